What follows belongs to an exercise in optimizing a design on an open flow for small area and a short achievable clock period; a production flow would make more cautious choices. At most, simulation tests tie the RTL to the original design; equivalence was not proved. Runs are listed by start time; runs that overlapped did not see each other's results, and the first one shown may already differ from the original design. Some runs may be left out. An edit can pass the tests and still lose a function that they never use. The RTL of runs 1 to 4, 7 and 11 to 20 was laid out without a check of its function. Power and IR drop assume default switching activity.

[config.mk]
export PLATFORM = sky130hd
export DESIGN_NAME = alu_stage
export DESIGN_NICKNAME = alu_stage
export VERILOG_FILES = /design/flow/design.v
export SDC_FILE = /design/flow/constraint.sdc
export NUM_CORES = 4
export LEC_CHECK = 0
export CAP_MARGIN = 20
export CORE_MARGIN = 2
export CORE_UTILIZATION = 40
export SLEW_MARGIN = 20
[constraint.sdc]
create_clock -name core_clock -period 15.0 [get_ports {clk}]
set_input_delay 3.0000 -clock core_clock [delete_from_list [all_inputs] [get_ports {clk}]]
set_output_delay 3.0000 -clock core_clock [all_outputs]
set_load 0.01 [all_outputs]
[design.v]
module Adder32Bit(a, b, s);
	input [31:0] a, b;
	output [31:0] s;
	wire [32:0] c;
	assign c[0] = 1'b0;
	genvar i;
	generate
		for(i=0; i<32; i=i+1) begin : fa_chain
			fullAdder fa(c[i], a[i], b[i], c[i+1], s[i]);
		end
	endgenerate
endmodule
module fullAdder(cin, x, y, cout, s);
	input cin, x, y;
	output cout, s;
	assign cout = (x&y) | (x&cin) | (y&cin);
	assign s = x^y^cin;
endmodule
module SignExtender(sign, _sign);
	input [9:0] sign;
	output [31:0] _sign;
	assign _sign[9:0] = sign[9:0]; 
	genvar i;
	for(i=10; i<32; i=i+1)
		assign _sign[i] = sign[9];
endmodule
module ALU(readData1, readData2, sign_extended, aluSrc, aluControl, zero, result);
	input [31:0] readData1, readData2, sign_extended;
	input aluSrc;
	input [2:0] aluControl;
	output zero;
	output [31:0] result;
	reg [31:0] res;
	reg [31:0] temp1, temp2;
	wire [31:0] sum;
	assign result = (aluControl == 3'b000 || aluControl == 3'b001) ? sum : res;
	assign zero = (result == 32'b0);
	always@(*)begin
		temp1 = 32'b0;
		temp2 = 32'b0;
		res = 32'b0;
		case(aluControl)
		3'b000:begin	 
			temp1 = readData1;
			temp2 = aluSrc? sign_extended : readData2;
		end
		3'b001:begin	 
			temp1 = readData1;
			temp2 = aluSrc? -sign_extended : -readData2;
		end
		3'b010:begin	 
			res = -readData1;
		end
		3'b011:begin
			res = readData1*readData2;	 
		end
		3'b100:begin
			res = readData1&readData2;
		end
		3'b101:begin
			res = readData1|readData2;
		end
		3'b110:begin
			res = readData1^readData2;
		end
		3'b111:begin
			res = ~readData1;
		end
		endcase
	end
	Adder32Bit adder(temp1, temp2, sum);
endmodule
module alu_stage(clk, a, b, imm, alu_src, alu_ctl, result, zero);
	input clk;
	input [31:0] a, b;
	input [9:0] imm;
	input alu_src;
	input [2:0] alu_ctl;
	output reg [31:0] result;
	output reg zero;
	reg [31:0] a_q, b_q;
	reg [9:0] imm_q;
	reg src_q;
	reg [2:0] ctl_q;
	wire [31:0] imm_ext;
	wire [31:0] alu_result;
	wire alu_zero;
	always@(posedge clk) begin
		a_q <= a;
		b_q <= b;
		imm_q <= imm;
		src_q <= alu_src;
		ctl_q <= alu_ctl;
		result <= alu_result;
		zero <= alu_zero;
	end
	SignExtender se(imm_q, imm_ext);
	ALU alu(a_q, b_q, imm_ext, src_q, ctl_q, alu_zero, alu_result);
endmodule
[run.sh]
#!/bin/bash
# synth_recipe.tcl (not shown) runs the flow's synth.tcl, then flattens the netlist and writes it again
# the make line also repeats each setting of config.mk as NAME=value (left out here)
make -C /OpenROAD-flow-scripts/flow DESIGN_CONFIG=/design/flow/config.mk WORK_HOME=/design/flow/orfs CLKGATE_MAP_FILE= SYNTH_SCRIPT=/design/flow/synth_recipe.tcl finish
==> results of run 1 <==
-- stage by stage --
stage	instances	worst slack, ns
after global routing	3675	0.0282
after detailed placement	3659	-0.173
after global placement	3659	-0.0559
final	3675	0.407
after CTS	3675	0.0350
after floorplan	2857	0.0445
-- how the worst max path moves through the flow --
stage,to,cells past startpoint,startpoint
final,zero,43,imm_q[0]
after global routing,zero,43,imm_q[0]
after CTS,zero,43,b_q[0]
after detailed placement,zero,43,b_q[0]
after global placement,zero,43,imm_q[0]
after floorplan,zero,45,b_q[0]
-- registers in the layout (all words and copies together) (netlist names) --
| name | cells |
|---|---|
| a_q | 32 |
| b_q | 32 |
| ctl_q | 3 |
| imm_q | 10 |
| result | 32 |
| src_q | 1 |
| zero | 1 |
-- cell type report --
cell class,instances,area (um^2)
Sequential cell,111,2230
Inverter,614,2310
Multi-Input combinational cell,1978,18700
Clock inverter,7,101
Fill cell,5873,32600
Tap cell,773,967
Timing Repair Buffer,183,1650
Clock buffer,9,225
-- per-layer routing --
layer  track usage (%)  routed length, um  vias up
met3              6.62               9150      248
met1              42.2              37900    10342
li1                  -                  -     8803
met4              16.1               5260        4
met5                 0                 35        -
met2              48.0              40700     1129
-- kinds of logic after synthesis --
logic type,Yosys count,synth area share [%]
buffers and inverters,768,12.3
DFF,111,9.36
muxes,39,2.19
and+or+nand+nor,863,15.3
AOI/OAI and AO/OA,318,8.83
xor gates and xnor gates,122,4.56
adders and majority gates,636,47.4
-- worst register-to-register path: cells and delay by family, from the launching register on --
family | cells | cell delay, ns
flip-flops | 1 | 0.34
buffers and inverters | 2 | 0.10
AND/OR/NAND/NOR | 5 | 1.23
XOR/XNOR | 1 | 0.17
multiplexers | 1 | 0.50
adder cells (fa/ha/maj) | 31 | 11.63
AO/OA/AOI/OAI | 3 | 0.54
-- cells in the final DEF, fill, tap and decap left out, types with 14 or more instances in the layout --
| cell type | n |
|---|---|
| sky130_fd_sc_hd__xor2_1 | 22 |
| sky130_fd_sc_hd__o22ai_1 | 14 |
| sky130_fd_sc_hd__clkdlybuf4s50_1 | 111 |
| sky130_fd_sc_hd__nand3_1 | 24 |
| sky130_fd_sc_hd__a21oi_1 | 82 |
| sky130_fd_sc_hd__xnor2_1 | 99 |
| sky130_fd_sc_hd__nor2_1 | 255 |
| sky130_fd_sc_hd__mux2i_1 | 26 |
| sky130_fd_sc_hd__or3_1 | 14 |
| sky130_fd_sc_hd__nand2_1 | 466 |
| sky130_fd_sc_hd__o21ai_0 | 76 |
| sky130_fd_sc_hd__fa_2 | 28 |
| sky130_fd_sc_hd__inv_1 | 596 |
| sky130_fd_sc_hd__fa_1 | 410 |
| sky130_fd_sc_hd__clkinv_1 | 14 |
| sky130_fd_sc_hd__nor3_1 | 26 |
| sky130_fd_sc_hd__dfxtp_1 | 106 |
| sky130_fd_sc_hd__buf_4 | 72 |
| sky130_fd_sc_hd__ha_1 | 198 |
-- timing repair --
action	CTS	global route
resized for setup	4	2
hold buffers	0	0
pin swaps	3	11
endpoints found under the hold margin	0	0
endpoints found under the setup margin	1	1
==> out/metrics.sh, run 1 <==
GRT_START_MAX_NET_PINS=73
SYNTH.DISTINCT_CELLS=81
INITIAL_CORE_UTIL_PCT=40.4
DRT.ANTENNA.VIOLATING_NETS=0
MIN-DELAY-START='a_q[1]'
YOSYS.AREA.TOP_TYPE='sky130_fd_sc_hd__fa_1'
CTS_BUFFERS=9
SETUP-TNS-FINAL_NS=0
SYNTH-EDFF-COUNT=0
AVGSYNTHCELLAREA_UM2=8.31
POST_SYNTH_MOST_FREQUENT_CELLS='596 x sky130_fd_sc_hd__inv_1, 468 x sky130_fd_sc_hd__nand2_1, 438 x sky130_fd_sc_hd__fa_1'
N_ANTENNA_CELL=0
DETAIL_ROUTE.WIRELENGTH_MM=93.1
WORST-PATH-BUF-INV=2
POST_SYNTH_INSTANCE_AREA_UM2=23700
CAP_VIOLATIONS=0
DIE-WIDTH_UM=248
CTS.ROOT.BUFFER_CELL='sky130_fd_sc_hd__clkbuf_16'
FINAL_NETS=3612
VIA_COUNT_OF_THE_FIRST_GLOBAL_ROUTING_PASS=21751
DRC=0
POST_CTS.REPAIR.SETUP_BUFFERS=0
RUN_STATUS='timing/DRC/antenna clean'
WHS_ENDPOINT='result[1]'
MAX_SLEW.WORST_PIN.SLEW_NS=1.20
CRITPATHARRIVALTIME_NS=14.94
SETUP_VIOLATIONS=0
STD_CELL_ROWS=89
CP-END-KIND='flip-flop'
R2R_START='imm_q[0]'
ROUTED-VIA-COUNT=20526
DP.FINAL_HPWL_MM=71.7
POST_SYNTH_INST_COUNT=2857
FINALCRITICALPERIOD_NS=14.59
GRT_SETUP_UNREPAIRED='no'
FINAL_HOLD_SLACK_NS=0.743
WORST_SKEW_PAIR.LATE_LATENCY_NS=0.43
CRITICAL_PATH.MAX_FANOUT=3
CLOCK-SKEW-FINAL_NS=0.0326
CORE-AREA_UM2=58800
FINAL_MIN_PERIOD_OVER_CLOCK_PERIOD_PCT=97.3
CTSLONGESTPATHBUFFERS=2
DRIVE_ABOVE_1_SHARE_PCT=5.75
SYNTH.AREA.TOP_CELLS='sky130_fd_sc_hd__fa_1 37%, sky130_fd_sc_hd__ha_1 10%, sky130_fd_sc_hd__inv_1 9.4%, sky130_fd_sc_hd__dfxtp_1 9.4%, sky130_fd_sc_hd__nand2_1 7.4%'
GRT_UTIL_ALL_LAYERS_PCT=31.4
CTS_NUM_SINKS=111
TIMING.CRITICAL_PATH.MAX_DELAY_FAMILY='adder cells'
FINAL_CELL_AREA_UM2=26200
POST-SYNTH-TOP-AREA-FRACTION_PCT=37.0
FINALWEIGHTEDCONGESTION=1.03
R2R-END='zero'
PATH_COMMON_CELL='sky130_fd_sc_hd__fa_2'
MAX_FREQ_MHz=68.5
YOSYSMOSTFREQUENTCELL='sky130_fd_sc_hd__inv_1'
MAX_SLEW_MARGIN_PCT=19.8
SYNTH_FP_NETS=3572
SETUP.REG_TO_REG.WORST_SLACK_NS=0.41
SYNTH.YOSYS.WARNINGS=2
GLOBALROUTE.TOTALOVERFLOW=0
CP_MAX_STAGE_DELAY_NS=0.50
FLOORPLAN.DIE.HEIGHT_UM=248
ASYNCSETRESETFLOPFRACSYNTH_PCT=0
PIN_COUNT=112
REQ_TIME_CRIT_PATH_NS=15.34
FINAL-MAX-SLEW-VIOLATION-COUNT=0
CRIT_PATH_START_KIND='flip-flop'
DETAILED_PLACE.AREA_UM2=25800
LAYOUT.CORE_UTILIZATION_PCT=44.5
CTS_MAX_LEVEL=3
MIN_PATH_CELLS=3
PORT_BUFFERS=111
FP.DIEAREA_UM2=61300
CTS.REPORTEDPATHS.CLKPINSLEW_NS=0.10
ROUTE.DETAILED.WL_PER_INST_UM=25.3
YOSYS_REGISTER_BITS=111
CTS_TREE='built'
SYNTH-SEQ-AREA-SHARE_PCT=9.36
GRT_FIRST_PASS_WIRELENGTH_MM=139
GRT_ANTENNA_BEFORE_REPAIR=4
DETAIL_ROUTE.ITER0.VIOLATIONS=2059
WORST-R2R-CELL-COUNT=43
SYNTHFLOPTYPE='sky130_fd_sc_hd__dfxtp_1'
VIAS_PER_CELL=5.59
WORST_HOLD_PATH_TYPE='reg2reg'
TIMING.SETUP.CRITICAL_PATH_CLASS='reg2reg'
AREA.GROWTH.SYNTH_TO_FINAL_PCT=10.3
SLOWEST_STAGE='sky130_fd_sc_hd__mux4_2'
DRT-PASS1-ITER-COUNT=6
NUMBER_OF_HOLD_SLACK_VIOLATIONS_IN_THE_FINAL_TIMING_REPORT=0
Power of run 1 is not shown: default switching activity piles up to over one toggle a cycle in this logic, so the estimate is an artifact.
==> run 2: changes to the inputs <==
==> design.v (replaced) <==
module Adder32Bit(a, b, s);
	input [31:0] a, b;
	output [31:0] s;
	assign s = a + b;
endmodule
module SignExtender(sign, _sign);
	input [9:0] sign;
	output [31:0] _sign;
	assign _sign[9:0] = sign[9:0]; 
	genvar i;
	for(i=10; i<32; i=i+1)
		assign _sign[i] = sign[9];
endmodule
module ALUEncode(readData1, readData2, sign_extended, aluSrc, aluControl, one, two, inv, k0, cr);
	input [31:0] readData1, readData2, sign_extended;
	input aluSrc;
	input [2:0] aluControl;
	output [15:0] one, two, inv;
	output k0;
	output [31:0] cr;
	wire [31:0] a = readData1;
	wire [31:0] b = readData2;
	wire [31:0] op2 = aluSrc ? sign_extended : readData2;
	wire is_add = aluControl == 3'b000;
	wire is_sub = aluControl == 3'b001;
	wire is_neg = aluControl == 3'b010;
	wire is_mul = aluControl == 3'b011;
	wire is_and = aluControl == 3'b100;
	wire is_or  = aluControl == 3'b101;
	wire is_xor = aluControl == 3'b110;
	wire is_not = aluControl == 3'b111;
	assign cr = ({32{is_add}} & op2) | ({32{is_sub}} & ~op2) |
		({32{is_and}} & (a & b)) | ({32{is_or}} & (a | b)) | ({32{is_xor}} & (a ^ b));
	wire [32:0] bx = {b, 1'b0};
	assign k0 = is_mul ? bx[2] : (is_neg | is_sub);
	genvar i;
	generate
		for (i = 0; i < 16; i = i + 1) begin : enc
			wire b0 = bx[2*i], b1 = bx[2*i+1], b2 = bx[2*i+2];
			if (i == 0) begin : d0
				assign one[i] = is_mul ? (b1 ^ b0) : (is_add | is_sub | is_neg | is_not);
				assign two[i] = is_mul & ((b2 & ~b1 & ~b0) | (~b2 & b1 & b0));
				assign inv[i] = is_mul ? b2 : (is_neg | is_not);
			end else begin : dn
				assign one[i] = is_mul & (b1 ^ b0);
				assign two[i] = is_mul & ((b2 & ~b1 & ~b0) | (~b2 & b1 & b0));
				assign inv[i] = is_mul & b2;
			end
		end
	endgenerate
endmodule
module ALU(a, one, two, inv, k0, cr, result);
	input [31:0] a;
	input [15:0] one, two, inv;
	input k0;
	input [31:0] cr;
	output [31:0] result;
	wire [31:0] pp0 = ((({32{one[0]}} & a[31:0]) | ({32{two[0]}} & {a[30:0], 1'b0})) ^ {32{inv[0]}});
	wire [29:0] pp1 = ((({30{one[1]}} & a[29:0]) | ({30{two[1]}} & {a[28:0], 1'b0})) ^ {30{inv[1]}});
	wire [27:0] pp2 = ((({28{one[2]}} & a[27:0]) | ({28{two[2]}} & {a[26:0], 1'b0})) ^ {28{inv[2]}});
	wire [25:0] pp3 = ((({26{one[3]}} & a[25:0]) | ({26{two[3]}} & {a[24:0], 1'b0})) ^ {26{inv[3]}});
	wire [23:0] pp4 = ((({24{one[4]}} & a[23:0]) | ({24{two[4]}} & {a[22:0], 1'b0})) ^ {24{inv[4]}});
	wire [21:0] pp5 = ((({22{one[5]}} & a[21:0]) | ({22{two[5]}} & {a[20:0], 1'b0})) ^ {22{inv[5]}});
	wire [19:0] pp6 = ((({20{one[6]}} & a[19:0]) | ({20{two[6]}} & {a[18:0], 1'b0})) ^ {20{inv[6]}});
	wire [17:0] pp7 = ((({18{one[7]}} & a[17:0]) | ({18{two[7]}} & {a[16:0], 1'b0})) ^ {18{inv[7]}});
	wire [15:0] pp8 = ((({16{one[8]}} & a[15:0]) | ({16{two[8]}} & {a[14:0], 1'b0})) ^ {16{inv[8]}});
	wire [13:0] pp9 = ((({14{one[9]}} & a[13:0]) | ({14{two[9]}} & {a[12:0], 1'b0})) ^ {14{inv[9]}});
	wire [11:0] pp10 = ((({12{one[10]}} & a[11:0]) | ({12{two[10]}} & {a[10:0], 1'b0})) ^ {12{inv[10]}});
	wire [9:0] pp11 = ((({10{one[11]}} & a[9:0]) | ({10{two[11]}} & {a[8:0], 1'b0})) ^ {10{inv[11]}});
	wire [7:0] pp12 = ((({8{one[12]}} & a[7:0]) | ({8{two[12]}} & {a[6:0], 1'b0})) ^ {8{inv[12]}});
	wire [5:0] pp13 = ((({6{one[13]}} & a[5:0]) | ({6{two[13]}} & {a[4:0], 1'b0})) ^ {6{inv[13]}});
	wire [3:0] pp14 = ((({4{one[14]}} & a[3:0]) | ({4{two[14]}} & {a[2:0], 1'b0})) ^ {4{inv[14]}});
	wire [1:0] pp15 = ((({2{one[15]}} & a[1:0]) | ({2{two[15]}} & {a[0:0], 1'b0})) ^ {2{inv[15]}});
	wire s0, t0, s1, t1, s2, t2, s3, t3, s4, t4, s5, t5, s6, t6, s7, t7;
	wire s8, t8, s9, t9, s10, t10, s11, t11, s12, t12, s13, t13, s14, t14, s15, t15;
	wire s16, t16, s17, t17, s18, t18, s19, t19, s20, t20, s21, t21, s22, t22, s23, t23;
	wire s24, t24, s25, s26, s27, s28, s29, s30, t30, s31, t31, s32, t32, s33, t33, s34;
	wire t34, s35, t35, s36, t36, s37, t37, s38, t38, s39, t39, s40, t40, s41, t41, s42;
	wire t42, s43, t43, s44, t44, s45, t45, s46, t46, s47, t47, s48, t48, s49, t49, s50;
	wire t50, s51, t51, s52, t52, s53, t53, s54, t54, s55, t55, s56, t56, s57, t57, s58;
	wire t58, s59, t59, s60, t60, s61, t61, s62, t62, s63, t63, s64, t64, s65, t65, s66;
	wire t66, s67, t67, s68, t68, s69, t69, s70, t70, s71, t71, s72, t72, s73, t73, s74;
	wire t74, s75, t75, s76, t76, s77, t77, s78, t78, s79, t79, s80, t80, s81, t81, s82;
	wire t82, s83, t83, s84, t84, s85, t85, s86, s87, s88, s89, s90, t90, s91, t91, s92;
	wire t92, s93, t93, s94, t94, s95, t95, s96, t96, s97, t97, s98, t98, s99, t99, s100;
	wire t100, s101, t101, s102, t102, s103, t103, s104, t104, s105, t105, s106, t106, s107, t107, s108;
	wire t108, s109, t109, s110, t110, s111, t111, s112, t112, s113, t113, s114, t114, s115, t115, s116;
	wire t116, s117, t117, s118, t118, s119, t119, s120, t120, s121, t121, s122, t122, s123, t123, s124;
	wire t124, s125, t125, s126, t126, s127, t127, s128, t128, s129, t129, s130, t130, s131, t131, s132;
	wire t132, s133, t133, s134, t134, s135, t135, s136, t136, s137, t137, s138, t138, s139, t139, s140;
	wire t140, s141, t141, s142, t142, s143, t143, s144, t144, s145, t145, s146, t146, s147, t147, s148;
	wire t148, s149, t149, s150, t150, s151, t151, s152, t152, s153, s154, s155, s156, t156, s157, t157;
	wire s158, t158, s159, t159, s160, t160, s161, t161, s162, t162, s163, t163, s164, t164, s165, t165;
	wire s166, t166, s167, t167, s168, t168, s169, t169, s170, t170, s171, t171, s172, t172, s173, t173;
	wire s174, t174, s175, t175, s176, t176, s177, t177, s178, t178, s179, t179, s180, t180, s181, t181;
	wire s182, t182, s183, t183, s184, t184, s185, t185, s186, t186, s187, t187, s188, t188, s189, t189;
	wire s190, t190, s191, t191, s192, t192, s193, t193, s194, t194, s195, t195, s196, t196, s197, t197;
	wire s198, t198, s199, t199, s200, t200, s201, t201, s202, t202, s203, t203, s204, t204, s205, t205;
	wire s206, t206, s207, t207, s208, s209, s210, t210, s211, t211, s212, t212, s213, t213, s214, t214;
	wire s215, t215, s216, t216, s217, t217, s218, t218, s219, t219, s220, t220, s221, t221, s222, t222;
	wire s223, t223, s224, t224, s225, t225, s226, t226, s227, t227, s228, t228, s229, t229, s230, t230;
	wire s231, t231, s232, t232, s233, t233, s234, t234, s235, t235, s236, t236, s237, t237, s238, t238;
	wire s239, s240, t240, s241, t241, s242, t242, s243, t243, s244, t244, s245, t245, s246, t246, s247;
	wire t247, s248, t248, s249, t249, s250, t250, s251, t251, s252, t252, s253, t253, s254, t254, s255;
	wire t255, s256, t256, s257, t257, s258, t258, s259, t259, s260, t260, s261, t261, s262, t262, s263;
	wire t263, s264, t264, s265, t265, s266, t266, s267, t267, s268, t268, s269, t269, s270, t270, s271;
	assign s0 = inv[11] ^ cr[22];
	assign t0 = inv[11] & cr[22];
	assign s1 = cr[23] ^ pp0[23];
	assign t1 = cr[23] & pp0[23];
	assign s2 = inv[12] ^ cr[24] ^ pp0[24];
	assign t2 = (inv[12] & cr[24]) | (inv[12] & pp0[24]) | (cr[24] & pp0[24]);
	assign s3 = pp1[22] ^ pp2[20];
	assign t3 = pp1[22] & pp2[20];
	assign s4 = cr[25] ^ pp0[25] ^ pp1[23];
	assign t4 = (cr[25] & pp0[25]) | (cr[25] & pp1[23]) | (pp0[25] & pp1[23]);
	assign s5 = pp2[21] ^ pp3[19];
	assign t5 = pp2[21] & pp3[19];
	assign s6 = inv[13] ^ cr[26] ^ pp0[26];
	assign t6 = (inv[13] & cr[26]) | (inv[13] & pp0[26]) | (cr[26] & pp0[26]);
	assign s7 = pp1[24] ^ pp2[22] ^ pp3[20];
	assign t7 = (pp1[24] & pp2[22]) | (pp1[24] & pp3[20]) | (pp2[22] & pp3[20]);
	assign s8 = pp4[18] ^ pp5[16];
	assign t8 = pp4[18] & pp5[16];
	assign s9 = cr[27] ^ pp0[27] ^ pp1[25];
	assign t9 = (cr[27] & pp0[27]) | (cr[27] & pp1[25]) | (pp0[27] & pp1[25]);
	assign s10 = pp2[23] ^ pp3[21] ^ pp4[19];
	assign t10 = (pp2[23] & pp3[21]) | (pp2[23] & pp4[19]) | (pp3[21] & pp4[19]);
	assign s11 = pp5[17] ^ pp6[15];
	assign t11 = pp5[17] & pp6[15];
	assign s12 = inv[14] ^ cr[28] ^ pp0[28];
	assign t12 = (inv[14] & cr[28]) | (inv[14] & pp0[28]) | (cr[28] & pp0[28]);
	assign s13 = pp1[26] ^ pp2[24] ^ pp3[22];
	assign t13 = (pp1[26] & pp2[24]) | (pp1[26] & pp3[22]) | (pp2[24] & pp3[22]);
	assign s14 = pp4[20] ^ pp5[18] ^ pp6[16];
	assign t14 = (pp4[20] & pp5[18]) | (pp4[20] & pp6[16]) | (pp5[18] & pp6[16]);
	assign s15 = pp7[14] ^ pp8[12];
	assign t15 = pp7[14] & pp8[12];
	assign s16 = cr[29] ^ pp0[29] ^ pp1[27];
	assign t16 = (cr[29] & pp0[29]) | (cr[29] & pp1[27]) | (pp0[29] & pp1[27]);
	assign s17 = pp2[25] ^ pp3[23] ^ pp4[21];
	assign t17 = (pp2[25] & pp3[23]) | (pp2[25] & pp4[21]) | (pp3[23] & pp4[21]);
	assign s18 = pp5[19] ^ pp6[17] ^ pp7[15];
	assign t18 = (pp5[19] & pp6[17]) | (pp5[19] & pp7[15]) | (pp6[17] & pp7[15]);
	assign s19 = pp8[13] ^ pp9[11];
	assign t19 = pp8[13] & pp9[11];
	assign s20 = inv[15] ^ cr[30] ^ pp0[30];
	assign t20 = (inv[15] & cr[30]) | (inv[15] & pp0[30]) | (cr[30] & pp0[30]);
	assign s21 = pp1[28] ^ pp2[26] ^ pp3[24];
	assign t21 = (pp1[28] & pp2[26]) | (pp1[28] & pp3[24]) | (pp2[26] & pp3[24]);
	assign s22 = pp4[22] ^ pp5[20] ^ pp6[18];
	assign t22 = (pp4[22] & pp5[20]) | (pp4[22] & pp6[18]) | (pp5[20] & pp6[18]);
	assign s23 = pp7[16] ^ pp8[14] ^ pp9[12];
	assign t23 = (pp7[16] & pp8[14]) | (pp7[16] & pp9[12]) | (pp8[14] & pp9[12]);
	assign s24 = pp10[10] ^ pp11[8];
	assign t24 = pp10[10] & pp11[8];
	assign s25 = cr[31] ^ pp0[31] ^ pp1[29];
	assign s26 = pp2[27] ^ pp3[25] ^ pp4[23];
	assign s27 = pp5[21] ^ pp6[19] ^ pp7[17];
	assign s28 = pp8[15] ^ pp9[13] ^ pp10[11];
	assign s29 = pp11[9] ^ pp12[7];
	assign s30 = inv[7] ^ cr[14];
	assign t30 = inv[7] & cr[14];
	assign s31 = cr[15] ^ pp0[15];
	assign t31 = cr[15] & pp0[15];
	assign s32 = inv[8] ^ cr[16] ^ pp0[16];
	assign t32 = (inv[8] & cr[16]) | (inv[8] & pp0[16]) | (cr[16] & pp0[16]);
	assign s33 = pp1[14] ^ pp2[12];
	assign t33 = pp1[14] & pp2[12];
	assign s34 = cr[17] ^ pp0[17] ^ pp1[15];
	assign t34 = (cr[17] & pp0[17]) | (cr[17] & pp1[15]) | (pp0[17] & pp1[15]);
	assign s35 = pp2[13] ^ pp3[11];
	assign t35 = pp2[13] & pp3[11];
	assign s36 = inv[9] ^ cr[18] ^ pp0[18];
	assign t36 = (inv[9] & cr[18]) | (inv[9] & pp0[18]) | (cr[18] & pp0[18]);
	assign s37 = pp1[16] ^ pp2[14] ^ pp3[12];
	assign t37 = (pp1[16] & pp2[14]) | (pp1[16] & pp3[12]) | (pp2[14] & pp3[12]);
	assign s38 = pp4[10] ^ pp5[8];
	assign t38 = pp4[10] & pp5[8];
	assign s39 = cr[19] ^ pp0[19] ^ pp1[17];
	assign t39 = (cr[19] & pp0[19]) | (cr[19] & pp1[17]) | (pp0[19] & pp1[17]);
	assign s40 = pp2[15] ^ pp3[13] ^ pp4[11];
	assign t40 = (pp2[15] & pp3[13]) | (pp2[15] & pp4[11]) | (pp3[13] & pp4[11]);
	assign s41 = pp5[9] ^ pp6[7];
	assign t41 = pp5[9] & pp6[7];
	assign s42 = inv[10] ^ cr[20] ^ pp0[20];
	assign t42 = (inv[10] & cr[20]) | (inv[10] & pp0[20]) | (cr[20] & pp0[20]);
	assign s43 = pp1[18] ^ pp2[16] ^ pp3[14];
	assign t43 = (pp1[18] & pp2[16]) | (pp1[18] & pp3[14]) | (pp2[16] & pp3[14]);
	assign s44 = pp4[12] ^ pp5[10] ^ pp6[8];
	assign t44 = (pp4[12] & pp5[10]) | (pp4[12] & pp6[8]) | (pp5[10] & pp6[8]);
	assign s45 = pp7[6] ^ pp8[4];
	assign t45 = pp7[6] & pp8[4];
	assign s46 = cr[21] ^ pp0[21] ^ pp1[19];
	assign t46 = (cr[21] & pp0[21]) | (cr[21] & pp1[19]) | (pp0[21] & pp1[19]);
	assign s47 = pp2[17] ^ pp3[15] ^ pp4[13];
	assign t47 = (pp2[17] & pp3[15]) | (pp2[17] & pp4[13]) | (pp3[15] & pp4[13]);
	assign s48 = pp5[11] ^ pp6[9] ^ pp7[7];
	assign t48 = (pp5[11] & pp6[9]) | (pp5[11] & pp7[7]) | (pp6[9] & pp7[7]);
	assign s49 = pp8[5] ^ pp9[3];
	assign t49 = pp8[5] & pp9[3];
	assign s50 = s0 ^ pp0[22] ^ pp1[20];
	assign t50 = (s0 & pp0[22]) | (s0 & pp1[20]) | (pp0[22] & pp1[20]);
	assign s51 = pp2[18] ^ pp3[16] ^ pp4[14];
	assign t51 = (pp2[18] & pp3[16]) | (pp2[18] & pp4[14]) | (pp3[16] & pp4[14]);
	assign s52 = pp5[12] ^ pp6[10] ^ pp7[8];
	assign t52 = (pp5[12] & pp6[10]) | (pp5[12] & pp7[8]) | (pp6[10] & pp7[8]);
	assign s53 = pp8[6] ^ pp9[4] ^ pp10[2];
	assign t53 = (pp8[6] & pp9[4]) | (pp8[6] & pp10[2]) | (pp9[4] & pp10[2]);
	assign s54 = t0 ^ pp1[21] ^ pp2[19];
	assign t54 = (t0 & pp1[21]) | (t0 & pp2[19]) | (pp1[21] & pp2[19]);
	assign s55 = pp3[17] ^ pp4[15] ^ pp5[13];
	assign t55 = (pp3[17] & pp4[15]) | (pp3[17] & pp5[13]) | (pp4[15] & pp5[13]);
	assign s56 = pp6[11] ^ pp7[9] ^ pp8[7];
	assign t56 = (pp6[11] & pp7[9]) | (pp6[11] & pp8[7]) | (pp7[9] & pp8[7]);
	assign s57 = pp9[5] ^ pp10[3] ^ pp11[1];
	assign t57 = (pp9[5] & pp10[3]) | (pp9[5] & pp11[1]) | (pp10[3] & pp11[1]);
	assign s58 = pp3[18] ^ pp4[16] ^ pp5[14];
	assign t58 = (pp3[18] & pp4[16]) | (pp3[18] & pp5[14]) | (pp4[16] & pp5[14]);
	assign s59 = pp6[12] ^ pp7[10] ^ pp8[8];
	assign t59 = (pp6[12] & pp7[10]) | (pp6[12] & pp8[8]) | (pp7[10] & pp8[8]);
	assign s60 = pp9[6] ^ pp10[4] ^ pp11[2];
	assign t60 = (pp9[6] & pp10[4]) | (pp9[6] & pp11[2]) | (pp10[4] & pp11[2]);
	assign s61 = pp12[0] ^ t1 ^ s2;
	assign t61 = (pp12[0] & t1) | (pp12[0] & s2) | (t1 & s2);
	assign s62 = pp4[17] ^ pp5[15] ^ pp6[13];
	assign t62 = (pp4[17] & pp5[15]) | (pp4[17] & pp6[13]) | (pp5[15] & pp6[13]);
	assign s63 = pp7[11] ^ pp8[9] ^ pp9[7];
	assign t63 = (pp7[11] & pp8[9]) | (pp7[11] & pp9[7]) | (pp8[9] & pp9[7]);
	assign s64 = pp10[5] ^ pp11[3] ^ pp12[1];
	assign t64 = (pp10[5] & pp11[3]) | (pp10[5] & pp12[1]) | (pp11[3] & pp12[1]);
	assign s65 = t2 ^ t3 ^ s4;
	assign t65 = (t2 & t3) | (t2 & s4) | (t3 & s4);
	assign s66 = pp6[14] ^ pp7[12] ^ pp8[10];
	assign t66 = (pp6[14] & pp7[12]) | (pp6[14] & pp8[10]) | (pp7[12] & pp8[10]);
	assign s67 = pp9[8] ^ pp10[6] ^ pp11[4];
	assign t67 = (pp9[8] & pp10[6]) | (pp9[8] & pp11[4]) | (pp10[6] & pp11[4]);
	assign s68 = pp12[2] ^ pp13[0] ^ t4;
	assign t68 = (pp12[2] & pp13[0]) | (pp12[2] & t4) | (pp13[0] & t4);
	assign s69 = t5 ^ s6 ^ s7;
	assign t69 = (t5 & s6) | (t5 & s7) | (s6 & s7);
	assign s70 = pp7[13] ^ pp8[11] ^ pp9[9];
	assign t70 = (pp7[13] & pp8[11]) | (pp7[13] & pp9[9]) | (pp8[11] & pp9[9]);
	assign s71 = pp10[7] ^ pp11[5] ^ pp12[3];
	assign t71 = (pp10[7] & pp11[5]) | (pp10[7] & pp12[3]) | (pp11[5] & pp12[3]);
	assign s72 = pp13[1] ^ t6 ^ t7;
	assign t72 = (pp13[1] & t6) | (pp13[1] & t7) | (t6 & t7);
	assign s73 = t8 ^ s9 ^ s10;
	assign t73 = (t8 & s9) | (t8 & s10) | (s9 & s10);
	assign s74 = pp9[10] ^ pp10[8] ^ pp11[6];
	assign t74 = (pp9[10] & pp10[8]) | (pp9[10] & pp11[6]) | (pp10[8] & pp11[6]);
	assign s75 = pp12[4] ^ pp13[2] ^ pp14[0];
	assign t75 = (pp12[4] & pp13[2]) | (pp12[4] & pp14[0]) | (pp13[2] & pp14[0]);
	assign s76 = t9 ^ t10 ^ t11;
	assign t76 = (t9 & t10) | (t9 & t11) | (t10 & t11);
	assign s77 = s12 ^ s13 ^ s14;
	assign t77 = (s12 & s13) | (s12 & s14) | (s13 & s14);
	assign s78 = pp10[9] ^ pp11[7] ^ pp12[5];
	assign t78 = (pp10[9] & pp11[7]) | (pp10[9] & pp12[5]) | (pp11[7] & pp12[5]);
	assign s79 = pp13[3] ^ pp14[1] ^ t12;
	assign t79 = (pp13[3] & pp14[1]) | (pp13[3] & t12) | (pp14[1] & t12);
	assign s80 = t13 ^ t14 ^ t15;
	assign t80 = (t13 & t14) | (t13 & t15) | (t14 & t15);
	assign s81 = s16 ^ s17 ^ s18;
	assign t81 = (s16 & s17) | (s16 & s18) | (s17 & s18);
	assign s82 = pp12[6] ^ pp13[4] ^ pp14[2];
	assign t82 = (pp12[6] & pp13[4]) | (pp12[6] & pp14[2]) | (pp13[4] & pp14[2]);
	assign s83 = pp15[0] ^ t16 ^ t17;
	assign t83 = (pp15[0] & t16) | (pp15[0] & t17) | (t16 & t17);
	assign s84 = t18 ^ t19 ^ s20;
	assign t84 = (t18 & t19) | (t18 & s20) | (t19 & s20);
	assign s85 = s21 ^ s22 ^ s23;
	assign t85 = (s21 & s22) | (s21 & s23) | (s22 & s23);
	assign s86 = pp13[5] ^ pp14[3] ^ pp15[1];
	assign s87 = t20 ^ t21 ^ t22;
	assign s88 = t23 ^ t24 ^ s25;
	assign s89 = s26 ^ s27 ^ s28;
	assign s90 = inv[4] ^ cr[8];
	assign t90 = inv[4] & cr[8];
	assign s91 = cr[9] ^ pp0[9];
	assign t91 = cr[9] & pp0[9];
	assign s92 = inv[5] ^ cr[10] ^ pp0[10];
	assign t92 = (inv[5] & cr[10]) | (inv[5] & pp0[10]) | (cr[10] & pp0[10]);
	assign s93 = pp1[8] ^ pp2[6];
	assign t93 = pp1[8] & pp2[6];
	assign s94 = cr[11] ^ pp0[11] ^ pp1[9];
	assign t94 = (cr[11] & pp0[11]) | (cr[11] & pp1[9]) | (pp0[11] & pp1[9]);
	assign s95 = pp2[7] ^ pp3[5];
	assign t95 = pp2[7] & pp3[5];
	assign s96 = inv[6] ^ cr[12] ^ pp0[12];
	assign t96 = (inv[6] & cr[12]) | (inv[6] & pp0[12]) | (cr[12] & pp0[12]);
	assign s97 = pp1[10] ^ pp2[8] ^ pp3[6];
	assign t97 = (pp1[10] & pp2[8]) | (pp1[10] & pp3[6]) | (pp2[8] & pp3[6]);
	assign s98 = pp4[4] ^ pp5[2];
	assign t98 = pp4[4] & pp5[2];
	assign s99 = cr[13] ^ pp0[13] ^ pp1[11];
	assign t99 = (cr[13] & pp0[13]) | (cr[13] & pp1[11]) | (pp0[13] & pp1[11]);
	assign s100 = pp2[9] ^ pp3[7] ^ pp4[5];
	assign t100 = (pp2[9] & pp3[7]) | (pp2[9] & pp4[5]) | (pp3[7] & pp4[5]);
	assign s101 = pp5[3] ^ pp6[1];
	assign t101 = pp5[3] & pp6[1];
	assign s102 = s30 ^ pp0[14] ^ pp1[12];
	assign t102 = (s30 & pp0[14]) | (s30 & pp1[12]) | (pp0[14] & pp1[12]);
	assign s103 = pp2[10] ^ pp3[8] ^ pp4[6];
	assign t103 = (pp2[10] & pp3[8]) | (pp2[10] & pp4[6]) | (pp3[8] & pp4[6]);
	assign s104 = pp5[4] ^ pp6[2] ^ pp7[0];
	assign t104 = (pp5[4] & pp6[2]) | (pp5[4] & pp7[0]) | (pp6[2] & pp7[0]);
	assign s105 = t30 ^ pp1[13] ^ pp2[11];
	assign t105 = (t30 & pp1[13]) | (t30 & pp2[11]) | (pp1[13] & pp2[11]);
	assign s106 = pp3[9] ^ pp4[7] ^ pp5[5];
	assign t106 = (pp3[9] & pp4[7]) | (pp3[9] & pp5[5]) | (pp4[7] & pp5[5]);
	assign s107 = pp6[3] ^ pp7[1] ^ s31;
	assign t107 = (pp6[3] & pp7[1]) | (pp6[3] & s31) | (pp7[1] & s31);
	assign s108 = pp3[10] ^ pp4[8] ^ pp5[6];
	assign t108 = (pp3[10] & pp4[8]) | (pp3[10] & pp5[6]) | (pp4[8] & pp5[6]);
	assign s109 = pp6[4] ^ pp7[2] ^ pp8[0];
	assign t109 = (pp6[4] & pp7[2]) | (pp6[4] & pp8[0]) | (pp7[2] & pp8[0]);
	assign s110 = t31 ^ s32 ^ s33;
	assign t110 = (t31 & s32) | (t31 & s33) | (s32 & s33);
	assign s111 = pp4[9] ^ pp5[7] ^ pp6[5];
	assign t111 = (pp4[9] & pp5[7]) | (pp4[9] & pp6[5]) | (pp5[7] & pp6[5]);
	assign s112 = pp7[3] ^ pp8[1] ^ t32;
	assign t112 = (pp7[3] & pp8[1]) | (pp7[3] & t32) | (pp8[1] & t32);
	assign s113 = t33 ^ s34 ^ s35;
	assign t113 = (t33 & s34) | (t33 & s35) | (s34 & s35);
	assign s114 = pp6[6] ^ pp7[4] ^ pp8[2];
	assign t114 = (pp6[6] & pp7[4]) | (pp6[6] & pp8[2]) | (pp7[4] & pp8[2]);
	assign s115 = pp9[0] ^ t34 ^ t35;
	assign t115 = (pp9[0] & t34) | (pp9[0] & t35) | (t34 & t35);
	assign s116 = s36 ^ s37 ^ s38;
	assign t116 = (s36 & s37) | (s36 & s38) | (s37 & s38);
	assign s117 = pp7[5] ^ pp8[3] ^ pp9[1];
	assign t117 = (pp7[5] & pp8[3]) | (pp7[5] & pp9[1]) | (pp8[3] & pp9[1]);
	assign s118 = t36 ^ t37 ^ t38;
	assign t118 = (t36 & t37) | (t36 & t38) | (t37 & t38);
	assign s119 = s39 ^ s40 ^ s41;
	assign t119 = (s39 & s40) | (s39 & s41) | (s40 & s41);
	assign s120 = pp9[2] ^ pp10[0] ^ t39;
	assign t120 = (pp9[2] & pp10[0]) | (pp9[2] & t39) | (pp10[0] & t39);
	assign s121 = t40 ^ t41 ^ s42;
	assign t121 = (t40 & t41) | (t40 & s42) | (t41 & s42);
	assign s122 = s43 ^ s44 ^ s45;
	assign t122 = (s43 & s44) | (s43 & s45) | (s44 & s45);
	assign s123 = pp10[1] ^ t42 ^ t43;
	assign t123 = (pp10[1] & t42) | (pp10[1] & t43) | (t42 & t43);
	assign s124 = t44 ^ t45 ^ s46;
	assign t124 = (t44 & t45) | (t44 & s46) | (t45 & s46);
	assign s125 = s47 ^ s48 ^ s49;
	assign t125 = (s47 & s48) | (s47 & s49) | (s48 & s49);
	assign s126 = pp11[0] ^ t46 ^ t47;
	assign t126 = (pp11[0] & t46) | (pp11[0] & t47) | (t46 & t47);
	assign s127 = t48 ^ t49 ^ s50;
	assign t127 = (t48 & t49) | (t48 & s50) | (t49 & s50);
	assign s128 = s51 ^ s52 ^ s53;
	assign t128 = (s51 & s52) | (s51 & s53) | (s52 & s53);
	assign s129 = t50 ^ t51 ^ t52;
	assign t129 = (t50 & t51) | (t50 & t52) | (t51 & t52);
	assign s130 = t53 ^ s54 ^ s55;
	assign t130 = (t53 & s54) | (t53 & s55) | (s54 & s55);
	assign s131 = s56 ^ s57 ^ s1;
	assign t131 = (s56 & s57) | (s56 & s1) | (s57 & s1);
	assign s132 = t54 ^ t55 ^ t56;
	assign t132 = (t54 & t55) | (t54 & t56) | (t55 & t56);
	assign s133 = t57 ^ s58 ^ s59;
	assign t133 = (t57 & s58) | (t57 & s59) | (s58 & s59);
	assign s134 = s60 ^ s3 ^ s61;
	assign t134 = (s60 & s3) | (s60 & s61) | (s3 & s61);
	assign s135 = t58 ^ t59 ^ t60;
	assign t135 = (t58 & t59) | (t58 & t60) | (t59 & t60);
	assign s136 = s62 ^ s63 ^ s64;
	assign t136 = (s62 & s63) | (s62 & s64) | (s63 & s64);
	assign s137 = s5 ^ t61 ^ s65;
	assign t137 = (s5 & t61) | (s5 & s65) | (t61 & s65);
	assign s138 = t62 ^ t63 ^ t64;
	assign t138 = (t62 & t63) | (t62 & t64) | (t63 & t64);
	assign s139 = s66 ^ s67 ^ s8;
	assign t139 = (s66 & s67) | (s66 & s8) | (s67 & s8);
	assign s140 = s68 ^ t65 ^ s69;
	assign t140 = (s68 & t65) | (s68 & s69) | (t65 & s69);
	assign s141 = t66 ^ t67 ^ s70;
	assign t141 = (t66 & t67) | (t66 & s70) | (t67 & s70);
	assign s142 = s71 ^ s11 ^ t68;
	assign t142 = (s71 & s11) | (s71 & t68) | (s11 & t68);
	assign s143 = s72 ^ t69 ^ s73;
	assign t143 = (s72 & t69) | (s72 & s73) | (t69 & s73);
	assign s144 = t70 ^ t71 ^ s74;
	assign t144 = (t70 & t71) | (t70 & s74) | (t71 & s74);
	assign s145 = s75 ^ s15 ^ t72;
	assign t145 = (s75 & s15) | (s75 & t72) | (s15 & t72);
	assign s146 = s76 ^ t73 ^ s77;
	assign t146 = (s76 & t73) | (s76 & s77) | (t73 & s77);
	assign s147 = t74 ^ t75 ^ s78;
	assign t147 = (t74 & t75) | (t74 & s78) | (t75 & s78);
	assign s148 = s19 ^ t76 ^ s79;
	assign t148 = (s19 & t76) | (s19 & s79) | (t76 & s79);
	assign s149 = s80 ^ t77 ^ s81;
	assign t149 = (s80 & t77) | (s80 & s81) | (t77 & s81);
	assign s150 = t78 ^ s82 ^ s24;
	assign t150 = (t78 & s82) | (t78 & s24) | (s82 & s24);
	assign s151 = t79 ^ t80 ^ s83;
	assign t151 = (t79 & t80) | (t79 & s83) | (t80 & s83);
	assign s152 = t81 ^ s84 ^ s85;
	assign t152 = (t81 & s84) | (t81 & s85) | (s84 & s85);
	assign s153 = t82 ^ s86 ^ s29;
	assign s154 = t83 ^ s87 ^ t84;
	assign s155 = t85 ^ s88 ^ s89;
	assign s156 = inv[2] ^ cr[4];
	assign t156 = inv[2] & cr[4];
	assign s157 = cr[5] ^ pp0[5];
	assign t157 = cr[5] & pp0[5];
	assign s158 = inv[3] ^ cr[6] ^ pp0[6];
	assign t158 = (inv[3] & cr[6]) | (inv[3] & pp0[6]) | (cr[6] & pp0[6]);
	assign s159 = pp1[4] ^ pp2[2];
	assign t159 = pp1[4] & pp2[2];
	assign s160 = cr[7] ^ pp0[7] ^ pp1[5];
	assign t160 = (cr[7] & pp0[7]) | (cr[7] & pp1[5]) | (pp0[7] & pp1[5]);
	assign s161 = pp2[3] ^ pp3[1];
	assign t161 = pp2[3] & pp3[1];
	assign s162 = s90 ^ pp0[8] ^ pp1[6];
	assign t162 = (s90 & pp0[8]) | (s90 & pp1[6]) | (pp0[8] & pp1[6]);
	assign s163 = pp2[4] ^ pp3[2] ^ pp4[0];
	assign t163 = (pp2[4] & pp3[2]) | (pp2[4] & pp4[0]) | (pp3[2] & pp4[0]);
	assign s164 = t90 ^ pp1[7] ^ pp2[5];
	assign t164 = (t90 & pp1[7]) | (t90 & pp2[5]) | (pp1[7] & pp2[5]);
	assign s165 = pp3[3] ^ pp4[1] ^ s91;
	assign t165 = (pp3[3] & pp4[1]) | (pp3[3] & s91) | (pp4[1] & s91);
	assign s166 = pp3[4] ^ pp4[2] ^ pp5[0];
	assign t166 = (pp3[4] & pp4[2]) | (pp3[4] & pp5[0]) | (pp4[2] & pp5[0]);
	assign s167 = t91 ^ s92 ^ s93;
	assign t167 = (t91 & s92) | (t91 & s93) | (s92 & s93);
	assign s168 = pp4[3] ^ pp5[1] ^ t92;
	assign t168 = (pp4[3] & pp5[1]) | (pp4[3] & t92) | (pp5[1] & t92);
	assign s169 = t93 ^ s94 ^ s95;
	assign t169 = (t93 & s94) | (t93 & s95) | (s94 & s95);
	assign s170 = pp6[0] ^ t94 ^ t95;
	assign t170 = (pp6[0] & t94) | (pp6[0] & t95) | (t94 & t95);
	assign s171 = s96 ^ s97 ^ s98;
	assign t171 = (s96 & s97) | (s96 & s98) | (s97 & s98);
	assign s172 = t96 ^ t97 ^ t98;
	assign t172 = (t96 & t97) | (t96 & t98) | (t97 & t98);
	assign s173 = s99 ^ s100 ^ s101;
	assign t173 = (s99 & s100) | (s99 & s101) | (s100 & s101);
	assign s174 = t99 ^ t100 ^ t101;
	assign t174 = (t99 & t100) | (t99 & t101) | (t100 & t101);
	assign s175 = s102 ^ s103 ^ s104;
	assign t175 = (s102 & s103) | (s102 & s104) | (s103 & s104);
	assign s176 = t102 ^ t103 ^ t104;
	assign t176 = (t102 & t103) | (t102 & t104) | (t103 & t104);
	assign s177 = s105 ^ s106 ^ s107;
	assign t177 = (s105 & s106) | (s105 & s107) | (s106 & s107);
	assign s178 = t105 ^ t106 ^ s108;
	assign t178 = (t105 & t106) | (t105 & s108) | (t106 & s108);
	assign s179 = s109 ^ t107 ^ s110;
	assign t179 = (s109 & t107) | (s109 & s110) | (t107 & s110);
	assign s180 = t108 ^ t109 ^ s111;
	assign t180 = (t108 & t109) | (t108 & s111) | (t109 & s111);
	assign s181 = s112 ^ t110 ^ s113;
	assign t181 = (s112 & t110) | (s112 & s113) | (t110 & s113);
	assign s182 = t111 ^ s114 ^ t112;
	assign t182 = (t111 & s114) | (t111 & t112) | (s114 & t112);
	assign s183 = s115 ^ t113 ^ s116;
	assign t183 = (s115 & t113) | (s115 & s116) | (t113 & s116);
	assign s184 = t114 ^ s117 ^ t115;
	assign t184 = (t114 & s117) | (t114 & t115) | (s117 & t115);
	assign s185 = s118 ^ t116 ^ s119;
	assign t185 = (s118 & t116) | (s118 & s119) | (t116 & s119);
	assign s186 = t117 ^ t118 ^ s120;
	assign t186 = (t117 & t118) | (t117 & s120) | (t118 & s120);
	assign s187 = t119 ^ s121 ^ s122;
	assign t187 = (t119 & s121) | (t119 & s122) | (s121 & s122);
	assign s188 = t120 ^ s123 ^ t121;
	assign t188 = (t120 & s123) | (t120 & t121) | (s123 & t121);
	assign s189 = t122 ^ s124 ^ s125;
	assign t189 = (t122 & s124) | (t122 & s125) | (s124 & s125);
	assign s190 = t123 ^ s126 ^ t124;
	assign t190 = (t123 & s126) | (t123 & t124) | (s126 & t124);
	assign s191 = t125 ^ s127 ^ s128;
	assign t191 = (t125 & s127) | (t125 & s128) | (s127 & s128);
	assign s192 = t126 ^ s129 ^ t127;
	assign t192 = (t126 & s129) | (t126 & t127) | (s129 & t127);
	assign s193 = t128 ^ s130 ^ s131;
	assign t193 = (t128 & s130) | (t128 & s131) | (s130 & s131);
	assign s194 = t129 ^ s132 ^ t130;
	assign t194 = (t129 & s132) | (t129 & t130) | (s132 & t130);
	assign s195 = t131 ^ s133 ^ s134;
	assign t195 = (t131 & s133) | (t131 & s134) | (s133 & s134);
	assign s196 = t132 ^ s135 ^ t133;
	assign t196 = (t132 & s135) | (t132 & t133) | (s135 & t133);
	assign s197 = s136 ^ t134 ^ s137;
	assign t197 = (s136 & t134) | (s136 & s137) | (t134 & s137);
	assign s198 = t135 ^ s138 ^ t136;
	assign t198 = (t135 & s138) | (t135 & t136) | (s138 & t136);
	assign s199 = s139 ^ t137 ^ s140;
	assign t199 = (s139 & t137) | (s139 & s140) | (t137 & s140);
	assign s200 = t138 ^ t139 ^ s141;
	assign t200 = (t138 & t139) | (t138 & s141) | (t139 & s141);
	assign s201 = s142 ^ t140 ^ s143;
	assign t201 = (s142 & t140) | (s142 & s143) | (t140 & s143);
	assign s202 = t141 ^ s144 ^ t142;
	assign t202 = (t141 & s144) | (t141 & t142) | (s144 & t142);
	assign s203 = s145 ^ t143 ^ s146;
	assign t203 = (s145 & t143) | (s145 & s146) | (t143 & s146);
	assign s204 = t144 ^ s147 ^ t145;
	assign t204 = (t144 & s147) | (t144 & t145) | (s147 & t145);
	assign s205 = t146 ^ s148 ^ s149;
	assign t205 = (t146 & s148) | (t146 & s149) | (s148 & s149);
	assign s206 = t147 ^ s150 ^ t148;
	assign t206 = (t147 & s150) | (t147 & t148) | (s150 & t148);
	assign s207 = t149 ^ s151 ^ s152;
	assign t207 = (t149 & s151) | (t149 & s152) | (s151 & s152);
	assign s208 = t150 ^ s153 ^ t151;
	assign s209 = t152 ^ s154 ^ s155;
	assign s210 = inv[1] ^ cr[2];
	assign t210 = inv[1] & cr[2];
	assign s211 = cr[3] ^ pp0[3];
	assign t211 = cr[3] & pp0[3];
	assign s212 = s156 ^ pp0[4] ^ pp1[2];
	assign t212 = (s156 & pp0[4]) | (s156 & pp1[2]) | (pp0[4] & pp1[2]);
	assign s213 = t156 ^ pp1[3] ^ pp2[1];
	assign t213 = (t156 & pp1[3]) | (t156 & pp2[1]) | (pp1[3] & pp2[1]);
	assign s214 = pp3[0] ^ t157 ^ s158;
	assign t214 = (pp3[0] & t157) | (pp3[0] & s158) | (t157 & s158);
	assign s215 = t158 ^ t159 ^ s160;
	assign t215 = (t158 & t159) | (t158 & s160) | (t159 & s160);
	assign s216 = t160 ^ t161 ^ s162;
	assign t216 = (t160 & t161) | (t160 & s162) | (t161 & s162);
	assign s217 = t162 ^ t163 ^ s164;
	assign t217 = (t162 & t163) | (t162 & s164) | (t163 & s164);
	assign s218 = t164 ^ s166 ^ t165;
	assign t218 = (t164 & s166) | (t164 & t165) | (s166 & t165);
	assign s219 = t166 ^ s168 ^ t167;
	assign t219 = (t166 & s168) | (t166 & t167) | (s168 & t167);
	assign s220 = t168 ^ s170 ^ t169;
	assign t220 = (t168 & s170) | (t168 & t169) | (s170 & t169);
	assign s221 = t170 ^ s172 ^ t171;
	assign t221 = (t170 & s172) | (t170 & t171) | (s172 & t171);
	assign s222 = t172 ^ s174 ^ t173;
	assign t222 = (t172 & s174) | (t172 & t173) | (s174 & t173);
	assign s223 = t174 ^ s176 ^ t175;
	assign t223 = (t174 & s176) | (t174 & t175) | (s176 & t175);
	assign s224 = t176 ^ s178 ^ t177;
	assign t224 = (t176 & s178) | (t176 & t177) | (s178 & t177);
	assign s225 = t178 ^ s180 ^ t179;
	assign t225 = (t178 & s180) | (t178 & t179) | (s180 & t179);
	assign s226 = t180 ^ s182 ^ t181;
	assign t226 = (t180 & s182) | (t180 & t181) | (s182 & t181);
	assign s227 = t182 ^ s184 ^ t183;
	assign t227 = (t182 & s184) | (t182 & t183) | (s184 & t183);
	assign s228 = t184 ^ t185 ^ s186;
	assign t228 = (t184 & t185) | (t184 & s186) | (t185 & s186);
	assign s229 = t186 ^ t187 ^ s188;
	assign t229 = (t186 & t187) | (t186 & s188) | (t187 & s188);
	assign s230 = t188 ^ t189 ^ s190;
	assign t230 = (t188 & t189) | (t188 & s190) | (t189 & s190);
	assign s231 = t190 ^ t191 ^ s192;
	assign t231 = (t190 & t191) | (t190 & s192) | (t191 & s192);
	assign s232 = t192 ^ t193 ^ s194;
	assign t232 = (t192 & t193) | (t192 & s194) | (t193 & s194);
	assign s233 = t194 ^ s196 ^ t195;
	assign t233 = (t194 & s196) | (t194 & t195) | (s196 & t195);
	assign s234 = t196 ^ s198 ^ t197;
	assign t234 = (t196 & s198) | (t196 & t197) | (s198 & t197);
	assign s235 = t198 ^ s200 ^ t199;
	assign t235 = (t198 & s200) | (t198 & t199) | (s200 & t199);
	assign s236 = t200 ^ s202 ^ t201;
	assign t236 = (t200 & s202) | (t200 & t201) | (s202 & t201);
	assign s237 = t202 ^ s204 ^ t203;
	assign t237 = (t202 & s204) | (t202 & t203) | (s204 & t203);
	assign s238 = t204 ^ s206 ^ t205;
	assign t238 = (t204 & s206) | (t204 & t205) | (s206 & t205);
	assign s239 = t206 ^ s208 ^ t207;
	assign s240 = k0 ^ cr[0];
	assign t240 = k0 & cr[0];
	assign s241 = cr[1] ^ pp0[1];
	assign t241 = cr[1] & pp0[1];
	assign s242 = s210 ^ pp0[2] ^ pp1[0];
	assign t242 = (s210 & pp0[2]) | (s210 & pp1[0]) | (pp0[2] & pp1[0]);
	assign s243 = t210 ^ pp1[1] ^ s211;
	assign t243 = (t210 & pp1[1]) | (t210 & s211) | (pp1[1] & s211);
	assign s244 = pp2[0] ^ t211 ^ s212;
	assign t244 = (pp2[0] & t211) | (pp2[0] & s212) | (t211 & s212);
	assign s245 = t212 ^ s213 ^ s157;
	assign t245 = (t212 & s213) | (t212 & s157) | (s213 & s157);
	assign s246 = t213 ^ s159 ^ s214;
	assign t246 = (t213 & s159) | (t213 & s214) | (s159 & s214);
	assign s247 = s161 ^ t214 ^ s215;
	assign t247 = (s161 & t214) | (s161 & s215) | (t214 & s215);
	assign s248 = s163 ^ t215 ^ s216;
	assign t248 = (s163 & t215) | (s163 & s216) | (t215 & s216);
	assign s249 = t216 ^ s217 ^ s165;
	assign t249 = (t216 & s217) | (t216 & s165) | (s217 & s165);
	assign s250 = t217 ^ s167 ^ s218;
	assign t250 = (t217 & s167) | (t217 & s218) | (s167 & s218);
	assign s251 = s169 ^ t218 ^ s219;
	assign t251 = (s169 & t218) | (s169 & s219) | (t218 & s219);
	assign s252 = s171 ^ t219 ^ s220;
	assign t252 = (s171 & t219) | (s171 & s220) | (t219 & s220);
	assign s253 = s173 ^ t220 ^ s221;
	assign t253 = (s173 & t220) | (s173 & s221) | (t220 & s221);
	assign s254 = s175 ^ t221 ^ s222;
	assign t254 = (s175 & t221) | (s175 & s222) | (t221 & s222);
	assign s255 = t222 ^ s223 ^ s177;
	assign t255 = (t222 & s223) | (t222 & s177) | (s223 & s177);
	assign s256 = t223 ^ s179 ^ s224;
	assign t256 = (t223 & s179) | (t223 & s224) | (s179 & s224);
	assign s257 = s181 ^ t224 ^ s225;
	assign t257 = (s181 & t224) | (s181 & s225) | (t224 & s225);
	assign s258 = s183 ^ t225 ^ s226;
	assign t258 = (s183 & t225) | (s183 & s226) | (t225 & s226);
	assign s259 = s185 ^ t226 ^ s227;
	assign t259 = (s185 & t226) | (s185 & s227) | (t226 & s227);
	assign s260 = s187 ^ t227 ^ s228;
	assign t260 = (s187 & t227) | (s187 & s228) | (t227 & s228);
	assign s261 = s189 ^ t228 ^ s229;
	assign t261 = (s189 & t228) | (s189 & s229) | (t228 & s229);
	assign s262 = s191 ^ t229 ^ s230;
	assign t262 = (s191 & t229) | (s191 & s230) | (t229 & s230);
	assign s263 = s193 ^ t230 ^ s231;
	assign t263 = (s193 & t230) | (s193 & s231) | (t230 & s231);
	assign s264 = t231 ^ s232 ^ s195;
	assign t264 = (t231 & s232) | (t231 & s195) | (s232 & s195);
	assign s265 = t232 ^ s197 ^ s233;
	assign t265 = (t232 & s197) | (t232 & s233) | (s197 & s233);
	assign s266 = s199 ^ t233 ^ s234;
	assign t266 = (s199 & t233) | (s199 & s234) | (t233 & s234);
	assign s267 = s201 ^ t234 ^ s235;
	assign t267 = (s201 & t234) | (s201 & s235) | (t234 & s235);
	assign s268 = s203 ^ t235 ^ s236;
	assign t268 = (s203 & t235) | (s203 & s236) | (t235 & s236);
	assign s269 = s205 ^ t236 ^ s237;
	assign t269 = (s205 & t236) | (s205 & s237) | (t236 & s237);
	assign s270 = s207 ^ t237 ^ s238;
	assign t270 = (s207 & t237) | (s207 & s238) | (t237 & s238);
	assign s271 = s209 ^ t238 ^ s239;
	wire [31:0] x = {t270, t269, t268, t267, t266, t265, t264, t263, t262, t261, t260, t259, t258, t257, t256, t255, t254, t253, t252, t251, t250, t249, t248, t247, t246, t245, t244, t243, t242, t241, t240, s240};
	wire [31:0] y = {s271, s270, s269, s268, s267, s266, s265, s264, s263, s262, s261, s260, s259, s258, s257, s256, s255, s254, s253, s252, s251, s250, s249, s248, s247, s246, s245, s244, s243, s242, s241, pp0[0]};
	Adder32Bit cpa(x, y, result);
endmodule
module alu_stage(clk, a, b, imm, alu_src, alu_ctl, result, zero);
	input clk;
	input [31:0] a, b;
	input [9:0] imm;
	input alu_src;
	input [2:0] alu_ctl;
	output reg [31:0] result;
	output zero;
	wire [31:0] imm_ext;
	wire [15:0] one, two, inv;
	wire k0;
	wire [31:0] cr;
	wire [31:0] alu_result;
	reg [31:0] a_q, cr_q;
	reg [15:0] one_q, two_q, inv_q;
	reg k0_q;
	SignExtender se(imm, imm_ext);
	ALUEncode enc(a, b, imm_ext, alu_src, alu_ctl, one, two, inv, k0, cr);
	always@(posedge clk) begin
		a_q <= a;
		cr_q <= cr;
		one_q <= one;
		two_q <= two;
		inv_q <= inv;
		k0_q <= k0;
		result <= alu_result;
	end
	assign zero = (result == 32'b0);
	ALU alu(a_q, one_q, two_q, inv_q, k0_q, cr_q, alu_result);
endmodule
--- a/config.mk
+++ b/config.mk
@@ -6,4 +6,5 @@
 export NUM_CORES = 4
 export LEC_CHECK = 0
+export ABC_AREA = 1
 export CAP_MARGIN = 20
 export CORE_MARGIN = 2
==> run 2 against run 1 <==
Against the previous run:
- cell area down 20%
- critical path type unchanged
- highest routed layer unchanged
- first-iteration DRC count fell by 25%
- synthesized cell count fell by 20%
- final cell count fell by 20%
- register-to-register slack better by 8.3 ns
==> out/metrics.sh, run 2 <==
POST_SYNTH_MUX_AREA_SHARE_PCT=0  # -2.2 points
TOP_REGS='a_q x32, cr_q x32, result x32'
CTS.REPORTEDPATHS.CLKPINSLEW_NS=0.07  # -0.03 ns
POWER.SEQUENTIAL.FRACTION_PCT=15.7
AVGSYNTHCELLAREA_UM2=8.17  # -1.6%
FINAL_NETS=2753  # -24%
CTSLONGESTPATHBUFFERS=2  # unchanged
CTS_BUFFERS=17  # +8
CTS.REPAIR.RESIZED=0  # -4
CAP_VIOLATIONS=0  # unchanged
GRT_START_MAX_NET_PINS=37  # -49%
CP-END-KIND='flip-flop'
POWER.INTERNAL_W=0.00165
POST_SYNTH_MOST_FREQUENT_CELLS='426 x sky130_fd_sc_hd__inv_1, 282 x sky130_fd_sc_hd__xor2_1, 276 x sky130_fd_sc_hd__nand2_1'
CLOCK-SKEW-FINAL_NS=0.0171  # -0.0154 ns
ASYNCSETRESETFLOPFRACSYNTH_PCT=0  # unchanged
YOSYS.AREA.TOP_TYPE='sky130_fd_sc_hd__fa_1'
SYNTHFLOPTYPE='sky130_fd_sc_hd__dfxtp_1'
CRIT_PATH_START_KIND='flip-flop'
POWER.COMBINATIONAL.FRACTION_PCT=71.1
VDD.IR_DROP.WORST_mV=0.138
VIAS_PER_CELL=5.56  # -0.37%
FIN_TOTAL_PWR_W=0.00334
PORT_BUFFERS=111  # unchanged
SYNTH_TOP_FAMILY_BY_AREA='adder cells'
DETAILED_PLACE.AREA_UM2=20200  # -22%
GRT_SETUP_UNREPAIRED='no'
GRT_USE_MET2_PCT=40.5  # -7.5 points
DETAIL_ROUTE.WIRELENGTH_MM=63.1  # -32%
GLOBALROUTE.TOTALOVERFLOW=0  # unchanged
DRT.ANTENNA.VIOLATING_NETS=0  # unchanged
SETUP_VIOLATIONS=0  # unchanged
CORE-AREA_UM2=46400  # -21%
NUMBER_OF_HOLD_SLACK_VIOLATIONS_IN_THE_FINAL_TIMING_REPORT=0  # unchanged
FINAL_HOLD_SLACK_NS=0.615  # -0.128 ns
POST-SYNTH-TOP-AREA-FRACTION_PCT=24.2  # -13 points
GRT_UTIL_ALL_LAYERS_PCT=26.3  # -5.2 points
POST_SYNTH_INSTANCE_AREA_UM2=18700  # -21%
FINAL_MIN_PERIOD_OVER_CLOCK_PERIOD_PCT=41.9  # -55 points
POWER_SWITCHING_SHARE_PCT=50.5
SYNTH-SEQ-AREA-SHARE_PCT=15.5  # +6.2 points
REQ_TIME_CRIT_PATH_NS=15.38  # +0.04 ns
FINALWEIGHTEDCONGESTION=0.931  # -9.2%
POWER.NET_SWITCHING_W=0.00168
SYNTH_SIMPLE_GATE_AREA_SHARE_PCT=10.1  # -5.2 points
YOSYS.AREA_SHARE.XOR_XNOR_PCT=13.9  # +9.3 points
WORST_HOLD_PATH_TYPE='reg2reg'
TIMING.SETUP.CRITICAL_PATH_CLASS='reg2reg'
CTSHOLDBUFFERS=0  # unchanged
SYNTH-EDFF-COUNT=0  # unchanged
GRT_BUSIEST_LAYER='met2'
GR-USAGE-MET1_PCT=35.1  # -7.1 points
DRT-PASS1-ITER-COUNT=6  # unchanged
MAX_FREQ_MHz=159  # +130%
CTS.ROOT.BUFFER_CELL='sky130_fd_sc_hd__clkbuf_16'
ROUTE.DETAILED.WL_PER_INST_UM=21.4  # -15%
DETAIL_ROUTE.ITER0.VIOLATIONS=1541  # -25%
POWER.DENSITY_CELL_AREA_nW_PER_UM2=160
POWER.SHARE.CLOCK_PCT=13.2
GRT_ANTENNA_BEFORE_REPAIR=0  # -4
DP.FINAL_HPWL_MM=48.2  # -33%
SYNTH.YOSYS.WARNINGS=1  # -1
WORST_SKEW_PAIR.LATE_LATENCY_NS=0.46  # +0.03 ns
VIA_COUNT_OF_THE_FIRST_GLOBAL_ROUTING_PASS=16353  # -25%
YOSYS.AREA_SHARE.ADDER_PCT=32.6  # -15 points
PIN_COUNT=112  # unchanged
CRIT_CHAIN='inv_1 > xor2_1 > fa_1 > fa_1 > fa_1 > inv_1 > fa_1 > inv_1 > fa_1 > fa_1 > inv_1 > ha_1 > inv_1 > nor3_1 > nand2_1 > inv_1 > nand3_1 > o211ai_1 > xor2_1'
YOSYSMOSTFREQUENTCELL='sky130_fd_sc_hd__inv_1'
INITIAL_CORE_UTIL_PCT=40.4  # about the same
AREA.GROWTH.SYNTH_TO_FINAL_PCT=11.2
CTS_TREE='built'
FP.DIEAREA_UM2=48500  # -21%
TIMING.CRITICAL_PATH.MAX_DELAY_FAMILY='adder cells'
DRC=0  # unchanged
FINALCRITICALPERIOD_NS=6.29  # -8.30 ns
YOSYS_REGISTER_BITS=145  # +31%
SLOWEST_STAGE='sky130_fd_sc_hd__dfxtp_1'
CRITPATHARRIVALTIME_NS=6.67  # -8.27 ns
SYNTH_FP_NETS=2721  # -24%
GRT_FIRST_PASS_WIRELENGTH_MM=95.8  # -31%
CRITICAL_PATH.MAX_FANOUT=17  # +14
STD_CELL_ROWS=79  # -11%
SYNTH.DISTINCT_CELLS=46  # -43%
CTS_MAX_LEVEL=4  # +1
RUN_STATUS='timing/DRC/antenna clean'
MAX_SLEW.WORST_PIN.SLEW_NS=1.07  # -0.131 ns
CTS_NUM_SINKS=145  # +31%
ROUTED-VIA-COUNT=16376  # -20%
COMPLEX_GATE_FRACTION_OF_THE_SYNTHESIZED_AREA_PCT=15.8  # +7.0 points
MAX_SLEW_MARGIN_PCT=28.7  # +8.9 points
WORST-PATH-BUF-INV=6  # +4
DIE-WIDTH_UM=220  # -11%
SYNTH.AREA.TOP_CELLS='sky130_fd_sc_hd__fa_1 24%, sky130_fd_sc_hd__dfxtp_1 16%, sky130_fd_sc_hd__xor2_1 13%, sky130_fd_sc_hd__inv_1 8.5%, sky130_fd_sc_hd__ha_1 8.4%'
LAYOUT_COMMON_CELLS='426 x sky130_fd_sc_hd__inv_1, 282 x sky130_fd_sc_hd__xor2_1, 276 x sky130_fd_sc_hd__nand2_1, 244 x sky130_fd_sc_hd__o22ai_1, 226 x sky130_fd_sc_hd__fa_1'
POST_CTS.REPAIR.SETUP_BUFFERS=0  # unchanged
GRT_USE_MET3_PCT=5.46  # -1.2 points
FINAL_CELL_AREA_UM2=20800  # -20%
POST_SYNTH_INST_COUNT=2290  # -20%
DRIVE_ABOVE_1_SHARE_PCT=3.98  # -1.8 points
SETUP-TNS-FINAL_NS=0  # unchanged
FINAL-MAX-SLEW-VIOLATION-COUNT=0  # unchanged
FLOORPLAN.DIE.HEIGHT_UM=220  # -11%
CP_MAX_STAGE_DELAY_NS=0.94  # +0.44 ns
LAYOUT.CELLS.MOST_COMMON='sky130_fd_sc_hd__inv_1'
P_LEAK_nW=9.94
-- run 2: cell count changes after synthesis, moves of 170 or more --
cell                      before  now
sky130_fd_sc_hd__fa_1        438  226
sky130_fd_sc_hd__inv_1       596  426
sky130_fd_sc_hd__nand2_1     468  276
sky130_fd_sc_hd__nor2_1      255   66
sky130_fd_sc_hd__o22ai_1      14  244
sky130_fd_sc_hd__xor2_1       22  282
-- run 2: cell families (layout without fill, tap and decap cells) --
family,count (synthesis),in the layout
compound gates,468,468
simple gates,453,453
buf+inv,575,620
fa+ha+maj,352,352
flops,145,145
other cells,0,1
xor+xnor,297,297
-- run 2: cell type report --
| cell class | count | area [um^2] |
|---|---|---|
| Fill cell | 4527 | 25600 |
| Multi-Input combinational cell | 1570 | 13600 |
| Sequential cell | 145 | 2900 |
| Inverter | 458 | 1730 |
| Timing Repair Buffer | 130 | 1250 |
| Tap cell | 607 | 759 |
| Clock buffer | 18 | 439 |
| Clock inverter | 14 | 165 |
| Antenna cell | 1 | 2.50 |
-- run 2: worst reg2reg max path, stage by stage (launching register included) --
cell,delay (ns)
sky130_fd_sc_hd__dfxtp_1,0.94
sky130_fd_sc_hd__inv_1,0.62
sky130_fd_sc_hd__xor2_1,0.33
sky130_fd_sc_hd__fa_1,0.60
sky130_fd_sc_hd__fa_1,0.44
sky130_fd_sc_hd__fa_1,0.50
sky130_fd_sc_hd__inv_1,0.05
sky130_fd_sc_hd__fa_1,0.35
sky130_fd_sc_hd__inv_1,0.08
sky130_fd_sc_hd__fa_1,0.43
sky130_fd_sc_hd__fa_1,0.57
sky130_fd_sc_hd__inv_1,0.06
sky130_fd_sc_hd__ha_1,0.36
sky130_fd_sc_hd__inv_1,0.08
sky130_fd_sc_hd__nor3_1,0.24
sky130_fd_sc_hd__nand2_1,0.08
sky130_fd_sc_hd__inv_1,0.07
sky130_fd_sc_hd__nand3_1,0.06
sky130_fd_sc_hd__o211ai_1,0.21
sky130_fd_sc_hd__xor2_1,0.15
-- run 2: power by group through the flow --
stage / Sequential (W) / Clock [W] / Combinational (W)
3_3_place_gp: 0.000532 / 0 / 0.00232
5_1_grt: 0.000530 / 0.000463 / 0.00265
4_1_cts: 0.000524 / 0.000447 / 0.00236
6_report: 0.000523 / 0.000442 / 0.00237
3_5_place_dp: 0.000532 / 0 / 0.00235
2_1_floorplan: 0.000538 / 0 / 0.00164
-- run 2: worst paths after layout --
kind | startpoint | endpoint | slack (ns) | cells after the start
setup / recovery | inv_q[4] | result[30] | 8.71 | 19
setup reg to reg | inv_q[4] | result[30] | 8.71 | 19
hold / removal | k0_q | result[0] | 0.62 | 2
hold reg to reg | k0_q | result[0] | 0.62 | 2
-- run 2: per-layer routing --
metal  up-vias  wire length (um)
met5         -                56
met4         2              3100
met3       166              5850
met2       913             27600
met1      7836             26500
li1       7459                 -
-- run 2: stage by stage --
stage / util (%) / std cells / setup slack (ns)
floorplan: - / 2290 / 9.88
global placement: 43.6 / 2910 / 8.83
detailed placement: 43.6 / 2910 / 8.82
CTS: 44.9 / 2942 / 8.80
global route: 44.9 / 2942 / 8.36
finish: 44.9 / 2943 / 8.71
==> run 3: changes to the inputs <==
--- a/config.mk
+++ b/config.mk
@@ -10,3 +10,3 @@
 export CORE_MARGIN = 2
 export CORE_UTILIZATION = 40
-export SLEW_MARGIN = 20
+export SLEW_MARGIN = 85
==> run 3 against run 2 <==
Against the previous run:
- power grew 12%
- sequential power grew 4.2%
- critical endpoint is now zero
- critical path depth shrank 8
- sequential share of layout area shrank 2.5 points
- die area is the same
- flip-flop and latch count is the same
- critical path type is now reg2out
- register-to-register slack gained 0.33 ns
- routed wire length grew 10%
- synthesized cell count is the same
- largest power group unchanged
- via count grew 6.6%
==> out/metrics.sh, run 3 <==
RUN_STATUS='timing/DRC/antenna clean'
GRT_UTIL_ALL_LAYERS_PCT=27.9  # +1.6 points
SYNTH-EDFF-COUNT=0  # unchanged
VIA_COUNT_OF_THE_FIRST_GLOBAL_ROUTING_PASS=17789  # +8.8%
FINALCRITICALPERIOD_NS=6.60  # +0.311 ns
PIN_COUNT=112  # unchanged
POWER.DENSITY_CELL_AREA_nW_PER_UM2=143  # -11%
MAX_FREQ_MHz=151  # -4.7%
DPL_WORST_SLACK_NS=8.81  # -0.00542 ns
GRT_FIRST_PASS_WIRELENGTH_MM=102  # +6.8%
INITIAL_CORE_UTIL_PCT=40.4  # unchanged
POST_SYNTH_INST_COUNT=2290  # unchanged
POST_SYNTH_MOST_FREQUENT_CELLS='426 x sky130_fd_sc_hd__inv_1, 282 x sky130_fd_sc_hd__xor2_1, 276 x sky130_fd_sc_hd__nand2_1'
FINAL_HOLD_SLACK_NS=0.626  # +0.0108 ns
SETUP_VIOLATIONS=0  # unchanged
FP.DIEAREA_UM2=48500  # unchanged
YOSYSMOSTFREQUENTCELL='sky130_fd_sc_hd__inv_1'
CTS_MAX_LEVEL=4  # unchanged
SYNTH.AREA.TOP_CELLS='sky130_fd_sc_hd__fa_1 24%, sky130_fd_sc_hd__dfxtp_1 16%, sky130_fd_sc_hd__xor2_1 13%, sky130_fd_sc_hd__inv_1 8.5%, sky130_fd_sc_hd__ha_1 8.4%'
POST-SYNTH-TOP-AREA-FRACTION_PCT=24.2  # unchanged
FINAL-MAX-SLEW-VIOLATION-COUNT=0  # unchanged
GRT_START_MAX_NET_PINS=31  # -16%
VIAS_PER_CELL=5.74  # +3.1%
FILLCELLCOUNT=3750  # -17%
SYNTH.YOSYS.WARNINGS=1  # unchanged
CTS_BUFFERS=17  # unchanged
CLOCK-SKEW-FINAL_NS=0.0104  # -0.00666 ns
PORT_BUFFERS=111  # unchanged
NUMBER_OF_HOLD_SLACK_VIOLATIONS_IN_THE_FINAL_TIMING_REPORT=0  # unchanged
MAX_SLEW_MARGIN_PCT=82.7  # +54 points
SYNTHFLOPTYPE='sky130_fd_sc_hd__dfxtp_1'
POWER_SWITCHING_SHARE_PCT=50.7  # +0.17 points
DETAIL_ROUTE.ITER0.VIOLATIONS=1753  # +14%
CAP_VIOLATIONS=0  # unchanged
POST_SYNTH_INSTANCE_AREA_UM2=18700  # unchanged
CTSLONGESTPATHBUFFERS=2  # unchanged
DRIVE_ABOVE_1_SHARE_PCT=29.1  # +25 points
ROUTE.DETAILED.WL_PER_INST_UM=22.8  # +6.4%
DRT.ANTENNA.VIOLATING_NETS=0  # unchanged
POST_CTS.REPAIR.SETUP_BUFFERS=0  # unchanged
DRT-PASS1-ITER-COUNT=7  # +1
CRITPATHARRIVALTIME_NS=3.60  # -3.07 ns
MIN_SETUP_SLACK_POST_ROUTE_NS=8.40  # -0.311 ns
TOP_REGS='a_q x32, cr_q x32, result x32'
DETAIL_ROUTE.WIRELENGTH_MM=69.4  # +10%
AREA.GROWTH.SYNTH_TO_FINAL_PCT=39.4
WORST_HOLD_PATH_TYPE='reg2reg'
LAYOUT_COMMON_CELLS='387 x sky130_fd_sc_hd__inv_1, 270 x sky130_fd_sc_hd__nand2_1, 226 x sky130_fd_sc_hd__fa_1, 158 x sky130_fd_sc_hd__xor2_1, 120 x sky130_fd_sc_hd__xor2_2'
CRITICAL_PATH.MAX_FANOUT=2  # -15
AVGSYNTHCELLAREA_UM2=8.17  # unchanged
CTS_TREE='built'
POWER.NET_SWITCHING_W=0.00189  # +12%
POWER.COMBINATIONAL.FRACTION_PCT=74.3  # +3.2 points
GRT_BUSIEST_LAYER='met2'
CTSHOLDBUFFERS=0  # unchanged
CTS_NUM_SINKS=145  # unchanged
DRC=0  # unchanged
POWER.SEQUENTIAL.FRACTION_PCT=14.6  # -1.1 points
CORE-AREA_UM2=46400  # unchanged
VDD.IR_DROP.WORST_mV=0.173  # +26%
CRIT_PATH_START_KIND='flip-flop'
YOSYS_REGISTER_BITS=145  # unchanged
FINAL_NETS=2854  # +3.7%
FINALWEIGHTEDCONGESTION=0.931  # unchanged
POWER.SHARE.CLOCK_PCT=11.1  # -2.1 points
LAYOUT.CELLS.MOST_COMMON='sky130_fd_sc_hd__inv_1'
GRT_ANTENNA_BEFORE_REPAIR=0  # unchanged
N_ANTENNA_CELL=0  # -1
GRT_USE_MET2_PCT=43.6  # +3.1 points
STD_CELL_ROWS=79  # unchanged
GLOBALROUTE.TOTALOVERFLOW=0  # unchanged
CTS.REPAIR.RESIZED=0  # unchanged
DETAILED_PLACE.AREA_UM2=24300  # +20%
POWER.INTERNAL_W=0.00184  # +11%
MAX_SLEW.WORST_PIN.SLEW_NS=0.259  # -0.809 ns
SYNTH-SEQ-AREA-SHARE_PCT=15.5  # unchanged
GR-USAGE-MET1_PCT=35.8  # +0.71 points
DP.FINAL_HPWL_MM=54.0  # +12%
P_LEAK_nW=11.3  # +14%
CTS.ROOT.BUFFER_CELL='sky130_fd_sc_hd__clkbuf_16'
CP-END-KIND='output pin'
ROUTED-VIA-COUNT=17458  # +6.6%
REQ_TIME_CRIT_PATH_NS=12.00  # -3.38 ns
YOSYS.AREA.TOP_TYPE='sky130_fd_sc_hd__fa_1'
SETUP-TNS-FINAL_NS=0  # unchanged
FLOORPLAN.DIE.HEIGHT_UM=220  # unchanged
SYNTH.DISTINCT_CELLS=46  # unchanged
DIE-WIDTH_UM=220  # unchanged
GRT_SETUP_UNREPAIRED='no'
TIMING.SETUP.CRITICAL_PATH_CLASS='reg2out'
GRT_USE_MET3_PCT=6.31  # +0.85 points
SYNTH_FP_NETS=2721  # unchanged
CTS.REPORTEDPATHS.CLKPINSLEW_NS=0.06  # about the same
ASYNCSETRESETFLOPFRACSYNTH_PCT=0  # unchanged
FINAL_CELL_AREA_UM2=26100  # +25%
WORST_SKEW_PAIR.LATE_LATENCY_NS=0.44  # -0.02 ns
FINAL_MIN_PERIOD_OVER_CLOCK_PERIOD_PCT=44.0  # +2.1 points
## run 3: cell counts after synthesis
Identical to the previous run, type by type.
## run 3: per-layer routing
layer	vias up	share of wire, %	wire [um]
met4	0	6.7	4630
met3	281	8.9	6210
met5	-	0	0
li1	7599	-	-
met2	989	45	31500
met1	8589	39	27100
## run 3: area by class of cell
cell class | instances | area (um^2) | share of cell area [%]
clock inverters | 13 | 128 | 0.489
multi-input cells | 1570 | 17000 | 65.1
well taps | 607 | 759 | 2.91
repair buffers | 231 | 2710 | 10.4
inverters | 458 | 2090 | 8.01
flip-flops and latches | 145 | 2980 | 11.4
clock buffers | 19 | 443 | 1.70
## run 3: kinds of logic (layout without fill, tap and decap cells)
family	Yosys count	count (layout)	share of synthesized area [%]
AOI/OAI and AO/OA	468	468	15.8
xor gates and xnor gates	297	297	13.9
adders and majority gates	352	352	32.6
buffers and inverters	575	721	12.1
DFF	145	145	15.5
and+or+nand+nor	453	453	10.1
## run 3: through the flow
step	utilization, %	power (W)	std cells
2_1_floorplan	-	0.00218	2290
3_3_place_gp	43.6	0.00285	2910
3_5_place_dp	52.3	0.00318	3004
4_1_cts	53.5	0.00361	3036
5_1_grt	56.3	0.00404	3043
6_report	56.3	0.00372	3043
## run 3: power by group through the flow
stage | Clock [W] | Sequential [W] | Combinational (W)
6_report | 0.000414 | 0.000545 | 0.00276
2_1_floorplan | 0 | 0.000538 | 0.00164
3_3_place_gp | 0 | 0.000532 | 0.00232
3_5_place_dp | 0 | 0.000543 | 0.00264
4_1_cts | 0.000423 | 0.000534 | 0.00265
5_1_grt | 0.000438 | 0.000552 | 0.00305
## run 3: worst paths after layout
path / end / depth (start not counted) / startpoint / slack [ns]
worst min-delay path: result[0] / 2 / cr_q[0] / 0.63
worst min register to register: result[0] / 2 / cr_q[0] / 0.63
worst max-delay path: zero / 11 / result[1] / 8.40
worst max register to register: result[29] / 22 / two_q[2] / 9.04
## run 3: worst max-delay path, stage by stage (launching register included)
cell	delay (ns)
sky130_fd_sc_hd__dfxtp_1	0.34
sky130_fd_sc_hd__nor4_4	0.26
sky130_fd_sc_hd__clkdlybuf4s50_1	0.50
sky130_fd_sc_hd__clkdlybuf4s50_1	0.47
sky130_fd_sc_hd__clkdlybuf4s50_1	0.48
sky130_fd_sc_hd__buf_1	0.09
sky130_fd_sc_hd__buf_1	0.08
sky130_fd_sc_hd__buf_1	0.09
sky130_fd_sc_hd__buf_1	0.11
sky130_fd_sc_hd__nand4_1	0.10
sky130_fd_sc_hd__nor2_1	0.10
sky130_fd_sc_hd__clkdlybuf4s50_1	0.54
==> run 4: changes to the inputs <==
--- a/config.mk
+++ b/config.mk
@@ -10,3 +10,3 @@
 export CORE_MARGIN = 2
 export CORE_UTILIZATION = 40
-export SLEW_MARGIN = 85
+export SLEW_MARGIN = 70
==> run 4 against run 3 <==
Against the previous run:
- sequential power shrank 3%
- fmax grew 16%
- count of clock-buffer cells in the layout shrank 2
- worst setup slack gained 0.89 ns
- sequential share of layout area grew 2.5 points
- die area is the same
- cell area shrank 20%
- critical path depth grew 9
- final cell count shrank 3.3%
- utilization shrank 11 points
- global-route usage shrank 1.5 points
- largest cell class unchanged
- largest power group unchanged
==> out/metrics.sh, run 4 <==
SETUP_VIOLATIONS=0  # unchanged
WHS_ENDPOINT='result[0]'
FINAL_MIN_PERIOD_OVER_CLOCK_PERIOD_PCT=38.1  # -5.9 points
PATH_COMMON_CELL='sky130_fd_sc_hd__fa_1'
CRITPATHARRIVALTIME_NS=6.10  # +2.50 ns
PORT_BUFFERS=111  # unchanged
POST_SYNTH_INSTANCE_AREA_UM2=18700  # unchanged
SYNTH.DISTINCT_CELLS=46  # unchanged
YOSYSMOSTFREQUENTCELL='sky130_fd_sc_hd__inv_1'
CRIT_CHAIN='buf_6 > clkinv_2 > xor2_1 > fa_1 > fa_1 > fa_1 > inv_1 > fa_1 > inv_1 > fa_1 > fa_1 > inv_1 > ha_1 > inv_1 > nor3_1 > nand2_1 > inv_1 > nand3_1 > o211ai_1 > xor2_1'
R2R_START='inv_q[0]'
LAYOUT.CELLS.MOST_COMMON='sky130_fd_sc_hd__inv_1'
SYNTH_FP_NETS=2721  # unchanged
WORST_SKEW_PAIR.LATE_LATENCY_NS=0.46  # +0.02 ns
CTS.REPORTEDPATHS.CLKPINSLEW_NS=0.07  # about the same
N_ANTENNA_CELL=0  # unchanged
MAX_SLEW.WORST_PIN.SLEW_NS=0.441  # +0.182 ns
CTSHOLDBUFFERS=0  # unchanged
FLOORPLAN.DIE.HEIGHT_UM=220  # unchanged
SYNTH-SEQ-AREA-SHARE_PCT=15.5  # unchanged
CP_MAX_STAGE_DELAY_NS=0.55  # about the same
POST_CTS.REPAIR.SETUP_BUFFERS=0  # unchanged
P_LEAK_nW=9.95  # -12%
LAYOUT_COMMON_CELLS='399 x sky130_fd_sc_hd__inv_1, 282 x sky130_fd_sc_hd__xor2_1, 276 x sky130_fd_sc_hd__nand2_1, 244 x sky130_fd_sc_hd__o22ai_1, 226 x sky130_fd_sc_hd__fa_1'
NUMBER_OF_HOLD_SLACK_VIOLATIONS_IN_THE_FINAL_TIMING_REPORT=0  # unchanged
VIA_COUNT_OF_THE_FIRST_GLOBAL_ROUTING_PASS=16393  # -7.8%
FINAL_CELL_AREA_UM2=20900  # -20%
MAX_FREQ_MHz=175  # +16%
DRIVE_ABOVE_1_SHARE_PCT=5.82  # -23 points
FP.DIEAREA_UM2=48500  # unchanged
LAYOUT.CORE_UTILIZATION_PCT=45.1  # -11 points
ROUTE.DETAILED.WL_PER_INST_UM=21.5  # -6.0%
CTS_MAX_LEVEL=4  # unchanged
TIMING.CRITICAL_PATH.MAX_DELAY_FAMILY='adder cells'
DETAIL_ROUTE.ITER0.VIOLATIONS=1586  # -9.5%
SYNTHFLOPTYPE='sky130_fd_sc_hd__dfxtp_1'
INSTANCES_NO_FILL=2943  # -3.3%
SETUP.REG_TO_REG.WORST_SLACK_NS=9.28  # +0.24 ns
DIE-WIDTH_UM=220  # unchanged
ROUTED-VIA-COUNT=16572  # -5.1%
TOP_SIGNAL_LAYER_USED='met4'
PIN_COUNT=112  # unchanged
SETUP-TNS-FINAL_NS=0  # unchanged
FINAL-MAX-SLEW-VIOLATION-COUNT=0  # unchanged
STD_CELL_ROWS=79  # unchanged
CTS.ROOT.BUFFER_CELL='sky130_fd_sc_hd__clkbuf_16'
RUN_STATUS='timing/DRC/antenna clean'
SYNTH.YOSYS.WARNINGS=1  # unchanged
DRT-PASS1-ITER-COUNT=6  # -1
YOSYS_REGISTER_BITS=145  # unchanged
SYNTH.AREA.TOP_CELLS='sky130_fd_sc_hd__fa_1 24%, sky130_fd_sc_hd__dfxtp_1 16%, sky130_fd_sc_hd__xor2_1 13%, sky130_fd_sc_hd__inv_1 8.5%, sky130_fd_sc_hd__ha_1 8.4%'
ASYNCSETRESETFLOPFRACSYNTH_PCT=0  # unchanged
POST_SYNTH_INST_COUNT=2290  # unchanged
VIAS_PER_CELL=5.63  # -1.8%
DP_CELLS=2911  # -3.1%
CRITICAL_PATH.MAX_FANOUT=22  # +20
VDD.IR_DROP.WORST_mV=0.157  # -9.4%
WORST-PATH-BUF-INV=7  # -1
DRC=0  # unchanged
CAP_VIOLATIONS=0  # unchanged
DETAILED_PLACE.AREA_UM2=20300  # -16%
CTSLONGESTPATHBUFFERS=2  # unchanged
CTS.REPAIR.RESIZED=0  # unchanged
GRT_START_MAX_NET_PINS=37  # +19%
TOP_REGS='a_q x32, cr_q x32, result x32'
GRT_ANTENNA_BEFORE_REPAIR=0  # unchanged
WORST-R2R-CELL-COUNT=20  # -9.1%
SLOWEST_STAGE='sky130_fd_sc_hd__fa_1'
AVGSYNTHCELLAREA_UM2=8.17  # unchanged
CLOCK-SKEW-FINAL_NS=0.0119  # +0.00148 ns
CTS_NUM_SINKS=145  # unchanged
CTS_BUFFERS=17  # unchanged
POWER.DENSITY_CELL_AREA_nW_PER_UM2=159  # +11%
YOSYS.AREA.TOP_TYPE='sky130_fd_sc_hd__fa_1'
SYNTH-EDFF-COUNT=0  # unchanged
REQ_TIME_CRIT_PATH_NS=15.39  # +3.39 ns
INITIAL_CORE_UTIL_PCT=40.4  # unchanged
TIMING.SETUP.CRITICAL_PATH_CLASS='reg2reg'
DRT.ANTENNA.VIOLATING_NETS=0  # unchanged
MET2WIRELENGTH_MM=27.7  # -12%
FINALCRITICALPERIOD_NS=5.72  # -0.886 ns
GRT_SETUP_UNREPAIRED='no'
DR_WL_MET3_MM=5.87  # -5.6%
ROUTED_METAL_1_WIRE_LENGTH_MM=26.7  # -1.7%
MIN_PATH_CELLS=2  # unchanged
MIN-DELAY-START='k0_q'
CRIT_PATH_START_KIND='flip-flop'
DP.FINAL_HPWL_MM=48.3  # -11%
FINAL_NETS=2754  # -3.5%
GRT_FIRST_PASS_WIRELENGTH_MM=96.3  # -5.9%
GLOBALROUTE.TOTALOVERFLOW=0  # unchanged
FINALWEIGHTEDCONGESTION=0.931  # unchanged
GRT_UTIL_ALL_LAYERS_PCT=26.4  # -1.5 points
WORST_HOLD_PATH_TYPE='reg2reg'
POST-SYNTH-TOP-AREA-FRACTION_PCT=24.2  # unchanged
CTS_TREE='built'
CORE-AREA_UM2=46400  # unchanged
MAX_SLEW_MARGIN_PCT=70.6  # -12 points
AREA.GROWTH.SYNTH_TO_FINAL_PCT=11.7
R2R-END='result[30]'
CP-END-KIND='flip-flop'
POST_SYNTH_MOST_FREQUENT_CELLS='426 x sky130_fd_sc_hd__inv_1, 282 x sky130_fd_sc_hd__xor2_1, 276 x sky130_fd_sc_hd__nand2_1'
DETAIL_ROUTE.WIRELENGTH_MM=63.1  # -9.1%
[run 4: cell counts after synthesis]
No cell type changed its count.
[run 4: cell type report]
cell class                 count  area [um^2]
clock inverter                15          165
inverter                     458         1790
sequential                   145         2920
timing repair buffer         131         1270
multi-input combinational   1570        13600
fill                        4556        25500
tap                          607          759
clock buffer                  17          425
[run 4: routing by layer]
| metal | track usage (%) | up-vias |
|---|---|---|
| li1 | - | 7474 |
| met1 | 35.4 | 7954 |
| met2 | 40.9 | 968 |
| met3 | 5.42 | 176 |
| met4 | 12.0 | 0 |
| met5 | 0 | - |
[run 4: how the worst max path moves through the flow]
stage | slack, ns | to | depth (start not counted) | startpoint
global route | 8.95 | result[30] | 20 | inv_q[0]
finish | 9.28 | result[30] | 20 | inv_q[0]
floorplan | 9.88 | result[26] | 21 | one_q[0]
CTS | 9.37 | result[30] | 20 | inv_q[0]
detailed placement | 9.39 | result[30] | 20 | inv_q[0]
global placement | 8.83 | result[30] | 19 | inv_q[4]
[run 4: worst reg2reg max path, stage by stage (launching register included)]
cell                       delay, ns
sky130_fd_sc_hd__dfxtp_1        0.33
sky130_fd_sc_hd__buf_6          0.31
sky130_fd_sc_hd__clkinv_2       0.42
sky130_fd_sc_hd__xor2_1         0.31
sky130_fd_sc_hd__fa_1           0.53
sky130_fd_sc_hd__fa_1           0.51
sky130_fd_sc_hd__fa_1           0.49
sky130_fd_sc_hd__inv_1          0.05
sky130_fd_sc_hd__fa_1           0.36
sky130_fd_sc_hd__inv_1          0.08
sky130_fd_sc_hd__fa_1           0.42
sky130_fd_sc_hd__fa_1           0.55
sky130_fd_sc_hd__inv_1          0.07
sky130_fd_sc_hd__ha_1           0.36
sky130_fd_sc_hd__inv_1          0.07
sky130_fd_sc_hd__nor3_1         0.23
sky130_fd_sc_hd__nand2_1        0.07
sky130_fd_sc_hd__inv_1          0.07
sky130_fd_sc_hd__nand3_1        0.06
sky130_fd_sc_hd__o211ai_1       0.21
sky130_fd_sc_hd__xor2_1         0.15
[run 4: logic make-up (layout without fill, tap and decap cells)]
kind of cell / Yosys count / after routing / synth area share (%)
compound gates: 468 / 468 / 15.8
xor+xnor: 297 / 297 / 13.9
fa+ha+maj: 352 / 352 / 32.6
buf+inv: 575 / 621 / 12.1
flops: 145 / 145 / 15.5
simple gates: 453 / 453 / 10.1
[run 4: metrics by stage]
stage / power (W) / setup slack (ns) / hold WS, ns
2_1_floorplan: 0.00218 / 9.88 / 0.530
3_3_place_gp: 0.00285 / 8.83 / 0.609
3_5_place_dp: 0.00288 / 9.39 / 0.605
4_1_cts: 0.00332 / 9.37 / 0.626
5_1_grt: 0.00364 / 8.95 / 0.667
6_report: 0.00332 / 9.28 / 0.629
[run 4: where the power goes]
| part | switching (W) | internal (W) | total, W |
|---|---|---|---|
| Combinational | 0.00145 | 0.000920 | 0.00237 |
| Sequential | 0.0000472 | 0.000480 | 0.000527 |
| Clock | 0.000194 | 0.000236 | 0.000430 |
| Total | 0.00169 | 0.00164 | 0.00332 |
==> run 5: changes to the inputs <==
==> design.v (replaced) <==
module Adder32Bit(a, b, s);
	input [31:0] a, b;
	output [31:0] s;
	assign s = a + b;
endmodule
module SignExtender(sign, _sign);
	input [9:0] sign;
	output [31:0] _sign;
	assign _sign[9:0] = sign[9:0]; 
	genvar i;
	for(i=10; i<32; i=i+1)
		assign _sign[i] = sign[9];
endmodule
module fullAdder(cin, x, y, cout, s);
	input cin, x, y;
	output cout, s;
	assign cout = (x&y) | (x&cin) | (y&cin);
	assign s = x^y^cin;
endmodule
module halfAdder(x, y, cout, s);
	input x, y;
	output cout, s;
	assign cout = x & y;
	assign s = x ^ y;
endmodule
module alu_stage(clk, a, b, imm, alu_src, alu_ctl, result, zero);
	input clk;
	input [31:0] a, b;
	input [9:0] imm;
	input alu_src;
	input [2:0] alu_ctl;
	output [31:0] result;
	output zero;
	wire [31:0] se = {{22{imm[9]}}, imm};
	wire is_add = alu_ctl == 3'b000;
	wire is_sub = alu_ctl == 3'b001;
	wire is_neg = alu_ctl == 3'b010;
	wire is_mul = alu_ctl == 3'b011;
	wire is_and = alu_ctl == 3'b100;
	wire is_or  = alu_ctl == 3'b101;
	wire is_xor = alu_ctl == 3'b110;
	wire is_not = alu_ctl == 3'b111;
	wire [31:0] u = (alu_src & (is_add | is_sub)) ? se : b;
	wire p1 = is_add | is_or, q1 = is_and, r1 = is_xor;
	wire p0 = is_sub, q0 = is_or | is_xor;
	wire [31:0] cr = (u & ({32{p1}} | ({32{q1}} & a) | ({32{r1}} & ~a))) |
		(~u & ({32{p0}} | ({32{q0}} & a)));
	wire [15:0] one, two, inv;
	wire [32:0] bx = {b, 1'b0};
	wire k0 = is_mul ? bx[2] : (is_neg | is_sub);
	genvar i;
	generate
		for (i = 0; i < 16; i = i + 1) begin : enc
			wire b0 = bx[2*i], b1 = bx[2*i+1], b2 = bx[2*i+2];
			if (i == 0) begin : d0
				assign one[i] = is_mul ? (b1 ^ b0) : (is_add | is_sub | is_neg | is_not);
				assign two[i] = is_mul & ((b2 & ~b1 & ~b0) | (~b2 & b1 & b0));
				assign inv[i] = is_mul ? b2 : (is_neg | is_not);
			end else begin : dn
				assign one[i] = is_mul & (b1 ^ b0);
				assign two[i] = is_mul & ((b2 & ~b1 & ~b0) | (~b2 & b1 & b0));
				assign inv[i] = is_mul & b2;
			end
		end
	endgenerate
	reg [31:0] a_q, cr_q;
	reg [15:0] one_q, two_q, inv_q;
	reg k0_q;
	always@(posedge clk) begin
		a_q <= a;
		cr_q <= cr;
		one_q <= one;
		two_q <= two;
		inv_q <= inv;
		k0_q <= k0;
	end
	wire [31:0] pp0 = ((({32{one_q[0]}} & a_q[31:0]) | ({32{two_q[0]}} & {a_q[30:0], 1'b0})) ^ {32{inv_q[0]}});
	wire [29:0] pp1 = ((({30{one_q[1]}} & a_q[29:0]) | ({30{two_q[1]}} & {a_q[28:0], 1'b0})) ^ {30{inv_q[1]}});
	wire [27:0] pp2 = ((({28{one_q[2]}} & a_q[27:0]) | ({28{two_q[2]}} & {a_q[26:0], 1'b0})) ^ {28{inv_q[2]}});
	wire [25:0] pp3 = ((({26{one_q[3]}} & a_q[25:0]) | ({26{two_q[3]}} & {a_q[24:0], 1'b0})) ^ {26{inv_q[3]}});
	wire [23:0] pp4 = ((({24{one_q[4]}} & a_q[23:0]) | ({24{two_q[4]}} & {a_q[22:0], 1'b0})) ^ {24{inv_q[4]}});
	wire [21:0] pp5 = ((({22{one_q[5]}} & a_q[21:0]) | ({22{two_q[5]}} & {a_q[20:0], 1'b0})) ^ {22{inv_q[5]}});
	wire [19:0] pp6 = ((({20{one_q[6]}} & a_q[19:0]) | ({20{two_q[6]}} & {a_q[18:0], 1'b0})) ^ {20{inv_q[6]}});
	wire [17:0] pp7 = ((({18{one_q[7]}} & a_q[17:0]) | ({18{two_q[7]}} & {a_q[16:0], 1'b0})) ^ {18{inv_q[7]}});
	wire [15:0] pp8 = ((({16{one_q[8]}} & a_q[15:0]) | ({16{two_q[8]}} & {a_q[14:0], 1'b0})) ^ {16{inv_q[8]}});
	wire [13:0] pp9 = ((({14{one_q[9]}} & a_q[13:0]) | ({14{two_q[9]}} & {a_q[12:0], 1'b0})) ^ {14{inv_q[9]}});
	wire [11:0] pp10 = ((({12{one_q[10]}} & a_q[11:0]) | ({12{two_q[10]}} & {a_q[10:0], 1'b0})) ^ {12{inv_q[10]}});
	wire [9:0] pp11 = ((({10{one_q[11]}} & a_q[9:0]) | ({10{two_q[11]}} & {a_q[8:0], 1'b0})) ^ {10{inv_q[11]}});
	wire [7:0] pp12 = ((({8{one_q[12]}} & a_q[7:0]) | ({8{two_q[12]}} & {a_q[6:0], 1'b0})) ^ {8{inv_q[12]}});
	wire [5:0] pp13 = ((({6{one_q[13]}} & a_q[5:0]) | ({6{two_q[13]}} & {a_q[4:0], 1'b0})) ^ {6{inv_q[13]}});
	wire [3:0] pp14 = ((({4{one_q[14]}} & a_q[3:0]) | ({4{two_q[14]}} & {a_q[2:0], 1'b0})) ^ {4{inv_q[14]}});
	wire [1:0] pp15 = ((({2{one_q[15]}} & a_q[1:0]) | ({2{two_q[15]}} & {a_q[0:0], 1'b0})) ^ {2{inv_q[15]}});
	wire s0, t0, s1, t1, s2, t2, s3, t3, s4, t4, s5, t5, s6, t6, s7, t7;
	wire s8, t8, s9, t9, s10, t10, s11, t11, s12, t12, s13, t13, s14, t14, s15, t15;
	wire s16, t16, s17, t17, s18, t18, s19, t19, s20, t20, s21, t21, s22, t22, s23, t23;
	wire s24, t24, s25, s26, s27, s28, s29, s30, t30, s31, t31, s32, t32, s33, t33, s34;
	wire t34, s35, t35, s36, t36, s37, t37, s38, t38, s39, t39, s40, t40, s41, t41, s42;
	wire t42, s43, t43, s44, t44, s45, t45, s46, t46, s47, t47, s48, t48, s49, t49, s50;
	wire t50, s51, t51, s52, t52, s53, t53, s54, t54, s55, t55, s56, t56, s57, t57, s58;
	wire t58, s59, t59, s60, t60, s61, t61, s62, t62, s63, t63, s64, t64, s65, t65, s66;
	wire t66, s67, t67, s68, t68, s69, t69, s70, t70, s71, t71, s72, t72, s73, t73, s74;
	wire t74, s75, t75, s76, t76, s77, t77, s78, t78, s79, t79, s80, t80, s81, t81, s82;
	wire t82, s83, t83, s84, t84, s85, t85, s86, s87, s88, s89, s90, t90, s91, t91, s92;
	wire t92, s93, t93, s94, t94, s95, t95, s96, t96, s97, t97, s98, t98, s99, t99, s100;
	wire t100, s101, t101, s102, t102, s103, t103, s104, t104, s105, t105, s106, t106, s107, t107, s108;
	wire t108, s109, t109, s110, t110, s111, t111, s112, t112, s113, t113, s114, t114, s115, t115, s116;
	wire t116, s117, t117, s118, t118, s119, t119, s120, t120, s121, t121, s122, t122, s123, t123, s124;
	wire t124, s125, t125, s126, t126, s127, t127, s128, t128, s129, t129, s130, t130, s131, t131, s132;
	wire t132, s133, t133, s134, t134, s135, t135, s136, t136, s137, t137, s138, t138, s139, t139, s140;
	wire t140, s141, t141, s142, t142, s143, t143, s144, t144, s145, t145, s146, t146, s147, t147, s148;
	wire t148, s149, t149, s150, t150, s151, t151, s152, t152, s153, s154, s155, s156, t156, s157, t157;
	wire s158, t158, s159, t159, s160, t160, s161, t161, s162, t162, s163, t163, s164, t164, s165, t165;
	wire s166, t166, s167, t167, s168, t168, s169, t169, s170, t170, s171, t171, s172, t172, s173, t173;
	wire s174, t174, s175, t175, s176, t176, s177, t177, s178, t178, s179, t179, s180, t180, s181, t181;
	wire s182, t182, s183, t183, s184, t184, s185, t185, s186, t186, s187, t187, s188, t188, s189, t189;
	wire s190, t190, s191, t191, s192, t192, s193, t193, s194, t194, s195, t195, s196, t196, s197, t197;
	wire s198, t198, s199, t199, s200, t200, s201, t201, s202, t202, s203, t203, s204, t204, s205, t205;
	wire s206, t206, s207, t207, s208, s209, s210, t210, s211, t211, s212, t212, s213, t213, s214, t214;
	wire s215, t215, s216, t216, s217, t217, s218, t218, s219, t219, s220, t220, s221, t221, s222, t222;
	wire s223, t223, s224, t224, s225, t225, s226, t226, s227, t227, s228, t228, s229, t229, s230, t230;
	wire s231, t231, s232, t232, s233, t233, s234, t234, s235, t235, s236, t236, s237, t237, s238, t238;
	wire s239, s240, t240, s241, t241, s242, t242, s243, t243, s244, t244, s245, t245, s246, t246, s247;
	wire t247, s248, t248, s249, t249, s250, t250, s251, t251, s252, t252, s253, t253, s254, t254, s255;
	wire t255, s256, t256, s257, t257, s258, t258, s259, t259, s260, t260, s261, t261, s262, t262, s263;
	wire t263, s264, t264, s265, t265, s266, t266, s267, t267, s268, t268, s269, t269, s270, t270, s271;
	halfAdder ha0(inv_q[11], cr_q[22], t0, s0);
	halfAdder ha1(cr_q[23], pp0[23], t1, s1);
	fullAdder fa2(pp0[24], inv_q[12], cr_q[24], t2, s2);
	halfAdder ha3(pp1[22], pp2[20], t3, s3);
	fullAdder fa4(pp1[23], cr_q[25], pp0[25], t4, s4);
	halfAdder ha5(pp2[21], pp3[19], t5, s5);
	fullAdder fa6(pp0[26], inv_q[13], cr_q[26], t6, s6);
	fullAdder fa7(pp3[20], pp1[24], pp2[22], t7, s7);
	halfAdder ha8(pp4[18], pp5[16], t8, s8);
	fullAdder fa9(pp1[25], cr_q[27], pp0[27], t9, s9);
	fullAdder fa10(pp4[19], pp2[23], pp3[21], t10, s10);
	halfAdder ha11(pp5[17], pp6[15], t11, s11);
	fullAdder fa12(pp0[28], inv_q[14], cr_q[28], t12, s12);
	fullAdder fa13(pp3[22], pp1[26], pp2[24], t13, s13);
	fullAdder fa14(pp6[16], pp4[20], pp5[18], t14, s14);
	halfAdder ha15(pp7[14], pp8[12], t15, s15);
	fullAdder fa16(pp1[27], cr_q[29], pp0[29], t16, s16);
	fullAdder fa17(pp4[21], pp2[25], pp3[23], t17, s17);
	fullAdder fa18(pp7[15], pp5[19], pp6[17], t18, s18);
	halfAdder ha19(pp8[13], pp9[11], t19, s19);
	fullAdder fa20(pp0[30], inv_q[15], cr_q[30], t20, s20);
	fullAdder fa21(pp3[24], pp1[28], pp2[26], t21, s21);
	fullAdder fa22(pp6[18], pp4[22], pp5[20], t22, s22);
	fullAdder fa23(pp9[12], pp7[16], pp8[14], t23, s23);
	halfAdder ha24(pp10[10], pp11[8], t24, s24);
	assign s25 = cr_q[31] ^ pp0[31] ^ pp1[29];
	assign s26 = pp2[27] ^ pp3[25] ^ pp4[23];
	assign s27 = pp5[21] ^ pp6[19] ^ pp7[17];
	assign s28 = pp8[15] ^ pp9[13] ^ pp10[11];
	assign s29 = pp11[9] ^ pp12[7];
	halfAdder ha30(inv_q[7], cr_q[14], t30, s30);
	halfAdder ha31(cr_q[15], pp0[15], t31, s31);
	fullAdder fa32(pp0[16], inv_q[8], cr_q[16], t32, s32);
	halfAdder ha33(pp1[14], pp2[12], t33, s33);
	fullAdder fa34(pp1[15], cr_q[17], pp0[17], t34, s34);
	halfAdder ha35(pp2[13], pp3[11], t35, s35);
	fullAdder fa36(pp0[18], inv_q[9], cr_q[18], t36, s36);
	fullAdder fa37(pp3[12], pp1[16], pp2[14], t37, s37);
	halfAdder ha38(pp4[10], pp5[8], t38, s38);
	fullAdder fa39(pp1[17], cr_q[19], pp0[19], t39, s39);
	fullAdder fa40(pp4[11], pp2[15], pp3[13], t40, s40);
	halfAdder ha41(pp5[9], pp6[7], t41, s41);
	fullAdder fa42(pp0[20], inv_q[10], cr_q[20], t42, s42);
	fullAdder fa43(pp3[14], pp1[18], pp2[16], t43, s43);
	fullAdder fa44(pp6[8], pp4[12], pp5[10], t44, s44);
	halfAdder ha45(pp7[6], pp8[4], t45, s45);
	fullAdder fa46(pp1[19], cr_q[21], pp0[21], t46, s46);
	fullAdder fa47(pp4[13], pp2[17], pp3[15], t47, s47);
	fullAdder fa48(pp7[7], pp5[11], pp6[9], t48, s48);
	halfAdder ha49(pp8[5], pp9[3], t49, s49);
	fullAdder fa50(pp1[20], s0, pp0[22], t50, s50);
	fullAdder fa51(pp4[14], pp2[18], pp3[16], t51, s51);
	fullAdder fa52(pp7[8], pp5[12], pp6[10], t52, s52);
	fullAdder fa53(pp10[2], pp8[6], pp9[4], t53, s53);
	fullAdder fa54(pp2[19], t0, pp1[21], t54, s54);
	fullAdder fa55(pp5[13], pp3[17], pp4[15], t55, s55);
	fullAdder fa56(pp8[7], pp6[11], pp7[9], t56, s56);
	fullAdder fa57(pp11[1], pp9[5], pp10[3], t57, s57);
	fullAdder fa58(pp5[14], pp3[18], pp4[16], t58, s58);
	fullAdder fa59(pp8[8], pp6[12], pp7[10], t59, s59);
	fullAdder fa60(pp11[2], pp9[6], pp10[4], t60, s60);
	fullAdder fa61(s2, pp12[0], t1, t61, s61);
	fullAdder fa62(pp6[13], pp4[17], pp5[15], t62, s62);
	fullAdder fa63(pp9[7], pp7[11], pp8[9], t63, s63);
	fullAdder fa64(pp12[1], pp10[5], pp11[3], t64, s64);
	fullAdder fa65(s4, t2, t3, t65, s65);
	fullAdder fa66(pp8[10], pp6[14], pp7[12], t66, s66);
	fullAdder fa67(pp11[4], pp9[8], pp10[6], t67, s67);
	fullAdder fa68(t4, pp12[2], pp13[0], t68, s68);
	fullAdder fa69(s7, t5, s6, t69, s69);
	fullAdder fa70(pp9[9], pp7[13], pp8[11], t70, s70);
	fullAdder fa71(pp12[3], pp10[7], pp11[5], t71, s71);
	fullAdder fa72(t7, pp13[1], t6, t72, s72);
	fullAdder fa73(s10, t8, s9, t73, s73);
	fullAdder fa74(pp11[6], pp9[10], pp10[8], t74, s74);
	fullAdder fa75(pp14[0], pp12[4], pp13[2], t75, s75);
	fullAdder fa76(t11, t9, t10, t76, s76);
	fullAdder fa77(s14, s12, s13, t77, s77);
	fullAdder fa78(pp12[5], pp10[9], pp11[7], t78, s78);
	fullAdder fa79(t12, pp13[3], pp14[1], t79, s79);
	fullAdder fa80(t15, t13, t14, t80, s80);
	fullAdder fa81(s18, s16, s17, t81, s81);
	fullAdder fa82(pp14[2], pp12[6], pp13[4], t82, s82);
	fullAdder fa83(t17, pp15[0], t16, t83, s83);
	fullAdder fa84(s20, t18, t19, t84, s84);
	fullAdder fa85(s23, s21, s22, t85, s85);
	assign s86 = pp13[5] ^ pp14[3] ^ pp15[1];
	assign s87 = t20 ^ t21 ^ t22;
	assign s88 = t23 ^ t24 ^ s25;
	assign s89 = s26 ^ s27 ^ s28;
	halfAdder ha90(inv_q[4], cr_q[8], t90, s90);
	halfAdder ha91(cr_q[9], pp0[9], t91, s91);
	fullAdder fa92(pp0[10], inv_q[5], cr_q[10], t92, s92);
	halfAdder ha93(pp1[8], pp2[6], t93, s93);
	fullAdder fa94(pp1[9], cr_q[11], pp0[11], t94, s94);
	halfAdder ha95(pp2[7], pp3[5], t95, s95);
	fullAdder fa96(pp0[12], inv_q[6], cr_q[12], t96, s96);
	fullAdder fa97(pp3[6], pp1[10], pp2[8], t97, s97);
	halfAdder ha98(pp4[4], pp5[2], t98, s98);
	fullAdder fa99(pp1[11], cr_q[13], pp0[13], t99, s99);
	fullAdder fa100(pp4[5], pp2[9], pp3[7], t100, s100);
	halfAdder ha101(pp5[3], pp6[1], t101, s101);
	fullAdder fa102(pp1[12], s30, pp0[14], t102, s102);
	fullAdder fa103(pp4[6], pp2[10], pp3[8], t103, s103);
	fullAdder fa104(pp7[0], pp5[4], pp6[2], t104, s104);
	fullAdder fa105(pp2[11], t30, pp1[13], t105, s105);
	fullAdder fa106(pp5[5], pp3[9], pp4[7], t106, s106);
	fullAdder fa107(s31, pp6[3], pp7[1], t107, s107);
	fullAdder fa108(pp5[6], pp3[10], pp4[8], t108, s108);
	fullAdder fa109(pp8[0], pp6[4], pp7[2], t109, s109);
	fullAdder fa110(s33, t31, s32, t110, s110);
	fullAdder fa111(pp6[5], pp4[9], pp5[7], t111, s111);
	fullAdder fa112(t32, pp7[3], pp8[1], t112, s112);
	fullAdder fa113(s35, t33, s34, t113, s113);
	fullAdder fa114(pp8[2], pp6[6], pp7[4], t114, s114);
	fullAdder fa115(t35, pp9[0], t34, t115, s115);
	fullAdder fa116(s38, s36, s37, t116, s116);
	fullAdder fa117(pp9[1], pp7[5], pp8[3], t117, s117);
	fullAdder fa118(t38, t36, t37, t118, s118);
	fullAdder fa119(s41, s39, s40, t119, s119);
	fullAdder fa120(t39, pp9[2], pp10[0], t120, s120);
	fullAdder fa121(s42, t40, t41, t121, s121);
	fullAdder fa122(s45, s43, s44, t122, s122);
	fullAdder fa123(t43, pp10[1], t42, t123, s123);
	fullAdder fa124(s46, t44, t45, t124, s124);
	fullAdder fa125(s49, s47, s48, t125, s125);
	fullAdder fa126(t47, pp11[0], t46, t126, s126);
	fullAdder fa127(s50, t48, t49, t127, s127);
	fullAdder fa128(s53, s51, s52, t128, s128);
	fullAdder fa129(t52, t50, t51, t129, s129);
	fullAdder fa130(s55, t53, s54, t130, s130);
	fullAdder fa131(s1, s56, s57, t131, s131);
	fullAdder fa132(t56, t54, t55, t132, s132);
	fullAdder fa133(s59, t57, s58, t133, s133);
	fullAdder fa134(s61, s60, s3, t134, s134);
	fullAdder fa135(t60, t58, t59, t135, s135);
	fullAdder fa136(s64, s62, s63, t136, s136);
	fullAdder fa137(s65, s5, t61, t137, s137);
	fullAdder fa138(t64, t62, t63, t138, s138);
	fullAdder fa139(s8, s66, s67, t139, s139);
	fullAdder fa140(s69, s68, t65, t140, s140);
	fullAdder fa141(s70, t66, t67, t141, s141);
	fullAdder fa142(t68, s71, s11, t142, s142);
	fullAdder fa143(s73, s72, t69, t143, s143);
	fullAdder fa144(s74, t70, t71, t144, s144);
	fullAdder fa145(t72, s75, s15, t145, s145);
	fullAdder fa146(s77, s76, t73, t146, s146);
	fullAdder fa147(s78, t74, t75, t147, s147);
	fullAdder fa148(s79, s19, t76, t148, s148);
	fullAdder fa149(s81, s80, t77, t149, s149);
	fullAdder fa150(s24, t78, s82, t150, s150);
	fullAdder fa151(s83, t79, t80, t151, s151);
	fullAdder fa152(s85, t81, s84, t152, s152);
	assign s153 = t82 ^ s86 ^ s29;
	assign s154 = t83 ^ s87 ^ t84;
	assign s155 = t85 ^ s88 ^ s89;
	halfAdder ha156(inv_q[2], cr_q[4], t156, s156);
	halfAdder ha157(cr_q[5], pp0[5], t157, s157);
	fullAdder fa158(pp0[6], inv_q[3], cr_q[6], t158, s158);
	halfAdder ha159(pp1[4], pp2[2], t159, s159);
	fullAdder fa160(pp1[5], cr_q[7], pp0[7], t160, s160);
	halfAdder ha161(pp2[3], pp3[1], t161, s161);
	fullAdder fa162(pp1[6], s90, pp0[8], t162, s162);
	fullAdder fa163(pp4[0], pp2[4], pp3[2], t163, s163);
	fullAdder fa164(pp2[5], t90, pp1[7], t164, s164);
	fullAdder fa165(s91, pp3[3], pp4[1], t165, s165);
	fullAdder fa166(pp5[0], pp3[4], pp4[2], t166, s166);
	fullAdder fa167(s93, t91, s92, t167, s167);
	fullAdder fa168(t92, pp4[3], pp5[1], t168, s168);
	fullAdder fa169(s95, t93, s94, t169, s169);
	fullAdder fa170(t95, pp6[0], t94, t170, s170);
	fullAdder fa171(s98, s96, s97, t171, s171);
	fullAdder fa172(t98, t96, t97, t172, s172);
	fullAdder fa173(s101, s99, s100, t173, s173);
	fullAdder fa174(t101, t99, t100, t174, s174);
	fullAdder fa175(s104, s102, s103, t175, s175);
	fullAdder fa176(t104, t102, t103, t176, s176);
	fullAdder fa177(s107, s105, s106, t177, s177);
	fullAdder fa178(s108, t105, t106, t178, s178);
	fullAdder fa179(s110, s109, t107, t179, s179);
	fullAdder fa180(s111, t108, t109, t180, s180);
	fullAdder fa181(s113, s112, t110, t181, s181);
	fullAdder fa182(t112, t111, s114, t182, s182);
	fullAdder fa183(s116, s115, t113, t183, s183);
	fullAdder fa184(t115, t114, s117, t184, s184);
	fullAdder fa185(s119, s118, t116, t185, s185);
	fullAdder fa186(s120, t117, t118, t186, s186);
	fullAdder fa187(s122, t119, s121, t187, s187);
	fullAdder fa188(t121, t120, s123, t188, s188);
	fullAdder fa189(s125, t122, s124, t189, s189);
	fullAdder fa190(t124, t123, s126, t190, s190);
	fullAdder fa191(s128, t125, s127, t191, s191);
	fullAdder fa192(t127, t126, s129, t192, s192);
	fullAdder fa193(s131, t128, s130, t193, s193);
	fullAdder fa194(t130, t129, s132, t194, s194);
	fullAdder fa195(s134, t131, s133, t195, s195);
	fullAdder fa196(t133, t132, s135, t196, s196);
	fullAdder fa197(s137, s136, t134, t197, s197);
	fullAdder fa198(t136, t135, s138, t198, s198);
	fullAdder fa199(s140, s139, t137, t199, s199);
	fullAdder fa200(s141, t138, t139, t200, s200);
	fullAdder fa201(s143, s142, t140, t201, s201);
	fullAdder fa202(t142, t141, s144, t202, s202);
	fullAdder fa203(s146, s145, t143, t203, s203);
	fullAdder fa204(t145, t144, s147, t204, s204);
	fullAdder fa205(s149, t146, s148, t205, s205);
	fullAdder fa206(t148, t147, s150, t206, s206);
	fullAdder fa207(s152, t149, s151, t207, s207);
	assign s208 = t150 ^ s153 ^ t151;
	assign s209 = t152 ^ s154 ^ s155;
	halfAdder ha210(inv_q[1], cr_q[2], t210, s210);
	halfAdder ha211(cr_q[3], pp0[3], t211, s211);
	fullAdder fa212(pp1[2], s156, pp0[4], t212, s212);
	fullAdder fa213(pp2[1], t156, pp1[3], t213, s213);
	fullAdder fa214(s158, pp3[0], t157, t214, s214);
	fullAdder fa215(s160, t158, t159, t215, s215);
	fullAdder fa216(s162, t160, t161, t216, s216);
	fullAdder fa217(s164, t162, t163, t217, s217);
	fullAdder fa218(t165, t164, s166, t218, s218);
	fullAdder fa219(t167, t166, s168, t219, s219);
	fullAdder fa220(t169, t168, s170, t220, s220);
	fullAdder fa221(t171, t170, s172, t221, s221);
	fullAdder fa222(t173, t172, s174, t222, s222);
	fullAdder fa223(t175, t174, s176, t223, s223);
	fullAdder fa224(t177, t176, s178, t224, s224);
	fullAdder fa225(t179, t178, s180, t225, s225);
	fullAdder fa226(t181, t180, s182, t226, s226);
	fullAdder fa227(t183, t182, s184, t227, s227);
	fullAdder fa228(s186, t184, t185, t228, s228);
	fullAdder fa229(s188, t186, t187, t229, s229);
	fullAdder fa230(s190, t188, t189, t230, s230);
	fullAdder fa231(s192, t190, t191, t231, s231);
	fullAdder fa232(s194, t192, t193, t232, s232);
	fullAdder fa233(t195, t194, s196, t233, s233);
	fullAdder fa234(t197, t196, s198, t234, s234);
	fullAdder fa235(t199, t198, s200, t235, s235);
	fullAdder fa236(t201, t200, s202, t236, s236);
	fullAdder fa237(t203, t202, s204, t237, s237);
	fullAdder fa238(t205, t204, s206, t238, s238);
	assign s239 = t206 ^ s208 ^ t207;
	halfAdder ha240(k0_q, cr_q[0], t240, s240);
	halfAdder ha241(cr_q[1], pp0[1], t241, s241);
	fullAdder fa242(pp1[0], s210, pp0[2], t242, s242);
	fullAdder fa243(s211, t210, pp1[1], t243, s243);
	fullAdder fa244(s212, pp2[0], t211, t244, s244);
	fullAdder fa245(s157, t212, s213, t245, s245);
	fullAdder fa246(s214, t213, s159, t246, s246);
	fullAdder fa247(s215, s161, t214, t247, s247);
	fullAdder fa248(s216, s163, t215, t248, s248);
	fullAdder fa249(s165, t216, s217, t249, s249);
	fullAdder fa250(s218, t217, s167, t250, s250);
	fullAdder fa251(s219, s169, t218, t251, s251);
	fullAdder fa252(s220, s171, t219, t252, s252);
	fullAdder fa253(s221, s173, t220, t253, s253);
	fullAdder fa254(s222, s175, t221, t254, s254);
	fullAdder fa255(s177, t222, s223, t255, s255);
	fullAdder fa256(s224, t223, s179, t256, s256);
	fullAdder fa257(s225, s181, t224, t257, s257);
	fullAdder fa258(s226, s183, t225, t258, s258);
	fullAdder fa259(s227, s185, t226, t259, s259);
	fullAdder fa260(s228, s187, t227, t260, s260);
	fullAdder fa261(s229, s189, t228, t261, s261);
	fullAdder fa262(s230, s191, t229, t262, s262);
	fullAdder fa263(s231, s193, t230, t263, s263);
	fullAdder fa264(s195, t231, s232, t264, s264);
	fullAdder fa265(s233, t232, s197, t265, s265);
	fullAdder fa266(s234, s199, t233, t266, s266);
	fullAdder fa267(s235, s201, t234, t267, s267);
	fullAdder fa268(s236, s203, t235, t268, s268);
	fullAdder fa269(s237, s205, t236, t269, s269);
	fullAdder fa270(s238, s207, t237, t270, s270);
	assign s271 = s209 ^ t238 ^ s239;
	wire [31:0] x = {t270, t269, t268, t267, t266, t265, t264, t263, t262, t261, t260, t259, t258, t257, t256, t255, t254, t253, t252, t251, t250, t249, t248, t247, t246, t245, t244, t243, t242, t241, t240, s240};
	wire [31:0] y = {s271, s270, s269, s268, s267, s266, s265, s264, s263, s262, s261, s260, s259, s258, s257, s256, s255, s254, s253, s252, s251, s250, s249, s248, s247, s246, s245, s244, s243, s242, s241, pp0[0]};
	wire [20:0] lo = x[19:0] + y[19:0];
	reg [19:0] lo_q;
	reg c_q;
	reg [11:0] xh_q, yh_q;
	always@(posedge clk) begin
		lo_q <= lo[19:0];
		c_q <= lo[20];
		xh_q <= x[31:20];
		yh_q <= y[31:20];
	end
	wire [12:0] hs = {xh_q, 1'b1} + {yh_q, c_q};
	wire [11:0] hi = hs[12:1];
	assign result = {hi, lo_q};
	wire [11:0] hx = xh_q ^ yh_q;
	wire [11:0] hc = {xh_q[10:0] | yh_q[10:0], c_q};
	assign zero = (lo_q == 20'b0) & (hx == hc);
endmodule
--- a/config.mk
+++ b/config.mk
@@ -10,3 +10,5 @@
 export CORE_MARGIN = 2
 export CORE_UTILIZATION = 40
-export SLEW_MARGIN = 70
+export SLEW_MARGIN = 20
+export SYNTH_HIERARCHICAL = 1
+export SYNTH_MINIMUM_KEEP_SIZE = 0
==> run 5 against run 4 <==
Against the previous run:
- non-clock buffer count rose by 10
- largest cell class unchanged
- register-to-register slack improved by 0.39 ns
- routed wire length fell by 10%
- critical endpoint is now cr_q[23]
- power fell by 18%
- final cell count fell by 13%
==> out/metrics.sh, run 5 <==
RUN_STATUS='timing/DRC/antenna clean'
FINALCRITICALPERIOD_NS=5.86  # +0.144 ns
WORST_SKEW_PAIR.LATE_LATENCY_NS=0.47  # about the same
CRIT_PATH_START_KIND='input pin'
VDD.IR_DROP.WORST_mV=0.0974  # -38%
CTS.REPORTEDPATHS.CLKPINSLEW_NS=0.07  # about the same
DRC=0  # unchanged
CAP_VIOLATIONS=0  # unchanged
POWER.DENSITY_CELL_AREA_nW_PER_UM2=143  # -10%
DRT-PASS1-ITER-COUNT=6  # unchanged
CTS_NUM_SINKS=158  # +9.0%
DETAIL_ROUTE.WIRELENGTH_MM=56.7  # -10%
GRT_START_MAX_NET_PINS=35  # -5.4%
DRT.ANTENNA.VIOLATING_NETS=0  # unchanged
YOSYSMOSTFREQUENTCELL='sky130_fd_sc_hd__nand2_1'
VIA_COUNT_OF_THE_FIRST_GLOBAL_ROUTING_PASS=14769  # -9.9%
MAX_SLEW.WORST_PIN.SLEW_NS=1.04  # +0.600 ns
MIN-DELAY-START='k0_q'
SYNTH-SEQ-AREA-SHARE_PCT=18.5  # +2.9 points
R2R-END='c_q'
POST_SYNTH_MOST_FREQUENT_CELLS='285 x sky130_fd_sc_hd__nand2_1, 279 x sky130_fd_sc_hd__xor2_1, 241 x sky130_fd_sc_hd__o22ai_1'
TIMING.SETUP.CRITICAL_PATH_CLASS='in2reg'
R2R_START='one_q[0]'
SYNTH.DISTINCT_CELLS=43  # -6.5%
FP.DIEAREA_UM2=44500  # -8.3%
CTS.REPAIR.RESIZED=0  # unchanged
GRT_UTIL_ALL_LAYERS_PCT=26.1  # -0.33 points
P_LEAK_nW=9.65  # -3.1%
REQ_TIME_CRIT_PATH_NS=15.34  # -0.05 ns
CTSHOLDBUFFERS=0  # unchanged
N_ANTENNA_CELL=0  # unchanged
GLOBALROUTE.TOTALOVERFLOW=0  # unchanged
POST_CTS.REPAIR.SETUP_BUFFERS=0  # unchanged
CRITPATHARRIVALTIME_NS=6.20  # +0.10 ns
LAYOUT.CELLS.MOST_COMMON='sky130_fd_sc_hd__nand2_1'
FINALWEIGHTEDCONGESTION=0.932  # about the same
SETUP.REG_TO_REG.WORST_SLACK_NS=9.67  # +0.39 ns
SETUP-TNS-FINAL_NS=0  # unchanged
POST-SYNTH-TOP-AREA-FRACTION_PCT=26.5  # +2.3 points
SYNTH.AREA.TOP_CELLS='sky130_fd_sc_hd__fa_1 27%, sky130_fd_sc_hd__dfxtp_1 18%, sky130_fd_sc_hd__xor2_1 14%, sky130_fd_sc_hd__o22ai_1 8.8%, sky130_fd_sc_hd__nand2_1 6.2%'
ROUTED-VIA-COUNT=14769  # -11%
CRITICAL_PATH.MAX_FANOUT=34  # +55%
ROUTE.DETAILED.WL_PER_INST_UM=22.1  # +2.8%
DRIVE_ABOVE_1_SHARE_PCT=4.19  # -1.6 points
WORST_HOLD_PATH_TYPE='reg2reg'
DP.FINAL_HPWL_MM=42.1  # -13%
CTS_TREE='built'
POST_SYNTH_INST_COUNT=1987  # -13%
GRT_ANTENNA_BEFORE_REPAIR=2  # +2
CP-END-KIND='flip-flop'
FINAL_MIN_PERIOD_OVER_CLOCK_PERIOD_PCT=39.1  # +0.96 points
YOSYS.AREA.TOP_TYPE='sky130_fd_sc_hd__fa_1'
AVGSYNTHCELLAREA_UM2=8.62  # +5.5%
CTS_BUFFERS=17  # unchanged
SYNTH_FP_NETS=2366  # -13%
FIN_TOTAL_PWR_W=0.00274  # -18%
CLOCK-SKEW-FINAL_NS=0.0228  # +0.0109 ns
SYNTHFLOPTYPE='sky130_fd_sc_hd__dfxtp_1'
SETUP_VIOLATIONS=0  # unchanged
DP_CELLS=2537  # -13%
YOSYS_REGISTER_BITS=158  # +9.0%
STD_CELL_ROWS=75  # -5.1%
PORT_BUFFERS=111  # unchanged
CTSLONGESTPATHBUFFERS=2  # unchanged
FINAL-MAX-SLEW-VIOLATION-COUNT=0  # unchanged
MAX_FREQ_MHz=171  # -2.5%
CTS.ROOT.BUFFER_CELL='sky130_fd_sc_hd__clkbuf_16'
CTS_MAX_LEVEL=4  # unchanged
FINAL_NETS=2396  # -13%
INITIAL_CORE_UTIL_PCT=40.7  # +0.31 points
WHS_ENDPOINT='lo_q[0]'
LAYOUT_COMMON_CELLS='285 x sky130_fd_sc_hd__nand2_1, 279 x sky130_fd_sc_hd__xor2_1, 241 x sky130_fd_sc_hd__o22ai_1, 227 x sky130_fd_sc_hd__fa_1, 156 x sky130_fd_sc_hd__dfxtp_1'
AREA.GROWTH.SYNTH_TO_FINAL_PCT=11.9
TOP_REGS='a_q x32, cr_q x32, lo_q x20'
SYNTH-EDFF-COUNT=0  # unchanged
GRT_SETUP_UNREPAIRED='no'
MAX_SLEW_MARGIN_PCT=30.5  # -40 points
POST_SYNTH_INSTANCE_AREA_UM2=17100  # -8.4%
WORST-R2R-CELL-COUNT=16  # -20%
ASYNCSETRESETFLOPFRACSYNTH_PCT=0  # unchanged
PIN_COUNT=112  # unchanged
GRT_FIRST_PASS_WIRELENGTH_MM=88.0  # -8.6%
DETAIL_ROUTE.ITER0.VIOLATIONS=1587  # +0.063%
SYNTH.YOSYS.WARNINGS=7  # +6
VIAS_PER_CELL=5.75  # +2.1%
NUMBER_OF_HOLD_SLACK_VIOLATIONS_IN_THE_FINAL_TIMING_REPORT=0  # unchanged
MIN_PATH_CELLS=2  # unchanged
INSTANCES_NO_FILL=2569  # -13%
FLOORPLAN.DIE.HEIGHT_UM=211  # -4.2%
CORE-AREA_UM2=42100  # -9.1%
DIE-WIDTH_UM=211  # -4.2%
[run 5: through the flow]
stage          util, %  hold slack, ns  setup slack [ns]  instance area (um^2)
4_1_cts           45.5           0.635              9.23                 19200
5_1_grt           45.5           0.652              8.77                 19200
3_3_place_gp      44.1           0.615              8.87                 18600
3_5_place_dp      44.1           0.608              8.74                 18600
2_1_floorplan        -           0.543             10.32                 17100
6_report          45.5           0.645              9.14                 19200
[run 5: cells by family (layout without fill, tap and decap cells)]
kind of cell,after synthesis,count (layout),synth area share (%)
AOI/OAI and AO/OA,503,503,17.2
and+or+nand+nor,425,425,10.1
buffers and inverters,302,345,7.09
adders and majority gates,300,300,31.9
xor gates and xnor gates,297,297,15.2
DFF,158,158,18.5
muxes,2,2,0.117
[run 5: per-layer routing]
| metal | global-route usage, % | part of all wire, % | wire, um |
|---|---|---|---|
| met5 | 0 | 0.021 | 12 |
| met1 | 36.7 | 44 | 25100 |
| met4 | 11.4 | 4.1 | 2340 |
| met2 | 39.5 | 43 | 24600 |
| met3 | 4.37 | 8.2 | 4640 |
[run 5: final cells by class]
cell class	instances	area, um^2
fillers	4074	23000
multi-input cells	1527	12800
flip-flops and latches	158	3170
repair buffers	141	1340
well taps	539	674
inverters	172	646
clock buffers	17	425
clock inverters	15	170
[run 5: Yosys stat by module (local to each module, per instance)]
module,cell area (um^2),flip-flops and latches,cells inside,times used
halfAdder,12.5,0,1,31
alu_stage,12200,158,1731,1
fullAdder,20.0,0,1,225
[run 5: worst max-delay path: stages]
cell	delay, ns
sky130_fd_sc_hd__clkdlybuf4s50_1	0.56
sky130_fd_sc_hd__inv_2	0.17
sky130_fd_sc_hd__nand3_1	0.64
sky130_fd_sc_hd__inv_1	0.84
sky130_fd_sc_hd__nand2_2	0.56
sky130_fd_sc_hd__o21ai_0	0.29
sky130_fd_sc_hd__o21ai_1	0.12
[run 5: worst max-delay path by stage]
stage / from / end / slack [ns] / cells after the start
4_1_cts: alu_ctl[2] / cr_q[13] / 9.23 / 7
2_1_floorplan: xh_q[2] / result[29] / 10.32 / 10
6_report: alu_ctl[2] / cr_q[23] / 9.14 / 7
3_3_place_gp: alu_ctl[2] / cr_q[11] / 8.87 / 7
3_5_place_dp: alu_ctl[2] / cr_q[11] / 8.74 / 7
5_1_grt: alu_ctl[2] / cr_q[17] / 8.77 / 8
[run 5: report_power, final]
part | leakage, nW | internal [W] | switching, W | total, W
Combinational | 8.04 | 0.000748 | 0.000964 | 0.00171
Sequential | 1.32 | 0.000520 | 0.0000563 | 0.000576
Clock | 0.293 | 0.000224 | 0.000224 | 0.000449
Total | 9.65 | 0.00149 | 0.00124 | 0.00274
==> run 6: changes to the inputs <==
--- a/config.mk
+++ b/config.mk
@@ -10,5 +10,5 @@
 export CORE_MARGIN = 2
 export CORE_UTILIZATION = 40
-export SLEW_MARGIN = 20
+export SLEW_MARGIN = 70
 export SYNTH_HIERARCHICAL = 1
 export SYNTH_MINIMUM_KEEP_SIZE = 0
==> run 6 against run 5 <==
Against the previous run:
- cell area grew 1.0%
- combinational power is essentially flat
- flip-flop and latch count is the same
- non-clock buffer count grew 2
- still clean
- critical endpoint is now result[28]
- utilization grew 0.47 points
- hold slack lost 0.0041 ns
- routed wire length grew 0.31%
- worst setup slack gained 0.097 ns
- clock skew shrank 0.0098 ns
- global-route usage is essentially flat
- fmax grew 1.7%
==> out/metrics.sh, run 6 <==
CTS_TREE='built'
DIE-WIDTH_UM=211  # unchanged
DP.FINAL_HPWL_MM=42.2  # +0.24%
GRT_FIRST_PASS_WIRELENGTH_MM=87.8  # -0.24%
TIMING.CRITICAL_PATH.MAX_DELAY_FAMILY='compound AO/OA/AOI/OAI gates'
SYNTH-SEQ-AREA-SHARE_PCT=18.5  # unchanged
PORT_BUFFERS=111  # unchanged
LAYOUT_COMMON_CELLS='285 x sky130_fd_sc_hd__nand2_1, 278 x sky130_fd_sc_hd__xor2_1, 241 x sky130_fd_sc_hd__o22ai_1, 227 x sky130_fd_sc_hd__fa_1, 153 x sky130_fd_sc_hd__dfxtp_1'
INITIAL_CORE_UTIL_PCT=40.7  # unchanged
ASYNCSETRESETFLOPFRACSYNTH_PCT=0  # unchanged
CORE-AREA_UM2=42100  # unchanged
POWER.COMBINATIONAL.FRACTION_PCT=62.0  # -0.6 points
POST_SYNTH_INSTANCE_AREA_UM2=17100  # unchanged
CTSLONGESTPATHBUFFERS=2  # unchanged
SYNTH_FP_NETS=2366  # unchanged
FINAL_CELL_AREA_UM2=19400  # +1.0%
CRIT_CHAIN='inv_1 > ha_1 > inv_1 > o21bai_1 > a21oi_1 > o21ai_0 > xor2_1 > clkdlybuf4s50_1'
DETAILED_PLACE.AREA_UM2=18700  # +0.56%
SLOWEST_STAGE='sky130_fd_sc_hd__clkdlybuf4s50_1'
POST-SYNTH-TOP-AREA-FRACTION_PCT=26.5  # unchanged
SETUP.REG_TO_REG.WORST_SLACK_NS=9.85  # +0.18 ns
FINALCRITICALPERIOD_NS=5.76  # -0.0970 ns
GRT_BUSIEST_LAYER='met2'
POWER.NET_SWITCHING_W=0.00124  # -0.34%
NUMBER_OF_HOLD_SLACK_VIOLATIONS_IN_THE_FINAL_TIMING_REPORT=0  # unchanged
WORST_SKEW_PAIR.LATE_LATENCY_NS=0.46  # about the same
REQ_TIME_CRIT_PATH_NS=12.00  # -3.34 ns
FINAL_MIN_PERIOD_OVER_CLOCK_PERIOD_PCT=38.4  # -0.65 points
POWER.SEQUENTIAL.FRACTION_PCT=20.8  # -0.2 points
DRT-PASS1-ITER-COUNT=8  # +2
WORST-PATH-BUF-INV=3  # unchanged
CTS.REPAIR.RESIZED=0  # unchanged
SYNTH-EDFF-COUNT=0  # unchanged
DETAIL_ROUTE.WIRELENGTH_MM=56.8  # +0.31%
GRT_USE_MET3_PCT=4.46  # +0.089 points
CTS.ROOT.BUFFER_CELL='sky130_fd_sc_hd__clkbuf_16'
SYNTH.YOSYS.WARNINGS=7  # unchanged
FLOORPLAN.DIE.HEIGHT_UM=211  # unchanged
CLOCK-SKEW-FINAL_NS=0.0130  # -0.00983 ns
AREA.GROWTH.SYNTH_TO_FINAL_PCT=13.1
CRIT_PATH_START_KIND='flip-flop'
SETUP_VIOLATIONS=0  # unchanged
PIN_COUNT=112  # unchanged
DRT.ANTENNA.VIOLATING_NETS=0  # unchanged
MAX_FREQ_MHz=174  # +1.7%
LAYOUT.CELLS.MOST_COMMON='sky130_fd_sc_hd__nand2_1'
FINAL_HOLD_SLACK_NS=0.641  # -0.00414 ns
POWER.DENSITY_CELL_AREA_nW_PER_UM2=144  # +0.61%
SYNTHFLOPTYPE='sky130_fd_sc_hd__dfxtp_1'
GRT_SETUP_UNREPAIRED='no'
VDD.IR_DROP.WORST_mV=0.0891  # -8.5%
P_LEAK_nW=9.71  # +0.68%
YOSYS.AREA.TOP_TYPE='sky130_fd_sc_hd__fa_1'
CTSHOLDBUFFERS=0  # unchanged
FP.DIEAREA_UM2=44500  # unchanged
N_ANTENNA_CELL=0  # unchanged
CRITPATHARRIVALTIME_NS=2.76  # -3.44 ns
GRT_UTIL_ALL_LAYERS_PCT=26.0  # about the same
DRC=0  # unchanged
GLOBALROUTE.TOTALOVERFLOW=0  # unchanged
FILLCELLCOUNT=4005  # -1.7%
CTS_NUM_SINKS=158  # unchanged
POST_SYNTH_INST_COUNT=1987  # unchanged
SYNTH.AREA.TOP_CELLS='sky130_fd_sc_hd__fa_1 27%, sky130_fd_sc_hd__dfxtp_1 18%, sky130_fd_sc_hd__xor2_1 14%, sky130_fd_sc_hd__o22ai_1 8.8%, sky130_fd_sc_hd__nand2_1 6.2%'
RUN_STATUS='timing/DRC/antenna clean'
GRT_USE_MET2_PCT=39.2  # -0.30 points
TOP_REGS='a_q x32, cr_q x32, lo_q x20'
GRT_START_MAX_NET_PINS=35  # unchanged
VIAS_PER_CELL=5.82  # +1.2%
STD_CELL_ROWS=75  # unchanged
VIA_COUNT_OF_THE_FIRST_GLOBAL_ROUTING_PASS=14924  # +1.0%
CP-END-KIND='output pin'
POST_SYNTH_MOST_FREQUENT_CELLS='285 x sky130_fd_sc_hd__nand2_1, 279 x sky130_fd_sc_hd__xor2_1, 241 x sky130_fd_sc_hd__o22ai_1'
TIMING.SETUP.CRITICAL_PATH_CLASS='reg2out'
ROUTED-VIA-COUNT=14958  # +1.3%
CTS.REPORTEDPATHS.CLKPINSLEW_NS=0.07  # about the same
MAX_SLEW.WORST_PIN.SLEW_NS=0.452  # -0.589 ns
CTS_MAX_LEVEL=4  # unchanged
SYNTH.DISTINCT_CELLS=43  # unchanged
CP_MAX_STAGE_DELAY_NS=0.55  # -0.29 ns
FINAL_NETS=2398  # +0.083%
GR-USAGE-MET1_PCT=36.8  # +0.12 points
POWER_SWITCHING_SHARE_PCT=44.6  # -0.89 points
CAP_VIOLATIONS=0  # unchanged
DRIVE_ABOVE_1_SHARE_PCT=5.91  # +1.7 points
YOSYSMOSTFREQUENTCELL='sky130_fd_sc_hd__nand2_1'
YOSYS_REGISTER_BITS=158  # unchanged
MAX_SLEW_MARGIN_PCT=69.9  # +39 points
FINALWEIGHTEDCONGESTION=0.932  # unchanged
PATH_COMMON_CELL='sky130_fd_sc_hd__inv_1'
CTS_BUFFERS=17  # unchanged
POWER.SHARE.CLOCK_PCT=17.2  # +0.8 points
FINAL-MAX-SLEW-VIOLATION-COUNT=0  # unchanged
GRT_ANTENNA_BEFORE_REPAIR=1  # -1
DETAIL_ROUTE.ITER0.VIOLATIONS=1509  # -4.9%
CRITICAL_PATH.MAX_FANOUT=4  # -88%
SETUP-TNS-FINAL_NS=0  # unchanged
ROUTE.DETAILED.WL_PER_INST_UM=22.1  # +0.23%
AVGSYNTHCELLAREA_UM2=8.62  # unchanged
WORST_HOLD_PATH_TYPE='reg2reg'
POWER.INTERNAL_W=0.00154  # +3.3%
POST_CTS.REPAIR.SETUP_BUFFERS=0  # unchanged
==> run 6: cell counts after synthesis <==
Identical to the previous run, type by type.
==> run 6: path summary, 6_finish.rpt <==
path,endpoint,cells after the start,startpoint
max reg2reg,c_q,16,one_q[0]
max,result[28],8,xh_q[1]
min,lo_q[0],2,k0_q
min reg2reg,lo_q[0],2,k0_q
==> run 6: through the flow <==
| stage | std cells | power (W) | setup WS (ns) | util [%] |
|---|---|---|---|---|
| 2_1_floorplan | 1987 | 0.00169 | 10.32 | - |
| 3_3_place_gp | 2537 | 0.00228 | 8.87 | 44.1 |
| 3_5_place_dp | 2537 | 0.00231 | 9.72 | 44.4 |
| 4_1_cts | 2569 | 0.00279 | 9.21 | 45.8 |
| 5_1_grt | 2571 | 0.00300 | 9.03 | 46.0 |
| 6_report | 2571 | 0.00278 | 9.24 | 46.0 |
==> run 6: cell families (layout without fill, tap and decap cells) <==
group / Yosys count / count (layout) / share of synthesized area, %
adder cells (fa/ha/maj): 300 / 300 / 31.9
AND/OR/NAND/NOR: 425 / 425 / 10.1
multiplexers: 2 / 2 / 0.117
XOR/XNOR: 297 / 297 / 15.2
AO/OA/AOI/OAI: 503 / 503 / 17.2
flip-flops: 158 / 158 / 18.5
buffers and inverters: 302 / 347 / 7.09
==> run 6: power by group through the flow <==
stage	clock network (W)	logic [W]	registers (W)
3_5_place_dp	0	0.00172	0.000590
4_1_cts	0.000484	0.00173	0.000580
2_1_floorplan	0	0.00111	0.000576
6_report	0.000478	0.00172	0.000579
3_3_place_gp	0	0.00169	0.000586
5_1_grt	0.000499	0.00191	0.000589
==> run 6: routing by layer <==
layer	vias up	share of wire (%)	wire length, um
met5	-	0	0
met4	0	4.1	2310
met3	122	9.5	5410
met2	878	43	24700
met1	7233	43	24500
li1	6725	-	-
==> run 6: Yosys stat by module, one instance, submodules excluded <==
module	cell area, um^2	flip-flops and latches	cells
alu_stage	12200	158	1731
fullAdder	20.0	0	1
halfAdder	12.5	0	1
==> run 6: cell type report <==
cell class	instances	area, um^2	share of cell area, %
flip-flops and latches	158	3170	16.4
clock buffers	18	429	2.21
inverters	172	681	3.51
clock inverters	14	200	1.03
multi-input cells	1527	12800	66.1
well taps	539	674	3.48
repair buffers	143	1410	7.28
==> run 6: worst reg2reg max path, cell delays in order (launching register included) <==
cell	delay, ns
sky130_fd_sc_hd__dfxtp_1	0.44
sky130_fd_sc_hd__inv_2	0.18
sky130_fd_sc_hd__buf_4	0.24
sky130_fd_sc_hd__o22ai_1	0.21
sky130_fd_sc_hd__xor2_1	0.24
sky130_fd_sc_hd__fa_1	0.48
sky130_fd_sc_hd__fa_1	0.53
sky130_fd_sc_hd__fa_1	0.45
sky130_fd_sc_hd__fa_1	0.56
sky130_fd_sc_hd__fa_1	0.43
sky130_fd_sc_hd__ha_1	0.37
sky130_fd_sc_hd__nand2_1	0.09
sky130_fd_sc_hd__nor4_1	0.34
sky130_fd_sc_hd__nand4_1	0.14
sky130_fd_sc_hd__nand3_1	0.14
sky130_fd_sc_hd__a21oi_1	0.09
sky130_fd_sc_hd__o21bai_1	0.13
==> run 7: changes to the inputs <==
--- a/design.v
+++ b/design.v
@@ -398,19 +398,19 @@
 	wire [31:0] x = {t270, t269, t268, t267, t266, t265, t264, t263, t262, t261, t260, t259, t258, t257, t256, t255, t254, t253, t252, t251, t250, t249, t248, t247, t246, t245, t244, t243, t242, t241, t240, s240};
 	wire [31:0] y = {s271, s270, s269, s268, s267, s266, s265, s264, s263, s262, s261, s260, s259, s258, s257, s256, s255, s254, s253, s252, s251, s250, s249, s248, s247, s246, s245, s244, s243, s242, s241, pp0[0]};
-	wire [20:0] lo = x[19:0] + y[19:0];
-	reg [19:0] lo_q;
+	wire [24:0] lo = x[23:0] + y[23:0];
+	reg [23:0] lo_q;
 	reg c_q;
-	reg [11:0] xh_q, yh_q;
+	reg [7:0] xh_q, yh_q;
 	always@(posedge clk) begin
-		lo_q <= lo[19:0];
-		c_q <= lo[20];
-		xh_q <= x[31:20];
-		yh_q <= y[31:20];
+		lo_q <= lo[23:0];
+		c_q <= lo[24];
+		xh_q <= x[31:24];
+		yh_q <= y[31:24];
 	end
-	wire [12:0] hs = {xh_q, 1'b1} + {yh_q, c_q};
-	wire [11:0] hi = hs[12:1];
+	wire [8:0] hs = {xh_q, 1'b1} + {yh_q, c_q};
+	wire [7:0] hi = hs[8:1];
 	assign result = {hi, lo_q};
-	wire [11:0] hx = xh_q ^ yh_q;
-	wire [11:0] hc = {xh_q[10:0] | yh_q[10:0], c_q};
-	assign zero = (lo_q == 20'b0) & (hx == hc);
+	wire [7:0] hx = xh_q ^ yh_q;
+	wire [7:0] hc = {xh_q[6:0] | yh_q[6:0], c_q};
+	assign zero = (lo_q == 24'b0) & (hx == hc);
 endmodule
==> run 7 against run 6 <==
Against the previous run:
- clock skew increased by 0.0056 ns
- sequential power shrank 2%
- register-to-register slack got worse by 0.08 ns
- flip-flop and latch count down 4
- clock power shrank 6.5%
- cell area decreased by 1.8%
- critical endpoint is now result[31]
- highest routed layer unchanged
==> out/metrics.sh, run 7 <==
RUN_STATUS='timing/DRC/antenna clean'
VIA_COUNT_OF_THE_FIRST_GLOBAL_ROUTING_PASS=14519  # -2.7%
WORST_HOLD_PATH_TYPE='reg2reg'
CRITICAL_PATH.MAX_FANOUT=2  # -2
MAX_SLEW_MARGIN_PCT=69.7  # -0.19 points
SYNTHFLOPTYPE='sky130_fd_sc_hd__dfxtp_1'
FINAL-MAX-SLEW-VIOLATION-COUNT=0  # unchanged
CP-END-KIND='output pin'
GRT_SETUP_UNREPAIRED='no'
TOP_REGS='a_q x32, cr_q x32, lo_q x24'
CTS_TREE='built'
FINAL_MIN_PERIOD_OVER_CLOCK_PERIOD_PCT=38.2  # -0.22 points
DIE-WIDTH_UM=210  # -0.59%
FINAL_CELL_AREA_UM2=19000  # -1.8%
POST_SYNTH_MUX_AREA_SHARE_PCT=0.237  # +0.12 points
R2R-END='lo_q[21]'
N_ANTENNA_CELL=0  # unchanged
AVGSYNTHCELLAREA_UM2=8.75  # +1.5%
DRT-PASS1-ITER-COUNT=6  # -2
FINALWEIGHTEDCONGESTION=0.878  # -5.8%
ROUTED-VIA-COUNT=14521  # -2.9%
SYNTH_FP_NETS=2310  # -2.4%
SYNTH.DISTINCT_CELLS=43  # unchanged
POST-SYNTH-TOP-AREA-FRACTION_PCT=26.8  # +0.32 points
CTSHOLDBUFFERS=0  # unchanged
SETUP_VIOLATIONS=0  # unchanged
CTS_BUFFERS=17  # unchanged
FINALCRITICALPERIOD_NS=5.73  # -0.0337 ns
CTS_NUM_SINKS=154  # -2.5%
WORST_SKEW_PAIR.LATE_LATENCY_NS=0.45  # about the same
SYNTH.YOSYS.WARNINGS=7  # unchanged
POST_CTS.REPAIR.SETUP_BUFFERS=0  # unchanged
CAP_VIOLATIONS=0  # unchanged
POWER.SHARE.CLOCK_PCT=15.9  # -1.3 points
GLOBALROUTE.TOTALOVERFLOW=0  # unchanged
WORST_SETUP_PATH_STARTPOINT='c_q'
SYNTH-EDFF-COUNT=0  # unchanged
WORST-R2R-CELL-COUNT=16  # unchanged
VDD.IR_DROP.WORST_mV=0.0854  # -4.2%
INITIAL_CORE_UTIL_PCT=40.4  # -0.22 points
STD_CELL_ROWS=75  # unchanged
INSTANCES_NO_FILL=2522  # -1.9%
GRT_UTIL_ALL_LAYERS_PCT=25.8  # -0.27 points
FINAL_NETS=2345  # -2.2%
NUMBER_OF_HOLD_SLACK_VIOLATIONS_IN_THE_FINAL_TIMING_REPORT=0  # unchanged
YOSYS.AREA_SHARE.ADDER_PCT=31.9  # +0.090 points
CTS.REPAIR.RESIZED=0  # unchanged
YOSYS_REGISTER_BITS=154  # -2.5%
TIMING.SETUP.CRITICAL_PATH_CLASS='reg2out'
GRT_ANTENNA_BEFORE_REPAIR=1  # unchanged
MAX_FREQ_MHz=175  # +0.59%
MAX_SLEW.WORST_PIN.SLEW_NS=0.454  # +0.00226 ns
POWER.INTERNAL_W=0.00151  # -1.8%
COMPLEX_GATE_FRACTION_OF_THE_SYNTHESIZED_AREA_PCT=16.7  # -0.49 points
YOSYSMOSTFREQUENTCELL='sky130_fd_sc_hd__xor2_1'
FILLCELLCOUNT=4049  # +1.1%
FP.DIEAREA_UM2=44000  # -1.2%
PIN_COUNT=112  # unchanged
VIAS_PER_CELL=5.76  # -1.0%
CTS.ROOT.BUFFER_CELL='sky130_fd_sc_hd__clkbuf_16'
CLOCK-SKEW-FINAL_NS=0.0186  # +0.00556 ns
LAYOUT.CELLS.MOST_COMMON='sky130_fd_sc_hd__xor2_1'
SETUP-TNS-FINAL_NS=0  # unchanged
REQ_TIME_CRIT_PATH_NS=12.00  # about the same
ASYNCSETRESETFLOPFRACSYNTH_PCT=0  # unchanged
DRIVE_ABOVE_1_SHARE_PCT=6.81  # +0.90 points
PORT_BUFFERS=111  # unchanged
SYNTH_TOP_FAMILY_BY_AREA='adder cells'
SYNTH.AREA.TOP_CELLS='sky130_fd_sc_hd__fa_1 27%, sky130_fd_sc_hd__dfxtp_1 18%, sky130_fd_sc_hd__xor2_1 14%, sky130_fd_sc_hd__o22ai_1 8.9%, sky130_fd_sc_hd__nand2_1 5.7%'
POWER.COMBINATIONAL.FRACTION_PCT=63.8  # +1.8 points
YOSYS.AREA_SHARE.XOR_XNOR_PCT=15.5  # +0.34 points
SYNTH_SIMPLE_GATE_AREA_SHARE_PCT=10.3  # +0.25 points
POWER.SEQUENTIAL.FRACTION_PCT=20.3  # -0.5 points
POWER.DENSITY_CELL_AREA_nW_PER_UM2=147  # +2.5%
CRITPATHARRIVALTIME_NS=2.73  # -0.03 ns
DETAIL_ROUTE.ITER0.VIOLATIONS=1375  # -8.9%
AREA.GROWTH.SYNTH_TO_FINAL_PCT=12.4
DRT.ANTENNA.VIOLATING_NETS=0  # unchanged
DETAILED_PLACE.AREA_UM2=18500  # -1.3%
R2R_START='one_q[0]'
ROUTE.DETAILED.WL_PER_INST_UM=22.2  # +0.26%
CORE-AREA_UM2=41900  # -0.67%
CTSLONGESTPATHBUFFERS=2  # unchanged
LAYOUT_COMMON_CELLS='276 x sky130_fd_sc_hd__xor2_1, 255 x sky130_fd_sc_hd__nand2_1, 242 x sky130_fd_sc_hd__o22ai_1, 227 x sky130_fd_sc_hd__fa_1, 152 x sky130_fd_sc_hd__dfxtp_1'
GRT_START_MAX_NET_PINS=35  # unchanged
DP.FINAL_HPWL_MM=41.8  # -0.91%
POWER_SWITCHING_SHARE_PCT=45.9  # +1.3 points
CTS.REPORTEDPATHS.CLKPINSLEW_NS=0.07  # about the same
POWER.NET_SWITCHING_W=0.00129  # +3.7%
CTS_MAX_LEVEL=4  # unchanged
POST_SYNTH_MOST_FREQUENT_CELLS='277 x sky130_fd_sc_hd__xor2_1, 255 x sky130_fd_sc_hd__nand2_1, 242 x sky130_fd_sc_hd__o22ai_1'
POST_SYNTH_INSTANCE_AREA_UM2=16900  # -1.2%
DETAIL_ROUTE.WIRELENGTH_MM=55.9  # -1.7%
SETUP.REG_TO_REG.WORST_SLACK_NS=9.77  # -0.08 ns
YOSYS.AREA.TOP_TYPE='sky130_fd_sc_hd__fa_1'
DP_CELLS=2490  # -1.9%
POST_SYNTH_INST_COUNT=1935  # -2.6%
SYNTH-SEQ-AREA-SHARE_PCT=18.2  # -0.25 points
CRIT_END='result[31]'
GRT_FIRST_PASS_WIRELENGTH_MM=86.5  # -1.5%
P_LEAK_nW=9.49  # -2.3%
CRIT_PATH_START_KIND='flip-flop'
FLOORPLAN.DIE.HEIGHT_UM=210  # -0.59%
DRC=0  # unchanged
==> run 7: changes by cell type after synthesis, sizes merged, moves of 4 or more <==
| cell | previous run | this run |
|---|---|---|
| xnor2 | 18 | 23 |
| inv | 160 | 145 |
| nor2 | 71 | 89 |
| nand2 | 287 | 264 |
| buf | 63 | 71 |
| a31oi | 21 | 14 |
| nor4 | 9 | 5 |
| a21oi | 126 | 119 |
| dfxtp | 158 | 154 |
| ha | 73 | 69 |
| clkbuf | 67 | 57 |
==> run 7: logic make-up after synthesis <==
logic type | Yosys count
adder cells (fa/ha/maj) | 296
AO/OA/AOI/OAI | 483
buffers and inverters | 282
multiplexers | 4
flip-flops | 154
XOR/XNOR | 300
AND/OR/NAND/NOR | 416
==> run 7: power groups by stage <==
stage	sequential (W)	clock, W	combinational, W
after floorplan	0.000566	0	0.00119
after global placement	0.000574	0	0.00176
after detailed placement	0.000579	0	0.00180
after CTS	0.000569	0.000453	0.00181
after global routing	0.000576	0.000467	0.00201
final	0.000567	0.000447	0.00179
==> run 7: per-stage QoR <==
| step | worst slack [ns] | total power (W) | hold WS [ns] | util [%] |
|---|---|---|---|---|
| 6_report | 9.27 | 0.00280 | 0.810 | 45.5 |
| 3_5_place_dp | 9.65 | 0.00238 | 0.758 | 44.1 |
| 2_1_floorplan | 10.30 | 0.00176 | 0.543 | - |
| 4_1_cts | 9.16 | 0.00283 | 0.781 | 45.5 |
| 5_1_grt | 8.92 | 0.00306 | 0.808 | 45.5 |
| 3_3_place_gp | 9.41 | 0.00233 | 0.749 | 43.8 |
==> run 7: worst min-delay path by stage <==
stage / start / end / cells past startpoint
2_1_floorplan: k0_q / lo_q[0] / 2
3_3_place_gp: k0_q / lo_q[0] / 2
3_5_place_dp: k0_q / lo_q[0] / 2
4_1_cts: k0_q / lo_q[0] / 2
5_1_grt: k0_q / lo_q[0] / 2
6_report: k0_q / lo_q[0] / 2
==> run 7: final cells by class <==
class	instances	area (um^2)	share of cell area (%)
clock buffer	19	443	2.33
multi-input combinational	1499	12700	66.8
sequential	154	3090	16.2
clock inverter	13	131	0.690
inverter	154	608	3.20
tap	539	674	3.54
timing repair buffer	144	1390	7.28
==> run 7: layer usage <==
| layer | vias up | routed length [um] | global-route usage [%] |
|---|---|---|---|
| li1 | 6556 | - | - |
| met1 | 6991 | 23800 | 35.6 |
| met2 | 835 | 24500 | 39.7 |
| met3 | 139 | 4980 | 4.25 |
| met4 | 0 | 2690 | 11.7 |
| met5 | - | 0 | 0 |
==> run 7: worst max-delay path: stages (launching register included) <==
cell and delay, ns:
sky130_fd_sc_hd__dfxtp_1 0.33, sky130_fd_sc_hd__fa_1 0.47, sky130_fd_sc_hd__nand3_1 0.11, sky130_fd_sc_hd__nand3_1 0.11, sky130_fd_sc_hd__nand2_1 0.08, sky130_fd_sc_hd__nand2_1 0.05, sky130_fd_sc_hd__nand2_1 0.07, sky130_fd_sc_hd__a21boi_0 0.11
sky130_fd_sc_hd__nor2_1 0.10, sky130_fd_sc_hd__nor2_1 0.04, sky130_fd_sc_hd__nor2_1 0.10, sky130_fd_sc_hd__xor2_1 0.16, sky130_fd_sc_hd__clkdlybuf4s50_1 0.55
==> run 7: modules after synthesis, one instance, submodules excluded <==
| module | cells inside | area [um^2] |
|---|---|---|
| alu_stage | 1679 | 12000 |
| fullAdder | 1 | 20.0 |
| halfAdder | 1 | 12.5 |
==> run 8: changes to the inputs <==
--- a/design.v
+++ b/design.v
@@ -398,19 +398,19 @@
 	wire [31:0] x = {t270, t269, t268, t267, t266, t265, t264, t263, t262, t261, t260, t259, t258, t257, t256, t255, t254, t253, t252, t251, t250, t249, t248, t247, t246, t245, t244, t243, t242, t241, t240, s240};
 	wire [31:0] y = {s271, s270, s269, s268, s267, s266, s265, s264, s263, s262, s261, s260, s259, s258, s257, s256, s255, s254, s253, s252, s251, s250, s249, s248, s247, s246, s245, s244, s243, s242, s241, pp0[0]};
-	wire [24:0] lo = x[23:0] + y[23:0];
-	reg [23:0] lo_q;
+	wire [20:0] lo = x[19:0] + y[19:0];
+	reg [19:0] lo_q;
 	reg c_q;
-	reg [7:0] xh_q, yh_q;
+	reg [11:0] xh_q, yh_q;
 	always@(posedge clk) begin
-		lo_q <= lo[23:0];
-		c_q <= lo[24];
-		xh_q <= x[31:24];
-		yh_q <= y[31:24];
+		lo_q <= lo[19:0];
+		c_q <= lo[20];
+		xh_q <= x[31:20];
+		yh_q <= y[31:20];
 	end
-	wire [8:0] hs = {xh_q, 1'b1} + {yh_q, c_q};
-	wire [7:0] hi = hs[8:1];
+	wire [12:0] hs = {xh_q, 1'b1} + {yh_q, c_q};
+	wire [11:0] hi = hs[12:1];
 	assign result = {hi, lo_q};
-	wire [7:0] hx = xh_q ^ yh_q;
-	wire [7:0] hc = {xh_q[6:0] | yh_q[6:0], c_q};
-	assign zero = (lo_q == 24'b0) & (hx == hc);
+	wire [11:0] hx = xh_q ^ yh_q;
+	wire [11:0] hc = {xh_q[10:0] | yh_q[10:0], c_q};
+	assign zero = (lo_q == 20'b0) & (hx == hc);
 endmodule
==> flow/run.sh (new file) <==
#!/bin/bash
# The standard layout with faster port buffers and early gate sizing by load.
set -euo pipefail
bash standard.sh BUFFER_PORTS_ARGS="-buffer_cell sky130_fd_sc_hd__buf_4" EARLY_SIZING_CAP_RATIO=4 finish > standard.log 2>&1
==> standard.sh (new file) <==
#!/bin/bash
# synth_recipe.tcl (not shown) runs the flow's synth.tcl, then flattens the netlist and writes it again
# the make line also repeats each setting of config.mk as NAME=value (left out here)
make -C /OpenROAD-flow-scripts/flow DESIGN_CONFIG=/design/flow/config.mk WORK_HOME=/design/flow/orfs CLKGATE_MAP_FILE= SYNTH_SCRIPT=/design/flow/synth_recipe.tcl "${@:-finish}"
removed: run.sh
==> run 8 against run 7 <==
Against the previous run:
- power shrank 2.8%
- utilization shrank 0.21 points
- routed wire length grew 2.8%
- die area grew 1.2%
- sequential share of layout area grew 0.40 points
- largest cell class unchanged
- global-route usage grew 0.54 points
- flip-flop and latch count grew 4
- register-to-register slack gained 0.13 ns
- critical endpoint is now result[28]
- clock skew is essentially flat
- first-iteration DRC count grew 19%
- area after synthesis grew 1.2%
- final cell count grew 1.9%
==> out/metrics.sh, run 8 <==
ASYNCSETRESETFLOPFRACSYNTH_PCT=0  # unchanged
CTS_MAX_LEVEL=4  # unchanged
YOSYS_REGISTER_BITS=158  # +2.6%
AREA_OF_THE_MULTI_INPUT_GATES_UM2=12800  # +0.98%
LAYOUT.CORE_UTILIZATION_PCT=45.3  # -0.21 points
FP.DIEAREA_UM2=44500  # +1.2%
SYNTH-SEQ-AREA-SHARE_PCT=18.5  # +0.25 points
MAX_SLEW_MARGIN_PCT=69.5  # -0.20 points
R2R-END='c_q'
SYNTHFLOPTYPE='sky130_fd_sc_hd__dfxtp_1'
CTS_BUFFERS=17  # unchanged
VIA_COUNT_OF_THE_FIRST_GLOBAL_ROUTING_PASS=14947  # +2.9%
GRT_FIRST_PASS_WIRELENGTH_MM=88.3  # +2.1%
INITIAL_CORE_UTIL_PCT=40.7  # +0.22 points
POST-SYNTH-TOP-AREA-FRACTION_PCT=26.5  # -0.32 points
FINAL-MAX-SLEW-VIOLATION-COUNT=0  # unchanged
WORST-R2R-CELL-COUNT=16  # unchanged
CTS.REPAIR.RESIZED=0  # unchanged
FINAL_HOLD_SLACK_NS=0.624  # -0.186 ns
DP.FINAL_HPWL_MM=42.3  # +1.1%
FLOORPLAN.DIE.HEIGHT_UM=211  # +0.59%
RUN_STATUS='timing/DRC/antenna clean'
POST_SYNTH_MOST_FREQUENT_CELLS='285 x sky130_fd_sc_hd__nand2_1, 279 x sky130_fd_sc_hd__xor2_1, 241 x sky130_fd_sc_hd__o22ai_1'
FINALWEIGHTEDCONGESTION=0.923  # +5.1%
CP-END-KIND='output pin'
GRT_UTIL_ALL_LAYERS_PCT=26.3  # +0.54 points
MIN-DELAY-START='k0_q'
DIE-WIDTH_UM=211  # +0.59%
LAYOUT_COMMON_CELLS='285 x sky130_fd_sc_hd__nand2_1, 278 x sky130_fd_sc_hd__xor2_1, 241 x sky130_fd_sc_hd__o22ai_1, 227 x sky130_fd_sc_hd__fa_1, 154 x sky130_fd_sc_hd__dfxtp_1'
FILLCELLCOUNT=4074  # +0.62%
SETUP.REG_TO_REG.WORST_SLACK_NS=9.90  # +0.13 ns
CTS.REPORTEDPATHS.CLKPINSLEW_NS=0.08  # about the same
REGAREA_UM2=3170  # +2.7%
GRT_ANTENNA_BEFORE_REPAIR=0  # -1
POST_SYNTH_INSTANCE_AREA_UM2=17100  # +1.2%
YOSYSMOSTFREQUENTCELL='sky130_fd_sc_hd__nand2_1'
POST_CTS.REPAIR.SETUP_BUFFERS=0  # unchanged
FINAL_CELL_AREA_UM2=19100  # +0.21%
DRT.ANTENNA.VIOLATING_NETS=0  # unchanged
FINAL_MIN_PERIOD_OVER_CLOCK_PERIOD_PCT=35.5  # -2.7 points
DETAIL_ROUTE.WIRELENGTH_MM=57.5  # +2.8%
SYNTH.YOSYS.WARNINGS=7  # unchanged
DRT-PASS1-ITER-COUNT=6  # unchanged
SYNTH.DISTINCT_CELLS=43  # unchanged
GRT_START_MAX_NET_PINS=35  # unchanged
LAYOUT.CELLS.MOST_COMMON='sky130_fd_sc_hd__nand2_1'
WORST_SKEW_PAIR.LATE_LATENCY_NS=0.46  # about the same
SETUP-TNS-FINAL_NS=0  # unchanged
CRIT_PATH_START_KIND='flip-flop'
CAP_VIOLATIONS=0  # unchanged
VIAS_PER_CELL=5.82  # +1.0%
POST_SYNTH_INST_COUNT=1987  # +2.7%
AREA.GROWTH.SYNTH_TO_FINAL_PCT=11.3
CRITPATHARRIVALTIME_NS=2.33  # -0.40 ns
CTS.ROOT.BUFFER_CELL='sky130_fd_sc_hd__clkbuf_16'
REQ_TIME_CRIT_PATH_NS=12.00  # about the same
CTSLONGESTPATHBUFFERS=2  # unchanged
SYNTH-EDFF-COUNT=0  # unchanged
MAX_FREQ_MHz=188  # +7.5%
DRIVE_ABOVE_1_SHARE_PCT=11.4  # +4.6 points
DETAILED_PLACE.AREA_UM2=18500  # about the same
INSTANCES_NO_FILL=2570  # +1.9%
PORT_BUFFERS=111  # unchanged
ROUTE.DETAILED.WL_PER_INST_UM=22.4  # +0.88%
MAX_SLEW.WORST_PIN.SLEW_NS=0.458  # +0.00360 ns
TOP_REGS='a_q x32, cr_q x32, lo_q x20'
P_LEAK_nW=9.77  # +2.9%
GLOBALROUTE.TOTALOVERFLOW=0  # unchanged
FINALCRITICALPERIOD_NS=5.33  # -0.398 ns
PIN_COUNT=112  # unchanged
ROUTED-VIA-COUNT=14945  # +2.9%
DP_CELLS=2537  # +1.9%
AVGSYNTHCELLAREA_UM2=8.62  # -1.4%
NUMBER_OF_HOLD_SLACK_VIOLATIONS_IN_THE_FINAL_TIMING_REPORT=0  # unchanged
YOSYS.AREA.TOP_TYPE='sky130_fd_sc_hd__fa_1'
SYNTH.AREA.TOP_CELLS='sky130_fd_sc_hd__fa_1 27%, sky130_fd_sc_hd__dfxtp_1 18%, sky130_fd_sc_hd__xor2_1 14%, sky130_fd_sc_hd__o22ai_1 8.8%, sky130_fd_sc_hd__nand2_1 6.2%'
MIN_PATH_CELLS=2  # unchanged
DETAIL_ROUTE.ITER0.VIOLATIONS=1638  # +19%
GRT_SETUP_UNREPAIRED='no'
SYNTH_FP_NETS=2366  # +2.4%
CRITICAL_PATH.MAX_FANOUT=4  # +2
FINAL_NETS=2396  # +2.2%
DRC=0  # unchanged
POWER.DENSITY_CELL_AREA_nW_PER_UM2=143  # -3.0%
STD_CELL_ROWS=75  # unchanged
SETUP_VIOLATIONS=0  # unchanged
CORE-AREA_UM2=42100  # +0.67%
CTS_NUM_SINKS=158  # +2.6%
CTS_TREE='built'
WORST_HOLD_PATH_TYPE='reg2reg'
WHS_ENDPOINT='lo_q[0]'
VDD.IR_DROP.WORST_mV=0.0865  # +1.3%
R2R_START='one_q[0]'
CLOCK-SKEW-FINAL_NS=0.0181  # -0.000462 ns
TIMING.SETUP.CRITICAL_PATH_CLASS='reg2out'
CTSHOLDBUFFERS=0  # unchanged
run 8: how the worst max path moves through the flow:
stage / slack, ns / end / from / cells past startpoint
global route: 9.47 / result[28] / xh_q[1] / 8
detailed placement: 9.84 / lo_q[19] / one_q[0] / 15
CTS: 9.64 / result[28] / xh_q[1] / 8
floorplan: 10.32 / result[29] / xh_q[2] / 10
global placement: 9.33 / cr_q[13] / alu_ctl[2] / 7
finish: 9.67 / result[28] / xh_q[1] / 8
run 8: power breakdown:
part | switching (W) | internal (W) | total (W)
sequential | 0.0000641 | 0.000520 | 0.000584
combinational | 0.000970 | 0.000710 | 0.00168
clock | 0.000221 | 0.000238 | 0.000459
total | 0.00126 | 0.00147 | 0.00272
run 8: worst max-delay path, cell delays in order (launching register included):
cell,delay [ns]
sky130_fd_sc_hd__dfxtp_1,0.35
sky130_fd_sc_hd__inv_1,0.05
sky130_fd_sc_hd__ha_1,0.34
sky130_fd_sc_hd__inv_1,0.09
sky130_fd_sc_hd__o21bai_1,0.36
sky130_fd_sc_hd__a21oi_1,0.17
sky130_fd_sc_hd__o21ai_0,0.23
sky130_fd_sc_hd__xor2_1,0.17
sky130_fd_sc_hd__buf_4,0.14
run 8: through the flow:
step	total power, W	worst slack, ns
2_1_floorplan	0.00169	10.32
3_3_place_gp	0.00223	9.33
3_5_place_dp	0.00227	9.84
4_1_cts	0.00273	9.64
5_1_grt	0.00296	9.47
6_report	0.00272	9.67
run 8: cells by family (layout without fill, tap and decap cells):
logic type	Yosys count	in the layout	synth area share (%)
AOI/OAI and AO/OA	503	503	17.2
and+or+nand+nor	425	425	10.1
buffers and inverters	302	345	7.09
adders and majority gates	300	300	31.9
xor gates and xnor gates	297	297	15.2
DFF	158	158	18.5
muxes	2	2	0.117
other	0	1	0
run 8: layout make-up:
class / count / area share [%]
multi-input cells: 1527 / 67.3
clock buffers: 17 / 2.23
repair buffers: 141 / 5.83
clock inverters: 15 / 0.899
diodes: 1 / 0.0131
inverters: 172 / 3.61
flip-flops and latches: 158 / 16.6
well taps: 539 / 3.54
run 8: per-layer routing:
metal  vias to the layer above  share of wire (%)  GRT usage (%)  routed length, um
met5                         -                  0              0                  0
met4                         0                4.3           11.3               2470
met3                       138                 11           5.95               6050
met2                       901                 43           39.5              24400
met1                      7183                 43           36.5              24500
li1                       6723                  -              -                  -
run 8: modules after synthesis, one instance, submodules excluded:
module,area (um^2),copies in the design,cells
fullAdder,20.0,225,1
halfAdder,12.5,31,1
alu_stage,12200,1,1731
==> run 9: changes to the inputs <==
==> flow/run.sh (replaced) <==
#!/bin/bash
# The standard layout with faster port buffers and gain-based buffering of
# high-fanout nets before the placement repair.
set -euo pipefail
bash standard.sh BUFFER_PORTS_ARGS="-buffer_cell sky130_fd_sc_hd__buf_4" PRE_RESIZE_TCL="$PWD/flow/pre_resize.tcl" finish > standard.log 2>&1
==> flow/pre_resize.tcl (new file) <==
# Gain-based buffering of high-fanout nets.
repair_design -buffer_gain 4.0 -verbose
==> run 9 against run 8 <==
Against the previous run:
- still clean on timing, DRC and antenna
- sequential power fell by 1%
- final cell count rose by 3.3%
- hold slack improved by 0.014 ns
- critical path depth rose by 2
- routed wire length rose by 5.3%
- register-to-register slack got worse by 0.07 ns
- via count rose by 3.6%
- clock skew rose by 0.0044 ns
- combinational power barely moved
- area after synthesis did not move
- fmax fell by 1.7%
- critical path type unchanged
- largest power group unchanged
- highest routed layer unchanged
==> out/metrics.sh, run 9 <==
CTS.REPAIR.RESIZED=0  # unchanged
DETAIL_ROUTE.ITER0.VIOLATIONS=1743  # +6.4%
MAX_SLEW.WORST_PIN.SLEW_NS=0.418  # -0.0395 ns
SETUP-TNS-FINAL_NS=0  # unchanged
POST_SYNTH_INSTANCE_AREA_UM2=17100  # unchanged
YOSYS.AREA.TOP_TYPE='sky130_fd_sc_hd__fa_1'
VIAS_PER_CELL=5.83  # +0.33%
STD_CELL_ROWS=75  # unchanged
WORST-R2R-CELL-COUNT=17  # +1
FINALWEIGHTEDCONGESTION=0.923  # unchanged
GRT_FIRST_PASS_WIRELENGTH_MM=92.2  # +4.5%
DRC=0  # unchanged
CAP_VIOLATIONS=0  # unchanged
DP.FINAL_HPWL_MM=45.2  # +6.7%
SYNTH.YOSYS.WARNINGS=7  # unchanged
GRT_UTIL_ALL_LAYERS_PCT=27.6  # +1.2 points
CLOCK-SKEW-FINAL_NS=0.0226  # +0.00445 ns
CTS_NUM_SINKS=158  # unchanged
ROUTE.DETAILED.WL_PER_INST_UM=22.8  # +1.9%
RUN_STATUS='timing/DRC/antenna clean'
POST_SYNTH_MOST_FREQUENT_CELLS='285 x sky130_fd_sc_hd__nand2_1, 279 x sky130_fd_sc_hd__xor2_1, 241 x sky130_fd_sc_hd__o22ai_1'
LAYOUT.CELLS.MOST_COMMON='sky130_fd_sc_hd__nand2_1'
GRT_ANTENNA_BEFORE_REPAIR=0  # unchanged
R2R-END='lo_q[19]'
LAYOUT.CORE_UTILIZATION_PCT=48.0  # +2.7 points
SYNTH.AREA.TOP_CELLS='sky130_fd_sc_hd__fa_1 27%, sky130_fd_sc_hd__dfxtp_1 18%, sky130_fd_sc_hd__xor2_1 14%, sky130_fd_sc_hd__o22ai_1 8.8%, sky130_fd_sc_hd__nand2_1 6.2%'
TOP_REGS='a_q x32, cr_q x32, lo_q x20'
NUMBER_OF_HOLD_SLACK_VIOLATIONS_IN_THE_FINAL_TIMING_REPORT=0  # unchanged
WORST_SKEW_PAIR.LATE_LATENCY_NS=0.47  # about the same
MAX_FREQ_MHz=184  # -1.7%
SETUP_VIOLATIONS=0  # unchanged
INITIAL_CORE_UTIL_PCT=40.7  # unchanged
POST_CTS.REPAIR.SETUP_BUFFERS=0  # unchanged
GRT_START_MAX_NET_PINS=35  # unchanged
AREA.GROWTH.SYNTH_TO_FINAL_PCT=18.0
FINAL_MIN_PERIOD_OVER_CLOCK_PERIOD_PCT=36.2  # +0.62 points
GLOBALROUTE.TOTALOVERFLOW=0  # unchanged
DRT-PASS1-ITER-COUNT=6  # unchanged
DETAIL_ROUTE.WIRELENGTH_MM=60.5  # +5.3%
FLOORPLAN.DIE.HEIGHT_UM=211  # unchanged
FINALCRITICALPERIOD_NS=5.42  # +0.0926 ns
CRITPATHARRIVALTIME_NS=2.42  # +0.09 ns
FINAL-MAX-SLEW-VIOLATION-COUNT=0  # unchanged
CTS.ROOT.BUFFER_CELL='sky130_fd_sc_hd__clkbuf_16'
PORT_BUFFERS=111  # unchanged
SLOWEST_STAGE='sky130_fd_sc_hd__ha_1'
SYNTH.DISTINCT_CELLS=43  # unchanged
CTS.REPORTEDPATHS.CLKPINSLEW_NS=0.08  # about the same
CORE-AREA_UM2=42100  # unchanged
POST_SYNTH_INST_COUNT=1987  # unchanged
YOSYS_REGISTER_BITS=158  # unchanged
CP-END-KIND='output pin'
FP.DIEAREA_UM2=44500  # unchanged
MIN_SETUP_SLACK_POST_ROUTE_NS=9.58  # -0.0926 ns
POWER.DENSITY_CELL_AREA_nW_PER_UM2=136  # -5.0%
ASYNCSETRESETFLOPFRACSYNTH_PCT=0  # unchanged
VIA_COUNT_OF_THE_FIRST_GLOBAL_ROUTING_PASS=15482  # +3.6%
TIMING.SETUP.CRITICAL_PATH_CLASS='reg2out'
CRIT_CHAIN='inv_1 > ha_1 > nand2_1 > nand2_1 > a31oi_1 > inv_1 > a21o_1 > a31oi_1 > xor2_1 > buf_4'
P_LEAK_nW=10.4  # +6.2%
CTSLONGESTPATHBUFFERS=2  # unchanged
DPL_WORST_SLACK_NS=9.82  # -0.0237 ns
N_ANTENNA_CELL=0  # -1
WHS_ENDPOINT='lo_q[0]'
LAYOUT_COMMON_CELLS='281 x sky130_fd_sc_hd__nand2_1, 277 x sky130_fd_sc_hd__xor2_1, 241 x sky130_fd_sc_hd__o22ai_1, 227 x sky130_fd_sc_hd__fa_1, 184 x sky130_fd_sc_hd__buf_4'
SYNTH-SEQ-AREA-SHARE_PCT=18.5  # unchanged
FINAL_NETS=2482  # +3.6%
CRIT_PATH_START_KIND='flip-flop'
YOSYSMOSTFREQUENTCELL='sky130_fd_sc_hd__nand2_1'
MIN_PATH_CELLS=2  # unchanged
CP_MAX_STAGE_DELAY_NS=0.38  # +0.02 ns
GRT_SETUP_UNREPAIRED='no'
ROUTED-VIA-COUNT=15490  # +3.6%
POST-SYNTH-TOP-AREA-FRACTION_PCT=26.5  # unchanged
SYNTH-EDFF-COUNT=0  # unchanged
WORST-PATH-BUF-INV=3  # unchanged
DRIVE_ABOVE_1_SHARE_PCT=14.9  # +3.5 points
WORST_HOLD_PATH_TYPE='reg2reg'
DIE-WIDTH_UM=211  # unchanged
DRT.ANTENNA.VIOLATING_NETS=0  # unchanged
CTS_BUFFERS=17  # unchanged
CTS_MAX_LEVEL=4  # unchanged
R2R_START='one_q[0]'
CTSHOLDBUFFERS=0  # unchanged
SYNTH_FP_NETS=2366  # unchanged
MIN-DELAY-START='k0_q'
CTS_TREE='built'
CRITICAL_PATH.MAX_FANOUT=7  # +3
TIMING.CRITICAL_PATH.MAX_DELAY_FAMILY='compound AO/OA/AOI/OAI gates'
VDD.IR_DROP.WORST_mV=0.0928  # +7.4%
MAX_SLEW_MARGIN_PCT=72.1  # +2.6 points
SYNTHFLOPTYPE='sky130_fd_sc_hd__dfxtp_1'
PIN_COUNT=112  # unchanged
SETUP.REG_TO_REG.WORST_SLACK_NS=9.83  # -0.07 ns
REQ_TIME_CRIT_PATH_NS=12.00  # about the same
AVGSYNTHCELLAREA_UM2=8.62  # unchanged
[run 9: worst max path at each step]
stage                     startpoint          to  slack [ns]  depth (start not counted)
after floorplan              xh_q[2]  result[29]       10.32                         10
after global placement    alu_ctl[2]    cr_q[13]        9.33                          7
after detailed placement    one_q[0]    lo_q[19]        9.82                         17
after CTS                    xh_q[2]  result[29]        9.53                         10
after global routing         xh_q[2]  result[29]        9.39                         10
final                        xh_q[2]  result[29]        9.58                         10
[run 9: where the power goes]
group          switching (W)  internal [W]
clock network       0.000228      0.000224
logic               0.000982      0.000732
registers          0.0000583      0.000520
[run 9: final cells by class]
type,instances,area [um^2]
inverters,172,816
multi-input cells,1527,12800
fillers,3975,21900
well taps,539,674
flip-flops and latches,158,3160
repair buffers,227,2210
clock buffers,17,425
clock inverters,15,169
[run 9: through the flow]
stage	total power (W)	std cells	instance area, um^2	hold slack (ns)
final	0.00274	2655	20200	0.638
after global routing	0.00298	2655	20200	0.651
after CTS	0.00276	2655	20200	0.639
after detailed placement	0.00230	2623	19600	0.614
after global placement	0.00223	2534	18300	0.606
after floorplan	0.00169	1987	17100	0.543
[run 9: per-module statistics from Yosys (local to each module, per instance)]
module | times used | cell area (um^2)
alu_stage | 1 | 12200
fullAdder | 225 | 20.0
halfAdder | 31 | 12.5
[run 9: layer usage]
metal  vias to the layer above  share of wire (%)  track usage, %
met4                         0                4.6            12.8
li1                       6900                  -               -
met2                       971                 43            41.1
met3                       154                 11            6.85
met1                      7465                 42            37.6
met5                         -                  0               0
[run 9: worst register-to-register path, cell delays in order, from the launching register on]
cell	delay (ns)
sky130_fd_sc_hd__dfxtp_1	0.34
sky130_fd_sc_hd__buf_4	0.15
sky130_fd_sc_hd__inv_1	0.05
sky130_fd_sc_hd__buf_4	0.14
sky130_fd_sc_hd__buf_12	0.17
sky130_fd_sc_hd__o22ai_1	0.23
sky130_fd_sc_hd__xor2_1	0.22
sky130_fd_sc_hd__fa_1	0.48
sky130_fd_sc_hd__fa_1	0.54
sky130_fd_sc_hd__fa_1	0.44
sky130_fd_sc_hd__fa_1	0.56
sky130_fd_sc_hd__fa_1	0.43
sky130_fd_sc_hd__ha_1	0.37
sky130_fd_sc_hd__nand2_1	0.13
sky130_fd_sc_hd__nor4_1	0.43
sky130_fd_sc_hd__nand4_1	0.15
sky130_fd_sc_hd__nand3_1	0.15
sky130_fd_sc_hd__xor2_1	0.14
[run 9: cell families after synthesis]
logic type	after synthesis	share of synthesized area, %
AOI/OAI and AO/OA	503	17.2
and+or+nand+nor	425	10.1
buffers and inverters	302	7.09
adders and majority gates	300	31.9
xor gates and xnor gates	297	15.2
DFF	158	18.5
muxes	2	0.117
==> run 10: changes to the inputs <==
==> flow/run.sh (replaced) <==
#!/bin/bash
# The standard layout, with faster port buffers than the default choice.
set -euo pipefail
bash standard.sh BUFFER_PORTS_ARGS="-buffer_cell sky130_fd_sc_hd__buf_4" finish > standard.log 2>&1
removed: flow/pre_resize.tcl
==> run 10 against run 9 <==
Against the previous run:
- critical endpoint is now result[28]
- highest routed layer unchanged
- largest cell class unchanged
- combinational power about the same
- clock power up 2%
- final cell count down 3.2%
==> out/metrics.sh, run 10 <==
WHS_ENDPOINT='lo_q[0]'
ROUTE.DETAILED.WL_PER_INST_UM=22.4  # -1.9%
CTS_MAX_LEVEL=4  # unchanged
DETAIL_ROUTE.ITER0.VIOLATIONS=1638  # -6.0%
R2R_START='one_q[0]'
SETUP-TNS-FINAL_NS=0  # unchanged
SYNTH.YOSYS.WARNINGS=7  # unchanged
ASYNCSETRESETFLOPFRACSYNTH_PCT=0  # unchanged
FINAL_MIN_PERIOD_OVER_CLOCK_PERIOD_PCT=35.5  # -0.62 points
YOSYSMOSTFREQUENTCELL='sky130_fd_sc_hd__nand2_1'
SYNTH.AREA.TOP_CELLS='sky130_fd_sc_hd__fa_1 27%, sky130_fd_sc_hd__dfxtp_1 18%, sky130_fd_sc_hd__xor2_1 14%, sky130_fd_sc_hd__o22ai_1 8.8%, sky130_fd_sc_hd__nand2_1 6.2%'
CTS.REPORTEDPATHS.CLKPINSLEW_NS=0.08  # about the same
FINAL_CELL_AREA_UM2=19100  # -5.7%
GRT_FIRST_PASS_WIRELENGTH_MM=88.3  # -4.3%
DRIVE_ABOVE_1_SHARE_PCT=11.4  # -3.5 points
SYNTH_FP_NETS=2366  # unchanged
CTS.ROOT.BUFFER_CELL='sky130_fd_sc_hd__clkbuf_16'
DETAILED_PLACE.AREA_UM2=18500  # -5.9%
TOP_SIGNAL_LAYER_USED='met4'
MAX_SLEW_MARGIN_PCT=69.5  # -2.6 points
INITIAL_CORE_UTIL_PCT=40.7  # unchanged
DIE-WIDTH_UM=211  # unchanged
MAX_SLEW.WORST_PIN.SLEW_NS=0.458  # +0.0395 ns
POST_CTS.REPAIR.SETUP_BUFFERS=0  # unchanged
POWER.DENSITY_CELL_AREA_nW_PER_UM2=143  # +5.2%
FINALWEIGHTEDCONGESTION=0.923  # unchanged
POST-SYNTH-TOP-AREA-FRACTION_PCT=26.5  # unchanged
TOP_REGS='a_q x32, cr_q x32, lo_q x20'
CTS_TREE='built'
SETUP.REG_TO_REG.WORST_SLACK_NS=9.90  # +0.07 ns
DRT.ANTENNA.VIOLATING_NETS=0  # unchanged
SYNTH.DISTINCT_CELLS=43  # unchanged
POST_SYNTH_INST_COUNT=1987  # unchanged
SYNTH-SEQ-AREA-SHARE_PCT=18.5  # unchanged
CTS_NUM_SINKS=158  # unchanged
FILLCELLCOUNT=4074  # +2.5%
ROUTED_METAL_1_WIRE_LENGTH_MM=24.5  # -2.8%
MET2WIRELENGTH_MM=24.4  # -5.9%
MIN_PATH_CELLS=2  # unchanged
DRT-PASS1-ITER-COUNT=6  # unchanged
PIN_COUNT=112  # unchanged
CTS.REPAIR.RESIZED=0  # unchanged
YOSYS.AREA.TOP_TYPE='sky130_fd_sc_hd__fa_1'
STD_CELL_ROWS=75  # unchanged
FINAL_NETS=2396  # -3.5%
VIAS_PER_CELL=5.82  # -0.33%
SETUP_VIOLATIONS=0  # unchanged
POST_SYNTH_MOST_FREQUENT_CELLS='285 x sky130_fd_sc_hd__nand2_1, 279 x sky130_fd_sc_hd__xor2_1, 241 x sky130_fd_sc_hd__o22ai_1'
CTSHOLDBUFFERS=0  # unchanged
FP.DIEAREA_UM2=44500  # unchanged
DETAIL_ROUTE.WIRELENGTH_MM=57.5  # -5.0%
AREA.GROWTH.SYNTH_TO_FINAL_PCT=11.3
R2R-END='c_q'
LAYOUT.CELLS.MOST_COMMON='sky130_fd_sc_hd__nand2_1'
AVGSYNTHCELLAREA_UM2=8.62  # unchanged
POST_SYNTH_INSTANCE_AREA_UM2=17100  # unchanged
REQ_TIME_CRIT_PATH_NS=12.00  # about the same
CRITPATHARRIVALTIME_NS=2.33  # -0.09 ns
CTSLONGESTPATHBUFFERS=2  # unchanged
DR_WL_MET3_MM=6.05  # -7.7%
GRT_UTIL_ALL_LAYERS_PCT=26.3  # -1.2 points
P_LEAK_nW=9.77  # -5.8%
TIMING.SETUP.CRITICAL_PATH_CLASS='reg2out'
MAX_FREQ_MHz=188  # +1.7%
VDD.IR_DROP.WORST_mV=0.0865  # -6.9%
CTS_BUFFERS=17  # unchanged
SYNTH-EDFF-COUNT=0  # unchanged
WORST-R2R-CELL-COUNT=16  # -1
MIN-DELAY-START='k0_q'
CORE-AREA_UM2=42100  # unchanged
WORST_HOLD_PATH_TYPE='reg2reg'
CAP_VIOLATIONS=0  # unchanged
VIA_COUNT_OF_THE_FIRST_GLOBAL_ROUTING_PASS=14947  # -3.5%
DRC=0  # unchanged
YOSYS_REGISTER_BITS=158  # unchanged
LAYOUT_COMMON_CELLS='285 x sky130_fd_sc_hd__nand2_1, 278 x sky130_fd_sc_hd__xor2_1, 241 x sky130_fd_sc_hd__o22ai_1, 227 x sky130_fd_sc_hd__fa_1, 154 x sky130_fd_sc_hd__dfxtp_1'
ROUTED-VIA-COUNT=14945  # -3.5%
WORST_SKEW_PAIR.LATE_LATENCY_NS=0.46  # about the same
GRT_START_MAX_NET_PINS=35  # unchanged
SYNTHFLOPTYPE='sky130_fd_sc_hd__dfxtp_1'
GRT_ANTENNA_BEFORE_REPAIR=0  # unchanged
CRITICAL_PATH.MAX_FANOUT=4  # -3
CRIT_PATH_START_KIND='flip-flop'
FINALCRITICALPERIOD_NS=5.33  # -0.0926 ns
RUN_STATUS='timing/DRC/antenna clean'
GRT_SETUP_UNREPAIRED='no'
DP.FINAL_HPWL_MM=42.3  # -6.3%
NUMBER_OF_HOLD_SLACK_VIOLATIONS_IN_THE_FINAL_TIMING_REPORT=0  # unchanged
GLOBALROUTE.TOTALOVERFLOW=0  # unchanged
CLOCK-SKEW-FINAL_NS=0.0181  # -0.00445 ns
FLOORPLAN.DIE.HEIGHT_UM=211  # unchanged
FINAL-MAX-SLEW-VIOLATION-COUNT=0  # unchanged
PORT_BUFFERS=111  # unchanged
CP-END-KIND='output pin'
==> run 10: cell count changes in the layout (fill, tap and decap cells not counted), sizes merged <==
cell      before  now
buf          227  140
clkbuf        17   18
inv          169  167
bufinv         0    1
diode          0    1
clkinvlp       2    5
clkinv        16   14
==> run 10: how the worst max path moves through the flow <==
stage	startpoint	endpoint	slack, ns
after global placement	alu_ctl[2]	cr_q[13]	9.33
after detailed placement	one_q[0]	lo_q[19]	9.84
after floorplan	xh_q[2]	result[29]	10.32
after CTS	xh_q[1]	result[28]	9.64
final	xh_q[1]	result[28]	9.67
after global routing	xh_q[1]	result[28]	9.47
==> run 10: where the power goes <==
part / switching [W] / internal, W
clock network: 0.000221 / 0.000238
registers: 0.0000641 / 0.000520
logic: 0.000970 / 0.000710
total: 0.00126 / 0.00147
==> run 10: cell families after synthesis <==
kind of cell | count (synthesis) | synth area share, %
AOI/OAI and AO/OA | 503 | 17.2
xor gates and xnor gates | 297 | 15.2
adders and majority gates | 300 | 31.9
buffers and inverters | 302 | 7.09
DFF | 158 | 18.5
muxes | 2 | 0.117
and+or+nand+nor | 425 | 10.1
==> run 10: through the flow <==
stage / utilization [%] / total power, W / instances / worst slack [ns] / hold slack (ns)
detailed placement: 43.8 / 0.00227 / 2537 / 9.84 / 0.601
finish: 45.3 / 0.00272 / 2570 / 9.67 / 0.624
floorplan: - / 0.00169 / 1987 / 10.32 / 0.543
global placement: 43.4 / 0.00223 / 2534 / 9.33 / 0.606
global route: 45.3 / 0.00296 / 2569 / 9.47 / 0.636
CTS: 45.2 / 0.00273 / 2569 / 9.64 / 0.621
==> run 10: cell type report <==
type                    count  area [um^2]  area share [%]
repair buffers            141         1110            5.83
multi-input cells        1527        12800            67.3
well taps                 539          674            3.54
inverters                 172          688            3.61
diodes                      1         2.50          0.0131
clock buffers              17          425            2.23
flip-flops and latches    158         3170            16.6
clock inverters            15          171           0.899
==> run 10: per-module statistics from Yosys (local to each module, per instance) <==
module,cells,cell area (um^2),copies in the design,flip-flops and latches
alu_stage,1731,12200,1,158
fullAdder,1,20.0,225,0
halfAdder,1,12.5,31,0
==> run 10: layer usage <==
layer	GRT usage [%]	vias up
li1	-	6723
met1	36.5	7183
met2	39.5	901
met3	5.95	138
met4	11.3	0
met5	0	-
==> run 10: critical path, cell delays in order (launching register included) <==
cell and delay, ns:
sky130_fd_sc_hd__dfxtp_1 0.35, sky130_fd_sc_hd__inv_1 0.05, sky130_fd_sc_hd__ha_1 0.34, sky130_fd_sc_hd__inv_1 0.09
sky130_fd_sc_hd__o21bai_1 0.36, sky130_fd_sc_hd__a21oi_1 0.17, sky130_fd_sc_hd__o21ai_0 0.23, sky130_fd_sc_hd__xor2_1 0.17
sky130_fd_sc_hd__buf_4 0.14
==> run 11: changes to the inputs <==
--- a/design.v
+++ b/design.v
@@ -24,4 +24,14 @@
 	assign s = x ^ y;
 endmodule
+module boothSel(onen, twon, inv, an1, an0, pp);
+	input onen, twon, inv, an1, an0;
+	output pp;
+	assign pp = ~((onen | an1) & (twon | an0)) ^ inv;
+endmodule
+module boothSel0(onen, inv, an1, pp);
+	input onen, inv, an1;
+	output pp;
+	assign pp = ~(onen | an1) ^ inv;
+endmodule
 module alu_stage(clk, a, b, imm, alu_src, alu_ctl, result, zero);
 	input clk;
@@ -64,31 +74,303 @@
 		end
 	endgenerate
-	reg [31:0] a_q, cr_q;
-	reg [15:0] one_q, two_q, inv_q;
+	reg [31:0] an_q, cr_q;
+	reg [15:0] onen_q, twon_q, inv_q;
 	reg k0_q;
 	always@(posedge clk) begin
-		a_q <= a;
+		an_q <= ~a;
 		cr_q <= cr;
-		one_q <= one;
-		two_q <= two;
+		onen_q <= ~one;
+		twon_q <= ~two;
 		inv_q <= inv;
 		k0_q <= k0;
 	end
-	wire [31:0] pp0 = ((({32{one_q[0]}} & a_q[31:0]) | ({32{two_q[0]}} & {a_q[30:0], 1'b0})) ^ {32{inv_q[0]}});
-	wire [29:0] pp1 = ((({30{one_q[1]}} & a_q[29:0]) | ({30{two_q[1]}} & {a_q[28:0], 1'b0})) ^ {30{inv_q[1]}});
-	wire [27:0] pp2 = ((({28{one_q[2]}} & a_q[27:0]) | ({28{two_q[2]}} & {a_q[26:0], 1'b0})) ^ {28{inv_q[2]}});
-	wire [25:0] pp3 = ((({26{one_q[3]}} & a_q[25:0]) | ({26{two_q[3]}} & {a_q[24:0], 1'b0})) ^ {26{inv_q[3]}});
-	wire [23:0] pp4 = ((({24{one_q[4]}} & a_q[23:0]) | ({24{two_q[4]}} & {a_q[22:0], 1'b0})) ^ {24{inv_q[4]}});
-	wire [21:0] pp5 = ((({22{one_q[5]}} & a_q[21:0]) | ({22{two_q[5]}} & {a_q[20:0], 1'b0})) ^ {22{inv_q[5]}});
-	wire [19:0] pp6 = ((({20{one_q[6]}} & a_q[19:0]) | ({20{two_q[6]}} & {a_q[18:0], 1'b0})) ^ {20{inv_q[6]}});
-	wire [17:0] pp7 = ((({18{one_q[7]}} & a_q[17:0]) | ({18{two_q[7]}} & {a_q[16:0], 1'b0})) ^ {18{inv_q[7]}});
-	wire [15:0] pp8 = ((({16{one_q[8]}} & a_q[15:0]) | ({16{two_q[8]}} & {a_q[14:0], 1'b0})) ^ {16{inv_q[8]}});
-	wire [13:0] pp9 = ((({14{one_q[9]}} & a_q[13:0]) | ({14{two_q[9]}} & {a_q[12:0], 1'b0})) ^ {14{inv_q[9]}});
-	wire [11:0] pp10 = ((({12{one_q[10]}} & a_q[11:0]) | ({12{two_q[10]}} & {a_q[10:0], 1'b0})) ^ {12{inv_q[10]}});
-	wire [9:0] pp11 = ((({10{one_q[11]}} & a_q[9:0]) | ({10{two_q[11]}} & {a_q[8:0], 1'b0})) ^ {10{inv_q[11]}});
-	wire [7:0] pp12 = ((({8{one_q[12]}} & a_q[7:0]) | ({8{two_q[12]}} & {a_q[6:0], 1'b0})) ^ {8{inv_q[12]}});
-	wire [5:0] pp13 = ((({6{one_q[13]}} & a_q[5:0]) | ({6{two_q[13]}} & {a_q[4:0], 1'b0})) ^ {6{inv_q[13]}});
-	wire [3:0] pp14 = ((({4{one_q[14]}} & a_q[3:0]) | ({4{two_q[14]}} & {a_q[2:0], 1'b0})) ^ {4{inv_q[14]}});
-	wire [1:0] pp15 = ((({2{one_q[15]}} & a_q[1:0]) | ({2{two_q[15]}} & {a_q[0:0], 1'b0})) ^ {2{inv_q[15]}});
+	wire [31:0] pp0;
+	boothSel0 bs0_0(onen_q[0], inv_q[0], an_q[0], pp0[0]);
+	boothSel bs0_1(onen_q[0], twon_q[0], inv_q[0], an_q[1], an_q[0], pp0[1]);
+	boothSel bs0_2(onen_q[0], twon_q[0], inv_q[0], an_q[2], an_q[1], pp0[2]);
+	boothSel bs0_3(onen_q[0], twon_q[0], inv_q[0], an_q[3], an_q[2], pp0[3]);
+	boothSel bs0_4(onen_q[0], twon_q[0], inv_q[0], an_q[4], an_q[3], pp0[4]);
+	boothSel bs0_5(onen_q[0], twon_q[0], inv_q[0], an_q[5], an_q[4], pp0[5]);
+	boothSel bs0_6(onen_q[0], twon_q[0], inv_q[0], an_q[6], an_q[5], pp0[6]);
+	boothSel bs0_7(onen_q[0], twon_q[0], inv_q[0], an_q[7], an_q[6], pp0[7]);
+	boothSel bs0_8(onen_q[0], twon_q[0], inv_q[0], an_q[8], an_q[7], pp0[8]);
+	boothSel bs0_9(onen_q[0], twon_q[0], inv_q[0], an_q[9], an_q[8], pp0[9]);
+	boothSel bs0_10(onen_q[0], twon_q[0], inv_q[0], an_q[10], an_q[9], pp0[10]);
+	boothSel bs0_11(onen_q[0], twon_q[0], inv_q[0], an_q[11], an_q[10], pp0[11]);
+	boothSel bs0_12(onen_q[0], twon_q[0], inv_q[0], an_q[12], an_q[11], pp0[12]);
+	boothSel bs0_13(onen_q[0], twon_q[0], inv_q[0], an_q[13], an_q[12], pp0[13]);
+	boothSel bs0_14(onen_q[0], twon_q[0], inv_q[0], an_q[14], an_q[13], pp0[14]);
+	boothSel bs0_15(onen_q[0], twon_q[0], inv_q[0], an_q[15], an_q[14], pp0[15]);
+	boothSel bs0_16(onen_q[0], twon_q[0], inv_q[0], an_q[16], an_q[15], pp0[16]);
+	boothSel bs0_17(onen_q[0], twon_q[0], inv_q[0], an_q[17], an_q[16], pp0[17]);
+	boothSel bs0_18(onen_q[0], twon_q[0], inv_q[0], an_q[18], an_q[17], pp0[18]);
+	boothSel bs0_19(onen_q[0], twon_q[0], inv_q[0], an_q[19], an_q[18], pp0[19]);
+	boothSel bs0_20(onen_q[0], twon_q[0], inv_q[0], an_q[20], an_q[19], pp0[20]);
+	boothSel bs0_21(onen_q[0], twon_q[0], inv_q[0], an_q[21], an_q[20], pp0[21]);
+	boothSel bs0_22(onen_q[0], twon_q[0], inv_q[0], an_q[22], an_q[21], pp0[22]);
+	boothSel bs0_23(onen_q[0], twon_q[0], inv_q[0], an_q[23], an_q[22], pp0[23]);
+	boothSel bs0_24(onen_q[0], twon_q[0], inv_q[0], an_q[24], an_q[23], pp0[24]);
+	boothSel bs0_25(onen_q[0], twon_q[0], inv_q[0], an_q[25], an_q[24], pp0[25]);
+	boothSel bs0_26(onen_q[0], twon_q[0], inv_q[0], an_q[26], an_q[25], pp0[26]);
+	boothSel bs0_27(onen_q[0], twon_q[0], inv_q[0], an_q[27], an_q[26], pp0[27]);
+	boothSel bs0_28(onen_q[0], twon_q[0], inv_q[0], an_q[28], an_q[27], pp0[28]);
+	boothSel bs0_29(onen_q[0], twon_q[0], inv_q[0], an_q[29], an_q[28], pp0[29]);
+	boothSel bs0_30(onen_q[0], twon_q[0], inv_q[0], an_q[30], an_q[29], pp0[30]);
+	boothSel bs0_31(onen_q[0], twon_q[0], inv_q[0], an_q[31], an_q[30], pp0[31]);
+	wire [29:0] pp1;
+	boothSel0 bs1_0(onen_q[1], inv_q[1], an_q[0], pp1[0]);
+	boothSel bs1_1(onen_q[1], twon_q[1], inv_q[1], an_q[1], an_q[0], pp1[1]);
+	boothSel bs1_2(onen_q[1], twon_q[1], inv_q[1], an_q[2], an_q[1], pp1[2]);
+	boothSel bs1_3(onen_q[1], twon_q[1], inv_q[1], an_q[3], an_q[2], pp1[3]);
+	boothSel bs1_4(onen_q[1], twon_q[1], inv_q[1], an_q[4], an_q[3], pp1[4]);
+	boothSel bs1_5(onen_q[1], twon_q[1], inv_q[1], an_q[5], an_q[4], pp1[5]);
+	boothSel bs1_6(onen_q[1], twon_q[1], inv_q[1], an_q[6], an_q[5], pp1[6]);
+	boothSel bs1_7(onen_q[1], twon_q[1], inv_q[1], an_q[7], an_q[6], pp1[7]);
+	boothSel bs1_8(onen_q[1], twon_q[1], inv_q[1], an_q[8], an_q[7], pp1[8]);
+	boothSel bs1_9(onen_q[1], twon_q[1], inv_q[1], an_q[9], an_q[8], pp1[9]);
+	boothSel bs1_10(onen_q[1], twon_q[1], inv_q[1], an_q[10], an_q[9], pp1[10]);
+	boothSel bs1_11(onen_q[1], twon_q[1], inv_q[1], an_q[11], an_q[10], pp1[11]);
+	boothSel bs1_12(onen_q[1], twon_q[1], inv_q[1], an_q[12], an_q[11], pp1[12]);
+	boothSel bs1_13(onen_q[1], twon_q[1], inv_q[1], an_q[13], an_q[12], pp1[13]);
+	boothSel bs1_14(onen_q[1], twon_q[1], inv_q[1], an_q[14], an_q[13], pp1[14]);
+	boothSel bs1_15(onen_q[1], twon_q[1], inv_q[1], an_q[15], an_q[14], pp1[15]);
+	boothSel bs1_16(onen_q[1], twon_q[1], inv_q[1], an_q[16], an_q[15], pp1[16]);
+	boothSel bs1_17(onen_q[1], twon_q[1], inv_q[1], an_q[17], an_q[16], pp1[17]);
+	boothSel bs1_18(onen_q[1], twon_q[1], inv_q[1], an_q[18], an_q[17], pp1[18]);
+	boothSel bs1_19(onen_q[1], twon_q[1], inv_q[1], an_q[19], an_q[18], pp1[19]);
+	boothSel bs1_20(onen_q[1], twon_q[1], inv_q[1], an_q[20], an_q[19], pp1[20]);
+	boothSel bs1_21(onen_q[1], twon_q[1], inv_q[1], an_q[21], an_q[20], pp1[21]);
+	boothSel bs1_22(onen_q[1], twon_q[1], inv_q[1], an_q[22], an_q[21], pp1[22]);
+	boothSel bs1_23(onen_q[1], twon_q[1], inv_q[1], an_q[23], an_q[22], pp1[23]);
+	boothSel bs1_24(onen_q[1], twon_q[1], inv_q[1], an_q[24], an_q[23], pp1[24]);
+	boothSel bs1_25(onen_q[1], twon_q[1], inv_q[1], an_q[25], an_q[24], pp1[25]);
+	boothSel bs1_26(onen_q[1], twon_q[1], inv_q[1], an_q[26], an_q[25], pp1[26]);
+	boothSel bs1_27(onen_q[1], twon_q[1], inv_q[1], an_q[27], an_q[26], pp1[27]);
+	boothSel bs1_28(onen_q[1], twon_q[1], inv_q[1], an_q[28], an_q[27], pp1[28]);
+	boothSel bs1_29(onen_q[1], twon_q[1], inv_q[1], an_q[29], an_q[28], pp1[29]);
+	wire [27:0] pp2;
+	boothSel0 bs2_0(onen_q[2], inv_q[2], an_q[0], pp2[0]);
+	boothSel bs2_1(onen_q[2], twon_q[2], inv_q[2], an_q[1], an_q[0], pp2[1]);
+	boothSel bs2_2(onen_q[2], twon_q[2], inv_q[2], an_q[2], an_q[1], pp2[2]);
+	boothSel bs2_3(onen_q[2], twon_q[2], inv_q[2], an_q[3], an_q[2], pp2[3]);
+	boothSel bs2_4(onen_q[2], twon_q[2], inv_q[2], an_q[4], an_q[3], pp2[4]);
+	boothSel bs2_5(onen_q[2], twon_q[2], inv_q[2], an_q[5], an_q[4], pp2[5]);
+	boothSel bs2_6(onen_q[2], twon_q[2], inv_q[2], an_q[6], an_q[5], pp2[6]);
+	boothSel bs2_7(onen_q[2], twon_q[2], inv_q[2], an_q[7], an_q[6], pp2[7]);
+	boothSel bs2_8(onen_q[2], twon_q[2], inv_q[2], an_q[8], an_q[7], pp2[8]);
+	boothSel bs2_9(onen_q[2], twon_q[2], inv_q[2], an_q[9], an_q[8], pp2[9]);
+	boothSel bs2_10(onen_q[2], twon_q[2], inv_q[2], an_q[10], an_q[9], pp2[10]);
+	boothSel bs2_11(onen_q[2], twon_q[2], inv_q[2], an_q[11], an_q[10], pp2[11]);
+	boothSel bs2_12(onen_q[2], twon_q[2], inv_q[2], an_q[12], an_q[11], pp2[12]);
+	boothSel bs2_13(onen_q[2], twon_q[2], inv_q[2], an_q[13], an_q[12], pp2[13]);
+	boothSel bs2_14(onen_q[2], twon_q[2], inv_q[2], an_q[14], an_q[13], pp2[14]);
+	boothSel bs2_15(onen_q[2], twon_q[2], inv_q[2], an_q[15], an_q[14], pp2[15]);
+	boothSel bs2_16(onen_q[2], twon_q[2], inv_q[2], an_q[16], an_q[15], pp2[16]);
+	boothSel bs2_17(onen_q[2], twon_q[2], inv_q[2], an_q[17], an_q[16], pp2[17]);
+	boothSel bs2_18(onen_q[2], twon_q[2], inv_q[2], an_q[18], an_q[17], pp2[18]);
+	boothSel bs2_19(onen_q[2], twon_q[2], inv_q[2], an_q[19], an_q[18], pp2[19]);
+	boothSel bs2_20(onen_q[2], twon_q[2], inv_q[2], an_q[20], an_q[19], pp2[20]);
+	boothSel bs2_21(onen_q[2], twon_q[2], inv_q[2], an_q[21], an_q[20], pp2[21]);
+	boothSel bs2_22(onen_q[2], twon_q[2], inv_q[2], an_q[22], an_q[21], pp2[22]);
+	boothSel bs2_23(onen_q[2], twon_q[2], inv_q[2], an_q[23], an_q[22], pp2[23]);
+	boothSel bs2_24(onen_q[2], twon_q[2], inv_q[2], an_q[24], an_q[23], pp2[24]);
+	boothSel bs2_25(onen_q[2], twon_q[2], inv_q[2], an_q[25], an_q[24], pp2[25]);
+	boothSel bs2_26(onen_q[2], twon_q[2], inv_q[2], an_q[26], an_q[25], pp2[26]);
+	boothSel bs2_27(onen_q[2], twon_q[2], inv_q[2], an_q[27], an_q[26], pp2[27]);
+	wire [25:0] pp3;
+	boothSel0 bs3_0(onen_q[3], inv_q[3], an_q[0], pp3[0]);
+	boothSel bs3_1(onen_q[3], twon_q[3], inv_q[3], an_q[1], an_q[0], pp3[1]);
+	boothSel bs3_2(onen_q[3], twon_q[3], inv_q[3], an_q[2], an_q[1], pp3[2]);
+	boothSel bs3_3(onen_q[3], twon_q[3], inv_q[3], an_q[3], an_q[2], pp3[3]);
+	boothSel bs3_4(onen_q[3], twon_q[3], inv_q[3], an_q[4], an_q[3], pp3[4]);
+	boothSel bs3_5(onen_q[3], twon_q[3], inv_q[3], an_q[5], an_q[4], pp3[5]);
+	boothSel bs3_6(onen_q[3], twon_q[3], inv_q[3], an_q[6], an_q[5], pp3[6]);
+	boothSel bs3_7(onen_q[3], twon_q[3], inv_q[3], an_q[7], an_q[6], pp3[7]);
+	boothSel bs3_8(onen_q[3], twon_q[3], inv_q[3], an_q[8], an_q[7], pp3[8]);
+	boothSel bs3_9(onen_q[3], twon_q[3], inv_q[3], an_q[9], an_q[8], pp3[9]);
+	boothSel bs3_10(onen_q[3], twon_q[3], inv_q[3], an_q[10], an_q[9], pp3[10]);
+	boothSel bs3_11(onen_q[3], twon_q[3], inv_q[3], an_q[11], an_q[10], pp3[11]);
+	boothSel bs3_12(onen_q[3], twon_q[3], inv_q[3], an_q[12], an_q[11], pp3[12]);
+	boothSel bs3_13(onen_q[3], twon_q[3], inv_q[3], an_q[13], an_q[12], pp3[13]);
+	boothSel bs3_14(onen_q[3], twon_q[3], inv_q[3], an_q[14], an_q[13], pp3[14]);
+	boothSel bs3_15(onen_q[3], twon_q[3], inv_q[3], an_q[15], an_q[14], pp3[15]);
+	boothSel bs3_16(onen_q[3], twon_q[3], inv_q[3], an_q[16], an_q[15], pp3[16]);
+	boothSel bs3_17(onen_q[3], twon_q[3], inv_q[3], an_q[17], an_q[16], pp3[17]);
+	boothSel bs3_18(onen_q[3], twon_q[3], inv_q[3], an_q[18], an_q[17], pp3[18]);
+	boothSel bs3_19(onen_q[3], twon_q[3], inv_q[3], an_q[19], an_q[18], pp3[19]);
+	boothSel bs3_20(onen_q[3], twon_q[3], inv_q[3], an_q[20], an_q[19], pp3[20]);
+	boothSel bs3_21(onen_q[3], twon_q[3], inv_q[3], an_q[21], an_q[20], pp3[21]);
+	boothSel bs3_22(onen_q[3], twon_q[3], inv_q[3], an_q[22], an_q[21], pp3[22]);
+	boothSel bs3_23(onen_q[3], twon_q[3], inv_q[3], an_q[23], an_q[22], pp3[23]);
+	boothSel bs3_24(onen_q[3], twon_q[3], inv_q[3], an_q[24], an_q[23], pp3[24]);
+	boothSel bs3_25(onen_q[3], twon_q[3], inv_q[3], an_q[25], an_q[24], pp3[25]);
+	wire [23:0] pp4;
+	boothSel0 bs4_0(onen_q[4], inv_q[4], an_q[0], pp4[0]);
+	boothSel bs4_1(onen_q[4], twon_q[4], inv_q[4], an_q[1], an_q[0], pp4[1]);
+	boothSel bs4_2(onen_q[4], twon_q[4], inv_q[4], an_q[2], an_q[1], pp4[2]);
+	boothSel bs4_3(onen_q[4], twon_q[4], inv_q[4], an_q[3], an_q[2], pp4[3]);
+	boothSel bs4_4(onen_q[4], twon_q[4], inv_q[4], an_q[4], an_q[3], pp4[4]);
+	boothSel bs4_5(onen_q[4], twon_q[4], inv_q[4], an_q[5], an_q[4], pp4[5]);
+	boothSel bs4_6(onen_q[4], twon_q[4], inv_q[4], an_q[6], an_q[5], pp4[6]);
+	boothSel bs4_7(onen_q[4], twon_q[4], inv_q[4], an_q[7], an_q[6], pp4[7]);
+	boothSel bs4_8(onen_q[4], twon_q[4], inv_q[4], an_q[8], an_q[7], pp4[8]);
+	boothSel bs4_9(onen_q[4], twon_q[4], inv_q[4], an_q[9], an_q[8], pp4[9]);
+	boothSel bs4_10(onen_q[4], twon_q[4], inv_q[4], an_q[10], an_q[9], pp4[10]);
+	boothSel bs4_11(onen_q[4], twon_q[4], inv_q[4], an_q[11], an_q[10], pp4[11]);
+	boothSel bs4_12(onen_q[4], twon_q[4], inv_q[4], an_q[12], an_q[11], pp4[12]);
+	boothSel bs4_13(onen_q[4], twon_q[4], inv_q[4], an_q[13], an_q[12], pp4[13]);
+	boothSel bs4_14(onen_q[4], twon_q[4], inv_q[4], an_q[14], an_q[13], pp4[14]);
+	boothSel bs4_15(onen_q[4], twon_q[4], inv_q[4], an_q[15], an_q[14], pp4[15]);
+	boothSel bs4_16(onen_q[4], twon_q[4], inv_q[4], an_q[16], an_q[15], pp4[16]);
+	boothSel bs4_17(onen_q[4], twon_q[4], inv_q[4], an_q[17], an_q[16], pp4[17]);
+	boothSel bs4_18(onen_q[4], twon_q[4], inv_q[4], an_q[18], an_q[17], pp4[18]);
+	boothSel bs4_19(onen_q[4], twon_q[4], inv_q[4], an_q[19], an_q[18], pp4[19]);
+	boothSel bs4_20(onen_q[4], twon_q[4], inv_q[4], an_q[20], an_q[19], pp4[20]);
+	boothSel bs4_21(onen_q[4], twon_q[4], inv_q[4], an_q[21], an_q[20], pp4[21]);
+	boothSel bs4_22(onen_q[4], twon_q[4], inv_q[4], an_q[22], an_q[21], pp4[22]);
+	boothSel bs4_23(onen_q[4], twon_q[4], inv_q[4], an_q[23], an_q[22], pp4[23]);
+	wire [21:0] pp5;
+	boothSel0 bs5_0(onen_q[5], inv_q[5], an_q[0], pp5[0]);
+	boothSel bs5_1(onen_q[5], twon_q[5], inv_q[5], an_q[1], an_q[0], pp5[1]);
+	boothSel bs5_2(onen_q[5], twon_q[5], inv_q[5], an_q[2], an_q[1], pp5[2]);
+	boothSel bs5_3(onen_q[5], twon_q[5], inv_q[5], an_q[3], an_q[2], pp5[3]);
+	boothSel bs5_4(onen_q[5], twon_q[5], inv_q[5], an_q[4], an_q[3], pp5[4]);
+	boothSel bs5_5(onen_q[5], twon_q[5], inv_q[5], an_q[5], an_q[4], pp5[5]);
+	boothSel bs5_6(onen_q[5], twon_q[5], inv_q[5], an_q[6], an_q[5], pp5[6]);
+	boothSel bs5_7(onen_q[5], twon_q[5], inv_q[5], an_q[7], an_q[6], pp5[7]);
+	boothSel bs5_8(onen_q[5], twon_q[5], inv_q[5], an_q[8], an_q[7], pp5[8]);
+	boothSel bs5_9(onen_q[5], twon_q[5], inv_q[5], an_q[9], an_q[8], pp5[9]);
+	boothSel bs5_10(onen_q[5], twon_q[5], inv_q[5], an_q[10], an_q[9], pp5[10]);
+	boothSel bs5_11(onen_q[5], twon_q[5], inv_q[5], an_q[11], an_q[10], pp5[11]);
+	boothSel bs5_12(onen_q[5], twon_q[5], inv_q[5], an_q[12], an_q[11], pp5[12]);
+	boothSel bs5_13(onen_q[5], twon_q[5], inv_q[5], an_q[13], an_q[12], pp5[13]);
+	boothSel bs5_14(onen_q[5], twon_q[5], inv_q[5], an_q[14], an_q[13], pp5[14]);
+	boothSel bs5_15(onen_q[5], twon_q[5], inv_q[5], an_q[15], an_q[14], pp5[15]);
+	boothSel bs5_16(onen_q[5], twon_q[5], inv_q[5], an_q[16], an_q[15], pp5[16]);
+	boothSel bs5_17(onen_q[5], twon_q[5], inv_q[5], an_q[17], an_q[16], pp5[17]);
+	boothSel bs5_18(onen_q[5], twon_q[5], inv_q[5], an_q[18], an_q[17], pp5[18]);
+	boothSel bs5_19(onen_q[5], twon_q[5], inv_q[5], an_q[19], an_q[18], pp5[19]);
+	boothSel bs5_20(onen_q[5], twon_q[5], inv_q[5], an_q[20], an_q[19], pp5[20]);
+	boothSel bs5_21(onen_q[5], twon_q[5], inv_q[5], an_q[21], an_q[20], pp5[21]);
+	wire [19:0] pp6;
+	boothSel0 bs6_0(onen_q[6], inv_q[6], an_q[0], pp6[0]);
+	boothSel bs6_1(onen_q[6], twon_q[6], inv_q[6], an_q[1], an_q[0], pp6[1]);
+	boothSel bs6_2(onen_q[6], twon_q[6], inv_q[6], an_q[2], an_q[1], pp6[2]);
+	boothSel bs6_3(onen_q[6], twon_q[6], inv_q[6], an_q[3], an_q[2], pp6[3]);
+	boothSel bs6_4(onen_q[6], twon_q[6], inv_q[6], an_q[4], an_q[3], pp6[4]);
+	boothSel bs6_5(onen_q[6], twon_q[6], inv_q[6], an_q[5], an_q[4], pp6[5]);
+	boothSel bs6_6(onen_q[6], twon_q[6], inv_q[6], an_q[6], an_q[5], pp6[6]);
+	boothSel bs6_7(onen_q[6], twon_q[6], inv_q[6], an_q[7], an_q[6], pp6[7]);
+	boothSel bs6_8(onen_q[6], twon_q[6], inv_q[6], an_q[8], an_q[7], pp6[8]);
+	boothSel bs6_9(onen_q[6], twon_q[6], inv_q[6], an_q[9], an_q[8], pp6[9]);
+	boothSel bs6_10(onen_q[6], twon_q[6], inv_q[6], an_q[10], an_q[9], pp6[10]);
+	boothSel bs6_11(onen_q[6], twon_q[6], inv_q[6], an_q[11], an_q[10], pp6[11]);
+	boothSel bs6_12(onen_q[6], twon_q[6], inv_q[6], an_q[12], an_q[11], pp6[12]);
+	boothSel bs6_13(onen_q[6], twon_q[6], inv_q[6], an_q[13], an_q[12], pp6[13]);
+	boothSel bs6_14(onen_q[6], twon_q[6], inv_q[6], an_q[14], an_q[13], pp6[14]);
+	boothSel bs6_15(onen_q[6], twon_q[6], inv_q[6], an_q[15], an_q[14], pp6[15]);
+	boothSel bs6_16(onen_q[6], twon_q[6], inv_q[6], an_q[16], an_q[15], pp6[16]);
+	boothSel bs6_17(onen_q[6], twon_q[6], inv_q[6], an_q[17], an_q[16], pp6[17]);
+	boothSel bs6_18(onen_q[6], twon_q[6], inv_q[6], an_q[18], an_q[17], pp6[18]);
+	boothSel bs6_19(onen_q[6], twon_q[6], inv_q[6], an_q[19], an_q[18], pp6[19]);
+	wire [17:0] pp7;
+	boothSel0 bs7_0(onen_q[7], inv_q[7], an_q[0], pp7[0]);
+	boothSel bs7_1(onen_q[7], twon_q[7], inv_q[7], an_q[1], an_q[0], pp7[1]);
+	boothSel bs7_2(onen_q[7], twon_q[7], inv_q[7], an_q[2], an_q[1], pp7[2]);
+	boothSel bs7_3(onen_q[7], twon_q[7], inv_q[7], an_q[3], an_q[2], pp7[3]);
+	boothSel bs7_4(onen_q[7], twon_q[7], inv_q[7], an_q[4], an_q[3], pp7[4]);
+	boothSel bs7_5(onen_q[7], twon_q[7], inv_q[7], an_q[5], an_q[4], pp7[5]);
+	boothSel bs7_6(onen_q[7], twon_q[7], inv_q[7], an_q[6], an_q[5], pp7[6]);
+	boothSel bs7_7(onen_q[7], twon_q[7], inv_q[7], an_q[7], an_q[6], pp7[7]);
+	boothSel bs7_8(onen_q[7], twon_q[7], inv_q[7], an_q[8], an_q[7], pp7[8]);
+	boothSel bs7_9(onen_q[7], twon_q[7], inv_q[7], an_q[9], an_q[8], pp7[9]);
+	boothSel bs7_10(onen_q[7], twon_q[7], inv_q[7], an_q[10], an_q[9], pp7[10]);
+	boothSel bs7_11(onen_q[7], twon_q[7], inv_q[7], an_q[11], an_q[10], pp7[11]);
+	boothSel bs7_12(onen_q[7], twon_q[7], inv_q[7], an_q[12], an_q[11], pp7[12]);
+	boothSel bs7_13(onen_q[7], twon_q[7], inv_q[7], an_q[13], an_q[12], pp7[13]);
+	boothSel bs7_14(onen_q[7], twon_q[7], inv_q[7], an_q[14], an_q[13], pp7[14]);
+	boothSel bs7_15(onen_q[7], twon_q[7], inv_q[7], an_q[15], an_q[14], pp7[15]);
+	boothSel bs7_16(onen_q[7], twon_q[7], inv_q[7], an_q[16], an_q[15], pp7[16]);
+	boothSel bs7_17(onen_q[7], twon_q[7], inv_q[7], an_q[17], an_q[16], pp7[17]);
+	wire [15:0] pp8;
+	boothSel0 bs8_0(onen_q[8], inv_q[8], an_q[0], pp8[0]);
+	boothSel bs8_1(onen_q[8], twon_q[8], inv_q[8], an_q[1], an_q[0], pp8[1]);
+	boothSel bs8_2(onen_q[8], twon_q[8], inv_q[8], an_q[2], an_q[1], pp8[2]);
+	boothSel bs8_3(onen_q[8], twon_q[8], inv_q[8], an_q[3], an_q[2], pp8[3]);
+	boothSel bs8_4(onen_q[8], twon_q[8], inv_q[8], an_q[4], an_q[3], pp8[4]);
+	boothSel bs8_5(onen_q[8], twon_q[8], inv_q[8], an_q[5], an_q[4], pp8[5]);
+	boothSel bs8_6(onen_q[8], twon_q[8], inv_q[8], an_q[6], an_q[5], pp8[6]);
+	boothSel bs8_7(onen_q[8], twon_q[8], inv_q[8], an_q[7], an_q[6], pp8[7]);
+	boothSel bs8_8(onen_q[8], twon_q[8], inv_q[8], an_q[8], an_q[7], pp8[8]);
+	boothSel bs8_9(onen_q[8], twon_q[8], inv_q[8], an_q[9], an_q[8], pp8[9]);
+	boothSel bs8_10(onen_q[8], twon_q[8], inv_q[8], an_q[10], an_q[9], pp8[10]);
+	boothSel bs8_11(onen_q[8], twon_q[8], inv_q[8], an_q[11], an_q[10], pp8[11]);
+	boothSel bs8_12(onen_q[8], twon_q[8], inv_q[8], an_q[12], an_q[11], pp8[12]);
+	boothSel bs8_13(onen_q[8], twon_q[8], inv_q[8], an_q[13], an_q[12], pp8[13]);
+	boothSel bs8_14(onen_q[8], twon_q[8], inv_q[8], an_q[14], an_q[13], pp8[14]);
+	boothSel bs8_15(onen_q[8], twon_q[8], inv_q[8], an_q[15], an_q[14], pp8[15]);
+	wire [13:0] pp9;
+	boothSel0 bs9_0(onen_q[9], inv_q[9], an_q[0], pp9[0]);
+	boothSel bs9_1(onen_q[9], twon_q[9], inv_q[9], an_q[1], an_q[0], pp9[1]);
+	boothSel bs9_2(onen_q[9], twon_q[9], inv_q[9], an_q[2], an_q[1], pp9[2]);
+	boothSel bs9_3(onen_q[9], twon_q[9], inv_q[9], an_q[3], an_q[2], pp9[3]);
+	boothSel bs9_4(onen_q[9], twon_q[9], inv_q[9], an_q[4], an_q[3], pp9[4]);
+	boothSel bs9_5(onen_q[9], twon_q[9], inv_q[9], an_q[5], an_q[4], pp9[5]);
+	boothSel bs9_6(onen_q[9], twon_q[9], inv_q[9], an_q[6], an_q[5], pp9[6]);
+	boothSel bs9_7(onen_q[9], twon_q[9], inv_q[9], an_q[7], an_q[6], pp9[7]);
+	boothSel bs9_8(onen_q[9], twon_q[9], inv_q[9], an_q[8], an_q[7], pp9[8]);
+	boothSel bs9_9(onen_q[9], twon_q[9], inv_q[9], an_q[9], an_q[8], pp9[9]);
+	boothSel bs9_10(onen_q[9], twon_q[9], inv_q[9], an_q[10], an_q[9], pp9[10]);
+	boothSel bs9_11(onen_q[9], twon_q[9], inv_q[9], an_q[11], an_q[10], pp9[11]);
+	boothSel bs9_12(onen_q[9], twon_q[9], inv_q[9], an_q[12], an_q[11], pp9[12]);
+	boothSel bs9_13(onen_q[9], twon_q[9], inv_q[9], an_q[13], an_q[12], pp9[13]);
+	wire [11:0] pp10;
+	boothSel0 bs10_0(onen_q[10], inv_q[10], an_q[0], pp10[0]);
+	boothSel bs10_1(onen_q[10], twon_q[10], inv_q[10], an_q[1], an_q[0], pp10[1]);
+	boothSel bs10_2(onen_q[10], twon_q[10], inv_q[10], an_q[2], an_q[1], pp10[2]);
+	boothSel bs10_3(onen_q[10], twon_q[10], inv_q[10], an_q[3], an_q[2], pp10[3]);
+	boothSel bs10_4(onen_q[10], twon_q[10], inv_q[10], an_q[4], an_q[3], pp10[4]);
+	boothSel bs10_5(onen_q[10], twon_q[10], inv_q[10], an_q[5], an_q[4], pp10[5]);
+	boothSel bs10_6(onen_q[10], twon_q[10], inv_q[10], an_q[6], an_q[5], pp10[6]);
+	boothSel bs10_7(onen_q[10], twon_q[10], inv_q[10], an_q[7], an_q[6], pp10[7]);
+	boothSel bs10_8(onen_q[10], twon_q[10], inv_q[10], an_q[8], an_q[7], pp10[8]);
+	boothSel bs10_9(onen_q[10], twon_q[10], inv_q[10], an_q[9], an_q[8], pp10[9]);
+	boothSel bs10_10(onen_q[10], twon_q[10], inv_q[10], an_q[10], an_q[9], pp10[10]);
+	boothSel bs10_11(onen_q[10], twon_q[10], inv_q[10], an_q[11], an_q[10], pp10[11]);
+	wire [9:0] pp11;
+	boothSel0 bs11_0(onen_q[11], inv_q[11], an_q[0], pp11[0]);
+	boothSel bs11_1(onen_q[11], twon_q[11], inv_q[11], an_q[1], an_q[0], pp11[1]);
+	boothSel bs11_2(onen_q[11], twon_q[11], inv_q[11], an_q[2], an_q[1], pp11[2]);
+	boothSel bs11_3(onen_q[11], twon_q[11], inv_q[11], an_q[3], an_q[2], pp11[3]);
+	boothSel bs11_4(onen_q[11], twon_q[11], inv_q[11], an_q[4], an_q[3], pp11[4]);
+	boothSel bs11_5(onen_q[11], twon_q[11], inv_q[11], an_q[5], an_q[4], pp11[5]);
+	boothSel bs11_6(onen_q[11], twon_q[11], inv_q[11], an_q[6], an_q[5], pp11[6]);
+	boothSel bs11_7(onen_q[11], twon_q[11], inv_q[11], an_q[7], an_q[6], pp11[7]);
+	boothSel bs11_8(onen_q[11], twon_q[11], inv_q[11], an_q[8], an_q[7], pp11[8]);
+	boothSel bs11_9(onen_q[11], twon_q[11], inv_q[11], an_q[9], an_q[8], pp11[9]);
+	wire [7:0] pp12;
+	boothSel0 bs12_0(onen_q[12], inv_q[12], an_q[0], pp12[0]);
+	boothSel bs12_1(onen_q[12], twon_q[12], inv_q[12], an_q[1], an_q[0], pp12[1]);
+	boothSel bs12_2(onen_q[12], twon_q[12], inv_q[12], an_q[2], an_q[1], pp12[2]);
+	boothSel bs12_3(onen_q[12], twon_q[12], inv_q[12], an_q[3], an_q[2], pp12[3]);
+	boothSel bs12_4(onen_q[12], twon_q[12], inv_q[12], an_q[4], an_q[3], pp12[4]);
+	boothSel bs12_5(onen_q[12], twon_q[12], inv_q[12], an_q[5], an_q[4], pp12[5]);
+	boothSel bs12_6(onen_q[12], twon_q[12], inv_q[12], an_q[6], an_q[5], pp12[6]);
+	boothSel bs12_7(onen_q[12], twon_q[12], inv_q[12], an_q[7], an_q[6], pp12[7]);
+	wire [5:0] pp13;
+	boothSel0 bs13_0(onen_q[13], inv_q[13], an_q[0], pp13[0]);
+	boothSel bs13_1(onen_q[13], twon_q[13], inv_q[13], an_q[1], an_q[0], pp13[1]);
+	boothSel bs13_2(onen_q[13], twon_q[13], inv_q[13], an_q[2], an_q[1], pp13[2]);
+	boothSel bs13_3(onen_q[13], twon_q[13], inv_q[13], an_q[3], an_q[2], pp13[3]);
+	boothSel bs13_4(onen_q[13], twon_q[13], inv_q[13], an_q[4], an_q[3], pp13[4]);
+	boothSel bs13_5(onen_q[13], twon_q[13], inv_q[13], an_q[5], an_q[4], pp13[5]);
+	wire [3:0] pp14;
+	boothSel0 bs14_0(onen_q[14], inv_q[14], an_q[0], pp14[0]);
+	boothSel bs14_1(onen_q[14], twon_q[14], inv_q[14], an_q[1], an_q[0], pp14[1]);
+	boothSel bs14_2(onen_q[14], twon_q[14], inv_q[14], an_q[2], an_q[1], pp14[2]);
+	boothSel bs14_3(onen_q[14], twon_q[14], inv_q[14], an_q[3], an_q[2], pp14[3]);
+	wire [1:0] pp15;
+	boothSel0 bs15_0(onen_q[15], inv_q[15], an_q[0], pp15[0]);
+	boothSel bs15_1(onen_q[15], twon_q[15], inv_q[15], an_q[1], an_q[0], pp15[1]);
 	wire s0, t0, s1, t1, s2, t2, s3, t3, s4, t4, s5, t5, s6, t6, s7, t7;
 	wire s8, t8, s9, t9, s10, t10, s11, t11, s12, t12, s13, t13, s14, t14, s15, t15;
==> flow/run.sh (replaced) <==
#!/bin/bash
# Layout flow: the standard flow (standard.sh), except that
#  - the arithmetic primitive modules (full/half adders, Booth selectors) are
#    synthesized as the library cells given in flow/cells.v (the rest of the
#    design goes through the standard synthesis unchanged), each module kept
#    whole until the final flatten;
#  - ports are buffered with buf_4 cells.
set -euo pipefail
python3 flow/map.py design.v flow/cells.v design_mapped.v > map.log 2>&1
bash standard.sh VERILOG_FILES="$PWD/design_mapped.v" \
  BUFFER_PORTS_ARGS="-buffer_cell sky130_fd_sc_hd__buf_4" finish > standard.log 2>&1
==> flow/cells.v (new file) <==
// Cell-level bodies for the design's arithmetic primitive modules. map.py puts
// these in place of the RTL bodies of the modules of the same names.
module fullAdder(cin, x, y, cout, s);
	input cin, x, y;
	output cout, s;
	sky130_fd_sc_hd__fa_1 c(.A(x), .B(y), .CIN(cin), .COUT(cout), .SUM(s));
endmodule
module halfAdder(x, y, cout, s);
	input x, y;
	output cout, s;
	sky130_fd_sc_hd__ha_1 c(.A(x), .B(y), .COUT(cout), .SUM(s));
endmodule
module boothSel(onen, twon, inv, an1, an0, pp);
	input onen, twon, inv, an1, an0;
	output pp;
	wire n;
	sky130_fd_sc_hd__o22ai_1 c0(.A1(onen), .A2(an1), .B1(twon), .B2(an0), .Y(n));
	sky130_fd_sc_hd__xor2_1 c1(.A(n), .B(inv), .X(pp));
endmodule
module boothSel0(onen, inv, an1, pp);
	input onen, inv, an1;
	output pp;
	wire n;
	sky130_fd_sc_hd__nor2_1 c0(.A(onen), .B(an1), .Y(n));
	sky130_fd_sc_hd__xor2_1 c1(.A(n), .B(inv), .X(pp));
endmodule
==> flow/map.py (new file) <==
#!/usr/bin/env python3
"""map.py DESIGN CELLS OUT: copy DESIGN to OUT with the body of every module
that CELLS also defines replaced by CELLS's cell-level body."""
import re, sys
design, cells, out = sys.argv[1:4]
mod = re.compile(r'^\s*module\s+(\w+).*?^\s*endmodule\b', re.S | re.M)
repl = {m.group(1): m.group(0) for m in mod.finditer(open(cells).read())}
done = set()
def sub(m):
    name = m.group(1)
    if name in repl:
        done.add(name)
        return repl[name]
    return m.group(0)
text = mod.sub(sub, open(design).read())
missing = set(repl) - done
if missing:
    sys.exit(f"map.py: modules not found in {design}: {sorted(missing)}")
open(out, 'w').write(text)
==> run 11 against run 10 <==
Against the previous run:
- flip-flop and latch count unchanged
- die area fell by 2.8%
- fmax down 0.89%
- critical path depth increased by 1
- area after synthesis decreased by 2.9%
- via count shrank 2.3%
- combinational power grew 5%
- first-iteration DRC count shrank 14%
- clock skew shrank 0.00052 ns
- non-clock buffer count rose by 12
- power grew 3.0%
- register-to-register slack improved by 0.37 ns
- critical path type unchanged
- critical endpoint is now zero
==> out/metrics.sh, run 11 <==
RUN_STATUS='timing/DRC/antenna clean'
GRT_ANTENNA_BEFORE_REPAIR=0  # unchanged
REQ_TIME_CRIT_PATH_NS=12.00  # about the same
TOP_REGS='an_q x32, cr_q x32, lo_q x20'
WORST_HOLD_PATH_TYPE='reg2reg'
WORST_SKEW_PAIR.LATE_LATENCY_NS=0.46  # about the same
INITIAL_CORE_UTIL_PCT=40.7  # about the same
FP.DIEAREA_UM2=43300  # -2.8%
GRT_FIRST_PASS_WIRELENGTH_MM=86.0  # -2.5%
MAX_SLEW.WORST_PIN.SLEW_NS=0.447  # -0.0112 ns
REGAREA_UM2=3240  # +2.3%
CTS.REPAIR.RESIZED=0  # unchanged
FINAL-MAX-SLEW-VIOLATION-COUNT=0  # unchanged
DRC=0  # unchanged
CP-END-KIND='output pin'
FINAL_NETS=2342  # -2.3%
YOSYSMOSTFREQUENTCELL='sky130_fd_sc_hd__xor2_1'
VIA_COUNT_OF_THE_FIRST_GLOBAL_ROUTING_PASS=14684  # -1.8%
N_ANTENNA_CELL=0  # -1
GLOBALROUTE.TOTALOVERFLOW=0  # unchanged
POST_SYNTH_INST_COUNT=1821  # -8.4%
SETUP_VIOLATIONS=0  # unchanged
CAP_VIOLATIONS=0  # unchanged
SYNTH.YOSYS.WARNINGS=7  # unchanged
YOSYS.AREA.TOP_TYPE='sky130_fd_sc_hd__fa_1'
CTS.REPORTEDPATHS.CLKPINSLEW_NS=0.07  # about the same
SYNTH.DISTINCT_CELLS=42  # -2.3%
CTSHOLDBUFFERS=0  # unchanged
SYNTH_FP_NETS=2200  # -7.0%
POST-SYNTH-TOP-AREA-FRACTION_PCT=27.3  # +0.78 points
ROUTE.DETAILED.WL_PER_INST_UM=22.3  # -0.33%
CTS_MAX_LEVEL=4  # unchanged
ASYNCSETRESETFLOPFRACSYNTH_PCT=0  # unchanged
YOSYS_REGISTER_BITS=158  # unchanged
POWER.DENSITY_CELL_AREA_nW_PER_UM2=147  # +3.1%
VIAS_PER_CELL=5.82  # +0.12%
CORE-AREA_UM2=40900  # -2.9%
CLOCK-SKEW-FINAL_NS=0.0176  # -0.000517 ns
DETAIL_ROUTE.ITER0.VIOLATIONS=1407  # -14%
DETAIL_ROUTE.WIRELENGTH_MM=55.9  # -2.8%
GRT_SETUP_UNREPAIRED='no'
AREA.GROWTH.SYNTH_TO_FINAL_PCT=14.5
ROUTED-VIA-COUNT=14596  # -2.3%
SETUP-TNS-FINAL_NS=0  # unchanged
FLOORPLAN.DIE.HEIGHT_UM=208  # -1.4%
LAYOUT.CORE_UTILIZATION_PCT=46.6  # +1.3 points
CTSLONGESTPATHBUFFERS=2  # unchanged
VDD.IR_DROP.WORST_mV=0.0743  # -14%
PORT_BUFFERS=111  # unchanged
SYNTH-SEQ-AREA-SHARE_PCT=19.0  # +0.54 points
AVGSYNTHCELLAREA_UM2=9.14  # +6.0%
CTS_NUM_SINKS=158  # unchanged
POST_CTS.REPAIR.SETUP_BUFFERS=0  # unchanged
DRT.ANTENNA.VIOLATING_NETS=0  # unchanged
FILLCELLCOUNT=3917  # -3.9%
LAYOUT_COMMON_CELLS='299 x sky130_fd_sc_hd__xor2_1, 258 x sky130_fd_sc_hd__o22ai_1, 227 x sky130_fd_sc_hd__fa_1, 211 x sky130_fd_sc_hd__nand2_1'
GRT_UTIL_ALL_LAYERS_PCT=25.8  # -0.56 points
FINALWEIGHTEDCONGESTION=0.899  # -2.5%
NUMBER_OF_HOLD_SLACK_VIOLATIONS_IN_THE_FINAL_TIMING_REPORT=0  # unchanged
GRT_START_MAX_NET_PINS=38  # +8.6%
MAX_FREQ_MHz=186  # -0.89%
LAYOUT.CELLS.MOST_COMMON='sky130_fd_sc_hd__xor2_1'
FINAL_MIN_PERIOD_OVER_CLOCK_PERIOD_PCT=35.9  # +0.32 points
CRITPATHARRIVALTIME_NS=2.38  # +0.05 ns
SYNTH.AREA.TOP_CELLS='sky130_fd_sc_hd__fa_1 27%, sky130_fd_sc_hd__dfxtp_1 19%, sky130_fd_sc_hd__xor2_1 16%, sky130_fd_sc_hd__o22ai_1 9.7%, sky130_fd_sc_hd__ha_1 5.5%'
SYNTH-EDFF-COUNT=0  # unchanged
CTS_BUFFERS=17  # unchanged
P_LEAK_nW=9.99  # +2.2%
AREA_OF_THE_MULTI_INPUT_GATES_UM2=12800  # -0.60%
CRIT_PATH_START_KIND='flip-flop'
DRT-PASS1-ITER-COUNT=7  # +1
CRITICAL_PATH.MAX_FANOUT=3  # -1
SYNTHFLOPTYPE='sky130_fd_sc_hd__dfxtp_1'
CTS_TREE='built'
TIMING.SETUP.CRITICAL_PATH_CLASS='reg2out'
DP.FINAL_HPWL_MM=39.6  # -6.3%
POST_SYNTH_MOST_FREQUENT_CELLS='299 x sky130_fd_sc_hd__xor2_1, 258 x sky130_fd_sc_hd__o22ai_1, 227 x sky130_fd_sc_hd__fa_1'
MAX_SLEW_MARGIN_PCT=70.2  # +0.75 points
CTS.ROOT.BUFFER_CELL='sky130_fd_sc_hd__clkbuf_16'
PIN_COUNT=112  # unchanged
STD_CELL_ROWS=74  # -1.3%
FINALCRITICALPERIOD_NS=5.38  # +0.0480 ns
FIN_TOTAL_PWR_W=0.00280  # +3.0%
POST_SYNTH_INSTANCE_AREA_UM2=16600  # -2.9%
DIE-WIDTH_UM=208  # -1.4%
DRIVE_ABOVE_1_SHARE_PCT=12.0  # +0.57 points
run 11: cell count changes after synthesis, sizes merged, moves of 15 or more:
cell,previous run,this run
a31oi,21,36
nand3,41,70
nor2,71,89
o22ai,241,258
xor2,279,299
clkbuf,67,7
o21ai,93,141
inv,160,141
a21oi,126,30
buf,63,23
nand2,287,214
run 11: worst max-delay path, stage by stage, from the launching register on:
cell and delay [ns]:
sky130_fd_sc_hd__dfxtp_1 0.31, sky130_fd_sc_hd__inv_1 0.08, sky130_fd_sc_hd__fa_1 0.54, sky130_fd_sc_hd__inv_1 0.05, sky130_fd_sc_hd__a211oi_1 0.29, sky130_fd_sc_hd__nand2_1 0.08, sky130_fd_sc_hd__nor2_1 0.17, sky130_fd_sc_hd__nand2_1 0.07
sky130_fd_sc_hd__nor3_1 0.17, sky130_fd_sc_hd__buf_4 0.16
run 11: per-stage QoR:
step / instance area, um^2 / hold WS (ns) / worst slack [ns] / std cells
final: 19100 / 0.875 / 9.62 / 2507
after global routing: 19100 / 0.861 / 9.43 / 2507
after CTS: 19000 / 0.833 / 9.59 / 2507
after detailed placement: 18500 / 0.801 / 10.08 / 2476
after global placement: 18200 / 0.814 / 10.02 / 2466
after floorplan: 16600 / 0.530 / 10.30 / 1821
run 11: area by class of cell:
type | instances | area share (%)
flip-flops and latches | 158 | 17.0
clock inverters | 10 | 0.545
well taps | 532 | 3.49
clock buffers | 21 | 2.48
multi-input cells | 1491 | 66.9
inverters | 142 | 2.89
repair buffers | 153 | 6.66
run 11: final timing paths:
path	startpoint	end	slack [ns]	cells past startpoint
setup / recovery	c_q	zero	9.62	9
hold / removal	cr_q[0]	lo_q[0]	0.88	2
setup reg to reg	twon_q[0]	lo_q[18]	10.27	14
hold reg to reg	cr_q[0]	lo_q[0]	0.88	2
run 11: report_power, final:
| part | internal [W] | total (W) | switching, W |
|---|---|---|---|
| logic | 0.000754 | 0.00177 | 0.00101 |
| clock network | 0.000245 | 0.000440 | 0.000195 |
| registers | 0.000522 | 0.000596 | 0.0000741 |
| total | 0.00152 | 0.00280 | 0.00128 |
run 11: logic make-up after synthesis:
family | Yosys count | share of synthesized area, %
xor gates and xnor gates | 317 | 16.7
DFF | 158 | 19.0
buffers and inverters | 172 | 4.58
AOI/OAI and AO/OA | 475 | 16.7
adders and majority gates | 300 | 32.8
and+or+nand+nor | 399 | 10.3
run 11: routing by layer:
| layer | global-route usage (%) | wire length [um] | vias up | part of all wire [%] |
|---|---|---|---|---|
| li1 | - | - | 6594 | - |
| met1 | 36.5 | 25100 | 7176 | 45 |
| met2 | 39.4 | 24500 | 726 | 44 |
| met3 | 5.30 | 4850 | 100 | 8.7 |
| met4 | 8.24 | 1440 | 0 | 2.6 |
| met5 | 0 | 0 | - | 0 |
run 11: per-module statistics from Yosys (local to each module, per instance):
module / cell area (um^2) / flip-flops and latches
alu_stage: 7710 / 158
fullAdder: 20.0 / 0
boothSel: 15.0 / 0
boothSel0: 12.5 / 0
halfAdder: 12.5 / 0
==> run 12: changes to the inputs <==
--- a/flow/run.sh
+++ b/flow/run.sh
@@ -5,7 +5,9 @@
 #    design goes through the standard synthesis unchanged), each module kept
 #    whole until the final flatten;
-#  - ports are buffered with buf_4 cells.
+#  - ports are buffered with buf_4 cells;
+#  - flip-flops driving many pins are upsized before the placement repair.
 set -euo pipefail
 python3 flow/map.py design.v flow/cells.v design_mapped.v > map.log 2>&1
 bash standard.sh VERILOG_FILES="$PWD/design_mapped.v" \
-  BUFFER_PORTS_ARGS="-buffer_cell sky130_fd_sc_hd__buf_4" finish > standard.log 2>&1
+  BUFFER_PORTS_ARGS="-buffer_cell sky130_fd_sc_hd__buf_4" \
+  PRE_RESIZE_TCL="$PWD/flow/pre_resize.tcl" finish > standard.log 2>&1
==> flow/pre_resize.tcl (new file) <==
# Before the placement repair: flip-flops whose output drives many pins get
# the library's strongest version of their own cell type.
set n 0
foreach inst [get_cells *] {
  set ref [get_property $inst ref_name]
  if {$ref ne "sky130_fd_sc_hd__dfxtp_1"} { continue }
  set q [get_pins -of_objects $inst -filter "direction == output"]
  set net [get_nets -of_objects $q]
  set fo [llength [get_pins -of_objects $net -filter "direction == input"]]
  if {$fo >= 8} {
    replace_cell $inst sky130_fd_sc_hd__dfxtp_4
    incr n
  }
}
puts "pre_resize: $n flip-flops upsized"
==> run 12 against run 11 <==
Against the previous run:
- still clean on timing, DRC and antenna
- clock power down 6.1%
- fmax up 1.7%
- first-iteration DRC count up 15%
- combinational power about the same
- cell area up 0.15%
- register-to-register slack better by 0.11 ns
- worst setup slack better by 0.088 ns
- flip-flop and latch count unchanged
- critical endpoint unchanged
- highest routed layer unchanged
==> out/metrics.sh, run 12 <==
FINALWEIGHTEDCONGESTION=0.899  # unchanged
SYNTHFLOPTYPE='sky130_fd_sc_hd__dfxtp_1'
POST_SYNTH_INSTANCE_AREA_UM2=16600  # unchanged
SYNTH-SEQ-AREA-SHARE_PCT=19.0  # unchanged
CRITPATHARRIVALTIME_NS=2.29  # -0.09 ns
CORE-AREA_UM2=40900  # unchanged
PIN_COUNT=112  # unchanged
VDD.IR_DROP.WORST_mV=0.0910  # +22%
FINAL-MAX-SLEW-VIOLATION-COUNT=0  # unchanged
YOSYS.AREA.TOP_TYPE='sky130_fd_sc_hd__fa_1'
SYNTH_FP_NETS=2200  # unchanged
CTS_TREE='built'
DRIVE_ABOVE_1_SHARE_PCT=12.3  # +0.30 points
POST-SYNTH-TOP-AREA-FRACTION_PCT=27.3  # unchanged
GRT_FIRST_PASS_WIRELENGTH_MM=86.4  # +0.49%
FLOORPLAN.DIE.HEIGHT_UM=208  # unchanged
CTS_BUFFERS=17  # unchanged
GRT_ANTENNA_BEFORE_REPAIR=0  # unchanged
YOSYSMOSTFREQUENTCELL='sky130_fd_sc_hd__xor2_1'
FINAL_MIN_PERIOD_OVER_CLOCK_PERIOD_PCT=35.3  # -0.59 points
SLOWEST_STAGE='sky130_fd_sc_hd__fa_1'
LAYOUT.CELLS.MOST_COMMON='sky130_fd_sc_hd__xor2_1'
VIA_COUNT_OF_THE_FIRST_GLOBAL_ROUTING_PASS=14688  # +0.027%
CP-END-KIND='output pin'
GRT_UTIL_ALL_LAYERS_PCT=25.7  # about the same
DP.FINAL_HPWL_MM=39.7  # +0.16%
DETAIL_ROUTE.ITER0.VIOLATIONS=1624  # +15%
DETAIL_ROUTE.WIRELENGTH_MM=55.6  # -0.39%
NUMBER_OF_HOLD_SLACK_VIOLATIONS_IN_THE_FINAL_TIMING_REPORT=0  # unchanged
POST_CTS.REPAIR.SETUP_BUFFERS=0  # unchanged
DRT.ANTENNA.VIOLATING_NETS=0  # unchanged
SETUP_VIOLATIONS=0  # unchanged
DIE-WIDTH_UM=208  # unchanged
FINALCRITICALPERIOD_NS=5.29  # -0.0885 ns
SYNTH.AREA.TOP_CELLS='sky130_fd_sc_hd__fa_1 27%, sky130_fd_sc_hd__dfxtp_1 19%, sky130_fd_sc_hd__xor2_1 16%, sky130_fd_sc_hd__o22ai_1 9.7%, sky130_fd_sc_hd__ha_1 5.5%'
CAP_VIOLATIONS=0  # unchanged
REQ_TIME_CRIT_PATH_NS=12.00  # about the same
PORT_BUFFERS=111  # unchanged
TIMING.CRITICAL_PATH.MAX_DELAY_FAMILY='adder cells'
GRT_SETUP_UNREPAIRED='no'
TOP_REGS='an_q x32, cr_q x32, lo_q x20'
FP.DIEAREA_UM2=43300  # unchanged
DRC=0  # unchanged
DRT-PASS1-ITER-COUNT=5  # -2
MAX_FREQ_MHz=189  # +1.7%
P_LEAK_nW=9.99  # about the same
CTSLONGESTPATHBUFFERS=2  # unchanged
CRIT_CHAIN='inv_1 > fa_1 > inv_1 > a211oi_1 > nand2_1 > nor2_1 > nand2_1 > nor3_1 > buf_4'
RUN_STATUS='timing/DRC/antenna clean'
AVGSYNTHCELLAREA_UM2=9.14  # unchanged
GLOBALROUTE.TOTALOVERFLOW=0  # unchanged
CTS_MAX_LEVEL=4  # unchanged
DPL_WORST_SLACK_NS=10.11  # +0.0302 ns
CTS.REPORTEDPATHS.CLKPINSLEW_NS=0.06  # about the same
FINAL_HOLD_SLACK_NS=0.829  # -0.0468 ns
POST_SYNTH_INST_COUNT=1821  # unchanged
TIMING.SETUP.CRITICAL_PATH_CLASS='reg2out'
CTS_NUM_SINKS=158  # unchanged
WORST_SKEW_PAIR.LATE_LATENCY_NS=0.45  # about the same
POST_SYNTH_MOST_FREQUENT_CELLS='299 x sky130_fd_sc_hd__xor2_1, 258 x sky130_fd_sc_hd__o22ai_1, 227 x sky130_fd_sc_hd__fa_1'
CTS.REPAIR.RESIZED=0  # unchanged
CTSHOLDBUFFERS=0  # unchanged
FILLCELLCOUNT=3941  # +0.61%
CTS.ROOT.BUFFER_CELL='sky130_fd_sc_hd__clkbuf_16'
YOSYS_REGISTER_BITS=158  # unchanged
VIAS_PER_CELL=5.80  # -0.34%
ROUTED-VIA-COUNT=14552  # -0.30%
ASYNCSETRESETFLOPFRACSYNTH_PCT=0  # unchanged
SYNTH-EDFF-COUNT=0  # unchanged
FIN_TOTAL_PWR_W=0.00276  # -1.5%
SYNTH.YOSYS.WARNINGS=7  # unchanged
GRT_START_MAX_NET_PINS=38  # unchanged
MAX_SLEW_MARGIN_PCT=70.5  # +0.28 points
AREA.GROWTH.SYNTH_TO_FINAL_PCT=14.7
WORST-PATH-BUF-INV=3  # unchanged
CRITICAL_PATH.MAX_FANOUT=3  # unchanged
STD_CELL_ROWS=74  # unchanged
N_ANTENNA_CELL=0  # unchanged
POWER.DENSITY_CELL_AREA_nW_PER_UM2=145  # -1.7%
SYNTH.DISTINCT_CELLS=42  # unchanged
ROUTE.DETAILED.WL_PER_INST_UM=22.2  # -0.43%
LAYOUT_COMMON_CELLS='299 x sky130_fd_sc_hd__xor2_1, 258 x sky130_fd_sc_hd__o22ai_1, 227 x sky130_fd_sc_hd__fa_1, 211 x sky130_fd_sc_hd__nand2_1'
FINAL_NETS=2342  # unchanged
SETUP-TNS-FINAL_NS=0  # unchanged
MAX_SLEW.WORST_PIN.SLEW_NS=0.442  # -0.00427 ns
CLOCK-SKEW-FINAL_NS=0.0161  # -0.00151 ns
CRIT_PATH_START_KIND='flip-flop'
MIN_SETUP_SLACK_POST_ROUTE_NS=9.71  # +0.0885 ns
INITIAL_CORE_UTIL_PCT=40.7  # unchanged
CP_MAX_STAGE_DELAY_NS=0.54  # about the same
WORST_HOLD_PATH_TYPE='reg2reg'
==> run 12: cell counts after synthesis <==
Identical to the previous run, type by type.
==> run 12: through the flow <==
stage | utilization, % | cells | instance area (um^2)
3_3_place_gp | 44.4 | 2466 | 18200
4_1_cts | 46.6 | 2508 | 19100
2_1_floorplan | - | 1821 | 16600
3_5_place_dp | 45.3 | 2476 | 18500
6_report | 46.6 | 2508 | 19100
5_1_grt | 46.6 | 2508 | 19100
==> run 12: path summary, 6_finish.rpt <==
kind	start	to	slack, ns	cells past startpoint
setup reg to reg	twon_q[0]	lo_q[19]	10.38	14
hold / removal	cr_q[0]	lo_q[0]	0.83	2
setup / recovery	c_q	zero	9.71	9
hold reg to reg	cr_q[0]	lo_q[0]	0.83	2
==> run 12: layer usage <==
| metal | track usage (%) | up-vias | part of all wire [%] |
|---|---|---|---|
| li1 | - | 6590 | - |
| met3 | 4.71 | 90 | 9.2 |
| met5 | 0 | - | 0 |
| met1 | 36.8 | 7092 | 44 |
| met4 | 7.65 | 0 | 2.4 |
| met2 | 39.6 | 780 | 44 |
==> run 12: logic make-up (layout without fill, tap and decap cells) <==
group / Yosys count / count (layout) / synth area share [%]
buf+inv: 172 / 327 / 4.58
simple gates: 399 / 399 / 10.3
compound gates: 475 / 475 / 16.7
fa+ha+maj: 300 / 300 / 32.8
flops: 158 / 158 / 19.0
xor+xnor: 317 / 317 / 16.7
==> run 12: worst min-delay path, cell delays in order, from the launching register on <==
cell	delay, ns
sky130_fd_sc_hd__dfxtp_1	0.32
sky130_fd_sc_hd__ha_1	0.26
sky130_fd_sc_hd__ha_1	0.20
==> run 12: power breakdown <==
part / internal, W / total [W] / leakage (nW) / switching [W]
Combinational: 0.000751 / 0.00176 / 8.38 / 0.00100
Sequential: 0.000520 / 0.000594 / 1.33 / 0.0000743
Clock: 0.000227 / 0.000413 / 0.278 / 0.000186
Total: 0.00150 / 0.00276 / 9.99 / 0.00126
==> run 12: cell type report <==
cell class	count	area [um^2]	share of cell area [%]
repair buffers	153	1270	6.65
clock inverters	10	76.3	0.400
flip-flops and latches	158	3300	17.3
inverters	142	551	2.88
well taps	532	666	3.49
multi-input cells	1491	12800	66.8
clock buffers	22	474	2.48
==> run 12: modules after synthesis (local to each module, per instance) <==
module     flops+latches  times used  area (um^2)  cells
boothSel               0         256         15.0      2
halfAdder              0          31         12.5      1
alu_stage            158           1         7710   1021
fullAdder              0         225         20.0      1
boothSel0              0          16         12.5      2
==> run 13: changes to the inputs <==
--- a/design.v
+++ b/design.v
@@ -680,19 +680,19 @@
 	wire [31:0] x = {t270, t269, t268, t267, t266, t265, t264, t263, t262, t261, t260, t259, t258, t257, t256, t255, t254, t253, t252, t251, t250, t249, t248, t247, t246, t245, t244, t243, t242, t241, t240, s240};
 	wire [31:0] y = {s271, s270, s269, s268, s267, s266, s265, s264, s263, s262, s261, s260, s259, s258, s257, s256, s255, s254, s253, s252, s251, s250, s249, s248, s247, s246, s245, s244, s243, s242, s241, pp0[0]};
-	wire [20:0] lo = x[19:0] + y[19:0];
-	reg [19:0] lo_q;
+	wire [24:0] lo = x[23:0] + y[23:0];
+	reg [23:0] lo_q;
 	reg c_q;
-	reg [11:0] xh_q, yh_q;
+	reg [7:0] xh_q, yh_q;
 	always@(posedge clk) begin
-		lo_q <= lo[19:0];
-		c_q <= lo[20];
-		xh_q <= x[31:20];
-		yh_q <= y[31:20];
+		lo_q <= lo[23:0];
+		c_q <= lo[24];
+		xh_q <= x[31:24];
+		yh_q <= y[31:24];
 	end
-	wire [12:0] hs = {xh_q, 1'b1} + {yh_q, c_q};
-	wire [11:0] hi = hs[12:1];
+	wire [8:0] hs = {xh_q, 1'b1} + {yh_q, c_q};
+	wire [7:0] hi = hs[8:1];
 	assign result = {hi, lo_q};
-	wire [11:0] hx = xh_q ^ yh_q;
-	wire [11:0] hc = {xh_q[10:0] | yh_q[10:0], c_q};
-	assign zero = (lo_q == 20'b0) & (hx == hc);
+	wire [7:0] hx = xh_q ^ yh_q;
+	wire [7:0] hc = {xh_q[6:0] | yh_q[6:0], c_q};
+	assign zero = (lo_q == 24'b0) & (hx == hc);
 endmodule
==> run 13 against run 12 <==
Against the previous run:
- still clean on timing, DRC and antenna
- routed wire length up 5.1%
- combinational power is 11% higher
- clock skew is 0.00083 ns higher
- sequential power fell by 3%
- hold slack gained 0.0056 ns
- critical path type unchanged
- critical endpoint is now result[28]
- largest power group unchanged
==> out/metrics.sh, run 13 <==
FINALCRITICALPERIOD_NS=5.10  # -0.188 ns
CTSLONGESTPATHBUFFERS=2  # unchanged
CORE-AREA_UM2=40900  # unchanged
DPL_WORST_SLACK_NS=10.21  # +0.0997 ns
VIAS_PER_CELL=5.88  # +1.3%
VIA_COUNT_OF_THE_FIRST_GLOBAL_ROUTING_PASS=15181  # +3.4%
DIE-WIDTH_UM=208  # -0.17%
CTS.REPORTEDPATHS.CLKPINSLEW_NS=0.08  # +0.02 ns
ROUTED-VIA-COUNT=14839  # +2.0%
SLOWEST_STAGE='sky130_fd_sc_hd__ha_1'
YOSYS_REGISTER_BITS=154  # -2.5%
AREA_OF_THE_MULTI_INPUT_GATES_UM2=12800  # +0.37%
GLOBALROUTE.TOTALOVERFLOW=0  # unchanged
CLOCK-SKEW-FINAL_NS=0.0169  # +0.000831 ns
CTS.ROOT.BUFFER_CELL='sky130_fd_sc_hd__clkbuf_16'
GRT_START_MAX_NET_PINS=38  # unchanged
YOSYS.AREA.TOP_TYPE='sky130_fd_sc_hd__fa_1'
YOSYS.AREA_SHARE.XOR_XNOR_PCT=16.6  # -0.048 points
INITIAL_CORE_UTIL_PCT=40.5  # -0.14 points
FP.DIEAREA_UM2=43100  # -0.34%
SYNTHFLOPTYPE='sky130_fd_sc_hd__dfxtp_1'
CRIT_CHAIN='inv_1 > ha_1 > a21oi_1 > o21ai_0 > a41oi_1 > xor2_1 > buf_4'
DRIVE_ABOVE_1_SHARE_PCT=12.2  # -0.049 points
DRC=0  # unchanged
FILLCELLCOUNT=3952  # +0.28%
GRT_UTIL_ALL_LAYERS_PCT=27.4  # +1.6 points
GRT_FIRST_PASS_WIRELENGTH_MM=90.9  # +5.2%
RUN_STATUS='timing/DRC/antenna clean'
CRITICAL_PATH.MAX_FANOUT=6  # +3
AVGSYNTHCELLAREA_UM2=9.06  # -0.84%
CAP_VIOLATIONS=0  # unchanged
DRT-PASS1-ITER-COUNT=5  # unchanged
MET2WIRELENGTH_MM=26.2  # +6.9%
SYNTH_TOP_FAMILY_BY_AREA='adder cells'
POST_SYNTH_INST_COUNT=1830  # +0.49%
POST_SYNTH_INSTANCE_AREA_UM2=16600  # -0.35%
LAYOUT.CELLS.MOST_COMMON='sky130_fd_sc_hd__xor2_1'
CTSHOLDBUFFERS=0  # unchanged
R2R_START='onen_q[0]'
PATH_DEPTH=7  # -2
SETUP-TNS-FINAL_NS=0  # unchanged
POST-SYNTH-TOP-AREA-FRACTION_PCT=27.4  # +0.095 points
SYNTH.YOSYS.WARNINGS=7  # unchanged
FLOORPLAN.DIE.HEIGHT_UM=208  # -0.17%
SYNTH.AREA.TOP_CELLS='sky130_fd_sc_hd__fa_1 27%, sky130_fd_sc_hd__dfxtp_1 19%, sky130_fd_sc_hd__xor2_1 16%, sky130_fd_sc_hd__o22ai_1 9.7%, sky130_fd_sc_hd__ha_1 5.2%'
CP-END-KIND='output pin'
SETUP.REG_TO_REG.WORST_SLACK_NS=10.15  # -0.23 ns
WORST_SETUP_PATH_STARTPOINT='xh_q[3]'
YOSYSMOSTFREQUENTCELL='sky130_fd_sc_hd__xor2_1'
FINAL_CELL_AREA_UM2=19100  # about the same
CRIT_END='result[28]'
SYNTH-EDFF-COUNT=0  # unchanged
FINALWEIGHTEDCONGESTION=0.995  # +11%
CTS.REPAIR.RESIZED=0  # unchanged
TIMING.SETUP.CRITICAL_PATH_CLASS='reg2out'
INSTANCES_NO_FILL=2524  # +0.64%
MAX_FREQ_MHz=196  # +3.7%
POST_CTS.REPAIR.SETUP_BUFFERS=0  # unchanged
MAX_SLEW.WORST_PIN.SLEW_NS=0.461  # +0.0182 ns
R2R-END='lo_q[21]'
LAYOUT_COMMON_CELLS='301 x sky130_fd_sc_hd__xor2_1, 257 x sky130_fd_sc_hd__o22ai_1, 227 x sky130_fd_sc_hd__fa_1, 224 x sky130_fd_sc_hd__nand2_1, 147 x sky130_fd_sc_hd__buf_4'
TIMING.CRITICAL_PATH.MAX_DELAY_FAMILY='compound AO/OA/AOI/OAI gates'
CRIT_PATH_START_KIND='flip-flop'
STD_CELL_ROWS=74  # unchanged
NUMBER_OF_HOLD_SLACK_VIOLATIONS_IN_THE_FINAL_TIMING_REPORT=0  # unchanged
FINAL_MIN_PERIOD_OVER_CLOCK_PERIOD_PCT=34.0  # -1.3 points
SYNTH.DISTINCT_CELLS=47  # +12%
PORT_BUFFERS=111  # unchanged
AREA.GROWTH.SYNTH_TO_FINAL_PCT=15.0
CTS_TREE='built'
DETAIL_ROUTE.ITER0.VIOLATIONS=1244  # -23%
DR_WL_MET3_MM=5.15  # +1.0%
MIN_SETUP_SLACK_POST_ROUTE_NS=9.90  # +0.188 ns
LAYOUT.CORE_UTILIZATION_PCT=46.6  # about the same
GRT_ANTENNA_BEFORE_REPAIR=0  # unchanged
CTS_MAX_LEVEL=4  # unchanged
CTS_NUM_SINKS=154  # -2.5%
WORST_SKEW_PAIR.LATE_LATENCY_NS=0.46  # about the same
ASYNCSETRESETFLOPFRACSYNTH_PCT=0  # unchanged
GRT_SETUP_UNREPAIRED='no'
POWER.DENSITY_CELL_AREA_nW_PER_UM2=156  # +8.0%
CRITPATHARRIVALTIME_NS=2.10  # -0.19 ns
ROUTE.DETAILED.WL_PER_INST_UM=23.2  # +4.4%
TOP_REGS='an_q x32, cr_q x32, lo_q x24'
TOP_SIGNAL_LAYER_USED='met4'
SYNTH-SEQ-AREA-SHARE_PCT=18.6  # -0.42 points
P_LEAK_nW=9.99  # about the same
SYNTH_FP_NETS=2205  # +0.23%
DP_CELLS=2492  # +0.65%
CP_MAX_STAGE_DELAY_NS=0.38  # -0.16 ns
SYNTH_SIMPLE_GATE_AREA_SHARE_PCT=10.8  # +0.48 points
REGAREA_UM2=3180  # -3.6%
DETAILED_PLACE.AREA_UM2=18500  # -0.27%
FINAL_NETS=2354  # +0.51%
YOSYS.AREA_SHARE.ADDER_PCT=32.6  # -0.19 points
N_ANTENNA_CELL=0  # unchanged
ROUTED_METAL_1_WIRE_LENGTH_MM=24.7  # +0.17%
WORST_HOLD_PATH_TYPE='reg2reg'
CTS_BUFFERS=17  # unchanged
REQ_TIME_CRIT_PATH_NS=12.00  # about the same
WORST-PATH-BUF-INV=2  # -1
DETAIL_ROUTE.WIRELENGTH_MM=58.5  # +5.1%
PIN_COUNT=112  # unchanged
DRT.ANTENNA.VIOLATING_NETS=0  # unchanged
WORST-R2R-CELL-COUNT=14  # unchanged
SETUP_VIOLATIONS=0  # unchanged
DP.FINAL_HPWL_MM=42.0  # +5.9%
POST_SYNTH_MOST_FREQUENT_CELLS='301 x sky130_fd_sc_hd__xor2_1, 257 x sky130_fd_sc_hd__o22ai_1, 227 x sky130_fd_sc_hd__fa_1'
VDD.IR_DROP.WORST_mV=0.0842  # -7.5%
POST_SYNTH_MUX_AREA_SHARE_PCT=0  # unchanged
COMPLEX_GATE_FRACTION_OF_THE_SYNTHESIZED_AREA_PCT=17.1  # +0.43 points
MAX_SLEW_MARGIN_PCT=69.3  # -1.2 points
FINAL-MAX-SLEW-VIOLATION-COUNT=0  # unchanged
==> run 13: stage by stage <==
| step | hold WS (ns) | power [W] |
|---|---|---|
| finish | 0.834 | 0.00298 |
| global placement | 0.823 | 0.00252 |
| global route | 0.847 | 0.00326 |
| detailed placement | 0.820 | 0.00255 |
| floorplan | 0.530 | 0.00190 |
| CTS | 0.833 | 0.00300 |
==> run 13: worst reg2reg max path, delay by kind of cell, from the launching register on <==
| kind | cells | cell delay, ns |
|---|---|---|
| fa+ha+maj | 6 | 2.75 |
| simple gates | 4 | 0.67 |
| flops | 1 | 0.44 |
| compound gates | 2 | 0.36 |
| buf+inv | 1 | 0.29 |
| xor+xnor | 1 | 0.23 |
==> run 13: cell families (layout without fill, tap and decap cells) <==
| logic type | count (synthesis) | after routing |
|---|---|---|
| adders and majority gates | 296 | 296 |
| and+or+nand+nor | 421 | 421 |
| AOI/OAI and AO/OA | 480 | 480 |
| buffers and inverters | 164 | 326 |
| DFF | 154 | 154 |
| xor gates and xnor gates | 315 | 315 |
==> run 13: routing by layer <==
metal	global-route usage, %	up-vias
li1	-	6640
met1	37.4	7166
met2	42.7	870
met3	5.14	163
met4	11.3	0
met5	0	-
==> run 13: modules after synthesis (local to each module, per instance) <==
module     cells  copies in the design  cell area (um^2)
halfAdder      1                    31              12.5
alu_stage   1030                     1              7650
boothSel0      2                    16              12.5
fullAdder      1                   225              20.0
boothSel       2                   256              15.0
==> run 13: final cells by class <==
class	count	area share, %
Sequential cell	154	16.7
Inverter	133	2.71
Multi-Input combinational cell	1512	67.1
Clock inverter	12	0.689
Tap cell	532	3.49
Clock buffer	20	2.34
Timing Repair Buffer	161	6.98
==> run 13: report_power, final <==
| group | internal [W] | switching, W | total [W] |
|---|---|---|---|
| Clock | 0.000238 | 0.000208 | 0.000446 |
| Combinational | 0.000804 | 0.00115 | 0.00196 |
| Sequential | 0.000509 | 0.0000692 | 0.000578 |
==> run 13: how the worst min path moves through the flow <==
stage | slack, ns | cells after the start | end | startpoint
finish | 0.83 | 2 | lo_q[1] | cr_q[1]
global route | 0.85 | 2 | lo_q[0] | cr_q[0]
CTS | 0.83 | 2 | lo_q[1] | cr_q[1]
detailed placement | 0.82 | 2 | lo_q[1] | cr_q[1]
global placement | 0.82 | 2 | lo_q[1] | cr_q[1]
floorplan | 0.53 | 2 | lo_q[0] | cr_q[0]
==> run 14: changes to the inputs <==
--- a/design.v
+++ b/design.v
@@ -680,19 +680,19 @@
 	wire [31:0] x = {t270, t269, t268, t267, t266, t265, t264, t263, t262, t261, t260, t259, t258, t257, t256, t255, t254, t253, t252, t251, t250, t249, t248, t247, t246, t245, t244, t243, t242, t241, t240, s240};
 	wire [31:0] y = {s271, s270, s269, s268, s267, s266, s265, s264, s263, s262, s261, s260, s259, s258, s257, s256, s255, s254, s253, s252, s251, s250, s249, s248, s247, s246, s245, s244, s243, s242, s241, pp0[0]};
-	wire [24:0] lo = x[23:0] + y[23:0];
-	reg [23:0] lo_q;
+	wire [26:0] lo = x[25:0] + y[25:0];
+	reg [25:0] lo_q;
 	reg c_q;
-	reg [7:0] xh_q, yh_q;
+	reg [5:0] xh_q, yh_q;
 	always@(posedge clk) begin
-		lo_q <= lo[23:0];
-		c_q <= lo[24];
-		xh_q <= x[31:24];
-		yh_q <= y[31:24];
+		lo_q <= lo[25:0];
+		c_q <= lo[26];
+		xh_q <= x[31:26];
+		yh_q <= y[31:26];
 	end
-	wire [8:0] hs = {xh_q, 1'b1} + {yh_q, c_q};
-	wire [7:0] hi = hs[8:1];
+	wire [6:0] hs = {xh_q, 1'b1} + {yh_q, c_q};
+	wire [5:0] hi = hs[6:1];
 	assign result = {hi, lo_q};
-	wire [7:0] hx = xh_q ^ yh_q;
-	wire [7:0] hc = {xh_q[6:0] | yh_q[6:0], c_q};
-	assign zero = (lo_q == 24'b0) & (hx == hc);
+	wire [5:0] hx = xh_q ^ yh_q;
+	wire [5:0] hc = {xh_q[4:0] | yh_q[4:0], c_q};
+	assign zero = (lo_q == 26'b0) & (hx == hc);
 endmodule
==> run 14 against run 13 <==
Against the previous run:
- global-route usage fell by 0.21 points
- non-clock buffer count fell by 4
- critical endpoint is now result[31]
- area after synthesis decreased by 0.38%
- combinational power grew 7%
- fmax is 3.9% lower
- utilization grew 0.090 points
- largest power group unchanged
- routed wire length shrank 1.1%
- highest routed layer unchanged
- first-iteration DRC count is 18% higher
- clock power is 4.9% lower
- count of clock-buffer cells in the layout is 2 higher
- via count increased by 0.75%
- worst setup slack worse by 0.21 ns
==> out/metrics.sh, run 14 <==
FP.DIEAREA_UM2=43000  # -0.38%
DRC=0  # unchanged
CTS_MAX_LEVEL=4  # unchanged
FINAL_NETS=2381  # +1.1%
TOP_REGS='an_q x32, cr_q x32, lo_q x26'
CRITICAL_PATH.MAX_FANOUT=2  # -4
FIN_TOTAL_PWR_W=0.00309  # +3.8%
POWER.SHARE.CLOCK_PCT=13.7  # -1.3 points
POST_SYNTH_INST_COUNT=1860  # +1.6%
N_ANTENNA_CELL=0  # unchanged
CRIT_CHAIN='inv_1 > fa_1 > o21ai_0 > a21oi_1 > nor2_1 > nor2_1 > xor2_1 > buf_4'
CTS.REPAIR.RESIZED=0  # unchanged
SETUP-TNS-FINAL_NS=0  # unchanged
ROUTED_METAL_1_WIRE_LENGTH_MM=24.2  # -2.0%
POST_SYNTH_INSTANCE_AREA_UM2=16500  # -0.38%
GLOBALROUTE.TOTALOVERFLOW=0  # unchanged
CTS.ROOT.BUFFER_CELL='sky130_fd_sc_hd__clkbuf_16'
POWER.NET_SWITCHING_W=0.00152  # +6.2%
SYNTH-EDFF-COUNT=0  # unchanged
FINAL-MAX-SLEW-VIOLATION-COUNT=0  # unchanged
STD_CELL_ROWS=74  # unchanged
POWER.INTERNAL_W=0.00157  # +1.5%
ASYNCSETRESETFLOPFRACSYNTH_PCT=0  # unchanged
VIAS_PER_CELL=5.86  # -0.36%
MAX_SLEW_MARGIN_PCT=68.1  # -1.2 points
POWER.COMBINATIONAL.FRACTION_PCT=67.9  # +2.3 points
FILLCELLCOUNT=3906  # -1.2%
NUMBER_OF_HOLD_SLACK_VIOLATIONS_IN_THE_FINAL_TIMING_REPORT=0  # unchanged
ROUTED-VIA-COUNT=14950  # +0.75%
LAYOUT.CORE_UTILIZATION_PCT=46.7  # +0.090 points
CTSLONGESTPATHBUFFERS=2  # unchanged
CTS_TREE='built'
CLOCK-SKEW-FINAL_NS=0.0173  # +0.000387 ns
SYNTH_FP_NETS=2233  # +1.3%
YOSYSMOSTFREQUENTCELL='sky130_fd_sc_hd__xor2_1'
CTSHOLDBUFFERS=0  # unchanged
CRIT_PATH_START_KIND='flip-flop'
SYNTH.DISTINCT_CELLS=40  # -15%
DRIVE_ABOVE_1_SHARE_PCT=11.8  # -0.47 points
SYNTH-SEQ-AREA-SHARE_PCT=18.4  # -0.17 points
MET2WIRELENGTH_MM=26.0  # -0.82%
POST_CTS.REPAIR.SETUP_BUFFERS=0  # unchanged
DRT-PASS1-ITER-COUNT=5  # unchanged
FINAL_MIN_PERIOD_OVER_CLOCK_PERIOD_PCT=35.4  # +1.4 points
DRT.ANTENNA.VIOLATING_NETS=0  # unchanged
GRT_SETUP_UNREPAIRED='no'
SYNTHFLOPTYPE='sky130_fd_sc_hd__dfxtp_1'
DETAIL_ROUTE.ITER0.VIOLATIONS=1471  # +18%
DETAIL_ROUTE.WIRELENGTH_MM=57.8  # -1.1%
AVGSYNTHCELLAREA_UM2=8.88  # -2.0%
POWER.SEQUENTIAL.FRACTION_PCT=18.4  # -1.0 points
GRT_FIRST_PASS_WIRELENGTH_MM=90.5  # -0.49%
SETUP_VIOLATIONS=0  # unchanged
CP_MAX_STAGE_DELAY_NS=0.48  # +0.10 ns
CRITPATHARRIVALTIME_NS=2.31  # +0.21 ns
POWER.DENSITY_CELL_AREA_nW_PER_UM2=162  # +3.8%
CTS_NUM_SINKS=152  # -1.3%
ROUTE.DETAILED.WL_PER_INST_UM=22.7  # -2.2%
CP-END-KIND='output pin'
PATH_COMMON_CELL='sky130_fd_sc_hd__nor2_1'
PIN_COUNT=112  # unchanged
DIE-WIDTH_UM=207  # -0.19%
CAP_VIOLATIONS=0  # unchanged
VIA_COUNT_OF_THE_FIRST_GLOBAL_ROUTING_PASS=15540  # +2.4%
FINALWEIGHTEDCONGESTION=0.874  # -12%
SYNTH.YOSYS.WARNINGS=7  # unchanged
PORT_BUFFERS=111  # unchanged
RUN_STATUS='timing/DRC/antenna clean'
WORST_HOLD_PATH_TYPE='reg2reg'
GRT_UTIL_ALL_LAYERS_PCT=27.2  # -0.21 points
CTS.REPORTEDPATHS.CLKPINSLEW_NS=0.07  # about the same
SYNTH.AREA.TOP_CELLS='sky130_fd_sc_hd__fa_1 28%, sky130_fd_sc_hd__dfxtp_1 18%, sky130_fd_sc_hd__xor2_1 16%, sky130_fd_sc_hd__o22ai_1 9.7%, sky130_fd_sc_hd__nand2_1 5.7%'
GRT_START_MAX_NET_PINS=38  # unchanged
YOSYS_REGISTER_BITS=152  # -1.3%
P_LEAK_nW=9.96  # -0.30%
REQ_TIME_CRIT_PATH_NS=12.00  # about the same
DR_WL_MET3_MM=5.65  # +9.8%
TIMING.SETUP.CRITICAL_PATH_CLASS='reg2out'
FINALCRITICALPERIOD_NS=5.31  # +0.207 ns
LAYOUT_COMMON_CELLS='297 x sky130_fd_sc_hd__xor2_1, 256 x sky130_fd_sc_hd__o22ai_1, 249 x sky130_fd_sc_hd__nand2_1, 227 x sky130_fd_sc_hd__fa_1, 140 x sky130_fd_sc_hd__buf_4'
WORST_SKEW_PAIR.LATE_LATENCY_NS=0.47  # about the same
TOP_SIGNAL_LAYER_USED='met4'
FLOORPLAN.DIE.HEIGHT_UM=207  # -0.19%
DP.FINAL_HPWL_MM=41.1  # -2.2%
CORE-AREA_UM2=40800  # -0.23%
LAYOUT.CELLS.MOST_COMMON='sky130_fd_sc_hd__xor2_1'
SLOWEST_STAGE='sky130_fd_sc_hd__fa_1'
YOSYS.AREA.TOP_TYPE='sky130_fd_sc_hd__fa_1'
INITIAL_CORE_UTIL_PCT=40.5  # -0.064 points
POST-SYNTH-TOP-AREA-FRACTION_PCT=27.5  # +0.11 points
VDD.IR_DROP.WORST_mV=0.0853  # +1.3%
CTS_BUFFERS=17  # unchanged
MAX_SLEW.WORST_PIN.SLEW_NS=0.478  # +0.0173 ns
GRT_ANTENNA_BEFORE_REPAIR=0  # unchanged
AREA.GROWTH.SYNTH_TO_FINAL_PCT=15.4
POST_SYNTH_MOST_FREQUENT_CELLS='297 x sky130_fd_sc_hd__xor2_1, 256 x sky130_fd_sc_hd__o22ai_1, 250 x sky130_fd_sc_hd__nand2_1'
POWER_SWITCHING_SHARE_PCT=49.1  # +1.1 points
MAX_FREQ_MHz=188  # -3.9%
run 14: cell families after synthesis:
logic type | count (synthesis) | share of synthesized area [%]
buffers and inverters | 163 | 3.93
AOI/OAI and AO/OA | 480 | 16.9
adders and majority gates | 294 | 32.6
DFF | 152 | 18.4
and+or+nand+nor | 460 | 11.7
xor gates and xnor gates | 311 | 16.5
run 14: worst paths after layout:
| path | start | end | slack [ns] | depth (start not counted) |
|---|---|---|---|---|
| setup / recovery | c_q | result[31] | 9.69 | 8 |
| hold / removal | cr_q[0] | lo_q[0] | 0.79 | 2 |
| setup reg to reg | twon_q[0] | c_q | 9.99 | 14 |
| hold reg to reg | cr_q[0] | lo_q[0] | 0.79 | 2 |
run 14: power by group through the flow:
stage                     logic (W)  registers [W]  clock network [W]
after floorplan             0.00141       0.000591                  0
after global placement      0.00208       0.000579                  0
after detailed placement    0.00211       0.000578                  0
after CTS                   0.00212       0.000569           0.000429
after global routing        0.00238       0.000576           0.000448
final                       0.00210       0.000569           0.000424
run 14: stage by stage:
step,area (um^2),instances,worst slack [ns],hold WS [ns]
after global placement,18200,2515,9.78,0.772
after CTS,19000,2552,9.66,0.774
after global routing,19100,2552,9.55,0.828
after floorplan,16500,1860,10.09,0.530
final,19100,2552,9.69,0.794
after detailed placement,18500,2521,9.89,0.763
run 14: cell type report:
class                      count  area [um^2]  area share (%)
timing repair buffer         157         1310            6.86
clock buffer                  22          485            2.55
clock inverter                 9         67.6           0.354
inverter                     135          518            2.72
sequential                   152         3150            16.5
tap                          532          666            3.49
multi-input combinational   1545        12900            67.5
run 14: Yosys stat by module (local to each module, per instance):
module,copies in the design,cell area [um^2]
alu_stage,1,7590
boothSel,256,15.0
boothSel0,16,12.5
fullAdder,225,20.0
halfAdder,31,12.5
run 14: per-layer routing:
layer  global-route usage (%)  vias to the layer above
li1                         -                     6723
met1                     35.9                     7270
met2                     42.5                      809
met3                     7.13                      148
met4                     10.6                        0
met5                        0                        -
run 14: worst max-delay path, delay by kind of cell (launching register included):
kind	cells	cell delay, ns
flops	1	0.34
buf+inv	2	0.22
simple gates	2	0.18
xor+xnor	1	0.14
compound gates	2	0.50
fa+ha+maj	1	0.48
==> run 15: changes to the inputs <==
--- a/design.v
+++ b/design.v
@@ -376,34 +376,35 @@
 	wire s8, t8, s9, t9, s10, t10, s11, t11, s12, t12, s13, t13, s14, t14, s15, t15;
 	wire s16, t16, s17, t17, s18, t18, s19, t19, s20, t20, s21, t21, s22, t22, s23, t23;
-	wire s24, t24, s25, s26, s27, s28, s29, s30, t30, s31, t31, s32, t32, s33, t33, s34;
-	wire t34, s35, t35, s36, t36, s37, t37, s38, t38, s39, t39, s40, t40, s41, t41, s42;
-	wire t42, s43, t43, s44, t44, s45, t45, s46, t46, s47, t47, s48, t48, s49, t49, s50;
-	wire t50, s51, t51, s52, t52, s53, t53, s54, t54, s55, t55, s56, t56, s57, t57, s58;
-	wire t58, s59, t59, s60, t60, s61, t61, s62, t62, s63, t63, s64, t64, s65, t65, s66;
-	wire t66, s67, t67, s68, t68, s69, t69, s70, t70, s71, t71, s72, t72, s73, t73, s74;
-	wire t74, s75, t75, s76, t76, s77, t77, s78, t78, s79, t79, s80, t80, s81, t81, s82;
-	wire t82, s83, t83, s84, t84, s85, t85, s86, s87, s88, s89, s90, t90, s91, t91, s92;
-	wire t92, s93, t93, s94, t94, s95, t95, s96, t96, s97, t97, s98, t98, s99, t99, s100;
-	wire t100, s101, t101, s102, t102, s103, t103, s104, t104, s105, t105, s106, t106, s107, t107, s108;
-	wire t108, s109, t109, s110, t110, s111, t111, s112, t112, s113, t113, s114, t114, s115, t115, s116;
-	wire t116, s117, t117, s118, t118, s119, t119, s120, t120, s121, t121, s122, t122, s123, t123, s124;
-	wire t124, s125, t125, s126, t126, s127, t127, s128, t128, s129, t129, s130, t130, s131, t131, s132;
-	wire t132, s133, t133, s134, t134, s135, t135, s136, t136, s137, t137, s138, t138, s139, t139, s140;
-	wire t140, s141, t141, s142, t142, s143, t143, s144, t144, s145, t145, s146, t146, s147, t147, s148;
-	wire t148, s149, t149, s150, t150, s151, t151, s152, t152, s153, s154, s155, s156, t156, s157, t157;
-	wire s158, t158, s159, t159, s160, t160, s161, t161, s162, t162, s163, t163, s164, t164, s165, t165;
-	wire s166, t166, s167, t167, s168, t168, s169, t169, s170, t170, s171, t171, s172, t172, s173, t173;
-	wire s174, t174, s175, t175, s176, t176, s177, t177, s178, t178, s179, t179, s180, t180, s181, t181;
-	wire s182, t182, s183, t183, s184, t184, s185, t185, s186, t186, s187, t187, s188, t188, s189, t189;
-	wire s190, t190, s191, t191, s192, t192, s193, t193, s194, t194, s195, t195, s196, t196, s197, t197;
-	wire s198, t198, s199, t199, s200, t200, s201, t201, s202, t202, s203, t203, s204, t204, s205, t205;
-	wire s206, t206, s207, t207, s208, s209, s210, t210, s211, t211, s212, t212, s213, t213, s214, t214;
-	wire s215, t215, s216, t216, s217, t217, s218, t218, s219, t219, s220, t220, s221, t221, s222, t222;
-	wire s223, t223, s224, t224, s225, t225, s226, t226, s227, t227, s228, t228, s229, t229, s230, t230;
-	wire s231, t231, s232, t232, s233, t233, s234, t234, s235, t235, s236, t236, s237, t237, s238, t238;
-	wire s239, s240, t240, s241, t241, s242, t242, s243, t243, s244, t244, s245, t245, s246, t246, s247;
-	wire t247, s248, t248, s249, t249, s250, t250, s251, t251, s252, t252, s253, t253, s254, t254, s255;
-	wire t255, s256, t256, s257, t257, s258, t258, s259, t259, s260, t260, s261, t261, s262, t262, s263;
-	wire t263, s264, t264, s265, t265, s266, t266, s267, t267, s268, t268, s269, t269, s270, t270, s271;
+	wire s24, t24, s25, nc25, s26, nc26, s27, nc27, s28, nc28, s29, nc29, s30, t30, s31, t31;
+	wire s32, t32, s33, t33, s34, t34, s35, t35, s36, t36, s37, t37, s38, t38, s39, t39;
+	wire s40, t40, s41, t41, s42, t42, s43, t43, s44, t44, s45, t45, s46, t46, s47, t47;
+	wire s48, t48, s49, t49, s50, t50, s51, t51, s52, t52, s53, t53, s54, t54, s55, t55;
+	wire s56, t56, s57, t57, s58, t58, s59, t59, s60, t60, s61, t61, s62, t62, s63, t63;
+	wire s64, t64, s65, t65, s66, t66, s67, t67, s68, t68, s69, t69, s70, t70, s71, t71;
+	wire s72, t72, s73, t73, s74, t74, s75, t75, s76, t76, s77, t77, s78, t78, s79, t79;
+	wire s80, t80, s81, t81, s82, t82, s83, t83, s84, t84, s85, t85, s86, nc86, s87, nc87;
+	wire s88, nc88, s89, nc89, s90, t90, s91, t91, s92, t92, s93, t93, s94, t94, s95, t95;
+	wire s96, t96, s97, t97, s98, t98, s99, t99, s100, t100, s101, t101, s102, t102, s103, t103;
+	wire s104, t104, s105, t105, s106, t106, s107, t107, s108, t108, s109, t109, s110, t110, s111, t111;
+	wire s112, t112, s113, t113, s114, t114, s115, t115, s116, t116, s117, t117, s118, t118, s119, t119;
+	wire s120, t120, s121, t121, s122, t122, s123, t123, s124, t124, s125, t125, s126, t126, s127, t127;
+	wire s128, t128, s129, t129, s130, t130, s131, t131, s132, t132, s133, t133, s134, t134, s135, t135;
+	wire s136, t136, s137, t137, s138, t138, s139, t139, s140, t140, s141, t141, s142, t142, s143, t143;
+	wire s144, t144, s145, t145, s146, t146, s147, t147, s148, t148, s149, t149, s150, t150, s151, t151;
+	wire s152, t152, s153, nc153, s154, nc154, s155, nc155, s156, t156, s157, t157, s158, t158, s159, t159;
+	wire s160, t160, s161, t161, s162, t162, s163, t163, s164, t164, s165, t165, s166, t166, s167, t167;
+	wire s168, t168, s169, t169, s170, t170, s171, t171, s172, t172, s173, t173, s174, t174, s175, t175;
+	wire s176, t176, s177, t177, s178, t178, s179, t179, s180, t180, s181, t181, s182, t182, s183, t183;
+	wire s184, t184, s185, t185, s186, t186, s187, t187, s188, t188, s189, t189, s190, t190, s191, t191;
+	wire s192, t192, s193, t193, s194, t194, s195, t195, s196, t196, s197, t197, s198, t198, s199, t199;
+	wire s200, t200, s201, t201, s202, t202, s203, t203, s204, t204, s205, t205, s206, t206, s207, t207;
+	wire s208, nc208, s209, nc209, s210, t210, s211, t211, s212, t212, s213, t213, s214, t214, s215, t215;
+	wire s216, t216, s217, t217, s218, t218, s219, t219, s220, t220, s221, t221, s222, t222, s223, t223;
+	wire s224, t224, s225, t225, s226, t226, s227, t227, s228, t228, s229, t229, s230, t230, s231, t231;
+	wire s232, t232, s233, t233, s234, t234, s235, t235, s236, t236, s237, t237, s238, t238, s239, nc239;
+	wire s240, t240, s241, t241, s242, t242, s243, t243, s244, t244, s245, t245, s246, t246, s247, t247;
+	wire s248, t248, s249, t249, s250, t250, s251, t251, s252, t252, s253, t253, s254, t254, s255, t255;
+	wire s256, t256, s257, t257, s258, t258, s259, t259, s260, t260, s261, t261, s262, t262, s263, t263;
+	wire s264, t264, s265, t265, s266, t266, s267, t267, s268, t268, s269, t269, s270, t270, s271, nc271;
 	halfAdder ha0(inv_q[11], cr_q[22], t0, s0);
 	halfAdder ha1(cr_q[23], pp0[23], t1, s1);
@@ -431,9 +432,9 @@
 	fullAdder fa23(pp9[12], pp7[16], pp8[14], t23, s23);
 	halfAdder ha24(pp10[10], pp11[8], t24, s24);
-	assign s25 = cr_q[31] ^ pp0[31] ^ pp1[29];
-	assign s26 = pp2[27] ^ pp3[25] ^ pp4[23];
-	assign s27 = pp5[21] ^ pp6[19] ^ pp7[17];
-	assign s28 = pp8[15] ^ pp9[13] ^ pp10[11];
-	assign s29 = pp11[9] ^ pp12[7];
+	fullAdder fa25(pp1[29], cr_q[31], pp0[31], nc25, s25);
+	fullAdder fa26(pp4[23], pp2[27], pp3[25], nc26, s26);
+	fullAdder fa27(pp7[17], pp5[21], pp6[19], nc27, s27);
+	fullAdder fa28(pp10[11], pp8[15], pp9[13], nc28, s28);
+	halfAdder ha29(pp11[9], pp12[7], nc29, s29);
 	halfAdder ha30(inv_q[7], cr_q[14], t30, s30);
 	halfAdder ha31(cr_q[15], pp0[15], t31, s31);
@@ -492,8 +493,8 @@
 	fullAdder fa84(s20, t18, t19, t84, s84);
 	fullAdder fa85(s23, s21, s22, t85, s85);
-	assign s86 = pp13[5] ^ pp14[3] ^ pp15[1];
-	assign s87 = t20 ^ t21 ^ t22;
-	assign s88 = t23 ^ t24 ^ s25;
-	assign s89 = s26 ^ s27 ^ s28;
+	fullAdder fa86(pp15[1], pp13[5], pp14[3], nc86, s86);
+	fullAdder fa87(t22, t20, t21, nc87, s87);
+	fullAdder fa88(s25, t23, t24, nc88, s88);
+	fullAdder fa89(s28, s26, s27, nc89, s89);
 	halfAdder ha90(inv_q[4], cr_q[8], t90, s90);
 	halfAdder ha91(cr_q[9], pp0[9], t91, s91);
@@ -559,7 +560,7 @@
 	fullAdder fa151(s83, t79, t80, t151, s151);
 	fullAdder fa152(s85, t81, s84, t152, s152);
-	assign s153 = t82 ^ s86 ^ s29;
-	assign s154 = t83 ^ s87 ^ t84;
-	assign s155 = t85 ^ s88 ^ s89;
+	fullAdder fa153(s29, t82, s86, nc153, s153);
+	fullAdder fa154(t84, t83, s87, nc154, s154);
+	fullAdder fa155(s89, t85, s88, nc155, s155);
 	halfAdder ha156(inv_q[2], cr_q[4], t156, s156);
 	halfAdder ha157(cr_q[5], pp0[5], t157, s157);
@@ -614,6 +615,6 @@
 	fullAdder fa206(t148, t147, s150, t206, s206);
 	fullAdder fa207(s152, t149, s151, t207, s207);
-	assign s208 = t150 ^ s153 ^ t151;
-	assign s209 = t152 ^ s154 ^ s155;
+	fullAdder fa208(t151, t150, s153, nc208, s208);
+	fullAdder fa209(s155, t152, s154, nc209, s209);
 	halfAdder ha210(inv_q[1], cr_q[2], t210, s210);
 	halfAdder ha211(cr_q[3], pp0[3], t211, s211);
@@ -645,5 +646,5 @@
 	fullAdder fa237(t203, t202, s204, t237, s237);
 	fullAdder fa238(t205, t204, s206, t238, s238);
-	assign s239 = t206 ^ s208 ^ t207;
+	fullAdder fa239(t207, t206, s208, nc239, s239);
 	halfAdder ha240(k0_q, cr_q[0], t240, s240);
 	halfAdder ha241(cr_q[1], pp0[1], t241, s241);
@@ -677,22 +678,42 @@
 	fullAdder fa269(s237, s205, t236, t269, s269);
 	fullAdder fa270(s238, s207, t237, t270, s270);
-	assign s271 = s209 ^ t238 ^ s239;
+	fullAdder fa271(s239, s209, t238, nc271, s271);
 	wire [31:0] x = {t270, t269, t268, t267, t266, t265, t264, t263, t262, t261, t260, t259, t258, t257, t256, t255, t254, t253, t252, t251, t250, t249, t248, t247, t246, t245, t244, t243, t242, t241, t240, s240};
 	wire [31:0] y = {s271, s270, s269, s268, s267, s266, s265, s264, s263, s262, s261, s260, s259, s258, s257, s256, s255, s254, s253, s252, s251, s250, s249, s248, s247, s246, s245, s244, s243, s242, s241, pp0[0]};
-	wire [26:0] lo = x[25:0] + y[25:0];
-	reg [25:0] lo_q;
+	wire [24:0] lo = x[23:0] + y[23:0];
+	wire [7:0] hp, hg;
+	halfAdder hpg0(x[24], y[24], hg[0], hp[0]);
+	halfAdder hpg1(x[25], y[25], hg[1], hp[1]);
+	halfAdder hpg2(x[26], y[26], hg[2], hp[2]);
+	halfAdder hpg3(x[27], y[27], hg[3], hp[3]);
+	halfAdder hpg4(x[28], y[28], hg[4], hp[4]);
+	halfAdder hpg5(x[29], y[29], hg[5], hp[5]);
+	halfAdder hpg6(x[30], y[30], hg[6], hp[6]);
+	halfAdder hpg7(x[31], y[31], hg[7], hp[7]);
+	reg [23:0] lo_q;
 	reg c_q;
-	reg [5:0] xh_q, yh_q;
+	reg [7:0] p_q;
+	reg [6:0] g_q;
 	always@(posedge clk) begin
-		lo_q <= lo[25:0];
-		c_q <= lo[26];
-		xh_q <= x[31:26];
-		yh_q <= y[31:26];
+		lo_q <= lo[23:0];
+		c_q <= lo[24];
+		p_q <= hp;
+		g_q <= hg[6:0];
 	end
-	wire [6:0] hs = {xh_q, 1'b1} + {yh_q, c_q};
-	wire [5:0] hi = hs[6:1];
-	assign result = {hi, lo_q};
-	wire [5:0] hx = xh_q ^ yh_q;
-	wire [5:0] hc = {xh_q[4:0] | yh_q[4:0], c_q};
-	assign zero = (lo_q == 26'b0) & (hx == hc);
+	wire hg0_0 = g_q[0] | (p_q[0] & c_q);
+	wire hg1_1 = g_q[1] | (p_q[1] & hg0_0);
+	wire hg1_3 = g_q[3] | (p_q[3] & g_q[2]);
+	wire hp1_3 = p_q[3] & p_q[2];
+	wire hg1_5 = g_q[5] | (p_q[5] & g_q[4]);
+	wire hp1_5 = p_q[5] & p_q[4];
+	wire hg2_2 = g_q[2] | (p_q[2] & hg1_1);
+	wire hg2_3 = hg1_3 | (hp1_3 & hg1_1);
+	wire hg2_6 = g_q[6] | (p_q[6] & hg1_5);
+	wire hp2_6 = p_q[6] & hp1_5;
+	wire hg3_4 = g_q[4] | (p_q[4] & hg2_3);
+	wire hg3_5 = hg1_5 | (hp1_5 & hg2_3);
+	wire hg3_6 = hg2_6 | (hp2_6 & hg2_3);
+	wire [7:0] hcy = {hg3_6, hg3_5, hg3_4, hg2_3, hg2_2, hg1_1, hg0_0, c_q};
+	assign result = {p_q ^ hcy, lo_q};
+	assign zero = (lo_q == 24'b0) & (p_q == {g_q | p_q[6:0], c_q});
 endmodule
==> run 15 against run 14 <==
Against the previous run:
- still clean
- die area down 0.80%
- final cell count decreased by 1.1%
- clock power is 6.8% higher
- synthesized cell count is 1.6% lower
- sequential share of layout area increased by 0.23 points
- first-iteration DRC count grew 7.3%
- flip-flop and latch count up 1
- worst setup slack lost 0.16 ns
==> out/metrics.sh, run 15 <==
POWER.DENSITY_CELL_AREA_nW_PER_UM2=156  # -3.5%
WORST_SKEW_PAIR.LATE_LATENCY_NS=0.46  # about the same
DIE-WIDTH_UM=206  # -0.40%
DRIVE_ABOVE_1_SHARE_PCT=11.6  # -0.14 points
WORST_HOLD_PATH_TYPE='reg2reg'
CRIT_PATH_START_KIND='flip-flop'
PORT_BUFFERS=111  # unchanged
SYNTH.AREA.TOP_CELLS='sky130_fd_sc_hd__fa_1 29%, sky130_fd_sc_hd__dfxtp_1 19%, sky130_fd_sc_hd__xor2_1 15%, sky130_fd_sc_hd__o22ai_1 9.8%, sky130_fd_sc_hd__nand2_1 6.0%'
CTS.ROOT.BUFFER_CELL='sky130_fd_sc_hd__clkbuf_16'
FINAL_CELL_AREA_UM2=18900  # -1.0%
GRT_START_MAX_NET_PINS=38  # unchanged
MIN_PATH_CELLS=2  # unchanged
SYNTH.YOSYS.WARNINGS=7  # unchanged
SYNTH.DISTINCT_CELLS=30  # -25%
GLOBALROUTE.TOTALOVERFLOW=0  # unchanged
AREA_OF_THE_MULTI_INPUT_GATES_UM2=12700  # -1.6%
VIAS_PER_CELL=5.70  # -2.7%
POST_SYNTH_MOST_FREQUENT_CELLS='287 x sky130_fd_sc_hd__xor2_1, 261 x sky130_fd_sc_hd__nand2_1, 256 x sky130_fd_sc_hd__o22ai_1'
RUN_STATUS='timing/DRC/antenna clean'
POWER.SEQUENTIAL.FRACTION_PCT=19.4  # +1.0 points
FIN_TOTAL_PWR_W=0.00295  # -4.5%
FP.DIEAREA_UM2=42600  # -0.80%
POWER.INTERNAL_W=0.00154  # -2.4%
YOSYS.AREA.TOP_TYPE='sky130_fd_sc_hd__fa_1'
FINALWEIGHTEDCONGESTION=0.894  # +2.2%
FINALCRITICALPERIOD_NS=5.47  # +0.159 ns
SETUP-TNS-FINAL_NS=0  # unchanged
N_ANTENNA_CELL=0  # unchanged
MIN-DELAY-START='k0_q'
CTS_MAX_LEVEL=4  # unchanged
POST_SYNTH_INST_COUNT=1831  # -1.6%
FINAL_NETS=2367  # -0.59%
INSTANCES_NO_FILL=2524  # -1.1%
ROUTED-VIA-COUNT=14393  # -3.7%
CORE-AREA_UM2=40600  # -0.45%
YOSYS_REGISTER_BITS=153  # +0.66%
POWER_SWITCHING_SHARE_PCT=48.0  # -1.1 points
WHS_ENDPOINT='lo_q[0]'
SYNTHFLOPTYPE='sky130_fd_sc_hd__dfxtp_1'
GRT_ANTENNA_BEFORE_REPAIR=0  # unchanged
FLOORPLAN.DIE.HEIGHT_UM=206  # -0.40%
CRITPATHARRIVALTIME_NS=2.47  # +0.16 ns
POWER.COMBINATIONAL.FRACTION_PCT=65.3  # -2.6 points
POST_CTS.REPAIR.SETUP_BUFFERS=0  # unchanged
DETAIL_ROUTE.WIRELENGTH_MM=53.7  # -7.2%
YOSYSMOSTFREQUENTCELL='sky130_fd_sc_hd__xor2_1'
AVGSYNTHCELLAREA_UM2=8.95  # +0.75%
CTS_BUFFERS=17  # unchanged
VIA_COUNT_OF_THE_FIRST_GLOBAL_ROUTING_PASS=14573  # -6.2%
CTS.REPORTEDPATHS.CLKPINSLEW_NS=0.07  # about the same
SETUP_VIOLATIONS=0  # unchanged
R2R-END='lo_q[20]'
GRT_UTIL_ALL_LAYERS_PCT=25.8  # -1.3 points
R2R_START='onen_q[1]'
WORST-R2R-CELL-COUNT=16  # +2
POWER.NET_SWITCHING_W=0.00142  # -6.7%
CLOCK-SKEW-FINAL_NS=0.0152  # -0.00207 ns
P_LEAK_nW=10.1  # +1.7%
DETAILED_PLACE.AREA_UM2=18200  # -1.3%
SETUP.REG_TO_REG.WORST_SLACK_NS=10.22  # +0.23 ns
TIMING.SETUP.CRITICAL_PATH_CLASS='reg2out'
POWER.SHARE.CLOCK_PCT=15.3  # +1.6 points
REGAREA_UM2=3160  # +0.36%
POST-SYNTH-TOP-AREA-FRACTION_PCT=29.4  # +1.9 points
DRC=0  # unchanged
TOP_REGS='an_q x32, cr_q x32, lo_q x24'
NUMBER_OF_HOLD_SLACK_VIOLATIONS_IN_THE_FINAL_TIMING_REPORT=0  # unchanged
DP.FINAL_HPWL_MM=37.9  # -7.9%
ASYNCSETRESETFLOPFRACSYNTH_PCT=0  # unchanged
DETAIL_ROUTE.ITER0.VIOLATIONS=1578  # +7.3%
GRT_FIRST_PASS_WIRELENGTH_MM=83.7  # -7.5%
SYNTH-SEQ-AREA-SHARE_PCT=18.7  # +0.27 points
CTS.REPAIR.RESIZED=0  # unchanged
GRT_SETUP_UNREPAIRED='no'
VDD.IR_DROP.WORST_mV=0.0835  # -2.0%
SYNTH-EDFF-COUNT=0  # unchanged
CTS_TREE='built'
CRITICAL_PATH.MAX_FANOUT=3  # +1
CTS_NUM_SINKS=153  # +0.66%
LAYOUT.CELLS.MOST_COMMON='sky130_fd_sc_hd__xor2_1'
SYNTH_FP_NETS=2219  # -0.63%
DRT-PASS1-ITER-COUNT=5  # unchanged
MAX_SLEW.WORST_PIN.SLEW_NS=0.462  # -0.0163 ns
CTSHOLDBUFFERS=0  # unchanged
CAP_VIOLATIONS=0  # unchanged
LAYOUT_COMMON_CELLS='287 x sky130_fd_sc_hd__xor2_1, 260 x sky130_fd_sc_hd__nand2_1, 256 x sky130_fd_sc_hd__o22ai_1, 241 x sky130_fd_sc_hd__fa_1, 147 x sky130_fd_sc_hd__inv_1'
AREA.GROWTH.SYNTH_TO_FINAL_PCT=15.1
PIN_COUNT=112  # unchanged
REQ_TIME_CRIT_PATH_NS=12.00  # about the same
ROUTE.DETAILED.WL_PER_INST_UM=21.3  # -6.1%
MAX_FREQ_MHz=183  # -2.9%
INITIAL_CORE_UTIL_PCT=40.3  # -0.15 points
FINAL_MIN_PERIOD_OVER_CLOCK_PERIOD_PCT=36.5  # +1.1 points
CP-END-KIND='output pin'
LAYOUT.CORE_UTILIZATION_PCT=46.4  # -0.26 points
POST_SYNTH_INSTANCE_AREA_UM2=16400  # -0.82%
DRT.ANTENNA.VIOLATING_NETS=0  # unchanged
DP_CELLS=2491  # -1.2%
FILLCELLCOUNT=3876  # -0.77%
FINAL-MAX-SLEW-VIOLATION-COUNT=0  # unchanged
STD_CELL_ROWS=74  # unchanged
MAX_SLEW_MARGIN_PCT=69.2  # +1.1 points
CTSLONGESTPATHBUFFERS=2  # unchanged
==> run 15: worst max-delay path: stages, from the launching register on <==
cell                      delay [ns]
sky130_fd_sc_hd__dfxtp_1        0.32
sky130_fd_sc_hd__ha_1           0.17
sky130_fd_sc_hd__or2_2          0.27
sky130_fd_sc_hd__ha_1           0.18
sky130_fd_sc_hd__or2_2          0.31
sky130_fd_sc_hd__nand3_1        0.07
sky130_fd_sc_hd__nand2_1        0.09
sky130_fd_sc_hd__ha_1           0.19
sky130_fd_sc_hd__nor2_1         0.12
sky130_fd_sc_hd__xor2_1         0.15
sky130_fd_sc_hd__buf_4          0.14
==> run 15: Yosys stat by module (local to each module, per instance) <==
module     times used  cells  cell area, um^2  flops+latches
boothSel0          16      2             12.5              0
boothSel          256      2             15.0              0
halfAdder          40      1             12.5              0
alu_stage           1   1007             7040            153
fullAdder         240      1             20.0              0
==> run 15: power by group through the flow <==
stage               clock, W  combinational [W]  sequential [W]
finish              0.000453            0.00193        0.000573
global route        0.000476            0.00223        0.000583
CTS                 0.000459            0.00195        0.000574
detailed placement         0            0.00193        0.000583
global placement           0            0.00192        0.000584
floorplan                  0            0.00131        0.000595
==> run 15: worst max path at each step <==
stage	start	endpoint	slack, ns	depth (start not counted)
after floorplan	p_q[0]	result[29]	10.15	9
after global placement	p_q[0]	result[29]	9.98	10
after detailed placement	p_q[0]	result[29]	10.01	10
after CTS	p_q[0]	result[29]	9.50	10
after global routing	p_q[0]	result[29]	9.36	10
final	p_q[0]	result[29]	9.53	10
==> run 15: logic make-up (layout without fill, tap and decap cells) <==
family | count (synthesis) | after routing | synth area share (%)
compound gates | 436 | 436 | 15.3
xor+xnor | 288 | 288 | 15.4
fa+ha+maj | 309 | 309 | 34.6
buf+inv | 175 | 336 | 4.22
flops | 153 | 153 | 18.7
simple gates | 470 | 470 | 11.7
==> run 15: metal layers <==
metal	vias up	GRT usage [%]	share of wire (%)
met5	-	0	0
met4	0	9.06	3.2
met3	131	5.41	9.0
met2	780	40.4	45
met1	6971	35.4	43
li1	6511	-	-
==> run 15: per-stage QoR <==
stage | worst slack (ns) | hold WS [ns]
2_1_floorplan | 10.15 | 0.530
3_3_place_gp | 9.98 | 0.732
3_5_place_dp | 10.01 | 0.716
4_1_cts | 9.50 | 0.733
5_1_grt | 9.36 | 0.759
6_report | 9.53 | 0.754
==> run 15: final cells by class <==
class,count,area share [%]
sequential,153,16.8
clock buffer,20,2.48
multi-input combinational,1503,67.1
tap,532,3.53
clock inverter,12,0.663
inverter,151,3.04
timing repair buffer,153,6.40
==> run 16: changes to the inputs <==
--- a/design.v
+++ b/design.v
@@ -681,23 +681,25 @@
 	wire [31:0] x = {t270, t269, t268, t267, t266, t265, t264, t263, t262, t261, t260, t259, t258, t257, t256, t255, t254, t253, t252, t251, t250, t249, t248, t247, t246, t245, t244, t243, t242, t241, t240, s240};
 	wire [31:0] y = {s271, s270, s269, s268, s267, s266, s265, s264, s263, s262, s261, s260, s259, s258, s257, s256, s255, s254, s253, s252, s251, s250, s249, s248, s247, s246, s245, s244, s243, s242, s241, pp0[0]};
-	wire [24:0] lo = x[23:0] + y[23:0];
-	wire [7:0] hp, hg;
-	halfAdder hpg0(x[24], y[24], hg[0], hp[0]);
-	halfAdder hpg1(x[25], y[25], hg[1], hp[1]);
-	halfAdder hpg2(x[26], y[26], hg[2], hp[2]);
-	halfAdder hpg3(x[27], y[27], hg[3], hp[3]);
-	halfAdder hpg4(x[28], y[28], hg[4], hp[4]);
-	halfAdder hpg5(x[29], y[29], hg[5], hp[5]);
-	halfAdder hpg6(x[30], y[30], hg[6], hp[6]);
-	halfAdder hpg7(x[31], y[31], hg[7], hp[7]);
-	reg [23:0] lo_q;
+	wire [22:0] lo = x[21:0] + y[21:0];
+	wire [9:0] hp, hg;
+	halfAdder hpg0(x[22], y[22], hg[0], hp[0]);
+	halfAdder hpg1(x[23], y[23], hg[1], hp[1]);
+	halfAdder hpg2(x[24], y[24], hg[2], hp[2]);
+	halfAdder hpg3(x[25], y[25], hg[3], hp[3]);
+	halfAdder hpg4(x[26], y[26], hg[4], hp[4]);
+	halfAdder hpg5(x[27], y[27], hg[5], hp[5]);
+	halfAdder hpg6(x[28], y[28], hg[6], hp[6]);
+	halfAdder hpg7(x[29], y[29], hg[7], hp[7]);
+	halfAdder hpg8(x[30], y[30], hg[8], hp[8]);
+	halfAdder hpg9(x[31], y[31], hg[9], hp[9]);
+	reg [21:0] lo_q;
 	reg c_q;
-	reg [7:0] p_q;
-	reg [6:0] g_q;
+	reg [9:0] p_q;
+	reg [8:0] g_q;
 	always@(posedge clk) begin
-		lo_q <= lo[23:0];
-		c_q <= lo[24];
+		lo_q <= lo[21:0];
+		c_q <= lo[22];
 		p_q <= hp;
-		g_q <= hg[6:0];
+		g_q <= hg[8:0];
 	end
 	wire hg0_0 = g_q[0] | (p_q[0] & c_q);
@@ -707,13 +709,19 @@
 	wire hg1_5 = g_q[5] | (p_q[5] & g_q[4]);
 	wire hp1_5 = p_q[5] & p_q[4];
+	wire hg1_7 = g_q[7] | (p_q[7] & g_q[6]);
+	wire hp1_7 = p_q[7] & p_q[6];
 	wire hg2_2 = g_q[2] | (p_q[2] & hg1_1);
 	wire hg2_3 = hg1_3 | (hp1_3 & hg1_1);
 	wire hg2_6 = g_q[6] | (p_q[6] & hg1_5);
 	wire hp2_6 = p_q[6] & hp1_5;
+	wire hg2_7 = hg1_7 | (hp1_7 & hg1_5);
+	wire hp2_7 = hp1_7 & hp1_5;
 	wire hg3_4 = g_q[4] | (p_q[4] & hg2_3);
 	wire hg3_5 = hg1_5 | (hp1_5 & hg2_3);
 	wire hg3_6 = hg2_6 | (hp2_6 & hg2_3);
-	wire [7:0] hcy = {hg3_6, hg3_5, hg3_4, hg2_3, hg2_2, hg1_1, hg0_0, c_q};
+	wire hg3_7 = hg2_7 | (hp2_7 & hg2_3);
+	wire hg4_8 = g_q[8] | (p_q[8] & hg3_7);
+	wire [9:0] hcy = {hg4_8, hg3_7, hg3_6, hg3_5, hg3_4, hg2_3, hg2_2, hg1_1, hg0_0, c_q};
 	assign result = {p_q ^ hcy, lo_q};
-	assign zero = (lo_q == 24'b0) & (p_q == {g_q | p_q[6:0], c_q});
+	assign zero = (lo_q == 22'b0) & (p_q == {g_q | p_q[8:0], c_q});
 endmodule
==> run 16 against run 15 <==
Against the previous run:
- still clean
- utilization up 0.54 points
- worst setup slack got worse by 0.30 ns
- critical path depth up 3
- non-clock buffer count shrank 1
- sequential share of layout area up 0.54 points
- count of clock-buffer cells in the layout fell by 3
- critical endpoint is now result[31]
==> out/metrics.sh, run 16 <==
RUN_STATUS='timing/DRC/antenna clean'
INSTANCES_NO_FILL=2461  # -2.5%
FINAL_NETS=2312  # -2.3%
POST-SYNTH-TOP-AREA-FRACTION_PCT=29.7  # +0.23 points
GLOBALROUTE.TOTALOVERFLOW=0  # unchanged
FP.DIEAREA_UM2=42300  # -0.77%
FINALCRITICALPERIOD_NS=5.76  # +0.295 ns
POWER.INTERNAL_W=0.00150  # -2.0%
DP.FINAL_HPWL_MM=38.5  # +1.6%
DETAIL_ROUTE.WIRELENGTH_MM=52.2  # -2.9%
GRT_FIRST_PASS_WIRELENGTH_MM=80.8  # -3.5%
MAX_SLEW_MARGIN_PCT=70.3  # +1.1 points
POWER.NET_SWITCHING_W=0.00132  # -6.9%
MAX_SLEW.WORST_PIN.SLEW_NS=0.445  # -0.0164 ns
POWER.COMBINATIONAL.FRACTION_PCT=63.7  # -1.6 points
STD_CELL_ROWS=73  # -1.4%
SYNTH_FP_NETS=2165  # -2.4%
YOSYS_REGISTER_BITS=155  # +1.3%
CTS.REPAIR.RESIZED=0  # unchanged
DIE-WIDTH_UM=206  # -0.39%
CTS_TREE='built'
YOSYS.AREA.TOP_TYPE='sky130_fd_sc_hd__fa_1'
DP_CELLS=2428  # -2.5%
PATH_COMMON_CELL='sky130_fd_sc_hd__ha_1'
CTS.ROOT.BUFFER_CELL='sky130_fd_sc_hd__clkbuf_16'
CORE-AREA_UM2=39900  # -1.8%
POWER.SEQUENTIAL.FRACTION_PCT=20.6  # +1.2 points
SYNTH-SEQ-AREA-SHARE_PCT=19.1  # +0.39 points
VIAS_PER_CELL=5.68  # -0.35%
GRT_UTIL_ALL_LAYERS_PCT=25.3  # -0.56 points
DRT.ANTENNA.VIOLATING_NETS=0  # unchanged
CLOCK-SKEW-FINAL_NS=0.0123  # -0.00290 ns
MAX_FREQ_MHz=174  # -5.1%
PIN_COUNT=112  # unchanged
SETUP-TNS-FINAL_NS=0  # unchanged
WORST_SKEW_PAIR.LATE_LATENCY_NS=0.45  # about the same
DETAILED_PLACE.AREA_UM2=18100  # -0.66%
CTS.REPORTEDPATHS.CLKPINSLEW_NS=0.07  # about the same
GRT_START_MAX_NET_PINS=38  # unchanged
VDD.IR_DROP.WORST_mV=0.0810  # -3.1%
GRT_ANTENNA_BEFORE_REPAIR=0  # unchanged
CP_MAX_STAGE_DELAY_NS=0.32  # about the same
GRT_SETUP_UNREPAIRED='no'
ROUTE.DETAILED.WL_PER_INST_UM=21.2  # -0.38%
POST_CTS.REPAIR.SETUP_BUFFERS=0  # unchanged
POWER_SWITCHING_SHARE_PCT=46.7  # -1.3 points
P_LEAK_nW=10.0  # -1.3%
FINAL-MAX-SLEW-VIOLATION-COUNT=0  # unchanged
POST_SYNTH_MOST_FREQUENT_CELLS='289 x sky130_fd_sc_hd__xor2_1, 256 x sky130_fd_sc_hd__o22ai_1, 241 x sky130_fd_sc_hd__fa_1'
FINALWEIGHTEDCONGESTION=0.867  # -3.0%
POST_SYNTH_INST_COUNT=1776  # -3.0%
POST_SYNTH_INSTANCE_AREA_UM2=16300  # -0.79%
CRIT_CHAIN='ha_1 > or2_2 > ha_1 > or2_2 > nand3_1 > nand2_1 > nand3_1 > nand2_1 > a21o_1 > ha_1 > nor2_1 > xnor2_1 > buf_4'
POWER.DENSITY_CELL_AREA_nW_PER_UM2=151  # -3.7%
SYNTH.DISTINCT_CELLS=30  # unchanged
PATH_DEPTH=13  # +3
WORST-PATH-BUF-INV=1  # unchanged
WORST_HOLD_PATH_TYPE='reg2reg'
CAP_VIOLATIONS=0  # unchanged
CTS_BUFFERS=17  # unchanged
CTS_MAX_LEVEL=4  # unchanged
VIA_COUNT_OF_THE_FIRST_GLOBAL_ROUTING_PASS=13943  # -4.3%
ASYNCSETRESETFLOPFRACSYNTH_PCT=0  # unchanged
FLOORPLAN.DIE.HEIGHT_UM=206  # -0.39%
DRC=0  # unchanged
CRITICAL_PATH.MAX_FANOUT=3  # unchanged
POWER.SHARE.CLOCK_PCT=15.7  # +0.4 points
N_ANTENNA_CELL=0  # unchanged
TIMING.CRITICAL_PATH.MAX_DELAY_FAMILY='simple AND/OR/NAND/NOR gates'
DRT-PASS1-ITER-COUNT=6  # +1
MIN_SETUP_SLACK_POST_ROUTE_NS=9.24  # -0.295 ns
CRITPATHARRIVALTIME_NS=2.76  # +0.29 ns
CTSHOLDBUFFERS=0  # unchanged
SLOWEST_STAGE='sky130_fd_sc_hd__dfxtp_1'
TOP_REGS='an_q x32, cr_q x32, lo_q x22'
DETAIL_ROUTE.ITER0.VIOLATIONS=1436  # -9.0%
CRIT_PATH_START_KIND='flip-flop'
DPL_WORST_SLACK_NS=9.70  # -0.310 ns
YOSYSMOSTFREQUENTCELL='sky130_fd_sc_hd__xor2_1'
SYNTHFLOPTYPE='sky130_fd_sc_hd__dfxtp_1'
WORST-R2R-CELL-COUNT=15  # -1
TIMING.SETUP.CRITICAL_PATH_CLASS='reg2out'
FINAL_MIN_PERIOD_OVER_CLOCK_PERIOD_PCT=38.4  # +2.0 points
SYNTH.YOSYS.WARNINGS=7  # unchanged
NUMBER_OF_HOLD_SLACK_VIOLATIONS_IN_THE_FINAL_TIMING_REPORT=0  # unchanged
CP-END-KIND='output pin'
LAYOUT_COMMON_CELLS='289 x sky130_fd_sc_hd__xor2_1, 256 x sky130_fd_sc_hd__o22ai_1, 241 x sky130_fd_sc_hd__fa_1, 220 x sky130_fd_sc_hd__nand2_1, 142 x sky130_fd_sc_hd__buf_4'
INITIAL_CORE_UTIL_PCT=40.7  # +0.42 points
AREA.GROWTH.SYNTH_TO_FINAL_PCT=15.3
LAYOUT.CELLS.MOST_COMMON='sky130_fd_sc_hd__xor2_1'
CTSLONGESTPATHBUFFERS=2  # unchanged
AVGSYNTHCELLAREA_UM2=9.16  # +2.3%
MIN_PATH_CELLS=2  # unchanged
REQ_TIME_CRIT_PATH_NS=12.00  # about the same
DRIVE_ABOVE_1_SHARE_PCT=12.5  # +0.85 points
ROUTED-VIA-COUNT=13985  # -2.8%
FINAL_CELL_AREA_UM2=18700  # -0.65%
SYNTH.AREA.TOP_CELLS='sky130_fd_sc_hd__fa_1 30%, sky130_fd_sc_hd__dfxtp_1 19%, sky130_fd_sc_hd__xor2_1 16%, sky130_fd_sc_hd__o22ai_1 9.8%, sky130_fd_sc_hd__ha_1 5.3%'
PORT_BUFFERS=111  # unchanged
CTS_NUM_SINKS=155  # +1.3%
SETUP_VIOLATIONS=0  # unchanged
SYNTH-EDFF-COUNT=0  # unchanged
-- run 16: Yosys stat by module, one instance, submodules excluded --
module     cells inside  copies in the design  area, um^2
halfAdder             1                    42        12.5
boothSel              2                   256        15.0
boothSel0             2                    16        12.5
fullAdder             1                   240        20.0
alu_stage           950                     1        6890
-- run 16: worst min-delay path: stages, from the launching register on --
cell and delay, ns:
sky130_fd_sc_hd__dfxtp_1 0.31, sky130_fd_sc_hd__ha_1 0.13, sky130_fd_sc_hd__ha_1 0.11
-- run 16: power by group through the flow --
stage	Clock, W	Sequential, W	Combinational, W
after global routing	0.000464	0.000590	0.00204
final	0.000443	0.000581	0.00180
after floorplan	0	0.000603	0.00120
after global placement	0	0.000591	0.00178
after CTS	0.000449	0.000581	0.00181
after detailed placement	0	0.000590	0.00180
-- run 16: path summary, 6_finish.rpt --
kind,slack [ns],startpoint,end
max,9.24,p_q[0],result[31]
min,0.58,cr_q[0],lo_q[0]
max reg2reg,10.25,twon_q[0],lo_q[20]
min reg2reg,0.58,cr_q[0],lo_q[0]
-- run 16: cell families after synthesis --
kind of cell	share of synthesized area [%]
AOI/OAI and AO/OA	15.5
adders and majority gates	35.0
xor gates and xnor gates	16.0
DFF	19.1
buffers and inverters	3.78
and+or+nand+nor	10.6
-- run 16: area by class of cell --
| type | count | area (um^2) |
|---|---|---|
| multi-input cells | 1465 | 12600 |
| inverters | 132 | 503 |
| flip-flops and latches | 155 | 3240 |
| clock inverters | 15 | 163 |
| well taps | 525 | 657 |
| repair buffers | 152 | 1190 |
| clock buffers | 17 | 425 |
| fillers | 3778 | 21200 |
-- run 16: routing by layer --
| layer | vias up | wire length (um) | track usage [%] |
|---|---|---|---|
| met4 | 0 | 1750 | 10.4 |
| met5 | - | 0 | 0 |
| met3 | 114 | 4540 | 3.82 |
| li1 | 6363 | - | - |
| met1 | 6773 | 22800 | 35.7 |
| met2 | 735 | 23000 | 38.7 |
-- run 16: through the flow --
stage,hold slack [ns],utilization (%),power [W]
floorplan,0.530,-,0.00180
global placement,0.564,44.9,0.00238
detailed placement,0.563,45.4,0.00239
CTS,0.585,46.9,0.00284
global route,0.616,47.0,0.00310
finish,0.577,47.0,0.00282
==> run 17: changes to the inputs <==
--- a/design.v
+++ b/design.v
@@ -34,4 +34,24 @@
 	assign pp = ~(onen | an1) ^ inv;
 endmodule
+module gpCell(gh, ph, gl, g);
+	input gh, ph, gl;
+	output g;
+	assign g = gh | (ph & gl);
+endmodule
+module andCell(x, y, z);
+	input x, y;
+	output z;
+	assign z = x & y;
+endmodule
+module xorCell(x, y, z);
+	input x, y;
+	output z;
+	assign z = x ^ y;
+endmodule
+module xnorCell(x, y, z);
+	input x, y;
+	output z;
+	assign z = ~(x ^ y);
+endmodule
 module alu_stage(clk, a, b, imm, alu_src, alu_ctl, result, zero);
 	input clk;
@@ -681,47 +701,70 @@
 	wire [31:0] x = {t270, t269, t268, t267, t266, t265, t264, t263, t262, t261, t260, t259, t258, t257, t256, t255, t254, t253, t252, t251, t250, t249, t248, t247, t246, t245, t244, t243, t242, t241, t240, s240};
 	wire [31:0] y = {s271, s270, s269, s268, s267, s266, s265, s264, s263, s262, s261, s260, s259, s258, s257, s256, s255, s254, s253, s252, s251, s250, s249, s248, s247, s246, s245, s244, s243, s242, s241, pp0[0]};
-	wire [22:0] lo = x[21:0] + y[21:0];
-	wire [9:0] hp, hg;
-	halfAdder hpg0(x[22], y[22], hg[0], hp[0]);
-	halfAdder hpg1(x[23], y[23], hg[1], hp[1]);
-	halfAdder hpg2(x[24], y[24], hg[2], hp[2]);
-	halfAdder hpg3(x[25], y[25], hg[3], hp[3]);
-	halfAdder hpg4(x[26], y[26], hg[4], hp[4]);
-	halfAdder hpg5(x[27], y[27], hg[5], hp[5]);
-	halfAdder hpg6(x[28], y[28], hg[6], hp[6]);
-	halfAdder hpg7(x[29], y[29], hg[7], hp[7]);
-	halfAdder hpg8(x[30], y[30], hg[8], hp[8]);
-	halfAdder hpg9(x[31], y[31], hg[9], hp[9]);
-	reg [21:0] lo_q;
+	wire [24:0] lo = x[23:0] + y[23:0];
+	wire [7:0] hp, hg;
+	halfAdder hpg0(x[24], y[24], hg[0], hp[0]);
+	halfAdder hpg1(x[25], y[25], hg[1], hp[1]);
+	halfAdder hpg2(x[26], y[26], hg[2], hp[2]);
+	halfAdder hpg3(x[27], y[27], hg[3], hp[3]);
+	halfAdder hpg4(x[28], y[28], hg[4], hp[4]);
+	halfAdder hpg5(x[29], y[29], hg[5], hp[5]);
+	halfAdder hpg6(x[30], y[30], hg[6], hp[6]);
+	halfAdder hpg7(x[31], y[31], hg[7], hp[7]);
+	reg [23:0] lo_q;
 	reg c_q;
-	reg [9:0] p_q;
-	reg [8:0] g_q;
+	reg [7:0] p_q;
+	reg [6:0] g_q;
 	always@(posedge clk) begin
-		lo_q <= lo[21:0];
-		c_q <= lo[22];
+		lo_q <= lo[23:0];
+		c_q <= lo[24];
 		p_q <= hp;
-		g_q <= hg[8:0];
+		g_q <= hg[6:0];
 	end
-	wire hg0_0 = g_q[0] | (p_q[0] & c_q);
-	wire hg1_1 = g_q[1] | (p_q[1] & hg0_0);
-	wire hg1_3 = g_q[3] | (p_q[3] & g_q[2]);
-	wire hp1_3 = p_q[3] & p_q[2];
-	wire hg1_5 = g_q[5] | (p_q[5] & g_q[4]);
-	wire hp1_5 = p_q[5] & p_q[4];
-	wire hg1_7 = g_q[7] | (p_q[7] & g_q[6]);
-	wire hp1_7 = p_q[7] & p_q[6];
-	wire hg2_2 = g_q[2] | (p_q[2] & hg1_1);
-	wire hg2_3 = hg1_3 | (hp1_3 & hg1_1);
-	wire hg2_6 = g_q[6] | (p_q[6] & hg1_5);
-	wire hp2_6 = p_q[6] & hp1_5;
-	wire hg2_7 = hg1_7 | (hp1_7 & hg1_5);
-	wire hp2_7 = hp1_7 & hp1_5;
-	wire hg3_4 = g_q[4] | (p_q[4] & hg2_3);
-	wire hg3_5 = hg1_5 | (hp1_5 & hg2_3);
-	wire hg3_6 = hg2_6 | (hp2_6 & hg2_3);
-	wire hg3_7 = hg2_7 | (hp2_7 & hg2_3);
-	wire hg4_8 = g_q[8] | (p_q[8] & hg3_7);
-	wire [9:0] hcy = {hg4_8, hg3_7, hg3_6, hg3_5, hg3_4, hg2_3, hg2_2, hg1_1, hg0_0, c_q};
-	assign result = {p_q ^ hcy, lo_q};
-	assign zero = (lo_q == 22'b0) & (p_q == {g_q | p_q[8:0], c_q});
+	wire hg0_0;
+	gpCell gp0_0(g_q[0], p_q[0], c_q, hg0_0);
+	wire hg1_1;
+	gpCell gp1_1(g_q[1], p_q[1], hg0_0, hg1_1);
+	wire hg1_3;
+	gpCell gp1_3(g_q[3], p_q[3], g_q[2], hg1_3);
+	wire hp1_3;
+	andCell pa1_3(p_q[3], p_q[2], hp1_3);
+	wire hg1_5;
+	gpCell gp1_5(g_q[5], p_q[5], g_q[4], hg1_5);
+	wire hp1_5;
+	andCell pa1_5(p_q[5], p_q[4], hp1_5);
+	wire hg2_2;
+	gpCell gp2_2(g_q[2], p_q[2], hg1_1, hg2_2);
+	wire hg2_3;
+	gpCell gp2_3(hg1_3, hp1_3, hg1_1, hg2_3);
+	wire hg2_6;
+	gpCell gp2_6(g_q[6], p_q[6], hg1_5, hg2_6);
+	wire hp2_6;
+	andCell pa2_6(p_q[6], hp1_5, hp2_6);
+	wire hg3_4;
+	gpCell gp3_4(g_q[4], p_q[4], hg2_3, hg3_4);
+	wire hg3_5;
+	gpCell gp3_5(hg1_5, hp1_5, hg2_3, hg3_5);
+	wire hg3_6;
+	gpCell gp3_6(hg2_6, hp2_6, hg2_3, hg3_6);
+	wire [7:0] hcy = {hg3_6, hg3_5, hg3_4, hg2_3, hg2_2, hg1_1, hg0_0, c_q};
+	wire [7:0] hi, heq;
+	wire [7:0] he = {g_q | p_q[6:0], c_q};
+	xorCell hs0(p_q[0], hcy[0], hi[0]);
+	xorCell hs1(p_q[1], hcy[1], hi[1]);
+	xorCell hs2(p_q[2], hcy[2], hi[2]);
+	xorCell hs3(p_q[3], hcy[3], hi[3]);
+	xorCell hs4(p_q[4], hcy[4], hi[4]);
+	xorCell hs5(p_q[5], hcy[5], hi[5]);
+	xorCell hs6(p_q[6], hcy[6], hi[6]);
+	xorCell hs7(p_q[7], hcy[7], hi[7]);
+	xnorCell hz0(p_q[0], he[0], heq[0]);
+	xnorCell hz1(p_q[1], he[1], heq[1]);
+	xnorCell hz2(p_q[2], he[2], heq[2]);
+	xnorCell hz3(p_q[3], he[3], heq[3]);
+	xnorCell hz4(p_q[4], he[4], heq[4]);
+	xnorCell hz5(p_q[5], he[5], heq[5]);
+	xnorCell hz6(p_q[6], he[6], heq[6]);
+	xnorCell hz7(p_q[7], he[7], heq[7]);
+	assign result = {hi, lo_q};
+	assign zero = (lo_q == 24'b0) & (&heq);
 endmodule
--- a/flow/cells.v
+++ b/flow/cells.v
@@ -25,2 +25,22 @@
 	sky130_fd_sc_hd__xor2_1 c1(.A(n), .B(inv), .X(pp));
 endmodule
+module gpCell(gh, ph, gl, g);
+	input gh, ph, gl;
+	output g;
+	sky130_fd_sc_hd__a21o_1 c(.A1(ph), .A2(gl), .B1(gh), .X(g));
+endmodule
+module andCell(x, y, z);
+	input x, y;
+	output z;
+	sky130_fd_sc_hd__and2_1 c(.A(x), .B(y), .X(z));
+endmodule
+module xorCell(x, y, z);
+	input x, y;
+	output z;
+	sky130_fd_sc_hd__xor2_1 c(.A(x), .B(y), .X(z));
+endmodule
+module xnorCell(x, y, z);
+	input x, y;
+	output z;
+	sky130_fd_sc_hd__xnor2_1 c(.A(x), .B(y), .Y(z));
+endmodule
==> run 17 against run 16 <==
Against the previous run:
- sequential power is 1% lower
- via count is 2.0% higher
- combinational power is 9% higher
- still clean on timing, DRC and antenna
- first-iteration DRC count is 7.7% lower
==> out/metrics.sh, run 17 <==
RUN_STATUS='timing/DRC/antenna clean'
FP.DIEAREA_UM2=42600  # +0.74%
DP_CELLS=2477  # +2.0%
DETAILED_PLACE.AREA_UM2=18300  # +0.79%
WORST_HOLD_PATH_TYPE='reg2reg'
YOSYSMOSTFREQUENTCELL='sky130_fd_sc_hd__xor2_1'
DRT-PASS1-ITER-COUNT=5  # -1
GRT_UTIL_ALL_LAYERS_PCT=26.6  # +1.4 points
CAP_VIOLATIONS=0  # unchanged
P_LEAK_nW=10.2  # +1.7%
CRIT_PATH_START_KIND='flip-flop'
CRITPATHARRIVALTIME_NS=2.09  # -0.67 ns
DRC=0  # unchanged
SYNTHFLOPTYPE='sky130_fd_sc_hd__dfxtp_1'
TOP_REGS='an_q x32, cr_q x32, lo_q x24'
POWER_SWITCHING_SHARE_PCT=48.0  # +1.3 points
SYNTH-EDFF-COUNT=0  # unchanged
ROUTE.DETAILED.WL_PER_INST_UM=21.9  # +3.2%
POST_SYNTH_INSTANCE_AREA_UM2=16400  # +0.75%
DP.FINAL_HPWL_MM=38.9  # +1.1%
TIMING.SETUP.CRITICAL_PATH_CLASS='reg2out'
STD_CELL_ROWS=74  # +1.4%
SYNTH_FP_NETS=2195  # +1.4%
POST_SYNTH_MOST_FREQUENT_CELLS='291 x sky130_fd_sc_hd__xor2_1, 256 x sky130_fd_sc_hd__o22ai_1, 246 x sky130_fd_sc_hd__nand2_1'
SYNTH.DISTINCT_CELLS=29  # -3.3%
SYNTH.AREA.TOP_CELLS='sky130_fd_sc_hd__fa_1 29%, sky130_fd_sc_hd__dfxtp_1 19%, sky130_fd_sc_hd__xor2_1 16%, sky130_fd_sc_hd__o22ai_1 9.8%, sky130_fd_sc_hd__nand2_1 5.6%'
FINAL_MIN_PERIOD_OVER_CLOCK_PERIOD_PCT=33.9  # -4.5 points
DETAIL_ROUTE.WIRELENGTH_MM=54.9  # +5.3%
FINALWEIGHTEDCONGESTION=0.909  # +4.8%
CTSHOLDBUFFERS=0  # unchanged
CORE-AREA_UM2=40600  # +1.8%
LAYOUT.CELLS.MOST_COMMON='sky130_fd_sc_hd__xor2_1'
CP-END-KIND='output pin'
ASYNCSETRESETFLOPFRACSYNTH_PCT=0  # unchanged
SYNTH.YOSYS.WARNINGS=7  # unchanged
GLOBALROUTE.TOTALOVERFLOW=0  # unchanged
POWER.SEQUENTIAL.FRACTION_PCT=19.1  # -1.5 points
FIN_TOTAL_PWR_W=0.00301  # +6.5%
GRT_FIRST_PASS_WIRELENGTH_MM=85.2  # +5.5%
MAX_SLEW_MARGIN_PCT=69.5  # -0.81 points
DIE-WIDTH_UM=206  # +0.37%
SETUP_VIOLATIONS=0  # unchanged
POWER.INTERNAL_W=0.00156  # +4.0%
CTS.REPAIR.RESIZED=0  # unchanged
MIN-DELAY-START='k0_q'
R2R-END='lo_q[18]'
CTS.REPORTEDPATHS.CLKPINSLEW_NS=0.07  # about the same
SYNTH-SEQ-AREA-SHARE_PCT=18.7  # -0.39 points
POWER.DENSITY_CELL_AREA_nW_PER_UM2=159  # +5.6%
REQ_TIME_CRIT_PATH_NS=12.00  # about the same
CTS_TREE='built'
YOSYS.AREA.TOP_TYPE='sky130_fd_sc_hd__fa_1'
POWER.NET_SWITCHING_W=0.00144  # +9.4%
N_ANTENNA_CELL=0  # unchanged
LAYOUT_COMMON_CELLS='291 x sky130_fd_sc_hd__xor2_1, 256 x sky130_fd_sc_hd__o22ai_1, 245 x sky130_fd_sc_hd__nand2_1, 241 x sky130_fd_sc_hd__fa_1, 150 x sky130_fd_sc_hd__buf_4'
DRIVE_ABOVE_1_SHARE_PCT=12.1  # -0.37 points
FINALCRITICALPERIOD_NS=5.09  # -0.676 ns
CTS.ROOT.BUFFER_CELL='sky130_fd_sc_hd__clkbuf_16'
CLOCK-SKEW-FINAL_NS=0.0156  # +0.00325 ns
PIN_COUNT=112  # unchanged
INSTANCES_NO_FILL=2510  # +2.0%
CRITICAL_PATH.MAX_FANOUT=5  # +2
VIA_COUNT_OF_THE_FIRST_GLOBAL_ROUTING_PASS=14787  # +6.1%
MIN_PATH_CELLS=2  # unchanged
FINAL-MAX-SLEW-VIOLATION-COUNT=0  # unchanged
WHS_ENDPOINT='lo_q[0]'
R2R_START='onen_q[0]'
SETUP-TNS-FINAL_NS=0  # unchanged
YOSYS_REGISTER_BITS=153  # -1.3%
POST-SYNTH-TOP-AREA-FRACTION_PCT=29.5  # -0.22 points
SETUP.REG_TO_REG.WORST_SLACK_NS=10.23  # -0.02 ns
AVGSYNTHCELLAREA_UM2=9.05  # -1.2%
NUMBER_OF_HOLD_SLACK_VIOLATIONS_IN_THE_FINAL_TIMING_REPORT=0  # unchanged
POST_CTS.REPAIR.SETUP_BUFFERS=0  # unchanged
FINAL_NETS=2349  # +1.6%
POST_SYNTH_INST_COUNT=1811  # +2.0%
WORST_SKEW_PAIR.LATE_LATENCY_NS=0.46  # about the same
INITIAL_CORE_UTIL_PCT=40.3  # -0.43 points
POWER.SHARE.CLOCK_PCT=15.5  # -0.2 points
CTS_BUFFERS=17  # unchanged
VIAS_PER_CELL=5.68  # about the same
GRT_START_MAX_NET_PINS=38  # unchanged
WORST-R2R-CELL-COUNT=16  # +1
POWER.COMBINATIONAL.FRACTION_PCT=65.4  # +1.7 points
CTSLONGESTPATHBUFFERS=2  # unchanged
FINAL_CELL_AREA_UM2=18900  # +0.91%
VDD.IR_DROP.WORST_mV=0.0953  # +18%
PORT_BUFFERS=111  # unchanged
FLOORPLAN.DIE.HEIGHT_UM=206  # +0.37%
CTS_NUM_SINKS=153  # -1.3%
DRT.ANTENNA.VIOLATING_NETS=0  # unchanged
CTS_MAX_LEVEL=4  # unchanged
GRT_ANTENNA_BEFORE_REPAIR=0  # unchanged
DETAIL_ROUTE.ITER0.VIOLATIONS=1325  # -7.7%
ROUTED-VIA-COUNT=14258  # +2.0%
GRT_SETUP_UNREPAIRED='no'
MAX_SLEW.WORST_PIN.SLEW_NS=0.457  # +0.0121 ns
AREA.GROWTH.SYNTH_TO_FINAL_PCT=15.5
MAX_FREQ_MHz=197  # +13%
[run 17: critical path: stages (launching register included)]
cell	delay, ns
sky130_fd_sc_hd__dfxtp_1	0.36
sky130_fd_sc_hd__or2_2	0.32
sky130_fd_sc_hd__xnor2_1	0.14
sky130_fd_sc_hd__nand4_1	0.16
sky130_fd_sc_hd__nor2_2	0.28
sky130_fd_sc_hd__nand3_1	0.12
sky130_fd_sc_hd__nor2_1	0.12
sky130_fd_sc_hd__buf_4	0.13
[run 17: layout make-up]
| class | instances | area [um^2] |
|---|---|---|
| Timing Repair Buffer | 159 | 1250 |
| Tap cell | 532 | 666 |
| Sequential cell | 153 | 3150 |
| Clock buffer | 19 | 453 |
| Inverter | 146 | 556 |
| Multi-Input combinational cell | 1488 | 12700 |
| Fill cell | 3971 | 21700 |
| Clock inverter | 13 | 159 |
[run 17: kinds of logic after synthesis]
group,after synthesis,share of synthesized area (%)
DFF,153,18.7
adders and majority gates,305,34.3
and+or+nand+nor,445,11.3
buffers and inverters,170,4.11
AOI/OAI and AO/OA,439,15.6
xor gates and xnor gates,299,16.0
[run 17: power by group through the flow]
stage          clock network (W)  logic, W  registers, W
5_1_grt                 0.000487   0.00224      0.000585
4_1_cts                 0.000474   0.00199      0.000575
3_5_place_dp                   0   0.00198      0.000584
6_report                0.000465   0.00197      0.000575
3_3_place_gp                   0   0.00196      0.000581
2_1_floorplan                  0   0.00132      0.000597
[run 17: layer usage]
layer | vias up | share of wire [%] | track usage (%)
met2 | 724 | 45 | 41.9
met4 | 0 | 3.5 | 10.4
li1 | 6474 | - | -
met5 | - | 0 | 0
met3 | 143 | 9.0 | 6.35
met1 | 6917 | 43 | 35.4
[run 17: metrics by stage]
stage                     hold slack [ns]  setup slack, ns  utilization, %
after floorplan                     0.530            10.21               -
after global placement              0.661            10.02            44.6
after detailed placement            0.665            10.24            44.9
after CTS                           0.683             9.76            46.4
after global routing                0.696             9.69            46.5
final                               0.669             9.91            46.5
[run 17: worst max-delay path by stage]
stage	start	to	slack [ns]	depth (start not counted)
2_1_floorplan	inv_q[0]	lo_q[22]	10.21	14
4_1_cts	p_q[6]	zero	9.76	7
6_report	p_q[5]	zero	9.91	7
5_1_grt	p_q[6]	zero	9.69	7
3_3_place_gp	onen_q[1]	c_q	10.02	15
3_5_place_dp	twon_q[0]	lo_q[18]	10.24	16
[run 17: modules after synthesis (local to each module, per instance), a selection]
module	flops+latches	times used
xnorCell	0	8
halfAdder	0	40
boothSel0	0	16
boothSel	0	256
fullAdder	0	240
alu_stage	153	1
andCell	0	3
gpCell	0	10
==> run 18: changes to the inputs <==
--- a/design.v
+++ b/design.v
@@ -701,23 +701,25 @@
 	wire [31:0] x = {t270, t269, t268, t267, t266, t265, t264, t263, t262, t261, t260, t259, t258, t257, t256, t255, t254, t253, t252, t251, t250, t249, t248, t247, t246, t245, t244, t243, t242, t241, t240, s240};
 	wire [31:0] y = {s271, s270, s269, s268, s267, s266, s265, s264, s263, s262, s261, s260, s259, s258, s257, s256, s255, s254, s253, s252, s251, s250, s249, s248, s247, s246, s245, s244, s243, s242, s241, pp0[0]};
-	wire [24:0] lo = x[23:0] + y[23:0];
-	wire [7:0] hp, hg;
-	halfAdder hpg0(x[24], y[24], hg[0], hp[0]);
-	halfAdder hpg1(x[25], y[25], hg[1], hp[1]);
-	halfAdder hpg2(x[26], y[26], hg[2], hp[2]);
-	halfAdder hpg3(x[27], y[27], hg[3], hp[3]);
-	halfAdder hpg4(x[28], y[28], hg[4], hp[4]);
-	halfAdder hpg5(x[29], y[29], hg[5], hp[5]);
-	halfAdder hpg6(x[30], y[30], hg[6], hp[6]);
-	halfAdder hpg7(x[31], y[31], hg[7], hp[7]);
-	reg [23:0] lo_q;
+	wire [22:0] lo = x[21:0] + y[21:0];
+	wire [9:0] hp, hg;
+	halfAdder hpg0(x[22], y[22], hg[0], hp[0]);
+	halfAdder hpg1(x[23], y[23], hg[1], hp[1]);
+	halfAdder hpg2(x[24], y[24], hg[2], hp[2]);
+	halfAdder hpg3(x[25], y[25], hg[3], hp[3]);
+	halfAdder hpg4(x[26], y[26], hg[4], hp[4]);
+	halfAdder hpg5(x[27], y[27], hg[5], hp[5]);
+	halfAdder hpg6(x[28], y[28], hg[6], hp[6]);
+	halfAdder hpg7(x[29], y[29], hg[7], hp[7]);
+	halfAdder hpg8(x[30], y[30], hg[8], hp[8]);
+	halfAdder hpg9(x[31], y[31], hg[9], hp[9]);
+	reg [21:0] lo_q;
 	reg c_q;
-	reg [7:0] p_q;
-	reg [6:0] g_q;
+	reg [9:0] p_q;
+	reg [8:0] g_q;
 	always@(posedge clk) begin
-		lo_q <= lo[23:0];
-		c_q <= lo[24];
+		lo_q <= lo[21:0];
+		c_q <= lo[22];
 		p_q <= hp;
-		g_q <= hg[6:0];
+		g_q <= hg[8:0];
 	end
 	wire hg0_0;
@@ -733,4 +735,8 @@
 	wire hp1_5;
 	andCell pa1_5(p_q[5], p_q[4], hp1_5);
+	wire hg1_7;
+	gpCell gp1_7(g_q[7], p_q[7], g_q[6], hg1_7);
+	wire hp1_7;
+	andCell pa1_7(p_q[7], p_q[6], hp1_7);
 	wire hg2_2;
 	gpCell gp2_2(g_q[2], p_q[2], hg1_1, hg2_2);
@@ -741,4 +747,8 @@
 	wire hp2_6;
 	andCell pa2_6(p_q[6], hp1_5, hp2_6);
+	wire hg2_7;
+	gpCell gp2_7(hg1_7, hp1_7, hg1_5, hg2_7);
+	wire hp2_7;
+	andCell pa2_7(hp1_7, hp1_5, hp2_7);
 	wire hg3_4;
 	gpCell gp3_4(g_q[4], p_q[4], hg2_3, hg3_4);
@@ -747,7 +757,11 @@
 	wire hg3_6;
 	gpCell gp3_6(hg2_6, hp2_6, hg2_3, hg3_6);
-	wire [7:0] hcy = {hg3_6, hg3_5, hg3_4, hg2_3, hg2_2, hg1_1, hg0_0, c_q};
-	wire [7:0] hi, heq;
-	wire [7:0] he = {g_q | p_q[6:0], c_q};
+	wire hg3_7;
+	gpCell gp3_7(hg2_7, hp2_7, hg2_3, hg3_7);
+	wire hg4_8;
+	gpCell gp4_8(g_q[8], p_q[8], hg3_7, hg4_8);
+	wire [9:0] hcy = {hg4_8, hg3_7, hg3_6, hg3_5, hg3_4, hg2_3, hg2_2, hg1_1, hg0_0, c_q};
+	wire [9:0] hi, heq;
+	wire [9:0] he = {g_q | p_q[8:0], c_q};
 	xorCell hs0(p_q[0], hcy[0], hi[0]);
 	xorCell hs1(p_q[1], hcy[1], hi[1]);
@@ -758,4 +772,6 @@
 	xorCell hs6(p_q[6], hcy[6], hi[6]);
 	xorCell hs7(p_q[7], hcy[7], hi[7]);
+	xorCell hs8(p_q[8], hcy[8], hi[8]);
+	xorCell hs9(p_q[9], hcy[9], hi[9]);
 	xnorCell hz0(p_q[0], he[0], heq[0]);
 	xnorCell hz1(p_q[1], he[1], heq[1]);
@@ -766,5 +782,7 @@
 	xnorCell hz6(p_q[6], he[6], heq[6]);
 	xnorCell hz7(p_q[7], he[7], heq[7]);
+	xnorCell hz8(p_q[8], he[8], heq[8]);
+	xnorCell hz9(p_q[9], he[9], heq[9]);
 	assign result = {hi, lo_q};
-	assign zero = (lo_q == 24'b0) & (&heq);
+	assign zero = (lo_q == 22'b0) & (&heq);
 endmodule
==> run 18 against run 17 <==
Against the previous run:
- largest cell class unchanged
- combinational power shrank about 10%
- register-to-register slack lost 0.03 ns
- sequential power grew 2%
- critical path depth is the same
- fmax shrank 2.6%
==> out/metrics.sh, run 18 <==
RUN_STATUS='timing/DRC/antenna clean'
FINAL-MAX-SLEW-VIOLATION-COUNT=0  # unchanged
PIN_COUNT=112  # unchanged
ROUTE.DETAILED.WL_PER_INST_UM=21.9  # about the same
SLOWEST_STAGE='sky130_fd_sc_hd__dfxtp_1'
N_ANTENNA_CELL=0  # unchanged
CORE-AREA_UM2=40000  # -1.6%
DETAIL_ROUTE.ITER0.VIOLATIONS=1354  # +2.2%
SETUP-TNS-FINAL_NS=0  # unchanged
LAYOUT_COMMON_CELLS='291 x sky130_fd_sc_hd__xor2_1, 256 x sky130_fd_sc_hd__o22ai_1, 241 x sky130_fd_sc_hd__fa_1, 216 x sky130_fd_sc_hd__nand2_1, 136 x sky130_fd_sc_hd__buf_4'
DRC=0  # unchanged
YOSYS.AREA.TOP_TYPE='sky130_fd_sc_hd__fa_1'
POST-SYNTH-TOP-AREA-FRACTION_PCT=29.6  # +0.14 points
STD_CELL_ROWS=73  # -1.4%
POST_CTS.REPAIR.SETUP_BUFFERS=0  # unchanged
CRITPATHARRIVALTIME_NS=2.22  # +0.13 ns
DIE-WIDTH_UM=206  # -0.23%
SYNTH-SEQ-AREA-SHARE_PCT=19.0  # +0.33 points
PATH_COMMON_CELL='sky130_fd_sc_hd__a21o_1'
TOP_REGS='an_q x32, cr_q x32, lo_q x22'
P_LEAK_nW=10.0  # -1.3%
CTSHOLDBUFFERS=0  # unchanged
CRIT_CHAIN='a21o_1 > a21o_1 > a21o_1 > a21o_1 > a21o_1 > xor2_1 > buf_4'
GRT_FIRST_PASS_WIRELENGTH_MM=82.6  # -3.1%
CTS_MAX_LEVEL=4  # unchanged
DETAIL_ROUTE.WIRELENGTH_MM=53.6  # -2.3%
AREA.GROWTH.SYNTH_TO_FINAL_PCT=15.1
POWER.SEQUENTIAL.FRACTION_PCT=21.0  # +1.9 points
VDD.IR_DROP.WORST_mV=0.0829  # -13%
POWER_SWITCHING_SHARE_PCT=46.2  # -1.8 points
GLOBALROUTE.TOTALOVERFLOW=0  # unchanged
WORST-PATH-BUF-INV=1  # unchanged
CAP_VIOLATIONS=0  # unchanged
LAYOUT.CORE_UTILIZATION_PCT=46.9  # +0.37 points
CTS.REPAIR.RESIZED=0  # unchanged
CTSLONGESTPATHBUFFERS=2  # unchanged
FINAL_NETS=2297  # -2.2%
POWER.SHARE.CLOCK_PCT=15.9  # +0.4 points
GRT_START_MAX_NET_PINS=38  # unchanged
PORT_BUFFERS=111  # unchanged
DRT-PASS1-ITER-COUNT=6  # +1
DP.FINAL_HPWL_MM=38.5  # -1.1%
VIA_COUNT_OF_THE_FIRST_GLOBAL_ROUTING_PASS=14238  # -3.7%
CP-END-KIND='output pin'
YOSYSMOSTFREQUENTCELL='sky130_fd_sc_hd__xor2_1'
POWER.DENSITY_CELL_AREA_nW_PER_UM2=149  # -6.0%
CLOCK-SKEW-FINAL_NS=0.0173  # +0.00171 ns
POST_SYNTH_MOST_FREQUENT_CELLS='291 x sky130_fd_sc_hd__xor2_1, 256 x sky130_fd_sc_hd__o22ai_1, 241 x sky130_fd_sc_hd__fa_1'
DPL_WORST_SLACK_NS=10.18  # -0.0590 ns
FINALCRITICALPERIOD_NS=5.22  # +0.137 ns
POWER.NET_SWITCHING_W=0.00129  # -10%
TIMING.SETUP.CRITICAL_PATH_CLASS='reg2out'
CTS_TREE='built'
YOSYS_REGISTER_BITS=155  # +1.3%
ASYNCSETRESETFLOPFRACSYNTH_PCT=0  # unchanged
CTS_NUM_SINKS=155  # +1.3%
LAYOUT.CELLS.MOST_COMMON='sky130_fd_sc_hd__xor2_1'
CTS_BUFFERS=17  # unchanged
GRT_UTIL_ALL_LAYERS_PCT=25.7  # -0.94 points
MIN_SETUP_SLACK_POST_ROUTE_NS=9.78  # -0.137 ns
VIAS_PER_CELL=5.71  # +0.55%
SYNTH-EDFF-COUNT=0  # unchanged
FINAL_MIN_PERIOD_OVER_CLOCK_PERIOD_PCT=34.8  # +0.91 points
SYNTH.YOSYS.WARNINGS=7  # unchanged
MAX_SLEW.WORST_PIN.SLEW_NS=0.457  # -0.000386 ns
NUMBER_OF_HOLD_SLACK_VIOLATIONS_IN_THE_FINAL_TIMING_REPORT=0  # unchanged
REQ_TIME_CRIT_PATH_NS=12.00  # about the same
DRT.ANTENNA.VIOLATING_NETS=0  # unchanged
FIN_TOTAL_PWR_W=0.00280  # -6.7%
AVGSYNTHCELLAREA_UM2=9.21  # +1.8%
ROUTED-VIA-COUNT=14000  # -1.8%
POST_SYNTH_INSTANCE_AREA_UM2=16300  # -0.47%
MAX_SLEW_MARGIN_PCT=69.5  # about the same
GRT_ANTENNA_BEFORE_REPAIR=0  # unchanged
SETUP_VIOLATIONS=0  # unchanged
CTS.REPORTEDPATHS.CLKPINSLEW_NS=0.08  # about the same
MAX_FREQ_MHz=191  # -2.6%
CTS.ROOT.BUFFER_CELL='sky130_fd_sc_hd__clkbuf_16'
SYNTH.DISTINCT_CELLS=31  # +6.9%
SYNTH.AREA.TOP_CELLS='sky130_fd_sc_hd__fa_1 30%, sky130_fd_sc_hd__dfxtp_1 19%, sky130_fd_sc_hd__xor2_1 16%, sky130_fd_sc_hd__o22ai_1 9.8%, sky130_fd_sc_hd__nand2_1 5.0%'
POWER.COMBINATIONAL.FRACTION_PCT=63.1  # -2.3 points
SYNTH_FP_NETS=2155  # -1.8%
GRT_SETUP_UNREPAIRED='no'
WORST_HOLD_PATH_TYPE='reg2reg'
FLOORPLAN.DIE.HEIGHT_UM=206  # -0.23%
WORST_SKEW_PAIR.LATE_LATENCY_NS=0.44  # -0.02 ns
POST_SYNTH_INST_COUNT=1771  # -2.2%
DRIVE_ABOVE_1_SHARE_PCT=12.4  # +0.22 points
SYNTHFLOPTYPE='sky130_fd_sc_hd__dfxtp_1'
FINALWEIGHTEDCONGESTION=0.881  # -3.0%
CRITICAL_PATH.MAX_FANOUT=5  # unchanged
POWER.INTERNAL_W=0.00151  # -3.5%
CRIT_PATH_START_KIND='flip-flop'
TIMING.CRITICAL_PATH.MAX_DELAY_FAMILY='compound AO/OA/AOI/OAI gates'
FP.DIEAREA_UM2=42400  # -0.46%
INITIAL_CORE_UTIL_PCT=40.8  # +0.45 points
FILLCELLCOUNT=3873  # -2.5%
CP_MAX_STAGE_DELAY_NS=0.37  # about the same
[run 18: cell count changes in the layout (fill, tap and decap cells not counted), moves of 8 or more]
| cell | previous run | this run |
|---|---|---|
| sky130_fd_sc_hd__dfxtp_1 | 129 | 118 |
| sky130_fd_sc_hd__buf_4 | 150 | 136 |
| sky130_fd_sc_hd__nand2_1 | 245 | 216 |
| sky130_fd_sc_hd__dfxtp_4 | 22 | 34 |
| sky130_fd_sc_hd__nor2_1 | 102 | 94 |
| sky130_fd_sc_hd__inv_1 | 142 | 126 |
[run 18: per-module statistics from Yosys, one instance, submodules excluded, excerpt]
module     cells  flip-flops and latches  cell area [um^2]
boothSel0      2                       0              12.5
andCell        1                       0              6.26
xnorCell       1                       0              8.76
alu_stage    906                     155              6620
fullAdder      1                       0              20.0
boothSel       2                       0              15.0
[run 18: cells by family (layout without fill, tap and decap cells)]
family	after synthesis	count (layout)	synth area share, %
buffers and inverters	154	309	3.72
AND/OR/NAND/NOR	407	407	10.5
AO/OA/AOI/OAI	447	447	16.0
flip-flops	155	155	19.0
XOR/XNOR	303	303	16.3
adder cells (fa/ha/maj)	305	305	34.5
[run 18: final timing paths]
check,startpoint,end,slack (ns),depth (start not counted)
worst max-delay path,c_q,result[31],9.78,7
worst min-delay path,cr_q[0],lo_q[0],0.62,2
worst max register to register,onen_q[1],lo_q[20],10.20,15
worst min register to register,cr_q[0],lo_q[0],0.62,2
[run 18: cell type report]
class                      count  area [um^2]  area share (%)
sequential                   155         3230            17.2
tap                          525          657            3.50
clock buffer                  20          447            2.38
clock inverter                12          138           0.733
multi-input combinational   1462        12600            67.2
timing repair buffer         147         1180            6.27
inverter                     130          493            2.63
[run 18: per-stage QoR]
stage	instances	cell area, um^2	hold slack [ns]
floorplan	1771	16300	0.530
global placement	2417	17900	0.608
detailed placement	2419	18200	0.601
CTS	2451	18800	0.626
global route	2451	18800	0.660
finish	2451	18800	0.618
[run 18: tightest hold or removal path, cell delays in order, from the launching register on]
cell	delay, ns
sky130_fd_sc_hd__dfxtp_1	0.32
sky130_fd_sc_hd__ha_1	0.15
sky130_fd_sc_hd__ha_1	0.12
[run 18: power by group through the flow]
| stage | clock network, W | logic [W] | registers (W) |
|---|---|---|---|
| 2_1_floorplan | 0 | 0.00121 | 0.000605 |
| 3_3_place_gp | 0 | 0.00177 | 0.000599 |
| 3_5_place_dp | 0 | 0.00178 | 0.000599 |
| 4_1_cts | 0.000453 | 0.00179 | 0.000589 |
| 5_1_grt | 0.000471 | 0.00203 | 0.000598 |
| 6_report | 0.000446 | 0.00177 | 0.000588 |
[run 18: routing by layer]
layer | vias to the layer above | share of wire, % | global-route usage (%) | wire, um
li1 | 6350 | - | - | -
met1 | 6775 | 43 | 35.8 | 23200
met2 | 770 | 45 | 40.8 | 24400
met3 | 105 | 8.4 | 4.15 | 4520
met4 | 0 | 2.9 | 8.42 | 1580
met5 | - | 0 | 0 | 0
==> run 19: changes to the inputs <==
--- a/design.v
+++ b/design.v
@@ -701,67 +701,109 @@
 	wire [31:0] x = {t270, t269, t268, t267, t266, t265, t264, t263, t262, t261, t260, t259, t258, t257, t256, t255, t254, t253, t252, t251, t250, t249, t248, t247, t246, t245, t244, t243, t242, t241, t240, s240};
 	wire [31:0] y = {s271, s270, s269, s268, s267, s266, s265, s264, s263, s262, s261, s260, s259, s258, s257, s256, s255, s254, s253, s252, s251, s250, s249, s248, s247, s246, s245, s244, s243, s242, s241, pp0[0]};
-	wire [22:0] lo = x[21:0] + y[21:0];
-	wire [9:0] hp, hg;
-	halfAdder hpg0(x[22], y[22], hg[0], hp[0]);
-	halfAdder hpg1(x[23], y[23], hg[1], hp[1]);
-	halfAdder hpg2(x[24], y[24], hg[2], hp[2]);
-	halfAdder hpg3(x[25], y[25], hg[3], hp[3]);
-	halfAdder hpg4(x[26], y[26], hg[4], hp[4]);
-	halfAdder hpg5(x[27], y[27], hg[5], hp[5]);
-	halfAdder hpg6(x[28], y[28], hg[6], hp[6]);
-	halfAdder hpg7(x[29], y[29], hg[7], hp[7]);
-	halfAdder hpg8(x[30], y[30], hg[8], hp[8]);
-	halfAdder hpg9(x[31], y[31], hg[9], hp[9]);
-	reg [21:0] lo_q;
+	wire [20:0] lo = x[19:0] + y[19:0];
+	wire [11:0] hp, hg;
+	halfAdder hpg0(x[20], y[20], hg[0], hp[0]);
+	halfAdder hpg1(x[21], y[21], hg[1], hp[1]);
+	halfAdder hpg2(x[22], y[22], hg[2], hp[2]);
+	halfAdder hpg3(x[23], y[23], hg[3], hp[3]);
+	halfAdder hpg4(x[24], y[24], hg[4], hp[4]);
+	halfAdder hpg5(x[25], y[25], hg[5], hp[5]);
+	halfAdder hpg6(x[26], y[26], hg[6], hp[6]);
+	halfAdder hpg7(x[27], y[27], hg[7], hp[7]);
+	halfAdder hpg8(x[28], y[28], hg[8], hp[8]);
+	halfAdder hpg9(x[29], y[29], hg[9], hp[9]);
+	halfAdder hpg10(x[30], y[30], hg[10], hp[10]);
+	halfAdder hpg11(x[31], y[31], hg[11], hp[11]);
+	wire bg1_1, bp1_1;
+	gpCell bgc1_1(hg[1], hp[1], hg[0], bg1_1);
+	andCell bpc1_1(hp[1], hp[0], bp1_1);
+	wire bg1_3, bp1_3;
+	gpCell bgc1_3(hg[3], hp[3], hg[2], bg1_3);
+	andCell bpc1_3(hp[3], hp[2], bp1_3);
+	wire bg1_5, bp1_5;
+	gpCell bgc1_5(hg[5], hp[5], hg[4], bg1_5);
+	andCell bpc1_5(hp[5], hp[4], bp1_5);
+	wire bg1_7, bp1_7;
+	gpCell bgc1_7(hg[7], hp[7], hg[6], bg1_7);
+	andCell bpc1_7(hp[7], hp[6], bp1_7);
+	wire bg1_9, bp1_9;
+	gpCell bgc1_9(hg[9], hp[9], hg[8], bg1_9);
+	andCell bpc1_9(hp[9], hp[8], bp1_9);
+	wire bg2_2, bp2_2;
+	gpCell bgc2_2(hg[2], hp[2], bg1_1, bg2_2);
+	andCell bpc2_2(hp[2], bp1_1, bp2_2);
+	wire bg2_3, bp2_3;
+	gpCell bgc2_3(bg1_3, bp1_3, bg1_1, bg2_3);
+	andCell bpc2_3(bp1_3, bp1_1, bp2_3);
+	wire bg2_6, bp2_6;
+	gpCell bgc2_6(hg[6], hp[6], bg1_5, bg2_6);
+	andCell bpc2_6(hp[6], bp1_5, bp2_6);
+	wire bg2_7, bp2_7;
+	gpCell bgc2_7(bg1_7, bp1_7, bg1_5, bg2_7);
+	andCell bpc2_7(bp1_7, bp1_5, bp2_7);
+	wire bg2_10, bp2_10;
+	gpCell bgc2_10(hg[10], hp[10], bg1_9, bg2_10);
+	andCell bpc2_10(hp[10], bp1_9, bp2_10);
+	wire bg3_4, bp3_4;
+	gpCell bgc3_4(hg[4], hp[4], bg2_3, bg3_4);
+	andCell bpc3_4(hp[4], bp2_3, bp3_4);
+	wire bg3_5, bp3_5;
+	gpCell bgc3_5(bg1_5, bp1_5, bg2_3, bg3_5);
+	andCell bpc3_5(bp1_5, bp2_3, bp3_5);
+	wire bg3_6, bp3_6;
+	gpCell bgc3_6(bg2_6, bp2_6, bg2_3, bg3_6);
+	andCell bpc3_6(bp2_6, bp2_3, bp3_6);
+	wire bg3_7, bp3_7;
+	gpCell bgc3_7(bg2_7, bp2_7, bg2_3, bg3_7);
+	andCell bpc3_7(bp2_7, bp2_3, bp3_7);
+	wire bg4_8, bp4_8;
+	gpCell bgc4_8(hg[8], hp[8], bg3_7, bg4_8);
+	andCell bpc4_8(hp[8], bp3_7, bp4_8);
+	wire bg4_9, bp4_9;
+	gpCell bgc4_9(bg1_9, bp1_9, bg3_7, bg4_9);
+	andCell bpc4_9(bp1_9, bp3_7, bp4_9);
+	wire bg4_10, bp4_10;
+	gpCell bgc4_10(bg2_10, bp2_10, bg3_7, bg4_10);
+	andCell bpc4_10(bp2_10, bp3_7, bp4_10);
+	wire [10:0] bg = {bg4_10, bg4_9, bg4_8, bg3_7, bg3_6, bg3_5, bg3_4, bg2_3, bg2_2, bg1_1, hg[0]};
+	wire [10:0] bp = {bp4_10, bp4_9, bp4_8, bp3_7, bp3_6, bp3_5, bp3_4, bp2_3, bp2_2, bp1_1, hp[0]};
+	wire [11:1] heq;
+	xnorCell hz1(hp[1], hg[0] | hp[0], heq[1]);
+	xnorCell hz2(hp[2], hg[1] | hp[1], heq[2]);
+	xnorCell hz3(hp[3], hg[2] | hp[2], heq[3]);
+	xnorCell hz4(hp[4], hg[3] | hp[3], heq[4]);
+	xnorCell hz5(hp[5], hg[4] | hp[4], heq[5]);
+	xnorCell hz6(hp[6], hg[5] | hp[5], heq[6]);
+	xnorCell hz7(hp[7], hg[6] | hp[6], heq[7]);
+	xnorCell hz8(hp[8], hg[7] | hp[7], heq[8]);
+	xnorCell hz9(hp[9], hg[8] | hp[8], heq[9]);
+	xnorCell hz10(hp[10], hg[9] | hp[9], heq[10]);
+	xnorCell hz11(hp[11], hg[10] | hp[10], heq[11]);
+	reg [19:0] lo_q;
 	reg c_q;
-	reg [9:0] p_q;
-	reg [8:0] g_q;
+	reg [11:0] p_q;
+	reg [10:0] bg_q, bp_q;
+	reg zh_q;
 	always@(posedge clk) begin
-		lo_q <= lo[21:0];
-		c_q <= lo[22];
+		lo_q <= lo[19:0];
+		c_q <= lo[20];
 		p_q <= hp;
-		g_q <= hg[8:0];
+		bg_q <= bg;
+		bp_q <= bp;
+		zh_q <= &heq;
 	end
-	wire hg0_0;
-	gpCell gp0_0(g_q[0], p_q[0], c_q, hg0_0);
-	wire hg1_1;
-	gpCell gp1_1(g_q[1], p_q[1], hg0_0, hg1_1);
-	wire hg1_3;
-	gpCell gp1_3(g_q[3], p_q[3], g_q[2], hg1_3);
-	wire hp1_3;
-	andCell pa1_3(p_q[3], p_q[2], hp1_3);
-	wire hg1_5;
-	gpCell gp1_5(g_q[5], p_q[5], g_q[4], hg1_5);
-	wire hp1_5;
-	andCell pa1_5(p_q[5], p_q[4], hp1_5);
-	wire hg1_7;
-	gpCell gp1_7(g_q[7], p_q[7], g_q[6], hg1_7);
-	wire hp1_7;
-	andCell pa1_7(p_q[7], p_q[6], hp1_7);
-	wire hg2_2;
-	gpCell gp2_2(g_q[2], p_q[2], hg1_1, hg2_2);
-	wire hg2_3;
-	gpCell gp2_3(hg1_3, hp1_3, hg1_1, hg2_3);
-	wire hg2_6;
-	gpCell gp2_6(g_q[6], p_q[6], hg1_5, hg2_6);
-	wire hp2_6;
-	andCell pa2_6(p_q[6], hp1_5, hp2_6);
-	wire hg2_7;
-	gpCell gp2_7(hg1_7, hp1_7, hg1_5, hg2_7);
-	wire hp2_7;
-	andCell pa2_7(hp1_7, hp1_5, hp2_7);
-	wire hg3_4;
-	gpCell gp3_4(g_q[4], p_q[4], hg2_3, hg3_4);
-	wire hg3_5;
-	gpCell gp3_5(hg1_5, hp1_5, hg2_3, hg3_5);
-	wire hg3_6;
-	gpCell gp3_6(hg2_6, hp2_6, hg2_3, hg3_6);
-	wire hg3_7;
-	gpCell gp3_7(hg2_7, hp2_7, hg2_3, hg3_7);
-	wire hg4_8;
-	gpCell gp4_8(g_q[8], p_q[8], hg3_7, hg4_8);
-	wire [9:0] hcy = {hg4_8, hg3_7, hg3_6, hg3_5, hg3_4, hg2_3, hg2_2, hg1_1, hg0_0, c_q};
-	wire [9:0] hi, heq;
-	wire [9:0] he = {g_q | p_q[8:0], c_q};
+	wire [11:0] hcy, hi;
+	assign hcy[0] = c_q;
+	gpCell hc1(bg_q[0], bp_q[0], c_q, hcy[1]);
+	gpCell hc2(bg_q[1], bp_q[1], c_q, hcy[2]);
+	gpCell hc3(bg_q[2], bp_q[2], c_q, hcy[3]);
+	gpCell hc4(bg_q[3], bp_q[3], c_q, hcy[4]);
+	gpCell hc5(bg_q[4], bp_q[4], c_q, hcy[5]);
+	gpCell hc6(bg_q[5], bp_q[5], c_q, hcy[6]);
+	gpCell hc7(bg_q[6], bp_q[6], c_q, hcy[7]);
+	gpCell hc8(bg_q[7], bp_q[7], c_q, hcy[8]);
+	gpCell hc9(bg_q[8], bp_q[8], c_q, hcy[9]);
+	gpCell hc10(bg_q[9], bp_q[9], c_q, hcy[10]);
+	gpCell hc11(bg_q[10], bp_q[10], c_q, hcy[11]);
 	xorCell hs0(p_q[0], hcy[0], hi[0]);
 	xorCell hs1(p_q[1], hcy[1], hi[1]);
@@ -774,15 +816,9 @@
 	xorCell hs8(p_q[8], hcy[8], hi[8]);
 	xorCell hs9(p_q[9], hcy[9], hi[9]);
-	xnorCell hz0(p_q[0], he[0], heq[0]);
-	xnorCell hz1(p_q[1], he[1], heq[1]);
-	xnorCell hz2(p_q[2], he[2], heq[2]);
-	xnorCell hz3(p_q[3], he[3], heq[3]);
-	xnorCell hz4(p_q[4], he[4], heq[4]);
-	xnorCell hz5(p_q[5], he[5], heq[5]);
-	xnorCell hz6(p_q[6], he[6], heq[6]);
-	xnorCell hz7(p_q[7], he[7], heq[7]);
-	xnorCell hz8(p_q[8], he[8], heq[8]);
-	xnorCell hz9(p_q[9], he[9], heq[9]);
+	xorCell hs10(p_q[10], hcy[10], hi[10]);
+	xorCell hs11(p_q[11], hcy[11], hi[11]);
+	wire heq0;
+	xnorCell hz0(p_q[0], c_q, heq0);
 	assign result = {hi, lo_q};
-	assign zero = (lo_q == 22'b0) & (&heq);
+	assign zero = (lo_q == 20'b0) & zh_q & heq0;
 endmodule
==> run 19 against run 18 <==
Against the previous run:
- via count rose by 0.15%
- non-clock buffer count rose by 7
- synthesized cell count fell by 1.4%
- critical path depth rose by 7
- count of clock-buffer cells in the layout fell by 3
- power rose by 26%
- utilization fell by 0.18 points
- combinational power rose by 37%
==> out/metrics.sh, run 19 <==
RUN_STATUS='timing/DRC/antenna clean'
CRIT_CHAIN='buf_4 > o22ai_1 > xor2_1 > fa_1 > fa_1 > fa_1 > fa_1 > fa_1 > fa_1 > ha_1 > or2_2 > xnor2_1 > nand4_1 > nor3_1'
CORE-AREA_UM2=40800  # +2.1%
SYNTH.YOSYS.WARNINGS=7  # unchanged
DETAIL_ROUTE.ITER0.VIOLATIONS=1144  # -16%
GRT_USE_MET2_PCT=38.6  # -2.2 points
CTS_NUM_SINKS=168  # +8.4%
WORST-PATH-BUF-INV=1  # unchanged
WORST-R2R-CELL-COUNT=14  # -1
GRT_BUSIEST_LAYER='met2'
CLOCK-SKEW-FINAL_NS=0.0141  # -0.00315 ns
CTSHOLDBUFFERS=0  # unchanged
TIMING.SETUP.CRITICAL_PATH_CLASS='reg2reg'
DPL_WORST_SLACK_NS=9.81  # -0.372 ns
PIN_COUNT=112  # unchanged
SETUP.REG_TO_REG.WORST_SLACK_NS=9.72  # -0.48 ns
SYNTH-SEQ-AREA-SHARE_PCT=20.4  # +1.3 points
DRT.ANTENNA.VIOLATING_NETS=0  # unchanged
CTS.ROOT.BUFFER_CELL='sky130_fd_sc_hd__clkbuf_16'
CTS_MAX_LEVEL=4  # unchanged
YOSYSMOSTFREQUENTCELL='sky130_fd_sc_hd__xor2_1'
WORST_HOLD_PATH_TYPE='reg2reg'
SYNTH-EDFF-COUNT=0  # unchanged
YOSYS.AREA.TOP_TYPE='sky130_fd_sc_hd__fa_1'
SYNTH.DISTINCT_CELLS=32  # +3.2%
CAP_VIOLATIONS=0  # unchanged
REGAREA_UM2=3500  # +8.1%
AVGSYNTHCELLAREA_UM2=9.46  # +2.7%
WORST_SETUP_PATH_STARTPOINT='onen_q[1]'
FP.DIEAREA_UM2=42900  # +1.3%
N_ANTENNA_CELL=0  # unchanged
FINAL_MIN_PERIOD_OVER_CLOCK_PERIOD_PCT=35.2  # +0.34 points
DP.FINAL_HPWL_MM=38.4  # about the same
REQ_TIME_CRIT_PATH_NS=15.39  # +3.39 ns
GRT_UTIL_ALL_LAYERS_PCT=25.1  # -0.56 points
SLOWEST_STAGE='sky130_fd_sc_hd__fa_1'
POST_CTS.REPAIR.SETUP_BUFFERS=0  # unchanged
STD_CELL_ROWS=74  # +1.4%
YOSYS_REGISTER_BITS=168  # +8.4%
ROUTED-VIA-COUNT=14021  # +0.15%
CRITPATHARRIVALTIME_NS=5.67  # +3.45 ns
VDD.IR_DROP.WORST_mV=0.243  # +190%
DETAIL_ROUTE.WIRELENGTH_MM=53.7  # +0.10%
POST_SYNTH_MOST_FREQUENT_CELLS='292 x sky130_fd_sc_hd__xor2_1, 256 x sky130_fd_sc_hd__o22ai_1, 241 x sky130_fd_sc_hd__fa_1'
PORT_BUFFERS=111  # unchanged
TOP_REGS='an_q x32, cr_q x32, lo_q x20'
CTSLONGESTPATHBUFFERS=2  # unchanged
ASYNCSETRESETFLOPFRACSYNTH_PCT=0  # unchanged
INITIAL_CORE_UTIL_PCT=40.4  # -0.32 points
POST-SYNTH-TOP-AREA-FRACTION_PCT=29.2  # -0.37 points
FINALWEIGHTEDCONGESTION=0.916  # +3.9%
SYNTH_FP_NETS=2130  # -1.2%
LAYOUT.CORE_UTILIZATION_PCT=46.7  # -0.18 points
MIN_SETUP_SLACK_POST_ROUTE_NS=9.72  # -0.0516 ns
R2R_START='onen_q[1]'
GRT_START_MAX_NET_PINS=38  # unchanged
GLOBALROUTE.TOTALOVERFLOW=0  # unchanged
CTS_TREE='built'
CTS_BUFFERS=17  # unchanged
TIMING.CRITICAL_PATH.MAX_DELAY_FAMILY='adder cells'
MIN-DELAY-START='cr_q[0]'
FINALCRITICALPERIOD_NS=5.28  # +0.0516 ns
FINAL-MAX-SLEW-VIOLATION-COUNT=0  # unchanged
CTS.REPORTEDPATHS.CLKPINSLEW_NS=0.07  # about the same
DRIVE_ABOVE_1_SHARE_PCT=12.9  # +0.59 points
FINAL_NETS=2279  # -0.78%
GR-USAGE-MET1_PCT=34.8  # -1.0 points
AREA_OF_THE_MULTI_INPUT_GATES_UM2=12700  # +0.58%
MAX_SLEW.WORST_PIN.SLEW_NS=0.476  # +0.0195 ns
CP_MAX_STAGE_DELAY_NS=0.64  # +0.27 ns
SETUP_VIOLATIONS=0  # unchanged
POWER.DENSITY_CELL_AREA_nW_PER_UM2=185  # +23%
AREA.GROWTH.SYNTH_TO_FINAL_PCT=15.5
R2R-END='zh_q'
SETUP-TNS-FINAL_NS=0  # unchanged
ROUTE.DETAILED.WL_PER_INST_UM=22.0  # +0.55%
MIN_PATH_CELLS=2  # unchanged
SYNTHFLOPTYPE='sky130_fd_sc_hd__dfxtp_1'
PATH_COMMON_CELL='sky130_fd_sc_hd__fa_1'
NUMBER_OF_HOLD_SLACK_VIOLATIONS_IN_THE_FINAL_TIMING_REPORT=0  # unchanged
DRT-PASS1-ITER-COUNT=6  # unchanged
WHS_ENDPOINT='lo_q[0]'
MAX_SLEW_MARGIN_PCT=68.2  # -1.3 points
WORST_SKEW_PAIR.LATE_LATENCY_NS=0.48  # +0.04 ns
GRT_FIRST_PASS_WIRELENGTH_MM=83.2  # +0.75%
GRT_USE_MET3_PCT=5.81  # +1.7 points
LAYOUT.CELLS.MOST_COMMON='sky130_fd_sc_hd__xor2_1'
CTS.REPAIR.RESIZED=0  # unchanged
SYNTH.AREA.TOP_CELLS='sky130_fd_sc_hd__fa_1 29%, sky130_fd_sc_hd__dfxtp_1 20%, sky130_fd_sc_hd__xor2_1 15%, sky130_fd_sc_hd__o22ai_1 9.7%, sky130_fd_sc_hd__ha_1 4.8%'
FINAL_HOLD_SLACK_NS=0.585  # -0.0331 ns
DRC=0  # unchanged
GRT_SETUP_UNREPAIRED='no'
MAX_FREQ_MHz=190  # -0.98%
FLOORPLAN.DIE.HEIGHT_UM=207  # +0.62%
VIA_COUNT_OF_THE_FIRST_GLOBAL_ROUTING_PASS=14107  # -0.92%
POST_SYNTH_INSTANCE_AREA_UM2=16500  # +1.3%
POST_SYNTH_INST_COUNT=1746  # -1.4%
FILLCELLCOUNT=3877  # +0.10%
CRITICAL_PATH.MAX_FANOUT=30  # +25
LAYOUT_COMMON_CELLS='292 x sky130_fd_sc_hd__xor2_1, 256 x sky130_fd_sc_hd__o22ai_1, 241 x sky130_fd_sc_hd__fa_1, 179 x sky130_fd_sc_hd__nand2_1, 140 x sky130_fd_sc_hd__buf_4'
CP-END-KIND='flip-flop'
CRIT_PATH_START_KIND='flip-flop'
GRT_ANTENNA_BEFORE_REPAIR=0  # unchanged
P_LEAK_nW=10.1  # +0.80%
DIE-WIDTH_UM=207  # +0.62%
VIAS_PER_CELL=5.75  # +0.60%
## run 19: cell count changes in the layout (fill, tap and decap cells not counted), moves of 4 or more
cell,previous run,this run
sky130_fd_sc_hd__and2_1,8,19
sky130_fd_sc_hd__nand2_1,216,179
sky130_fd_sc_hd__inv_1,126,94
sky130_fd_sc_hd__a21o_1,14,28
sky130_fd_sc_hd__inv_6,3,7
sky130_fd_sc_hd__buf_4,136,140
sky130_fd_sc_hd__dfxtp_1,118,131
## run 19: how the worst max path moves through the flow
stage | to | cells after the start
2_1_floorplan | zh_q | 12
3_3_place_gp | zh_q | 13
3_5_place_dp | zh_q | 14
4_1_cts | zh_q | 14
5_1_grt | zh_q | 14
6_report | zh_q | 14
## run 19: per-module statistics from Yosys (local to each module, per instance)
module     copies in the design  cells inside  flops+latches
alu_stage                     1           849            168
fullAdder                   240             1              0
boothSel                    256             2              0
boothSel0                    16             2              0
halfAdder                    44             1              0
xnorCell                     12             1              0
xorCell                      12             1              0
gpCell                       28             1              0
andCell                      17             1              0
## run 19: tightest hold or removal path, stage by stage (launching register included)
cell and delay [ns]:
sky130_fd_sc_hd__dfxtp_1 0.32, sky130_fd_sc_hd__ha_1 0.12, sky130_fd_sc_hd__ha_1 0.11
## run 19: cell families (layout without fill, tap and decap cells)
kind of cell,Yosys count,in the layout,synth area share (%)
compound gates,466,466,16.6
simple gates,380,380,9.90
fa+ha+maj,305,305,34.1
xor+xnor,305,305,16.2
flops,168,168,20.4
buf+inv,122,284,2.93
## run 19: area by class of cell
type	count	area share, %
Clock buffer	17	2.23
Inverter	98	1.97
Sequential cell	168	18.3
Clock inverter	15	0.990
Multi-Input combinational cell	1456	66.5
Tap cell	532	3.49
Timing Repair Buffer	154	6.47
## run 19: stage by stage
step / power, W / std cells / cell area (um^2)
2_1_floorplan: 0.00242 / 1746 / 16500
3_3_place_gp: 0.00304 / 2402 / 18200
5_1_grt: 0.00388 / 2440 / 19100
3_5_place_dp: 0.00306 / 2407 / 18400
6_report: 0.00352 / 2440 / 19100
4_1_cts: 0.00355 / 2439 / 19000
## run 19: per-layer routing
metal / share of wire, % / vias to the layer above
met1: 44 / 6868
met5: 0 / -
met4: 2.9 / 0
li1: - / 6329
met3: 8.8 / 106
met2: 45 / 718
## run 19: report_power, final
group	leakage (nW)	total [W]	internal [W]	switching (W)
sequential	1.41	0.000625	0.000561	0.0000644
clock	0.291	0.000480	0.000266	0.000215
combinational	8.42	0.00242	0.00111	0.00130
total	10.1	0.00352	0.00194	0.00158
==> run 20: changes to the inputs <==
--- a/design.v
+++ b/design.v
@@ -701,18 +701,14 @@
 	wire [31:0] x = {t270, t269, t268, t267, t266, t265, t264, t263, t262, t261, t260, t259, t258, t257, t256, t255, t254, t253, t252, t251, t250, t249, t248, t247, t246, t245, t244, t243, t242, t241, t240, s240};
 	wire [31:0] y = {s271, s270, s269, s268, s267, s266, s265, s264, s263, s262, s261, s260, s259, s258, s257, s256, s255, s254, s253, s252, s251, s250, s249, s248, s247, s246, s245, s244, s243, s242, s241, pp0[0]};
-	wire [20:0] lo = x[19:0] + y[19:0];
-	wire [11:0] hp, hg;
-	halfAdder hpg0(x[20], y[20], hg[0], hp[0]);
-	halfAdder hpg1(x[21], y[21], hg[1], hp[1]);
-	halfAdder hpg2(x[22], y[22], hg[2], hp[2]);
-	halfAdder hpg3(x[23], y[23], hg[3], hp[3]);
-	halfAdder hpg4(x[24], y[24], hg[4], hp[4]);
-	halfAdder hpg5(x[25], y[25], hg[5], hp[5]);
-	halfAdder hpg6(x[26], y[26], hg[6], hp[6]);
-	halfAdder hpg7(x[27], y[27], hg[7], hp[7]);
-	halfAdder hpg8(x[28], y[28], hg[8], hp[8]);
-	halfAdder hpg9(x[29], y[29], hg[9], hp[9]);
-	halfAdder hpg10(x[30], y[30], hg[10], hp[10]);
-	halfAdder hpg11(x[31], y[31], hg[11], hp[11]);
+	wire [24:0] lo = x[23:0] + y[23:0];
+	wire [7:0] hp, hg;
+	halfAdder hpg0(x[24], y[24], hg[0], hp[0]);
+	halfAdder hpg1(x[25], y[25], hg[1], hp[1]);
+	halfAdder hpg2(x[26], y[26], hg[2], hp[2]);
+	halfAdder hpg3(x[27], y[27], hg[3], hp[3]);
+	halfAdder hpg4(x[28], y[28], hg[4], hp[4]);
+	halfAdder hpg5(x[29], y[29], hg[5], hp[5]);
+	halfAdder hpg6(x[30], y[30], hg[6], hp[6]);
+	halfAdder hpg7(x[31], y[31], hg[7], hp[7]);
 	wire bg1_1, bp1_1;
 	gpCell bgc1_1(hg[1], hp[1], hg[0], bg1_1);
@@ -724,10 +720,4 @@
 	gpCell bgc1_5(hg[5], hp[5], hg[4], bg1_5);
 	andCell bpc1_5(hp[5], hp[4], bp1_5);
-	wire bg1_7, bp1_7;
-	gpCell bgc1_7(hg[7], hp[7], hg[6], bg1_7);
-	andCell bpc1_7(hp[7], hp[6], bp1_7);
-	wire bg1_9, bp1_9;
-	gpCell bgc1_9(hg[9], hp[9], hg[8], bg1_9);
-	andCell bpc1_9(hp[9], hp[8], bp1_9);
 	wire bg2_2, bp2_2;
 	gpCell bgc2_2(hg[2], hp[2], bg1_1, bg2_2);
@@ -739,10 +729,4 @@
 	gpCell bgc2_6(hg[6], hp[6], bg1_5, bg2_6);
 	andCell bpc2_6(hp[6], bp1_5, bp2_6);
-	wire bg2_7, bp2_7;
-	gpCell bgc2_7(bg1_7, bp1_7, bg1_5, bg2_7);
-	andCell bpc2_7(bp1_7, bp1_5, bp2_7);
-	wire bg2_10, bp2_10;
-	gpCell bgc2_10(hg[10], hp[10], bg1_9, bg2_10);
-	andCell bpc2_10(hp[10], bp1_9, bp2_10);
 	wire bg3_4, bp3_4;
 	gpCell bgc3_4(hg[4], hp[4], bg2_3, bg3_4);
@@ -754,19 +738,7 @@
 	gpCell bgc3_6(bg2_6, bp2_6, bg2_3, bg3_6);
 	andCell bpc3_6(bp2_6, bp2_3, bp3_6);
-	wire bg3_7, bp3_7;
-	gpCell bgc3_7(bg2_7, bp2_7, bg2_3, bg3_7);
-	andCell bpc3_7(bp2_7, bp2_3, bp3_7);
-	wire bg4_8, bp4_8;
-	gpCell bgc4_8(hg[8], hp[8], bg3_7, bg4_8);
-	andCell bpc4_8(hp[8], bp3_7, bp4_8);
-	wire bg4_9, bp4_9;
-	gpCell bgc4_9(bg1_9, bp1_9, bg3_7, bg4_9);
-	andCell bpc4_9(bp1_9, bp3_7, bp4_9);
-	wire bg4_10, bp4_10;
-	gpCell bgc4_10(bg2_10, bp2_10, bg3_7, bg4_10);
-	andCell bpc4_10(bp2_10, bp3_7, bp4_10);
-	wire [10:0] bg = {bg4_10, bg4_9, bg4_8, bg3_7, bg3_6, bg3_5, bg3_4, bg2_3, bg2_2, bg1_1, hg[0]};
-	wire [10:0] bp = {bp4_10, bp4_9, bp4_8, bp3_7, bp3_6, bp3_5, bp3_4, bp2_3, bp2_2, bp1_1, hp[0]};
-	wire [11:1] heq;
+	wire [6:0] bg = {bg3_6, bg3_5, bg3_4, bg2_3, bg2_2, bg1_1, hg[0]};
+	wire [6:0] bp = {bp3_6, bp3_5, bp3_4, bp2_3, bp2_2, bp1_1, hp[0]};
+	wire [7:1] heq;
 	xnorCell hz1(hp[1], hg[0] | hp[0], heq[1]);
 	xnorCell hz2(hp[2], hg[1] | hp[1], heq[2]);
@@ -776,16 +748,12 @@
 	xnorCell hz6(hp[6], hg[5] | hp[5], heq[6]);
 	xnorCell hz7(hp[7], hg[6] | hp[6], heq[7]);
-	xnorCell hz8(hp[8], hg[7] | hp[7], heq[8]);
-	xnorCell hz9(hp[9], hg[8] | hp[8], heq[9]);
-	xnorCell hz10(hp[10], hg[9] | hp[9], heq[10]);
-	xnorCell hz11(hp[11], hg[10] | hp[10], heq[11]);
-	reg [19:0] lo_q;
+	reg [23:0] lo_q;
 	reg c_q;
-	reg [11:0] p_q;
-	reg [10:0] bg_q, bp_q;
+	reg [7:0] p_q;
+	reg [6:0] bg_q, bp_q;
 	reg zh_q;
 	always@(posedge clk) begin
-		lo_q <= lo[19:0];
-		c_q <= lo[20];
+		lo_q <= lo[23:0];
+		c_q <= lo[24];
 		p_q <= hp;
 		bg_q <= bg;
@@ -793,5 +761,5 @@
 		zh_q <= &heq;
 	end
-	wire [11:0] hcy, hi;
+	wire [7:0] hcy, hi;
 	assign hcy[0] = c_q;
 	gpCell hc1(bg_q[0], bp_q[0], c_q, hcy[1]);
@@ -802,8 +770,4 @@
 	gpCell hc6(bg_q[5], bp_q[5], c_q, hcy[6]);
 	gpCell hc7(bg_q[6], bp_q[6], c_q, hcy[7]);
-	gpCell hc8(bg_q[7], bp_q[7], c_q, hcy[8]);
-	gpCell hc9(bg_q[8], bp_q[8], c_q, hcy[9]);
-	gpCell hc10(bg_q[9], bp_q[9], c_q, hcy[10]);
-	gpCell hc11(bg_q[10], bp_q[10], c_q, hcy[11]);
 	xorCell hs0(p_q[0], hcy[0], hi[0]);
 	xorCell hs1(p_q[1], hcy[1], hi[1]);
@@ -814,11 +778,7 @@
 	xorCell hs6(p_q[6], hcy[6], hi[6]);
 	xorCell hs7(p_q[7], hcy[7], hi[7]);
-	xorCell hs8(p_q[8], hcy[8], hi[8]);
-	xorCell hs9(p_q[9], hcy[9], hi[9]);
-	xorCell hs10(p_q[10], hcy[10], hi[10]);
-	xorCell hs11(p_q[11], hcy[11], hi[11]);
 	wire heq0;
 	xnorCell hz0(p_q[0], c_q, heq0);
 	assign result = {hi, lo_q};
-	assign zero = (lo_q == 20'b0) & zh_q & heq0;
+	assign zero = (lo_q == 24'b0) & zh_q & heq0;
 endmodule
==> run 20 against run 19 <==
Against the previous run:
- clock skew is 0.0043 ns higher
- routed wire length rose by 4.4%
- combinational power grew 3%
- final cell count is 3.5% higher
- power is 0.72% higher
- count of clock-buffer cells in the layout rose by 5
- synthesized cell count is 4.9% higher
- fmax grew 1.6%
- critical path depth stayed put
- critical endpoint unchanged
- largest power group unchanged
- highest routed layer unchanged
==> out/metrics.sh, run 20 <==
CTSLONGESTPATHBUFFERS=2  # unchanged
POST_SYNTH_MUX_AREA_SHARE_PCT=0  # unchanged
POST-SYNTH-TOP-AREA-FRACTION_PCT=29.0  # -0.17 points
ROUTE.DETAILED.WL_PER_INST_UM=22.2  # +0.80%
POST_SYNTH_INST_COUNT=1832  # +4.9%
CTS.REPAIR.RESIZED=0  # unchanged
WORST_HOLD_PATH_TYPE='reg2reg'
POWER.SHARE.CLOCK_PCT=12.7  # -0.9 points
AVGSYNTHCELLAREA_UM2=9.07  # -4.1%
ASYNCSETRESETFLOPFRACSYNTH_PCT=0  # unchanged
N_ANTENNA_CELL=0  # unchanged
STD_CELL_ROWS=74  # unchanged
TIMING.SETUP.CRITICAL_PATH_CLASS='reg2reg'
SETUP-TNS-FINAL_NS=0  # unchanged
DRT-PASS1-ITER-COUNT=6  # unchanged
CRITICAL_PATH.MAX_FANOUT=25  # -17%
CTS.ROOT.BUFFER_CELL='sky130_fd_sc_hd__clkbuf_16'
NUMBER_OF_HOLD_SLACK_VIOLATIONS_IN_THE_FINAL_TIMING_REPORT=0  # unchanged
DETAIL_ROUTE.WIRELENGTH_MM=56.0  # +4.4%
FINALCRITICALPERIOD_NS=5.19  # -0.0853 ns
DIE-WIDTH_UM=208  # +0.28%
P_LEAK_nW=10.3  # +1.8%
YOSYSMOSTFREQUENTCELL='sky130_fd_sc_hd__xor2_1'
FINAL-MAX-SLEW-VIOLATION-COUNT=0  # unchanged
CP-END-KIND='flip-flop'
SYNTH_TOP_FAMILY_BY_AREA='adder cells'
POWER.COMBINATIONAL.FRACTION_PCT=70.4  # +1.8 points
VIA_COUNT_OF_THE_FIRST_GLOBAL_ROUTING_PASS=14999  # +6.3%
SYNTH_SIMPLE_GATE_AREA_SHARE_PCT=11.4  # +1.5 points
CTSHOLDBUFFERS=0  # unchanged
CAP_VIOLATIONS=0  # unchanged
FINALWEIGHTEDCONGESTION=0.906  # -1.1%
FP.DIEAREA_UM2=43200  # +0.57%
GRT_FIRST_PASS_WIRELENGTH_MM=87.4  # +5.0%
MIN_SETUP_SLACK_POST_ROUTE_NS=9.81  # +0.0853 ns
CTS_TREE='built'
REQ_TIME_CRIT_PATH_NS=15.41  # +0.02 ns
LAYOUT_COMMON_CELLS='291 x sky130_fd_sc_hd__xor2_1, 256 x sky130_fd_sc_hd__o22ai_1, 246 x sky130_fd_sc_hd__nand2_1, 241 x sky130_fd_sc_hd__fa_1'
POWER.INTERNAL_W=0.00185  # -4.4%
POST_CTS.REPAIR.SETUP_BUFFERS=0  # unchanged
CRIT_PATH_START_KIND='flip-flop'
CTS_MAX_LEVEL=4  # unchanged
POWER.DENSITY_CELL_AREA_nW_PER_UM2=185  # +0.37%
SYNTHFLOPTYPE='sky130_fd_sc_hd__dfxtp_1'
GRT_UTIL_ALL_LAYERS_PCT=26.2  # +1.0 points
SYNTH_FP_NETS=2216  # +4.0%
INITIAL_CORE_UTIL_PCT=40.6  # +0.14 points
LAYOUT.CELLS.MOST_COMMON='sky130_fd_sc_hd__xor2_1'
SETUP.REG_TO_REG.WORST_SLACK_NS=9.81  # +0.09 ns
COMPLEX_GATE_FRACTION_OF_THE_SYNTHESIZED_AREA_PCT=15.6  # -0.94 points
GRT_ANTENNA_BEFORE_REPAIR=0  # unchanged
DPL_WORST_SLACK_NS=9.89  # +0.0817 ns
ROUTED-VIA-COUNT=14372  # +2.5%
DRIVE_ABOVE_1_SHARE_PCT=11.9  # -1.0 points
POWER.NET_SWITCHING_W=0.00169  # +7.0%
SYNTH-EDFF-COUNT=0  # unchanged
PORT_BUFFERS=111  # unchanged
FLOORPLAN.DIE.HEIGHT_UM=208  # +0.28%
CTS_NUM_SINKS=160  # -4.8%
SYNTH-SEQ-AREA-SHARE_PCT=19.3  # -1.1 points
POST_SYNTH_MOST_FREQUENT_CELLS='291 x sky130_fd_sc_hd__xor2_1, 256 x sky130_fd_sc_hd__o22ai_1, 247 x sky130_fd_sc_hd__nand2_1'
YOSYS_REGISTER_BITS=160  # -4.8%
RUN_STATUS='timing/DRC/antenna clean'
GLOBALROUTE.TOTALOVERFLOW=0  # unchanged
SYNTH.YOSYS.WARNINGS=7  # unchanged
SYNTH.DISTINCT_CELLS=29  # -9.4%
SETUP_VIOLATIONS=0  # unchanged
POWER_SWITCHING_SHARE_PCT=47.7  # +2.8 points
POST_SYNTH_INSTANCE_AREA_UM2=16600  # +0.58%
DP.FINAL_HPWL_MM=40.4  # +5.1%
CTS_BUFFERS=17  # unchanged
GRT_SETUP_UNREPAIRED='no'
WORST_SKEW_PAIR.LATE_LATENCY_NS=0.48  # about the same
YOSYS.AREA_SHARE.ADDER_PCT=33.9  # -0.20 points
MAX_SLEW_MARGIN_PCT=69.3  # +1.0 points
PIN_COUNT=112  # unchanged
TOP_REGS='an_q x32, cr_q x32, lo_q x24'
SYNTH.AREA.TOP_CELLS='sky130_fd_sc_hd__fa_1 29%, sky130_fd_sc_hd__dfxtp_1 19%, sky130_fd_sc_hd__xor2_1 15%, sky130_fd_sc_hd__o22ai_1 9.6%, sky130_fd_sc_hd__nand2_1 5.6%'
FINAL_MIN_PERIOD_OVER_CLOCK_PERIOD_PCT=34.6  # -0.57 points
GRT_START_MAX_NET_PINS=38  # unchanged
MAX_SLEW.WORST_PIN.SLEW_NS=0.461  # -0.0156 ns
AREA.GROWTH.SYNTH_TO_FINAL_PCT=15.3
CRITPATHARRIVALTIME_NS=5.60  # -0.07 ns
CORE-AREA_UM2=40900  # +0.23%
VIAS_PER_CELL=5.69  # -0.99%
YOSYS.AREA.TOP_TYPE='sky130_fd_sc_hd__fa_1'
YOSYS.AREA_SHARE.XOR_XNOR_PCT=15.8  # -0.41 points
DETAIL_ROUTE.ITER0.VIOLATIONS=1211  # +5.9%
MAX_FREQ_MHz=193  # +1.6%
POWER.SEQUENTIAL.FRACTION_PCT=16.9  # -0.9 points
DRT.ANTENNA.VIOLATING_NETS=0  # unchanged
CTS.REPORTEDPATHS.CLKPINSLEW_NS=0.07  # about the same
VDD.IR_DROP.WORST_mV=0.230  # -5.7%
DRC=0  # unchanged
FINAL_NETS=2366  # +3.8%
CLOCK-SKEW-FINAL_NS=0.0184  # +0.00426 ns
-- run 20: cell types whose count changed after synthesis, sizes merged, moves of 4 or more --
cell	change
a21o	-12
and2	-8
dfxtp	-8
inv	+48
nand2	+68
nand3	+5
nor2	+8
nor4	+4
o21ai	-4
or2	-4
xnor2	-5
-- run 20: layout make-up --
| class | instances | area, um^2 |
|---|---|---|
| Timing Repair Buffer | 155 | 1270 |
| Fill cell | 3966 | 21800 |
| Multi-Input combinational cell | 1502 | 12800 |
| Tap cell | 532 | 666 |
| Inverter | 146 | 556 |
| Clock buffer | 22 | 484 |
| Sequential cell | 160 | 3320 |
| Clock inverter | 9 | 93.8 |
-- run 20: cells by family after synthesis --
kind of cell | after synthesis
AND/OR/NAND/NOR | 453
AO/OA/AOI/OAI | 445
buffers and inverters | 170
flip-flops | 160
adder cells (fa/ha/maj) | 305
XOR/XNOR | 299
-- run 20: power groups by stage --
stage	logic (W)	clock network (W)	registers (W)
5_1_grt	0.00284	0.000475	0.000608
3_3_place_gp	0.00247	0	0.000612
2_1_floorplan	0.00178	0	0.000623
6_report	0.00250	0.000451	0.000600
3_5_place_dp	0.00250	0	0.000610
4_1_cts	0.00252	0.000456	0.000600
-- run 20: modules after synthesis (local to each module, per instance) --
| module | cells inside | cell area [um^2] | flops+latches |
|---|---|---|---|
| xnorCell | 1 | 8.76 | 0 |
| boothSel0 | 2 | 12.5 | 0 |
| xorCell | 1 | 8.76 | 0 |
| halfAdder | 1 | 12.5 | 0 |
| fullAdder | 1 | 20.0 | 0 |
| alu_stage | 967 | 6940 | 160 |
| gpCell | 1 | 7.51 | 0 |
| boothSel | 2 | 15.0 | 0 |
| andCell | 1 | 6.26 | 0 |
-- run 20: worst paths after layout --
| kind | from | to | cells past startpoint |
|---|---|---|---|
| min | k0_q | lo_q[0] | 2 |
| min reg2reg | k0_q | lo_q[0] | 2 |
| max | onen_q[1] | zh_q | 14 |
| max reg2reg | onen_q[1] | zh_q | 14 |
-- run 20: through the flow --
step	total power [W]	instance area, um^2	cells	util [%]	hold slack [ns]
5_1_grt	0.00392	19100	2526	46.8	0.758
3_3_place_gp	0.00308	18300	2490	44.7	0.686
3_5_place_dp	0.00311	18500	2494	45.3	0.703
4_1_cts	0.00357	19100	2525	46.7	0.724
6_report	0.00355	19100	2526	46.8	0.735
2_1_floorplan	0.00240	16600	1832	-	0.530
-- run 20: worst max-delay path, stage by stage, from the launching register on --
cell and delay (ns):
sky130_fd_sc_hd__dfxtp_1 0.43, sky130_fd_sc_hd__buf_4 0.38, sky130_fd_sc_hd__o22ai_1 0.20, sky130_fd_sc_hd__xor2_1 0.22, sky130_fd_sc_hd__fa_1 0.46, sky130_fd_sc_hd__fa_1 0.52, sky130_fd_sc_hd__fa_1 0.45, sky130_fd_sc_hd__fa_1 0.43
sky130_fd_sc_hd__fa_1 0.53, sky130_fd_sc_hd__fa_1 0.42, sky130_fd_sc_hd__ha_1 0.36, sky130_fd_sc_hd__or2_2 0.33, sky130_fd_sc_hd__xnor2_1 0.13, sky130_fd_sc_hd__nand4_1 0.14, sky130_fd_sc_hd__nor2_1 0.12
-- run 20: per-layer routing --
metal	GRT usage (%)	wire length (um)
met5	0	0
met4	10.2	2060
met3	5.75	5200
met2	40.2	24900
met1	35.9	23900
==> run 21: changes to the inputs <==
--- a/design.v
+++ b/design.v
@@ -54,4 +54,9 @@
 	assign z = ~(x ^ y);
 endmodule
+module norCell(x, y, z);
+	input x, y;
+	output z;
+	assign z = ~(x | y);
+endmodule
 module alu_stage(clk, a, b, imm, alu_src, alu_ctl, result, zero);
 	input clk;
@@ -711,45 +716,23 @@
 	halfAdder hpg6(x[30], y[30], hg[6], hp[6]);
 	halfAdder hpg7(x[31], y[31], hg[7], hp[7]);
-	wire bg1_1, bp1_1;
-	gpCell bgc1_1(hg[1], hp[1], hg[0], bg1_1);
-	andCell bpc1_1(hp[1], hp[0], bp1_1);
-	wire bg1_3, bp1_3;
-	gpCell bgc1_3(hg[3], hp[3], hg[2], bg1_3);
-	andCell bpc1_3(hp[3], hp[2], bp1_3);
-	wire bg1_5, bp1_5;
-	gpCell bgc1_5(hg[5], hp[5], hg[4], bg1_5);
-	andCell bpc1_5(hp[5], hp[4], bp1_5);
-	wire bg2_2, bp2_2;
-	gpCell bgc2_2(hg[2], hp[2], bg1_1, bg2_2);
-	andCell bpc2_2(hp[2], bp1_1, bp2_2);
-	wire bg2_3, bp2_3;
-	gpCell bgc2_3(bg1_3, bp1_3, bg1_1, bg2_3);
-	andCell bpc2_3(bp1_3, bp1_1, bp2_3);
-	wire bg2_6, bp2_6;
-	gpCell bgc2_6(hg[6], hp[6], bg1_5, bg2_6);
-	andCell bpc2_6(hp[6], bp1_5, bp2_6);
-	wire bg3_4, bp3_4;
-	gpCell bgc3_4(hg[4], hp[4], bg2_3, bg3_4);
-	andCell bpc3_4(hp[4], bp2_3, bp3_4);
-	wire bg3_5, bp3_5;
-	gpCell bgc3_5(bg1_5, bp1_5, bg2_3, bg3_5);
-	andCell bpc3_5(bp1_5, bp2_3, bp3_5);
-	wire bg3_6, bp3_6;
-	gpCell bgc3_6(bg2_6, bp2_6, bg2_3, bg3_6);
-	andCell bpc3_6(bp2_6, bp2_3, bp3_6);
-	wire [6:0] bg = {bg3_6, bg3_5, bg3_4, bg2_3, bg2_2, bg1_1, hg[0]};
-	wire [6:0] bp = {bp3_6, bp3_5, bp3_4, bp2_3, bp2_2, bp1_1, hp[0]};
-	wire [7:1] heq;
-	xnorCell hz1(hp[1], hg[0] | hp[0], heq[1]);
-	xnorCell hz2(hp[2], hg[1] | hp[1], heq[2]);
-	xnorCell hz3(hp[3], hg[2] | hp[2], heq[3]);
-	xnorCell hz4(hp[4], hg[3] | hp[3], heq[4]);
-	xnorCell hz5(hp[5], hg[4] | hp[4], heq[5]);
-	xnorCell hz6(hp[6], hg[5] | hp[5], heq[6]);
-	xnorCell hz7(hp[7], hg[6] | hp[6], heq[7]);
+	wire [7:1] heq, hn;
+	norCell hn1(x[24], y[24], hn[1]);
+	xorCell hz1(hp[1], hn[1], heq[1]);
+	norCell hn2(x[25], y[25], hn[2]);
+	xorCell hz2(hp[2], hn[2], heq[2]);
+	norCell hn3(x[26], y[26], hn[3]);
+	xorCell hz3(hp[3], hn[3], heq[3]);
+	norCell hn4(x[27], y[27], hn[4]);
+	xorCell hz4(hp[4], hn[4], heq[4]);
+	norCell hn5(x[28], y[28], hn[5]);
+	xorCell hz5(hp[5], hn[5], heq[5]);
+	norCell hn6(x[29], y[29], hn[6]);
+	xorCell hz6(hp[6], hn[6], heq[6]);
+	norCell hn7(x[30], y[30], hn[7]);
+	xorCell hz7(hp[7], hn[7], heq[7]);
 	reg [23:0] lo_q;
 	reg c_q;
 	reg [7:0] p_q;
-	reg [6:0] bg_q, bp_q;
+	reg [6:0] g_q;
 	reg zh_q;
 	always@(posedge clk) begin
@@ -757,17 +740,35 @@
 		c_q <= lo[24];
 		p_q <= hp;
-		bg_q <= bg;
-		bp_q <= bp;
+		g_q <= hg[6:0];
 		zh_q <= &heq;
 	end
-	wire [7:0] hcy, hi;
-	assign hcy[0] = c_q;
-	gpCell hc1(bg_q[0], bp_q[0], c_q, hcy[1]);
-	gpCell hc2(bg_q[1], bp_q[1], c_q, hcy[2]);
-	gpCell hc3(bg_q[2], bp_q[2], c_q, hcy[3]);
-	gpCell hc4(bg_q[3], bp_q[3], c_q, hcy[4]);
-	gpCell hc5(bg_q[4], bp_q[4], c_q, hcy[5]);
-	gpCell hc6(bg_q[5], bp_q[5], c_q, hcy[6]);
-	gpCell hc7(bg_q[6], bp_q[6], c_q, hcy[7]);
+	wire hg0_0;
+	gpCell gp0_0(g_q[0], p_q[0], c_q, hg0_0);
+	wire hg1_1;
+	gpCell gp1_1(g_q[1], p_q[1], hg0_0, hg1_1);
+	wire hg1_3;
+	gpCell gp1_3(g_q[3], p_q[3], g_q[2], hg1_3);
+	wire hp1_3;
+	andCell pa1_3(p_q[3], p_q[2], hp1_3);
+	wire hg1_5;
+	gpCell gp1_5(g_q[5], p_q[5], g_q[4], hg1_5);
+	wire hp1_5;
+	andCell pa1_5(p_q[5], p_q[4], hp1_5);
+	wire hg2_2;
+	gpCell gp2_2(g_q[2], p_q[2], hg1_1, hg2_2);
+	wire hg2_3;
+	gpCell gp2_3(hg1_3, hp1_3, hg1_1, hg2_3);
+	wire hg2_6;
+	gpCell gp2_6(g_q[6], p_q[6], hg1_5, hg2_6);
+	wire hp2_6;
+	andCell pa2_6(p_q[6], hp1_5, hp2_6);
+	wire hg3_4;
+	gpCell gp3_4(g_q[4], p_q[4], hg2_3, hg3_4);
+	wire hg3_5;
+	gpCell gp3_5(hg1_5, hp1_5, hg2_3, hg3_5);
+	wire hg3_6;
+	gpCell gp3_6(hg2_6, hp2_6, hg2_3, hg3_6);
+	wire [7:0] hcy = {hg3_6, hg3_5, hg3_4, hg2_3, hg2_2, hg1_1, hg0_0, c_q};
+	wire [7:0] hi;
 	xorCell hs0(p_q[0], hcy[0], hi[0]);
 	xorCell hs1(p_q[1], hcy[1], hi[1]);
--- a/flow/cells.v
+++ b/flow/cells.v
@@ -45,2 +45,7 @@
 	sky130_fd_sc_hd__xnor2_1 c(.A(x), .B(y), .Y(z));
 endmodule
+module norCell(x, y, z);
+	input x, y;
+	output z;
+	sky130_fd_sc_hd__nor2_1 c(.A(x), .B(y), .Y(z));
+endmodule
==> run 21 against run 20 <==
Against the previous run:
- critical endpoint is now result[31]
- flip-flop and latch count shrank 6
- fmax grew 4.4%
- global-route usage up 0.22 points
- highest routed layer unchanged
- sequential power fell by 4.7%
- critical path type is now reg2out
- clock skew decreased by 0.0052 ns
- worst setup slack better by 0.22 ns
- first-iteration DRC count increased by 11%
- area after synthesis shrank 1.2%
- largest cell class unchanged
- final cell count down 0.55%
- hold slack lost 0.027 ns
- non-clock buffer count down 2
- register-to-register slack better by 0.37 ns
==> out/metrics.sh, run 21 <==
CTS_TREE='built'
GRT_SETUP_UNREPAIRED='no'
TOP_REGS='an_q x32, cr_q x32, lo_q x24'
CTS_NUM_SINKS=154  # -3.8%
POST_SYNTH_INST_COUNT=1819  # -0.71%
DETAIL_ROUTE.WIRELENGTH_MM=54.8  # -2.1%
WORST_HOLD_PATH_TYPE='reg2reg'
INSTANCES_NO_FILL=2512  # -0.55%
R2R_START='twon_q[0]'
SETUP.REG_TO_REG.WORST_SLACK_NS=10.18  # +0.37 ns
CP-END-KIND='output pin'
GRT_FIRST_PASS_WIRELENGTH_MM=85.0  # -2.7%
REQ_TIME_CRIT_PATH_NS=12.00  # -3.41 ns
SYNTH-SEQ-AREA-SHARE_PCT=18.8  # -0.49 points
MAX_SLEW.WORST_PIN.SLEW_NS=0.457  # -0.00402 ns
AREA.GROWTH.SYNTH_TO_FINAL_PCT=15.3  # about the same
MIN_PATH_CELLS=2  # unchanged
CRITPATHARRIVALTIME_NS=1.97  # -3.63 ns
CP_MAX_STAGE_DELAY_NS=0.36  # -0.17 ns
VIA_COUNT_OF_THE_FIRST_GLOBAL_ROUTING_PASS=14569  # -2.9%
DP.FINAL_HPWL_MM=39.5  # -2.3%
CTSHOLDBUFFERS=0  # unchanged
FP.DIEAREA_UM2=42700  # -1.2%
FINAL_CELL_AREA_UM2=18900  # -1.2%
VDD.IR_DROP.WORST_mV=0.127  # -45%
ROUTE.DETAILED.WL_PER_INST_UM=21.8  # -1.6%
TIMING.SETUP.CRITICAL_PATH_CLASS='reg2out'
CTS.REPORTEDPATHS.CLKPINSLEW_NS=0.08  # about the same
CTS_BUFFERS=17  # unchanged
FINAL_MIN_PERIOD_OVER_CLOCK_PERIOD_PCT=33.2  # -1.4 points
WHS_ENDPOINT='lo_q[0]'
MAX_FREQ_MHz=201  # +4.4%
P_LEAK_nW=10.2  # -0.87%
YOSYS_REGISTER_BITS=154  # -3.8%
DETAIL_ROUTE.ITER0.VIOLATIONS=1344  # +11%
ASYNCSETRESETFLOPFRACSYNTH_PCT=0  # unchanged
INITIAL_CORE_UTIL_PCT=40.4  # -0.22 points
CRITICAL_PATH.MAX_FANOUT=4  # -84%
LAYOUT.CELLS.MOST_COMMON='sky130_fd_sc_hd__xor2_1'
CTS.REPAIR.RESIZED=0  # unchanged
PIN_COUNT=112  # unchanged
RUN_STATUS='timing/DRC/antenna clean'
DP_CELLS=2480  # -0.56%
CRIT_PATH_START_KIND='flip-flop'
DETAILED_PLACE.AREA_UM2=18300  # -1.2%
FINAL_NETS=2351  # -0.63%
MAX_SLEW_MARGIN_PCT=69.5  # +0.27 points
YOSYSMOSTFREQUENTCELL='sky130_fd_sc_hd__xor2_1'
CRIT_CHAIN='a21o_1 > a21o_1 > a21o_1 > a21o_1 > xor2_1 > buf_4'
YOSYS.AREA.TOP_TYPE='sky130_fd_sc_hd__fa_1'
DRIVE_ABOVE_1_SHARE_PCT=11.7  # -0.27 points
NUMBER_OF_HOLD_SLACK_VIOLATIONS_IN_THE_FINAL_TIMING_REPORT=0  # unchanged
POWER.DENSITY_CELL_AREA_nW_PER_UM2=169  # -9.0%
FINALCRITICALPERIOD_NS=4.97  # -0.217 ns
DRT.ANTENNA.VIOLATING_NETS=0  # unchanged
CTS.ROOT.BUFFER_CELL='sky130_fd_sc_hd__clkbuf_16'
STD_CELL_ROWS=74  # unchanged
ROUTED-VIA-COUNT=14311  # -0.42%
POST_SYNTH_MOST_FREQUENT_CELLS='298 x sky130_fd_sc_hd__xor2_1, 256 x sky130_fd_sc_hd__o22ai_1, 255 x sky130_fd_sc_hd__nand2_1'
GRT_ANTENNA_BEFORE_REPAIR=0  # unchanged
SYNTH.AREA.TOP_CELLS='sky130_fd_sc_hd__fa_1 29%, sky130_fd_sc_hd__dfxtp_1 19%, sky130_fd_sc_hd__xor2_1 16%, sky130_fd_sc_hd__o22ai_1 9.8%, sky130_fd_sc_hd__nand2_1 5.8%'
FLOORPLAN.DIE.HEIGHT_UM=207  # -0.60%
CTSLONGESTPATHBUFFERS=2  # unchanged
MIN-DELAY-START='cr_q[0]'
CTS_MAX_LEVEL=4  # unchanged
LAYOUT_COMMON_CELLS='298 x sky130_fd_sc_hd__xor2_1, 256 x sky130_fd_sc_hd__o22ai_1, 254 x sky130_fd_sc_hd__nand2_1, 241 x sky130_fd_sc_hd__fa_1, 144 x sky130_fd_sc_hd__inv_1'
DIE-WIDTH_UM=207  # -0.60%
SYNTH_FP_NETS=2203  # -0.59%
FINALWEIGHTEDCONGESTION=0.924  # +2.0%
GRT_UTIL_ALL_LAYERS_PCT=26.4  # +0.22 points
GRT_START_MAX_NET_PINS=38  # unchanged
SYNTHFLOPTYPE='sky130_fd_sc_hd__dfxtp_1'
SLOWEST_STAGE='sky130_fd_sc_hd__dfxtp_1'
CAP_VIOLATIONS=0  # unchanged
SETUP_VIOLATIONS=0  # unchanged
AVGSYNTHCELLAREA_UM2=9.02  # -0.52%
WORST_SKEW_PAIR.LATE_LATENCY_NS=0.47  # about the same
CORE-AREA_UM2=40600  # -0.68%
R2R-END='zh_q'
POST_CTS.REPAIR.SETUP_BUFFERS=0  # unchanged
DRT-PASS1-ITER-COUNT=5  # -1
POST-SYNTH-TOP-AREA-FRACTION_PCT=29.4  # +0.36 points
VIAS_PER_CELL=5.70  # +0.13%
N_ANTENNA_CELL=0  # unchanged
SYNTH.DISTINCT_CELLS=30  # +3.4%
GLOBALROUTE.TOTALOVERFLOW=0  # unchanged
SETUP-TNS-FINAL_NS=0  # unchanged
CLOCK-SKEW-FINAL_NS=0.0132  # -0.00521 ns
POST_SYNTH_INSTANCE_AREA_UM2=16400  # -1.2%
DRC=0  # unchanged
PORT_BUFFERS=111  # unchanged
SYNTH-EDFF-COUNT=0  # unchanged
PATH_COMMON_CELL='sky130_fd_sc_hd__a21o_1'
FINAL-MAX-SLEW-VIOLATION-COUNT=0  # unchanged
SYNTH.YOSYS.WARNINGS=7  # unchanged
WORST-R2R-CELL-COUNT=13  # -1
-- run 21: cell count changes after synthesis, sizes merged, moves of 2 or more --
cell   before  now
inv       146  148
dfxtp     160  154
nand2     248  256
or2        11    4
nor2      105  110
and2       11    4
xnor2       8    1
a21o       16   10
xor2      291  298
-- run 21: power breakdown --
part | leakage [nW] | switching [W] | internal (W)
Sequential | 1.29 | 0.0000660 | 0.000506
Clock | 0.301 | 0.000204 | 0.000252
Combinational | 8.61 | 0.00127 | 0.000889
Total | 10.2 | 0.00154 | 0.00165
-- run 21: per-module statistics from Yosys, one instance, submodules excluded, excerpt --
module	times used	cell area (um^2)
alu_stage	1	6800
gpCell	10	7.51
boothSel0	16	12.5
xorCell	15	8.76
boothSel	256	15.0
xnorCell	1	8.76
fullAdder	240	20.0
norCell	7	3.75
halfAdder	40	12.5
-- run 21: routing by layer --
metal	share of wire [%]	routed length, um	global-route usage (%)	vias to the layer above
met2	46	25200	42.4	756
met5	0	0	0	-
met4	2.9	1620	8.98	0
li1	-	-	-	6480
met3	8.7	4790	5.27	109
met1	42	23300	35.5	6966
-- run 21: worst max-delay path by stage --
| stage | startpoint | cells after the start | to |
|---|---|---|---|
| global placement | inv_q[1] | 11 | zh_q |
| floorplan | inv_q[0] | 11 | zh_q |
| detailed placement | twon_q[0] | 13 | zh_q |
| finish | c_q | 6 | result[31] |
| CTS | c_q | 6 | result[31] |
| global route | c_q | 6 | result[29] |
-- run 21: layout make-up --
class,instances,area [um^2]
clock inverter,12,124
tap,532,666
sequential,154,3200
inverter,148,563
fill,3890,21700
multi-input combinational,1493,12700
timing repair buffer,153,1230
clock buffer,20,478
-- run 21: worst max-delay path, delay by kind of cell (launching register included) --
family          cells  cell delay, ns
xor+xnor            1            0.14
compound gates      4            0.87
buf+inv             1            0.14
flops               1            0.36
-- run 21: cells by family after synthesis --
group | after synthesis | share of synthesized area, %
AO/OA/AOI/OAI | 438 | 15.5
XOR/XNOR | 299 | 16.0
adder cells (fa/ha/maj) | 305 | 34.3
buffers and inverters | 172 | 4.15
flip-flops | 154 | 18.8
AND/OR/NAND/NOR | 451 | 11.3
-- run 21: through the flow --
step	power (W)	hold slack, ns	utilization, %	setup slack [ns]
after floorplan	0.00210	0.530	-	10.11
after global placement	0.00270	0.693	44.5	10.07
after detailed placement	0.00274	0.693	45.0	10.25
after CTS	0.00321	0.701	46.5	9.95
after global routing	0.00352	0.737	46.5	9.94
final	0.00319	0.708	46.5	10.03
==> run 22: changes to the inputs <==
--- a/flow/run.sh
+++ b/flow/run.sh
@@ -5,9 +5,9 @@
 #    design goes through the standard synthesis unchanged), each module kept
 #    whole until the final flatten;
-#  - ports are buffered with buf_4 cells;
+#  - ports are buffered with buf_2 cells;
 #  - flip-flops driving many pins are upsized before the placement repair.
 set -euo pipefail
 python3 flow/map.py design.v flow/cells.v design_mapped.v > map.log 2>&1
 bash standard.sh VERILOG_FILES="$PWD/design_mapped.v" \
-  BUFFER_PORTS_ARGS="-buffer_cell sky130_fd_sc_hd__buf_4" \
+  BUFFER_PORTS_ARGS="-buffer_cell sky130_fd_sc_hd__buf_2" \
   PRE_RESIZE_TCL="$PWD/flow/pre_resize.tcl" finish > standard.log 2>&1
--- a/config.mk
+++ b/config.mk
@@ -10,4 +10,5 @@
 export CORE_MARGIN = 2
 export CORE_UTILIZATION = 40
+export CTS_BUF_LIST = sky130_fd_sc_hd__clkbuf_8
 export SLEW_MARGIN = 70
 export SYNTH_HIERARCHICAL = 1
==> run 22 against run 21 <==
Against the previous run:
- flip-flop and latch count unchanged
- cell area down 2.3%
- register-to-register slack better by 0.04 ns
- worst setup slack worse by 0.053 ns
- count of clock-buffer cells in the layout down 2
- fmax down 1.1%
==> out/metrics.sh, run 22 <==
R2R_START='twon_q[0]'
POST_SYNTH_INST_COUNT=1819  # unchanged
RUN_STATUS='timing/DRC/antenna clean'
DETAIL_ROUTE.ITER0.VIOLATIONS=1259  # -6.3%
SETUP.REG_TO_REG.WORST_SLACK_NS=10.22  # +0.04 ns
CAP_VIOLATIONS=0  # unchanged
SYNTH_FP_NETS=2203  # unchanged
GRT_START_MAX_NET_PINS=38  # unchanged
FINALWEIGHTEDCONGESTION=0.905  # -2.0%
SYNTH_TOP_FAMILY_BY_AREA='adder cells'
TOP_REGS='an_q x32, cr_q x32, lo_q x24'
MIN-DELAY-START='cr_q[0]'
FINAL_MIN_PERIOD_OVER_CLOCK_PERIOD_PCT=33.5  # +0.36 points
CTSHOLDBUFFERS=0  # unchanged
NUMBER_OF_HOLD_SLACK_VIOLATIONS_IN_THE_FINAL_TIMING_REPORT=0  # unchanged
GRT_SETUP_UNREPAIRED='no'
DRIVE_ABOVE_1_SHARE_PCT=11.7  # unchanged
GRT_BUSIEST_LAYER='met2'
SYNTH_SIMPLE_GATE_AREA_SHARE_PCT=11.3  # unchanged
WORST_SKEW_PAIR.LATE_LATENCY_NS=0.52  # +0.05 ns
CTS.REPAIR.RESIZED=0  # unchanged
PATH_COMMON_CELL='sky130_fd_sc_hd__a21o_1'
CRIT_PATH_START_KIND='flip-flop'
N_ANTENNA_CELL=0  # unchanged
FINAL_NETS=2351  # unchanged
LAYOUT_COMMON_CELLS='298 x sky130_fd_sc_hd__xor2_1, 256 x sky130_fd_sc_hd__o22ai_1, 254 x sky130_fd_sc_hd__nand2_1, 241 x sky130_fd_sc_hd__fa_1, 146 x sky130_fd_sc_hd__inv_1'
GRT_USE_MET3_PCT=6.21  # +0.95 points
WHS_ENDPOINT='lo_q[0]'
AREA.GROWTH.SYNTH_TO_FINAL_PCT=12.7
YOSYS.AREA_SHARE.ADDER_PCT=34.3  # unchanged
CTS_NUM_SINKS=154  # unchanged
PORT_BUFFERS=111  # unchanged
GRT_FIRST_PASS_WIRELENGTH_MM=84.1  # -1.0%
WORST-R2R-CELL-COUNT=13  # unchanged
YOSYS.AREA.TOP_TYPE='sky130_fd_sc_hd__fa_1'
TIMING.CRITICAL_PATH.MAX_DELAY_FAMILY='compound AO/OA/AOI/OAI gates'
CRITPATHARRIVALTIME_NS=2.03  # +0.06 ns
FINALCRITICALPERIOD_NS=5.03  # +0.0534 ns
DETAILED_PLACE.AREA_UM2=18100  # -1.4%
LAYOUT.CELLS.MOST_COMMON='sky130_fd_sc_hd__xor2_1'
TIMING.SETUP.CRITICAL_PATH_CLASS='reg2out'
VIAS_PER_CELL=5.68  # -0.34%
CP-END-KIND='output pin'
FINAL-MAX-SLEW-VIOLATION-COUNT=0  # unchanged
SYNTH-EDFF-COUNT=0  # unchanged
DIE-WIDTH_UM=207  # unchanged
ROUTE.DETAILED.WL_PER_INST_UM=21.5  # -1.5%
SETUP_VIOLATIONS=0  # unchanged
POWER.SEQUENTIAL.FRACTION_PCT=18.9  # +1.0 points
DRT.ANTENNA.VIOLATING_NETS=0  # unchanged
POWER.SHARE.CLOCK_PCT=11.8  # -2.5 points
CTS_MAX_LEVEL=4  # unchanged
FINAL_CELL_AREA_UM2=18500  # -2.3%
WORST-PATH-BUF-INV=1  # unchanged
GRT_UTIL_ALL_LAYERS_PCT=26.2  # -0.20 points
DRC=0  # unchanged
ROUTED-VIA-COUNT=14263  # -0.34%
DP.FINAL_HPWL_MM=39.5  # about the same
AVGSYNTHCELLAREA_UM2=9.02  # unchanged
CRITICAL_PATH.MAX_FANOUT=4  # unchanged
CLOCK-SKEW-FINAL_NS=0.0262  # +0.0130 ns
GLOBALROUTE.TOTALOVERFLOW=0  # unchanged
P_LEAK_nW=10.0  # -1.6%
POWER.DENSITY_CELL_AREA_nW_PER_UM2=164  # -2.8%
PIN_COUNT=112  # unchanged
DRT-PASS1-ITER-COUNT=7  # +2
POST_SYNTH_MOST_FREQUENT_CELLS='298 x sky130_fd_sc_hd__xor2_1, 256 x sky130_fd_sc_hd__o22ai_1, 255 x sky130_fd_sc_hd__nand2_1'
VDD.IR_DROP.WORST_mV=0.144  # +14%
MIN_PATH_CELLS=2  # unchanged
WORST_HOLD_PATH_TYPE='reg2reg'
FLOORPLAN.DIE.HEIGHT_UM=207  # unchanged
STD_CELL_ROWS=74  # unchanged
POWER.INTERNAL_W=0.00153  # -7.3%
POWER.NET_SWITCHING_W=0.00150  # -2.6%
POWER_SWITCHING_SHARE_PCT=49.6  # +1.2 points
MAX_SLEW.WORST_PIN.SLEW_NS=0.457  # -0.0000674 ns
R2R-END='zh_q'
MAX_FREQ_MHz=199  # -1.1%
POST_SYNTH_MUX_AREA_SHARE_PCT=0  # unchanged
CTS_BUFFERS=17  # unchanged
SLOWEST_STAGE='sky130_fd_sc_hd__dfxtp_1'
CORE-AREA_UM2=40600  # unchanged
POST_SYNTH_INSTANCE_AREA_UM2=16400  # unchanged
SYNTH.YOSYS.WARNINGS=7  # unchanged
CTS.REPORTEDPATHS.CLKPINSLEW_NS=0.11  # +0.03 ns
SYNTH-SEQ-AREA-SHARE_PCT=18.8  # unchanged
GRT_ANTENNA_BEFORE_REPAIR=0  # unchanged
YOSYS_REGISTER_BITS=154  # unchanged
POST_CTS.REPAIR.SETUP_BUFFERS=0  # unchanged
POWER.COMBINATIONAL.FRACTION_PCT=69.3  # +1.5 points
SYNTH.DISTINCT_CELLS=30  # unchanged
YOSYSMOSTFREQUENTCELL='sky130_fd_sc_hd__xor2_1'
ASYNCSETRESETFLOPFRACSYNTH_PCT=0  # unchanged
INITIAL_CORE_UTIL_PCT=40.4  # unchanged
CTS_TREE='built'
COMPLEX_GATE_FRACTION_OF_THE_SYNTHESIZED_AREA_PCT=15.5  # unchanged
SYNTH.AREA.TOP_CELLS='sky130_fd_sc_hd__fa_1 29%, sky130_fd_sc_hd__dfxtp_1 19%, sky130_fd_sc_hd__xor2_1 16%, sky130_fd_sc_hd__o22ai_1 9.8%, sky130_fd_sc_hd__nand2_1 5.8%'
POST-SYNTH-TOP-AREA-FRACTION_PCT=29.4  # unchanged
GRT_USE_MET2_PCT=41.5  # -0.97 points
CRIT_CHAIN='a21o_1 > a21o_1 > a21o_1 > a21o_1 > xor2_1 > buf_2'
YOSYS.AREA_SHARE.XOR_XNOR_PCT=16.0  # unchanged
CTS.ROOT.BUFFER_CELL='sky130_fd_sc_hd__clkbuf_8'
CP_MAX_STAGE_DELAY_NS=0.37  # about the same
SYNTHFLOPTYPE='sky130_fd_sc_hd__dfxtp_1'
GR-USAGE-MET1_PCT=35.1  # -0.43 points
CTSLONGESTPATHBUFFERS=2  # unchanged
SETUP-TNS-FINAL_NS=0  # unchanged
DETAIL_ROUTE.WIRELENGTH_MM=54.0  # -1.5%
REQ_TIME_CRIT_PATH_NS=12.00  # about the same
MAX_SLEW_MARGIN_PCT=69.5  # about the same
VIA_COUNT_OF_THE_FIRST_GLOBAL_ROUTING_PASS=14616  # +0.32%
FP.DIEAREA_UM2=42700  # unchanged
## run 22: cell counts after synthesis
No cell type changed its count.
## run 22: kinds of logic after synthesis
kind of cell | Yosys count
and+or+nand+nor | 451
AOI/OAI and AO/OA | 438
adders and majority gates | 305
xor gates and xnor gates | 299
buffers and inverters | 172
DFF | 154
## run 22: tightest hold or removal path: stages, from the launching register on
cell and delay, ns:
sky130_fd_sc_hd__dfxtp_1 0.33, sky130_fd_sc_hd__ha_1 0.25, sky130_fd_sc_hd__ha_1 0.17
## run 22: stage by stage
step | instances | utilization [%] | setup slack (ns) | total power, W | hold slack [ns]
final | 2512 | 45.5 | 9.97 | 0.00303 | 0.759
after global routing | 2512 | 45.5 | 9.81 | 0.00339 | 0.810
after floorplan | 1819 | - | 10.11 | 0.00210 | 0.530
after global placement | 2475 | 43.8 | 10.06 | 0.00267 | 0.690
after detailed placement | 2480 | 44.4 | 10.29 | 0.00269 | 0.741
after CTS | 2512 | 45.5 | 9.88 | 0.00306 | 0.751
## run 22: power by group through the flow
stage	clock, W	combinational [W]	sequential, W
after floorplan	0	0.00151	0.000595
after global placement	0	0.00209	0.000588
after detailed placement	0	0.00210	0.000584
after CTS	0.000366	0.00212	0.000574
after global routing	0.000379	0.00243	0.000582
final	0.000358	0.00210	0.000573
## run 22: how the worst max path moves through the flow
stage               from         end  slack [ns]  cells after the start
6_report             c_q  result[30]        9.97                      6
5_1_grt              c_q  result[31]        9.81                      6
4_1_cts              c_q        zero        9.88                      6
3_5_place_dp   onen_q[0]    lo_q[21]       10.29                     16
3_3_place_gp    inv_q[1]        zh_q       10.06                     11
2_1_floorplan   inv_q[0]        zh_q       10.11                     11
## run 22: final cells by class
class | count | area [um^2]
clock buffers | 18 | 248
clock inverters | 14 | 170
fillers | 3951 | 22200
inverters | 148 | 563
multi-input cells | 1493 | 12700
flip-flops and latches | 154 | 3200
well taps | 532 | 666
repair buffers | 153 | 968
## run 22: layer usage
metal	up-vias	part of all wire [%]
met5	-	0
met4	0	2.9
met3	100	8.6
met2	693	46
met1	6983	43
li1	6487	-
## run 22: modules after synthesis, one instance, submodules excluded
module | area (um^2) | flip-flops and latches | copies in the design | cells inside
alu_stage | 6800 | 154 | 1 | 959
fullAdder | 20.0 | 0 | 240 | 1
boothSel | 15.0 | 0 | 256 | 2
boothSel0 | 12.5 | 0 | 16 | 2
halfAdder | 12.5 | 0 | 40 | 1
xnorCell | 8.76 | 0 | 1 | 1
xorCell | 8.76 | 0 | 15 | 1
gpCell | 7.51 | 0 | 10 | 1
andCell | 6.26 | 0 | 3 | 1
norCell | 3.75 | 0 | 7 | 1

separate check: timing with driven ports:
Ports are ideal in the flow. The routed layouts listed here were re-timed in OpenROAD.
Step 1 (the two cells are an assumption about what drives the block):
set clk [get_ports {clk}]
set_driving_cell -lib_cell sky130_fd_sc_hd__clkbuf_16 $clk
set_driving_cell -lib_cell sky130_fd_sc_hd__buf_2 [delete_from_list [all_inputs] $clk]
Step 2 adds t to the input delays and takes it off the output delays; t is the mean of the earliest and latest rising clock arrival at the registers after step 1. Input paths then give back, and output paths get back, about the clock's delay inside the block.
Slacks: no drivers / after step 1 / after step 2; pairs: no drivers / after step 1.
| run | shift t [ns] | slack for setup (ns) | clock arrival spread, ns |
|---|---|---|---|
| run 1 | 0.475 | 0.407 / 0.407 / 0.407 | 0.033 / 0.033 |
| run 2 | 0.511 | 8.709 / 8.709 / 8.709 | 0.019 / 0.018 |
| run 3 | 0.498 | 8.398 / 8.339 / 8.838 | 0.010 / 0.011 |
| run 4 | 0.510 | 9.284 / 9.284 / 9.284 | 0.012 / 0.013 |
| run 5 | 0.512 | 9.141 / 9.175 / 8.663 | 0.026 / 0.026 |
| run 6 | 0.506 | 9.238 / 9.187 / 9.693 | 0.016 / 0.016 |
| run 7 | 0.491 | 9.272 / 9.221 / 9.712 | 0.019 / 0.018 |
| run 8 | 0.501 | 9.670 / 9.621 / 9.905 | 0.018 / 0.018 |
| run 9 | 0.508 | 9.577 / 9.526 / 9.829 | 0.023 / 0.024 |
| run 10 | 0.501 | 9.670 / 9.621 / 9.905 | 0.018 / 0.018 |
| run 11 | 0.504 | 9.622 / 9.570 / 10.074 | 0.017 / 0.018 |
| run 12 | 0.491 | 9.710 / 9.659 / 10.150 | 0.017 / 0.016 |
| run 13 | 0.504 | 9.898 / 9.846 / 10.149 | 0.021 / 0.021 |
| run 14 | 0.507 | 9.691 / 9.641 / 9.988 | 0.017 / 0.018 |
| run 15 | 0.506 | 9.532 / 9.481 / 9.987 | 0.016 / 0.016 |
| run 16 | 0.497 | 9.237 / 9.187 / 9.685 | 0.013 / 0.013 |
| run 17 | 0.507 | 9.913 / 9.862 / 10.233 | 0.016 / 0.016 |
| run 18 | 0.483 | 9.776 / 9.724 / 10.197 | 0.017 / 0.017 |
| run 19 | 0.524 | 9.725 / 9.725 / 9.725 | 0.015 / 0.015 |
| run 20 | 0.521 | 9.810 / 9.810 / 9.810 | 0.019 / 0.018 |
| run 21 | 0.514 | 10.027 / 9.974 / 10.178 | 0.013 / 0.014 |
| run 22 | 0.556 | 9.974 / 9.927 / 10.218 | 0.027 / 0.027 |
After both steps every run listed still meets setup and hold. For run 5, which loses most, drivers alone change the setup slack by +0.034 ns; drivers and shift together by -0.478 ns.
